Background: an optimization exercise with open tools, aiming at small area. Do not read the settings as production practice.
The RTL was checked by simulation tests, not by an equivalence proof against the original design.
Order is by start time. A run may have started before the one above it ended, and the first run may already hold edits.
Some runs may be left out. An edit can pass the tests and still lose a function that they never use.

## flow/design.v

```verilog
`timescale 1ns / 1ps
module _latency #(
    parameter Latency = 7,
    parameter DATA_Width = 8,
    parameter RST_Enable = 1
)
(
    input clk,rst,clk_en,
    input [DATA_Width-1:0] din,
    output [DATA_Width-1:0] dout 
);
reg [DATA_Width-1:0] _delay [Latency-1:0];
integer i;
always @(posedge clk) begin
    if(clk_en) begin
        for(i=0; i<Latency-1; i=i+1)
            _delay[i+1] <= _delay[i];
        _delay[0] <= din;
    end
    if(RST_Enable) begin
        if(rst) begin
            for(i=0; i<Latency-1; i=i+1)
                _delay[i] <= 0;
        end
    end
end
assign dout = _delay[Latency-1];
endmodule
`timescale 1ns / 1ps
module  interpolator_raw #
(
    parameter D_width = 6
)
(
    input clk,rst,
    input clk_en,
    input din_valid,
    input din_last,
    input [D_width-1:0]dx,dy,
    input [7:0] lu,ru,ld,rd,
    output dout_valid,
    output dout_last,
    output [7:0] p
);
localparam AW = D_width + 8;
localparam SW = 2*D_width + 8;
function [AW-1:0] lerp8;
    input [D_width-1:0] f;
    input [7:0] l, r;
    integer j;
    begin
        lerp8 = 0;
        for (j = 0; j < D_width; j = j + 1)
            lerp8 = lerp8 + ((f[j] ? r : l) << j);
    end
endfunction
function [SW-1:0] lerp14;
    input [D_width-1:0] f;
    input [AW-1:0] l, r;
    integer j;
    begin
        lerp14 = 0;
        for (j = 0; j < D_width; j = j + 1)
            lerp14 = lerp14 + ((f[j] ? r : l) << j);
    end
endfunction
reg [AW-1:0] a_1, b_1;
reg [D_width-1:0] dy_1;
always @ (posedge clk)
    if (clk_en) begin
        a_1 <= lerp8(dx, lu, ru);
        b_1 <= lerp8(dx, ld, rd);
        dy_1 <= dy;
    end
wire [SW-1:0] s = lerp14(dy_1, a_1, b_1);
reg [7:0] p2, p3, p4;
always @ (posedge clk)
    if (clk_en) begin
        p2 <= s[SW-1 -: 8];
        p3 <= p2;
        p4 <= p3;
    end
assign p = p4;
_latency #(
    .Latency(4),
    .DATA_Width(1),
    .RST_Enable(1)
) u_valid_latecny
(
    .clk(clk),
    .clk_en(clk_en),
    .rst(rst),
    .din(din_valid),
    .dout(dout_valid)
);
_latency #(
    .Latency(4),
    .DATA_Width(1),
    .RST_Enable(0)
) u_last_latecny
(
    .clk(clk),
    .clk_en(clk_en),
    .rst(rst),
    .din(din_last),
    .dout(dout_last)
);
endmodule
```

## flow/constraint.sdc

```tcl
create_clock -name core_clock -period 5.0 [get_ports {clk}]
set_input_delay 1.0000 -clock core_clock [delete_from_list [all_inputs] [get_ports {clk}]]
set_output_delay 1.0000 -clock core_clock [all_outputs]
set_load 0.01 [all_outputs]
```

## flow/config.mk

```make
export PLATFORM = sky130hd
export DESIGN_NAME = interpolator_raw
export DESIGN_NICKNAME = interpolator_raw
export VERILOG_FILES = /design/flow/design.v
export SDC_FILE = /design/flow/constraint.sdc
export NUM_CORES = 4
export LEC_CHECK = 0
export CAP_MARGIN = 20
export CORE_MARGIN = 2
export CORE_UTILIZATION = 40
export SLEW_MARGIN = 20
```

## flow/run.sh

```bash
#!/bin/bash
# synth_recipe.tcl (not shown) runs the flow's synth.tcl, then flattens the netlist and writes it again
# the make line also repeats each setting of config.mk as NAME=value (left out here)
make -C /OpenROAD-flow-scripts/flow DESIGN_CONFIG=/design/flow/config.mk WORK_HOME=/design/flow/orfs CLKGATE_MAP_FILE= SYNTH_SCRIPT=/design/flow/synth_recipe.tcl finish
```

==> flow_metrics.tcl, run 1 <==
set metrics [dict create \
    ys_types 41 \
    finalHoldViolations 0 \
    grt_pass1_vias 5868 \
    reg2regPathDepth 14 \
    cp-end-kind "flip-flop" \
    setup_viol 0 \
    drc 0 \
    cts_made_buffers 9 \
    cap_violations 0 \
    cts.path.max_buffers 2 \
    crit_type "primary input to flip-flop" \
    postSynth.asyncResetShare_pct 0 \
    first_iter_violations 209 \
    synth-seq-cells 66 \
    status "complete, no violations" \
    drive_gt1_share_pct 12.4 \
    core.rowCount 52 \
    place.gp.congestion 0.859 \
    pre_cts_slack_ps -95.3 \
    synthToLayoutAreaGrowth_pct 18.2 \
    antenna_cells 0 \
    skew_ps 7.74 \
    max_freq_mhz 211 \
    antenna_found_initial 0 \
    ys_seq_area_share_pct 24.1 \
    synth_compound_area_share_pct 4.09 \
    grt.overflow.total 0 \
    muxShareOfSynthArea_pct 23.1 \
    fin_nets 1015 \
    grt_max_degree 35 \
    startpoint_type "primary input" \
    hold_ws_ps 415 \
    synth_top_cell_by_area "fa_1" \
    wl_um 16400 \
    yosys-top-cells-area "fa_1, edfxtp_1, mux2i_1" \
    final.setup.worst_slack_ps 269 \
    io_pins 59 \
    yosys.area_share.simple_pct 3.09 \
    synth-main-ff-cell "edfxtp_1" \
    clk_pin_slew_ps 60 \
    r2r-start "dy_1[0]$_DFFE_PP_" \
    layout.cells.non_filler 1078 \
    yosysTopAreaCellShare_pct 24.9 \
    hold_path_class "flip-flop to flip-flop" \
    syn_area_um2 8110 \
    start_util_pct 40.5 \
    r2r_setup_slack_ps 460 \
    period_share_pct 94.6 \
    synth-edff-count 63 \
    yosys_warnings 5 \
    reg2reg_to "p2[7]$_DFFE_PP_" \
    cts_tree "built" \
    worstPathArrival_ps 4800 \
    postLayoutCoreUtil_pct 47.8 \
    io_buffers 58 \
    syn_area_per_cell_um2 11.3 \
    dp_hpwl_um 13500 \
    clock-sinks 66 \
    core-area_um2 20000 \
    maxSlewHeadroom_pct 50.0 \
    die-area_um2 21400 \
    yosysMostFrequentCell "inv_1" \
    dp_cells 1062 \
    cts_setup_buffers 0 \
    synth_cells 720 \
    slew_violations 0 \
    min_period_ps 4730 \
    grt_use_total_pct 16.2 \
    first_pass_iters 4 \
    crit_required_ps 5070 \
    grt_pass1_wl_um 28300 \
    viasPerCell 4.91 \
    clkLatencyLatePin_ps 330 \
    cts_max_level 3 \
    die_w_um 146 \
    worst_pin_slew_ps 751 \
    routedWlPerCell_um 15.2 \
    vias 5295 \
    synth_xor_area_share_pct 2.27 \
    cts_hold_buf 0 \
    path_max_fanout 13 \
    fp.dieH_um 146 \
    fillCellCount 1899 \
    crit_path_start "dx[3]" \
    yosys.area_share.adder_pct 34.5 \
    synth_top_family_by_area "adder cells" \
    endpoint "a_1[11]$_DFFE_PP_" \
    synthTopCellsByCount "inv_1, mux2i_1, fa_1" \
    rsz0062_at_grt "false" \
    root_buffer "clkbuf_16" \
    antenna_left 0 \
    synth_fp_nets 932 \
    cts.repair.resized 0 \
]
==> registers in the layout (all words and copies together) (netlist names) <==
name	count
a_1	14
b_1	14
p2	8
p3	8
p4	8
dy_1	6
u_last_latecny._delay	4
u_valid_latecny._delay	4
==> area by class of cell <==
type / instances / area (um^2) / share of cell area (%)
multi-input cells: 465 / 5440 / 56.7
flip-flops and latches: 66 / 1950 / 20.4
repair buffers: 96 / 911 / 9.50
inverters: 165 / 619 / 6.46
well taps: 270 / 338 / 3.52
clock buffers: 9 / 225 / 2.35
clock inverters: 7 / 103 / 1.07
==> stage by stage <==
stage / TNS, ps / area (um^2)
2_1_floorplan: 0 / 8110
3_3_place_gp: 0 / 9260
3_5_place_dp: -328 / 9260
4_1_cts: 0 / 9590
5_1_grt: 0 / 9590
6_report: 0 / 9590
==> kinds of logic (layout without fill, tap and decap cells) <==
family | Yosys count | after routing
buf+inv | 189 | 277
mux | 182 | 182
fa+ha+maj | 163 | 163
flops | 66 | 66
simple gates | 50 | 50
compound gates | 49 | 49
xor+xnor | 21 | 21
==> worst max-delay path, cell delays in order <==
cell	delay, ps
clkdlybuf4s50_1	510
buf_12	170
mux2i_1	290
fa_1	440
inv_1	80
fa_1	430
fa_1	520
ha_1	310
a21o_1	180
a21oi_1	170
o21ai_0	180
o41ai_1	390
xnor2_1	120
==> cell usage in the layout, fill, tap and decap left out, types with 2 or more instances in the layout <==
master,instances
o221ai_1,2
o21ai_0,10
a21oi_1,15
inv_1,165
clkbuf_16,9
clkdlybuf4s50_1,57
o41ai_1,2
and2_1,2
mux2i_1,140
a211oi_1,2
mux2_2,42
o21a_1,3
xnor2_1,17
ha_1,62
nand2b_1,5
nor3_1,2
buf_12,4
dfxtp_1,3
a21o_1,7
and3_1,2
nor2_1,13
buf_4,34
nand4_1,2
xor2_1,4
fa_1,101
edfxtp_1,63
clkinv_4,3
nand3b_1,2
nand2_1,14
nor2b_1,4
bufinv_16,2
==> worst min-delay path by stage <==
stage	startpoint	endpoint	slack (ps)	cells past startpoint
after detailed placement	p3[5]$_DFFE_PP_	p4[5]$_DFFE_PP_	400	0
after global routing	p3[5]$_DFFE_PP_	p4[5]$_DFFE_PP_	420	0
after floorplan	p2[0]$_DFFE_PP_	p3[0]$_DFFE_PP_	400	0
after CTS	p3[3]$_DFFE_PP_	p4[3]$_DFFE_PP_	420	0
final	p3[3]$_DFFE_PP_	p4[3]$_DFFE_PP_	410	0
after global placement	p2[6]$_DFFE_PP_	p3[6]$_DFFE_PP_	400	0
==> per-layer routing <==
metal / GRT usage (%) / routed length [um] / vias to the layer above
li1: - / - / 2560
met1: 20.8 / 7640 / 2642
met2: 28.9 / 8210 / 81
met3: 2.31 / 340 / 12
met4: 3.93 / 175 / 0
met5: 0 / 0 / -
Power of run 1 is not shown: default switching activity piles up to over one toggle a cycle in this logic, so the estimate is an artifact.
==> run 2: changes to the inputs <==
--- a/flow/design.v
+++ b/flow/design.v
@@ -42,41 +42,237 @@
     output dout_last,
     output [7:0] p
 );
-localparam AW = D_width + 8;
-localparam SW = 2*D_width + 8;
-function [AW-1:0] lerp8;
-    input [D_width-1:0] f;
-    input [7:0] l, r;
-    integer j;
-    begin
-        lerp8 = 0;
-        for (j = 0; j < D_width; j = j + 1)
-            lerp8 = lerp8 + ((f[j] ? r : l) << j);
-    end
-endfunction
-function [SW-1:0] lerp14;
-    input [D_width-1:0] f;
-    input [AW-1:0] l, r;
-    integer j;
-    begin
-        lerp14 = 0;
-        for (j = 0; j < D_width; j = j + 1)
-            lerp14 = lerp14 + ((f[j] ? r : l) << j);
-    end
-endfunction
-reg [AW-1:0] a_1, b_1;
-reg [D_width-1:0] dy_1;
+wire xas1, xac2;
+fa u_xas1 (.a((dx[0] ? ru[2] : lu[2])), .b((dx[1] ? ru[1] : lu[1])), .ci((dx[2] ? ru[0] : lu[0])), .s(xas1), .co(xac2));
+wire xas3, xac4;
+fa u_xas3 (.a((dx[0] ? ru[3] : lu[3])), .b((dx[1] ? ru[2] : lu[2])), .ci((dx[2] ? ru[1] : lu[1])), .s(xas3), .co(xac4));
+wire xas5, xac6;
+fa u_xas5 (.a((dx[3] ? ru[0] : lu[0])), .b(xac2), .ci(xas3), .s(xas5), .co(xac6));
+wire xas7, xac8;
+fa u_xas7 (.a((dx[0] ? ru[4] : lu[4])), .b((dx[1] ? ru[3] : lu[3])), .ci((dx[2] ? ru[2] : lu[2])), .s(xas7), .co(xac8));
+wire xas9, xac10;
+fa u_xas9 (.a((dx[3] ? ru[1] : lu[1])), .b((dx[4] ? ru[0] : lu[0])), .ci(xac4), .s(xas9), .co(xac10));
+wire xas11, xac12;
+fa u_xas11 (.a(xas7), .b(xac6), .ci(xas9), .s(xas11), .co(xac12));
+wire xas13, xac14;
+fa u_xas13 (.a((dx[0] ? ru[5] : lu[5])), .b((dx[1] ? ru[4] : lu[4])), .ci((dx[2] ? ru[3] : lu[3])), .s(xas13), .co(xac14));
+wire xas15, xac16;
+fa u_xas15 (.a((dx[3] ? ru[2] : lu[2])), .b((dx[4] ? ru[1] : lu[1])), .ci((dx[5] ? ru[0] : lu[0])), .s(xas15), .co(xac16));
+wire xas17, xac18;
+fa u_xas17 (.a(xac8), .b(xas13), .ci(xas15), .s(xas17), .co(xac18));
+wire xas19, xac20;
+fa u_xas19 (.a(xac10), .b(xas17), .ci(xac12), .s(xas19), .co(xac20));
+wire xas21, xac22;
+fa u_xas21 (.a((dx[0] ? ru[6] : lu[6])), .b((dx[1] ? ru[5] : lu[5])), .ci((dx[2] ? ru[4] : lu[4])), .s(xas21), .co(xac22));
+wire xas23, xac24;
+fa u_xas23 (.a((dx[3] ? ru[3] : lu[3])), .b((dx[4] ? ru[2] : lu[2])), .ci((dx[5] ? ru[1] : lu[1])), .s(xas23), .co(xac24));
+wire xas25, xac26;
+fa u_xas25 (.a(xac14), .b(xac16), .ci(xas21), .s(xas25), .co(xac26));
+wire xas27, xac28;
+fa u_xas27 (.a(xas23), .b(xac18), .ci(xas25), .s(xas27), .co(xac28));
+wire xas29, xac30;
+fa u_xas29 (.a((dx[0] ? ru[7] : lu[7])), .b((dx[1] ? ru[6] : lu[6])), .ci((dx[2] ? ru[5] : lu[5])), .s(xas29), .co(xac30));
+wire xas31, xac32;
+fa u_xas31 (.a((dx[3] ? ru[4] : lu[4])), .b((dx[4] ? ru[3] : lu[3])), .ci((dx[5] ? ru[2] : lu[2])), .s(xas31), .co(xac32));
+wire xas33, xac34;
+fa u_xas33 (.a(xac22), .b(xac24), .ci(xas29), .s(xas33), .co(xac34));
+wire xas35, xac36;
+fa u_xas35 (.a(xas31), .b(xac26), .ci(xas33), .s(xas35), .co(xac36));
+wire xas37, xac38;
+fa u_xas37 (.a((dx[1] ? ru[7] : lu[7])), .b((dx[2] ? ru[6] : lu[6])), .ci((dx[3] ? ru[5] : lu[5])), .s(xas37), .co(xac38));
+wire xas39, xac40;
+fa u_xas39 (.a((dx[4] ? ru[4] : lu[4])), .b((dx[5] ? ru[3] : lu[3])), .ci(xac30), .s(xas39), .co(xac40));
+wire xas41, xac42;
+fa u_xas41 (.a(xac32), .b(xas37), .ci(xac34), .s(xas41), .co(xac42));
+wire xas43, xac44;
+fa u_xas43 (.a(xas39), .b(xac36), .ci(xas41), .s(xas43), .co(xac44));
+wire xas45, xac46;
+fa u_xas45 (.a((dx[2] ? ru[7] : lu[7])), .b((dx[3] ? ru[6] : lu[6])), .ci((dx[4] ? ru[5] : lu[5])), .s(xas45), .co(xac46));
+wire xas47, xac48;
+fa u_xas47 (.a((dx[5] ? ru[4] : lu[4])), .b(xac38), .ci(xas45), .s(xas47), .co(xac48));
+wire xas49, xac50;
+fa u_xas49 (.a(xac40), .b(xas47), .ci(xac42), .s(xas49), .co(xac50));
+wire xas51, xac52;
+fa u_xas51 (.a((dx[3] ? ru[7] : lu[7])), .b((dx[4] ? ru[6] : lu[6])), .ci((dx[5] ? ru[5] : lu[5])), .s(xas51), .co(xac52));
+wire xas53, xac54;
+fa u_xas53 (.a(xac46), .b(xas51), .ci(xac48), .s(xas53), .co(xac54));
+wire xas55, xac56;
+fa u_xas55 (.a((dx[4] ? ru[7] : lu[7])), .b((dx[5] ? ru[6] : lu[6])), .ci(xac52), .s(xas55), .co(xac56));
+wire xbs57, xbc58;
+fa u_xbs57 (.a((dx[0] ? rd[2] : ld[2])), .b((dx[1] ? rd[1] : ld[1])), .ci((dx[2] ? rd[0] : ld[0])), .s(xbs57), .co(xbc58));
+wire xbs59, xbc60;
+fa u_xbs59 (.a((dx[0] ? rd[3] : ld[3])), .b((dx[1] ? rd[2] : ld[2])), .ci((dx[2] ? rd[1] : ld[1])), .s(xbs59), .co(xbc60));
+wire xbs61, xbc62;
+fa u_xbs61 (.a((dx[3] ? rd[0] : ld[0])), .b(xbc58), .ci(xbs59), .s(xbs61), .co(xbc62));
+wire xbs63, xbc64;
+fa u_xbs63 (.a((dx[0] ? rd[4] : ld[4])), .b((dx[1] ? rd[3] : ld[3])), .ci((dx[2] ? rd[2] : ld[2])), .s(xbs63), .co(xbc64));
+wire xbs65, xbc66;
+fa u_xbs65 (.a((dx[3] ? rd[1] : ld[1])), .b((dx[4] ? rd[0] : ld[0])), .ci(xbc60), .s(xbs65), .co(xbc66));
+wire xbs67, xbc68;
+fa u_xbs67 (.a(xbs63), .b(xbc62), .ci(xbs65), .s(xbs67), .co(xbc68));
+wire xbs69, xbc70;
+fa u_xbs69 (.a((dx[0] ? rd[5] : ld[5])), .b((dx[1] ? rd[4] : ld[4])), .ci((dx[2] ? rd[3] : ld[3])), .s(xbs69), .co(xbc70));
+wire xbs71, xbc72;
+fa u_xbs71 (.a((dx[3] ? rd[2] : ld[2])), .b((dx[4] ? rd[1] : ld[1])), .ci((dx[5] ? rd[0] : ld[0])), .s(xbs71), .co(xbc72));
+wire xbs73, xbc74;
+fa u_xbs73 (.a(xbc64), .b(xbs69), .ci(xbs71), .s(xbs73), .co(xbc74));
+wire xbs75, xbc76;
+fa u_xbs75 (.a(xbc66), .b(xbs73), .ci(xbc68), .s(xbs75), .co(xbc76));
+wire xbs77, xbc78;
+fa u_xbs77 (.a((dx[0] ? rd[6] : ld[6])), .b((dx[1] ? rd[5] : ld[5])), .ci((dx[2] ? rd[4] : ld[4])), .s(xbs77), .co(xbc78));
+wire xbs79, xbc80;
+fa u_xbs79 (.a((dx[3] ? rd[3] : ld[3])), .b((dx[4] ? rd[2] : ld[2])), .ci((dx[5] ? rd[1] : ld[1])), .s(xbs79), .co(xbc80));
+wire xbs81, xbc82;
+fa u_xbs81 (.a(xbc70), .b(xbc72), .ci(xbs77), .s(xbs81), .co(xbc82));
+wire xbs83, xbc84;
+fa u_xbs83 (.a(xbs79), .b(xbc74), .ci(xbs81), .s(xbs83), .co(xbc84));
+wire xbs85, xbc86;
+fa u_xbs85 (.a((dx[0] ? rd[7] : ld[7])), .b((dx[1] ? rd[6] : ld[6])), .ci((dx[2] ? rd[5] : ld[5])), .s(xbs85), .co(xbc86));
+wire xbs87, xbc88;
+fa u_xbs87 (.a((dx[3] ? rd[4] : ld[4])), .b((dx[4] ? rd[3] : ld[3])), .ci((dx[5] ? rd[2] : ld[2])), .s(xbs87), .co(xbc88));
+wire xbs89, xbc90;
+fa u_xbs89 (.a(xbc78), .b(xbc80), .ci(xbs85), .s(xbs89), .co(xbc90));
+wire xbs91, xbc92;
+fa u_xbs91 (.a(xbs87), .b(xbc82), .ci(xbs89), .s(xbs91), .co(xbc92));
+wire xbs93, xbc94;
+fa u_xbs93 (.a((dx[1] ? rd[7] : ld[7])), .b((dx[2] ? rd[6] : ld[6])), .ci((dx[3] ? rd[5] : ld[5])), .s(xbs93), .co(xbc94));
+wire xbs95, xbc96;
+fa u_xbs95 (.a((dx[4] ? rd[4] : ld[4])), .b((dx[5] ? rd[3] : ld[3])), .ci(xbc86), .s(xbs95), .co(xbc96));
+wire xbs97, xbc98;
+fa u_xbs97 (.a(xbc88), .b(xbs93), .ci(xbc90), .s(xbs97), .co(xbc98));
+wire xbs99, xbc100;
+fa u_xbs99 (.a(xbs95), .b(xbc92), .ci(xbs97), .s(xbs99), .co(xbc100));
+wire xbs101, xbc102;
+fa u_xbs101 (.a((dx[2] ? rd[7] : ld[7])), .b((dx[3] ? rd[6] : ld[6])), .ci((dx[4] ? rd[5] : ld[5])), .s(xbs101), .co(xbc102));
+wire xbs103, xbc104;
+fa u_xbs103 (.a((dx[5] ? rd[4] : ld[4])), .b(xbc94), .ci(xbs101), .s(xbs103), .co(xbc104));
+wire xbs105, xbc106;
+fa u_xbs105 (.a(xbc96), .b(xbs103), .ci(xbc98), .s(xbs105), .co(xbc106));
+wire xbs107, xbc108;
+fa u_xbs107 (.a((dx[3] ? rd[7] : ld[7])), .b((dx[4] ? rd[6] : ld[6])), .ci((dx[5] ? rd[5] : ld[5])), .s(xbs107), .co(xbc108));
+wire xbs109, xbc110;
+fa u_xbs109 (.a(xbc102), .b(xbs107), .ci(xbc104), .s(xbs109), .co(xbc110));
+wire xbs111, xbc112;
+fa u_xbs111 (.a((dx[4] ? rd[7] : ld[7])), .b((dx[5] ? rd[6] : ld[6])), .ci(xbc108), .s(xbs111), .co(xbc112));
+wire [13:0] a = {1'b0, (dx[5] ? ru[7] : lu[7]), xas55, xas53, xac44, xas43, xac28, xas27, xas19, xas11, xas5, xas1, (dx[0] ? ru[1] : lu[1]), (dx[0] ? ru[0] : lu[0])} + {1'b0, xac56, xac54, xac50, xas49, 1'b0, xas35, xac20, 1'b0, 1'b0, 1'b0, 1'b0, (dx[1] ? ru[0] : lu[0]), 1'b0};
+wire [13:0] b = {1'b0, (dx[5] ? rd[7] : ld[7]), xbs111, xbs109, xbc100, xbs99, xbc84, xbs83, xbs75, xbs67, xbs61, xbs57, (dx[0] ? rd[1] : ld[1]), (dx[0] ? rd[0] : ld[0])} + {1'b0, xbc112, xbc110, xbc106, xbs105, 1'b0, xbs91, xbc76, 1'b0, 1'b0, 1'b0, 1'b0, (dx[1] ? rd[0] : ld[0]), 1'b0};
+reg [13:0] a_1, b_1;
+reg [5:0] dy_1;
 always @ (posedge clk)
     if (clk_en) begin
-        a_1 <= lerp8(dx, lu, ru);
-        b_1 <= lerp8(dx, ld, rd);
+        a_1 <= a;
+        b_1 <= b;
         dy_1 <= dy;
     end
-wire [SW-1:0] s = lerp14(dy_1, a_1, b_1);
+wire ys113, yc114;
+fa u_ys113 (.a((dy_1[0] ? b_1[2] : a_1[2])), .b((dy_1[1] ? b_1[1] : a_1[1])), .ci((dy_1[2] ? b_1[0] : a_1[0])), .s(ys113), .co(yc114));
+wire ys115, yc116;
+fa u_ys115 (.a((dy_1[0] ? b_1[3] : a_1[3])), .b((dy_1[1] ? b_1[2] : a_1[2])), .ci((dy_1[2] ? b_1[1] : a_1[1])), .s(ys115), .co(yc116));
+wire ys117, yc118;
+fa u_ys117 (.a((dy_1[3] ? b_1[0] : a_1[0])), .b(yc114), .ci(ys115), .s(ys117), .co(yc118));
+wire ys119, yc120;
+fa u_ys119 (.a((dy_1[0] ? b_1[4] : a_1[4])), .b((dy_1[1] ? b_1[3] : a_1[3])), .ci((dy_1[2] ? b_1[2] : a_1[2])), .s(ys119), .co(yc120));
+wire ys121, yc122;
+fa u_ys121 (.a((dy_1[3] ? b_1[1] : a_1[1])), .b((dy_1[4] ? b_1[0] : a_1[0])), .ci(yc116), .s(ys121), .co(yc122));
+wire ys123, yc124;
+fa u_ys123 (.a(ys119), .b(yc118), .ci(ys121), .s(ys123), .co(yc124));
+wire ys125, yc126;
+fa u_ys125 (.a((dy_1[0] ? b_1[5] : a_1[5])), .b((dy_1[1] ? b_1[4] : a_1[4])), .ci((dy_1[2] ? b_1[3] : a_1[3])), .s(ys125), .co(yc126));
+wire ys127, yc128;
+fa u_ys127 (.a((dy_1[3] ? b_1[2] : a_1[2])), .b((dy_1[4] ? b_1[1] : a_1[1])), .ci((dy_1[5] ? b_1[0] : a_1[0])), .s(ys127), .co(yc128));
+wire ys129, yc130;
+fa u_ys129 (.a(yc120), .b(ys125), .ci(ys127), .s(ys129), .co(yc130));
+wire ys131, yc132;
+fa u_ys131 (.a(yc122), .b(ys129), .ci(yc124), .s(ys131), .co(yc132));
+wire ys133, yc134;
+fa u_ys133 (.a((dy_1[0] ? b_1[6] : a_1[6])), .b((dy_1[1] ? b_1[5] : a_1[5])), .ci((dy_1[2] ? b_1[4] : a_1[4])), .s(ys133), .co(yc134));
+wire ys135, yc136;
+fa u_ys135 (.a((dy_1[3] ? b_1[3] : a_1[3])), .b((dy_1[4] ? b_1[2] : a_1[2])), .ci((dy_1[5] ? b_1[1] : a_1[1])), .s(ys135), .co(yc136));
+wire ys137, yc138;
+fa u_ys137 (.a(yc126), .b(yc128), .ci(ys133), .s(ys137), .co(yc138));
+wire ys139, yc140;
+fa u_ys139 (.a(ys135), .b(yc130), .ci(ys137), .s(ys139), .co(yc140));
+wire ys141, yc142;
+fa u_ys141 (.a((dy_1[0] ? b_1[7] : a_1[7])), .b((dy_1[1] ? b_1[6] : a_1[6])), .ci((dy_1[2] ? b_1[5] : a_1[5])), .s(ys141), .co(yc142));
+wire ys143, yc144;
+fa u_ys143 (.a((dy_1[3] ? b_1[4] : a_1[4])), .b((dy_1[4] ? b_1[3] : a_1[3])), .ci((dy_1[5] ? b_1[2] : a_1[2])), .s(ys143), .co(yc144));
+wire ys145, yc146;
+fa u_ys145 (.a(yc134), .b(yc136), .ci(ys141), .s(ys145), .co(yc146));
+wire ys147, yc148;
+fa u_ys147 (.a(ys143), .b(yc138), .ci(ys145), .s(ys147), .co(yc148));
+wire ys149, yc150;
+fa u_ys149 (.a((dy_1[0] ? b_1[8] : a_1[8])), .b((dy_1[1] ? b_1[7] : a_1[7])), .ci((dy_1[2] ? b_1[6] : a_1[6])), .s(ys149), .co(yc150));
+wire ys151, yc152;
+fa u_ys151 (.a((dy_1[3] ? b_1[5] : a_1[5])), .b((dy_1[4] ? b_1[4] : a_1[4])), .ci((dy_1[5] ? b_1[3] : a_1[3])), .s(ys151), .co(yc152));
+wire ys153, yc154;
+fa u_ys153 (.a(yc142), .b(yc144), .ci(ys149), .s(ys153), .co(yc154));
+wire ys155, yc156;
+fa u_ys155 (.a(ys151), .b(yc146), .ci(ys153), .s(ys155), .co(yc156));
+wire ys157, yc158;
+fa u_ys157 (.a((dy_1[0] ? b_1[9] : a_1[9])), .b((dy_1[1] ? b_1[8] : a_1[8])), .ci((dy_1[2] ? b_1[7] : a_1[7])), .s(ys157), .co(yc158));
+wire ys159, yc160;
+fa u_ys159 (.a((dy_1[3] ? b_1[6] : a_1[6])), .b((dy_1[4] ? b_1[5] : a_1[5])), .ci((dy_1[5] ? b_1[4] : a_1[4])), .s(ys159), .co(yc160));
+wire ys161, yc162;
+fa u_ys161 (.a(yc150), .b(yc152), .ci(ys157), .s(ys161), .co(yc162));
+wire ys163, yc164;
+fa u_ys163 (.a(ys159), .b(yc154), .ci(ys161), .s(ys163), .co(yc164));
+wire ys165, yc166;
+fa u_ys165 (.a((dy_1[0] ? b_1[10] : a_1[10])), .b((dy_1[1] ? b_1[9] : a_1[9])), .ci((dy_1[2] ? b_1[8] : a_1[8])), .s(ys165), .co(yc166));
+wire ys167, yc168;
+fa u_ys167 (.a((dy_1[3] ? b_1[7] : a_1[7])), .b((dy_1[4] ? b_1[6] : a_1[6])), .ci((dy_1[5] ? b_1[5] : a_1[5])), .s(ys167), .co(yc168));
+wire ys169, yc170;
+fa u_ys169 (.a(yc158), .b(yc160), .ci(ys165), .s(ys169), .co(yc170));
+wire ys171, yc172;
+fa u_ys171 (.a(ys167), .b(yc162), .ci(ys169), .s(ys171), .co(yc172));
+wire ys173, yc174;
+fa u_ys173 (.a((dy_1[0] ? b_1[11] : a_1[11])), .b((dy_1[1] ? b_1[10] : a_1[10])), .ci((dy_1[2] ? b_1[9] : a_1[9])), .s(ys173), .co(yc174));
+wire ys175, yc176;
+fa u_ys175 (.a((dy_1[3] ? b_1[8] : a_1[8])), .b((dy_1[4] ? b_1[7] : a_1[7])), .ci((dy_1[5] ? b_1[6] : a_1[6])), .s(ys175), .co(yc176));
+wire ys177, yc178;
+fa u_ys177 (.a(yc166), .b(yc168), .ci(ys173), .s(ys177), .co(yc178));
+wire ys179, yc180;
+fa u_ys179 (.a(ys175), .b(yc170), .ci(ys177), .s(ys179), .co(yc180));
+wire ys181, yc182;
+fa u_ys181 (.a((dy_1[0] ? b_1[12] : a_1[12])), .b((dy_1[1] ? b_1[11] : a_1[11])), .ci((dy_1[2] ? b_1[10] : a_1[10])), .s(ys181), .co(yc182));
+wire ys183, yc184;
+fa u_ys183 (.a((dy_1[3] ? b_1[9] : a_1[9])), .b((dy_1[4] ? b_1[8] : a_1[8])), .ci((dy_1[5] ? b_1[7] : a_1[7])), .s(ys183), .co(yc184));
+wire ys185, yc186;
+fa u_ys185 (.a(yc174), .b(yc176), .ci(ys181), .s(ys185), .co(yc186));
+wire ys187, yc188;
+fa u_ys187 (.a(ys183), .b(yc178), .ci(ys185), .s(ys187), .co(yc188));
+wire ys189, yc190;
+fa u_ys189 (.a((dy_1[0] ? b_1[13] : a_1[13])), .b((dy_1[1] ? b_1[12] : a_1[12])), .ci((dy_1[2] ? b_1[11] : a_1[11])), .s(ys189), .co(yc190));
+wire ys191, yc192;
+fa u_ys191 (.a((dy_1[3] ? b_1[10] : a_1[10])), .b((dy_1[4] ? b_1[9] : a_1[9])), .ci((dy_1[5] ? b_1[8] : a_1[8])), .s(ys191), .co(yc192));
+wire ys193, yc194;
+fa u_ys193 (.a(yc182), .b(yc184), .ci(ys189), .s(ys193), .co(yc194));
+wire ys195, yc196;
+fa u_ys195 (.a(ys191), .b(yc186), .ci(ys193), .s(ys195), .co(yc196));
+wire ys197, yc198;
+fa u_ys197 (.a((dy_1[1] ? b_1[13] : a_1[13])), .b((dy_1[2] ? b_1[12] : a_1[12])), .ci((dy_1[3] ? b_1[11] : a_1[11])), .s(ys197), .co(yc198));
+wire ys199, yc200;
+fa u_ys199 (.a((dy_1[4] ? b_1[10] : a_1[10])), .b((dy_1[5] ? b_1[9] : a_1[9])), .ci(yc190), .s(ys199), .co(yc200));
+wire ys201, yc202;
+fa u_ys201 (.a(yc192), .b(ys197), .ci(yc194), .s(ys201), .co(yc202));
+wire ys203, yc204;
+fa u_ys203 (.a(ys199), .b(yc196), .ci(ys201), .s(ys203), .co(yc204));
+wire ys205, yc206;
+fa u_ys205 (.a((dy_1[2] ? b_1[13] : a_1[13])), .b((dy_1[3] ? b_1[12] : a_1[12])), .ci((dy_1[4] ? b_1[11] : a_1[11])), .s(ys205), .co(yc206));
+wire ys207, yc208;
+fa u_ys207 (.a((dy_1[5] ? b_1[10] : a_1[10])), .b(yc198), .ci(ys205), .s(ys207), .co(yc208));
+wire ys209, yc210;
+fa u_ys209 (.a(yc200), .b(ys207), .ci(yc202), .s(ys209), .co(yc210));
+wire ys211, yc212;
+fa u_ys211 (.a((dy_1[3] ? b_1[13] : a_1[13])), .b((dy_1[4] ? b_1[12] : a_1[12])), .ci((dy_1[5] ? b_1[11] : a_1[11])), .s(ys211), .co(yc212));
+wire ys213, yc214;
+fa u_ys213 (.a(yc206), .b(ys211), .ci(yc208), .s(ys213), .co(yc214));
+wire ys215, yc216;
+fa u_ys215 (.a((dy_1[4] ? b_1[13] : a_1[13])), .b((dy_1[5] ? b_1[12] : a_1[12])), .ci(yc212), .s(ys215), .co(yc216));
+wire [19:0] s = {1'b0, (dy_1[5] ? b_1[13] : a_1[13]), ys215, ys213, yc204, ys203, yc188, yc180, yc172, yc164, yc156, yc148, yc140, ys139, ys131, ys123, ys117, ys113, (dy_1[0] ? b_1[1] : a_1[1]), (dy_1[0] ? b_1[0] : a_1[0])} + {1'b0, yc216, yc214, yc210, ys209, 1'b0, ys195, ys187, ys179, ys171, ys163, ys155, ys147, yc132, 1'b0, 1'b0, 1'b0, 1'b0, (dy_1[1] ? b_1[0] : a_1[0]), 1'b0};
 reg [7:0] p2, p3, p4;
 always @ (posedge clk)
     if (clk_en) begin
-        p2 <= s[SW-1 -: 8];
+        p2 <= s[19:12];
         p3 <= p2;
         p4 <= p3;
     end
@@ -106,3 +302,9 @@
     .dout(dout_last)
 );
 endmodule
+module fa (
+    input a, b, ci,
+    output s, co
+);
+assign {co, s} = a + b + ci;
+endmodule
--- a/flow/config.mk
+++ b/flow/config.mk
@@ -9,3 +9,5 @@
 export CORE_MARGIN = 2
 export CORE_UTILIZATION = 40
 export SLEW_MARGIN = 20
+export SYNTH_HIERARCHICAL = 1
+export SYNTH_MINIMUM_KEEP_SIZE = 0
==> flow_metrics.tcl, run 2 <==
set metrics [dict create \
    ys_types 39 \
    synth_fp_nets 707 \
    cts_made_buffers 9 \
    yosys.area_share.adder_pct 34.2 \
    timing.critical_path.buf_inv 2 \
    postLayoutCoreUtil_pct 49.6 \
    path_delay_family "adder cells" \
    wl_um 15000 \
    synth-main-ff-cell "edfxtp_1" \
    setup_viol 0 \
    hold_ws_ps 418 \
    dp_hpwl_um 12100 \
    worstSetupPathDepth 12 \
    yosys-top-cells-area "fa_1, mux2_2, edfxtp_1" \
    reg2regPathDepth 10 \
    die-area_um2 19500 \
    worst_pin_slew_ps 697 \
    place.gp.congestion 0.840 \
    dp_cells 841 \
    synth_xor_area_share_pct 2.74 \
    cts.path.max_buffers 2 \
    synth_top_cell_by_area "fa_1" \
    antenna_left 0 \
    cp_slowest_stage_delay_ps 510 \
    root_buffer "clkbuf_16" \
    slew_violations 0 \
    status "complete, no violations" \
    grt_pass1_vias 5212 \
    ys_seq_area_share_pct 26.6 \
    max_freq_mhz 207 \
    hold_path_class "flip-flop to flip-flop" \
    path_max_fanout 10 \
    crit_required_ps 5080 \
    grt_use_total_pct 16.1 \
    synth_top_family_by_area "adder cells" \
    viasPerCell 5.28 \
    routedWlPerCell_um 17.5 \
    postSynth.asyncResetShare_pct 0 \
    yosysTopAreaCellShare_pct 29.4 \
    synthToLayoutAreaGrowth_pct 21.8 \
    core-area_um2 18000 \
    maxSlewHeadroom_pct 53.5 \
    start_util_pct 40.8 \
    period_share_pct 96.8 \
    startpoint_type "primary input" \
    io_buffers 58 \
    die_w_um 140 \
    layout.cells.non_filler 857 \
    min_period_ps 4840 \
    synth-seq-cells 66 \
    synth_cells 522 \
    crit_path_cell_trace "clkdlybuf4s50_1 > buf_12 > mux2_2 > fa_1 > fa_1 > fa_1 > fa_1 > ha_1 > a31o_2 > a21oi_1 > o21ai_0 > a21o_1" \
    clock-sinks 66 \
    cts_hold_buf 0 \
    grt_max_degree 38 \
    min_path_cells 0 \
    yosys.area_share.simple_pct 3.24 \
    rsz0062_at_grt "false" \
    mostFrequentLayoutCells "mux2_2, fa_1, edfxtp_1" \
    clkLatencyLatePin_ps 330 \
    synth_compound_area_share_pct 4.17 \
    synthTopCellsByCount "mux2_2, fa_1, edfxtp_1" \
    cts_max_level 3 \
    setup-tns-final_ps 0 \
    crit_type "primary input to flip-flop" \
    cts_setup_buffers 0 \
    cp-end-kind "flip-flop" \
    antenna_cells 0 \
    antenna_found_initial 0 \
    yosys_warnings 11 \
    syn_area_um2 7350 \
    yosysMostFrequentCell "mux2_2" \
    cts_tree "built" \
    skew_ps 4.58 \
    drc 0 \
    clk_pin_slew_ps 60 \
    first_iter_violations 216 \
    muxShareOfSynthArea_pct 27.8 \
    cts.repair.resized 0 \
    worstPathArrival_ps 4920 \
    cap_violations 0 \
    cpMostUsedCell "fa_1" \
    finalHoldViolations 0 \
    grt.overflow.total 0 \
    grt_pass1_wl_um 25700 \
    top_regs "a_1 (14), b_1 (14)" \
    cp_slowest_cell "clkdlybuf4s50_1" \
    syn_area_per_cell_um2 14.1 \
    fin_nets 808 \
    drive_gt1_share_pct 39.6 \
    core.rowCount 49 \
    final_common_cell "mux2_2" \
    io_pins 59 \
    vias 4525 \
    first_pass_iters 4 \
    synth-edff-count 63 \
    fp.dieH_um 140 \
]
-- run 2: changes by cell type in the layout (fill, tap and decap cells not counted), sizes merged, moves of 10 or more --
cell   change
nand3     +10
mux2     +135
ha        -34
inv      -158
buf       +13
mux2i    -135
-- run 2: path summary, 6_finish.rpt --
check	start	endpoint	slack, ps
worst max-delay path	dx[0]	b_1[13]$_DFFE_PP_	160
worst min-delay path	p3[4]$_DFFE_PP_	p4[4]$_DFFE_PP_	420
worst max register to register	dy_1[0]$_DFFE_PP_	p2[5]$_DFFE_PP_	380
worst min register to register	p3[4]$_DFFE_PP_	p4[4]$_DFFE_PP_	420
-- run 2: kinds of logic (layout without fill, tap and decap cells) --
logic type	Yosys count	in the layout
xor gates and xnor gates	23	23
adders and majority gates	136	136
muxes	182	182
and+or+nand+nor	45	45
buffers and inverters	25	131
DFF	66	66
AOI/OAI and AO/OA	45	45
-- run 2: layout make-up --
cell class / count / area (um^2)
clock inverter: 7 / 101
timing repair buffer: 109 / 1060
multi-input combinational: 431 / 5300
tap: 229 / 287
inverter: 6 / 22.5
fill: 1573 / 9080
sequential: 66 / 1950
clock buffer: 9 / 225
-- run 2: metal layers --
| metal | part of all wire (%) | GRT usage [%] | up-vias |
|---|---|---|---|
| li1 | - | - | 2137 |
| met3 | 2.1 | 1.82 | 21 |
| met1 | 46 | 20.7 | 2289 |
| met2 | 50 | 28.9 | 78 |
| met4 | 1.8 | 4.53 | 0 |
| met5 | 0 | 0 | - |
-- run 2: Yosys stat by module, one instance, submodules excluded, excerpt --
module	cells inside	area (um^2)
interpolator_raw	400	4930
fa	1	20.0
-- run 2: through the flow --
stage	setup slack, ps	cell area, um^2
finish	158	8950
global route	9.32	8950
CTS	152	8950
detailed placement	-178	8620
global placement	-66.2	8620
floorplan	35.2	7350
Power of run 2 is left out for the same reason.
==> run 3: changes to the inputs <==
==> flow/design.v (replaced) <==
`timescale 1ns / 1ps
module _latency #(
    parameter Latency = 7,
    parameter DATA_Width = 8,
    parameter RST_Enable = 1
)
(
    input clk,rst,clk_en,
    input [DATA_Width-1:0] din,
    output [DATA_Width-1:0] dout 
);
reg [DATA_Width-1:0] _delay [Latency-1:0];
integer i;
always @(posedge clk) begin
    if(clk_en) begin
        for(i=0; i<Latency-1; i=i+1)
            _delay[i+1] <= _delay[i];
        _delay[0] <= din;
    end
    if(RST_Enable) begin
        if(rst) begin
            for(i=0; i<Latency-1; i=i+1)
                _delay[i] <= 0;
        end
    end
end
assign dout = _delay[Latency-1];
endmodule
`timescale 1ns / 1ps
module  interpolator_raw #
(
    parameter D_width = 6
)
(
    input clk,rst,
    input clk_en,
    input din_valid,
    input din_last,
    input [D_width-1:0]dx,dy,
    input [7:0] lu,ru,ld,rd,
    output dout_valid,
    output dout_last,
    output [7:0] p
);
wire xap1;
mxn u_xap1 (.s(dx[0]), .l(lu[0]), .r(ru[0]), .y(xap1));
wire xap2;
mxn u_xap2 (.s(dx[0]), .l(lu[1]), .r(ru[1]), .y(xap2));
wire xap3;
mxn u_xap3 (.s(dx[0]), .l(lu[2]), .r(ru[2]), .y(xap3));
wire xap4;
mxn u_xap4 (.s(dx[0]), .l(lu[3]), .r(ru[3]), .y(xap4));
wire xap5;
mxn u_xap5 (.s(dx[0]), .l(lu[4]), .r(ru[4]), .y(xap5));
wire xap6;
mxn u_xap6 (.s(dx[0]), .l(lu[5]), .r(ru[5]), .y(xap6));
wire xap7;
mxn u_xap7 (.s(dx[0]), .l(lu[6]), .r(ru[6]), .y(xap7));
wire xap8;
mxn u_xap8 (.s(dx[0]), .l(lu[7]), .r(ru[7]), .y(xap8));
wire xap9;
mxn u_xap9 (.s(dx[1]), .l(lu[0]), .r(ru[0]), .y(xap9));
wire xap10;
mxn u_xap10 (.s(dx[1]), .l(lu[1]), .r(ru[1]), .y(xap10));
wire xap11;
mxn u_xap11 (.s(dx[1]), .l(lu[2]), .r(ru[2]), .y(xap11));
wire xap12;
mxn u_xap12 (.s(dx[1]), .l(lu[3]), .r(ru[3]), .y(xap12));
wire xap13;
mxn u_xap13 (.s(dx[1]), .l(lu[4]), .r(ru[4]), .y(xap13));
wire xap14;
mxn u_xap14 (.s(dx[1]), .l(lu[5]), .r(ru[5]), .y(xap14));
wire xap15;
mxn u_xap15 (.s(dx[1]), .l(lu[6]), .r(ru[6]), .y(xap15));
wire xap16;
mxn u_xap16 (.s(dx[1]), .l(lu[7]), .r(ru[7]), .y(xap16));
wire xap17;
mxn u_xap17 (.s(dx[2]), .l(lu[0]), .r(ru[0]), .y(xap17));
wire xap18;
mxn u_xap18 (.s(dx[2]), .l(lu[1]), .r(ru[1]), .y(xap18));
wire xap19;
mxn u_xap19 (.s(dx[2]), .l(lu[2]), .r(ru[2]), .y(xap19));
wire xap20;
mxn u_xap20 (.s(dx[2]), .l(lu[3]), .r(ru[3]), .y(xap20));
wire xap21;
mxn u_xap21 (.s(dx[2]), .l(lu[4]), .r(ru[4]), .y(xap21));
wire xap22;
mxn u_xap22 (.s(dx[2]), .l(lu[5]), .r(ru[5]), .y(xap22));
wire xap23;
mxn u_xap23 (.s(dx[2]), .l(lu[6]), .r(ru[6]), .y(xap23));
wire xap24;
mxn u_xap24 (.s(dx[2]), .l(lu[7]), .r(ru[7]), .y(xap24));
wire xap25;
mxn u_xap25 (.s(dx[3]), .l(lu[0]), .r(ru[0]), .y(xap25));
wire xap26;
mxn u_xap26 (.s(dx[3]), .l(lu[1]), .r(ru[1]), .y(xap26));
wire xap27;
mxn u_xap27 (.s(dx[3]), .l(lu[2]), .r(ru[2]), .y(xap27));
wire xap28;
mxn u_xap28 (.s(dx[3]), .l(lu[3]), .r(ru[3]), .y(xap28));
wire xap29;
mxn u_xap29 (.s(dx[3]), .l(lu[4]), .r(ru[4]), .y(xap29));
wire xap30;
mxn u_xap30 (.s(dx[3]), .l(lu[5]), .r(ru[5]), .y(xap30));
wire xap31;
mxn u_xap31 (.s(dx[3]), .l(lu[6]), .r(ru[6]), .y(xap31));
wire xap32;
mxn u_xap32 (.s(dx[3]), .l(lu[7]), .r(ru[7]), .y(xap32));
wire xap33;
mxn u_xap33 (.s(dx[4]), .l(lu[0]), .r(ru[0]), .y(xap33));
wire xap34;
mxn u_xap34 (.s(dx[4]), .l(lu[1]), .r(ru[1]), .y(xap34));
wire xap35;
mxn u_xap35 (.s(dx[4]), .l(lu[2]), .r(ru[2]), .y(xap35));
wire xap36;
mxn u_xap36 (.s(dx[4]), .l(lu[3]), .r(ru[3]), .y(xap36));
wire xap37;
mxn u_xap37 (.s(dx[4]), .l(lu[4]), .r(ru[4]), .y(xap37));
wire xap38;
mxn u_xap38 (.s(dx[4]), .l(lu[5]), .r(ru[5]), .y(xap38));
wire xap39;
mxn u_xap39 (.s(dx[4]), .l(lu[6]), .r(ru[6]), .y(xap39));
wire xap40;
mxn u_xap40 (.s(dx[4]), .l(lu[7]), .r(ru[7]), .y(xap40));
wire xap41;
mxn u_xap41 (.s(dx[5]), .l(lu[0]), .r(ru[0]), .y(xap41));
wire xap42;
mxn u_xap42 (.s(dx[5]), .l(lu[1]), .r(ru[1]), .y(xap42));
wire xap43;
mxn u_xap43 (.s(dx[5]), .l(lu[2]), .r(ru[2]), .y(xap43));
wire xap44;
mxn u_xap44 (.s(dx[5]), .l(lu[3]), .r(ru[3]), .y(xap44));
wire xap45;
mxn u_xap45 (.s(dx[5]), .l(lu[4]), .r(ru[4]), .y(xap45));
wire xap46;
mxn u_xap46 (.s(dx[5]), .l(lu[5]), .r(ru[5]), .y(xap46));
wire xap47;
mxn u_xap47 (.s(dx[5]), .l(lu[6]), .r(ru[6]), .y(xap47));
wire xap48;
mxn u_xap48 (.s(dx[5]), .l(lu[7]), .r(ru[7]), .y(xap48));
wire xas50, xac49;
fa u_xas50 (.a(xap10), .b(xap17), .ci(xap3), .s(xas50), .co(xac49));
wire xas52, xac51;
fa u_xas52 (.a(xap11), .b(xap18), .ci(xap25), .s(xas52), .co(xac51));
wire xas54, xac53;
fa u_xas54 (.a(xap4), .b(xac49), .ci(xas52), .s(xas54), .co(xac53));
wire xas56, xac55;
fa u_xas56 (.a(xap12), .b(xap19), .ci(xap26), .s(xas56), .co(xac55));
wire xas58, xac57;
fa u_xas58 (.a(xap33), .b(xap5), .ci(xac51), .s(xas58), .co(xac57));
wire xas60, xac59;
fa u_xas60 (.a(xas56), .b(xac53), .ci(xas58), .s(xas60), .co(xac59));
wire xas62, xac61;
fa u_xas62 (.a(xap13), .b(xap20), .ci(xap27), .s(xas62), .co(xac61));
wire xas64, xac63;
fa u_xas64 (.a(xap34), .b(xap41), .ci(xap6), .s(xas64), .co(xac63));
wire xas66, xac65;
fa u_xas66 (.a(xac55), .b(xas62), .ci(xas64), .s(xas66), .co(xac65));
wire xas68, xac67;
fa u_xas68 (.a(xac57), .b(xas66), .ci(xac59), .s(xas68), .co(xac67));
wire xas70, xac69;
fa u_xas70 (.a(xap14), .b(xap21), .ci(xap28), .s(xas70), .co(xac69));
wire xas72, xac71;
fa u_xas72 (.a(xap35), .b(xap42), .ci(xap7), .s(xas72), .co(xac71));
wire xas74, xac73;
fa u_xas74 (.a(xac61), .b(xac63), .ci(xas70), .s(xas74), .co(xac73));
wire xas76, xac75;
fa u_xas76 (.a(xas72), .b(xac65), .ci(xas74), .s(xas76), .co(xac75));
wire xas78, xac77;
fa u_xas78 (.a(xap15), .b(xap22), .ci(xap29), .s(xas78), .co(xac77));
wire xas80, xac79;
fa u_xas80 (.a(xap36), .b(xap43), .ci(xap8), .s(xas80), .co(xac79));
wire xas82, xac81;
fa u_xas82 (.a(xac69), .b(xac71), .ci(xas78), .s(xas82), .co(xac81));
wire xas84, xac83;
fa u_xas84 (.a(xas80), .b(xac73), .ci(xas82), .s(xas84), .co(xac83));
wire xas86, xac85;
fa u_xas86 (.a(xap16), .b(xap23), .ci(xap30), .s(xas86), .co(xac85));
wire xas88, xac87;
fa u_xas88 (.a(xap37), .b(xap44), .ci(xac77), .s(xas88), .co(xac87));
wire xas90, xac89;
fa u_xas90 (.a(xac79), .b(xas86), .ci(xac81), .s(xas90), .co(xac89));
wire xas92, xac91;
fa u_xas92 (.a(xas88), .b(xac83), .ci(xas90), .s(xas92), .co(xac91));
wire xas94, xac93;
fa u_xas94 (.a(xap24), .b(xap31), .ci(xap38), .s(xas94), .co(xac93));
wire xas96, xac95;
fa u_xas96 (.a(xap45), .b(xac85), .ci(xas94), .s(xas96), .co(xac95));
wire xas98, xac97;
fa u_xas98 (.a(xac87), .b(xas96), .ci(xac89), .s(xas98), .co(xac97));
wire xas100, xac99;
fa u_xas100 (.a(xap32), .b(xap39), .ci(xap46), .s(xas100), .co(xac99));
wire xas102, xac101;
fa u_xas102 (.a(xac93), .b(xas100), .ci(xac95), .s(xas102), .co(xac101));
wire xas104, xac103;
fa u_xas104 (.a(xap40), .b(xap47), .ci(xac99), .s(xas104), .co(xac103));
wire [13:0] xasum105 = {1'b1, xap48, xas104, xas102, xac91, xas92, xac75, xas76, xas68, xas60, xas54, xas50, xap2, xap1} + {1'b1, xac103, xac101, xac97, xas98, 1'b1, xas84, xac67, 1'b1, 1'b1, 1'b1, 1'b1, xap9, 1'b1} + 1'b1;
wire xbp106;
mxn u_xbp106 (.s(dx[0]), .l(ld[0]), .r(rd[0]), .y(xbp106));
wire xbp107;
mxn u_xbp107 (.s(dx[0]), .l(ld[1]), .r(rd[1]), .y(xbp107));
wire xbp108;
mxn u_xbp108 (.s(dx[0]), .l(ld[2]), .r(rd[2]), .y(xbp108));
wire xbp109;
mxn u_xbp109 (.s(dx[0]), .l(ld[3]), .r(rd[3]), .y(xbp109));
wire xbp110;
mxn u_xbp110 (.s(dx[0]), .l(ld[4]), .r(rd[4]), .y(xbp110));
wire xbp111;
mxn u_xbp111 (.s(dx[0]), .l(ld[5]), .r(rd[5]), .y(xbp111));
wire xbp112;
mxn u_xbp112 (.s(dx[0]), .l(ld[6]), .r(rd[6]), .y(xbp112));
wire xbp113;
mxn u_xbp113 (.s(dx[0]), .l(ld[7]), .r(rd[7]), .y(xbp113));
wire xbp114;
mxn u_xbp114 (.s(dx[1]), .l(ld[0]), .r(rd[0]), .y(xbp114));
wire xbp115;
mxn u_xbp115 (.s(dx[1]), .l(ld[1]), .r(rd[1]), .y(xbp115));
wire xbp116;
mxn u_xbp116 (.s(dx[1]), .l(ld[2]), .r(rd[2]), .y(xbp116));
wire xbp117;
mxn u_xbp117 (.s(dx[1]), .l(ld[3]), .r(rd[3]), .y(xbp117));
wire xbp118;
mxn u_xbp118 (.s(dx[1]), .l(ld[4]), .r(rd[4]), .y(xbp118));
wire xbp119;
mxn u_xbp119 (.s(dx[1]), .l(ld[5]), .r(rd[5]), .y(xbp119));
wire xbp120;
mxn u_xbp120 (.s(dx[1]), .l(ld[6]), .r(rd[6]), .y(xbp120));
wire xbp121;
mxn u_xbp121 (.s(dx[1]), .l(ld[7]), .r(rd[7]), .y(xbp121));
wire xbp122;
mxn u_xbp122 (.s(dx[2]), .l(ld[0]), .r(rd[0]), .y(xbp122));
wire xbp123;
mxn u_xbp123 (.s(dx[2]), .l(ld[1]), .r(rd[1]), .y(xbp123));
wire xbp124;
mxn u_xbp124 (.s(dx[2]), .l(ld[2]), .r(rd[2]), .y(xbp124));
wire xbp125;
mxn u_xbp125 (.s(dx[2]), .l(ld[3]), .r(rd[3]), .y(xbp125));
wire xbp126;
mxn u_xbp126 (.s(dx[2]), .l(ld[4]), .r(rd[4]), .y(xbp126));
wire xbp127;
mxn u_xbp127 (.s(dx[2]), .l(ld[5]), .r(rd[5]), .y(xbp127));
wire xbp128;
mxn u_xbp128 (.s(dx[2]), .l(ld[6]), .r(rd[6]), .y(xbp128));
wire xbp129;
mxn u_xbp129 (.s(dx[2]), .l(ld[7]), .r(rd[7]), .y(xbp129));
wire xbp130;
mxn u_xbp130 (.s(dx[3]), .l(ld[0]), .r(rd[0]), .y(xbp130));
wire xbp131;
mxn u_xbp131 (.s(dx[3]), .l(ld[1]), .r(rd[1]), .y(xbp131));
wire xbp132;
mxn u_xbp132 (.s(dx[3]), .l(ld[2]), .r(rd[2]), .y(xbp132));
wire xbp133;
mxn u_xbp133 (.s(dx[3]), .l(ld[3]), .r(rd[3]), .y(xbp133));
wire xbp134;
mxn u_xbp134 (.s(dx[3]), .l(ld[4]), .r(rd[4]), .y(xbp134));
wire xbp135;
mxn u_xbp135 (.s(dx[3]), .l(ld[5]), .r(rd[5]), .y(xbp135));
wire xbp136;
mxn u_xbp136 (.s(dx[3]), .l(ld[6]), .r(rd[6]), .y(xbp136));
wire xbp137;
mxn u_xbp137 (.s(dx[3]), .l(ld[7]), .r(rd[7]), .y(xbp137));
wire xbp138;
mxn u_xbp138 (.s(dx[4]), .l(ld[0]), .r(rd[0]), .y(xbp138));
wire xbp139;
mxn u_xbp139 (.s(dx[4]), .l(ld[1]), .r(rd[1]), .y(xbp139));
wire xbp140;
mxn u_xbp140 (.s(dx[4]), .l(ld[2]), .r(rd[2]), .y(xbp140));
wire xbp141;
mxn u_xbp141 (.s(dx[4]), .l(ld[3]), .r(rd[3]), .y(xbp141));
wire xbp142;
mxn u_xbp142 (.s(dx[4]), .l(ld[4]), .r(rd[4]), .y(xbp142));
wire xbp143;
mxn u_xbp143 (.s(dx[4]), .l(ld[5]), .r(rd[5]), .y(xbp143));
wire xbp144;
mxn u_xbp144 (.s(dx[4]), .l(ld[6]), .r(rd[6]), .y(xbp144));
wire xbp145;
mxn u_xbp145 (.s(dx[4]), .l(ld[7]), .r(rd[7]), .y(xbp145));
wire xbp146;
mxn u_xbp146 (.s(dx[5]), .l(ld[0]), .r(rd[0]), .y(xbp146));
wire xbp147;
mxn u_xbp147 (.s(dx[5]), .l(ld[1]), .r(rd[1]), .y(xbp147));
wire xbp148;
mxn u_xbp148 (.s(dx[5]), .l(ld[2]), .r(rd[2]), .y(xbp148));
wire xbp149;
mxn u_xbp149 (.s(dx[5]), .l(ld[3]), .r(rd[3]), .y(xbp149));
wire xbp150;
mxn u_xbp150 (.s(dx[5]), .l(ld[4]), .r(rd[4]), .y(xbp150));
wire xbp151;
mxn u_xbp151 (.s(dx[5]), .l(ld[5]), .r(rd[5]), .y(xbp151));
wire xbp152;
mxn u_xbp152 (.s(dx[5]), .l(ld[6]), .r(rd[6]), .y(xbp152));
wire xbp153;
mxn u_xbp153 (.s(dx[5]), .l(ld[7]), .r(rd[7]), .y(xbp153));
wire xbs155, xbc154;
fa u_xbs155 (.a(xbp108), .b(xbp115), .ci(xbp122), .s(xbs155), .co(xbc154));
wire xbs157, xbc156;
fa u_xbs157 (.a(xbp109), .b(xbp116), .ci(xbp123), .s(xbs157), .co(xbc156));
wire xbs159, xbc158;
fa u_xbs159 (.a(xbp130), .b(xbc154), .ci(xbs157), .s(xbs159), .co(xbc158));
wire xbs161, xbc160;
fa u_xbs161 (.a(xbp110), .b(xbp117), .ci(xbp124), .s(xbs161), .co(xbc160));
wire xbs163, xbc162;
fa u_xbs163 (.a(xbp131), .b(xbp138), .ci(xbc156), .s(xbs163), .co(xbc162));
wire xbs165, xbc164;
fa u_xbs165 (.a(xbs161), .b(xbc158), .ci(xbs163), .s(xbs165), .co(xbc164));
wire xbs167, xbc166;
fa u_xbs167 (.a(xbp111), .b(xbp118), .ci(xbp125), .s(xbs167), .co(xbc166));
wire xbs169, xbc168;
fa u_xbs169 (.a(xbp132), .b(xbp139), .ci(xbp146), .s(xbs169), .co(xbc168));
wire xbs171, xbc170;
fa u_xbs171 (.a(xbc160), .b(xbs167), .ci(xbs169), .s(xbs171), .co(xbc170));
wire xbs173, xbc172;
fa u_xbs173 (.a(xbc162), .b(xbs171), .ci(xbc164), .s(xbs173), .co(xbc172));
wire xbs175, xbc174;
fa u_xbs175 (.a(xbp112), .b(xbp119), .ci(xbp126), .s(xbs175), .co(xbc174));
wire xbs177, xbc176;
fa u_xbs177 (.a(xbp133), .b(xbp140), .ci(xbp147), .s(xbs177), .co(xbc176));
wire xbs179, xbc178;
fa u_xbs179 (.a(xbc166), .b(xbc168), .ci(xbs175), .s(xbs179), .co(xbc178));
wire xbs181, xbc180;
fa u_xbs181 (.a(xbs177), .b(xbc170), .ci(xbs179), .s(xbs181), .co(xbc180));
wire xbs183, xbc182;
fa u_xbs183 (.a(xbp113), .b(xbp120), .ci(xbp127), .s(xbs183), .co(xbc182));
wire xbs185, xbc184;
fa u_xbs185 (.a(xbp134), .b(xbp141), .ci(xbp148), .s(xbs185), .co(xbc184));
wire xbs187, xbc186;
fa u_xbs187 (.a(xbc174), .b(xbc176), .ci(xbs183), .s(xbs187), .co(xbc186));
wire xbs189, xbc188;
fa u_xbs189 (.a(xbs185), .b(xbc178), .ci(xbs187), .s(xbs189), .co(xbc188));
wire xbs191, xbc190;
fa u_xbs191 (.a(xbp121), .b(xbp128), .ci(xbp135), .s(xbs191), .co(xbc190));
wire xbs193, xbc192;
fa u_xbs193 (.a(xbp142), .b(xbp149), .ci(xbc182), .s(xbs193), .co(xbc192));
wire xbs195, xbc194;
fa u_xbs195 (.a(xbc184), .b(xbs191), .ci(xbc186), .s(xbs195), .co(xbc194));
wire xbs197, xbc196;
fa u_xbs197 (.a(xbs193), .b(xbc188), .ci(xbs195), .s(xbs197), .co(xbc196));
wire xbs199, xbc198;
fa u_xbs199 (.a(xbp129), .b(xbp136), .ci(xbp143), .s(xbs199), .co(xbc198));
wire xbs201, xbc200;
fa u_xbs201 (.a(xbp150), .b(xbc190), .ci(xbs199), .s(xbs201), .co(xbc200));
wire xbs203, xbc202;
fa u_xbs203 (.a(xbc192), .b(xbs201), .ci(xbc194), .s(xbs203), .co(xbc202));
wire xbs205, xbc204;
fa u_xbs205 (.a(xbp137), .b(xbp144), .ci(xbp151), .s(xbs205), .co(xbc204));
wire xbs207, xbc206;
fa u_xbs207 (.a(xbc198), .b(xbs205), .ci(xbc200), .s(xbs207), .co(xbc206));
wire xbs209, xbc208;
fa u_xbs209 (.a(xbp145), .b(xbp152), .ci(xbc204), .s(xbs209), .co(xbc208));
wire [13:0] xbsum210 = {1'b1, xbp153, xbs209, xbs207, xbc196, xbs197, xbc180, xbs181, xbs173, xbs165, xbs159, xbs155, xbp107, xbp106} + {1'b1, xbc208, xbc206, xbc202, xbs203, 1'b1, xbs189, xbc172, 1'b1, 1'b1, 1'b1, 1'b1, xbp114, 1'b1} + 1'b1;
wire [13:0] a_n = {xasum105[13], xasum105[12], xasum105[11], xasum105[10], xasum105[9], xasum105[8], xasum105[7], xasum105[6], xasum105[5], xasum105[4], xasum105[3], xasum105[2], xasum105[1], xasum105[0]};
wire [13:0] b_n = {xbsum210[13], xbsum210[12], xbsum210[11], xbsum210[10], xbsum210[9], xbsum210[8], xbsum210[7], xbsum210[6], xbsum210[5], xbsum210[4], xbsum210[3], xbsum210[2], xbsum210[1], xbsum210[0]};
reg [13:0] a_n1, b_n1;
reg [5:0] dy_1;
always @ (posedge clk)
    if (clk_en) begin
        a_n1 <= a_n;
        b_n1 <= b_n;
        dy_1 <= dy;
    end
wire yp211;
mxn u_yp211 (.s(dy_1[0]), .l(a_n1[0]), .r(b_n1[0]), .y(yp211));
wire yp212;
mxn u_yp212 (.s(dy_1[0]), .l(a_n1[1]), .r(b_n1[1]), .y(yp212));
wire yp213;
mxn u_yp213 (.s(dy_1[0]), .l(a_n1[2]), .r(b_n1[2]), .y(yp213));
wire yp214;
mxn u_yp214 (.s(dy_1[0]), .l(a_n1[3]), .r(b_n1[3]), .y(yp214));
wire yp215;
mxn u_yp215 (.s(dy_1[0]), .l(a_n1[4]), .r(b_n1[4]), .y(yp215));
wire yp216;
mxn u_yp216 (.s(dy_1[0]), .l(a_n1[5]), .r(b_n1[5]), .y(yp216));
wire yp217;
mxn u_yp217 (.s(dy_1[0]), .l(a_n1[6]), .r(b_n1[6]), .y(yp217));
wire yp218;
mxn u_yp218 (.s(dy_1[0]), .l(a_n1[7]), .r(b_n1[7]), .y(yp218));
wire yp219;
mxn u_yp219 (.s(dy_1[0]), .l(a_n1[8]), .r(b_n1[8]), .y(yp219));
wire yp220;
mxn u_yp220 (.s(dy_1[0]), .l(a_n1[9]), .r(b_n1[9]), .y(yp220));
wire yp221;
mxn u_yp221 (.s(dy_1[0]), .l(a_n1[10]), .r(b_n1[10]), .y(yp221));
wire yp222;
mxn u_yp222 (.s(dy_1[0]), .l(a_n1[11]), .r(b_n1[11]), .y(yp222));
wire yp223;
mxn u_yp223 (.s(dy_1[0]), .l(a_n1[12]), .r(b_n1[12]), .y(yp223));
wire yp224;
mxn u_yp224 (.s(dy_1[0]), .l(a_n1[13]), .r(b_n1[13]), .y(yp224));
wire yp225;
mxn u_yp225 (.s(dy_1[1]), .l(a_n1[0]), .r(b_n1[0]), .y(yp225));
wire yp226;
mxn u_yp226 (.s(dy_1[1]), .l(a_n1[1]), .r(b_n1[1]), .y(yp226));
wire yp227;
mxn u_yp227 (.s(dy_1[1]), .l(a_n1[2]), .r(b_n1[2]), .y(yp227));
wire yp228;
mxn u_yp228 (.s(dy_1[1]), .l(a_n1[3]), .r(b_n1[3]), .y(yp228));
wire yp229;
mxn u_yp229 (.s(dy_1[1]), .l(a_n1[4]), .r(b_n1[4]), .y(yp229));
wire yp230;
mxn u_yp230 (.s(dy_1[1]), .l(a_n1[5]), .r(b_n1[5]), .y(yp230));
wire yp231;
mxn u_yp231 (.s(dy_1[1]), .l(a_n1[6]), .r(b_n1[6]), .y(yp231));
wire yp232;
mxn u_yp232 (.s(dy_1[1]), .l(a_n1[7]), .r(b_n1[7]), .y(yp232));
wire yp233;
mxn u_yp233 (.s(dy_1[1]), .l(a_n1[8]), .r(b_n1[8]), .y(yp233));
wire yp234;
mxn u_yp234 (.s(dy_1[1]), .l(a_n1[9]), .r(b_n1[9]), .y(yp234));
wire yp235;
mxn u_yp235 (.s(dy_1[1]), .l(a_n1[10]), .r(b_n1[10]), .y(yp235));
wire yp236;
mxn u_yp236 (.s(dy_1[1]), .l(a_n1[11]), .r(b_n1[11]), .y(yp236));
wire yp237;
mxn u_yp237 (.s(dy_1[1]), .l(a_n1[12]), .r(b_n1[12]), .y(yp237));
wire yp238;
mxn u_yp238 (.s(dy_1[1]), .l(a_n1[13]), .r(b_n1[13]), .y(yp238));
wire yp239;
mxn u_yp239 (.s(dy_1[2]), .l(a_n1[0]), .r(b_n1[0]), .y(yp239));
wire yp240;
mxn u_yp240 (.s(dy_1[2]), .l(a_n1[1]), .r(b_n1[1]), .y(yp240));
wire yp241;
mxn u_yp241 (.s(dy_1[2]), .l(a_n1[2]), .r(b_n1[2]), .y(yp241));
wire yp242;
mxn u_yp242 (.s(dy_1[2]), .l(a_n1[3]), .r(b_n1[3]), .y(yp242));
wire yp243;
mxn u_yp243 (.s(dy_1[2]), .l(a_n1[4]), .r(b_n1[4]), .y(yp243));
wire yp244;
mxn u_yp244 (.s(dy_1[2]), .l(a_n1[5]), .r(b_n1[5]), .y(yp244));
wire yp245;
mxn u_yp245 (.s(dy_1[2]), .l(a_n1[6]), .r(b_n1[6]), .y(yp245));
wire yp246;
mxn u_yp246 (.s(dy_1[2]), .l(a_n1[7]), .r(b_n1[7]), .y(yp246));
wire yp247;
mxn u_yp247 (.s(dy_1[2]), .l(a_n1[8]), .r(b_n1[8]), .y(yp247));
wire yp248;
mxn u_yp248 (.s(dy_1[2]), .l(a_n1[9]), .r(b_n1[9]), .y(yp248));
wire yp249;
mxn u_yp249 (.s(dy_1[2]), .l(a_n1[10]), .r(b_n1[10]), .y(yp249));
wire yp250;
mxn u_yp250 (.s(dy_1[2]), .l(a_n1[11]), .r(b_n1[11]), .y(yp250));
wire yp251;
mxn u_yp251 (.s(dy_1[2]), .l(a_n1[12]), .r(b_n1[12]), .y(yp251));
wire yp252;
mxn u_yp252 (.s(dy_1[2]), .l(a_n1[13]), .r(b_n1[13]), .y(yp252));
wire yp253;
mxn u_yp253 (.s(dy_1[3]), .l(a_n1[0]), .r(b_n1[0]), .y(yp253));
wire yp254;
mxn u_yp254 (.s(dy_1[3]), .l(a_n1[1]), .r(b_n1[1]), .y(yp254));
wire yp255;
mxn u_yp255 (.s(dy_1[3]), .l(a_n1[2]), .r(b_n1[2]), .y(yp255));
wire yp256;
mxn u_yp256 (.s(dy_1[3]), .l(a_n1[3]), .r(b_n1[3]), .y(yp256));
wire yp257;
mxn u_yp257 (.s(dy_1[3]), .l(a_n1[4]), .r(b_n1[4]), .y(yp257));
wire yp258;
mxn u_yp258 (.s(dy_1[3]), .l(a_n1[5]), .r(b_n1[5]), .y(yp258));
wire yp259;
mxn u_yp259 (.s(dy_1[3]), .l(a_n1[6]), .r(b_n1[6]), .y(yp259));
wire yp260;
mxn u_yp260 (.s(dy_1[3]), .l(a_n1[7]), .r(b_n1[7]), .y(yp260));
wire yp261;
mxn u_yp261 (.s(dy_1[3]), .l(a_n1[8]), .r(b_n1[8]), .y(yp261));
wire yp262;
mxn u_yp262 (.s(dy_1[3]), .l(a_n1[9]), .r(b_n1[9]), .y(yp262));
wire yp263;
mxn u_yp263 (.s(dy_1[3]), .l(a_n1[10]), .r(b_n1[10]), .y(yp263));
wire yp264;
mxn u_yp264 (.s(dy_1[3]), .l(a_n1[11]), .r(b_n1[11]), .y(yp264));
wire yp265;
mxn u_yp265 (.s(dy_1[3]), .l(a_n1[12]), .r(b_n1[12]), .y(yp265));
wire yp266;
mxn u_yp266 (.s(dy_1[3]), .l(a_n1[13]), .r(b_n1[13]), .y(yp266));
wire yp267;
mxn u_yp267 (.s(dy_1[4]), .l(a_n1[0]), .r(b_n1[0]), .y(yp267));
wire yp268;
mxn u_yp268 (.s(dy_1[4]), .l(a_n1[1]), .r(b_n1[1]), .y(yp268));
wire yp269;
mxn u_yp269 (.s(dy_1[4]), .l(a_n1[2]), .r(b_n1[2]), .y(yp269));
wire yp270;
mxn u_yp270 (.s(dy_1[4]), .l(a_n1[3]), .r(b_n1[3]), .y(yp270));
wire yp271;
mxn u_yp271 (.s(dy_1[4]), .l(a_n1[4]), .r(b_n1[4]), .y(yp271));
wire yp272;
mxn u_yp272 (.s(dy_1[4]), .l(a_n1[5]), .r(b_n1[5]), .y(yp272));
wire yp273;
mxn u_yp273 (.s(dy_1[4]), .l(a_n1[6]), .r(b_n1[6]), .y(yp273));
wire yp274;
mxn u_yp274 (.s(dy_1[4]), .l(a_n1[7]), .r(b_n1[7]), .y(yp274));
wire yp275;
mxn u_yp275 (.s(dy_1[4]), .l(a_n1[8]), .r(b_n1[8]), .y(yp275));
wire yp276;
mxn u_yp276 (.s(dy_1[4]), .l(a_n1[9]), .r(b_n1[9]), .y(yp276));
wire yp277;
mxn u_yp277 (.s(dy_1[4]), .l(a_n1[10]), .r(b_n1[10]), .y(yp277));
wire yp278;
mxn u_yp278 (.s(dy_1[4]), .l(a_n1[11]), .r(b_n1[11]), .y(yp278));
wire yp279;
mxn u_yp279 (.s(dy_1[4]), .l(a_n1[12]), .r(b_n1[12]), .y(yp279));
wire yp280;
mxn u_yp280 (.s(dy_1[4]), .l(a_n1[13]), .r(b_n1[13]), .y(yp280));
wire yp281;
mxn u_yp281 (.s(dy_1[5]), .l(a_n1[0]), .r(b_n1[0]), .y(yp281));
wire yp282;
mxn u_yp282 (.s(dy_1[5]), .l(a_n1[1]), .r(b_n1[1]), .y(yp282));
wire yp283;
mxn u_yp283 (.s(dy_1[5]), .l(a_n1[2]), .r(b_n1[2]), .y(yp283));
wire yp284;
mxn u_yp284 (.s(dy_1[5]), .l(a_n1[3]), .r(b_n1[3]), .y(yp284));
wire yp285;
mxn u_yp285 (.s(dy_1[5]), .l(a_n1[4]), .r(b_n1[4]), .y(yp285));
wire yp286;
mxn u_yp286 (.s(dy_1[5]), .l(a_n1[5]), .r(b_n1[5]), .y(yp286));
wire yp287;
mxn u_yp287 (.s(dy_1[5]), .l(a_n1[6]), .r(b_n1[6]), .y(yp287));
wire yp288;
mxn u_yp288 (.s(dy_1[5]), .l(a_n1[7]), .r(b_n1[7]), .y(yp288));
wire yp289;
mxn u_yp289 (.s(dy_1[5]), .l(a_n1[8]), .r(b_n1[8]), .y(yp289));
wire yp290;
mxn u_yp290 (.s(dy_1[5]), .l(a_n1[9]), .r(b_n1[9]), .y(yp290));
wire yp291;
mxn u_yp291 (.s(dy_1[5]), .l(a_n1[10]), .r(b_n1[10]), .y(yp291));
wire yp292;
mxn u_yp292 (.s(dy_1[5]), .l(a_n1[11]), .r(b_n1[11]), .y(yp292));
wire yp293;
mxn u_yp293 (.s(dy_1[5]), .l(a_n1[12]), .r(b_n1[12]), .y(yp293));
wire yp294;
mxn u_yp294 (.s(dy_1[5]), .l(a_n1[13]), .r(b_n1[13]), .y(yp294));
wire ys296, yc295;
fa u_ys296 (.a(yp213), .b(yp226), .ci(yp239), .s(ys296), .co(yc295));
wire ys298, yc297;
fa u_ys298 (.a(yp214), .b(yp227), .ci(yp240), .s(ys298), .co(yc297));
wire ys300, yc299;
fa u_ys300 (.a(yp253), .b(yc295), .ci(ys298), .s(ys300), .co(yc299));
wire ys302, yc301;
fa u_ys302 (.a(yp215), .b(yp228), .ci(yp241), .s(ys302), .co(yc301));
wire ys304, yc303;
fa u_ys304 (.a(yp254), .b(yp267), .ci(yc297), .s(ys304), .co(yc303));
wire ys306, yc305;
fa u_ys306 (.a(ys302), .b(yc299), .ci(ys304), .s(ys306), .co(yc305));
wire ys308, yc307;
fa u_ys308 (.a(yp216), .b(yp229), .ci(yp242), .s(ys308), .co(yc307));
wire ys310, yc309;
fa u_ys310 (.a(yp255), .b(yp268), .ci(yp281), .s(ys310), .co(yc309));
wire ys312, yc311;
fa u_ys312 (.a(yc301), .b(ys308), .ci(ys310), .s(ys312), .co(yc311));
wire ys314, yc313;
fa u_ys314 (.a(yc303), .b(ys312), .ci(yc305), .s(ys314), .co(yc313));
wire ys316, yc315;
fa u_ys316 (.a(yp217), .b(yp230), .ci(yp243), .s(ys316), .co(yc315));
wire ys318, yc317;
fa u_ys318 (.a(yp256), .b(yp269), .ci(yp282), .s(ys318), .co(yc317));
wire ys320, yc319;
fa u_ys320 (.a(yc307), .b(yc309), .ci(ys316), .s(ys320), .co(yc319));
wire ys322, yc321;
fa u_ys322 (.a(ys318), .b(yc311), .ci(ys320), .s(ys322), .co(yc321));
wire ys324, yc323;
fa u_ys324 (.a(yp218), .b(yp231), .ci(yp244), .s(ys324), .co(yc323));
wire ys326, yc325;
fa u_ys326 (.a(yp257), .b(yp270), .ci(yp283), .s(ys326), .co(yc325));
wire ys328, yc327;
fa u_ys328 (.a(yc315), .b(yc317), .ci(ys324), .s(ys328), .co(yc327));
wire ys330, yc329;
fa u_ys330 (.a(ys326), .b(yc319), .ci(ys328), .s(ys330), .co(yc329));
wire ys332, yc331;
fa u_ys332 (.a(yp219), .b(yp232), .ci(yp245), .s(ys332), .co(yc331));
wire ys334, yc333;
fa u_ys334 (.a(yp258), .b(yp271), .ci(yp284), .s(ys334), .co(yc333));
wire ys336, yc335;
fa u_ys336 (.a(yc323), .b(yc325), .ci(ys332), .s(ys336), .co(yc335));
wire ys338, yc337;
fa u_ys338 (.a(ys334), .b(yc327), .ci(ys336), .s(ys338), .co(yc337));
wire ys340, yc339;
fa u_ys340 (.a(yp220), .b(yp233), .ci(yp246), .s(ys340), .co(yc339));
wire ys342, yc341;
fa u_ys342 (.a(yp259), .b(yp272), .ci(yp285), .s(ys342), .co(yc341));
wire ys344, yc343;
fa u_ys344 (.a(yc331), .b(yc333), .ci(ys340), .s(ys344), .co(yc343));
wire ys346, yc345;
fa u_ys346 (.a(ys342), .b(yc335), .ci(ys344), .s(ys346), .co(yc345));
wire ys348, yc347;
fa u_ys348 (.a(yp221), .b(yp234), .ci(yp247), .s(ys348), .co(yc347));
wire ys350, yc349;
fa u_ys350 (.a(yp260), .b(yp273), .ci(yp286), .s(ys350), .co(yc349));
wire ys352, yc351;
fa u_ys352 (.a(yc339), .b(yc341), .ci(ys348), .s(ys352), .co(yc351));
wire ys354, yc353;
fa u_ys354 (.a(ys350), .b(yc343), .ci(ys352), .s(ys354), .co(yc353));
wire ys356, yc355;
fa u_ys356 (.a(yp222), .b(yp235), .ci(yp248), .s(ys356), .co(yc355));
wire ys358, yc357;
fa u_ys358 (.a(yp261), .b(yp274), .ci(yp287), .s(ys358), .co(yc357));
wire ys360, yc359;
fa u_ys360 (.a(yc347), .b(yc349), .ci(ys356), .s(ys360), .co(yc359));
wire ys362, yc361;
fa u_ys362 (.a(ys358), .b(yc351), .ci(ys360), .s(ys362), .co(yc361));
wire ys364, yc363;
fa u_ys364 (.a(yp223), .b(yp236), .ci(yp249), .s(ys364), .co(yc363));
wire ys366, yc365;
fa u_ys366 (.a(yp262), .b(yp275), .ci(yp288), .s(ys366), .co(yc365));
wire ys368, yc367;
fa u_ys368 (.a(yc355), .b(yc357), .ci(ys364), .s(ys368), .co(yc367));
wire ys370, yc369;
fa u_ys370 (.a(ys366), .b(yc359), .ci(ys368), .s(ys370), .co(yc369));
wire ys372, yc371;
fa u_ys372 (.a(yp224), .b(yp237), .ci(yp250), .s(ys372), .co(yc371));
wire ys374, yc373;
fa u_ys374 (.a(yp263), .b(yp276), .ci(yp289), .s(ys374), .co(yc373));
wire ys376, yc375;
fa u_ys376 (.a(yc363), .b(yc365), .ci(ys372), .s(ys376), .co(yc375));
wire ys378, yc377;
fa u_ys378 (.a(ys374), .b(yc367), .ci(ys376), .s(ys378), .co(yc377));
wire ys380, yc379;
fa u_ys380 (.a(yp238), .b(yp251), .ci(yp264), .s(ys380), .co(yc379));
wire ys382, yc381;
fa u_ys382 (.a(yp277), .b(yp290), .ci(yc371), .s(ys382), .co(yc381));
wire ys384, yc383;
fa u_ys384 (.a(yc373), .b(ys380), .ci(yc375), .s(ys384), .co(yc383));
wire ys386, yc385;
fa u_ys386 (.a(ys382), .b(yc377), .ci(ys384), .s(ys386), .co(yc385));
wire ys388, yc387;
fa u_ys388 (.a(yp252), .b(yp265), .ci(yp278), .s(ys388), .co(yc387));
wire ys390, yc389;
fa u_ys390 (.a(yp291), .b(yc379), .ci(ys388), .s(ys390), .co(yc389));
wire ys392, yc391;
fa u_ys392 (.a(yc381), .b(ys390), .ci(yc383), .s(ys392), .co(yc391));
wire ys394, yc393;
fa u_ys394 (.a(yp266), .b(yp279), .ci(yp292), .s(ys394), .co(yc393));
wire ys396, yc395;
fa u_ys396 (.a(yc387), .b(ys394), .ci(yc389), .s(ys396), .co(yc395));
wire ys398, yc397;
fa u_ys398 (.a(yp280), .b(yp293), .ci(yc393), .s(ys398), .co(yc397));
wire [19:0] ysum399 = {1'b0, yp294, ys398, ys396, yc385, ys386, yc369, yc361, yc353, yc345, yc337, yc329, yc321, ys322, ys314, ys306, ys300, ys296, yp212, yp211} + {1'b0, yc397, yc395, yc391, ys392, 1'b0, ys378, ys370, ys362, ys354, ys346, ys338, ys330, yc313, 1'b0, 1'b0, 1'b0, 1'b0, yp225, 1'b0};
wire [7:0] s_hi = {ysum399[19], ysum399[18], ysum399[17], ysum399[16], ysum399[15], ysum399[14], ysum399[13], ysum399[12]};
reg [7:0] p2, p3, p4;
always @ (posedge clk)
    if (clk_en) begin
        p2 <= s_hi;
        p3 <= p2;
        p4 <= p3;
    end
assign p = p4;
reg [3:0] v, l;
always @ (posedge clk) begin
    if (clk_en) begin
        v <= {v[2:0], din_valid};
        l <= {l[2:0], din_last};
    end
    if (rst)
        v[2:0] <= 3'b0;
end
assign dout_valid = v[3];
assign dout_last = l[3];
endmodule
module mxn (
    input s, l, r,
    output y
);
assign y = ~(s ? r : l);
endmodule
module fa (
    input a, b, ci,
    output s, co
);
assign {co, s} = a + b + ci;
endmodule
module mj (
    input a, b, c,
    output y
);
assign y = (a & b) | (a & c) | (b & c);
endmodule
module ha (
    input a, b,
    output s, co
);
assign {co, s} = a + b;
endmodule
module han (
    input a, b,
    output s, co
);
assign s = ~(a ^ b);
assign co = a | b;
endmodule
==> flow_metrics.tcl, run 3 <==
set metrics [dict create \
    root_buffer "clkbuf_16" \
    core-area_um2 17800 \
    yosysMostFrequentCell "mux2i_1" \
    wl_um 15400 \
    slew_violations 0 \
    antenna_left 0 \
    antenna_found_initial 0 \
    synth-seq-cells 66 \
    min_period_ps 4890 \
    yosysTopAreaCellShare_pct 30.0 \
    fillCellCount 1512 \
    synth-edff-count 63 \
    crit_required_ps 5070 \
    io_buffers 58 \
    place.gp.congestion 0.873 \
    worstPathArrival_ps 4960 \
    fp.dieH_um 138 \
    fin_nets 854 \
    vias 4819 \
    dp_cells 885 \
    path_max_fanout 7 \
    startpoint_type "primary input" \
    grt_use_total_pct 16.2 \
    first_pass_iters 4 \
    crit_path_cell_trace "clkdlybuf4s50_1 > buf_12 > mux2i_4 > fa_1 > fa_2 > fa_1 > fa_1 > or4b_4 > a2111oi_4 > o21bai_1 > a21oi_1 > xnor2_1" \
    cap_violations 0 \
    cpMostUsedCell "fa_1" \
    maxSlewHeadroom_pct 55.2 \
    hold_path_class "flip-flop to flip-flop" \
    cts_made_buffers 9 \
    ys_seq_area_share_pct 27.0 \
    cp_slowest_cell "or4b_4" \
    syn_area_um2 7220 \
    clock-sinks 66 \
    status "complete, no violations" \
    grt_max_degree 38 \
    start_util_pct 40.5 \
    ys_types 38 \
    routedWlPerCell_um 17.0 \
    die_w_um 138 \
    cts.path.max_buffers 2 \
    period_share_pct 97.8 \
    worst_pin_slew_ps 672 \
    antenna_cells 0 \
    grt_pass1_vias 5223 \
    timing.critical_path.buf_inv 2 \
    core.rowCount 49 \
    synth_cells 529 \
    cp_slowest_stage_delay_ps 570 \
    grt.overflow.total 0 \
    postSynth.asyncResetShare_pct 0 \
    io_pins 59 \
    drc 0 \
    clkLatencyLatePin_ps 330 \
    grt_pass1_wl_um 25600 \
    cts_tree "built" \
    setup_viol 0 \
    syn_area_per_cell_um2 13.6 \
    cts_hold_buf 0 \
    synth_fp_nets 714 \
    dp_hpwl_um 12700 \
    cts_max_level 3 \
    final_common_cell "mux2i_1" \
    synth_top_cell_by_area "fa_1" \
    synth-main-ff-cell "edfxtp_1" \
    path_delay_family "adder cells" \
    clk_pin_slew_ps 50 \
    yosys-top-cells-area "fa_1, edfxtp_1, mux2i_1" \
    cp-end-kind "flip-flop" \
    first_iter_violations 161 \
    max_freq_mhz 205 \
    top_regs "a_n1 (14), b_n1 (14)" \
    die-area_um2 19100 \
    crit_type "primary input to flip-flop" \
    rsz0062_at_grt "false" \
    mostFrequentLayoutCells "mux2i_1, fa_1, buf_4" \
    synthToLayoutAreaGrowth_pct 25.5 \
    synthTopCellsByCount "mux2i_1, fa_1, edfxtp_1" \
    finalHoldViolations 0 \
    viasPerCell 5.34 \
    layout.cells.non_filler 903 \
    drive_gt1_share_pct 16.5 \
    skew_ps 8.75 \
    yosys_warnings 7 \
]
==> run 3: final cells by class <==
type | instances | area (um^2) | share of cell area [%]
flip-flops and latches | 66 | 1950 | 21.6
inverters | 13 | 48.8 | 0.539
well taps | 229 | 287 | 3.16
multi-input cells | 448 | 5310 | 58.6
repair buffers | 131 | 1160 | 12.8
clock buffers | 9 | 225 | 2.49
clock inverters | 7 | 77.6 | 0.857
==> run 3: stage by stage <==
step	setup TNS [ps]	cell area, um^2	hold WS, ps	setup WS (ps)	util (%)
after floorplan	0	7220	400	503	-
after detailed placement	-2130	8630	406	-359	48.4
after CTS	-6.82	8930	419	-4.83	50.1
after global routing	0	9050	423	8.20	50.8
final	0	9050	419	110	50.8
after global placement	-1510	8630	402	-285	48.4
==> run 3: repair_timing <==
item / in CTS / in global routing
buffers inserted: 0 / 2
endpoints found under the setup margin: 2 / 7
gates resized for setup: 0 / 22
pin swaps: 0 / 10
==> run 3: final timing paths <==
check                  endpoint              start  slack [ps]  cells past startpoint
min reg2reg     p3[3]$_DFFE_PP_    p2[3]$_DFFE_PP_         420                      0
min             p3[3]$_DFFE_PP_    p2[3]$_DFFE_PP_         420                      0
max          b_n1[11]$_DFFE_PP_              dx[2]         110                     12
max reg2reg     p2[5]$_DFFE_PP_  dy_1[2]$_DFFE_PP_         540                     12
==> run 3: metal layers <==
| layer | GRT usage (%) | wire length (um) | vias up |
|---|---|---|---|
| met5 | 0 | 0 | - |
| met4 | 4.03 | 184 | 0 |
| met3 | 2.15 | 435 | 18 |
| met2 | 28.9 | 7730 | 102 |
| met1 | 21.1 | 7010 | 2440 |
| li1 | - | - | 2259 |
==> run 3: logic make-up (layout without fill, tap and decap cells) <==
group / count (synthesis) / count (layout) / synth area share, %
adders and majority gates: 136 / 136 / 34.8
xor gates and xnor gates: 22 / 22 / 2.67
AOI/OAI and AO/OA: 52 / 52 / 5.50
DFF: 66 / 66 / 27.0
and+or+nand+nor: 56 / 56 / 3.95
buffers and inverters: 15 / 160 / 0.780
muxes: 182 / 182 / 25.2
==> run 3: worst register-to-register path, stage by stage, from the launching register on <==
cell and delay (ps):
edfxtp_1 360, buf_4 270, mux2i_1 270, fa_1 480
fa_1 430, fa_1 420, fa_1 380, ha_1 310
nand4_1 170, nor4_1 610, nor4_1 110, o31ai_1 280
xor2_1 110
==> run 3: Yosys stat by module (local to each module, per instance) <==
module,cell area (um^2),copies in the design,flops+latches,cells
interpolator_raw,3260,1,66,242
fa,20.0,108,0,1
mxn,10.0,179,0,1
Power of run 3 is left out for the same reason.
==> run 4: changes to the inputs <==
==> flow/design.v (replaced) <==
`timescale 1ns / 1ps
module _latency #(
    parameter Latency = 7,
    parameter DATA_Width = 8,
    parameter RST_Enable = 1
)
(
    input clk,rst,clk_en,
    input [DATA_Width-1:0] din,
    output [DATA_Width-1:0] dout 
);
reg [DATA_Width-1:0] _delay [Latency-1:0];
integer i;
always @(posedge clk) begin
    if(clk_en) begin
        for(i=0; i<Latency-1; i=i+1)
            _delay[i+1] <= _delay[i];
        _delay[0] <= din;
    end
    if(RST_Enable) begin
        if(rst) begin
            for(i=0; i<Latency-1; i=i+1)
                _delay[i] <= 0;
        end
    end
end
assign dout = _delay[Latency-1];
endmodule
`timescale 1ns / 1ps
module  interpolator_raw #
(
    parameter D_width = 6
)
(
    input clk,rst,
    input clk_en,
    input din_valid,
    input din_last,
    input [D_width-1:0]dx,dy,
    input [7:0] lu,ru,ld,rd,
    output dout_valid,
    output dout_last,
    output [7:0] p
);
wire [5:0] dx_n = ~dx;
wire xap1;
mxn u_xap1 (.s(dx[0]), .sn(dx_n[0]), .l(lu[0]), .r(ru[0]), .y(xap1));
wire xap2;
mxn u_xap2 (.s(dx[0]), .sn(dx_n[0]), .l(lu[1]), .r(ru[1]), .y(xap2));
wire xap3;
mxn u_xap3 (.s(dx[0]), .sn(dx_n[0]), .l(lu[2]), .r(ru[2]), .y(xap3));
wire xap4;
mxn u_xap4 (.s(dx[0]), .sn(dx_n[0]), .l(lu[3]), .r(ru[3]), .y(xap4));
wire xap5;
mxn u_xap5 (.s(dx[0]), .sn(dx_n[0]), .l(lu[4]), .r(ru[4]), .y(xap5));
wire xap6;
mxn u_xap6 (.s(dx[0]), .sn(dx_n[0]), .l(lu[5]), .r(ru[5]), .y(xap6));
wire xap7;
mxn u_xap7 (.s(dx[0]), .sn(dx_n[0]), .l(lu[6]), .r(ru[6]), .y(xap7));
wire xap8;
mxn u_xap8 (.s(dx[0]), .sn(dx_n[0]), .l(lu[7]), .r(ru[7]), .y(xap8));
wire xap9;
mxn u_xap9 (.s(dx[1]), .sn(dx_n[1]), .l(lu[0]), .r(ru[0]), .y(xap9));
wire xap10;
mxn u_xap10 (.s(dx[1]), .sn(dx_n[1]), .l(lu[1]), .r(ru[1]), .y(xap10));
wire xap11;
mxn u_xap11 (.s(dx[1]), .sn(dx_n[1]), .l(lu[2]), .r(ru[2]), .y(xap11));
wire xap12;
mxn u_xap12 (.s(dx[1]), .sn(dx_n[1]), .l(lu[3]), .r(ru[3]), .y(xap12));
wire xap13;
mxn u_xap13 (.s(dx[1]), .sn(dx_n[1]), .l(lu[4]), .r(ru[4]), .y(xap13));
wire xap14;
mxn u_xap14 (.s(dx[1]), .sn(dx_n[1]), .l(lu[5]), .r(ru[5]), .y(xap14));
wire xap15;
mxn u_xap15 (.s(dx[1]), .sn(dx_n[1]), .l(lu[6]), .r(ru[6]), .y(xap15));
wire xap16;
mxn u_xap16 (.s(dx[1]), .sn(dx_n[1]), .l(lu[7]), .r(ru[7]), .y(xap16));
wire xap17;
mxn u_xap17 (.s(dx[2]), .sn(dx_n[2]), .l(lu[0]), .r(ru[0]), .y(xap17));
wire xap18;
mxn u_xap18 (.s(dx[2]), .sn(dx_n[2]), .l(lu[1]), .r(ru[1]), .y(xap18));
wire xap19;
mxn u_xap19 (.s(dx[2]), .sn(dx_n[2]), .l(lu[2]), .r(ru[2]), .y(xap19));
wire xap20;
mxn u_xap20 (.s(dx[2]), .sn(dx_n[2]), .l(lu[3]), .r(ru[3]), .y(xap20));
wire xap21;
mxn u_xap21 (.s(dx[2]), .sn(dx_n[2]), .l(lu[4]), .r(ru[4]), .y(xap21));
wire xap22;
mxn u_xap22 (.s(dx[2]), .sn(dx_n[2]), .l(lu[5]), .r(ru[5]), .y(xap22));
wire xap23;
mxn u_xap23 (.s(dx[2]), .sn(dx_n[2]), .l(lu[6]), .r(ru[6]), .y(xap23));
wire xap24;
mxn u_xap24 (.s(dx[2]), .sn(dx_n[2]), .l(lu[7]), .r(ru[7]), .y(xap24));
wire xap25;
mxn u_xap25 (.s(dx[3]), .sn(dx_n[3]), .l(lu[0]), .r(ru[0]), .y(xap25));
wire xap26;
mxn u_xap26 (.s(dx[3]), .sn(dx_n[3]), .l(lu[1]), .r(ru[1]), .y(xap26));
wire xap27;
mxn u_xap27 (.s(dx[3]), .sn(dx_n[3]), .l(lu[2]), .r(ru[2]), .y(xap27));
wire xap28;
mxn u_xap28 (.s(dx[3]), .sn(dx_n[3]), .l(lu[3]), .r(ru[3]), .y(xap28));
wire xap29;
mxn u_xap29 (.s(dx[3]), .sn(dx_n[3]), .l(lu[4]), .r(ru[4]), .y(xap29));
wire xap30;
mxn u_xap30 (.s(dx[3]), .sn(dx_n[3]), .l(lu[5]), .r(ru[5]), .y(xap30));
wire xap31;
mxn u_xap31 (.s(dx[3]), .sn(dx_n[3]), .l(lu[6]), .r(ru[6]), .y(xap31));
wire xap32;
mxn u_xap32 (.s(dx[3]), .sn(dx_n[3]), .l(lu[7]), .r(ru[7]), .y(xap32));
wire xap33;
mxn u_xap33 (.s(dx[4]), .sn(dx_n[4]), .l(lu[0]), .r(ru[0]), .y(xap33));
wire xap34;
mxn u_xap34 (.s(dx[4]), .sn(dx_n[4]), .l(lu[1]), .r(ru[1]), .y(xap34));
wire xap35;
mxn u_xap35 (.s(dx[4]), .sn(dx_n[4]), .l(lu[2]), .r(ru[2]), .y(xap35));
wire xap36;
mxn u_xap36 (.s(dx[4]), .sn(dx_n[4]), .l(lu[3]), .r(ru[3]), .y(xap36));
wire xap37;
mxn u_xap37 (.s(dx[4]), .sn(dx_n[4]), .l(lu[4]), .r(ru[4]), .y(xap37));
wire xap38;
mxn u_xap38 (.s(dx[4]), .sn(dx_n[4]), .l(lu[5]), .r(ru[5]), .y(xap38));
wire xap39;
mxn u_xap39 (.s(dx[4]), .sn(dx_n[4]), .l(lu[6]), .r(ru[6]), .y(xap39));
wire xap40;
mxn u_xap40 (.s(dx[4]), .sn(dx_n[4]), .l(lu[7]), .r(ru[7]), .y(xap40));
wire xap41;
mxn u_xap41 (.s(dx[5]), .sn(dx_n[5]), .l(lu[0]), .r(ru[0]), .y(xap41));
wire xap42;
mxn u_xap42 (.s(dx[5]), .sn(dx_n[5]), .l(lu[1]), .r(ru[1]), .y(xap42));
wire xap43;
mxn u_xap43 (.s(dx[5]), .sn(dx_n[5]), .l(lu[2]), .r(ru[2]), .y(xap43));
wire xap44;
mxn u_xap44 (.s(dx[5]), .sn(dx_n[5]), .l(lu[3]), .r(ru[3]), .y(xap44));
wire xap45;
mxn u_xap45 (.s(dx[5]), .sn(dx_n[5]), .l(lu[4]), .r(ru[4]), .y(xap45));
wire xap46;
mxn u_xap46 (.s(dx[5]), .sn(dx_n[5]), .l(lu[5]), .r(ru[5]), .y(xap46));
wire xap47;
mxn u_xap47 (.s(dx[5]), .sn(dx_n[5]), .l(lu[6]), .r(ru[6]), .y(xap47));
wire xap48;
mxn u_xap48 (.s(dx[5]), .sn(dx_n[5]), .l(lu[7]), .r(ru[7]), .y(xap48));
wire xas50, xac49;
fa u_xas50 (.a(xap10), .b(xap17), .ci(xap3), .s(xas50), .co(xac49));
wire xas52, xac51;
fa u_xas52 (.a(xap11), .b(xap18), .ci(xap25), .s(xas52), .co(xac51));
wire xas54, xac53;
fa u_xas54 (.a(xap4), .b(xac49), .ci(xas52), .s(xas54), .co(xac53));
wire xas56, xac55;
fa u_xas56 (.a(xap12), .b(xap19), .ci(xap26), .s(xas56), .co(xac55));
wire xas58, xac57;
fa u_xas58 (.a(xap33), .b(xap5), .ci(xac51), .s(xas58), .co(xac57));
wire xas60, xac59;
fa u_xas60 (.a(xas56), .b(xac53), .ci(xas58), .s(xas60), .co(xac59));
wire xas62, xac61;
fa u_xas62 (.a(xap13), .b(xap20), .ci(xap27), .s(xas62), .co(xac61));
wire xas64, xac63;
fa u_xas64 (.a(xap34), .b(xap41), .ci(xap6), .s(xas64), .co(xac63));
wire xas66, xac65;
fa u_xas66 (.a(xac55), .b(xas62), .ci(xas64), .s(xas66), .co(xac65));
wire xas68, xac67;
fa u_xas68 (.a(xac57), .b(xas66), .ci(xac59), .s(xas68), .co(xac67));
wire xas70, xac69;
fa u_xas70 (.a(xap14), .b(xap21), .ci(xap28), .s(xas70), .co(xac69));
wire xas72, xac71;
fa u_xas72 (.a(xap35), .b(xap42), .ci(xap7), .s(xas72), .co(xac71));
wire xas74, xac73;
fa u_xas74 (.a(xac61), .b(xac63), .ci(xas70), .s(xas74), .co(xac73));
wire xas76, xac75;
fa u_xas76 (.a(xas72), .b(xac65), .ci(xas74), .s(xas76), .co(xac75));
wire xas78, xac77;
fa u_xas78 (.a(xap15), .b(xap22), .ci(xap29), .s(xas78), .co(xac77));
wire xas80, xac79;
fa u_xas80 (.a(xap36), .b(xap43), .ci(xap8), .s(xas80), .co(xac79));
wire xas82, xac81;
fa u_xas82 (.a(xac69), .b(xac71), .ci(xas78), .s(xas82), .co(xac81));
wire xas84, xac83;
fa u_xas84 (.a(xas80), .b(xac73), .ci(xas82), .s(xas84), .co(xac83));
wire xas86, xac85;
fa u_xas86 (.a(xap16), .b(xap23), .ci(xap30), .s(xas86), .co(xac85));
wire xas88, xac87;
fa u_xas88 (.a(xap37), .b(xap44), .ci(xac77), .s(xas88), .co(xac87));
wire xas90, xac89;
fa u_xas90 (.a(xac79), .b(xas86), .ci(xac81), .s(xas90), .co(xac89));
wire xas92, xac91;
fa u_xas92 (.a(xas88), .b(xac83), .ci(xas90), .s(xas92), .co(xac91));
wire xas94, xac93;
fa u_xas94 (.a(xap24), .b(xap31), .ci(xap38), .s(xas94), .co(xac93));
wire xas96, xac95;
fa u_xas96 (.a(xap45), .b(xac85), .ci(xas94), .s(xas96), .co(xac95));
wire xas98, xac97;
fa u_xas98 (.a(xac87), .b(xas96), .ci(xac89), .s(xas98), .co(xac97));
wire xas100, xac99;
fa u_xas100 (.a(xap32), .b(xap39), .ci(xap46), .s(xas100), .co(xac99));
wire xas102, xac101;
fa u_xas102 (.a(xac93), .b(xas100), .ci(xac95), .s(xas102), .co(xac101));
wire xas104, xac103;
fa u_xas104 (.a(xap40), .b(xap47), .ci(xac99), .s(xas104), .co(xac103));
wire xak105 = xap2 | xap9;
wire xap106 = xap2 ^ xap9;
wire xak107 = xas50;
wire xap108 = 1'b1;
wire xak109 = xas54;
wire xap110 = 1'b1;
wire xak111 = xas60;
wire xap112 = 1'b1;
wire xak113 = xas68;
wire xap114 = 1'b1;
wire xak115 = xas76 & xac67;
wire xap116 = xas76 ^ xac67;
wire xak117 = xac75 & xas84;
wire xap118 = xac75 ^ xas84;
wire xak119 = xas92;
wire xap120 = 1'b1;
wire xak121 = xac91 & xas98;
wire xap122 = xac91 ^ xas98;
wire xak123 = xas102 & xac97;
wire xap124 = xas102 ^ xac97;
wire xak125 = xas104 & xac101;
wire xap126 = xas104 ^ xac101;
wire xak127 = xap48 & xac103;
wire xap128 = xap48 ^ xac103;
wire xak129 = 1'b1;
wire xap130 = 1'b0;
wire xaK131 = xak107 | (xap108 & xak105);
wire xaP132 = xap108 & xap106;
wire xaK133 = xak111 | (xap112 & xak109);
wire xaP134 = xap112 & xap110;
wire xaK135 = xak115 | (xap116 & xak113);
wire xaP136 = xap116 & xap114;
wire xaK137 = xak119 | (xap120 & xak117);
wire xaP138 = xap120 & xap118;
wire xaK139 = xak123 | (xap124 & xak121);
wire xaP140 = xap124 & xap122;
wire xaK141 = xak127 | (xap128 & xak125);
wire xaP142 = xap128 & xap126;
wire xaK143 = xak109 | (xap110 & xaK131);
wire xaP144 = xap110 & xaP132;
wire xaK145 = xaK133 | (xaP134 & xaK131);
wire xaP146 = xaP134 & xaP132;
wire xaK147 = xak117 | (xap118 & xaK135);
wire xaP148 = xap118 & xaP136;
wire xaK149 = xaK137 | (xaP138 & xaK135);
wire xaP150 = xaP138 & xaP136;
wire xaK151 = xak125 | (xap126 & xaK139);
wire xaP152 = xap126 & xaP140;
wire xaK153 = xaK141 | (xaP142 & xaK139);
wire xaP154 = xaP142 & xaP140;
wire xaK155 = xak113 | (xap114 & xaK145);
wire xaP156 = xap114 & xaP146;
wire xaK157 = xaK135 | (xaP136 & xaK145);
wire xaP158 = xaP136 & xaP146;
wire xaK159 = xaK147 | (xaP148 & xaK145);
wire xaP160 = xaP148 & xaP146;
wire xaK161 = xaK149 | (xaP150 & xaK145);
wire xaP162 = xaP150 & xaP146;
wire xaK163 = xak129 | (xap130 & xaK153);
wire xaP164 = xap130 & xaP154;
wire xaK165 = xak121 | (xap122 & xaK161);
wire xaP166 = xap122 & xaP162;
wire xaK167 = xaK139 | (xaP140 & xaK161);
wire xaP168 = xaP140 & xaP162;
wire xaK169 = xaK151 | (xaP152 & xaK161);
wire xaP170 = xaP152 & xaP162;
wire xaK171 = xaK153 | (xaP154 & xaK161);
wire xaP172 = xaP154 & xaP162;
wire xaK173 = xaK163 | (xaP164 & xaK161);
wire xaP174 = xaP164 & xaP162;
wire xbp175;
mxn u_xbp175 (.s(dx[0]), .sn(dx_n[0]), .l(ld[0]), .r(rd[0]), .y(xbp175));
wire xbp176;
mxn u_xbp176 (.s(dx[0]), .sn(dx_n[0]), .l(ld[1]), .r(rd[1]), .y(xbp176));
wire xbp177;
mxn u_xbp177 (.s(dx[0]), .sn(dx_n[0]), .l(ld[2]), .r(rd[2]), .y(xbp177));
wire xbp178;
mxn u_xbp178 (.s(dx[0]), .sn(dx_n[0]), .l(ld[3]), .r(rd[3]), .y(xbp178));
wire xbp179;
mxn u_xbp179 (.s(dx[0]), .sn(dx_n[0]), .l(ld[4]), .r(rd[4]), .y(xbp179));
wire xbp180;
mxn u_xbp180 (.s(dx[0]), .sn(dx_n[0]), .l(ld[5]), .r(rd[5]), .y(xbp180));
wire xbp181;
mxn u_xbp181 (.s(dx[0]), .sn(dx_n[0]), .l(ld[6]), .r(rd[6]), .y(xbp181));
wire xbp182;
mxn u_xbp182 (.s(dx[0]), .sn(dx_n[0]), .l(ld[7]), .r(rd[7]), .y(xbp182));
wire xbp183;
mxn u_xbp183 (.s(dx[1]), .sn(dx_n[1]), .l(ld[0]), .r(rd[0]), .y(xbp183));
wire xbp184;
mxn u_xbp184 (.s(dx[1]), .sn(dx_n[1]), .l(ld[1]), .r(rd[1]), .y(xbp184));
wire xbp185;
mxn u_xbp185 (.s(dx[1]), .sn(dx_n[1]), .l(ld[2]), .r(rd[2]), .y(xbp185));
wire xbp186;
mxn u_xbp186 (.s(dx[1]), .sn(dx_n[1]), .l(ld[3]), .r(rd[3]), .y(xbp186));
wire xbp187;
mxn u_xbp187 (.s(dx[1]), .sn(dx_n[1]), .l(ld[4]), .r(rd[4]), .y(xbp187));
wire xbp188;
mxn u_xbp188 (.s(dx[1]), .sn(dx_n[1]), .l(ld[5]), .r(rd[5]), .y(xbp188));
wire xbp189;
mxn u_xbp189 (.s(dx[1]), .sn(dx_n[1]), .l(ld[6]), .r(rd[6]), .y(xbp189));
wire xbp190;
mxn u_xbp190 (.s(dx[1]), .sn(dx_n[1]), .l(ld[7]), .r(rd[7]), .y(xbp190));
wire xbp191;
mxn u_xbp191 (.s(dx[2]), .sn(dx_n[2]), .l(ld[0]), .r(rd[0]), .y(xbp191));
wire xbp192;
mxn u_xbp192 (.s(dx[2]), .sn(dx_n[2]), .l(ld[1]), .r(rd[1]), .y(xbp192));
wire xbp193;
mxn u_xbp193 (.s(dx[2]), .sn(dx_n[2]), .l(ld[2]), .r(rd[2]), .y(xbp193));
wire xbp194;
mxn u_xbp194 (.s(dx[2]), .sn(dx_n[2]), .l(ld[3]), .r(rd[3]), .y(xbp194));
wire xbp195;
mxn u_xbp195 (.s(dx[2]), .sn(dx_n[2]), .l(ld[4]), .r(rd[4]), .y(xbp195));
wire xbp196;
mxn u_xbp196 (.s(dx[2]), .sn(dx_n[2]), .l(ld[5]), .r(rd[5]), .y(xbp196));
wire xbp197;
mxn u_xbp197 (.s(dx[2]), .sn(dx_n[2]), .l(ld[6]), .r(rd[6]), .y(xbp197));
wire xbp198;
mxn u_xbp198 (.s(dx[2]), .sn(dx_n[2]), .l(ld[7]), .r(rd[7]), .y(xbp198));
wire xbp199;
mxn u_xbp199 (.s(dx[3]), .sn(dx_n[3]), .l(ld[0]), .r(rd[0]), .y(xbp199));
wire xbp200;
mxn u_xbp200 (.s(dx[3]), .sn(dx_n[3]), .l(ld[1]), .r(rd[1]), .y(xbp200));
wire xbp201;
mxn u_xbp201 (.s(dx[3]), .sn(dx_n[3]), .l(ld[2]), .r(rd[2]), .y(xbp201));
wire xbp202;
mxn u_xbp202 (.s(dx[3]), .sn(dx_n[3]), .l(ld[3]), .r(rd[3]), .y(xbp202));
wire xbp203;
mxn u_xbp203 (.s(dx[3]), .sn(dx_n[3]), .l(ld[4]), .r(rd[4]), .y(xbp203));
wire xbp204;
mxn u_xbp204 (.s(dx[3]), .sn(dx_n[3]), .l(ld[5]), .r(rd[5]), .y(xbp204));
wire xbp205;
mxn u_xbp205 (.s(dx[3]), .sn(dx_n[3]), .l(ld[6]), .r(rd[6]), .y(xbp205));
wire xbp206;
mxn u_xbp206 (.s(dx[3]), .sn(dx_n[3]), .l(ld[7]), .r(rd[7]), .y(xbp206));
wire xbp207;
mxn u_xbp207 (.s(dx[4]), .sn(dx_n[4]), .l(ld[0]), .r(rd[0]), .y(xbp207));
wire xbp208;
mxn u_xbp208 (.s(dx[4]), .sn(dx_n[4]), .l(ld[1]), .r(rd[1]), .y(xbp208));
wire xbp209;
mxn u_xbp209 (.s(dx[4]), .sn(dx_n[4]), .l(ld[2]), .r(rd[2]), .y(xbp209));
wire xbp210;
mxn u_xbp210 (.s(dx[4]), .sn(dx_n[4]), .l(ld[3]), .r(rd[3]), .y(xbp210));
wire xbp211;
mxn u_xbp211 (.s(dx[4]), .sn(dx_n[4]), .l(ld[4]), .r(rd[4]), .y(xbp211));
wire xbp212;
mxn u_xbp212 (.s(dx[4]), .sn(dx_n[4]), .l(ld[5]), .r(rd[5]), .y(xbp212));
wire xbp213;
mxn u_xbp213 (.s(dx[4]), .sn(dx_n[4]), .l(ld[6]), .r(rd[6]), .y(xbp213));
wire xbp214;
mxn u_xbp214 (.s(dx[4]), .sn(dx_n[4]), .l(ld[7]), .r(rd[7]), .y(xbp214));
wire xbp215;
mxn u_xbp215 (.s(dx[5]), .sn(dx_n[5]), .l(ld[0]), .r(rd[0]), .y(xbp215));
wire xbp216;
mxn u_xbp216 (.s(dx[5]), .sn(dx_n[5]), .l(ld[1]), .r(rd[1]), .y(xbp216));
wire xbp217;
mxn u_xbp217 (.s(dx[5]), .sn(dx_n[5]), .l(ld[2]), .r(rd[2]), .y(xbp217));
wire xbp218;
mxn u_xbp218 (.s(dx[5]), .sn(dx_n[5]), .l(ld[3]), .r(rd[3]), .y(xbp218));
wire xbp219;
mxn u_xbp219 (.s(dx[5]), .sn(dx_n[5]), .l(ld[4]), .r(rd[4]), .y(xbp219));
wire xbp220;
mxn u_xbp220 (.s(dx[5]), .sn(dx_n[5]), .l(ld[5]), .r(rd[5]), .y(xbp220));
wire xbp221;
mxn u_xbp221 (.s(dx[5]), .sn(dx_n[5]), .l(ld[6]), .r(rd[6]), .y(xbp221));
wire xbp222;
mxn u_xbp222 (.s(dx[5]), .sn(dx_n[5]), .l(ld[7]), .r(rd[7]), .y(xbp222));
wire xbs224, xbc223;
fa u_xbs224 (.a(xbp177), .b(xbp184), .ci(xbp191), .s(xbs224), .co(xbc223));
wire xbs226, xbc225;
fa u_xbs226 (.a(xbp178), .b(xbp185), .ci(xbp192), .s(xbs226), .co(xbc225));
wire xbs228, xbc227;
fa u_xbs228 (.a(xbp199), .b(xbc223), .ci(xbs226), .s(xbs228), .co(xbc227));
wire xbs230, xbc229;
fa u_xbs230 (.a(xbp179), .b(xbp186), .ci(xbp193), .s(xbs230), .co(xbc229));
wire xbs232, xbc231;
fa u_xbs232 (.a(xbp200), .b(xbp207), .ci(xbc225), .s(xbs232), .co(xbc231));
wire xbs234, xbc233;
fa u_xbs234 (.a(xbs230), .b(xbc227), .ci(xbs232), .s(xbs234), .co(xbc233));
wire xbs236, xbc235;
fa u_xbs236 (.a(xbp180), .b(xbp187), .ci(xbp194), .s(xbs236), .co(xbc235));
wire xbs238, xbc237;
fa u_xbs238 (.a(xbp201), .b(xbp208), .ci(xbp215), .s(xbs238), .co(xbc237));
wire xbs240, xbc239;
fa u_xbs240 (.a(xbc229), .b(xbs236), .ci(xbs238), .s(xbs240), .co(xbc239));
wire xbs242, xbc241;
fa u_xbs242 (.a(xbc231), .b(xbs240), .ci(xbc233), .s(xbs242), .co(xbc241));
wire xbs244, xbc243;
fa u_xbs244 (.a(xbp181), .b(xbp188), .ci(xbp195), .s(xbs244), .co(xbc243));
wire xbs246, xbc245;
fa u_xbs246 (.a(xbp202), .b(xbp209), .ci(xbp216), .s(xbs246), .co(xbc245));
wire xbs248, xbc247;
fa u_xbs248 (.a(xbc235), .b(xbc237), .ci(xbs244), .s(xbs248), .co(xbc247));
wire xbs250, xbc249;
fa u_xbs250 (.a(xbs246), .b(xbc239), .ci(xbs248), .s(xbs250), .co(xbc249));
wire xbs252, xbc251;
fa u_xbs252 (.a(xbp182), .b(xbp189), .ci(xbp196), .s(xbs252), .co(xbc251));
wire xbs254, xbc253;
fa u_xbs254 (.a(xbp203), .b(xbp210), .ci(xbp217), .s(xbs254), .co(xbc253));
wire xbs256, xbc255;
fa u_xbs256 (.a(xbc243), .b(xbc245), .ci(xbs252), .s(xbs256), .co(xbc255));
wire xbs258, xbc257;
fa u_xbs258 (.a(xbs254), .b(xbc247), .ci(xbs256), .s(xbs258), .co(xbc257));
wire xbs260, xbc259;
fa u_xbs260 (.a(xbp190), .b(xbp197), .ci(xbp204), .s(xbs260), .co(xbc259));
wire xbs262, xbc261;
fa u_xbs262 (.a(xbp211), .b(xbp218), .ci(xbc251), .s(xbs262), .co(xbc261));
wire xbs264, xbc263;
fa u_xbs264 (.a(xbc253), .b(xbs260), .ci(xbc255), .s(xbs264), .co(xbc263));
wire xbs266, xbc265;
fa u_xbs266 (.a(xbs262), .b(xbc257), .ci(xbs264), .s(xbs266), .co(xbc265));
wire xbs268, xbc267;
fa u_xbs268 (.a(xbp198), .b(xbp205), .ci(xbp212), .s(xbs268), .co(xbc267));
wire xbs270, xbc269;
fa u_xbs270 (.a(xbp219), .b(xbc259), .ci(xbs268), .s(xbs270), .co(xbc269));
wire xbs272, xbc271;
fa u_xbs272 (.a(xbc261), .b(xbs270), .ci(xbc263), .s(xbs272), .co(xbc271));
wire xbs274, xbc273;
fa u_xbs274 (.a(xbp206), .b(xbp213), .ci(xbp220), .s(xbs274), .co(xbc273));
wire xbs276, xbc275;
fa u_xbs276 (.a(xbc267), .b(xbs274), .ci(xbc269), .s(xbs276), .co(xbc275));
wire xbs278, xbc277;
fa u_xbs278 (.a(xbp214), .b(xbp221), .ci(xbc273), .s(xbs278), .co(xbc277));
wire xbk279 = xbp176 | xbp183;
wire xbp280 = xbp176 ^ xbp183;
wire xbk281 = xbs224;
wire xbp282 = 1'b1;
wire xbk283 = xbs228;
wire xbp284 = 1'b1;
wire xbk285 = xbs234;
wire xbp286 = 1'b1;
wire xbk287 = xbs242;
wire xbp288 = 1'b1;
wire xbk289 = xbs250 & xbc241;
wire xbp290 = xbs250 ^ xbc241;
wire xbk291 = xbc249 & xbs258;
wire xbp292 = xbc249 ^ xbs258;
wire xbk293 = xbs266;
wire xbp294 = 1'b1;
wire xbk295 = xbc265 & xbs272;
wire xbp296 = xbc265 ^ xbs272;
wire xbk297 = xbs276 & xbc271;
wire xbp298 = xbs276 ^ xbc271;
wire xbk299 = xbs278 & xbc275;
wire xbp300 = xbs278 ^ xbc275;
wire xbk301 = xbp222 & xbc277;
wire xbp302 = xbp222 ^ xbc277;
wire xbk303 = 1'b1;
wire xbp304 = 1'b0;
wire xbK305 = xbk281 | (xbp282 & xbk279);
wire xbP306 = xbp282 & xbp280;
wire xbK307 = xbk285 | (xbp286 & xbk283);
wire xbP308 = xbp286 & xbp284;
wire xbK309 = xbk289 | (xbp290 & xbk287);
wire xbP310 = xbp290 & xbp288;
wire xbK311 = xbk293 | (xbp294 & xbk291);
wire xbP312 = xbp294 & xbp292;
wire xbK313 = xbk297 | (xbp298 & xbk295);
wire xbP314 = xbp298 & xbp296;
wire xbK315 = xbk301 | (xbp302 & xbk299);
wire xbP316 = xbp302 & xbp300;
wire xbK317 = xbk283 | (xbp284 & xbK305);
wire xbP318 = xbp284 & xbP306;
wire xbK319 = xbK307 | (xbP308 & xbK305);
wire xbP320 = xbP308 & xbP306;
wire xbK321 = xbk291 | (xbp292 & xbK309);
wire xbP322 = xbp292 & xbP310;
wire xbK323 = xbK311 | (xbP312 & xbK309);
wire xbP324 = xbP312 & xbP310;
wire xbK325 = xbk299 | (xbp300 & xbK313);
wire xbP326 = xbp300 & xbP314;
wire xbK327 = xbK315 | (xbP316 & xbK313);
wire xbP328 = xbP316 & xbP314;
wire xbK329 = xbk287 | (xbp288 & xbK319);
wire xbP330 = xbp288 & xbP320;
wire xbK331 = xbK309 | (xbP310 & xbK319);
wire xbP332 = xbP310 & xbP320;
wire xbK333 = xbK321 | (xbP322 & xbK319);
wire xbP334 = xbP322 & xbP320;
wire xbK335 = xbK323 | (xbP324 & xbK319);
wire xbP336 = xbP324 & xbP320;
wire xbK337 = xbk303 | (xbp304 & xbK327);
wire xbP338 = xbp304 & xbP328;
wire xbK339 = xbk295 | (xbp296 & xbK335);
wire xbP340 = xbp296 & xbP336;
wire xbK341 = xbK313 | (xbP314 & xbK335);
wire xbP342 = xbP314 & xbP336;
wire xbK343 = xbK325 | (xbP326 & xbK335);
wire xbP344 = xbP326 & xbP336;
wire xbK345 = xbK327 | (xbP328 & xbK335);
wire xbP346 = xbP328 & xbP336;
wire xbK347 = xbK337 | (xbP338 & xbK335);
wire xbP348 = xbP338 & xbP336;
wire [13:0] a = {~xaK171, ~(xap128 ^ xaK169), ~(xap126 ^ xaK167), ~(xap124 ^ xaK165), ~(xap122 ^ xaK161), (xas92 ^ xaK159), ~(xap118 ^ xaK157), ~(xap116 ^ xaK155), (xas68 ^ xaK145), (xas60 ^ xaK143), (xas54 ^ xaK131), (xas50 ^ xak105), xap106, ~xap1};
wire [13:0] b = {~xbK345, ~(xbp302 ^ xbK343), ~(xbp300 ^ xbK341), ~(xbp298 ^ xbK339), ~(xbp296 ^ xbK335), (xbs266 ^ xbK333), ~(xbp292 ^ xbK331), ~(xbp290 ^ xbK329), (xbs242 ^ xbK319), (xbs234 ^ xbK317), (xbs228 ^ xbK305), (xbs224 ^ xbk279), xbp280, ~xbp175};
reg [13:0] a_1, b_1;
reg [5:0] dy_1;
always @ (posedge clk)
    if (clk_en) begin
        a_1 <= a;
        b_1 <= b;
        dy_1 <= dy;
    end
wire [5:0] dy_1_n = ~dy_1;
wire yp349;
mxn u_yp349 (.s(dy_1[0]), .sn(dy_1_n[0]), .l(a_1[0]), .r(b_1[0]), .y(yp349));
wire yp350;
mxn u_yp350 (.s(dy_1[0]), .sn(dy_1_n[0]), .l(a_1[1]), .r(b_1[1]), .y(yp350));
wire yp351;
mxn u_yp351 (.s(dy_1[0]), .sn(dy_1_n[0]), .l(a_1[2]), .r(b_1[2]), .y(yp351));
wire yp352;
mxn u_yp352 (.s(dy_1[0]), .sn(dy_1_n[0]), .l(a_1[3]), .r(b_1[3]), .y(yp352));
wire yp353;
mxn u_yp353 (.s(dy_1[0]), .sn(dy_1_n[0]), .l(a_1[4]), .r(b_1[4]), .y(yp353));
wire yp354;
mxn u_yp354 (.s(dy_1[0]), .sn(dy_1_n[0]), .l(a_1[5]), .r(b_1[5]), .y(yp354));
wire yp355;
mxn u_yp355 (.s(dy_1[0]), .sn(dy_1_n[0]), .l(a_1[6]), .r(b_1[6]), .y(yp355));
wire yp356;
mxn u_yp356 (.s(dy_1[0]), .sn(dy_1_n[0]), .l(a_1[7]), .r(b_1[7]), .y(yp356));
wire yp357;
mxn u_yp357 (.s(dy_1[0]), .sn(dy_1_n[0]), .l(a_1[8]), .r(b_1[8]), .y(yp357));
wire yp358;
mxn u_yp358 (.s(dy_1[0]), .sn(dy_1_n[0]), .l(a_1[9]), .r(b_1[9]), .y(yp358));
wire yp359;
mxn u_yp359 (.s(dy_1[0]), .sn(dy_1_n[0]), .l(a_1[10]), .r(b_1[10]), .y(yp359));
wire yp360;
mxn u_yp360 (.s(dy_1[0]), .sn(dy_1_n[0]), .l(a_1[11]), .r(b_1[11]), .y(yp360));
wire yp361;
mxn u_yp361 (.s(dy_1[0]), .sn(dy_1_n[0]), .l(a_1[12]), .r(b_1[12]), .y(yp361));
wire yp362;
mxn u_yp362 (.s(dy_1[0]), .sn(dy_1_n[0]), .l(a_1[13]), .r(b_1[13]), .y(yp362));
wire yp363;
mxn u_yp363 (.s(dy_1[1]), .sn(dy_1_n[1]), .l(a_1[0]), .r(b_1[0]), .y(yp363));
wire yp364;
mxn u_yp364 (.s(dy_1[1]), .sn(dy_1_n[1]), .l(a_1[1]), .r(b_1[1]), .y(yp364));
wire yp365;
mxn u_yp365 (.s(dy_1[1]), .sn(dy_1_n[1]), .l(a_1[2]), .r(b_1[2]), .y(yp365));
wire yp366;
mxn u_yp366 (.s(dy_1[1]), .sn(dy_1_n[1]), .l(a_1[3]), .r(b_1[3]), .y(yp366));
wire yp367;
mxn u_yp367 (.s(dy_1[1]), .sn(dy_1_n[1]), .l(a_1[4]), .r(b_1[4]), .y(yp367));
wire yp368;
mxn u_yp368 (.s(dy_1[1]), .sn(dy_1_n[1]), .l(a_1[5]), .r(b_1[5]), .y(yp368));
wire yp369;
mxn u_yp369 (.s(dy_1[1]), .sn(dy_1_n[1]), .l(a_1[6]), .r(b_1[6]), .y(yp369));
wire yp370;
mxn u_yp370 (.s(dy_1[1]), .sn(dy_1_n[1]), .l(a_1[7]), .r(b_1[7]), .y(yp370));
wire yp371;
mxn u_yp371 (.s(dy_1[1]), .sn(dy_1_n[1]), .l(a_1[8]), .r(b_1[8]), .y(yp371));
wire yp372;
mxn u_yp372 (.s(dy_1[1]), .sn(dy_1_n[1]), .l(a_1[9]), .r(b_1[9]), .y(yp372));
wire yp373;
mxn u_yp373 (.s(dy_1[1]), .sn(dy_1_n[1]), .l(a_1[10]), .r(b_1[10]), .y(yp373));
wire yp374;
mxn u_yp374 (.s(dy_1[1]), .sn(dy_1_n[1]), .l(a_1[11]), .r(b_1[11]), .y(yp374));
wire yp375;
mxn u_yp375 (.s(dy_1[1]), .sn(dy_1_n[1]), .l(a_1[12]), .r(b_1[12]), .y(yp375));
wire yp376;
mxn u_yp376 (.s(dy_1[1]), .sn(dy_1_n[1]), .l(a_1[13]), .r(b_1[13]), .y(yp376));
wire yp377;
mxn u_yp377 (.s(dy_1[2]), .sn(dy_1_n[2]), .l(a_1[0]), .r(b_1[0]), .y(yp377));
wire yp378;
mxn u_yp378 (.s(dy_1[2]), .sn(dy_1_n[2]), .l(a_1[1]), .r(b_1[1]), .y(yp378));
wire yp379;
mxn u_yp379 (.s(dy_1[2]), .sn(dy_1_n[2]), .l(a_1[2]), .r(b_1[2]), .y(yp379));
wire yp380;
mxn u_yp380 (.s(dy_1[2]), .sn(dy_1_n[2]), .l(a_1[3]), .r(b_1[3]), .y(yp380));
wire yp381;
mxn u_yp381 (.s(dy_1[2]), .sn(dy_1_n[2]), .l(a_1[4]), .r(b_1[4]), .y(yp381));
wire yp382;
mxn u_yp382 (.s(dy_1[2]), .sn(dy_1_n[2]), .l(a_1[5]), .r(b_1[5]), .y(yp382));
wire yp383;
mxn u_yp383 (.s(dy_1[2]), .sn(dy_1_n[2]), .l(a_1[6]), .r(b_1[6]), .y(yp383));
wire yp384;
mxn u_yp384 (.s(dy_1[2]), .sn(dy_1_n[2]), .l(a_1[7]), .r(b_1[7]), .y(yp384));
wire yp385;
mxn u_yp385 (.s(dy_1[2]), .sn(dy_1_n[2]), .l(a_1[8]), .r(b_1[8]), .y(yp385));
wire yp386;
mxn u_yp386 (.s(dy_1[2]), .sn(dy_1_n[2]), .l(a_1[9]), .r(b_1[9]), .y(yp386));
wire yp387;
mxn u_yp387 (.s(dy_1[2]), .sn(dy_1_n[2]), .l(a_1[10]), .r(b_1[10]), .y(yp387));
wire yp388;
mxn u_yp388 (.s(dy_1[2]), .sn(dy_1_n[2]), .l(a_1[11]), .r(b_1[11]), .y(yp388));
wire yp389;
mxn u_yp389 (.s(dy_1[2]), .sn(dy_1_n[2]), .l(a_1[12]), .r(b_1[12]), .y(yp389));
wire yp390;
mxn u_yp390 (.s(dy_1[2]), .sn(dy_1_n[2]), .l(a_1[13]), .r(b_1[13]), .y(yp390));
wire yp391;
mxn u_yp391 (.s(dy_1[3]), .sn(dy_1_n[3]), .l(a_1[0]), .r(b_1[0]), .y(yp391));
wire yp392;
mxn u_yp392 (.s(dy_1[3]), .sn(dy_1_n[3]), .l(a_1[1]), .r(b_1[1]), .y(yp392));
wire yp393;
mxn u_yp393 (.s(dy_1[3]), .sn(dy_1_n[3]), .l(a_1[2]), .r(b_1[2]), .y(yp393));
wire yp394;
mxn u_yp394 (.s(dy_1[3]), .sn(dy_1_n[3]), .l(a_1[3]), .r(b_1[3]), .y(yp394));
wire yp395;
mxn u_yp395 (.s(dy_1[3]), .sn(dy_1_n[3]), .l(a_1[4]), .r(b_1[4]), .y(yp395));
wire yp396;
mxn u_yp396 (.s(dy_1[3]), .sn(dy_1_n[3]), .l(a_1[5]), .r(b_1[5]), .y(yp396));
wire yp397;
mxn u_yp397 (.s(dy_1[3]), .sn(dy_1_n[3]), .l(a_1[6]), .r(b_1[6]), .y(yp397));
wire yp398;
mxn u_yp398 (.s(dy_1[3]), .sn(dy_1_n[3]), .l(a_1[7]), .r(b_1[7]), .y(yp398));
wire yp399;
mxn u_yp399 (.s(dy_1[3]), .sn(dy_1_n[3]), .l(a_1[8]), .r(b_1[8]), .y(yp399));
wire yp400;
mxn u_yp400 (.s(dy_1[3]), .sn(dy_1_n[3]), .l(a_1[9]), .r(b_1[9]), .y(yp400));
wire yp401;
mxn u_yp401 (.s(dy_1[3]), .sn(dy_1_n[3]), .l(a_1[10]), .r(b_1[10]), .y(yp401));
wire yp402;
mxn u_yp402 (.s(dy_1[3]), .sn(dy_1_n[3]), .l(a_1[11]), .r(b_1[11]), .y(yp402));
wire yp403;
mxn u_yp403 (.s(dy_1[3]), .sn(dy_1_n[3]), .l(a_1[12]), .r(b_1[12]), .y(yp403));
wire yp404;
mxn u_yp404 (.s(dy_1[3]), .sn(dy_1_n[3]), .l(a_1[13]), .r(b_1[13]), .y(yp404));
wire yp405;
mxn u_yp405 (.s(dy_1[4]), .sn(dy_1_n[4]), .l(a_1[0]), .r(b_1[0]), .y(yp405));
wire yp406;
mxn u_yp406 (.s(dy_1[4]), .sn(dy_1_n[4]), .l(a_1[1]), .r(b_1[1]), .y(yp406));
wire yp407;
mxn u_yp407 (.s(dy_1[4]), .sn(dy_1_n[4]), .l(a_1[2]), .r(b_1[2]), .y(yp407));
wire yp408;
mxn u_yp408 (.s(dy_1[4]), .sn(dy_1_n[4]), .l(a_1[3]), .r(b_1[3]), .y(yp408));
wire yp409;
mxn u_yp409 (.s(dy_1[4]), .sn(dy_1_n[4]), .l(a_1[4]), .r(b_1[4]), .y(yp409));
wire yp410;
mxn u_yp410 (.s(dy_1[4]), .sn(dy_1_n[4]), .l(a_1[5]), .r(b_1[5]), .y(yp410));
wire yp411;
mxn u_yp411 (.s(dy_1[4]), .sn(dy_1_n[4]), .l(a_1[6]), .r(b_1[6]), .y(yp411));
wire yp412;
mxn u_yp412 (.s(dy_1[4]), .sn(dy_1_n[4]), .l(a_1[7]), .r(b_1[7]), .y(yp412));
wire yp413;
mxn u_yp413 (.s(dy_1[4]), .sn(dy_1_n[4]), .l(a_1[8]), .r(b_1[8]), .y(yp413));
wire yp414;
mxn u_yp414 (.s(dy_1[4]), .sn(dy_1_n[4]), .l(a_1[9]), .r(b_1[9]), .y(yp414));
wire yp415;
mxn u_yp415 (.s(dy_1[4]), .sn(dy_1_n[4]), .l(a_1[10]), .r(b_1[10]), .y(yp415));
wire yp416;
mxn u_yp416 (.s(dy_1[4]), .sn(dy_1_n[4]), .l(a_1[11]), .r(b_1[11]), .y(yp416));
wire yp417;
mxn u_yp417 (.s(dy_1[4]), .sn(dy_1_n[4]), .l(a_1[12]), .r(b_1[12]), .y(yp417));
wire yp418;
mxn u_yp418 (.s(dy_1[4]), .sn(dy_1_n[4]), .l(a_1[13]), .r(b_1[13]), .y(yp418));
wire yp419;
mxn u_yp419 (.s(dy_1[5]), .sn(dy_1_n[5]), .l(a_1[0]), .r(b_1[0]), .y(yp419));
wire yp420;
mxn u_yp420 (.s(dy_1[5]), .sn(dy_1_n[5]), .l(a_1[1]), .r(b_1[1]), .y(yp420));
wire yp421;
mxn u_yp421 (.s(dy_1[5]), .sn(dy_1_n[5]), .l(a_1[2]), .r(b_1[2]), .y(yp421));
wire yp422;
mxn u_yp422 (.s(dy_1[5]), .sn(dy_1_n[5]), .l(a_1[3]), .r(b_1[3]), .y(yp422));
wire yp423;
mxn u_yp423 (.s(dy_1[5]), .sn(dy_1_n[5]), .l(a_1[4]), .r(b_1[4]), .y(yp423));
wire yp424;
mxn u_yp424 (.s(dy_1[5]), .sn(dy_1_n[5]), .l(a_1[5]), .r(b_1[5]), .y(yp424));
wire yp425;
mxn u_yp425 (.s(dy_1[5]), .sn(dy_1_n[5]), .l(a_1[6]), .r(b_1[6]), .y(yp425));
wire yp426;
mxn u_yp426 (.s(dy_1[5]), .sn(dy_1_n[5]), .l(a_1[7]), .r(b_1[7]), .y(yp426));
wire yp427;
mxn u_yp427 (.s(dy_1[5]), .sn(dy_1_n[5]), .l(a_1[8]), .r(b_1[8]), .y(yp427));
wire yp428;
mxn u_yp428 (.s(dy_1[5]), .sn(dy_1_n[5]), .l(a_1[9]), .r(b_1[9]), .y(yp428));
wire yp429;
mxn u_yp429 (.s(dy_1[5]), .sn(dy_1_n[5]), .l(a_1[10]), .r(b_1[10]), .y(yp429));
wire yp430;
mxn u_yp430 (.s(dy_1[5]), .sn(dy_1_n[5]), .l(a_1[11]), .r(b_1[11]), .y(yp430));
wire yp431;
mxn u_yp431 (.s(dy_1[5]), .sn(dy_1_n[5]), .l(a_1[12]), .r(b_1[12]), .y(yp431));
wire yp432;
mxn u_yp432 (.s(dy_1[5]), .sn(dy_1_n[5]), .l(a_1[13]), .r(b_1[13]), .y(yp432));
wire ys434, yc433;
fa u_ys434 (.a(yp351), .b(yp364), .ci(yp377), .s(ys434), .co(yc433));
wire ys436, yc435;
fa u_ys436 (.a(yp352), .b(yp365), .ci(yp378), .s(ys436), .co(yc435));
wire ys438, yc437;
fa u_ys438 (.a(yp391), .b(yc433), .ci(ys436), .s(ys438), .co(yc437));
wire ys440, yc439;
fa u_ys440 (.a(yp353), .b(yp366), .ci(yp379), .s(ys440), .co(yc439));
wire ys442, yc441;
fa u_ys442 (.a(yp392), .b(yp405), .ci(yc435), .s(ys442), .co(yc441));
wire ys444, yc443;
fa u_ys444 (.a(ys440), .b(yc437), .ci(ys442), .s(ys444), .co(yc443));
wire ys446, yc445;
fa u_ys446 (.a(yp354), .b(yp367), .ci(yp380), .s(ys446), .co(yc445));
wire ys448, yc447;
fa u_ys448 (.a(yp393), .b(yp406), .ci(yp419), .s(ys448), .co(yc447));
wire ys450, yc449;
fa u_ys450 (.a(yc439), .b(ys446), .ci(ys448), .s(ys450), .co(yc449));
wire ys452, yc451;
fa u_ys452 (.a(yc441), .b(ys450), .ci(yc443), .s(ys452), .co(yc451));
wire ys454, yc453;
fa u_ys454 (.a(yp355), .b(yp368), .ci(yp381), .s(ys454), .co(yc453));
wire ys456, yc455;
fa u_ys456 (.a(yp394), .b(yp407), .ci(yp420), .s(ys456), .co(yc455));
wire ys458, yc457;
fa u_ys458 (.a(yc445), .b(yc447), .ci(ys454), .s(ys458), .co(yc457));
wire ys460, yc459;
fa u_ys460 (.a(ys456), .b(yc449), .ci(ys458), .s(ys460), .co(yc459));
wire ys462, yc461;
fa u_ys462 (.a(yp356), .b(yp369), .ci(yp382), .s(ys462), .co(yc461));
wire ys464, yc463;
fa u_ys464 (.a(yp395), .b(yp408), .ci(yp421), .s(ys464), .co(yc463));
wire ys466, yc465;
fa u_ys466 (.a(yc453), .b(yc455), .ci(ys462), .s(ys466), .co(yc465));
wire ys468, yc467;
fa u_ys468 (.a(ys464), .b(yc457), .ci(ys466), .s(ys468), .co(yc467));
wire ys470, yc469;
fa u_ys470 (.a(yp357), .b(yp370), .ci(yp383), .s(ys470), .co(yc469));
wire ys472, yc471;
fa u_ys472 (.a(yp396), .b(yp409), .ci(yp422), .s(ys472), .co(yc471));
wire ys474, yc473;
fa u_ys474 (.a(yc461), .b(yc463), .ci(ys470), .s(ys474), .co(yc473));
wire ys476, yc475;
fa u_ys476 (.a(ys472), .b(yc465), .ci(ys474), .s(ys476), .co(yc475));
wire ys478, yc477;
fa u_ys478 (.a(yp358), .b(yp371), .ci(yp384), .s(ys478), .co(yc477));
wire ys480, yc479;
fa u_ys480 (.a(yp397), .b(yp410), .ci(yp423), .s(ys480), .co(yc479));
wire ys482, yc481;
fa u_ys482 (.a(yc469), .b(yc471), .ci(ys478), .s(ys482), .co(yc481));
wire ys484, yc483;
fa u_ys484 (.a(ys480), .b(yc473), .ci(ys482), .s(ys484), .co(yc483));
wire ys486, yc485;
fa u_ys486 (.a(yp359), .b(yp372), .ci(yp385), .s(ys486), .co(yc485));
wire ys488, yc487;
fa u_ys488 (.a(yp398), .b(yp411), .ci(yp424), .s(ys488), .co(yc487));
wire ys490, yc489;
fa u_ys490 (.a(yc477), .b(yc479), .ci(ys486), .s(ys490), .co(yc489));
wire ys492, yc491;
fa u_ys492 (.a(ys488), .b(yc481), .ci(ys490), .s(ys492), .co(yc491));
wire ys494, yc493;
fa u_ys494 (.a(yp360), .b(yp373), .ci(yp386), .s(ys494), .co(yc493));
wire ys496, yc495;
fa u_ys496 (.a(yp399), .b(yp412), .ci(yp425), .s(ys496), .co(yc495));
wire ys498, yc497;
fa u_ys498 (.a(yc485), .b(yc487), .ci(ys494), .s(ys498), .co(yc497));
wire ys500, yc499;
fa u_ys500 (.a(ys496), .b(yc489), .ci(ys498), .s(ys500), .co(yc499));
wire ys502, yc501;
fa u_ys502 (.a(yp361), .b(yp374), .ci(yp387), .s(ys502), .co(yc501));
wire ys504, yc503;
fa u_ys504 (.a(yp400), .b(yp413), .ci(yp426), .s(ys504), .co(yc503));
wire ys506, yc505;
fa u_ys506 (.a(yc493), .b(yc495), .ci(ys502), .s(ys506), .co(yc505));
wire ys508, yc507;
fa u_ys508 (.a(ys504), .b(yc497), .ci(ys506), .s(ys508), .co(yc507));
wire ys510, yc509;
fa u_ys510 (.a(yp362), .b(yp375), .ci(yp388), .s(ys510), .co(yc509));
wire ys512, yc511;
fa u_ys512 (.a(yp401), .b(yp414), .ci(yp427), .s(ys512), .co(yc511));
wire ys514, yc513;
fa u_ys514 (.a(yc501), .b(yc503), .ci(ys510), .s(ys514), .co(yc513));
wire ys516, yc515;
fa u_ys516 (.a(ys512), .b(yc505), .ci(ys514), .s(ys516), .co(yc515));
wire ys518, yc517;
fa u_ys518 (.a(yp376), .b(yp389), .ci(yp402), .s(ys518), .co(yc517));
wire ys520, yc519;
fa u_ys520 (.a(yp415), .b(yp428), .ci(yc509), .s(ys520), .co(yc519));
wire ys522, yc521;
fa u_ys522 (.a(yc511), .b(ys518), .ci(yc513), .s(ys522), .co(yc521));
wire ys524, yc523;
fa u_ys524 (.a(ys520), .b(yc515), .ci(ys522), .s(ys524), .co(yc523));
wire ys526, yc525;
fa u_ys526 (.a(yp390), .b(yp403), .ci(yp416), .s(ys526), .co(yc525));
wire ys528, yc527;
fa u_ys528 (.a(yp429), .b(yc517), .ci(ys526), .s(ys528), .co(yc527));
wire ys530, yc529;
fa u_ys530 (.a(yc519), .b(ys528), .ci(yc521), .s(ys530), .co(yc529));
wire ys532, yc531;
fa u_ys532 (.a(yp404), .b(yp417), .ci(yp430), .s(ys532), .co(yc531));
wire ys534, yc533;
fa u_ys534 (.a(yc525), .b(ys532), .ci(yc527), .s(ys534), .co(yc533));
wire ys536, yc535;
fa u_ys536 (.a(yp418), .b(yp431), .ci(yc531), .s(ys536), .co(yc535));
wire yk537 = yp350 | yp363;
wire yp538 = yp350 ^ yp363;
wire yk539 = ys434;
wire yp540 = 1'b1;
wire yk541 = ys438;
wire yp542 = 1'b1;
wire yk543 = ys444;
wire yp544 = 1'b1;
wire yk545 = ys452;
wire yp546 = 1'b1;
wire yk547 = ys460 & yc451;
wire yp548 = ys460 ^ yc451;
wire yk549 = yc459 & ys468;
wire yp550 = yc459 ^ ys468;
wire yk551 = yc467 & ys476;
wire yp552 = yc467 ^ ys476;
wire yk553 = yc475 & ys484;
wire yp554 = yc475 ^ ys484;
wire yk555 = yc483 & ys492;
wire yp556 = yc483 ^ ys492;
wire yk557 = yc491 & ys500;
wire yp558 = yc491 ^ ys500;
wire yk559 = yc499 & ys508;
wire yp560 = yc499 ^ ys508;
wire yk561 = yc507 & ys516;
wire yp562 = yc507 ^ ys516;
wire yk563 = ys524;
wire yp564 = 1'b1;
wire yk565 = yc523 & ys530;
wire yp566 = yc523 ^ ys530;
wire yk567 = ys534 & yc529;
wire yp568 = ys534 ^ yc529;
wire yk569 = ys536 & yc533;
wire yp570 = ys536 ^ yc533;
wire yk571 = yp432 & yc535;
wire yp572 = yp432 ^ yc535;
wire yk573 = 1'b1;
wire yp574 = 1'b0;
wire yK575 = yk539 | (yp540 & yk537);
wire yP576 = yp540 & yp538;
wire yK577 = yk543 | (yp544 & yk541);
wire yP578 = yp544 & yp542;
wire yK579 = yk547 | (yp548 & yk545);
wire yP580 = yp548 & yp546;
wire yK581 = yk551 | (yp552 & yk549);
wire yP582 = yp552 & yp550;
wire yK583 = yk555 | (yp556 & yk553);
wire yP584 = yp556 & yp554;
wire yK585 = yk559 | (yp560 & yk557);
wire yP586 = yp560 & yp558;
wire yK587 = yk563 | (yp564 & yk561);
wire yP588 = yp564 & yp562;
wire yK589 = yk567 | (yp568 & yk565);
wire yP590 = yp568 & yp566;
wire yK591 = yk571 | (yp572 & yk569);
wire yP592 = yp572 & yp570;
wire yK593 = yk541 | (yp542 & yK575);
wire yP594 = yp542 & yP576;
wire yK595 = yK577 | (yP578 & yK575);
wire yP596 = yP578 & yP576;
wire yK597 = yk549 | (yp550 & yK579);
wire yP598 = yp550 & yP580;
wire yK599 = yK581 | (yP582 & yK579);
wire yP600 = yP582 & yP580;
wire yK601 = yk557 | (yp558 & yK583);
wire yP602 = yp558 & yP584;
wire yK603 = yK585 | (yP586 & yK583);
wire yP604 = yP586 & yP584;
wire yK605 = yk565 | (yp566 & yK587);
wire yP606 = yp566 & yP588;
wire yK607 = yK589 | (yP590 & yK587);
wire yP608 = yP590 & yP588;
wire yK609 = yk573 | (yp574 & yK591);
wire yP610 = yp574 & yP592;
wire yK611 = yk545 | (yp546 & yK595);
wire yP612 = yp546 & yP596;
wire yK613 = yK579 | (yP580 & yK595);
wire yP614 = yP580 & yP596;
wire yK615 = yK597 | (yP598 & yK595);
wire yP616 = yP598 & yP596;
wire yK617 = yK599 | (yP600 & yK595);
wire yP618 = yP600 & yP596;
wire yK619 = yk561 | (yp562 & yK603);
wire yP620 = yp562 & yP604;
wire yK621 = yK587 | (yP588 & yK603);
wire yP622 = yP588 & yP604;
wire yK623 = yK605 | (yP606 & yK603);
wire yP624 = yP606 & yP604;
wire yK625 = yK607 | (yP608 & yK603);
wire yP626 = yP608 & yP604;
wire yK627 = yk553 | (yp554 & yK617);
wire yP628 = yp554 & yP618;
wire yK629 = yK583 | (yP584 & yK617);
wire yP630 = yP584 & yP618;
wire yK631 = yK601 | (yP602 & yK617);
wire yP632 = yP602 & yP618;
wire yK633 = yK603 | (yP604 & yK617);
wire yP634 = yP604 & yP618;
wire yK635 = yK619 | (yP620 & yK617);
wire yP636 = yP620 & yP618;
wire yK637 = yK621 | (yP622 & yK617);
wire yP638 = yP622 & yP618;
wire yK639 = yK623 | (yP624 & yK617);
wire yP640 = yP624 & yP618;
wire yK641 = yK625 | (yP626 & yK617);
wire yP642 = yP626 & yP618;
wire yK643 = yk569 | (yp570 & yK641);
wire yP644 = yp570 & yP642;
wire yK645 = yK591 | (yP592 & yK641);
wire yP646 = yP592 & yP642;
wire yK647 = yK609 | (yP610 & yK641);
wire yP648 = yP610 & yP642;
wire [7:0] s_hi = {~yK645, ~(yp572 ^ yK643), ~(yp570 ^ yK641), ~(yp568 ^ yK639), ~(yp566 ^ yK637), (ys524 ^ yK635), ~(yp562 ^ yK633), ~(yp560 ^ yK631)};
reg [7:0] p2, p3, p4;
always @ (posedge clk)
    if (clk_en) begin
        p2 <= s_hi;
        p3 <= p2;
        p4 <= p3;
    end
assign p = p4;
reg [3:0] v, l;
always @ (posedge clk) begin
    if (clk_en) begin
        v <= {v[2:0], din_valid};
        l <= {l[2:0], din_last};
    end
    if (rst)
        v[2:0] <= 3'b0;
end
assign dout_valid = v[3];
assign dout_last = l[3];
endmodule
module mxn (
    input s, sn, l, r,
    output y
);
assign y = ~((s | l) & (sn | r));
endmodule
module fa (
    input a, b, ci,
    output s, co
);
assign {co, s} = a + b + ci;
endmodule
module mj (
    input a, b, c,
    output y
);
assign y = (a & b) | (a & c) | (b & c);
endmodule
module ha (
    input a, b,
    output s, co
);
assign {co, s} = a + b;
endmodule
module han (
    input a, b,
    output s, co
);
assign s = ~(a ^ b);
assign co = a | b;
endmodule
==> flow/flow/run.sh (new file) <==
#!/bin/bash
# The standard layout (standard.sh: ORFS synthesis to final layout),
# with two changes:
#  - each port gets a sky130_fd_sc_hd__buf_1 buffer instead of the larger
#    delay cell buffer_ports picks by default;
#  - clock tree synthesis adds no dummy loads.
# All of make's output goes to standard.log in this folder; ORFS writes each
# tool's own log under orfs/logs/.
set -euo pipefail
bash standard.sh \
  "BUFFER_PORTS_ARGS=-buffer_cell sky130_fd_sc_hd__buf_1" \
  "CTS_ARGS=-sink_clustering_enable -repair_clock_nets -dont_use_dummy_load" \
  finish > standard.log 2>&1
==> flow/standard.sh (new file) <==
#!/bin/bash
# synth_recipe.tcl (not shown) runs the flow's synth.tcl, then flattens the netlist and writes it again
# the make line also repeats each setting of config.mk as NAME=value (left out here)
make -C /OpenROAD-flow-scripts/flow DESIGN_CONFIG=/design/flow/config.mk WORK_HOME=/design/flow/orfs CLKGATE_MAP_FILE= SYNTH_SCRIPT=/design/flow/synth_recipe.tcl "${@:-finish}"
--- a/flow/config.mk
+++ b/flow/config.mk
@@ -7,7 +7,8 @@
 export LEC_CHECK = 0
 export CAP_MARGIN = 20
 export CORE_MARGIN = 2
-export CORE_UTILIZATION = 40
+export CORE_UTILIZATION = 65
+export GPL_TIMING_DRIVEN = 0
 export SLEW_MARGIN = 20
 export SYNTH_HIERARCHICAL = 1
 export SYNTH_MINIMUM_KEEP_SIZE = 0
removed: flow/run.sh
==> flow_metrics.tcl, run 4 <==
set metrics [dict create \
    status "finished with violations" \
    failed_checks "setup timing" \
    period_share_pct 100 \
    top_regs "a_1 (14), b_1 (14)" \
    die_w_um 104 \
    clock-sinks 66 \
    synth_top_cell_by_area "fa_1" \
    setup_viol 1 \
    ys_types 35 \
    viasPerCell 7.17 \
    routedWlPerCell_um 21.7 \
    regArea_um2 1950 \
    synthToLayoutAreaGrowth_pct 11.8 \
    skew_ps 18.8 \
    first_pass_iters 7 \
    wl_um 16000 \
    vias 5286 \
    worst_pin_slew_ps 689 \
    min_period_ps 5010 \
    grt_pass1_vias 5335 \
    finalHoldViolations 0 \
    cts_made_buffers 9 \
    cts_hold_buf 0 \
    ys_seq_area_share_pct 30.1 \
    crit_path_cell_trace "clkinvlp_4 > o22ai_1 > fa_1 > fa_1 > fa_1 > fa_1 > ha_1 > o21ai_0 > nand2b_1 > a221oi_2 > o21ai_2 > fa_1 > xnor2_1" \
    io_buffers 58 \
    grt_max_degree 38 \
    cts_max_level 3 \
    hold_path_class "flip-flop to flip-flop" \
    postSynth.asyncResetShare_pct 0 \
    syn_area_um2 6490 \
    yosysMostFrequentCell "o22ai_1" \
    synthTopCellsByCount "o22ai_1, fa_1, edfxtp_1" \
    drive_gt1_share_pct 10.3 \
    cts.path.max_buffers 2 \
    final.setup.worst_slack_ps -5.37 \
    synth-seq-cells 66 \
    antenna_found_initial 0 \
    core.rowCount 36 \
    antenna_left 0 \
    path_max_fanout 15 \
    antenna_cells 0 \
    root_buffer "clkbuf_8" \
    yosys-top-cells-area "fa_1, edfxtp_1, o22ai_1" \
    io_pins 59 \
    fin_nets 798 \
    place.gp.congestion 0.889 \
    synth-edff-count 63 \
    r2r-start "dy_1[4]$_DFFE_PP_" \
    endpoint "p2[6]$_DFFE_PP_" \
    worstPathArrival_ps 5110 \
    reg2reg_to "p2[6]$_DFFE_PP_" \
    fillCellCount 672 \
    yosysTopAreaCellShare_pct 34.2 \
    multiInputGateArea_um2 4410 \
    crit_required_ps 5100 \
    drc 0 \
    maxSlewHeadroom_pct 54.0 \
    syn_area_per_cell_um2 12.7 \
    fp.dieH_um 104 \
    max_freq_mhz 200 \
    die-area_um2 10800 \
    cap_violations 0 \
    r2r_setup_slack_ps -5 \
    reg2regPathDepth 13 \
    cpMostUsedCell "fa_1" \
    startpoint_type "flip-flop" \
    grt.overflow.total 0 \
    crit_path_start "dy_1[4]$_DFFE_PP_" \
    crit_type "flip-flop to flip-flop" \
    core-area_um2 9730 \
    synth-main-ff-cell "edfxtp_1" \
    pre_cts_slack_ps -853 \
    postLayoutCoreUtil_pct 74.6 \
    cp_slowest_cell "edfxtp_1" \
    cp_slowest_stage_delay_ps 770 \
    final_common_cell "o22ai_1" \
    first_iter_violations 492 \
    cts_tree "built" \
    clk_pin_slew_ps 80 \
    synth_fp_nets 702 \
    grt_use_total_pct 29.4 \
    slew_violations 0 \
    dp_hpwl_um 11500 \
    yosys_warnings 7 \
    mostFrequentLayoutCells "o22ai_1, fa_1, edfxtp_1" \
    grt_pass1_wl_um 25300 \
    synth_cells 510 \
    cp-end-kind "flip-flop" \
    start_util_pct 66.7 \
    clkLatencyLatePin_ps 360 \
]
-- run 4: cell types whose count changed in the layout (fill, tap and decap cells not counted), sizes merged, moves of 6 or more --
| cell | before | now |
|---|---|---|
| buf | 74 | 84 |
| clkdlybuf4s50 | 57 | 0 |
| clkinvlp | 1 | 7 |
| inv | 15 | 24 |
| mux2i | 182 | 3 |
| nand2 | 11 | 5 |
| o22ai | 0 | 179 |
-- run 4: Yosys stat by module, one instance, submodules excluded --
module | cells | flip-flops and latches | copies in the design
mxn | 1 | 0 | 179
fa | 1 | 0 | 108
interpolator_raw | 223 | 66 | 1
-- run 4: logic make-up (layout without fill, tap and decap cells) --
family	Yosys count	count (layout)	share of synthesized area, %
multiplexers	3	3	0.463
AND/OR/NAND/NOR	32	32	2.53
adder cells (fa/ha/maj)	143	143	40.4
flip-flops	66	66	30.1
XOR/XNOR	16	16	2.16
buffers and inverters	31	125	1.91
AO/OA/AOI/OAI	219	219	22.4
-- run 4: how the worst min path moves through the flow --
| stage | from | end | slack, ps | cells past startpoint |
|---|---|---|---|---|
| 3_5_place_dp | p3[7]$_DFFE_PP_ | p4[7]$_DFFE_PP_ | 410 | 0 |
| 2_1_floorplan | l[0]$_DFFE_PP_ | l[1]$_DFFE_PP_ | 400 | 0 |
| 4_1_cts | p3[7]$_DFFE_PP_ | p4[7]$_DFFE_PP_ | 420 | 0 |
| 6_report | p3[6]$_DFFE_PP_ | p4[6]$_DFFE_PP_ | 420 | 0 |
| 3_3_place_gp | p2[5]$_DFFE_PP_ | p3[5]$_DFFE_PP_ | 400 | 0 |
| 5_1_grt | p3[7]$_DFFE_PP_ | p4[7]$_DFFE_PP_ | 430 | 0 |
-- run 4: per-layer routing --
layer | part of all wire (%) | vias to the layer above | GRT usage [%]
met3 | 11 | 75 | 5.76
met1 | 37 | 2554 | 38.1
li1 | - | 2230 | -
met4 | 3.8 | 0 | 13.8
met2 | 48 | 427 | 48.4
met5 | 0 | - | 0
-- run 4: final cells by class --
class / count / share of cell area, %
Clock buffer: 9 / 1.71
Inverter: 30 / 1.86
Sequential cell: 66 / 26.9
Timing Repair inverter: 1 / 0.0690
Timing Repair Buffer: 84 / 6.19
Multi-Input combinational cell: 413 / 60.8
Buffer: 1 / 0.155
Tap cell: 133 / 2.29
-- run 4: what timing repair did --
item                                    CTS  global route
gates resized for setup                   6             7
cloned                                    0             1
endpoints found under the setup margin   12             6
setup buffers                             0            25
-- run 4: metrics by stage --
step | TNS, ps | cell area (um^2) | hold slack [ps] | instances
final | -5.37 | 7260 | 423 | 737
after global routing | -184 | 7260 | 433 | 737
after CTS | 0 | 7030 | 421 | 711
after detailed placement | -7560 | 6890 | 405 | 702
after global placement | -6830 | 6870 | 400 | 701
after floorplan | 0 | 6490 | 400 | 510
-- run 4: worst max-delay path, delay by kind of cell, from the launching register on --
family	cells	cell delay, ps
fa+ha+maj	6	2340
compound gates	4	820
flops	1	770
buf+inv	1	510
simple gates	1	150
xor+xnor	1	140
Power of run 4 is left out for the same reason.
==> run 5: changes to the inputs <==
--- a/flow/design.v
+++ b/flow/design.v
@@ -195,8 +195,9 @@
 fa u_xas102 (.a(xac93), .b(xas100), .ci(xac95), .s(xas102), .co(xac101));
 wire xas104, xac103;
 fa u_xas104 (.a(xap40), .b(xap47), .ci(xac99), .s(xas104), .co(xac103));
-wire xak105 = xap2 | xap9;
-wire xap106 = xap2 ^ xap9;
+wire xak105, xap106;
+or2 u_xak105 (.a(xap2), .b(xap9), .y(xak105));
+xor2 u_xap106 (.a(xap2), .b(xap9), .y(xap106));
 wire xak107 = xas50;
 wire xap108 = 1'b1;
 wire xak109 = xas54;
@@ -205,20 +206,20 @@
 wire xap112 = 1'b1;
 wire xak113 = xas68;
 wire xap114 = 1'b1;
-wire xak115 = xas76 & xac67;
-wire xap116 = xas76 ^ xac67;
-wire xak117 = xac75 & xas84;
-wire xap118 = xac75 ^ xas84;
+wire xak115, xap116;
+kp u_xak115 (.a(xas76), .b(xac67), .k(xak115), .p(xap116));
+wire xak117, xap118;
+kp u_xak117 (.a(xac75), .b(xas84), .k(xak117), .p(xap118));
 wire xak119 = xas92;
 wire xap120 = 1'b1;
-wire xak121 = xac91 & xas98;
-wire xap122 = xac91 ^ xas98;
-wire xak123 = xas102 & xac97;
-wire xap124 = xas102 ^ xac97;
-wire xak125 = xas104 & xac101;
-wire xap126 = xas104 ^ xac101;
-wire xak127 = xap48 & xac103;
-wire xap128 = xap48 ^ xac103;
+wire xak121, xap122;
+kp u_xak121 (.a(xac91), .b(xas98), .k(xak121), .p(xap122));
+wire xak123, xap124;
+kp u_xak123 (.a(xas102), .b(xac97), .k(xak123), .p(xap124));
+wire xak125, xap126;
+kp u_xak125 (.a(xas104), .b(xac101), .k(xak125), .p(xap126));
+wire xak127, xap128;
+kp u_xak127 (.a(xap48), .b(xac103), .k(xak127), .p(xap128));
 wire xak129 = 1'b1;
 wire xap130 = 1'b0;
 wire xaK131 = xak107 | (xap108 & xak105);
@@ -417,8 +418,9 @@
 fa u_xbs276 (.a(xbc267), .b(xbs274), .ci(xbc269), .s(xbs276), .co(xbc275));
 wire xbs278, xbc277;
 fa u_xbs278 (.a(xbp214), .b(xbp221), .ci(xbc273), .s(xbs278), .co(xbc277));
-wire xbk279 = xbp176 | xbp183;
-wire xbp280 = xbp176 ^ xbp183;
+wire xbk279, xbp280;
+or2 u_xbk279 (.a(xbp176), .b(xbp183), .y(xbk279));
+xor2 u_xbp280 (.a(xbp176), .b(xbp183), .y(xbp280));
 wire xbk281 = xbs224;
 wire xbp282 = 1'b1;
 wire xbk283 = xbs228;
@@ -427,20 +429,20 @@
 wire xbp286 = 1'b1;
 wire xbk287 = xbs242;
 wire xbp288 = 1'b1;
-wire xbk289 = xbs250 & xbc241;
-wire xbp290 = xbs250 ^ xbc241;
-wire xbk291 = xbc249 & xbs258;
-wire xbp292 = xbc249 ^ xbs258;
+wire xbk289, xbp290;
+kp u_xbk289 (.a(xbs250), .b(xbc241), .k(xbk289), .p(xbp290));
+wire xbk291, xbp292;
+kp u_xbk291 (.a(xbc249), .b(xbs258), .k(xbk291), .p(xbp292));
 wire xbk293 = xbs266;
 wire xbp294 = 1'b1;
-wire xbk295 = xbc265 & xbs272;
-wire xbp296 = xbc265 ^ xbs272;
-wire xbk297 = xbs276 & xbc271;
-wire xbp298 = xbs276 ^ xbc271;
-wire xbk299 = xbs278 & xbc275;
-wire xbp300 = xbs278 ^ xbc275;
-wire xbk301 = xbp222 & xbc277;
-wire xbp302 = xbp222 ^ xbc277;
+wire xbk295, xbp296;
+kp u_xbk295 (.a(xbc265), .b(xbs272), .k(xbk295), .p(xbp296));
+wire xbk297, xbp298;
+kp u_xbk297 (.a(xbs276), .b(xbc271), .k(xbk297), .p(xbp298));
+wire xbk299, xbp300;
+kp u_xbk299 (.a(xbs278), .b(xbc275), .k(xbk299), .p(xbp300));
+wire xbk301, xbp302;
+kp u_xbk301 (.a(xbp222), .b(xbc277), .k(xbk301), .p(xbp302));
 wire xbk303 = 1'b1;
 wire xbp304 = 1'b0;
 wire xbK305 = xbk281 | (xbp282 & xbk279);
@@ -770,8 +772,9 @@
 fa u_ys534 (.a(yc525), .b(ys532), .ci(yc527), .s(ys534), .co(yc533));
 wire ys536, yc535;
 fa u_ys536 (.a(yp418), .b(yp431), .ci(yc531), .s(ys536), .co(yc535));
-wire yk537 = yp350 | yp363;
-wire yp538 = yp350 ^ yp363;
+wire yk537, yp538;
+or2 u_yk537 (.a(yp350), .b(yp363), .y(yk537));
+xor2 u_yp538 (.a(yp350), .b(yp363), .y(yp538));
 wire yk539 = ys434;
 wire yp540 = 1'b1;
 wire yk541 = ys438;
@@ -780,32 +783,32 @@
 wire yp544 = 1'b1;
 wire yk545 = ys452;
 wire yp546 = 1'b1;
-wire yk547 = ys460 & yc451;
-wire yp548 = ys460 ^ yc451;
-wire yk549 = yc459 & ys468;
-wire yp550 = yc459 ^ ys468;
-wire yk551 = yc467 & ys476;
-wire yp552 = yc467 ^ ys476;
-wire yk553 = yc475 & ys484;
-wire yp554 = yc475 ^ ys484;
-wire yk555 = yc483 & ys492;
-wire yp556 = yc483 ^ ys492;
-wire yk557 = yc491 & ys500;
-wire yp558 = yc491 ^ ys500;
-wire yk559 = yc499 & ys508;
-wire yp560 = yc499 ^ ys508;
-wire yk561 = yc507 & ys516;
-wire yp562 = yc507 ^ ys516;
+wire yk547, yp548;
+kp u_yk547 (.a(ys460), .b(yc451), .k(yk547), .p(yp548));
+wire yk549, yp550;
+kp u_yk549 (.a(yc459), .b(ys468), .k(yk549), .p(yp550));
+wire yk551, yp552;
+kp u_yk551 (.a(yc467), .b(ys476), .k(yk551), .p(yp552));
+wire yk553, yp554;
+kp u_yk553 (.a(yc475), .b(ys484), .k(yk553), .p(yp554));
+wire yk555, yp556;
+kp u_yk555 (.a(yc483), .b(ys492), .k(yk555), .p(yp556));
+wire yk557, yp558;
+kp u_yk557 (.a(yc491), .b(ys500), .k(yk557), .p(yp558));
+wire yk559, yp560;
+kp u_yk559 (.a(yc499), .b(ys508), .k(yk559), .p(yp560));
+wire yk561, yp562;
+kp u_yk561 (.a(yc507), .b(ys516), .k(yk561), .p(yp562));
 wire yk563 = ys524;
 wire yp564 = 1'b1;
-wire yk565 = yc523 & ys530;
-wire yp566 = yc523 ^ ys530;
-wire yk567 = ys534 & yc529;
-wire yp568 = ys534 ^ yc529;
-wire yk569 = ys536 & yc533;
-wire yp570 = ys536 ^ yc533;
-wire yk571 = yp432 & yc535;
-wire yp572 = yp432 ^ yc535;
+wire yk565, yp566;
+kp u_yk565 (.a(yc523), .b(ys530), .k(yk565), .p(yp566));
+wire yk567, yp568;
+kp u_yk567 (.a(ys534), .b(yc529), .k(yk567), .p(yp568));
+wire yk569, yp570;
+kp u_yk569 (.a(ys536), .b(yc533), .k(yk569), .p(yp570));
+wire yk571, yp572;
+kp u_yk571 (.a(yp432), .b(yc535), .k(yk571), .p(yp572));
 wire yk573 = 1'b1;
 wire yp574 = 1'b0;
 wire yK575 = yk539 | (yp540 & yk537);
@@ -934,3 +937,22 @@
 assign s = ~(a ^ b);
 assign co = a | b;
 endmodule
+module kp (
+    input a, b,
+    output k, p
+);
+assign k = a & b;
+assign p = a ^ b;
+endmodule
+module or2 (
+    input a, b,
+    output y
+);
+assign y = a | b;
+endmodule
+module xor2 (
+    input a, b,
+    output y
+);
+assign y = a ^ b;
+endmodule
==> flow_metrics.tcl, run 5 <==
set metrics [dict create \
    syn_area_um2 6430 \
    skew_ps 25.9 \
    cpMostUsedCell "fa_1" \
    wl_um 16100 \
    slew_violations 0 \
    core-area_um2 9680 \
    die_w_um 103 \
    cts_tree "built" \
    io_pins 59 \
    path_max_fanout 17 \
    crit_type "primary input to flip-flop" \
    drive_gt1_share_pct 8.82 \
    synth_top_cell_by_area "fa_1" \
    multiInputGateArea_um2 4390 \
    mostFrequentLayoutCells "o22ai_1, fa_1, edfxtp_1" \
    cp_slowest_stage_delay_ps 530 \
    root_buffer "clkbuf_8" \
    synth_fp_nets 702 \
    synth-edff-count 63 \
    fp.dieH_um 103 \
    synthTopCellsByCount "o22ai_1, fa_1, edfxtp_1" \
    dp_hpwl_um 11500 \
    maxSlewHeadroom_pct 53.5 \
    grt_pass1_wl_um 25300 \
    min_period_ps 4880 \
    synthToLayoutAreaGrowth_pct 11.3 \
    cts_hold_buf 0 \
    grt_pass1_vias 5243 \
    antenna_found_initial 0 \
    grt_max_degree 38 \
    cts_max_level 3 \
    start_util_pct 66.4 \
    fillCellCount 662 \
    cp-end-kind "flip-flop" \
    ys_seq_area_share_pct 30.4 \
    antenna_cells 0 \
    max_freq_mhz 205 \
    cts_made_buffers 9 \
    pre_cts_slack_ps -801 \
    first_iter_violations 464 \
    vias 5230 \
    clk_pin_slew_ps 80 \
    clock-sinks 66 \
    worstPathArrival_ps 4940 \
    cts.path.max_buffers 2 \
    cap_violations 0 \
    final.setup.worst_slack_ps 124 \
    crit_path_cell_trace "buf_2 > clkinvlp_4 > o22ai_1 > fa_1 > fa_1 > fa_1 > fa_1 > or4b_4 > nor4_4 > nor3_1 > ha_1 > nor2_1 > xor2_1" \
    startpoint_type "primary input" \
    grt_use_total_pct 30.8 \
    drc 0 \
    ys_types 30 \
    synth-main-ff-cell "edfxtp_1" \
    crit_required_ps 5070 \
    cp_slowest_cell "or4b_4" \
    synth-seq-cells 66 \
    regArea_um2 1950 \
    grt.overflow.total 0 \
    worst_pin_slew_ps 697 \
    syn_area_per_cell_um2 12.6 \
    final_common_cell "o22ai_1" \
    period_share_pct 97.5 \
    antenna_left 0 \
    place.gp.congestion 0.929 \
    path_delay_family "adder cells" \
    top_regs "a_1 (14), b_1 (14)" \
    core.rowCount 36 \
    hold_path_class "flip-flop to flip-flop" \
    clkLatencyLatePin_ps 340 \
    routedWlPerCell_um 22.0 \
    setup_viol 0 \
    first_pass_iters 5 \
    yosysMostFrequentCell "o22ai_1" \
    io_buffers 58 \
    viasPerCell 7.13 \
    postSynth.asyncResetShare_pct 0 \
    status "complete, no violations" \
    synth_cells 512 \
    yosys-top-cells-area "fa_1, edfxtp_1, o22ai_1" \
    die-area_um2 10700 \
    timing.critical_path.buf_inv 2 \
    yosysTopAreaCellShare_pct 33.6 \
    finalHoldViolations 0 \
    fin_nets 793 \
    yosys_warnings 7 \
]
[run 5: final timing paths]
| kind | slack [ps] | to | from | depth (start not counted) |
|---|---|---|---|---|
| worst min register to register | 420 | p4[4]$_DFFE_PP_ | p3[4]$_DFFE_PP_ | 0 |
| worst max-delay path | 120 | b_1[10]$_DFFE_PP_ | dx[0] | 13 |
| worst min-delay path | 420 | p4[4]$_DFFE_PP_ | p3[4]$_DFFE_PP_ | 0 |
| worst max register to register | 150 | p2[6]$_DFFE_PP_ | dy_1[3]$_DFFE_PP_ | 13 |
[run 5: timing repair]
| action | CTS | global route |
|---|---|---|
| gates cloned | 0 | 1 |
| setup buffers | 5 | 15 |
| endpoints found under the setup margin | 16 | 11 |
| gates resized for setup | 9 | 9 |
[run 5: layout make-up]
| type | count | area share, % |
|---|---|---|
| multi-input cells | 417 | 61.3 |
| flip-flops and latches | 66 | 27.3 |
| repair buffers | 79 | 5.61 |
| well taps | 133 | 2.32 |
| clock buffers | 9 | 1.73 |
| inverters | 29 | 1.73 |
| repair inverters | 1 | 0.0699 |
[run 5: logic make-up (layout without fill, tap and decap cells)]
logic type	after synthesis	in the layout	share of synthesized area (%)
simple gates	46	46	4.34
flops	66	66	30.4
buf+inv	29	118	1.69
compound gates	207	207	20.4
xor+xnor	20	20	2.72
mux	3	3	0.467
fa+ha+maj	141	141	40.0
[run 5: metrics by stage]
| step | setup TNS [ps] | utilization (%) | area (um^2) | hold WS [ps] | instances |
|---|---|---|---|---|---|
| after floorplan | 0 | - | 6430 | 400 | 512 |
| after global placement | -7310 | 70.4 | 6820 | 401 | 703 |
| after detailed placement | -8730 | 70.6 | 6840 | 405 | 704 |
| after CTS | 0 | 72.5 | 7020 | 421 | 718 |
| after global routing | -73.5 | 73.9 | 7160 | 429 | 734 |
| final | 0 | 73.9 | 7160 | 420 | 734 |
[run 5: per-module statistics from Yosys (local to each module, per instance)]
module | flops+latches | cells inside | cell area, um^2 | times used
xor2 | 0 | 1 | 8.76 | 2
mxn | 0 | 1 | 6.26 | 179
fa | 0 | 1 | 20.0 | 108
or2 | 0 | 1 | 6.26 | 3
interpolator_raw | 66 | 196 | 2810 | 1
kp | 0 | 1 | 12.5 | 24
[run 5: metal layers]
metal  vias up  GRT usage (%)  wire length, um
met5         -              0                0
met1      2534           40.4             6340
met4         0           9.41              386
li1       2229              -                -
met2       405           52.5             7930
met3        62           6.05             1480
Power of run 5 is left out for the same reason.
==> run 6: changes to the inputs <==
--- a/flow/config.mk
+++ b/flow/config.mk
@@ -9,6 +9,7 @@
 export CORE_MARGIN = 2
 export CORE_UTILIZATION = 65
 export GPL_TIMING_DRIVEN = 0
+export PLACE_DENSITY = 0.75
 export SLEW_MARGIN = 20
 export SYNTH_HIERARCHICAL = 1
 export SYNTH_MINIMUM_KEEP_SIZE = 0
==> flow_metrics.tcl, run 6 <==
set metrics [dict create \
    status "complete, no violations" \
    clock-sinks 66 \
    root_buffer "clkbuf_8" \
    min_period_ps 4920 \
    period_share_pct 98.4 \
    synthTopCellsByCount "o22ai_1, fa_1, edfxtp_1" \
    mostFrequentLayoutCells "o22ai_1, fa_1, edfxtp_1" \
    slew_violations 0 \
    yosys_warnings 7 \
    ys_types 30 \
    routedWlPerCell_um 20.6 \
    worst_pin_slew_ps 639 \
    grt_max_degree 39 \
    maxSlewHeadroom_pct 57.4 \
    crit_required_ps 5080 \
    yosysMostFrequentCell "o22ai_1" \
    cap_violations 0 \
    start_util_pct 66.4 \
    cts_made_buffers 9 \
    layout.cells.non_filler 725 \
    wl_um 14900 \
    core.rowCount 36 \
    grt_use_total_pct 28.6 \
    final_common_cell "o22ai_1" \
    fillCellCount 692 \
    postSynth.asyncResetShare_pct 0 \
    fin_nets 784 \
    startpoint_type "primary input" \
    cts_tree "built" \
    skew_ps 19.2 \
    synth-edff-count 63 \
    cp-end-kind "flip-flop" \
    antenna_cells 0 \
    antenna_found_initial 0 \
    antenna_left 0 \
    max_freq_mhz 203 \
    top_regs "a_1 (14), b_1 (14)" \
    synth-main-ff-cell "edfxtp_1" \
    viasPerCell 7.09 \
    die_w_um 103 \
    pre_cts_slack_ps -748 \
    crit_type "primary input to flip-flop" \
    finalHoldViolations 0 \
    synth_top_cell_by_area "fa_1" \
    synth_cells 512 \
    fp.dieH_um 103 \
    path_max_fanout 17 \
    yosys-top-cells-area "fa_1, edfxtp_1, o22ai_1" \
    clkLatencyLatePin_ps 340 \
    syn_area_per_cell_um2 12.6 \
    synth_fp_nets 702 \
    drive_gt1_share_pct 7.26 \
    first_pass_iters 5 \
    first_iter_violations 455 \
    clk_pin_slew_ps 70 \
    rsz0062_at_grt "true" \
    dp_hpwl_um 11200 \
    grt_pass1_wl_um 23300 \
    cts_max_level 3 \
    yosysTopAreaCellShare_pct 33.6 \
    syn_area_um2 6430 \
    core-area_um2 9680 \
    grt.overflow.total 0 \
    hold_path_class "flip-flop to flip-flop" \
    synth-seq-cells 66 \
    drc 0 \
    dp_cells 704 \
    ys_seq_area_share_pct 30.4 \
    cts_hold_buf 0 \
    hold_ws_ps 425 \
    r2r_setup_slack_ps 240 \
    place.gp.congestion 0.905 \
    postLayoutCoreUtil_pct 73.4 \
    io_buffers 58 \
    setup_viol 0 \
    io_pins 59 \
    cts.path.max_buffers 2 \
    worstPathArrival_ps 5000 \
    vias 5142 \
    grt_pass1_vias 4838 \
    synthToLayoutAreaGrowth_pct 10.5 \
    final.setup.worst_slack_ps 78.2 \
    die-area_um2 10700 \
]
-- run 6: worst paths after layout --
kind,start,endpoint,cells past startpoint
worst max register to register,dy_1[1]$_DFFE_PP_,p2[6]$_DFFE_PP_,13
worst min register to register,p3[6]$_DFFE_PP_,p4[6]$_DFFE_PP_,0
worst min-delay path,p3[6]$_DFFE_PP_,p4[6]$_DFFE_PP_,0
worst max-delay path,dx[2],a_1[10]$_DFFE_PP_,14
-- run 6: through the flow --
stage / TNS (ps) / cell area, um^2
global route: -39.5 / 7110
detailed placement: -8160 / 6840
CTS: 0 / 6980
global placement: -6800 / 6820
finish: 0 / 7110
floorplan: 0 / 6430
-- run 6: cell families after synthesis --
kind of cell	share of synthesized area, %
flops	30.4
mux	0.467
fa+ha+maj	40.0
simple gates	4.34
buf+inv	1.69
compound gates	20.4
xor+xnor	2.72
-- run 6: routing by layer --
| layer | track usage (%) | wire [um] | share of wire (%) | up-vias |
|---|---|---|---|---|
| li1 | - | - | - | 2209 |
| met3 | 4.44 | 1360 | 9.1 | 26 |
| met4 | 9.51 | 240 | 1.6 | 0 |
| met1 | 38.1 | 5710 | 38 | 2510 |
| met5 | 0 | 0 | 0 | - |
| met2 | 48.4 | 7630 | 51 | 397 |
-- run 6: layout make-up --
type                    count  area (um^2)  area share, %
multi-input cells         417         4380           61.6
inverters                  29          128           1.80
repair buffers             70          357           5.02
well taps                 133          166           2.34
clock buffers               9          124           1.74
flip-flops and latches     66         1950           27.5
repair inverters            1         5.00         0.0704
-- run 6: modules after synthesis (local to each module, per instance) --
| module | cells | flip-flops and latches | cell area, um^2 |
|---|---|---|---|
| kp | 1 | 0 | 12.5 |
| interpolator_raw | 196 | 66 | 2810 |
| fa | 1 | 0 | 20.0 |
| xor2 | 1 | 0 | 8.76 |
| or2 | 1 | 0 | 6.26 |
| mxn | 1 | 0 | 6.26 |
-- run 6: what timing repair did --
action / in CTS / in global routing
endpoints found under the setup margin: 14 / 15
gates resized for setup: 7 / 10
setup buffers: 1 / 10
gates cloned: 0 / 1
-- run 6: worst max-delay path, cell delays in order --
cell        delay, ps
buf_2             350
clkinvlp_4        300
buf_12            200
o22ai_1           170
fa_1              470
fa_1              410
fa_1              420
fa_1              470
or4b_4            520
nor4_4            180
nor3_1            120
ha_1              190
nor2_1            120
xor2_1             70
Power of run 6 is left out for the same reason.
==> run 7: changes to the inputs <==
--- a/flow/config.mk
+++ b/flow/config.mk
@@ -8,6 +8,7 @@
 export CAP_MARGIN = 20
 export CORE_MARGIN = 2
 export CORE_UTILIZATION = 65
+export GPL_ROUTABILITY_DRIVEN = 0
 export GPL_TIMING_DRIVEN = 0
 export PLACE_DENSITY = 0.75
 export SLEW_MARGIN = 20
==> flow_metrics.tcl, run 7 <==
set metrics [dict create \
    worst_pin_slew_ps 624 \
    max_freq_mhz 205 \
    synth_cells 512 \
    yosysMostFrequentCell "o22ai_1" \
    skew_ps 26.1 \
    yosysTopAreaCellShare_pct 33.6 \
    cts.path.max_buffers 2 \
    start_util_pct 66.4 \
    ys_types 30 \
    io_buffers 58 \
    root_buffer "clkbuf_8" \
    cts_hold_buf 0 \
    top_regs "a_1 (14), b_1 (14)" \
    slew_violations 0 \
    viasPerCell 7.05 \
    worstPathArrival_ps 4940 \
    min_period_ps 4870 \
    grt_max_degree 39 \
    cap_violations 0 \
    die-area_um2 10700 \
    status "complete, no violations" \
    period_share_pct 97.4 \
    mostFrequentLayoutCells "o22ai_1, fa_1, edfxtp_1" \
    drive_gt1_share_pct 7.25 \
    first_iter_violations 474 \
    antenna_left 0 \
    clkLatencyLatePin_ps 340 \
    dp_hpwl_um 10900 \
    synth_top_cell_by_area "fa_1" \
    antenna_found_initial 0 \
    cts_tree "built" \
    synthToLayoutAreaGrowth_pct 10.2 \
    ys_seq_area_share_pct 30.4 \
    crit_type "primary input to flip-flop" \
    core.rowCount 36 \
    finalHoldViolations 0 \
    setup_viol 0 \
    clock-sinks 66 \
    routedWlPerCell_um 20.2 \
    grt_pass1_wl_um 23000 \
    grt_use_total_pct 27.5 \
    regArea_um2 1950 \
    io_pins 59 \
    setup-tns-final_ps 0 \
    core-area_um2 9680 \
    yosys_warnings 7 \
    path_max_fanout 18 \
    synth_fp_nets 702 \
    maxSlewHeadroom_pct 58.4 \
    postSynth.asyncResetShare_pct 0 \
    synth-seq-cells 66 \
    synth-edff-count 63 \
    syn_area_per_cell_um2 12.6 \
    antenna_cells 0 \
    fp.dieH_um 103 \
    fillCellCount 667 \
    multiInputGateArea_um2 4380 \
    vias 5116 \
    synth-main-ff-cell "edfxtp_1" \
    cts_made_buffers 9 \
    synthTopCellsByCount "o22ai_1, fa_1, edfxtp_1" \
    cp-end-kind "flip-flop" \
    yosys-top-cells-area "fa_1, edfxtp_1, o22ai_1" \
    clk_pin_slew_ps 60 \
    syn_area_um2 6430 \
    die_w_um 103 \
    grt_pass1_vias 4910 \
    grt.overflow.total 0 \
    hold_path_class "flip-flop to flip-flop" \
    first_pass_iters 7 \
    fin_nets 785 \
    crit_required_ps 5070 \
    startpoint_type "primary input" \
    cts_max_level 3 \
    final_common_cell "o22ai_1" \
    drc 0 \
    wl_um 14700 \
]
run 7: timing repair:
action	4_1_cts	5_1_grt
cloned	0	1
buffers inserted	0	12
resized for setup	6	5
setup endpoints to repair	12	7
run 7: cell type report:
cell class	instances	share of cell area, %
timing repair buffer	71	4.75
clock buffer	9	1.75
inverter	29	1.70
multi-input combinational	417	61.8
sequential	66	27.5
timing repair inverter	1	0.0706
tap	133	2.35
run 7: final timing paths:
kind                       endpoint  depth (start not counted)  slack, ps         startpoint
setup / recovery  a_1[10]$_DFFE_PP_                         13        130              dx[1]
hold / removal      p3[2]$_DFFE_PP_                          0        420    p2[2]$_DFFE_PP_
setup reg to reg    p2[6]$_DFFE_PP_                         14        230  dy_1[2]$_DFFE_PP_
hold reg to reg     p3[2]$_DFFE_PP_                          0        420    p2[2]$_DFFE_PP_
run 7: Yosys stat by module (local to each module, per instance):
| module | cells | cell area (um^2) | times used |
|---|---|---|---|
| fa | 1 | 20.0 | 108 |
| interpolator_raw | 196 | 2810 | 1 |
| kp | 1 | 12.5 | 24 |
| mxn | 1 | 6.26 | 179 |
| or2 | 1 | 6.26 | 3 |
| xor2 | 1 | 8.76 | 2 |
run 7: critical path: stages:
cell and delay (ps):
buf_2 370, clkinvlp_4 340, o22ai_1 250, fa_1 450
fa_1 410, fa_1 420, fa_1 460, or4b_4 520
nor4_4 200, nor3_1 120, ha_1 200, nor2_1 120
xor2_1 80
run 7: logic make-up (layout without fill, tap and decap cells):
logic type               count (synthesis)  after routing  synth area share (%)
AND/OR/NAND/NOR                         46             46                  4.34
adder cells (fa/ha/maj)                141            141                  40.0
multiplexers                             3              3                 0.467
XOR/XNOR                                20             20                  2.72
AO/OA/AOI/OAI                          207            207                  20.4
buffers and inverters                   29            110                  1.69
flip-flops                              66             66                  30.4
run 7: metrics by stage:
stage	std cells	setup slack (ps)	cell area [um^2]	hold slack (ps)	utilization, %
5_1_grt	726	-8.21	7090	429	73.2
3_5_place_dp	704	-653	6840	407	70.6
2_1_floorplan	512	475	6430	400	-
4_1_cts	713	36.6	6970	426	72.0
6_report	726	132	7090	424	73.2
3_3_place_gp	703	-559	6820	401	70.4
run 7: routing by layer:
layer	vias to the layer above	GRT usage, %	wire length (um)
li1	2220	-	-
met1	2450	36.3	5510
met2	398	46.7	7470
met3	48	4.77	1330
met4	0	9.41	358
met5	-	0	0
Power of run 7 is left out for the same reason.
==> run 8: changes to the inputs <==
==> flow/flow/run.sh (replaced) <==
#!/bin/bash
# The standard layout (standard.sh: ORFS synthesis to final layout),
# with two changes:
#  - each port gets a sky130_fd_sc_hd__buf_1 buffer instead of the larger
#    delay cell buffer_ports picks by default;
#  - clock tree synthesis builds its tree from clkbuf_4 and adds no dummy
#    loads.
# All of make's output goes to standard.log in this folder; ORFS writes each
# tool's own log under orfs/logs/.
set -euo pipefail
bash standard.sh \
  "BUFFER_PORTS_ARGS=-buffer_cell sky130_fd_sc_hd__buf_1" \
  "CTS_ARGS=-sink_clustering_enable -repair_clock_nets -dont_use_dummy_load -root_buf sky130_fd_sc_hd__clkbuf_4 -buf_list sky130_fd_sc_hd__clkbuf_4" \
  finish > standard.log 2>&1
==> flow_metrics.tcl, run 8 <==
set metrics [dict create \
    status "complete, no violations" \
    worstPathArrival_ps 4990 \
    synth_cells 512 \
    drive_gt1_share_pct 4.82 \
    grt_pass1_wl_um 23000 \
    cts_hold_buf 0 \
    grt_use_total_pct 27.5 \
    postSynth.asyncResetShare_pct 0 \
    yosysTopAreaCellShare_pct 33.6 \
    top_regs "a_1 (14), b_1 (14)" \
    yosysMostFrequentCell "o22ai_1" \
    synth-main-ff-cell "edfxtp_1" \
    cts_max_level 3 \
    synthTopCellsByCount "o22ai_1, fa_1, edfxtp_1" \
    fp.dieH_um 103 \
    antenna_found_initial 0 \
    routedWlPerCell_um 19.8 \
    skew_ps 37.0 \
    grt_max_degree 39 \
    synth-seq-cells 66 \
    antenna_left 0 \
    max_freq_mhz 206 \
    core-area_um2 9680 \
    wl_um 14200 \
    syn_area_um2 6430 \
    cts.path.max_buffers 2 \
    cpMostUsedCell "fa_1" \
    synth-edff-count 63 \
    cp_slowest_cell "or4b_4" \
    min_path_cells 0 \
    cts_made_buffers 9 \
    root_buffer "clkbuf_4" \
    synth_fp_nets 702 \
    io_pins 59 \
    dp_cells 704 \
    synthToLayoutAreaGrowth_pct 7.76 \
    clock-sinks 66 \
    grt.overflow.total 0 \
    layout.cells.non_filler 715 \
    final.setup.worst_slack_ps 155 \
    die-area_um2 10700 \
    start_util_pct 66.4 \
    vias 5088 \
    place_area_um2 6840 \
    min_period_ps 4840 \
    syn_area_per_cell_um2 12.6 \
    fin_nets 773 \
    first_pass_iters 7 \
    synth_top_cell_by_area "fa_1" \
    yosys_warnings 7 \
    worst_pin_slew_ps 625 \
    crit_type "primary input to flip-flop" \
    startpoint_type "primary input" \
    cts_tree "built" \
    die_w_um 103 \
    cp_slowest_stage_delay_ps 520 \
    period_share_pct 96.9 \
    setup_viol 0 \
    drc 0 \
    ys_types 30 \
    slew_violations 0 \
    clk_pin_slew_ps 110 \
    io_buffers 58 \
    core.rowCount 36 \
    first_iter_violations 462 \
    clkLatencyLatePin_ps 410 \
    viasPerCell 7.12 \
    reg2regPathDepth 14 \
    rsz0062_at_grt "true" \
    grt_pass1_vias 4912 \
    final_common_cell "o22ai_1" \
    cp-end-kind "flip-flop" \
    ys_seq_area_share_pct 30.4 \
    hold_path_class "flip-flop to flip-flop" \
    pre_cts_slack_ps -653 \
    path_max_fanout 17 \
    final_area_um2 6930 \
    crit_path_cell_trace "buf_2 > inv_1 > o22ai_1 > fa_1 > fa_1 > fa_1 > fa_1 > or4b_4 > nor4_4 > nor3_1 > ha_1 > nor2_1 > xor2_1" \
    crit_required_ps 5140 \
    cap_violations 0 \
    maxSlewHeadroom_pct 58.3 \
    finalHoldViolations 0 \
    yosys-top-cells-area "fa_1, edfxtp_1, o22ai_1" \
    mostFrequentLayoutCells "o22ai_1, fa_1, edfxtp_1" \
    dp_hpwl_um 10900 \
]
-- run 8: changes by cell type in the layout (fill, tap and decap cells not counted) --
cell | before | now
buf_2 | 7 | 6
inv_1 | 26 | 28
nor4_1 | 3 | 4
clkinvlp_4 | 3 | 1
clkbuf_8 | 9 | 0
clkinvlp_2 | 1 | 0
diode_2 | 0 | 1
nor4_2 | 1 | 0
clkbuf_4 | 0 | 9
buf_4 | 12 | 1
clkbuf_2 | 0 | 1
-- run 8: cell type report --
cell class | count | area (um^2)
repair buffers | 60 | 254
clock buffers | 9 | 67.6
multi-input cells | 417 | 4380
inverters | 29 | 113
flip-flops and latches | 66 | 1950
well taps | 133 | 166
diodes | 1 | 2.50
fillers | 683 | 2750
-- run 8: logic make-up (layout without fill, tap and decap cells) --
kind of cell | after synthesis | in the layout | share of synthesized area, %
and+or+nand+nor | 46 | 46 | 4.34
DFF | 66 | 66 | 30.4
AOI/OAI and AO/OA | 207 | 207 | 20.4
other | 0 | 1 | 0
muxes | 3 | 3 | 0.467
buffers and inverters | 29 | 98 | 1.69
xor gates and xnor gates | 20 | 20 | 2.72
adders and majority gates | 141 | 141 | 40.0
-- run 8: through the flow --
stage,util [%],hold slack [ps],setup TNS (ps)
floorplan,-,400,0
CTS,71.4,428,0
global placement,70.4,401,-5800
detailed placement,70.6,407,-7310
finish,71.6,419,0
global route,71.5,427,-76.0
-- run 8: metal layers --
| layer | GRT usage (%) | routed length [um] | vias up |
|---|---|---|---|
| met3 | 4.70 | 1390 | 59 |
| met2 | 46.6 | 7080 | 411 |
| li1 | - | - | 2193 |
| met4 | 10.0 | 415 | 0 |
| met5 | 0 | 0 | - |
| met1 | 36.0 | 5300 | 2425 |
-- run 8: final timing paths --
| kind | to | slack, ps | startpoint |
|---|---|---|---|
| worst min register to register | p4[4]$_DFFE_PP_ | 420 | p3[4]$_DFFE_PP_ |
| worst max register to register | p2[6]$_DFFE_PP_ | 260 | dy_1[2]$_DFFE_PP_ |
| worst max-delay path | b_1[10]$_DFFE_PP_ | 160 | dx[1] |
| worst min-delay path | p4[4]$_DFFE_PP_ | 420 | p3[4]$_DFFE_PP_ |
-- run 8: Yosys stat by module, one instance, submodules excluded --
module            flip-flops and latches  cells
fa                                     0      1
mxn                                    0      1
kp                                     0      1
interpolator_raw                      66    196
or2                                    0      1
xor2                                   0      1
-- run 8: what timing repair did --
item / in CTS / in global routing
setup endpoints to repair: 10 / 11
gates resized for setup: 5 / 4
endpoints found under the hold margin: 0 / 0
buffers inserted: 0 / 1
-- run 8: worst max-delay path: cells and delay by family --
| kind | cells | cell delay (ps) |
|---|---|---|
| compound gates | 1 | 290 |
| xor+xnor | 1 | 70 |
| fa+ha+maj | 5 | 2000 |
| buf+inv | 2 | 700 |
| simple gates | 4 | 920 |
Power of run 8 is left out for the same reason.
==> run 9: changes to the inputs <==
==> flow/design.v (replaced) <==
`timescale 1ns / 1ps
module _latency #(
    parameter Latency = 7,
    parameter DATA_Width = 8,
    parameter RST_Enable = 1
)
(
    input clk,rst,clk_en,
    input [DATA_Width-1:0] din,
    output [DATA_Width-1:0] dout 
);
reg [DATA_Width-1:0] _delay [Latency-1:0];
integer i;
always @(posedge clk) begin
    if(clk_en) begin
        for(i=0; i<Latency-1; i=i+1)
            _delay[i+1] <= _delay[i];
        _delay[0] <= din;
    end
    if(RST_Enable) begin
        if(rst) begin
            for(i=0; i<Latency-1; i=i+1)
                _delay[i] <= 0;
        end
    end
end
assign dout = _delay[Latency-1];
endmodule
`timescale 1ns / 1ps
module  interpolator_raw #
(
    parameter D_width = 6
)
(
    input clk,rst,
    input clk_en,
    input din_valid,
    input din_last,
    input [D_width-1:0]dx,dy,
    input [7:0] lu,ru,ld,rd,
    output dout_valid,
    output dout_last,
    output [7:0] p
);
wire [5:0] dx_n = ~dx;
wire xap1;
mxn u_xap1 (.s(dx[0]), .sn(dx_n[0]), .l(lu[0]), .r(ru[0]), .y(xap1));
wire xap2;
mxn u_xap2 (.s(dx[0]), .sn(dx_n[0]), .l(lu[1]), .r(ru[1]), .y(xap2));
wire xap3;
mxn u_xap3 (.s(dx[0]), .sn(dx_n[0]), .l(lu[2]), .r(ru[2]), .y(xap3));
wire xap4;
mxn u_xap4 (.s(dx[0]), .sn(dx_n[0]), .l(lu[3]), .r(ru[3]), .y(xap4));
wire xap5;
mxn u_xap5 (.s(dx[0]), .sn(dx_n[0]), .l(lu[4]), .r(ru[4]), .y(xap5));
wire xap6;
mxn u_xap6 (.s(dx[0]), .sn(dx_n[0]), .l(lu[5]), .r(ru[5]), .y(xap6));
wire xap7;
mxn u_xap7 (.s(dx[0]), .sn(dx_n[0]), .l(lu[6]), .r(ru[6]), .y(xap7));
wire xap8;
mxn u_xap8 (.s(dx[0]), .sn(dx_n[0]), .l(lu[7]), .r(ru[7]), .y(xap8));
wire xap9;
mxn u_xap9 (.s(dx[1]), .sn(dx_n[1]), .l(lu[0]), .r(ru[0]), .y(xap9));
wire xap10;
mxn u_xap10 (.s(dx[1]), .sn(dx_n[1]), .l(lu[1]), .r(ru[1]), .y(xap10));
wire xap11;
mxn u_xap11 (.s(dx[1]), .sn(dx_n[1]), .l(lu[2]), .r(ru[2]), .y(xap11));
wire xap12;
mxn u_xap12 (.s(dx[1]), .sn(dx_n[1]), .l(lu[3]), .r(ru[3]), .y(xap12));
wire xap13;
mxn u_xap13 (.s(dx[1]), .sn(dx_n[1]), .l(lu[4]), .r(ru[4]), .y(xap13));
wire xap14;
mxn u_xap14 (.s(dx[1]), .sn(dx_n[1]), .l(lu[5]), .r(ru[5]), .y(xap14));
wire xap15;
mxn u_xap15 (.s(dx[1]), .sn(dx_n[1]), .l(lu[6]), .r(ru[6]), .y(xap15));
wire xap16;
mxn u_xap16 (.s(dx[1]), .sn(dx_n[1]), .l(lu[7]), .r(ru[7]), .y(xap16));
wire xap17;
mxn u_xap17 (.s(dx[2]), .sn(dx_n[2]), .l(lu[0]), .r(ru[0]), .y(xap17));
wire xap18;
mxn u_xap18 (.s(dx[2]), .sn(dx_n[2]), .l(lu[1]), .r(ru[1]), .y(xap18));
wire xap19;
mxn u_xap19 (.s(dx[2]), .sn(dx_n[2]), .l(lu[2]), .r(ru[2]), .y(xap19));
wire xap20;
mxn u_xap20 (.s(dx[2]), .sn(dx_n[2]), .l(lu[3]), .r(ru[3]), .y(xap20));
wire xap21;
mxn u_xap21 (.s(dx[2]), .sn(dx_n[2]), .l(lu[4]), .r(ru[4]), .y(xap21));
wire xap22;
mxn u_xap22 (.s(dx[2]), .sn(dx_n[2]), .l(lu[5]), .r(ru[5]), .y(xap22));
wire xap23;
mxn u_xap23 (.s(dx[2]), .sn(dx_n[2]), .l(lu[6]), .r(ru[6]), .y(xap23));
wire xap24;
mxn u_xap24 (.s(dx[2]), .sn(dx_n[2]), .l(lu[7]), .r(ru[7]), .y(xap24));
wire xap25;
mxn u_xap25 (.s(dx[3]), .sn(dx_n[3]), .l(lu[0]), .r(ru[0]), .y(xap25));
wire xap26;
mxn u_xap26 (.s(dx[3]), .sn(dx_n[3]), .l(lu[1]), .r(ru[1]), .y(xap26));
wire xap27;
mxn u_xap27 (.s(dx[3]), .sn(dx_n[3]), .l(lu[2]), .r(ru[2]), .y(xap27));
wire xap28;
mxn u_xap28 (.s(dx[3]), .sn(dx_n[3]), .l(lu[3]), .r(ru[3]), .y(xap28));
wire xap29;
mxn u_xap29 (.s(dx[3]), .sn(dx_n[3]), .l(lu[4]), .r(ru[4]), .y(xap29));
wire xap30;
mxn u_xap30 (.s(dx[3]), .sn(dx_n[3]), .l(lu[5]), .r(ru[5]), .y(xap30));
wire xap31;
mxn u_xap31 (.s(dx[3]), .sn(dx_n[3]), .l(lu[6]), .r(ru[6]), .y(xap31));
wire xap32;
mxn u_xap32 (.s(dx[3]), .sn(dx_n[3]), .l(lu[7]), .r(ru[7]), .y(xap32));
wire xap33;
mxn u_xap33 (.s(dx[4]), .sn(dx_n[4]), .l(lu[0]), .r(ru[0]), .y(xap33));
wire xap34;
mxn u_xap34 (.s(dx[4]), .sn(dx_n[4]), .l(lu[1]), .r(ru[1]), .y(xap34));
wire xap35;
mxn u_xap35 (.s(dx[4]), .sn(dx_n[4]), .l(lu[2]), .r(ru[2]), .y(xap35));
wire xap36;
mxn u_xap36 (.s(dx[4]), .sn(dx_n[4]), .l(lu[3]), .r(ru[3]), .y(xap36));
wire xap37;
mxn u_xap37 (.s(dx[4]), .sn(dx_n[4]), .l(lu[4]), .r(ru[4]), .y(xap37));
wire xap38;
mxn u_xap38 (.s(dx[4]), .sn(dx_n[4]), .l(lu[5]), .r(ru[5]), .y(xap38));
wire xap39;
mxn u_xap39 (.s(dx[4]), .sn(dx_n[4]), .l(lu[6]), .r(ru[6]), .y(xap39));
wire xap40;
mxn u_xap40 (.s(dx[4]), .sn(dx_n[4]), .l(lu[7]), .r(ru[7]), .y(xap40));
wire xap41;
mxn u_xap41 (.s(dx[5]), .sn(dx_n[5]), .l(lu[0]), .r(ru[0]), .y(xap41));
wire xap42;
mxn u_xap42 (.s(dx[5]), .sn(dx_n[5]), .l(lu[1]), .r(ru[1]), .y(xap42));
wire xap43;
mxn u_xap43 (.s(dx[5]), .sn(dx_n[5]), .l(lu[2]), .r(ru[2]), .y(xap43));
wire xap44;
mxn u_xap44 (.s(dx[5]), .sn(dx_n[5]), .l(lu[3]), .r(ru[3]), .y(xap44));
wire xap45;
mxn u_xap45 (.s(dx[5]), .sn(dx_n[5]), .l(lu[4]), .r(ru[4]), .y(xap45));
wire xap46;
mxn u_xap46 (.s(dx[5]), .sn(dx_n[5]), .l(lu[5]), .r(ru[5]), .y(xap46));
wire xap47;
mxn u_xap47 (.s(dx[5]), .sn(dx_n[5]), .l(lu[6]), .r(ru[6]), .y(xap47));
wire xap48;
mxn u_xap48 (.s(dx[5]), .sn(dx_n[5]), .l(lu[7]), .r(ru[7]), .y(xap48));
wire xas50, xac49;
fa u_xas50 (.a(xap10), .b(xap17), .ci(xap3), .s(xas50), .co(xac49));
wire xas52, xac51;
fa u_xas52 (.a(xap11), .b(xap18), .ci(xap25), .s(xas52), .co(xac51));
wire xas54, xac53;
fa u_xas54 (.a(xap4), .b(xac49), .ci(xas52), .s(xas54), .co(xac53));
wire xas56, xac55;
fa u_xas56 (.a(xap12), .b(xap19), .ci(xap26), .s(xas56), .co(xac55));
wire xas58, xac57;
fa u_xas58 (.a(xap33), .b(xap5), .ci(xac51), .s(xas58), .co(xac57));
wire xas60, xac59;
fa u_xas60 (.a(xas56), .b(xac53), .ci(xas58), .s(xas60), .co(xac59));
wire xas62, xac61;
fa u_xas62 (.a(xap13), .b(xap20), .ci(xap27), .s(xas62), .co(xac61));
wire xas64, xac63;
fa u_xas64 (.a(xap34), .b(xap41), .ci(xap6), .s(xas64), .co(xac63));
wire xas66, xac65;
fa u_xas66 (.a(xac55), .b(xas62), .ci(xas64), .s(xas66), .co(xac65));
wire xas68, xac67;
fa u_xas68 (.a(xac57), .b(xas66), .ci(xac59), .s(xas68), .co(xac67));
wire xas70, xac69;
fa u_xas70 (.a(xap14), .b(xap21), .ci(xap28), .s(xas70), .co(xac69));
wire xas72, xac71;
fa u_xas72 (.a(xap35), .b(xap42), .ci(xap7), .s(xas72), .co(xac71));
wire xas74, xac73;
fa u_xas74 (.a(xac61), .b(xac63), .ci(xas70), .s(xas74), .co(xac73));
wire xas76, xac75;
fa u_xas76 (.a(xas72), .b(xac65), .ci(xas74), .s(xas76), .co(xac75));
wire xas78, xac77;
fa u_xas78 (.a(xap15), .b(xap22), .ci(xap29), .s(xas78), .co(xac77));
wire xas80, xac79;
fa u_xas80 (.a(xap36), .b(xap43), .ci(xap8), .s(xas80), .co(xac79));
wire xas82, xac81;
fa u_xas82 (.a(xac69), .b(xac71), .ci(xas78), .s(xas82), .co(xac81));
wire xas84, xac83;
fa u_xas84 (.a(xas80), .b(xac73), .ci(xas82), .s(xas84), .co(xac83));
wire xas86, xac85;
fa u_xas86 (.a(xap16), .b(xap23), .ci(xap30), .s(xas86), .co(xac85));
wire xas88, xac87;
fa u_xas88 (.a(xap37), .b(xap44), .ci(xac77), .s(xas88), .co(xac87));
wire xas90, xac89;
fa u_xas90 (.a(xac79), .b(xas86), .ci(xac81), .s(xas90), .co(xac89));
wire xas92, xac91;
fa u_xas92 (.a(xas88), .b(xac83), .ci(xas90), .s(xas92), .co(xac91));
wire xas94, xac93;
fa u_xas94 (.a(xap24), .b(xap31), .ci(xap38), .s(xas94), .co(xac93));
wire xas96, xac95;
fa u_xas96 (.a(xap45), .b(xac85), .ci(xas94), .s(xas96), .co(xac95));
wire xas98, xac97;
fa u_xas98 (.a(xac87), .b(xas96), .ci(xac89), .s(xas98), .co(xac97));
wire xas100, xac99;
fa u_xas100 (.a(xap32), .b(xap39), .ci(xap46), .s(xas100), .co(xac99));
wire xas102, xac101;
fa u_xas102 (.a(xac93), .b(xas100), .ci(xac95), .s(xas102), .co(xac101));
wire xas104, xac103;
fa u_xas104 (.a(xap40), .b(xap47), .ci(xac99), .s(xas104), .co(xac103));
wire xak105, xap106;
or2 u_xak105 (.a(xap2), .b(xap9), .y(xak105));
xor2 u_xap106 (.a(xap2), .b(xap9), .y(xap106));
wire xak107 = xas50;
wire xap108 = 1'b1;
wire xak109 = xas54;
wire xap110 = 1'b1;
wire xak111 = xas60;
wire xap112 = 1'b1;
wire xak113 = xas68;
wire xap114 = 1'b1;
wire xak115, xap116;
kp u_xak115 (.a(xas76), .b(xac67), .k(xak115), .p(xap116));
wire xak117, xap118;
kp u_xak117 (.a(xac75), .b(xas84), .k(xak117), .p(xap118));
wire xak119 = xas92;
wire xap120 = 1'b1;
wire xak121, xap122;
kp u_xak121 (.a(xac91), .b(xas98), .k(xak121), .p(xap122));
wire xak123, xap124;
kp u_xak123 (.a(xas102), .b(xac97), .k(xak123), .p(xap124));
wire xak125, xap126;
kp u_xak125 (.a(xas104), .b(xac101), .k(xak125), .p(xap126));
wire xak127, xap128;
kp u_xak127 (.a(xap48), .b(xac103), .k(xak127), .p(xap128));
wire xak129 = 1'b1;
wire xap130 = 1'b0;
wire xaK131 = xak107 | (xap108 & xak105);
wire xaP132 = xap108 & xap106;
wire xaK133 = xak111 | (xap112 & xak109);
wire xaP134 = xap112 & xap110;
wire xaK135 = xak115 | (xap116 & xak113);
wire xaP136 = xap116 & xap114;
wire xaK137 = xak119 | (xap120 & xak117);
wire xaP138 = xap120 & xap118;
wire xaK139 = xak123 | (xap124 & xak121);
wire xaP140 = xap124 & xap122;
wire xaK141 = xak127 | (xap128 & xak125);
wire xaP142 = xap128 & xap126;
wire xaK143 = xak109 | (xap110 & xaK131);
wire xaP144 = xap110 & xaP132;
wire xaK145 = xaK133 | (xaP134 & xaK131);
wire xaP146 = xaP134 & xaP132;
wire xaK147 = xak117 | (xap118 & xaK135);
wire xaP148 = xap118 & xaP136;
wire xaK149 = xaK137 | (xaP138 & xaK135);
wire xaP150 = xaP138 & xaP136;
wire xaK151 = xak125 | (xap126 & xaK139);
wire xaP152 = xap126 & xaP140;
wire xaK153 = xaK141 | (xaP142 & xaK139);
wire xaP154 = xaP142 & xaP140;
wire xaK155 = xak113 | (xap114 & xaK145);
wire xaP156 = xap114 & xaP146;
wire xaK157 = xaK135 | (xaP136 & xaK145);
wire xaP158 = xaP136 & xaP146;
wire xaK159 = xaK147 | (xaP148 & xaK145);
wire xaP160 = xaP148 & xaP146;
wire xaK161 = xaK149 | (xaP150 & xaK145);
wire xaP162 = xaP150 & xaP146;
wire xaK163 = xak129 | (xap130 & xaK153);
wire xaP164 = xap130 & xaP154;
wire xaK165 = xak121 | (xap122 & xaK161);
wire xaP166 = xap122 & xaP162;
wire xaK167 = xaK139 | (xaP140 & xaK161);
wire xaP168 = xaP140 & xaP162;
wire xaK169 = xaK151 | (xaP152 & xaK161);
wire xaP170 = xaP152 & xaP162;
wire xaK171 = xaK153 | (xaP154 & xaK161);
wire xaP172 = xaP154 & xaP162;
wire xaK173 = xaK163 | (xaP164 & xaK161);
wire xaP174 = xaP164 & xaP162;
wire xao175;
xor2 u_xao175 (.a(xas50), .b(xak105), .y(xao175));
wire xao176;
xor2 u_xao176 (.a(xas54), .b(xaK131), .y(xao176));
wire xao177;
xor2 u_xao177 (.a(xas60), .b(xaK143), .y(xao177));
wire xao178;
xor2 u_xao178 (.a(xas68), .b(xaK145), .y(xao178));
wire xao179;
xnor2 u_xao179 (.a(xap116), .b(xaK155), .y(xao179));
wire xao180;
xnor2 u_xao180 (.a(xap118), .b(xaK157), .y(xao180));
wire xao181;
xor2 u_xao181 (.a(xas92), .b(xaK159), .y(xao181));
wire xao182;
xnor2 u_xao182 (.a(xap122), .b(xaK161), .y(xao182));
wire xao183;
xnor2 u_xao183 (.a(xap124), .b(xaK165), .y(xao183));
wire xao184;
xnor2 u_xao184 (.a(xap126), .b(xaK167), .y(xao184));
wire xao185;
xnor2 u_xao185 (.a(xap128), .b(xaK169), .y(xao185));
wire xbp186;
mxn u_xbp186 (.s(dx[0]), .sn(dx_n[0]), .l(ld[0]), .r(rd[0]), .y(xbp186));
wire xbp187;
mxn u_xbp187 (.s(dx[0]), .sn(dx_n[0]), .l(ld[1]), .r(rd[1]), .y(xbp187));
wire xbp188;
mxn u_xbp188 (.s(dx[0]), .sn(dx_n[0]), .l(ld[2]), .r(rd[2]), .y(xbp188));
wire xbp189;
mxn u_xbp189 (.s(dx[0]), .sn(dx_n[0]), .l(ld[3]), .r(rd[3]), .y(xbp189));
wire xbp190;
mxn u_xbp190 (.s(dx[0]), .sn(dx_n[0]), .l(ld[4]), .r(rd[4]), .y(xbp190));
wire xbp191;
mxn u_xbp191 (.s(dx[0]), .sn(dx_n[0]), .l(ld[5]), .r(rd[5]), .y(xbp191));
wire xbp192;
mxn u_xbp192 (.s(dx[0]), .sn(dx_n[0]), .l(ld[6]), .r(rd[6]), .y(xbp192));
wire xbp193;
mxn u_xbp193 (.s(dx[0]), .sn(dx_n[0]), .l(ld[7]), .r(rd[7]), .y(xbp193));
wire xbp194;
mxn u_xbp194 (.s(dx[1]), .sn(dx_n[1]), .l(ld[0]), .r(rd[0]), .y(xbp194));
wire xbp195;
mxn u_xbp195 (.s(dx[1]), .sn(dx_n[1]), .l(ld[1]), .r(rd[1]), .y(xbp195));
wire xbp196;
mxn u_xbp196 (.s(dx[1]), .sn(dx_n[1]), .l(ld[2]), .r(rd[2]), .y(xbp196));
wire xbp197;
mxn u_xbp197 (.s(dx[1]), .sn(dx_n[1]), .l(ld[3]), .r(rd[3]), .y(xbp197));
wire xbp198;
mxn u_xbp198 (.s(dx[1]), .sn(dx_n[1]), .l(ld[4]), .r(rd[4]), .y(xbp198));
wire xbp199;
mxn u_xbp199 (.s(dx[1]), .sn(dx_n[1]), .l(ld[5]), .r(rd[5]), .y(xbp199));
wire xbp200;
mxn u_xbp200 (.s(dx[1]), .sn(dx_n[1]), .l(ld[6]), .r(rd[6]), .y(xbp200));
wire xbp201;
mxn u_xbp201 (.s(dx[1]), .sn(dx_n[1]), .l(ld[7]), .r(rd[7]), .y(xbp201));
wire xbp202;
mxn u_xbp202 (.s(dx[2]), .sn(dx_n[2]), .l(ld[0]), .r(rd[0]), .y(xbp202));
wire xbp203;
mxn u_xbp203 (.s(dx[2]), .sn(dx_n[2]), .l(ld[1]), .r(rd[1]), .y(xbp203));
wire xbp204;
mxn u_xbp204 (.s(dx[2]), .sn(dx_n[2]), .l(ld[2]), .r(rd[2]), .y(xbp204));
wire xbp205;
mxn u_xbp205 (.s(dx[2]), .sn(dx_n[2]), .l(ld[3]), .r(rd[3]), .y(xbp205));
wire xbp206;
mxn u_xbp206 (.s(dx[2]), .sn(dx_n[2]), .l(ld[4]), .r(rd[4]), .y(xbp206));
wire xbp207;
mxn u_xbp207 (.s(dx[2]), .sn(dx_n[2]), .l(ld[5]), .r(rd[5]), .y(xbp207));
wire xbp208;
mxn u_xbp208 (.s(dx[2]), .sn(dx_n[2]), .l(ld[6]), .r(rd[6]), .y(xbp208));
wire xbp209;
mxn u_xbp209 (.s(dx[2]), .sn(dx_n[2]), .l(ld[7]), .r(rd[7]), .y(xbp209));
wire xbp210;
mxn u_xbp210 (.s(dx[3]), .sn(dx_n[3]), .l(ld[0]), .r(rd[0]), .y(xbp210));
wire xbp211;
mxn u_xbp211 (.s(dx[3]), .sn(dx_n[3]), .l(ld[1]), .r(rd[1]), .y(xbp211));
wire xbp212;
mxn u_xbp212 (.s(dx[3]), .sn(dx_n[3]), .l(ld[2]), .r(rd[2]), .y(xbp212));
wire xbp213;
mxn u_xbp213 (.s(dx[3]), .sn(dx_n[3]), .l(ld[3]), .r(rd[3]), .y(xbp213));
wire xbp214;
mxn u_xbp214 (.s(dx[3]), .sn(dx_n[3]), .l(ld[4]), .r(rd[4]), .y(xbp214));
wire xbp215;
mxn u_xbp215 (.s(dx[3]), .sn(dx_n[3]), .l(ld[5]), .r(rd[5]), .y(xbp215));
wire xbp216;
mxn u_xbp216 (.s(dx[3]), .sn(dx_n[3]), .l(ld[6]), .r(rd[6]), .y(xbp216));
wire xbp217;
mxn u_xbp217 (.s(dx[3]), .sn(dx_n[3]), .l(ld[7]), .r(rd[7]), .y(xbp217));
wire xbp218;
mxn u_xbp218 (.s(dx[4]), .sn(dx_n[4]), .l(ld[0]), .r(rd[0]), .y(xbp218));
wire xbp219;
mxn u_xbp219 (.s(dx[4]), .sn(dx_n[4]), .l(ld[1]), .r(rd[1]), .y(xbp219));
wire xbp220;
mxn u_xbp220 (.s(dx[4]), .sn(dx_n[4]), .l(ld[2]), .r(rd[2]), .y(xbp220));
wire xbp221;
mxn u_xbp221 (.s(dx[4]), .sn(dx_n[4]), .l(ld[3]), .r(rd[3]), .y(xbp221));
wire xbp222;
mxn u_xbp222 (.s(dx[4]), .sn(dx_n[4]), .l(ld[4]), .r(rd[4]), .y(xbp222));
wire xbp223;
mxn u_xbp223 (.s(dx[4]), .sn(dx_n[4]), .l(ld[5]), .r(rd[5]), .y(xbp223));
wire xbp224;
mxn u_xbp224 (.s(dx[4]), .sn(dx_n[4]), .l(ld[6]), .r(rd[6]), .y(xbp224));
wire xbp225;
mxn u_xbp225 (.s(dx[4]), .sn(dx_n[4]), .l(ld[7]), .r(rd[7]), .y(xbp225));
wire xbp226;
mxn u_xbp226 (.s(dx[5]), .sn(dx_n[5]), .l(ld[0]), .r(rd[0]), .y(xbp226));
wire xbp227;
mxn u_xbp227 (.s(dx[5]), .sn(dx_n[5]), .l(ld[1]), .r(rd[1]), .y(xbp227));
wire xbp228;
mxn u_xbp228 (.s(dx[5]), .sn(dx_n[5]), .l(ld[2]), .r(rd[2]), .y(xbp228));
wire xbp229;
mxn u_xbp229 (.s(dx[5]), .sn(dx_n[5]), .l(ld[3]), .r(rd[3]), .y(xbp229));
wire xbp230;
mxn u_xbp230 (.s(dx[5]), .sn(dx_n[5]), .l(ld[4]), .r(rd[4]), .y(xbp230));
wire xbp231;
mxn u_xbp231 (.s(dx[5]), .sn(dx_n[5]), .l(ld[5]), .r(rd[5]), .y(xbp231));
wire xbp232;
mxn u_xbp232 (.s(dx[5]), .sn(dx_n[5]), .l(ld[6]), .r(rd[6]), .y(xbp232));
wire xbp233;
mxn u_xbp233 (.s(dx[5]), .sn(dx_n[5]), .l(ld[7]), .r(rd[7]), .y(xbp233));
wire xbs235, xbc234;
fa u_xbs235 (.a(xbp188), .b(xbp195), .ci(xbp202), .s(xbs235), .co(xbc234));
wire xbs237, xbc236;
fa u_xbs237 (.a(xbp189), .b(xbp196), .ci(xbp203), .s(xbs237), .co(xbc236));
wire xbs239, xbc238;
fa u_xbs239 (.a(xbp210), .b(xbc234), .ci(xbs237), .s(xbs239), .co(xbc238));
wire xbs241, xbc240;
fa u_xbs241 (.a(xbp190), .b(xbp197), .ci(xbp204), .s(xbs241), .co(xbc240));
wire xbs243, xbc242;
fa u_xbs243 (.a(xbp211), .b(xbp218), .ci(xbc236), .s(xbs243), .co(xbc242));
wire xbs245, xbc244;
fa u_xbs245 (.a(xbs241), .b(xbc238), .ci(xbs243), .s(xbs245), .co(xbc244));
wire xbs247, xbc246;
fa u_xbs247 (.a(xbp191), .b(xbp198), .ci(xbp205), .s(xbs247), .co(xbc246));
wire xbs249, xbc248;
fa u_xbs249 (.a(xbp212), .b(xbp219), .ci(xbp226), .s(xbs249), .co(xbc248));
wire xbs251, xbc250;
fa u_xbs251 (.a(xbc240), .b(xbs247), .ci(xbs249), .s(xbs251), .co(xbc250));
wire xbs253, xbc252;
fa u_xbs253 (.a(xbc242), .b(xbs251), .ci(xbc244), .s(xbs253), .co(xbc252));
wire xbs255, xbc254;
fa u_xbs255 (.a(xbp192), .b(xbp199), .ci(xbp206), .s(xbs255), .co(xbc254));
wire xbs257, xbc256;
fa u_xbs257 (.a(xbp213), .b(xbp220), .ci(xbp227), .s(xbs257), .co(xbc256));
wire xbs259, xbc258;
fa u_xbs259 (.a(xbc246), .b(xbc248), .ci(xbs255), .s(xbs259), .co(xbc258));
wire xbs261, xbc260;
fa u_xbs261 (.a(xbs257), .b(xbc250), .ci(xbs259), .s(xbs261), .co(xbc260));
wire xbs263, xbc262;
fa u_xbs263 (.a(xbp193), .b(xbp200), .ci(xbp207), .s(xbs263), .co(xbc262));
wire xbs265, xbc264;
fa u_xbs265 (.a(xbp214), .b(xbp221), .ci(xbp228), .s(xbs265), .co(xbc264));
wire xbs267, xbc266;
fa u_xbs267 (.a(xbc254), .b(xbc256), .ci(xbs263), .s(xbs267), .co(xbc266));
wire xbs269, xbc268;
fa u_xbs269 (.a(xbs265), .b(xbc258), .ci(xbs267), .s(xbs269), .co(xbc268));
wire xbs271, xbc270;
fa u_xbs271 (.a(xbp201), .b(xbp208), .ci(xbp215), .s(xbs271), .co(xbc270));
wire xbs273, xbc272;
fa u_xbs273 (.a(xbp222), .b(xbp229), .ci(xbc262), .s(xbs273), .co(xbc272));
wire xbs275, xbc274;
fa u_xbs275 (.a(xbc264), .b(xbs271), .ci(xbc266), .s(xbs275), .co(xbc274));
wire xbs277, xbc276;
fa u_xbs277 (.a(xbs273), .b(xbc268), .ci(xbs275), .s(xbs277), .co(xbc276));
wire xbs279, xbc278;
fa u_xbs279 (.a(xbp209), .b(xbp216), .ci(xbp223), .s(xbs279), .co(xbc278));
wire xbs281, xbc280;
fa u_xbs281 (.a(xbp230), .b(xbc270), .ci(xbs279), .s(xbs281), .co(xbc280));
wire xbs283, xbc282;
fa u_xbs283 (.a(xbc272), .b(xbs281), .ci(xbc274), .s(xbs283), .co(xbc282));
wire xbs285, xbc284;
fa u_xbs285 (.a(xbp217), .b(xbp224), .ci(xbp231), .s(xbs285), .co(xbc284));
wire xbs287, xbc286;
fa u_xbs287 (.a(xbc278), .b(xbs285), .ci(xbc280), .s(xbs287), .co(xbc286));
wire xbs289, xbc288;
fa u_xbs289 (.a(xbp225), .b(xbp232), .ci(xbc284), .s(xbs289), .co(xbc288));
wire xbk290, xbp291;
or2 u_xbk290 (.a(xbp187), .b(xbp194), .y(xbk290));
xor2 u_xbp291 (.a(xbp187), .b(xbp194), .y(xbp291));
wire xbk292 = xbs235;
wire xbp293 = 1'b1;
wire xbk294 = xbs239;
wire xbp295 = 1'b1;
wire xbk296 = xbs245;
wire xbp297 = 1'b1;
wire xbk298 = xbs253;
wire xbp299 = 1'b1;
wire xbk300, xbp301;
kp u_xbk300 (.a(xbs261), .b(xbc252), .k(xbk300), .p(xbp301));
wire xbk302, xbp303;
kp u_xbk302 (.a(xbc260), .b(xbs269), .k(xbk302), .p(xbp303));
wire xbk304 = xbs277;
wire xbp305 = 1'b1;
wire xbk306, xbp307;
kp u_xbk306 (.a(xbc276), .b(xbs283), .k(xbk306), .p(xbp307));
wire xbk308, xbp309;
kp u_xbk308 (.a(xbs287), .b(xbc282), .k(xbk308), .p(xbp309));
wire xbk310, xbp311;
kp u_xbk310 (.a(xbs289), .b(xbc286), .k(xbk310), .p(xbp311));
wire xbk312, xbp313;
kp u_xbk312 (.a(xbp233), .b(xbc288), .k(xbk312), .p(xbp313));
wire xbk314 = 1'b1;
wire xbp315 = 1'b0;
wire xbK316 = xbk292 | (xbp293 & xbk290);
wire xbP317 = xbp293 & xbp291;
wire xbK318 = xbk296 | (xbp297 & xbk294);
wire xbP319 = xbp297 & xbp295;
wire xbK320 = xbk300 | (xbp301 & xbk298);
wire xbP321 = xbp301 & xbp299;
wire xbK322 = xbk304 | (xbp305 & xbk302);
wire xbP323 = xbp305 & xbp303;
wire xbK324 = xbk308 | (xbp309 & xbk306);
wire xbP325 = xbp309 & xbp307;
wire xbK326 = xbk312 | (xbp313 & xbk310);
wire xbP327 = xbp313 & xbp311;
wire xbK328 = xbk294 | (xbp295 & xbK316);
wire xbP329 = xbp295 & xbP317;
wire xbK330 = xbK318 | (xbP319 & xbK316);
wire xbP331 = xbP319 & xbP317;
wire xbK332 = xbk302 | (xbp303 & xbK320);
wire xbP333 = xbp303 & xbP321;
wire xbK334 = xbK322 | (xbP323 & xbK320);
wire xbP335 = xbP323 & xbP321;
wire xbK336 = xbk310 | (xbp311 & xbK324);
wire xbP337 = xbp311 & xbP325;
wire xbK338 = xbK326 | (xbP327 & xbK324);
wire xbP339 = xbP327 & xbP325;
wire xbK340 = xbk298 | (xbp299 & xbK330);
wire xbP341 = xbp299 & xbP331;
wire xbK342 = xbK320 | (xbP321 & xbK330);
wire xbP343 = xbP321 & xbP331;
wire xbK344 = xbK332 | (xbP333 & xbK330);
wire xbP345 = xbP333 & xbP331;
wire xbK346 = xbK334 | (xbP335 & xbK330);
wire xbP347 = xbP335 & xbP331;
wire xbK348 = xbk314 | (xbp315 & xbK338);
wire xbP349 = xbp315 & xbP339;
wire xbK350 = xbk306 | (xbp307 & xbK346);
wire xbP351 = xbp307 & xbP347;
wire xbK352 = xbK324 | (xbP325 & xbK346);
wire xbP353 = xbP325 & xbP347;
wire xbK354 = xbK336 | (xbP337 & xbK346);
wire xbP355 = xbP337 & xbP347;
wire xbK356 = xbK338 | (xbP339 & xbK346);
wire xbP357 = xbP339 & xbP347;
wire xbK358 = xbK348 | (xbP349 & xbK346);
wire xbP359 = xbP349 & xbP347;
wire xbo360;
xor2 u_xbo360 (.a(xbs235), .b(xbk290), .y(xbo360));
wire xbo361;
xor2 u_xbo361 (.a(xbs239), .b(xbK316), .y(xbo361));
wire xbo362;
xor2 u_xbo362 (.a(xbs245), .b(xbK328), .y(xbo362));
wire xbo363;
xor2 u_xbo363 (.a(xbs253), .b(xbK330), .y(xbo363));
wire xbo364;
xnor2 u_xbo364 (.a(xbp301), .b(xbK340), .y(xbo364));
wire xbo365;
xnor2 u_xbo365 (.a(xbp303), .b(xbK342), .y(xbo365));
wire xbo366;
xor2 u_xbo366 (.a(xbs277), .b(xbK344), .y(xbo366));
wire xbo367;
xnor2 u_xbo367 (.a(xbp307), .b(xbK346), .y(xbo367));
wire xbo368;
xnor2 u_xbo368 (.a(xbp309), .b(xbK350), .y(xbo368));
wire xbo369;
xnor2 u_xbo369 (.a(xbp311), .b(xbK352), .y(xbo369));
wire xbo370;
xnor2 u_xbo370 (.a(xbp313), .b(xbK354), .y(xbo370));
wire [13:0] a = {~xaK171, xao185, xao184, xao183, xao182, xao181, xao180, xao179, xao178, xao177, xao176, xao175, xap106, ~xap1};
wire [13:0] b = {~xbK356, xbo370, xbo369, xbo368, xbo367, xbo366, xbo365, xbo364, xbo363, xbo362, xbo361, xbo360, xbp291, ~xbp186};
reg [13:0] a_1, b_1;
reg [5:0] dy_1;
always @ (posedge clk)
    if (clk_en) begin
        a_1 <= a;
        b_1 <= b;
        dy_1 <= dy;
    end
wire [5:0] dy_1_n = ~dy_1;
wire yp371;
mxn u_yp371 (.s(dy_1[0]), .sn(dy_1_n[0]), .l(a_1[0]), .r(b_1[0]), .y(yp371));
wire yp372;
mxn u_yp372 (.s(dy_1[0]), .sn(dy_1_n[0]), .l(a_1[1]), .r(b_1[1]), .y(yp372));
wire yp373;
mxn u_yp373 (.s(dy_1[0]), .sn(dy_1_n[0]), .l(a_1[2]), .r(b_1[2]), .y(yp373));
wire yp374;
mxn u_yp374 (.s(dy_1[0]), .sn(dy_1_n[0]), .l(a_1[3]), .r(b_1[3]), .y(yp374));
wire yp375;
mxn u_yp375 (.s(dy_1[0]), .sn(dy_1_n[0]), .l(a_1[4]), .r(b_1[4]), .y(yp375));
wire yp376;
mxn u_yp376 (.s(dy_1[0]), .sn(dy_1_n[0]), .l(a_1[5]), .r(b_1[5]), .y(yp376));
wire yp377;
mxn u_yp377 (.s(dy_1[0]), .sn(dy_1_n[0]), .l(a_1[6]), .r(b_1[6]), .y(yp377));
wire yp378;
mxn u_yp378 (.s(dy_1[0]), .sn(dy_1_n[0]), .l(a_1[7]), .r(b_1[7]), .y(yp378));
wire yp379;
mxn u_yp379 (.s(dy_1[0]), .sn(dy_1_n[0]), .l(a_1[8]), .r(b_1[8]), .y(yp379));
wire yp380;
mxn u_yp380 (.s(dy_1[0]), .sn(dy_1_n[0]), .l(a_1[9]), .r(b_1[9]), .y(yp380));
wire yp381;
mxn u_yp381 (.s(dy_1[0]), .sn(dy_1_n[0]), .l(a_1[10]), .r(b_1[10]), .y(yp381));
wire yp382;
mxn u_yp382 (.s(dy_1[0]), .sn(dy_1_n[0]), .l(a_1[11]), .r(b_1[11]), .y(yp382));
wire yp383;
mxn u_yp383 (.s(dy_1[0]), .sn(dy_1_n[0]), .l(a_1[12]), .r(b_1[12]), .y(yp383));
wire yp384;
mxn u_yp384 (.s(dy_1[0]), .sn(dy_1_n[0]), .l(a_1[13]), .r(b_1[13]), .y(yp384));
wire yp385;
mxn u_yp385 (.s(dy_1[1]), .sn(dy_1_n[1]), .l(a_1[0]), .r(b_1[0]), .y(yp385));
wire yp386;
mxn u_yp386 (.s(dy_1[1]), .sn(dy_1_n[1]), .l(a_1[1]), .r(b_1[1]), .y(yp386));
wire yp387;
mxn u_yp387 (.s(dy_1[1]), .sn(dy_1_n[1]), .l(a_1[2]), .r(b_1[2]), .y(yp387));
wire yp388;
mxn u_yp388 (.s(dy_1[1]), .sn(dy_1_n[1]), .l(a_1[3]), .r(b_1[3]), .y(yp388));
wire yp389;
mxn u_yp389 (.s(dy_1[1]), .sn(dy_1_n[1]), .l(a_1[4]), .r(b_1[4]), .y(yp389));
wire yp390;
mxn u_yp390 (.s(dy_1[1]), .sn(dy_1_n[1]), .l(a_1[5]), .r(b_1[5]), .y(yp390));
wire yp391;
mxn u_yp391 (.s(dy_1[1]), .sn(dy_1_n[1]), .l(a_1[6]), .r(b_1[6]), .y(yp391));
wire yp392;
mxn u_yp392 (.s(dy_1[1]), .sn(dy_1_n[1]), .l(a_1[7]), .r(b_1[7]), .y(yp392));
wire yp393;
mxn u_yp393 (.s(dy_1[1]), .sn(dy_1_n[1]), .l(a_1[8]), .r(b_1[8]), .y(yp393));
wire yp394;
mxn u_yp394 (.s(dy_1[1]), .sn(dy_1_n[1]), .l(a_1[9]), .r(b_1[9]), .y(yp394));
wire yp395;
mxn u_yp395 (.s(dy_1[1]), .sn(dy_1_n[1]), .l(a_1[10]), .r(b_1[10]), .y(yp395));
wire yp396;
mxn u_yp396 (.s(dy_1[1]), .sn(dy_1_n[1]), .l(a_1[11]), .r(b_1[11]), .y(yp396));
wire yp397;
mxn u_yp397 (.s(dy_1[1]), .sn(dy_1_n[1]), .l(a_1[12]), .r(b_1[12]), .y(yp397));
wire yp398;
mxn u_yp398 (.s(dy_1[1]), .sn(dy_1_n[1]), .l(a_1[13]), .r(b_1[13]), .y(yp398));
wire yp399;
mxn u_yp399 (.s(dy_1[2]), .sn(dy_1_n[2]), .l(a_1[0]), .r(b_1[0]), .y(yp399));
wire yp400;
mxn u_yp400 (.s(dy_1[2]), .sn(dy_1_n[2]), .l(a_1[1]), .r(b_1[1]), .y(yp400));
wire yp401;
mxn u_yp401 (.s(dy_1[2]), .sn(dy_1_n[2]), .l(a_1[2]), .r(b_1[2]), .y(yp401));
wire yp402;
mxn u_yp402 (.s(dy_1[2]), .sn(dy_1_n[2]), .l(a_1[3]), .r(b_1[3]), .y(yp402));
wire yp403;
mxn u_yp403 (.s(dy_1[2]), .sn(dy_1_n[2]), .l(a_1[4]), .r(b_1[4]), .y(yp403));
wire yp404;
mxn u_yp404 (.s(dy_1[2]), .sn(dy_1_n[2]), .l(a_1[5]), .r(b_1[5]), .y(yp404));
wire yp405;
mxn u_yp405 (.s(dy_1[2]), .sn(dy_1_n[2]), .l(a_1[6]), .r(b_1[6]), .y(yp405));
wire yp406;
mxn u_yp406 (.s(dy_1[2]), .sn(dy_1_n[2]), .l(a_1[7]), .r(b_1[7]), .y(yp406));
wire yp407;
mxn u_yp407 (.s(dy_1[2]), .sn(dy_1_n[2]), .l(a_1[8]), .r(b_1[8]), .y(yp407));
wire yp408;
mxn u_yp408 (.s(dy_1[2]), .sn(dy_1_n[2]), .l(a_1[9]), .r(b_1[9]), .y(yp408));
wire yp409;
mxn u_yp409 (.s(dy_1[2]), .sn(dy_1_n[2]), .l(a_1[10]), .r(b_1[10]), .y(yp409));
wire yp410;
mxn u_yp410 (.s(dy_1[2]), .sn(dy_1_n[2]), .l(a_1[11]), .r(b_1[11]), .y(yp410));
wire yp411;
mxn u_yp411 (.s(dy_1[2]), .sn(dy_1_n[2]), .l(a_1[12]), .r(b_1[12]), .y(yp411));
wire yp412;
mxn u_yp412 (.s(dy_1[2]), .sn(dy_1_n[2]), .l(a_1[13]), .r(b_1[13]), .y(yp412));
wire yp413;
mxn u_yp413 (.s(dy_1[3]), .sn(dy_1_n[3]), .l(a_1[0]), .r(b_1[0]), .y(yp413));
wire yp414;
mxn u_yp414 (.s(dy_1[3]), .sn(dy_1_n[3]), .l(a_1[1]), .r(b_1[1]), .y(yp414));
wire yp415;
mxn u_yp415 (.s(dy_1[3]), .sn(dy_1_n[3]), .l(a_1[2]), .r(b_1[2]), .y(yp415));
wire yp416;
mxn u_yp416 (.s(dy_1[3]), .sn(dy_1_n[3]), .l(a_1[3]), .r(b_1[3]), .y(yp416));
wire yp417;
mxn u_yp417 (.s(dy_1[3]), .sn(dy_1_n[3]), .l(a_1[4]), .r(b_1[4]), .y(yp417));
wire yp418;
mxn u_yp418 (.s(dy_1[3]), .sn(dy_1_n[3]), .l(a_1[5]), .r(b_1[5]), .y(yp418));
wire yp419;
mxn u_yp419 (.s(dy_1[3]), .sn(dy_1_n[3]), .l(a_1[6]), .r(b_1[6]), .y(yp419));
wire yp420;
mxn u_yp420 (.s(dy_1[3]), .sn(dy_1_n[3]), .l(a_1[7]), .r(b_1[7]), .y(yp420));
wire yp421;
mxn u_yp421 (.s(dy_1[3]), .sn(dy_1_n[3]), .l(a_1[8]), .r(b_1[8]), .y(yp421));
wire yp422;
mxn u_yp422 (.s(dy_1[3]), .sn(dy_1_n[3]), .l(a_1[9]), .r(b_1[9]), .y(yp422));
wire yp423;
mxn u_yp423 (.s(dy_1[3]), .sn(dy_1_n[3]), .l(a_1[10]), .r(b_1[10]), .y(yp423));
wire yp424;
mxn u_yp424 (.s(dy_1[3]), .sn(dy_1_n[3]), .l(a_1[11]), .r(b_1[11]), .y(yp424));
wire yp425;
mxn u_yp425 (.s(dy_1[3]), .sn(dy_1_n[3]), .l(a_1[12]), .r(b_1[12]), .y(yp425));
wire yp426;
mxn u_yp426 (.s(dy_1[3]), .sn(dy_1_n[3]), .l(a_1[13]), .r(b_1[13]), .y(yp426));
wire yp427;
mxn u_yp427 (.s(dy_1[4]), .sn(dy_1_n[4]), .l(a_1[0]), .r(b_1[0]), .y(yp427));
wire yp428;
mxn u_yp428 (.s(dy_1[4]), .sn(dy_1_n[4]), .l(a_1[1]), .r(b_1[1]), .y(yp428));
wire yp429;
mxn u_yp429 (.s(dy_1[4]), .sn(dy_1_n[4]), .l(a_1[2]), .r(b_1[2]), .y(yp429));
wire yp430;
mxn u_yp430 (.s(dy_1[4]), .sn(dy_1_n[4]), .l(a_1[3]), .r(b_1[3]), .y(yp430));
wire yp431;
mxn u_yp431 (.s(dy_1[4]), .sn(dy_1_n[4]), .l(a_1[4]), .r(b_1[4]), .y(yp431));
wire yp432;
mxn u_yp432 (.s(dy_1[4]), .sn(dy_1_n[4]), .l(a_1[5]), .r(b_1[5]), .y(yp432));
wire yp433;
mxn u_yp433 (.s(dy_1[4]), .sn(dy_1_n[4]), .l(a_1[6]), .r(b_1[6]), .y(yp433));
wire yp434;
mxn u_yp434 (.s(dy_1[4]), .sn(dy_1_n[4]), .l(a_1[7]), .r(b_1[7]), .y(yp434));
wire yp435;
mxn u_yp435 (.s(dy_1[4]), .sn(dy_1_n[4]), .l(a_1[8]), .r(b_1[8]), .y(yp435));
wire yp436;
mxn u_yp436 (.s(dy_1[4]), .sn(dy_1_n[4]), .l(a_1[9]), .r(b_1[9]), .y(yp436));
wire yp437;
mxn u_yp437 (.s(dy_1[4]), .sn(dy_1_n[4]), .l(a_1[10]), .r(b_1[10]), .y(yp437));
wire yp438;
mxn u_yp438 (.s(dy_1[4]), .sn(dy_1_n[4]), .l(a_1[11]), .r(b_1[11]), .y(yp438));
wire yp439;
mxn u_yp439 (.s(dy_1[4]), .sn(dy_1_n[4]), .l(a_1[12]), .r(b_1[12]), .y(yp439));
wire yp440;
mxn u_yp440 (.s(dy_1[4]), .sn(dy_1_n[4]), .l(a_1[13]), .r(b_1[13]), .y(yp440));
wire yp441;
mxn u_yp441 (.s(dy_1[5]), .sn(dy_1_n[5]), .l(a_1[0]), .r(b_1[0]), .y(yp441));
wire yp442;
mxn u_yp442 (.s(dy_1[5]), .sn(dy_1_n[5]), .l(a_1[1]), .r(b_1[1]), .y(yp442));
wire yp443;
mxn u_yp443 (.s(dy_1[5]), .sn(dy_1_n[5]), .l(a_1[2]), .r(b_1[2]), .y(yp443));
wire yp444;
mxn u_yp444 (.s(dy_1[5]), .sn(dy_1_n[5]), .l(a_1[3]), .r(b_1[3]), .y(yp444));
wire yp445;
mxn u_yp445 (.s(dy_1[5]), .sn(dy_1_n[5]), .l(a_1[4]), .r(b_1[4]), .y(yp445));
wire yp446;
mxn u_yp446 (.s(dy_1[5]), .sn(dy_1_n[5]), .l(a_1[5]), .r(b_1[5]), .y(yp446));
wire yp447;
mxn u_yp447 (.s(dy_1[5]), .sn(dy_1_n[5]), .l(a_1[6]), .r(b_1[6]), .y(yp447));
wire yp448;
mxn u_yp448 (.s(dy_1[5]), .sn(dy_1_n[5]), .l(a_1[7]), .r(b_1[7]), .y(yp448));
wire yp449;
mxn u_yp449 (.s(dy_1[5]), .sn(dy_1_n[5]), .l(a_1[8]), .r(b_1[8]), .y(yp449));
wire yp450;
mxn u_yp450 (.s(dy_1[5]), .sn(dy_1_n[5]), .l(a_1[9]), .r(b_1[9]), .y(yp450));
wire yp451;
mxn u_yp451 (.s(dy_1[5]), .sn(dy_1_n[5]), .l(a_1[10]), .r(b_1[10]), .y(yp451));
wire yp452;
mxn u_yp452 (.s(dy_1[5]), .sn(dy_1_n[5]), .l(a_1[11]), .r(b_1[11]), .y(yp452));
wire yp453;
mxn u_yp453 (.s(dy_1[5]), .sn(dy_1_n[5]), .l(a_1[12]), .r(b_1[12]), .y(yp453));
wire yp454;
mxn u_yp454 (.s(dy_1[5]), .sn(dy_1_n[5]), .l(a_1[13]), .r(b_1[13]), .y(yp454));
wire ys456, yc455;
fa u_ys456 (.a(yp373), .b(yp386), .ci(yp399), .s(ys456), .co(yc455));
wire ys458, yc457;
fa u_ys458 (.a(yp374), .b(yp387), .ci(yp400), .s(ys458), .co(yc457));
wire ys460, yc459;
fa u_ys460 (.a(yp413), .b(yc455), .ci(ys458), .s(ys460), .co(yc459));
wire ys462, yc461;
fa u_ys462 (.a(yp375), .b(yp388), .ci(yp401), .s(ys462), .co(yc461));
wire ys464, yc463;
fa u_ys464 (.a(yp414), .b(yp427), .ci(yc457), .s(ys464), .co(yc463));
wire ys466, yc465;
fa u_ys466 (.a(ys462), .b(yc459), .ci(ys464), .s(ys466), .co(yc465));
wire ys468, yc467;
fa u_ys468 (.a(yp376), .b(yp389), .ci(yp402), .s(ys468), .co(yc467));
wire ys470, yc469;
fa u_ys470 (.a(yp415), .b(yp428), .ci(yp441), .s(ys470), .co(yc469));
wire ys472, yc471;
fa u_ys472 (.a(yc461), .b(ys468), .ci(ys470), .s(ys472), .co(yc471));
wire ys474, yc473;
fa u_ys474 (.a(yc463), .b(ys472), .ci(yc465), .s(ys474), .co(yc473));
wire ys476, yc475;
fa u_ys476 (.a(yp377), .b(yp390), .ci(yp403), .s(ys476), .co(yc475));
wire ys478, yc477;
fa u_ys478 (.a(yp416), .b(yp429), .ci(yp442), .s(ys478), .co(yc477));
wire ys480, yc479;
fa u_ys480 (.a(yc467), .b(yc469), .ci(ys476), .s(ys480), .co(yc479));
wire ys482, yc481;
fa u_ys482 (.a(ys478), .b(yc471), .ci(ys480), .s(ys482), .co(yc481));
wire ys484, yc483;
fa u_ys484 (.a(yp378), .b(yp391), .ci(yp404), .s(ys484), .co(yc483));
wire ys486, yc485;
fa u_ys486 (.a(yp417), .b(yp430), .ci(yp443), .s(ys486), .co(yc485));
wire ys488, yc487;
fa u_ys488 (.a(yc475), .b(yc477), .ci(ys484), .s(ys488), .co(yc487));
wire ys490, yc489;
fa u_ys490 (.a(ys486), .b(yc479), .ci(ys488), .s(ys490), .co(yc489));
wire ys492, yc491;
fa u_ys492 (.a(yp379), .b(yp392), .ci(yp405), .s(ys492), .co(yc491));
wire ys494, yc493;
fa u_ys494 (.a(yp418), .b(yp431), .ci(yp444), .s(ys494), .co(yc493));
wire ys496, yc495;
fa u_ys496 (.a(yc483), .b(yc485), .ci(ys492), .s(ys496), .co(yc495));
wire ys498, yc497;
fa u_ys498 (.a(ys494), .b(yc487), .ci(ys496), .s(ys498), .co(yc497));
wire ys500, yc499;
fa u_ys500 (.a(yp380), .b(yp393), .ci(yp406), .s(ys500), .co(yc499));
wire ys502, yc501;
fa u_ys502 (.a(yp419), .b(yp432), .ci(yp445), .s(ys502), .co(yc501));
wire ys504, yc503;
fa u_ys504 (.a(yc491), .b(yc493), .ci(ys500), .s(ys504), .co(yc503));
wire ys506, yc505;
fa u_ys506 (.a(ys502), .b(yc495), .ci(ys504), .s(ys506), .co(yc505));
wire ys508, yc507;
fa u_ys508 (.a(yp381), .b(yp394), .ci(yp407), .s(ys508), .co(yc507));
wire ys510, yc509;
fa u_ys510 (.a(yp420), .b(yp433), .ci(yp446), .s(ys510), .co(yc509));
wire ys512, yc511;
fa u_ys512 (.a(yc499), .b(yc501), .ci(ys508), .s(ys512), .co(yc511));
wire ys514, yc513;
fa u_ys514 (.a(ys510), .b(yc503), .ci(ys512), .s(ys514), .co(yc513));
wire ys516, yc515;
fa u_ys516 (.a(yp382), .b(yp395), .ci(yp408), .s(ys516), .co(yc515));
wire ys518, yc517;
fa u_ys518 (.a(yp421), .b(yp434), .ci(yp447), .s(ys518), .co(yc517));
wire ys520, yc519;
fa u_ys520 (.a(yc507), .b(yc509), .ci(ys516), .s(ys520), .co(yc519));
wire ys522, yc521;
fa u_ys522 (.a(ys518), .b(yc511), .ci(ys520), .s(ys522), .co(yc521));
wire ys524, yc523;
fa u_ys524 (.a(yp383), .b(yp396), .ci(yp409), .s(ys524), .co(yc523));
wire ys526, yc525;
fa u_ys526 (.a(yp422), .b(yp435), .ci(yp448), .s(ys526), .co(yc525));
wire ys528, yc527;
fa u_ys528 (.a(yc515), .b(yc517), .ci(ys524), .s(ys528), .co(yc527));
wire ys530, yc529;
fa u_ys530 (.a(ys526), .b(yc519), .ci(ys528), .s(ys530), .co(yc529));
wire ys532, yc531;
fa u_ys532 (.a(yp384), .b(yp397), .ci(yp410), .s(ys532), .co(yc531));
wire ys534, yc533;
fa u_ys534 (.a(yp423), .b(yp436), .ci(yp449), .s(ys534), .co(yc533));
wire ys536, yc535;
fa u_ys536 (.a(yc523), .b(yc525), .ci(ys532), .s(ys536), .co(yc535));
wire ys538, yc537;
fa u_ys538 (.a(ys534), .b(yc527), .ci(ys536), .s(ys538), .co(yc537));
wire ys540, yc539;
fa u_ys540 (.a(yp398), .b(yp411), .ci(yp424), .s(ys540), .co(yc539));
wire ys542, yc541;
fa u_ys542 (.a(yp437), .b(yp450), .ci(yc531), .s(ys542), .co(yc541));
wire ys544, yc543;
fa u_ys544 (.a(yc533), .b(ys540), .ci(yc535), .s(ys544), .co(yc543));
wire ys546, yc545;
fa u_ys546 (.a(ys542), .b(yc537), .ci(ys544), .s(ys546), .co(yc545));
wire ys548, yc547;
fa u_ys548 (.a(yp412), .b(yp425), .ci(yp438), .s(ys548), .co(yc547));
wire ys550, yc549;
fa u_ys550 (.a(yp451), .b(yc539), .ci(ys548), .s(ys550), .co(yc549));
wire ys552, yc551;
fa u_ys552 (.a(yc541), .b(ys550), .ci(yc543), .s(ys552), .co(yc551));
wire ys554, yc553;
fa u_ys554 (.a(yp426), .b(yp439), .ci(yp452), .s(ys554), .co(yc553));
wire ys556, yc555;
fa u_ys556 (.a(yc547), .b(ys554), .ci(yc549), .s(ys556), .co(yc555));
wire ys558, yc557;
fa u_ys558 (.a(yp440), .b(yp453), .ci(yc553), .s(ys558), .co(yc557));
wire yk559, yp560;
or2 u_yk559 (.a(yp372), .b(yp385), .y(yk559));
xor2 u_yp560 (.a(yp372), .b(yp385), .y(yp560));
wire yk561 = ys456;
wire yp562 = 1'b1;
wire yk563 = ys460;
wire yp564 = 1'b1;
wire yk565 = ys466;
wire yp566 = 1'b1;
wire yk567 = ys474;
wire yp568 = 1'b1;
wire yk569, yp570;
kp u_yk569 (.a(ys482), .b(yc473), .k(yk569), .p(yp570));
wire yk571, yp572;
kp u_yk571 (.a(yc481), .b(ys490), .k(yk571), .p(yp572));
wire yk573, yp574;
kp u_yk573 (.a(yc489), .b(ys498), .k(yk573), .p(yp574));
wire yk575, yp576;
kp u_yk575 (.a(yc497), .b(ys506), .k(yk575), .p(yp576));
wire yk577, yp578;
kp u_yk577 (.a(yc505), .b(ys514), .k(yk577), .p(yp578));
wire yk579, yp580;
kp u_yk579 (.a(yc513), .b(ys522), .k(yk579), .p(yp580));
wire yk581, yp582;
kp u_yk581 (.a(yc521), .b(ys530), .k(yk581), .p(yp582));
wire yk583, yp584;
kp u_yk583 (.a(yc529), .b(ys538), .k(yk583), .p(yp584));
wire yk585 = ys546;
wire yp586 = 1'b1;
wire yk587, yp588;
kp u_yk587 (.a(yc545), .b(ys552), .k(yk587), .p(yp588));
wire yk589, yp590;
kp u_yk589 (.a(ys556), .b(yc551), .k(yk589), .p(yp590));
wire yk591, yp592;
kp u_yk591 (.a(ys558), .b(yc555), .k(yk591), .p(yp592));
wire yk593, yp594;
kp u_yk593 (.a(yp454), .b(yc557), .k(yk593), .p(yp594));
wire yk595 = 1'b1;
wire yp596 = 1'b0;
wire yK597 = yk561 | (yp562 & yk559);
wire yP598 = yp562 & yp560;
wire yK599 = yk565 | (yp566 & yk563);
wire yP600 = yp566 & yp564;
wire yK601 = yk569 | (yp570 & yk567);
wire yP602 = yp570 & yp568;
wire yK603 = yk573 | (yp574 & yk571);
wire yP604 = yp574 & yp572;
wire yK605 = yk577 | (yp578 & yk575);
wire yP606 = yp578 & yp576;
wire yK607 = yk581 | (yp582 & yk579);
wire yP608 = yp582 & yp580;
wire yK609 = yk585 | (yp586 & yk583);
wire yP610 = yp586 & yp584;
wire yK611 = yk589 | (yp590 & yk587);
wire yP612 = yp590 & yp588;
wire yK613 = yk593 | (yp594 & yk591);
wire yP614 = yp594 & yp592;
wire yK615 = yk563 | (yp564 & yK597);
wire yP616 = yp564 & yP598;
wire yK617 = yK599 | (yP600 & yK597);
wire yP618 = yP600 & yP598;
wire yK619 = yk571 | (yp572 & yK601);
wire yP620 = yp572 & yP602;
wire yK621 = yK603 | (yP604 & yK601);
wire yP622 = yP604 & yP602;
wire yK623 = yk579 | (yp580 & yK605);
wire yP624 = yp580 & yP606;
wire yK625 = yK607 | (yP608 & yK605);
wire yP626 = yP608 & yP606;
wire yK627 = yk587 | (yp588 & yK609);
wire yP628 = yp588 & yP610;
wire yK629 = yK611 | (yP612 & yK609);
wire yP630 = yP612 & yP610;
wire yK631 = yk595 | (yp596 & yK613);
wire yP632 = yp596 & yP614;
wire yK633 = yk567 | (yp568 & yK617);
wire yP634 = yp568 & yP618;
wire yK635 = yK601 | (yP602 & yK617);
wire yP636 = yP602 & yP618;
wire yK637 = yK619 | (yP620 & yK617);
wire yP638 = yP620 & yP618;
wire yK639 = yK621 | (yP622 & yK617);
wire yP640 = yP622 & yP618;
wire yK641 = yk583 | (yp584 & yK625);
wire yP642 = yp584 & yP626;
wire yK643 = yK609 | (yP610 & yK625);
wire yP644 = yP610 & yP626;
wire yK645 = yK627 | (yP628 & yK625);
wire yP646 = yP628 & yP626;
wire yK647 = yK629 | (yP630 & yK625);
wire yP648 = yP630 & yP626;
wire yK649 = yk575 | (yp576 & yK639);
wire yP650 = yp576 & yP640;
wire yK651 = yK605 | (yP606 & yK639);
wire yP652 = yP606 & yP640;
wire yK653 = yK623 | (yP624 & yK639);
wire yP654 = yP624 & yP640;
wire yK655 = yK625 | (yP626 & yK639);
wire yP656 = yP626 & yP640;
wire yK657 = yK641 | (yP642 & yK639);
wire yP658 = yP642 & yP640;
wire yK659 = yK643 | (yP644 & yK639);
wire yP660 = yP644 & yP640;
wire yK661 = yK645 | (yP646 & yK639);
wire yP662 = yP646 & yP640;
wire yK663 = yK647 | (yP648 & yK639);
wire yP664 = yP648 & yP640;
wire yK665 = yk591 | (yp592 & yK663);
wire yP666 = yp592 & yP664;
wire yK667 = yK613 | (yP614 & yK663);
wire yP668 = yP614 & yP664;
wire yK669 = yK631 | (yP632 & yK663);
wire yP670 = yP632 & yP664;
wire yo671;
xnor2 u_yo671 (.a(yp582), .b(yK653), .y(yo671));
wire yo672;
xnor2 u_yo672 (.a(yp584), .b(yK655), .y(yo672));
wire yo673;
xor2 u_yo673 (.a(ys546), .b(yK657), .y(yo673));
wire yo674;
xnor2 u_yo674 (.a(yp588), .b(yK659), .y(yo674));
wire yo675;
xnor2 u_yo675 (.a(yp590), .b(yK661), .y(yo675));
wire yo676;
xnor2 u_yo676 (.a(yp592), .b(yK663), .y(yo676));
wire yo677;
xnor2 u_yo677 (.a(yp594), .b(yK665), .y(yo677));
wire [7:0] s_hi = {~yK667, yo677, yo676, yo675, yo674, yo673, yo672, yo671};
reg [7:0] p2, p3, p4;
always @ (posedge clk)
    if (clk_en) begin
        p2 <= s_hi;
        p3 <= p2;
        p4 <= p3;
    end
assign p = p4;
reg [3:0] v, l;
always @ (posedge clk) begin
    if (clk_en) begin
        v <= {v[2:0], din_valid};
        l <= {l[2:0], din_last};
    end
    if (rst)
        v[2:0] <= 3'b0;
end
assign dout_valid = v[3];
assign dout_last = l[3];
endmodule
module mxn (
    input s, sn, l, r,
    output y
);
assign y = ~((s | l) & (sn | r));
endmodule
module fa (
    input a, b, ci,
    output s, co
);
assign {co, s} = a + b + ci;
endmodule
module mj (
    input a, b, c,
    output y
);
assign y = (a & b) | (a & c) | (b & c);
endmodule
module ha (
    input a, b,
    output s, co
);
assign {co, s} = a + b;
endmodule
module han (
    input a, b,
    output s, co
);
assign s = ~(a ^ b);
assign co = a | b;
endmodule
module kp (
    input a, b,
    output k, p
);
assign k = a & b;
assign p = a ^ b;
endmodule
module or2 (
    input a, b,
    output y
);
assign y = a | b;
endmodule
module xor2 (
    input a, b,
    output y
);
assign y = a ^ b;
endmodule
module xnor2 (
    input a, b,
    output y
);
assign y = ~(a ^ b);
endmodule
==> flow_metrics.tcl, run 9 <==
set metrics [dict create \
    grt_pass1_wl_um 22900 \
    yosys-top-cells-area "fa_1, edfxtp_1, o22ai_1" \
    routedWlPerCell_um 20.0 \
    antenna_left 0 \
    startpoint_type "primary input" \
    slew_violations 0 \
    crit_path_cell_trace "clkdlybuf4s15_1 > clkinvlp_4 > buf_4 > o22ai_1 > fa_1 > fa_1 > fa_1 > ha_1 > nor3_1 > a211oi_2 > o21ai_2 > nand2b_2 > a21o_1 > xnor2_1" \
    cp_slowest_stage_delay_ps 680 \
    status "complete, no violations" \
    grt_use_total_pct 27.7 \
    crit_required_ps 5150 \
    synth-main-ff-cell "edfxtp_1" \
    antenna_found_initial 0 \
    root_buffer "clkbuf_4" \
    yosysTopAreaCellShare_pct 33.8 \
    final_common_cell "o22ai_1" \
    core-area_um2 9640 \
    syn_area_per_cell_um2 12.8 \
    path_max_fanout 17 \
    postLayoutCoreUtil_pct 71.9 \
    core.rowCount 36 \
    ys_seq_area_share_pct 30.5 \
    muxShareOfSynthArea_pct 0.470 \
    io_pins 59 \
    start_util_pct 66.3 \
    io_buffers 58 \
    rsz0062_at_grt "false" \
    ys_types 33 \
    max_freq_mhz 208 \
    synth-edff-count 63 \
    fp.dieH_um 103 \
    synth-seq-cells 66 \
    vias 5022 \
    worst_pin_slew_ps 776 \
    yosysMostFrequentCell "o22ai_1" \
    first_pass_iters 5 \
    grt_pass1_vias 4954 \
    cts_tree "built" \
    worstPathArrival_ps 4950 \
    min_period_ps 4800 \
    first_iter_violations 423 \
    synth_top_family_by_area "adder cells" \
    yosys.area_share.adder_pct 38.5 \
    skew_ps 40.7 \
    cpMostUsedCell "fa_1" \
    cts_hold_buf 0 \
    crit_type "primary input to flip-flop" \
    wl_um 14100 \
    drc 0 \
    cts_max_level 3 \
    maxSlewHeadroom_pct 48.3 \
    top_regs "a_1 (14), b_1 (14)" \
    synth_cells 499 \
    syn_area_um2 6390 \
    synthToLayoutAreaGrowth_pct 8.54 \
    cts.path.max_buffers 2 \
    mostFrequentLayoutCells "o22ai_1, fa_1, edfxtp_1" \
    grt_max_degree 38 \
    cap_violations 0 \
    clock-sinks 66 \
    synth_xor_area_share_pct 4.25 \
    die-area_um2 10600 \
    period_share_pct 96.0 \
    synthTopCellsByCount "o22ai_1, fa_1, edfxtp_1" \
    hold_path_class "flip-flop to flip-flop" \
    yosys.area_share.simple_pct 3.74 \
    synth_compound_area_share_pct 21.5 \
    grt.overflow.total 0 \
    clk_pin_slew_ps 100 \
    yosys_warnings 7 \
    synth_top_cell_by_area "fa_1" \
    postSynth.asyncResetShare_pct 0 \
    cp_slowest_cell "clkdlybuf4s15_1" \
    setup_viol 0 \
    fin_nets 756 \
    drive_gt1_share_pct 7.50 \
    viasPerCell 7.10 \
    clkLatencyLatePin_ps 410 \
    die_w_um 103 \
    finalHoldViolations 0 \
    fillCellCount 695 \
    cp-end-kind "flip-flop" \
    synth_fp_nets 680 \
    dp_hpwl_um 10700 \
    cts_made_buffers 9 \
]
-- run 9: cell count changes in the layout (fill, tap and decap cells not counted), moves of 5 or more --
cell	delta
inv_1	-13
a21o_1	+6
xnor2_1	+11
o21ai_2	+5
ha_1	-9
buf_4	+5
-- run 9: per-layer routing --
metal  share of wire (%)  track usage [%]
met3                 9.5             4.75
met1                  38             36.4
met2                  50             47.0
met4                 2.0             9.72
met5                   0                0
-- run 9: worst paths after layout --
kind	startpoint	to	slack, ps	depth (start not counted)
setup / recovery	dx[5]	a_1[11]$_DFFE_PP_	200	14
hold / removal	p3[5]$_DFFE_PP_	p4[5]$_DFFE_PP_	430	0
setup reg to reg	dy_1[3]$_DFFE_PP_	p2[6]$_DFFE_PP_	320	13
hold reg to reg	p3[5]$_DFFE_PP_	p4[5]$_DFFE_PP_	430	0
-- run 9: repair_timing --
| item | 4_1_cts | 5_1_grt |
|---|---|---|
| setup endpoints to repair | 9 | 2 |
| gates cloned | 0 | 0 |
| setup buffers | 0 | 6 |
| gates resized for setup | 4 | 4 |
| pin swaps | 0 | 0 |
-- run 9: per-stage QoR --
stage               area [um^2]  cells  hold slack (ps)  setup slack, ps  setup TNS (ps)
floorplan                  6390    499              400              540               0
global placement           6770    690              401             -548           -4440
detailed placement         6800    691              407             -634           -5400
CTS                        6870    700              432              140               0
global route               6930    706              439             71.9               0
finish                     6940    707              430              200               0
-- run 9: critical path, delay by kind of cell --
kind	cells	cell delay (ps)
AOI/OAI and AO/OA	4	650
xor gates and xnor gates	1	130
adders and majority gates	4	1700
buffers and inverters	3	1150
and+or+nand+nor	2	330
-- run 9: modules after synthesis (local to each module, per instance) --
module / times used / cells / flip-flops and latches
or2: 3 / 1 / 0
fa: 108 / 1 / 0
xnor2: 18 / 1 / 0
kp: 24 / 1 / 0
interpolator_raw: 1 / 154 / 66
xor2: 13 / 1 / 0
mxn: 179 / 1 / 0
-- run 9: area by class of cell --
| class | instances | area, um^2 | area share [%] |
|---|---|---|---|
| Antenna cell | 1 | 2.50 | 0.0361 |
| Clock buffer | 9 | 67.6 | 0.974 |
| Sequential cell | 66 | 1950 | 28.1 |
| Tap cell | 133 | 166 | 2.40 |
| Timing Repair Buffer | 65 | 302 | 4.35 |
| Multi-Input combinational cell | 416 | 4370 | 63.1 |
| Inverter | 17 | 71.3 | 1.03 |
-- run 9: kinds of logic after synthesis --
family,count (synthesis)
multiplexers,3
AND/OR/NAND/NOR,38
AO/OA/AOI/OAI,212
XOR/XNOR,31
buffers and inverters,17
adder cells (fa/ha/maj),132
flip-flops,66
Power of run 9 is left out for the same reason.
==> run 10: changes to the inputs <==
--- a/flow/config.mk
+++ b/flow/config.mk
@@ -7,7 +7,7 @@
 export LEC_CHECK = 0
 export CAP_MARGIN = 20
 export CORE_MARGIN = 2
-export CORE_UTILIZATION = 65
+export CORE_UTILIZATION = 60
 export GPL_ROUTABILITY_DRIVEN = 0
 export GPL_TIMING_DRIVEN = 0
 export PLACE_DENSITY = 0.75
==> flow_metrics.tcl, run 10 <==
set metrics [dict create \
    synth_cells 499 \
    rsz0062_at_grt "false" \
    first_pass_iters 7 \
    antenna_left 0 \
    ys_types 33 \
    yosys_warnings 7 \
    mostFrequentLayoutCells "o22ai_1, fa_1, edfxtp_1" \
    path_max_fanout 17 \
    yosys-top-cells-area "fa_1, edfxtp_1, o22ai_1" \
    top_regs "a_1 (14), b_1 (14)" \
    syn_area_per_cell_um2 12.8 \
    synth_top_cell_by_area "fa_1" \
    setup_viol 0 \
    start_util_pct 61.9 \
    die-area_um2 11500 \
    hold_path_class "flip-flop to flip-flop" \
    viasPerCell 7.00 \
    worst_pin_slew_ps 685 \
    wl_um 14000 \
    io_buffers 58 \
    fin_nets 753 \
    clkLatencyLatePin_ps 410 \
    fillCellCount 764 \
    yosysMostFrequentCell "o22ai_1" \
    final_common_cell "o22ai_1" \
    crit_path_cell_trace "buf_2 > inv_1 > o22ai_1 > fa_1 > fa_1 > fa_1 > fa_1 > ha_1 > nor3_1 > a211oi_2 > o21ai_2 > nand2b_2 > a21o_1 > xnor2_1" \
    drc 0 \
    synth-main-ff-cell "edfxtp_1" \
    drive_gt1_share_pct 7.37 \
    core-area_um2 10300 \
    dp_cells 694 \
    maxSlewHeadroom_pct 54.4 \
    finalHoldViolations 0 \
    multiInputGateArea_um2 4370 \
    worstPathArrival_ps 4910 \
    cts.path.max_buffers 2 \
    die_w_um 107 \
    slew_violations 0 \
    first_iter_violations 400 \
    grt_max_degree 37 \
    min_period_ps 4770 \
    grt_pass1_wl_um 23700 \
    antenna_found_initial 1 \
    dp_hpwl_um 10600 \
    synthTopCellsByCount "o22ai_1, fa_1, edfxtp_1" \
    routedWlPerCell_um 19.8 \
    ys_seq_area_share_pct 30.5 \
    synthToLayoutAreaGrowth_pct 8.18 \
    skew_ps 42.4 \
    startpoint_type "primary input" \
    io_pins 59 \
    crit_type "primary input to flip-flop" \
    fp.dieH_um 107 \
    syn_area_um2 6390 \
    cp-end-kind "flip-flop" \
    grt.overflow.total 0 \
    cap_violations 0 \
    regArea_um2 1950 \
    cts_made_buffers 9 \
    vias 4952 \
    postSynth.asyncResetShare_pct 0 \
    final_area_um2 6910 \
    yosysTopAreaCellShare_pct 33.8 \
    status "complete, no violations" \
    synth-edff-count 63 \
    clock-sinks 66 \
    crit_required_ps 5150 \
    period_share_pct 95.3 \
    place_area_um2 6800 \
    cts_max_level 3 \
    core.rowCount 37 \
    clk_pin_slew_ps 110 \
    root_buffer "clkbuf_4" \
    cp_slowest_cell "fa_1" \
    cts_tree "built" \
    synth-seq-cells 66 \
    cpMostUsedCell "fa_1" \
    layout.cells.non_filler 707 \
    grt_pass1_vias 5077 \
    grt_use_total_pct 26.2 \
    cp_slowest_stage_delay_ps 470 \
    synth_fp_nets 680 \
    max_freq_mhz 210 \
]
run 10: cell type report:
cell class	instances	area share (%)
repair buffers	62	3.98
flip-flops and latches	66	28.2
multi-input cells	416	63.3
well taps	136	2.46
clock buffers	9	0.977
inverters	17	1.03
diodes	1	0.0362
run 10: layer usage:
| layer | global-route usage (%) | up-vias | share of wire, % |
|---|---|---|---|
| li1 | - | 2154 | - |
| met1 | 34.7 | 2374 | 38 |
| met2 | 43.3 | 390 | 49 |
| met3 | 5.53 | 34 | 11 |
| met4 | 8.72 | 0 | 1.9 |
| met5 | 0 | - | 0 |
run 10: path summary, 6_finish.rpt:
check | depth (start not counted) | from | slack, ps | to
hold reg to reg | 0 | p3[5]$_DFFE_PP_ | 410 | p4[5]$_DFFE_PP_
setup reg to reg | 13 | dy_1[1]$_DFFE_PP_ | 280 | p2[6]$_DFFE_PP_
hold / removal | 0 | p3[5]$_DFFE_PP_ | 410 | p4[5]$_DFFE_PP_
setup / recovery | 14 | dx[2] | 230 | a_1[11]$_DFFE_PP_
run 10: cell families after synthesis:
| family | count (synthesis) | synth area share, % |
|---|---|---|
| XOR/XNOR | 31 | 4.25 |
| AND/OR/NAND/NOR | 38 | 3.74 |
| multiplexers | 3 | 0.470 |
| flip-flops | 66 | 30.5 |
| AO/OA/AOI/OAI | 212 | 21.5 |
| adder cells (fa/ha/maj) | 132 | 38.5 |
| buffers and inverters | 17 | 0.999 |
run 10: metrics by stage:
stage | hold WS [ps] | setup slack [ps] | setup TNS [ps] | util [%]
2_1_floorplan | 400 | 540 | 0 | -
3_3_place_gp | 400 | -564 | -4510 | 65.7
3_5_place_dp | 405 | -679 | -6030 | 65.9
4_1_cts | 417 | 94.0 | 0 | 66.9
5_1_grt | 425 | 50.8 | 0 | 67.0
6_report | 415 | 234 | 0 | 67.0
run 10: critical path, delay by kind of cell:
family,cells,cell delay (ps)
adder cells (fa/ha/maj),5,2000
AO/OA/AOI/OAI,4,730
buffers and inverters,2,710
AND/OR/NAND/NOR,2,320
XOR/XNOR,1,140
run 10: per-module statistics from Yosys, one instance, submodules excluded:
module            copies in the design  flops+latches
interpolator_raw                     1             66
kp                                  24              0
xnor2                               18              0
fa                                 108              0
xor2                                13              0
or2                                  3              0
mxn                                179              0
run 10: what timing repair did:
action                                  CTS  global route
hold buffers                              0             0
hold endpoints to repair                  0             0
resized for setup                         6             4
buffers inserted                          3             0
endpoints found under the setup margin   10             2
Power of run 10 is left out for the same reason.
==> run 11: changes to the inputs <==
==> flow/design.v (replaced) <==
`timescale 1ns / 1ps
module _latency #(
    parameter Latency = 7,
    parameter DATA_Width = 8,
    parameter RST_Enable = 1
)
(
    input clk,rst,clk_en,
    input [DATA_Width-1:0] din,
    output [DATA_Width-1:0] dout 
);
reg [DATA_Width-1:0] _delay [Latency-1:0];
integer i;
always @(posedge clk) begin
    if(clk_en) begin
        for(i=0; i<Latency-1; i=i+1)
            _delay[i+1] <= _delay[i];
        _delay[0] <= din;
    end
    if(RST_Enable) begin
        if(rst) begin
            for(i=0; i<Latency-1; i=i+1)
                _delay[i] <= 0;
        end
    end
end
assign dout = _delay[Latency-1];
endmodule
`timescale 1ns / 1ps
module  interpolator_raw #
(
    parameter D_width = 6
)
(
    input clk,rst,
    input clk_en,
    input din_valid,
    input din_last,
    input [D_width-1:0]dx,dy,
    input [7:0] lu,ru,ld,rd,
    output dout_valid,
    output dout_last,
    output [7:0] p
);
wire [5:0] dx_n = ~dx;
wire xap1;
mxn u_xap1 (.s(dx[0]), .sn(dx_n[0]), .l(lu[0]), .r(ru[0]), .y(xap1));
wire xap2;
mxn u_xap2 (.s(dx[0]), .sn(dx_n[0]), .l(lu[1]), .r(ru[1]), .y(xap2));
wire xap3;
mxn u_xap3 (.s(dx[0]), .sn(dx_n[0]), .l(lu[2]), .r(ru[2]), .y(xap3));
wire xap4;
mxn u_xap4 (.s(dx[0]), .sn(dx_n[0]), .l(lu[3]), .r(ru[3]), .y(xap4));
wire xap5;
mxn u_xap5 (.s(dx[0]), .sn(dx_n[0]), .l(lu[4]), .r(ru[4]), .y(xap5));
wire xap6;
mxn u_xap6 (.s(dx[0]), .sn(dx_n[0]), .l(lu[5]), .r(ru[5]), .y(xap6));
wire xap7;
mxn u_xap7 (.s(dx[0]), .sn(dx_n[0]), .l(lu[6]), .r(ru[6]), .y(xap7));
wire xap8;
mxn u_xap8 (.s(dx[0]), .sn(dx_n[0]), .l(lu[7]), .r(ru[7]), .y(xap8));
wire xap9;
mxn u_xap9 (.s(dx[1]), .sn(dx_n[1]), .l(lu[0]), .r(ru[0]), .y(xap9));
wire xap10;
mxn u_xap10 (.s(dx[1]), .sn(dx_n[1]), .l(lu[1]), .r(ru[1]), .y(xap10));
wire xap11;
mxn u_xap11 (.s(dx[1]), .sn(dx_n[1]), .l(lu[2]), .r(ru[2]), .y(xap11));
wire xap12;
mxn u_xap12 (.s(dx[1]), .sn(dx_n[1]), .l(lu[3]), .r(ru[3]), .y(xap12));
wire xap13;
mxn u_xap13 (.s(dx[1]), .sn(dx_n[1]), .l(lu[4]), .r(ru[4]), .y(xap13));
wire xap14;
mxn u_xap14 (.s(dx[1]), .sn(dx_n[1]), .l(lu[5]), .r(ru[5]), .y(xap14));
wire xap15;
mxn u_xap15 (.s(dx[1]), .sn(dx_n[1]), .l(lu[6]), .r(ru[6]), .y(xap15));
wire xap16;
mxn u_xap16 (.s(dx[1]), .sn(dx_n[1]), .l(lu[7]), .r(ru[7]), .y(xap16));
wire xap17;
mxn u_xap17 (.s(dx[2]), .sn(dx_n[2]), .l(lu[0]), .r(ru[0]), .y(xap17));
wire xap18;
mxn u_xap18 (.s(dx[2]), .sn(dx_n[2]), .l(lu[1]), .r(ru[1]), .y(xap18));
wire xap19;
mxn u_xap19 (.s(dx[2]), .sn(dx_n[2]), .l(lu[2]), .r(ru[2]), .y(xap19));
wire xap20;
mxn u_xap20 (.s(dx[2]), .sn(dx_n[2]), .l(lu[3]), .r(ru[3]), .y(xap20));
wire xap21;
mxn u_xap21 (.s(dx[2]), .sn(dx_n[2]), .l(lu[4]), .r(ru[4]), .y(xap21));
wire xap22;
mxn u_xap22 (.s(dx[2]), .sn(dx_n[2]), .l(lu[5]), .r(ru[5]), .y(xap22));
wire xap23;
mxn u_xap23 (.s(dx[2]), .sn(dx_n[2]), .l(lu[6]), .r(ru[6]), .y(xap23));
wire xap24;
mxn u_xap24 (.s(dx[2]), .sn(dx_n[2]), .l(lu[7]), .r(ru[7]), .y(xap24));
wire xap25;
mxn u_xap25 (.s(dx[3]), .sn(dx_n[3]), .l(lu[0]), .r(ru[0]), .y(xap25));
wire xap26;
mxn u_xap26 (.s(dx[3]), .sn(dx_n[3]), .l(lu[1]), .r(ru[1]), .y(xap26));
wire xap27;
mxn u_xap27 (.s(dx[3]), .sn(dx_n[3]), .l(lu[2]), .r(ru[2]), .y(xap27));
wire xap28;
mxn u_xap28 (.s(dx[3]), .sn(dx_n[3]), .l(lu[3]), .r(ru[3]), .y(xap28));
wire xap29;
mxn u_xap29 (.s(dx[3]), .sn(dx_n[3]), .l(lu[4]), .r(ru[4]), .y(xap29));
wire xap30;
mxn u_xap30 (.s(dx[3]), .sn(dx_n[3]), .l(lu[5]), .r(ru[5]), .y(xap30));
wire xap31;
mxn u_xap31 (.s(dx[3]), .sn(dx_n[3]), .l(lu[6]), .r(ru[6]), .y(xap31));
wire xap32;
mxn u_xap32 (.s(dx[3]), .sn(dx_n[3]), .l(lu[7]), .r(ru[7]), .y(xap32));
wire xap33;
mxn u_xap33 (.s(dx[4]), .sn(dx_n[4]), .l(lu[0]), .r(ru[0]), .y(xap33));
wire xap34;
mxn u_xap34 (.s(dx[4]), .sn(dx_n[4]), .l(lu[1]), .r(ru[1]), .y(xap34));
wire xap35;
mxn u_xap35 (.s(dx[4]), .sn(dx_n[4]), .l(lu[2]), .r(ru[2]), .y(xap35));
wire xap36;
mxn u_xap36 (.s(dx[4]), .sn(dx_n[4]), .l(lu[3]), .r(ru[3]), .y(xap36));
wire xap37;
mxn u_xap37 (.s(dx[4]), .sn(dx_n[4]), .l(lu[4]), .r(ru[4]), .y(xap37));
wire xap38;
mxn u_xap38 (.s(dx[4]), .sn(dx_n[4]), .l(lu[5]), .r(ru[5]), .y(xap38));
wire xap39;
mxn u_xap39 (.s(dx[4]), .sn(dx_n[4]), .l(lu[6]), .r(ru[6]), .y(xap39));
wire xap40;
mxn u_xap40 (.s(dx[4]), .sn(dx_n[4]), .l(lu[7]), .r(ru[7]), .y(xap40));
wire xap41;
mxn u_xap41 (.s(dx[5]), .sn(dx_n[5]), .l(lu[0]), .r(ru[0]), .y(xap41));
wire xap42;
mxn u_xap42 (.s(dx[5]), .sn(dx_n[5]), .l(lu[1]), .r(ru[1]), .y(xap42));
wire xap43;
mxn u_xap43 (.s(dx[5]), .sn(dx_n[5]), .l(lu[2]), .r(ru[2]), .y(xap43));
wire xap44;
mxn u_xap44 (.s(dx[5]), .sn(dx_n[5]), .l(lu[3]), .r(ru[3]), .y(xap44));
wire xap45;
mxn u_xap45 (.s(dx[5]), .sn(dx_n[5]), .l(lu[4]), .r(ru[4]), .y(xap45));
wire xap46;
mxn u_xap46 (.s(dx[5]), .sn(dx_n[5]), .l(lu[5]), .r(ru[5]), .y(xap46));
wire xap47;
mxn u_xap47 (.s(dx[5]), .sn(dx_n[5]), .l(lu[6]), .r(ru[6]), .y(xap47));
wire xap48;
mxn u_xap48 (.s(dx[5]), .sn(dx_n[5]), .l(lu[7]), .r(ru[7]), .y(xap48));
wire xas50, xac49;
fa u_xas50 (.a(xap10), .b(xap17), .ci(xap3), .s(xas50), .co(xac49));
wire xas52, xac51;
fa u_xas52 (.a(xap11), .b(xap18), .ci(xap25), .s(xas52), .co(xac51));
wire xas54, xac53;
fa u_xas54 (.a(xap4), .b(xac49), .ci(xas52), .s(xas54), .co(xac53));
wire xas56, xac55;
fa u_xas56 (.a(xap12), .b(xap19), .ci(xap26), .s(xas56), .co(xac55));
wire xas58, xac57;
fa u_xas58 (.a(xap33), .b(xap5), .ci(xac51), .s(xas58), .co(xac57));
wire xas60, xac59;
fa u_xas60 (.a(xas56), .b(xac53), .ci(xas58), .s(xas60), .co(xac59));
wire xas62, xac61;
fa u_xas62 (.a(xap13), .b(xap20), .ci(xap27), .s(xas62), .co(xac61));
wire xas64, xac63;
fa u_xas64 (.a(xap34), .b(xap41), .ci(xap6), .s(xas64), .co(xac63));
wire xas66, xac65;
fa u_xas66 (.a(xac55), .b(xas62), .ci(xas64), .s(xas66), .co(xac65));
wire xas68, xac67;
fa u_xas68 (.a(xac57), .b(xas66), .ci(xac59), .s(xas68), .co(xac67));
wire xas70, xac69;
fa u_xas70 (.a(xap14), .b(xap21), .ci(xap28), .s(xas70), .co(xac69));
wire xas72, xac71;
fa u_xas72 (.a(xap35), .b(xap42), .ci(xap7), .s(xas72), .co(xac71));
wire xas74, xac73;
fa u_xas74 (.a(xac61), .b(xac63), .ci(xas70), .s(xas74), .co(xac73));
wire xas76, xac75;
fa u_xas76 (.a(xas72), .b(xac65), .ci(xas74), .s(xas76), .co(xac75));
wire xas78, xac77;
fa u_xas78 (.a(xap15), .b(xap22), .ci(xap29), .s(xas78), .co(xac77));
wire xas80, xac79;
fa u_xas80 (.a(xap36), .b(xap43), .ci(xap8), .s(xas80), .co(xac79));
wire xas82, xac81;
fa u_xas82 (.a(xac69), .b(xac71), .ci(xas78), .s(xas82), .co(xac81));
wire xas84, xac83;
fa u_xas84 (.a(xas80), .b(xac73), .ci(xas82), .s(xas84), .co(xac83));
wire xas86, xac85;
fa u_xas86 (.a(xap16), .b(xap23), .ci(xap30), .s(xas86), .co(xac85));
wire xas88, xac87;
fa u_xas88 (.a(xap37), .b(xap44), .ci(xac77), .s(xas88), .co(xac87));
wire xas90, xac89;
fa u_xas90 (.a(xac79), .b(xas86), .ci(xac81), .s(xas90), .co(xac89));
wire xas92, xac91;
fa u_xas92 (.a(xas88), .b(xac83), .ci(xas90), .s(xas92), .co(xac91));
wire xas94, xac93;
fa u_xas94 (.a(xap24), .b(xap31), .ci(xap38), .s(xas94), .co(xac93));
wire xas96, xac95;
fa u_xas96 (.a(xap45), .b(xac85), .ci(xas94), .s(xas96), .co(xac95));
wire xas98, xac97;
fa u_xas98 (.a(xac87), .b(xas96), .ci(xac89), .s(xas98), .co(xac97));
wire xas100, xac99;
fa u_xas100 (.a(xap32), .b(xap39), .ci(xap46), .s(xas100), .co(xac99));
wire xas102, xac101;
fa u_xas102 (.a(xac93), .b(xas100), .ci(xac95), .s(xas102), .co(xac101));
wire xas104, xac103;
fa u_xas104 (.a(xap40), .b(xap47), .ci(xac99), .s(xas104), .co(xac103));
wire xak105, xap106;
or2 u_xak105 (.a(xap2), .b(xap9), .y(xak105));
xor2 u_xap106 (.a(xap2), .b(xap9), .y(xap106));
wire xak107 = xas50;
wire xap108 = 1'b1;
wire xak109 = xas54;
wire xap110 = 1'b1;
wire xak111 = xas60;
wire xap112 = 1'b1;
wire xak113 = xas68;
wire xap114 = 1'b1;
wire xak115, xap116;
kp u_xak115 (.a(xas76), .b(xac67), .k(xak115), .p(xap116));
wire xak117, xap118;
kp u_xak117 (.a(xac75), .b(xas84), .k(xak117), .p(xap118));
wire xak119 = xas92;
wire xap120 = 1'b1;
wire xak121, xap122;
kp u_xak121 (.a(xac91), .b(xas98), .k(xak121), .p(xap122));
wire xak123, xap124;
kp u_xak123 (.a(xas102), .b(xac97), .k(xak123), .p(xap124));
wire xak125, xap126;
kp u_xak125 (.a(xas104), .b(xac101), .k(xak125), .p(xap126));
wire xak127, xap128;
kp u_xak127 (.a(xap48), .b(xac103), .k(xak127), .p(xap128));
wire xak129 = 1'b1;
wire xap130 = 1'b0;
wire xaK131 = xak107 | (xap108 & xak105);
wire xaP132 = xap108 & xap106;
wire xaK133 = xak111 | (xap112 & xak109);
wire xaP134 = xap112 & xap110;
wire xaK135 = xak115 | (xap116 & xak113);
wire xaP136 = xap116 & xap114;
wire xaK137 = xak119 | (xap120 & xak117);
wire xaP138 = xap120 & xap118;
wire xaK139 = xak123 | (xap124 & xak121);
wire xaP140 = xap124 & xap122;
wire xaK141 = xak127 | (xap128 & xak125);
wire xaP142 = xap128 & xap126;
wire xaK143 = xaK133 | (xaP134 & xaK131);
wire xaP144 = xaP134 & xaP132;
wire xaK145 = xaK137 | (xaP138 & xaK135);
wire xaP146 = xaP138 & xaP136;
wire xaK147 = xaK141 | (xaP142 & xaK139);
wire xaP148 = xaP142 & xaP140;
wire xaK149 = xaK145 | (xaP146 & xaK143);
wire xaP150 = xaP146 & xaP144;
wire xaK151 = xaK147 | (xaP148 & xaK149);
wire xaP152 = xaP148 & xaP150;
wire xaK153 = xaK135 | (xaP136 & xaK143);
wire xaP154 = xaP136 & xaP144;
wire xaK155 = xaK139 | (xaP140 & xaK149);
wire xaP156 = xaP140 & xaP150;
wire xaK157 = xak109 | (xap110 & xaK131);
wire xaP158 = xap110 & xaP132;
wire xaK159 = xak113 | (xap114 & xaK143);
wire xaP160 = xap114 & xaP144;
wire xaK161 = xak117 | (xap118 & xaK153);
wire xaP162 = xap118 & xaP154;
wire xaK163 = xak121 | (xap122 & xaK149);
wire xaP164 = xap122 & xaP150;
wire xaK165 = xak125 | (xap126 & xaK155);
wire xaP166 = xap126 & xaP156;
wire xaK167 = xak129 | (xap130 & xaK151);
wire xaP168 = xap130 & xaP152;
wire xao169;
xor2 u_xao169 (.a(xas50), .b(xak105), .y(xao169));
wire xao170;
xor2 u_xao170 (.a(xas54), .b(xaK131), .y(xao170));
wire xao171;
xor2 u_xao171 (.a(xas60), .b(xaK157), .y(xao171));
wire xao172;
xor2 u_xao172 (.a(xas68), .b(xaK143), .y(xao172));
wire xao173;
xnor2 u_xao173 (.a(xap116), .b(xaK159), .y(xao173));
wire xao174;
xnor2 u_xao174 (.a(xap118), .b(xaK153), .y(xao174));
wire xao175;
xor2 u_xao175 (.a(xas92), .b(xaK161), .y(xao175));
wire xao176;
xnor2 u_xao176 (.a(xap122), .b(xaK149), .y(xao176));
wire xao177;
xnor2 u_xao177 (.a(xap124), .b(xaK163), .y(xao177));
wire xao178;
xnor2 u_xao178 (.a(xap126), .b(xaK155), .y(xao178));
wire xao179;
xnor2 u_xao179 (.a(xap128), .b(xaK165), .y(xao179));
wire xbp180;
mxn u_xbp180 (.s(dx[0]), .sn(dx_n[0]), .l(ld[0]), .r(rd[0]), .y(xbp180));
wire xbp181;
mxn u_xbp181 (.s(dx[0]), .sn(dx_n[0]), .l(ld[1]), .r(rd[1]), .y(xbp181));
wire xbp182;
mxn u_xbp182 (.s(dx[0]), .sn(dx_n[0]), .l(ld[2]), .r(rd[2]), .y(xbp182));
wire xbp183;
mxn u_xbp183 (.s(dx[0]), .sn(dx_n[0]), .l(ld[3]), .r(rd[3]), .y(xbp183));
wire xbp184;
mxn u_xbp184 (.s(dx[0]), .sn(dx_n[0]), .l(ld[4]), .r(rd[4]), .y(xbp184));
wire xbp185;
mxn u_xbp185 (.s(dx[0]), .sn(dx_n[0]), .l(ld[5]), .r(rd[5]), .y(xbp185));
wire xbp186;
mxn u_xbp186 (.s(dx[0]), .sn(dx_n[0]), .l(ld[6]), .r(rd[6]), .y(xbp186));
wire xbp187;
mxn u_xbp187 (.s(dx[0]), .sn(dx_n[0]), .l(ld[7]), .r(rd[7]), .y(xbp187));
wire xbp188;
mxn u_xbp188 (.s(dx[1]), .sn(dx_n[1]), .l(ld[0]), .r(rd[0]), .y(xbp188));
wire xbp189;
mxn u_xbp189 (.s(dx[1]), .sn(dx_n[1]), .l(ld[1]), .r(rd[1]), .y(xbp189));
wire xbp190;
mxn u_xbp190 (.s(dx[1]), .sn(dx_n[1]), .l(ld[2]), .r(rd[2]), .y(xbp190));
wire xbp191;
mxn u_xbp191 (.s(dx[1]), .sn(dx_n[1]), .l(ld[3]), .r(rd[3]), .y(xbp191));
wire xbp192;
mxn u_xbp192 (.s(dx[1]), .sn(dx_n[1]), .l(ld[4]), .r(rd[4]), .y(xbp192));
wire xbp193;
mxn u_xbp193 (.s(dx[1]), .sn(dx_n[1]), .l(ld[5]), .r(rd[5]), .y(xbp193));
wire xbp194;
mxn u_xbp194 (.s(dx[1]), .sn(dx_n[1]), .l(ld[6]), .r(rd[6]), .y(xbp194));
wire xbp195;
mxn u_xbp195 (.s(dx[1]), .sn(dx_n[1]), .l(ld[7]), .r(rd[7]), .y(xbp195));
wire xbp196;
mxn u_xbp196 (.s(dx[2]), .sn(dx_n[2]), .l(ld[0]), .r(rd[0]), .y(xbp196));
wire xbp197;
mxn u_xbp197 (.s(dx[2]), .sn(dx_n[2]), .l(ld[1]), .r(rd[1]), .y(xbp197));
wire xbp198;
mxn u_xbp198 (.s(dx[2]), .sn(dx_n[2]), .l(ld[2]), .r(rd[2]), .y(xbp198));
wire xbp199;
mxn u_xbp199 (.s(dx[2]), .sn(dx_n[2]), .l(ld[3]), .r(rd[3]), .y(xbp199));
wire xbp200;
mxn u_xbp200 (.s(dx[2]), .sn(dx_n[2]), .l(ld[4]), .r(rd[4]), .y(xbp200));
wire xbp201;
mxn u_xbp201 (.s(dx[2]), .sn(dx_n[2]), .l(ld[5]), .r(rd[5]), .y(xbp201));
wire xbp202;
mxn u_xbp202 (.s(dx[2]), .sn(dx_n[2]), .l(ld[6]), .r(rd[6]), .y(xbp202));
wire xbp203;
mxn u_xbp203 (.s(dx[2]), .sn(dx_n[2]), .l(ld[7]), .r(rd[7]), .y(xbp203));
wire xbp204;
mxn u_xbp204 (.s(dx[3]), .sn(dx_n[3]), .l(ld[0]), .r(rd[0]), .y(xbp204));
wire xbp205;
mxn u_xbp205 (.s(dx[3]), .sn(dx_n[3]), .l(ld[1]), .r(rd[1]), .y(xbp205));
wire xbp206;
mxn u_xbp206 (.s(dx[3]), .sn(dx_n[3]), .l(ld[2]), .r(rd[2]), .y(xbp206));
wire xbp207;
mxn u_xbp207 (.s(dx[3]), .sn(dx_n[3]), .l(ld[3]), .r(rd[3]), .y(xbp207));
wire xbp208;
mxn u_xbp208 (.s(dx[3]), .sn(dx_n[3]), .l(ld[4]), .r(rd[4]), .y(xbp208));
wire xbp209;
mxn u_xbp209 (.s(dx[3]), .sn(dx_n[3]), .l(ld[5]), .r(rd[5]), .y(xbp209));
wire xbp210;
mxn u_xbp210 (.s(dx[3]), .sn(dx_n[3]), .l(ld[6]), .r(rd[6]), .y(xbp210));
wire xbp211;
mxn u_xbp211 (.s(dx[3]), .sn(dx_n[3]), .l(ld[7]), .r(rd[7]), .y(xbp211));
wire xbp212;
mxn u_xbp212 (.s(dx[4]), .sn(dx_n[4]), .l(ld[0]), .r(rd[0]), .y(xbp212));
wire xbp213;
mxn u_xbp213 (.s(dx[4]), .sn(dx_n[4]), .l(ld[1]), .r(rd[1]), .y(xbp213));
wire xbp214;
mxn u_xbp214 (.s(dx[4]), .sn(dx_n[4]), .l(ld[2]), .r(rd[2]), .y(xbp214));
wire xbp215;
mxn u_xbp215 (.s(dx[4]), .sn(dx_n[4]), .l(ld[3]), .r(rd[3]), .y(xbp215));
wire xbp216;
mxn u_xbp216 (.s(dx[4]), .sn(dx_n[4]), .l(ld[4]), .r(rd[4]), .y(xbp216));
wire xbp217;
mxn u_xbp217 (.s(dx[4]), .sn(dx_n[4]), .l(ld[5]), .r(rd[5]), .y(xbp217));
wire xbp218;
mxn u_xbp218 (.s(dx[4]), .sn(dx_n[4]), .l(ld[6]), .r(rd[6]), .y(xbp218));
wire xbp219;
mxn u_xbp219 (.s(dx[4]), .sn(dx_n[4]), .l(ld[7]), .r(rd[7]), .y(xbp219));
wire xbp220;
mxn u_xbp220 (.s(dx[5]), .sn(dx_n[5]), .l(ld[0]), .r(rd[0]), .y(xbp220));
wire xbp221;
mxn u_xbp221 (.s(dx[5]), .sn(dx_n[5]), .l(ld[1]), .r(rd[1]), .y(xbp221));
wire xbp222;
mxn u_xbp222 (.s(dx[5]), .sn(dx_n[5]), .l(ld[2]), .r(rd[2]), .y(xbp222));
wire xbp223;
mxn u_xbp223 (.s(dx[5]), .sn(dx_n[5]), .l(ld[3]), .r(rd[3]), .y(xbp223));
wire xbp224;
mxn u_xbp224 (.s(dx[5]), .sn(dx_n[5]), .l(ld[4]), .r(rd[4]), .y(xbp224));
wire xbp225;
mxn u_xbp225 (.s(dx[5]), .sn(dx_n[5]), .l(ld[5]), .r(rd[5]), .y(xbp225));
wire xbp226;
mxn u_xbp226 (.s(dx[5]), .sn(dx_n[5]), .l(ld[6]), .r(rd[6]), .y(xbp226));
wire xbp227;
mxn u_xbp227 (.s(dx[5]), .sn(dx_n[5]), .l(ld[7]), .r(rd[7]), .y(xbp227));
wire xbs229, xbc228;
fa u_xbs229 (.a(xbp182), .b(xbp189), .ci(xbp196), .s(xbs229), .co(xbc228));
wire xbs231, xbc230;
fa u_xbs231 (.a(xbp183), .b(xbp190), .ci(xbp197), .s(xbs231), .co(xbc230));
wire xbs233, xbc232;
fa u_xbs233 (.a(xbp204), .b(xbc228), .ci(xbs231), .s(xbs233), .co(xbc232));
wire xbs235, xbc234;
fa u_xbs235 (.a(xbp184), .b(xbp191), .ci(xbp198), .s(xbs235), .co(xbc234));
wire xbs237, xbc236;
fa u_xbs237 (.a(xbp205), .b(xbp212), .ci(xbc230), .s(xbs237), .co(xbc236));
wire xbs239, xbc238;
fa u_xbs239 (.a(xbs235), .b(xbc232), .ci(xbs237), .s(xbs239), .co(xbc238));
wire xbs241, xbc240;
fa u_xbs241 (.a(xbp185), .b(xbp192), .ci(xbp199), .s(xbs241), .co(xbc240));
wire xbs243, xbc242;
fa u_xbs243 (.a(xbp206), .b(xbp213), .ci(xbp220), .s(xbs243), .co(xbc242));
wire xbs245, xbc244;
fa u_xbs245 (.a(xbc234), .b(xbs241), .ci(xbs243), .s(xbs245), .co(xbc244));
wire xbs247, xbc246;
fa u_xbs247 (.a(xbc236), .b(xbs245), .ci(xbc238), .s(xbs247), .co(xbc246));
wire xbs249, xbc248;
fa u_xbs249 (.a(xbp186), .b(xbp193), .ci(xbp200), .s(xbs249), .co(xbc248));
wire xbs251, xbc250;
fa u_xbs251 (.a(xbp207), .b(xbp214), .ci(xbp221), .s(xbs251), .co(xbc250));
wire xbs253, xbc252;
fa u_xbs253 (.a(xbc240), .b(xbc242), .ci(xbs249), .s(xbs253), .co(xbc252));
wire xbs255, xbc254;
fa u_xbs255 (.a(xbs251), .b(xbc244), .ci(xbs253), .s(xbs255), .co(xbc254));
wire xbs257, xbc256;
fa u_xbs257 (.a(xbp187), .b(xbp194), .ci(xbp201), .s(xbs257), .co(xbc256));
wire xbs259, xbc258;
fa u_xbs259 (.a(xbp208), .b(xbp215), .ci(xbp222), .s(xbs259), .co(xbc258));
wire xbs261, xbc260;
fa u_xbs261 (.a(xbc248), .b(xbc250), .ci(xbs257), .s(xbs261), .co(xbc260));
wire xbs263, xbc262;
fa u_xbs263 (.a(xbs259), .b(xbc252), .ci(xbs261), .s(xbs263), .co(xbc262));
wire xbs265, xbc264;
fa u_xbs265 (.a(xbp195), .b(xbp202), .ci(xbp209), .s(xbs265), .co(xbc264));
wire xbs267, xbc266;
fa u_xbs267 (.a(xbp216), .b(xbp223), .ci(xbc256), .s(xbs267), .co(xbc266));
wire xbs269, xbc268;
fa u_xbs269 (.a(xbc258), .b(xbs265), .ci(xbc260), .s(xbs269), .co(xbc268));
wire xbs271, xbc270;
fa u_xbs271 (.a(xbs267), .b(xbc262), .ci(xbs269), .s(xbs271), .co(xbc270));
wire xbs273, xbc272;
fa u_xbs273 (.a(xbp203), .b(xbp210), .ci(xbp217), .s(xbs273), .co(xbc272));
wire xbs275, xbc274;
fa u_xbs275 (.a(xbp224), .b(xbc264), .ci(xbs273), .s(xbs275), .co(xbc274));
wire xbs277, xbc276;
fa u_xbs277 (.a(xbc266), .b(xbs275), .ci(xbc268), .s(xbs277), .co(xbc276));
wire xbs279, xbc278;
fa u_xbs279 (.a(xbp211), .b(xbp218), .ci(xbp225), .s(xbs279), .co(xbc278));
wire xbs281, xbc280;
fa u_xbs281 (.a(xbc272), .b(xbs279), .ci(xbc274), .s(xbs281), .co(xbc280));
wire xbs283, xbc282;
fa u_xbs283 (.a(xbp219), .b(xbp226), .ci(xbc278), .s(xbs283), .co(xbc282));
wire xbk284, xbp285;
or2 u_xbk284 (.a(xbp181), .b(xbp188), .y(xbk284));
xor2 u_xbp285 (.a(xbp181), .b(xbp188), .y(xbp285));
wire xbk286 = xbs229;
wire xbp287 = 1'b1;
wire xbk288 = xbs233;
wire xbp289 = 1'b1;
wire xbk290 = xbs239;
wire xbp291 = 1'b1;
wire xbk292 = xbs247;
wire xbp293 = 1'b1;
wire xbk294, xbp295;
kp u_xbk294 (.a(xbs255), .b(xbc246), .k(xbk294), .p(xbp295));
wire xbk296, xbp297;
kp u_xbk296 (.a(xbc254), .b(xbs263), .k(xbk296), .p(xbp297));
wire xbk298 = xbs271;
wire xbp299 = 1'b1;
wire xbk300, xbp301;
kp u_xbk300 (.a(xbc270), .b(xbs277), .k(xbk300), .p(xbp301));
wire xbk302, xbp303;
kp u_xbk302 (.a(xbs281), .b(xbc276), .k(xbk302), .p(xbp303));
wire xbk304, xbp305;
kp u_xbk304 (.a(xbs283), .b(xbc280), .k(xbk304), .p(xbp305));
wire xbk306, xbp307;
kp u_xbk306 (.a(xbp227), .b(xbc282), .k(xbk306), .p(xbp307));
wire xbk308 = 1'b1;
wire xbp309 = 1'b0;
wire xbK310 = xbk286 | (xbp287 & xbk284);
wire xbP311 = xbp287 & xbp285;
wire xbK312 = xbk290 | (xbp291 & xbk288);
wire xbP313 = xbp291 & xbp289;
wire xbK314 = xbk294 | (xbp295 & xbk292);
wire xbP315 = xbp295 & xbp293;
wire xbK316 = xbk298 | (xbp299 & xbk296);
wire xbP317 = xbp299 & xbp297;
wire xbK318 = xbk302 | (xbp303 & xbk300);
wire xbP319 = xbp303 & xbp301;
wire xbK320 = xbk306 | (xbp307 & xbk304);
wire xbP321 = xbp307 & xbp305;
wire xbK322 = xbK312 | (xbP313 & xbK310);
wire xbP323 = xbP313 & xbP311;
wire xbK324 = xbK316 | (xbP317 & xbK314);
wire xbP325 = xbP317 & xbP315;
wire xbK326 = xbK320 | (xbP321 & xbK318);
wire xbP327 = xbP321 & xbP319;
wire xbK328 = xbK324 | (xbP325 & xbK322);
wire xbP329 = xbP325 & xbP323;
wire xbK330 = xbK326 | (xbP327 & xbK328);
wire xbP331 = xbP327 & xbP329;
wire xbK332 = xbK314 | (xbP315 & xbK322);
wire xbP333 = xbP315 & xbP323;
wire xbK334 = xbK318 | (xbP319 & xbK328);
wire xbP335 = xbP319 & xbP329;
wire xbK336 = xbk288 | (xbp289 & xbK310);
wire xbP337 = xbp289 & xbP311;
wire xbK338 = xbk292 | (xbp293 & xbK322);
wire xbP339 = xbp293 & xbP323;
wire xbK340 = xbk296 | (xbp297 & xbK332);
wire xbP341 = xbp297 & xbP333;
wire xbK342 = xbk300 | (xbp301 & xbK328);
wire xbP343 = xbp301 & xbP329;
wire xbK344 = xbk304 | (xbp305 & xbK334);
wire xbP345 = xbp305 & xbP335;
wire xbK346 = xbk308 | (xbp309 & xbK330);
wire xbP347 = xbp309 & xbP331;
wire xbo348;
xor2 u_xbo348 (.a(xbs229), .b(xbk284), .y(xbo348));
wire xbo349;
xor2 u_xbo349 (.a(xbs233), .b(xbK310), .y(xbo349));
wire xbo350;
xor2 u_xbo350 (.a(xbs239), .b(xbK336), .y(xbo350));
wire xbo351;
xor2 u_xbo351 (.a(xbs247), .b(xbK322), .y(xbo351));
wire xbo352;
xnor2 u_xbo352 (.a(xbp295), .b(xbK338), .y(xbo352));
wire xbo353;
xnor2 u_xbo353 (.a(xbp297), .b(xbK332), .y(xbo353));
wire xbo354;
xor2 u_xbo354 (.a(xbs271), .b(xbK340), .y(xbo354));
wire xbo355;
xnor2 u_xbo355 (.a(xbp301), .b(xbK328), .y(xbo355));
wire xbo356;
xnor2 u_xbo356 (.a(xbp303), .b(xbK342), .y(xbo356));
wire xbo357;
xnor2 u_xbo357 (.a(xbp305), .b(xbK334), .y(xbo357));
wire xbo358;
xnor2 u_xbo358 (.a(xbp307), .b(xbK344), .y(xbo358));
wire [13:0] a = {~xaK151, xao179, xao178, xao177, xao176, xao175, xao174, xao173, xao172, xao171, xao170, xao169, xap106, ~xap1};
wire [13:0] b = {~xbK330, xbo358, xbo357, xbo356, xbo355, xbo354, xbo353, xbo352, xbo351, xbo350, xbo349, xbo348, xbp285, ~xbp180};
reg [13:0] a_1, b_1;
reg [5:0] dy_1;
always @ (posedge clk)
    if (clk_en) begin
        a_1 <= a;
        b_1 <= b;
        dy_1 <= dy;
    end
wire [5:0] dy_1_n = ~dy_1;
wire yp359;
mxn u_yp359 (.s(dy_1[0]), .sn(dy_1_n[0]), .l(a_1[0]), .r(b_1[0]), .y(yp359));
wire yp360;
mxn u_yp360 (.s(dy_1[0]), .sn(dy_1_n[0]), .l(a_1[1]), .r(b_1[1]), .y(yp360));
wire yp361;
mxn u_yp361 (.s(dy_1[0]), .sn(dy_1_n[0]), .l(a_1[2]), .r(b_1[2]), .y(yp361));
wire yp362;
mxn u_yp362 (.s(dy_1[0]), .sn(dy_1_n[0]), .l(a_1[3]), .r(b_1[3]), .y(yp362));
wire yp363;
mxn u_yp363 (.s(dy_1[0]), .sn(dy_1_n[0]), .l(a_1[4]), .r(b_1[4]), .y(yp363));
wire yp364;
mxn u_yp364 (.s(dy_1[0]), .sn(dy_1_n[0]), .l(a_1[5]), .r(b_1[5]), .y(yp364));
wire yp365;
mxn u_yp365 (.s(dy_1[0]), .sn(dy_1_n[0]), .l(a_1[6]), .r(b_1[6]), .y(yp365));
wire yp366;
mxn u_yp366 (.s(dy_1[0]), .sn(dy_1_n[0]), .l(a_1[7]), .r(b_1[7]), .y(yp366));
wire yp367;
mxn u_yp367 (.s(dy_1[0]), .sn(dy_1_n[0]), .l(a_1[8]), .r(b_1[8]), .y(yp367));
wire yp368;
mxn u_yp368 (.s(dy_1[0]), .sn(dy_1_n[0]), .l(a_1[9]), .r(b_1[9]), .y(yp368));
wire yp369;
mxn u_yp369 (.s(dy_1[0]), .sn(dy_1_n[0]), .l(a_1[10]), .r(b_1[10]), .y(yp369));
wire yp370;
mxn u_yp370 (.s(dy_1[0]), .sn(dy_1_n[0]), .l(a_1[11]), .r(b_1[11]), .y(yp370));
wire yp371;
mxn u_yp371 (.s(dy_1[0]), .sn(dy_1_n[0]), .l(a_1[12]), .r(b_1[12]), .y(yp371));
wire yp372;
mxn u_yp372 (.s(dy_1[0]), .sn(dy_1_n[0]), .l(a_1[13]), .r(b_1[13]), .y(yp372));
wire yp373;
mxn u_yp373 (.s(dy_1[1]), .sn(dy_1_n[1]), .l(a_1[0]), .r(b_1[0]), .y(yp373));
wire yp374;
mxn u_yp374 (.s(dy_1[1]), .sn(dy_1_n[1]), .l(a_1[1]), .r(b_1[1]), .y(yp374));
wire yp375;
mxn u_yp375 (.s(dy_1[1]), .sn(dy_1_n[1]), .l(a_1[2]), .r(b_1[2]), .y(yp375));
wire yp376;
mxn u_yp376 (.s(dy_1[1]), .sn(dy_1_n[1]), .l(a_1[3]), .r(b_1[3]), .y(yp376));
wire yp377;
mxn u_yp377 (.s(dy_1[1]), .sn(dy_1_n[1]), .l(a_1[4]), .r(b_1[4]), .y(yp377));
wire yp378;
mxn u_yp378 (.s(dy_1[1]), .sn(dy_1_n[1]), .l(a_1[5]), .r(b_1[5]), .y(yp378));
wire yp379;
mxn u_yp379 (.s(dy_1[1]), .sn(dy_1_n[1]), .l(a_1[6]), .r(b_1[6]), .y(yp379));
wire yp380;
mxn u_yp380 (.s(dy_1[1]), .sn(dy_1_n[1]), .l(a_1[7]), .r(b_1[7]), .y(yp380));
wire yp381;
mxn u_yp381 (.s(dy_1[1]), .sn(dy_1_n[1]), .l(a_1[8]), .r(b_1[8]), .y(yp381));
wire yp382;
mxn u_yp382 (.s(dy_1[1]), .sn(dy_1_n[1]), .l(a_1[9]), .r(b_1[9]), .y(yp382));
wire yp383;
mxn u_yp383 (.s(dy_1[1]), .sn(dy_1_n[1]), .l(a_1[10]), .r(b_1[10]), .y(yp383));
wire yp384;
mxn u_yp384 (.s(dy_1[1]), .sn(dy_1_n[1]), .l(a_1[11]), .r(b_1[11]), .y(yp384));
wire yp385;
mxn u_yp385 (.s(dy_1[1]), .sn(dy_1_n[1]), .l(a_1[12]), .r(b_1[12]), .y(yp385));
wire yp386;
mxn u_yp386 (.s(dy_1[1]), .sn(dy_1_n[1]), .l(a_1[13]), .r(b_1[13]), .y(yp386));
wire yp387;
mxn u_yp387 (.s(dy_1[2]), .sn(dy_1_n[2]), .l(a_1[0]), .r(b_1[0]), .y(yp387));
wire yp388;
mxn u_yp388 (.s(dy_1[2]), .sn(dy_1_n[2]), .l(a_1[1]), .r(b_1[1]), .y(yp388));
wire yp389;
mxn u_yp389 (.s(dy_1[2]), .sn(dy_1_n[2]), .l(a_1[2]), .r(b_1[2]), .y(yp389));
wire yp390;
mxn u_yp390 (.s(dy_1[2]), .sn(dy_1_n[2]), .l(a_1[3]), .r(b_1[3]), .y(yp390));
wire yp391;
mxn u_yp391 (.s(dy_1[2]), .sn(dy_1_n[2]), .l(a_1[4]), .r(b_1[4]), .y(yp391));
wire yp392;
mxn u_yp392 (.s(dy_1[2]), .sn(dy_1_n[2]), .l(a_1[5]), .r(b_1[5]), .y(yp392));
wire yp393;
mxn u_yp393 (.s(dy_1[2]), .sn(dy_1_n[2]), .l(a_1[6]), .r(b_1[6]), .y(yp393));
wire yp394;
mxn u_yp394 (.s(dy_1[2]), .sn(dy_1_n[2]), .l(a_1[7]), .r(b_1[7]), .y(yp394));
wire yp395;
mxn u_yp395 (.s(dy_1[2]), .sn(dy_1_n[2]), .l(a_1[8]), .r(b_1[8]), .y(yp395));
wire yp396;
mxn u_yp396 (.s(dy_1[2]), .sn(dy_1_n[2]), .l(a_1[9]), .r(b_1[9]), .y(yp396));
wire yp397;
mxn u_yp397 (.s(dy_1[2]), .sn(dy_1_n[2]), .l(a_1[10]), .r(b_1[10]), .y(yp397));
wire yp398;
mxn u_yp398 (.s(dy_1[2]), .sn(dy_1_n[2]), .l(a_1[11]), .r(b_1[11]), .y(yp398));
wire yp399;
mxn u_yp399 (.s(dy_1[2]), .sn(dy_1_n[2]), .l(a_1[12]), .r(b_1[12]), .y(yp399));
wire yp400;
mxn u_yp400 (.s(dy_1[2]), .sn(dy_1_n[2]), .l(a_1[13]), .r(b_1[13]), .y(yp400));
wire yp401;
mxn u_yp401 (.s(dy_1[3]), .sn(dy_1_n[3]), .l(a_1[0]), .r(b_1[0]), .y(yp401));
wire yp402;
mxn u_yp402 (.s(dy_1[3]), .sn(dy_1_n[3]), .l(a_1[1]), .r(b_1[1]), .y(yp402));
wire yp403;
mxn u_yp403 (.s(dy_1[3]), .sn(dy_1_n[3]), .l(a_1[2]), .r(b_1[2]), .y(yp403));
wire yp404;
mxn u_yp404 (.s(dy_1[3]), .sn(dy_1_n[3]), .l(a_1[3]), .r(b_1[3]), .y(yp404));
wire yp405;
mxn u_yp405 (.s(dy_1[3]), .sn(dy_1_n[3]), .l(a_1[4]), .r(b_1[4]), .y(yp405));
wire yp406;
mxn u_yp406 (.s(dy_1[3]), .sn(dy_1_n[3]), .l(a_1[5]), .r(b_1[5]), .y(yp406));
wire yp407;
mxn u_yp407 (.s(dy_1[3]), .sn(dy_1_n[3]), .l(a_1[6]), .r(b_1[6]), .y(yp407));
wire yp408;
mxn u_yp408 (.s(dy_1[3]), .sn(dy_1_n[3]), .l(a_1[7]), .r(b_1[7]), .y(yp408));
wire yp409;
mxn u_yp409 (.s(dy_1[3]), .sn(dy_1_n[3]), .l(a_1[8]), .r(b_1[8]), .y(yp409));
wire yp410;
mxn u_yp410 (.s(dy_1[3]), .sn(dy_1_n[3]), .l(a_1[9]), .r(b_1[9]), .y(yp410));
wire yp411;
mxn u_yp411 (.s(dy_1[3]), .sn(dy_1_n[3]), .l(a_1[10]), .r(b_1[10]), .y(yp411));
wire yp412;
mxn u_yp412 (.s(dy_1[3]), .sn(dy_1_n[3]), .l(a_1[11]), .r(b_1[11]), .y(yp412));
wire yp413;
mxn u_yp413 (.s(dy_1[3]), .sn(dy_1_n[3]), .l(a_1[12]), .r(b_1[12]), .y(yp413));
wire yp414;
mxn u_yp414 (.s(dy_1[3]), .sn(dy_1_n[3]), .l(a_1[13]), .r(b_1[13]), .y(yp414));
wire yp415;
mxn u_yp415 (.s(dy_1[4]), .sn(dy_1_n[4]), .l(a_1[0]), .r(b_1[0]), .y(yp415));
wire yp416;
mxn u_yp416 (.s(dy_1[4]), .sn(dy_1_n[4]), .l(a_1[1]), .r(b_1[1]), .y(yp416));
wire yp417;
mxn u_yp417 (.s(dy_1[4]), .sn(dy_1_n[4]), .l(a_1[2]), .r(b_1[2]), .y(yp417));
wire yp418;
mxn u_yp418 (.s(dy_1[4]), .sn(dy_1_n[4]), .l(a_1[3]), .r(b_1[3]), .y(yp418));
wire yp419;
mxn u_yp419 (.s(dy_1[4]), .sn(dy_1_n[4]), .l(a_1[4]), .r(b_1[4]), .y(yp419));
wire yp420;
mxn u_yp420 (.s(dy_1[4]), .sn(dy_1_n[4]), .l(a_1[5]), .r(b_1[5]), .y(yp420));
wire yp421;
mxn u_yp421 (.s(dy_1[4]), .sn(dy_1_n[4]), .l(a_1[6]), .r(b_1[6]), .y(yp421));
wire yp422;
mxn u_yp422 (.s(dy_1[4]), .sn(dy_1_n[4]), .l(a_1[7]), .r(b_1[7]), .y(yp422));
wire yp423;
mxn u_yp423 (.s(dy_1[4]), .sn(dy_1_n[4]), .l(a_1[8]), .r(b_1[8]), .y(yp423));
wire yp424;
mxn u_yp424 (.s(dy_1[4]), .sn(dy_1_n[4]), .l(a_1[9]), .r(b_1[9]), .y(yp424));
wire yp425;
mxn u_yp425 (.s(dy_1[4]), .sn(dy_1_n[4]), .l(a_1[10]), .r(b_1[10]), .y(yp425));
wire yp426;
mxn u_yp426 (.s(dy_1[4]), .sn(dy_1_n[4]), .l(a_1[11]), .r(b_1[11]), .y(yp426));
wire yp427;
mxn u_yp427 (.s(dy_1[4]), .sn(dy_1_n[4]), .l(a_1[12]), .r(b_1[12]), .y(yp427));
wire yp428;
mxn u_yp428 (.s(dy_1[4]), .sn(dy_1_n[4]), .l(a_1[13]), .r(b_1[13]), .y(yp428));
wire yp429;
mxn u_yp429 (.s(dy_1[5]), .sn(dy_1_n[5]), .l(a_1[0]), .r(b_1[0]), .y(yp429));
wire yp430;
mxn u_yp430 (.s(dy_1[5]), .sn(dy_1_n[5]), .l(a_1[1]), .r(b_1[1]), .y(yp430));
wire yp431;
mxn u_yp431 (.s(dy_1[5]), .sn(dy_1_n[5]), .l(a_1[2]), .r(b_1[2]), .y(yp431));
wire yp432;
mxn u_yp432 (.s(dy_1[5]), .sn(dy_1_n[5]), .l(a_1[3]), .r(b_1[3]), .y(yp432));
wire yp433;
mxn u_yp433 (.s(dy_1[5]), .sn(dy_1_n[5]), .l(a_1[4]), .r(b_1[4]), .y(yp433));
wire yp434;
mxn u_yp434 (.s(dy_1[5]), .sn(dy_1_n[5]), .l(a_1[5]), .r(b_1[5]), .y(yp434));
wire yp435;
mxn u_yp435 (.s(dy_1[5]), .sn(dy_1_n[5]), .l(a_1[6]), .r(b_1[6]), .y(yp435));
wire yp436;
mxn u_yp436 (.s(dy_1[5]), .sn(dy_1_n[5]), .l(a_1[7]), .r(b_1[7]), .y(yp436));
wire yp437;
mxn u_yp437 (.s(dy_1[5]), .sn(dy_1_n[5]), .l(a_1[8]), .r(b_1[8]), .y(yp437));
wire yp438;
mxn u_yp438 (.s(dy_1[5]), .sn(dy_1_n[5]), .l(a_1[9]), .r(b_1[9]), .y(yp438));
wire yp439;
mxn u_yp439 (.s(dy_1[5]), .sn(dy_1_n[5]), .l(a_1[10]), .r(b_1[10]), .y(yp439));
wire yp440;
mxn u_yp440 (.s(dy_1[5]), .sn(dy_1_n[5]), .l(a_1[11]), .r(b_1[11]), .y(yp440));
wire yp441;
mxn u_yp441 (.s(dy_1[5]), .sn(dy_1_n[5]), .l(a_1[12]), .r(b_1[12]), .y(yp441));
wire yp442;
mxn u_yp442 (.s(dy_1[5]), .sn(dy_1_n[5]), .l(a_1[13]), .r(b_1[13]), .y(yp442));
wire ys444, yc443;
fa u_ys444 (.a(yp361), .b(yp374), .ci(yp387), .s(ys444), .co(yc443));
wire ys446, yc445;
fa u_ys446 (.a(yp362), .b(yp375), .ci(yp388), .s(ys446), .co(yc445));
wire ys448, yc447;
fa u_ys448 (.a(yp401), .b(yc443), .ci(ys446), .s(ys448), .co(yc447));
wire ys450, yc449;
fa u_ys450 (.a(yp363), .b(yp376), .ci(yp389), .s(ys450), .co(yc449));
wire ys452, yc451;
fa u_ys452 (.a(yp402), .b(yp415), .ci(yc445), .s(ys452), .co(yc451));
wire ys454, yc453;
fa u_ys454 (.a(ys450), .b(yc447), .ci(ys452), .s(ys454), .co(yc453));
wire ys456, yc455;
fa u_ys456 (.a(yp364), .b(yp377), .ci(yp390), .s(ys456), .co(yc455));
wire ys458, yc457;
fa u_ys458 (.a(yp403), .b(yp416), .ci(yp429), .s(ys458), .co(yc457));
wire ys460, yc459;
fa u_ys460 (.a(yc449), .b(ys456), .ci(ys458), .s(ys460), .co(yc459));
wire ys462, yc461;
fa u_ys462 (.a(yc451), .b(ys460), .ci(yc453), .s(ys462), .co(yc461));
wire ys464, yc463;
fa u_ys464 (.a(yp365), .b(yp378), .ci(yp391), .s(ys464), .co(yc463));
wire ys466, yc465;
fa u_ys466 (.a(yp404), .b(yp417), .ci(yp430), .s(ys466), .co(yc465));
wire ys468, yc467;
fa u_ys468 (.a(yc455), .b(yc457), .ci(ys464), .s(ys468), .co(yc467));
wire ys470, yc469;
fa u_ys470 (.a(ys466), .b(yc459), .ci(ys468), .s(ys470), .co(yc469));
wire ys472, yc471;
fa u_ys472 (.a(yp366), .b(yp379), .ci(yp392), .s(ys472), .co(yc471));
wire ys474, yc473;
fa u_ys474 (.a(yp405), .b(yp418), .ci(yp431), .s(ys474), .co(yc473));
wire ys476, yc475;
fa u_ys476 (.a(yc463), .b(yc465), .ci(ys472), .s(ys476), .co(yc475));
wire ys478, yc477;
fa u_ys478 (.a(ys474), .b(yc467), .ci(ys476), .s(ys478), .co(yc477));
wire ys480, yc479;
fa u_ys480 (.a(yp367), .b(yp380), .ci(yp393), .s(ys480), .co(yc479));
wire ys482, yc481;
fa u_ys482 (.a(yp406), .b(yp419), .ci(yp432), .s(ys482), .co(yc481));
wire ys484, yc483;
fa u_ys484 (.a(yc471), .b(yc473), .ci(ys480), .s(ys484), .co(yc483));
wire ys486, yc485;
fa u_ys486 (.a(ys482), .b(yc475), .ci(ys484), .s(ys486), .co(yc485));
wire ys488, yc487;
fa u_ys488 (.a(yp368), .b(yp381), .ci(yp394), .s(ys488), .co(yc487));
wire ys490, yc489;
fa u_ys490 (.a(yp407), .b(yp420), .ci(yp433), .s(ys490), .co(yc489));
wire ys492, yc491;
fa u_ys492 (.a(yc479), .b(yc481), .ci(ys488), .s(ys492), .co(yc491));
wire ys494, yc493;
fa u_ys494 (.a(ys490), .b(yc483), .ci(ys492), .s(ys494), .co(yc493));
wire ys496, yc495;
fa u_ys496 (.a(yp369), .b(yp382), .ci(yp395), .s(ys496), .co(yc495));
wire ys498, yc497;
fa u_ys498 (.a(yp408), .b(yp421), .ci(yp434), .s(ys498), .co(yc497));
wire ys500, yc499;
fa u_ys500 (.a(yc487), .b(yc489), .ci(ys496), .s(ys500), .co(yc499));
wire ys502, yc501;
fa u_ys502 (.a(ys498), .b(yc491), .ci(ys500), .s(ys502), .co(yc501));
wire ys504, yc503;
fa u_ys504 (.a(yp370), .b(yp383), .ci(yp396), .s(ys504), .co(yc503));
wire ys506, yc505;
fa u_ys506 (.a(yp409), .b(yp422), .ci(yp435), .s(ys506), .co(yc505));
wire ys508, yc507;
fa u_ys508 (.a(yc495), .b(yc497), .ci(ys504), .s(ys508), .co(yc507));
wire ys510, yc509;
fa u_ys510 (.a(ys506), .b(yc499), .ci(ys508), .s(ys510), .co(yc509));
wire ys512, yc511;
fa u_ys512 (.a(yp371), .b(yp384), .ci(yp397), .s(ys512), .co(yc511));
wire ys514, yc513;
fa u_ys514 (.a(yp410), .b(yp423), .ci(yp436), .s(ys514), .co(yc513));
wire ys516, yc515;
fa u_ys516 (.a(yc503), .b(yc505), .ci(ys512), .s(ys516), .co(yc515));
wire ys518, yc517;
fa u_ys518 (.a(ys514), .b(yc507), .ci(ys516), .s(ys518), .co(yc517));
wire ys520, yc519;
fa u_ys520 (.a(yp372), .b(yp385), .ci(yp398), .s(ys520), .co(yc519));
wire ys522, yc521;
fa u_ys522 (.a(yp411), .b(yp424), .ci(yp437), .s(ys522), .co(yc521));
wire ys524, yc523;
fa u_ys524 (.a(yc511), .b(yc513), .ci(ys520), .s(ys524), .co(yc523));
wire ys526, yc525;
fa u_ys526 (.a(ys522), .b(yc515), .ci(ys524), .s(ys526), .co(yc525));
wire ys528, yc527;
fa u_ys528 (.a(yp386), .b(yp399), .ci(yp412), .s(ys528), .co(yc527));
wire ys530, yc529;
fa u_ys530 (.a(yp425), .b(yp438), .ci(yc519), .s(ys530), .co(yc529));
wire ys532, yc531;
fa u_ys532 (.a(yc521), .b(ys528), .ci(yc523), .s(ys532), .co(yc531));
wire ys534, yc533;
fa u_ys534 (.a(ys530), .b(yc525), .ci(ys532), .s(ys534), .co(yc533));
wire ys536, yc535;
fa u_ys536 (.a(yp400), .b(yp413), .ci(yp426), .s(ys536), .co(yc535));
wire ys538, yc537;
fa u_ys538 (.a(yp439), .b(yc527), .ci(ys536), .s(ys538), .co(yc537));
wire ys540, yc539;
fa u_ys540 (.a(yc529), .b(ys538), .ci(yc531), .s(ys540), .co(yc539));
wire ys542, yc541;
fa u_ys542 (.a(yp414), .b(yp427), .ci(yp440), .s(ys542), .co(yc541));
wire ys544, yc543;
fa u_ys544 (.a(yc535), .b(ys542), .ci(yc537), .s(ys544), .co(yc543));
wire ys546, yc545;
fa u_ys546 (.a(yp428), .b(yp441), .ci(yc541), .s(ys546), .co(yc545));
wire yk547, yp548;
or2 u_yk547 (.a(yp360), .b(yp373), .y(yk547));
xor2 u_yp548 (.a(yp360), .b(yp373), .y(yp548));
wire yk549 = ys444;
wire yp550 = 1'b1;
wire yk551 = ys448;
wire yp552 = 1'b1;
wire yk553 = ys454;
wire yp554 = 1'b1;
wire yk555 = ys462;
wire yp556 = 1'b1;
wire yk557, yp558;
kp u_yk557 (.a(ys470), .b(yc461), .k(yk557), .p(yp558));
wire yk559, yp560;
kp u_yk559 (.a(yc469), .b(ys478), .k(yk559), .p(yp560));
wire yk561, yp562;
kp u_yk561 (.a(yc477), .b(ys486), .k(yk561), .p(yp562));
wire yk563, yp564;
kp u_yk563 (.a(yc485), .b(ys494), .k(yk563), .p(yp564));
wire yk565, yp566;
kp u_yk565 (.a(yc493), .b(ys502), .k(yk565), .p(yp566));
wire yk567, yp568;
kp u_yk567 (.a(yc501), .b(ys510), .k(yk567), .p(yp568));
wire yk569, yp570;
kp u_yk569 (.a(yc509), .b(ys518), .k(yk569), .p(yp570));
wire yk571, yp572;
kp u_yk571 (.a(yc517), .b(ys526), .k(yk571), .p(yp572));
wire yk573 = ys534;
wire yp574 = 1'b1;
wire yk575, yp576;
kp u_yk575 (.a(yc533), .b(ys540), .k(yk575), .p(yp576));
wire yk577, yp578;
kp u_yk577 (.a(ys544), .b(yc539), .k(yk577), .p(yp578));
wire yk579, yp580;
kp u_yk579 (.a(ys546), .b(yc543), .k(yk579), .p(yp580));
wire yk581, yp582;
kp u_yk581 (.a(yp442), .b(yc545), .k(yk581), .p(yp582));
wire yk583 = 1'b1;
wire yp584 = 1'b0;
wire yK585 = yk549 | (yp550 & yk547);
wire yP586 = yp550 & yp548;
wire yK587 = yk553 | (yp554 & yk551);
wire yP588 = yp554 & yp552;
wire yK589 = yk557 | (yp558 & yk555);
wire yP590 = yp558 & yp556;
wire yK591 = yk561 | (yp562 & yk559);
wire yP592 = yp562 & yp560;
wire yK593 = yk565 | (yp566 & yk563);
wire yP594 = yp566 & yp564;
wire yK595 = yk569 | (yp570 & yk567);
wire yP596 = yp570 & yp568;
wire yK597 = yk573 | (yp574 & yk571);
wire yP598 = yp574 & yp572;
wire yK599 = yk577 | (yp578 & yk575);
wire yP600 = yp578 & yp576;
wire yK601 = yk581 | (yp582 & yk579);
wire yP602 = yp582 & yp580;
wire yK603 = yK587 | (yP588 & yK585);
wire yP604 = yP588 & yP586;
wire yK605 = yK591 | (yP592 & yK589);
wire yP606 = yP592 & yP590;
wire yK607 = yK595 | (yP596 & yK593);
wire yP608 = yP596 & yP594;
wire yK609 = yK599 | (yP600 & yK597);
wire yP610 = yP600 & yP598;
wire yK611 = yK605 | (yP606 & yK603);
wire yP612 = yP606 & yP604;
wire yK613 = yK609 | (yP610 & yK607);
wire yP614 = yP610 & yP608;
wire yK615 = yK613 | (yP614 & yK611);
wire yP616 = yP614 & yP612;
wire yK617 = yK607 | (yP608 & yK611);
wire yP618 = yP608 & yP612;
wire yK619 = yK589 | (yP590 & yK603);
wire yP620 = yP590 & yP604;
wire yK621 = yK593 | (yP594 & yK611);
wire yP622 = yP594 & yP612;
wire yK623 = yK597 | (yP598 & yK617);
wire yP624 = yP598 & yP618;
wire yK625 = yK601 | (yP602 & yK615);
wire yP626 = yP602 & yP616;
wire yK627 = yk551 | (yp552 & yK585);
wire yP628 = yp552 & yP586;
wire yK629 = yk555 | (yp556 & yK603);
wire yP630 = yp556 & yP604;
wire yK631 = yk559 | (yp560 & yK619);
wire yP632 = yp560 & yP620;
wire yK633 = yk563 | (yp564 & yK611);
wire yP634 = yp564 & yP612;
wire yK635 = yk567 | (yp568 & yK621);
wire yP636 = yp568 & yP622;
wire yK637 = yk571 | (yp572 & yK617);
wire yP638 = yp572 & yP618;
wire yK639 = yk575 | (yp576 & yK623);
wire yP640 = yp576 & yP624;
wire yK641 = yk579 | (yp580 & yK615);
wire yP642 = yp580 & yP616;
wire yK643 = yk583 | (yp584 & yK625);
wire yP644 = yp584 & yP626;
wire yo645;
xnor2 u_yo645 (.a(yp570), .b(yK635), .y(yo645));
wire yo646;
xnor2 u_yo646 (.a(yp572), .b(yK617), .y(yo646));
wire yo647;
xor2 u_yo647 (.a(ys534), .b(yK637), .y(yo647));
wire yo648;
xnor2 u_yo648 (.a(yp576), .b(yK623), .y(yo648));
wire yo649;
xnor2 u_yo649 (.a(yp578), .b(yK639), .y(yo649));
wire yo650;
xnor2 u_yo650 (.a(yp580), .b(yK615), .y(yo650));
wire yo651;
xnor2 u_yo651 (.a(yp582), .b(yK641), .y(yo651));
wire [7:0] s_hi = {~yK625, yo651, yo650, yo649, yo648, yo647, yo646, yo645};
reg [7:0] p2, p3, p4;
always @ (posedge clk)
    if (clk_en) begin
        p2 <= s_hi;
        p3 <= p2;
        p4 <= p3;
    end
assign p = p4;
reg [3:0] v, l;
always @ (posedge clk) begin
    if (clk_en) begin
        v <= {v[2:0], din_valid};
        l <= {l[2:0], din_last};
    end
    if (rst)
        v[2:0] <= 3'b0;
end
assign dout_valid = v[3];
assign dout_last = l[3];
endmodule
module mxn (
    input s, sn, l, r,
    output y
);
assign y = ~((s | l) & (sn | r));
endmodule
module fa (
    input a, b, ci,
    output s, co
);
assign {co, s} = a + b + ci;
endmodule
module mj (
    input a, b, c,
    output y
);
assign y = (a & b) | (a & c) | (b & c);
endmodule
module ha (
    input a, b,
    output s, co
);
assign {co, s} = a + b;
endmodule
module han (
    input a, b,
    output s, co
);
assign s = ~(a ^ b);
assign co = a | b;
endmodule
module kp (
    input a, b,
    output k, p
);
assign k = a & b;
assign p = a ^ b;
endmodule
module or2 (
    input a, b,
    output y
);
assign y = a | b;
endmodule
module xor2 (
    input a, b,
    output y
);
assign y = a ^ b;
endmodule
module xnor2 (
    input a, b,
    output y
);
assign y = ~(a ^ b);
endmodule
==> flow_metrics.tcl, run 11 <==
set metrics [dict create \
    worst_pin_slew_ps 681 \
    cts_max_level 3 \
    crit_type "primary input to flip-flop" \
    drc 0 \
    startpoint_type "primary input" \
    min_period_ps 4840 \
    synth_fp_nets 674 \
    ys_seq_area_share_pct 30.7 \
    grt_pass1_wl_um 24000 \
    cts_tree "built" \
    mostFrequentLayoutCells "o22ai_1, fa_1, edfxtp_1" \
    min_from "p2[5]$_DFFE_PP_" \
    first_pass_iters 6 \
    viasPerCell 7.09 \
    max_freq_mhz 207 \
    slew_violations 0 \
    place_area_um2 6760 \
    io_buffers 58 \
    grt_use_total_pct 26.7 \
    top_regs "a_1 (14), b_1 (14)" \
    yosysMostFrequentCell "o22ai_1" \
    fp.dieH_um 107 \
    synth-edff-count 63 \
    die-area_um2 11400 \
    path_max_fanout 17 \
    r2r-start "dy_1[4]$_DFFE_PP_" \
    syn_area_um2 6350 \
    antenna_found_initial 1 \
    final_common_cell "o22ai_1" \
    cts_made_buffers 9 \
    die_w_um 107 \
    wl_um 14400 \
    finalHoldViolations 0 \
    clkLatencyLatePin_ps 410 \
    yosys-top-cells-area "fa_1, edfxtp_1, o22ai_1" \
    cts.path.max_buffers 2 \
    root_buffer "clkbuf_4" \
    start_util_pct 61.8 \
    clock-sinks 66 \
    hold_path_class "flip-flop to flip-flop" \
    core.rowCount 37 \
    grt.overflow.total 0 \
    dp_hpwl_um 10800 \
    synth_top_cell_by_area "fa_1" \
    synth_cells 493 \
    setup_viol 0 \
    period_share_pct 96.8 \
    status "complete, no violations" \
    worstPathArrival_ps 4980 \
    antenna_left 0 \
    vias 4973 \
    first_iter_violations 400 \
    drive_gt1_share_pct 4.96 \
    synthTopCellsByCount "o22ai_1, fa_1, edfxtp_1" \
    crit_required_ps 5140 \
    io_pins 59 \
    clk_pin_slew_ps 100 \
    ys_types 37 \
    yosysTopAreaCellShare_pct 34.1 \
    fillCellCount 771 \
    synth-main-ff-cell "edfxtp_1" \
    postSynth.asyncResetShare_pct 0 \
    final_area_um2 6860 \
    synth-seq-cells 66 \
    synthToLayoutAreaGrowth_pct 8.04 \
    routedWlPerCell_um 20.5 \
    cap_violations 0 \
    yosys_warnings 7 \
    rsz0062_at_grt "false" \
    syn_area_per_cell_um2 12.9 \
    maxSlewHeadroom_pct 54.6 \
    skew_ps 35.2 \
    fin_nets 747 \
    cp-end-kind "flip-flop" \
    grt_max_degree 38 \
    core-area_um2 10300 \
    grt_pass1_vias 5071 \
    crit_path_start "dx[2]" \
]
-- run 11: cell count changes in the layout (fill, tap and decap cells not counted), moves of 3 or more --
cell     before  now
nand2_1       5    2
o21ai_2       5    0
a21oi_1       8    5
nor3_1        5    0
o21ai_0       2    7
a211o_1       1    5
-- run 11: cell families after synthesis --
kind of cell | count (synthesis) | share of synthesized area [%]
compound gates | 219 | 22.3
xor+xnor | 31 | 4.28
fa+ha+maj | 132 | 38.8
buf+inv | 14 | 0.828
flops | 66 | 30.7
mux | 3 | 0.473
simple gates | 28 | 2.54
-- run 11: final timing paths --
kind                  endpoint  slack, ps  cells after the start
max          a_1[11]$_DFFE_PP_        160                     12
min            p3[5]$_DFFE_PP_        430                      0
max reg2reg    p2[6]$_DFFE_PP_        250                     12
min reg2reg    p3[5]$_DFFE_PP_        430                      0
-- run 11: layout make-up --
cell class	count	area, um^2	area share, %
Antenna cell	1	2.50	0.0365
Clock buffer	9	67.6	0.985
Inverter	14	52.6	0.766
Multi-Input combinational cell	413	4350	63.4
Sequential cell	66	1950	28.5
Tap cell	136	170	2.48
Timing Repair Buffer	62	269	3.92
-- run 11: what timing repair did --
action	in CTS	in global routing
setup buffers	2	1
hold endpoints to repair	0	0
endpoints found under the setup margin	11	7
hold buffers	0	0
gates resized for setup	6	1
-- run 11: per-stage QoR --
| step | utilization, % | setup WS [ps] | TNS (ps) | hold slack [ps] | instances |
|---|---|---|---|---|---|
| finish | 66.7 | 160 | 0 | 429 | 701 |
| detailed placement | 65.8 | -705 | -7040 | 405 | 688 |
| global route | 66.7 | 30.0 | 0 | 437 | 701 |
| CTS | 66.6 | 25.5 | 0 | 429 | 699 |
| floorplan | - | 457 | 0 | 400 | 493 |
| global placement | 65.5 | -565 | -4820 | 401 | 687 |
-- run 11: worst max-delay path, cell delays in order --
cell	delay, ps
buf_2	320
inv_1	390
o22ai_1	290
fa_1	470
fa_1	400
fa_1	510
or4_4	540
or2_4	260
a31o_4	250
a21o_1	200
a21o_1	190
xnor2_1	140
-- run 11: Yosys stat by module, one instance, submodules excluded --
module | cells inside | times used | area (um^2)
fa | 1 | 108 | 20.0
or2 | 1 | 3 | 6.26
xnor2 | 1 | 18 | 8.76
mxn | 1 | 179 | 6.26
kp | 1 | 24 | 12.5
interpolator_raw | 148 | 1 | 2480
xor2 | 1 | 13 | 8.76
-- run 11: layer usage --
| layer | routed length [um] | up-vias | global-route usage (%) |
|---|---|---|---|
| met5 | 0 | - | 0 |
| met2 | 7280 | 376 | 46.2 |
| met1 | 5510 | 2414 | 34.7 |
| li1 | - | 2147 | - |
| met3 | 1330 | 36 | 4.07 |
| met4 | 274 | 0 | 9.09 |
Power of run 11 is left out for the same reason.

afterwards: timing with drivers on the ports:
How much do the figures lean on ideal ports? The routed layouts below were timed once more, with nothing changed but the port constraints. Step 1 sets driving cells, clkbuf_16 on the clock port and buf_2 on the other inputs (assumed; they add their load-dependent delay and slew). Step 2 moves the port delays by t, midway between the first and last clock arrival at a register: inputs arrive t later, outputs are due t later. That takes back most of the time a late clock gives input paths. a / b / c = ideal ports / drivers / drivers and shift; a / b = the first two.
run	t (ns)	slack for setup (ns)	pins driven straight from the clock port
run 1	0.372	0.269 / 0.285 / -0.087	1
run 2	0.359	0.158 / 0.167 / -0.193	1
run 3	0.367	0.110 / 0.126 / -0.241	1
run 4	0.381	-0.005 / -0.005 / -0.290	1
run 5	0.355	0.124 / 0.132 / -0.223	1
run 6	0.367	0.078 / 0.088 / -0.279	1
run 7	0.360	0.132 / 0.136 / -0.225	1
run 8	0.426	0.155 / 0.161 / -0.266	1
run 9	0.430	0.200 / 0.208 / -0.223	1
run 10	0.423	0.234 / 0.244 / -0.179	1
run 11	0.423	0.160 / 0.171 / -0.252	1
With both steps, setup timing fails in 10 of these runs, where it was met with ideal ports. The setup slack of run 9, which loses most, moves by +0.008 ns with the drivers and by -0.423 ns with both steps.
